This is an optimization exercise on Yosys and OpenROAD, whose aim is small area, not a production implementation. RTL that was checked went through simulation tests only; none was proved equivalent to the original. Runs are listed by start time; runs that overlapped did not see each other's results, and the first one shown may already differ from the original design. Some runs may be left out. An edit can pass the tests and still lose a function that they never use. The RTL of runs 15, 17, 34 and 35 was laid out without a check of its function. The clock input has no modelled driver; a real chip could not lean on it and would need a root buffer or a full tree.

File: flow/design.v
module uart_receiver #(
    parameter int BIT_RATE = 9600,          
    parameter int CLK_FREQ = 50_000_000,    
    parameter int PAYLOAD_BITS = 8,         
    parameter int EOF_BITS = 1              
)(
    input wire clk,                         
    input wire resetn,                      
    input wire receiver_pin,                
    input wire enabled,                     
    output wire got_break,                  
    output wire is_valid,                   
    output logic [PAYLOAD_BITS-1:0] data    
);
localparam int CLK_PER_BIT = CLK_FREQ / BIT_RATE;       
localparam int HALF_BIT = CLK_PER_BIT / 2;               
localparam int COUNT_REG_LEN = 1 + $clog2(CLK_PER_BIT);  
typedef enum logic [2:0] {
    IDLE       ,     
    START_BIT  ,     
    DATA_BITS  ,     
    STOP_BIT   ,     
    CLEANUP          
} state_t;
state_t curr_state, next_state;            
reg rx_sync1;                              
reg rx_sync2;                              
reg [PAYLOAD_BITS-1:0] rx_shift_reg;         
reg [COUNT_REG_LEN-1:0] cycle_counter;    
reg [$clog2(PAYLOAD_BITS):0] bit_counter;    
reg data_valid;                            
reg break_detected;                        
always_ff @(posedge clk or negedge resetn) begin 
    if(!resetn) begin
        curr_state <= IDLE;
        cycle_counter <= 0;
        bit_counter <= 0;
        rx_shift_reg <= 0;
        data <= 0;
        data_valid <= 0;
        break_detected <= 0;
        rx_sync1 <= 1;
        rx_sync2 <= 1;
    end else if (enabled) begin 
        rx_sync1 <= receiver_pin;
        rx_sync2 <= rx_sync1;
        curr_state <= next_state;
        data_valid <= 0;
        case (curr_state) 
            IDLE: begin
                cycle_counter <= 0;
                bit_counter <= 0;
                break_detected <= 0;
            end
            START_BIT: begin
                if(cycle_counter == HALF_BIT - 1) begin
                    cycle_counter <= 0;
                end else begin 
                    cycle_counter <= cycle_counter + 1;
                end 
            end
            DATA_BITS: begin
                if(cycle_counter == CLK_PER_BIT - 1) begin
                    cycle_counter <= 0;
                    if (bit_counter < PAYLOAD_BITS)
                        rx_shift_reg[bit_counter[$clog2(PAYLOAD_BITS)-1:0]] <= rx_sync2;
                    bit_counter <= bit_counter + 1;
                end else begin 
                    cycle_counter <= cycle_counter + 1;
                end
            end
            STOP_BIT: begin 
                if(cycle_counter == CLK_PER_BIT - 1) begin
                    cycle_counter <= 0;
                    if(rx_sync2 == 1) begin
                        data <= rx_shift_reg;
                        data_valid <= 1;
                    end else begin
                        break_detected <= 1;
                    end
                end else begin
                    cycle_counter <= cycle_counter + 1;
                end
            end
            CLEANUP: begin
                cycle_counter <= 0;
                bit_counter <= 0;
            end
        endcase
    end 
end 
always_comb begin
    next_state = curr_state;
    case (curr_state)
        IDLE: begin
            if(rx_sync2 == 0) begin
                next_state = START_BIT;
            end
        end
        START_BIT: begin
            if (cycle_counter == HALF_BIT - 1) begin
                if(rx_sync2 == 0) begin
                    next_state = DATA_BITS;
                end else begin
                    next_state = IDLE;
                end
            end 
        end 
        DATA_BITS: begin
            if (cycle_counter == CLK_PER_BIT - 1) begin
                if (bit_counter >= PAYLOAD_BITS) begin
                    next_state = STOP_BIT;
                end
            end 
        end
        STOP_BIT: begin
            if(cycle_counter == CLK_PER_BIT - 1) begin
                next_state = CLEANUP;
            end
        end
        CLEANUP: begin
            next_state = IDLE;
        end
        default: begin
            next_state = IDLE;
        end
    endcase
end 
assign is_valid = data_valid;
assign got_break = break_detected;
endmodule
module uart_transmitter #(
    parameter int BIT_RATE = 9600,          
    parameter int CLK_FREQ = 50_000_000,    
    parameter int PAYLOAD_BITS = 8,         
    parameter int STOP_BITS = 1             
)(
    input wire clk,                         
    input wire resetn,                      
    input wire [PAYLOAD_BITS-1:0] tx_data,  
    input wire tx_start,                    
    output logic tx,                        
    output logic tx_busy                    
);
localparam int CLK_PER_BIT = CLK_FREQ / BIT_RATE;       
localparam int COUNT_REG_LEN = 1 + $clog2(CLK_PER_BIT);  
typedef enum logic [2:0] {
    IDLE       ,     
    START_BIT  ,     
    DATA_BITS  ,     
    STOP_BIT   ,     
    CLEANUP          
} state_t;
state_t curr_state, next_state;            
reg [PAYLOAD_BITS-1:0] tx_shift_reg;       
reg [COUNT_REG_LEN-1:0] cycle_counter;     
reg [$clog2(PAYLOAD_BITS):0] bit_counter;  
reg tx_reg;                                
reg busy_reg;                              
always_ff @(posedge clk or negedge resetn) begin
    if (!resetn) begin
        curr_state <= IDLE;
        cycle_counter <= 0;
        bit_counter <= 0;
        tx_shift_reg <= 0;
        tx_reg <= 1;          
        busy_reg <= 0;
    end else begin
        curr_state <= next_state;
        case (curr_state)
            IDLE: begin
                tx_reg <= 1;
                busy_reg <= 0;
                cycle_counter <= 0;
                bit_counter <= 0;
                if (tx_start) begin
                    tx_shift_reg <= tx_data;
                    busy_reg <= 1;
                end
            end
            START_BIT: begin
                tx_reg <= 0;
                if (cycle_counter == CLK_PER_BIT - 1) begin
                    cycle_counter <= 0;
                end else begin
                    cycle_counter <= cycle_counter + 1;
                end
            end
            DATA_BITS: begin
                tx_reg <= tx_shift_reg[bit_counter];
                if (cycle_counter == CLK_PER_BIT - 1) begin
                    cycle_counter <= 0;
                    bit_counter <= bit_counter + 1;
                end else begin
                    cycle_counter <= cycle_counter + 1;
                end
            end
            STOP_BIT: begin
                tx_reg <= 1;
                if (cycle_counter == CLK_PER_BIT - 1) begin
                    cycle_counter <= 0;
                end else begin
                    cycle_counter <= cycle_counter + 1;
                end
            end
            CLEANUP: begin
                tx_reg <= 1;
                busy_reg <= 0;
                cycle_counter <= 0;
                bit_counter <= 0;
            end
        endcase
    end
end
always_comb begin
    next_state = curr_state;
    case (curr_state)
        IDLE: begin
            if (tx_start) begin
                next_state = START_BIT;
            end
        end
        START_BIT: begin
            if (cycle_counter == CLK_PER_BIT - 1) begin
                next_state = DATA_BITS;
            end
        end
        DATA_BITS: begin
            if (cycle_counter == CLK_PER_BIT - 1) begin
                if (bit_counter == PAYLOAD_BITS - 1) begin
                    next_state = STOP_BIT;
                end
            end
        end
        STOP_BIT: begin
            if (cycle_counter == CLK_PER_BIT - 1) begin
                next_state = CLEANUP;
            end
        end
        CLEANUP: begin
            next_state = IDLE;
        end
        default: begin
            next_state = IDLE;
        end
    endcase
end
assign tx = tx_reg;
assign tx_busy = busy_reg;
endmodule
module vect_add_operator #(
    parameter int MAX_N = 128
)(
    input wire [31:0] n,
    input wire [MAX_N-1:0][31:0] v1,
    input wire [MAX_N-1:0][31:0] v2,
    output reg [MAX_N-1:0][31:0] result
);
    always_comb begin
        for (int i = 0; i < MAX_N; i++) begin
            if (i < n) begin
                result[i] = v1[i] + v2[i];
            end else begin
                result[i] = 0;
            end
        end
    end
endmodule
module vect_mult_operator #(
    parameter int MAX_N = 128 
)(
    input wire [31:0] n,
    input wire [MAX_N-1:0][31:0] v1,
    input wire [MAX_N-1:0][31:0] v2,
    output reg [MAX_N-1:0][31:0] result
);
    always_comb begin 
        for (int i = 0; i < MAX_N; i++) begin
            if (i < n) begin
                result[i] = (v1[i] * v2[i]) >> 8;
            end else begin
                result[i] = 0;
            end
        end
    end
endmodule
module vect_dot_operator #(
    parameter int MAX_N = 128 
)(
    input wire [31:0] n,
    input wire [MAX_N-1:0][31:0] v1,
    input wire [MAX_N-1:0][31:0] v2,
    output reg [31:0] result
);
    always_comb begin 
        logic [31:0] temp_sum;
        temp_sum = 32'b0;
        for (int i = 0; i < MAX_N; i++) begin
            if (i < n) begin
                temp_sum += v1[i] * v2[i];
            end
        end
        result = temp_sum >> 16;
    end
endmodule
module mat_add_operator #(
    parameter int MAX_N = 4,
    parameter int MAX_M = 4
)(
    input  wire [31:0] n,
    input  wire [31:0] m,
    input  wire [MAX_N*MAX_M-1:0][31:0] m1,
    input  wire [MAX_N*MAX_M-1:0][31:0] m2,
    output reg [MAX_N*MAX_M-1:0][31:0] result
);
    integer i,j;
    always_comb begin
        for (i=0; i < MAX_N; i=i+1) begin
            for (j=0; j < MAX_M; j=j+1) begin
                result[i*MAX_M + j] = m1[i*MAX_M + j] + m2[i*MAX_M + j];
            end
        end
    end
endmodule
module uart_vector_processor #(
    parameter int BIT_RATE = 115200,       
    parameter int CLK_FREQ = 1_843_200,     
    parameter int MAX_VECT_SIZE = 8,       
    parameter int MAX_MAT_ROWS = 4,        
    parameter int MAX_MAT_COLS = 4         
)(
    input wire clk,
    input wire resetn,
    input wire uart_rx,
    output wire uart_tx,
    output wire led_busy,           
    output wire led_rx_active,      
    output wire led_tx_active,      
    output wire led_error           
);
    typedef enum logic [3:0] {
        IDLE,
        RX_SIZE_N,
        RX_SIZE_M,
        RX_VECTOR1,
        RX_VECTOR2,
        RX_MATRIX1,
        RX_MATRIX2,
        COMPUTE,
        TX_RESULT,
        ERROR
    } state_t;
    state_t state, next_state;
    wire [7:0] rx_data;
    wire rx_valid;
    reg [7:0] tx_data;
    reg tx_start;
    wire tx_busy;
    reg [7:0] command;
    reg [31:0] size_n;          
    reg [31:0] size_m;          
    reg [MAX_VECT_SIZE-1:0][31:0] vector1;
    reg [MAX_VECT_SIZE-1:0][31:0] vector2;
    reg [MAX_VECT_SIZE-1:0][31:0] vect_result;
    reg [MAX_MAT_ROWS*MAX_MAT_COLS-1:0][31:0] matrix1;
    reg [MAX_MAT_ROWS*MAX_MAT_COLS-1:0][31:0] matrix2;
    reg [MAX_MAT_ROWS*MAX_MAT_COLS-1:0][31:0] mat_result;
    reg [31:0] scalar_result;
    reg [1:0] byte_index;       
    reg [31:0] temp_value;      
    reg [31:0] element_count;   
    reg [31:0] total_elements;  
    reg tx_busy_prev;           
    wire tx_all_sent;           
    wire [31:0] mat_index = (element_count / size_m) * MAX_MAT_COLS + element_count % size_m;
    wire [MAX_VECT_SIZE-1:0][31:0] vect_add_out;
    wire [MAX_VECT_SIZE-1:0][31:0] vect_mult_out;
    wire [31:0] vect_dot_out;
    wire [MAX_MAT_ROWS*MAX_MAT_COLS-1:0][31:0] mat_add_out;
    uart_receiver #(
        .BIT_RATE(BIT_RATE),
        .CLK_FREQ(CLK_FREQ),
        .PAYLOAD_BITS(8),
        .EOF_BITS(1)
    ) uart_rx_inst (
        .clk(clk),
        .resetn(resetn),
        .receiver_pin(uart_rx),
        .enabled(1'b1),
        .data(rx_data),
        .is_valid(rx_valid),
        .got_break()
    );
    uart_transmitter #(
        .BIT_RATE(BIT_RATE),
        .CLK_FREQ(CLK_FREQ),
        .PAYLOAD_BITS(8),
        .STOP_BITS(1)
    ) uart_tx_inst (
        .clk(clk),
        .resetn(resetn),
        .tx_data(tx_data),
        .tx_start(tx_start),
        .tx(uart_tx),
        .tx_busy(tx_busy)
    );
    vect_add_operator #(
        .MAX_N(MAX_VECT_SIZE)
    ) vect_add (
        .n(size_n),
        .v1(vector1),
        .v2(vector2),
        .result(vect_add_out)
    );
    vect_mult_operator #(
        .MAX_N(MAX_VECT_SIZE)
    ) vect_mult (
        .n(size_n),
        .v1(vector1),
        .v2(vector2),
        .result(vect_mult_out)
    );
    vect_dot_operator #(
        .MAX_N(MAX_VECT_SIZE)
    ) vect_dot (
        .n(size_n),
        .v1(vector1),
        .v2(vector2),
        .result(vect_dot_out)
    );
    mat_add_operator #(
        .MAX_N(MAX_MAT_ROWS),
        .MAX_M(MAX_MAT_COLS)
    ) mat_add (
        .n(size_n),
        .m(size_m),
        .m1(matrix1),
        .m2(matrix2),
        .result(mat_add_out)
    );
    always_ff @(posedge clk or negedge resetn) begin
        if (!resetn) begin
            state <= IDLE;
            command <= 0;
            size_n <= 0;
            size_m <= 0;
            byte_index <= 0;
            temp_value <= 0;
            element_count <= 0;
            total_elements <= 0;
            tx_start <= 0;
            tx_data <= 0;
            tx_busy_prev <= 0;
            for (int i = 0; i < MAX_VECT_SIZE; i++) begin
                vector1[i] <= 0;
                vector2[i] <= 0;
                vect_result[i] <= 0;
            end
            for (int i = 0; i < MAX_MAT_ROWS; i++) begin
                for (int j = 0; j < MAX_MAT_COLS; j++) begin
                    matrix1[i*MAX_MAT_COLS + j] <= 0;
                    matrix2[i*MAX_MAT_COLS + j] <= 0;
                    mat_result[i*MAX_MAT_COLS + j] <= 0;
                end
            end
            scalar_result <= 0;
        end else begin
            state <= next_state;
            tx_start <= 0;   
            case (state)
                IDLE: begin
                    if (rx_valid) begin
                        command <= rx_data;
                        byte_index <= 0;
                        element_count <= 0;
                        temp_value <= 0;
                    end
                end
                RX_SIZE_N: begin
                    if (rx_valid) begin
                        if (byte_index == 3) begin
                            size_n <= {rx_data, temp_value[23:0]};
                            byte_index <= 0;
                            temp_value <= 0;
                        end else begin
                            temp_value[byte_index*8 +: 8] <= rx_data;
                            byte_index <= byte_index + 1;
                        end
                    end
                end
                RX_SIZE_M: begin
                    if (rx_valid) begin
                        if (byte_index == 3) begin
                            size_m <= {rx_data, temp_value[23:0]};
                            byte_index <= 0;
                            temp_value <= 0;
                            total_elements <= {rx_data, temp_value[23:0]} * size_n;
                        end else begin
                            temp_value[byte_index*8 +: 8] <= rx_data;
                            byte_index <= byte_index + 1;
                        end
                    end
                end
                RX_VECTOR1, RX_VECTOR2: begin
                    if (rx_valid) begin
                        if (byte_index == 3) begin
                            if (state == RX_VECTOR1)
                                vector1[element_count] <= {rx_data, temp_value[23:0]};
                            else
                                vector2[element_count] <= {rx_data, temp_value[23:0]};
                            byte_index <= 0;
                            temp_value <= 0;
                            if ((state == RX_VECTOR1 && element_count == size_n - 1) ||
                                (state == RX_VECTOR2 && element_count == size_n - 1)) begin
                                element_count <= 0;
                            end else begin
                                element_count <= element_count + 1;
                            end
                        end else begin
                            temp_value[byte_index*8 +: 8] <= rx_data;
                            byte_index <= byte_index + 1;
                        end
                    end
                end
                RX_MATRIX1, RX_MATRIX2: begin
                    if (rx_valid) begin
                        if (byte_index == 3) begin
                            if (state == RX_MATRIX1)
                                matrix1[mat_index] <= {rx_data, temp_value[23:0]};
                            else
                                matrix2[mat_index] <= {rx_data, temp_value[23:0]};
                            byte_index <= 0;
                            temp_value <= 0;
                            if ((state == RX_MATRIX1 && element_count == total_elements - 1) ||
                                (state == RX_MATRIX2 && element_count == total_elements - 1)) begin
                                element_count <= 0;
                            end else begin
                                element_count <= element_count + 1;
                            end
                        end else begin
                            temp_value[byte_index*8 +: 8] <= rx_data;
                            byte_index <= byte_index + 1;
                        end
                    end
                end
                COMPUTE: begin
                    case (command)
                        8'h01: begin  
                            for (int i = 0; i < MAX_VECT_SIZE; i++)
                                vect_result[i] <= vect_add_out[i];
                        end
                        8'h02: begin  
                            for (int i = 0; i < MAX_VECT_SIZE; i++)
                                vect_result[i] <= vect_mult_out[i];
                        end
                        8'h03: begin  
                            scalar_result <= vect_dot_out;
                        end
                        8'h04: begin  
                            for (int i = 0; i < MAX_MAT_ROWS; i++)
                                for (int j = 0; j < MAX_MAT_COLS; j++)
                                    mat_result[i*MAX_MAT_COLS + j] <= mat_add_out[i*MAX_MAT_COLS + j];
                        end
                    endcase
                    element_count <= 0;
                    byte_index <= 0;
                    tx_busy_prev <= 0;   
                end
                TX_RESULT: begin
                    tx_busy_prev <= tx_busy;
                    if (!tx_busy && !tx_busy_prev && !tx_start && !tx_all_sent) begin
                        if (command == 8'h03) begin
                            tx_data <= scalar_result[byte_index*8 +: 8];
                        end else if (command == 8'h04) begin
                            tx_data <= mat_result[mat_index][byte_index*8 +: 8];
                        end else begin
                            tx_data <= vect_result[element_count][byte_index*8 +: 8];
                        end
                        tx_start <= 1;
                    end
                    if (tx_busy_prev && !tx_busy) begin
                        if (byte_index == 3) begin
                            byte_index <= 0;
                            element_count <= element_count + 1;
                        end else begin
                            byte_index <= byte_index + 1;
                        end
                    end
                end
                ERROR: begin
                end
            endcase
        end
    end
    always_comb begin
        next_state = state;
        case (state)
            IDLE: begin
                if (rx_valid) begin
                    if (rx_data >= 8'h01 && rx_data <= 8'h04)
                        next_state = RX_SIZE_N;
                    else
                        next_state = ERROR;
                end
            end
            RX_SIZE_N: begin
                if (rx_valid && byte_index == 3) begin
                    if (command == 8'h04)  
                        next_state = RX_SIZE_M;
                    else
                        next_state = RX_VECTOR1;
                end
            end
            RX_SIZE_M: begin
                if (rx_valid && byte_index == 3)
                    next_state = RX_MATRIX1;
            end
            RX_VECTOR1: begin
                if (rx_valid && byte_index == 3 && element_count == size_n - 1)
                    next_state = RX_VECTOR2;
            end
            RX_VECTOR2: begin
                if (rx_valid && byte_index == 3 && element_count == size_n - 1)
                    next_state = COMPUTE;
            end
            RX_MATRIX1: begin
                if (rx_valid && byte_index == 3 && element_count == total_elements - 1)
                    next_state = RX_MATRIX2;
            end
            RX_MATRIX2: begin
                if (rx_valid && byte_index == 3 && element_count == total_elements - 1)
                    next_state = COMPUTE;
            end
            COMPUTE: begin
                next_state = TX_RESULT;
            end
            TX_RESULT: begin
                if (tx_all_sent && !tx_busy && !tx_start)
                    next_state = IDLE;
            end
            ERROR: begin
                next_state = ERROR;
            end
        endcase
    end
    assign tx_all_sent = byte_index == 0 &&
                         (command == 8'h03 ? element_count >= 1 :
                          command == 8'h04 ? element_count >= total_elements :
                                             element_count >= size_n);
    assign led_busy = (state != IDLE && state != ERROR);
    assign led_rx_active = (state >= RX_SIZE_N && state <= RX_MATRIX2);
    assign led_tx_active = (state == TX_RESULT);
    assign led_error = (state == ERROR);
endmodule
File: flow/run.sh
#!/bin/bash
# synth_recipe.tcl (not shown) runs the flow's synth.tcl, then flattens the netlist and writes it again
# the make line also repeats each setting of config.mk as NAME=value (left out here)
make -C /OpenROAD-flow-scripts/flow DESIGN_CONFIG=/design/flow/config.mk WORK_HOME=/design/flow/orfs CLKGATE_MAP_FILE= SYNTH_SCRIPT=/design/flow/synth_recipe.tcl finish
File: flow/config.mk
export PLATFORM = sky130hd
export DESIGN_NAME = uart_vector_processor
export DESIGN_NICKNAME = uart_vector_processor
export VERILOG_FILES = /design/flow/design.v
export SDC_FILE = /design/flow/constraint.sdc
export NUM_CORES = 8
export LEC_CHECK = 0
export CAP_MARGIN = 20
export CORE_MARGIN = 2
export CORE_UTILIZATION = 40
export SLEW_MARGIN = 20
File: flow/constraint.sdc
create_clock -name core_clock -period 100.0 [get_ports {clk}]
set_input_delay 20.0000 -clock core_clock [delete_from_list [all_inputs] [get_ports {clk}]]
set_output_delay 20.0000 -clock core_clock [all_outputs]
set_load 0.01 [all_outputs]
==> impl_metrics.prom, run 1 <==
# TYPE chip_impl_metric gauge
chip_impl_metric{name="avgViaCountPerCell",unit=""} 5.64
chip_impl_metric{name="ant_nets",unit=""} 0
chip_impl_metric{name="number_of_antenna_violations_at_the_first_check_in_global_routing",unit=""} 100
chip_impl_metric{name="report.final.setup_viol",unit=""} 0
chip_impl_metric{name="number_of_global_route_vias_before_repair",unit=""} 256000
chip_impl_info{name="synth_top_family_by_area",value="adder cells"} 1
chip_impl_metric{name="detail_route.iter0.violations",unit=""} 23600
chip_impl_metric{name="synth_warnings",unit=""} 7
chip_impl_info{name="worst_path_most_repeated_cell",value="sky130_fd_sc_hd__o21a_1"} 1
chip_impl_info{name="cts_tree",value="yes"} 1
chip_impl_info{name="timing.critical_path.slowest_stage_cell",value="sky130_fd_sc_hd__o31ai_1"} 1
chip_impl_info{name="element_type_at_the_critical_path_start",value="flop"} 1
chip_impl_info{name="layout_commonest_cell",value="sky130_fd_sc_hd__nand2_1"} 1
chip_impl_info{name="criticalPathCategory",value="reg2reg"} 1
chip_impl_metric{name="worstMarginPinSlew",unit="ps"} 1320
chip_impl_metric{name="use_met2",unit="%"} 40.9
chip_impl_metric{name="path_clk_slew",unit="ps"} 60
chip_impl_info{name="global_route.peak_usage_layer",value="met2"} 1
chip_impl_metric{name="totalNegativeSetupSlack",unit="ps"} 0
chip_impl_metric{name="synth_cell_types",unit=""} 133
chip_impl_metric{name="postSynthNetCount",unit=""} 41300
chip_impl_info{name="ys.flop_type",value="sky130_fd_sc_hd__dfrtp_1"} 1
chip_impl_metric{name="port_buffers",unit=""} 7
chip_impl_metric{name="wl_per_cell",unit="um"} 24.1
chip_impl_metric{name="tritoncts.num_buffers",unit=""} 305
chip_impl_metric{name="ys_ff_latch",unit=""} 2549
chip_impl_metric{name="ioPinCount",unit=""} 8
chip_impl_metric{name="max_transition_viols_final",unit=""} 0
chip_impl_metric{name="synth.yosys.seq_area_share",unit="%"} 19.8
chip_impl_info{name="cts_root_buffer",value="sky130_fd_sc_hd__clkbuf_16"} 1
chip_impl_metric{name="flow.area_growth_from_synthesis",unit="%"} 7.00
chip_impl_metric{name="dr.pass1.iters",unit=""} 8
chip_impl_metric{name="finalWirelength",unit="mm"} 1080
chip_impl_metric{name="core-area",unit="um^2"} 802000
chip_impl_metric{name="ys_async_sr_fraction",unit="%"} 100
chip_impl_metric{name="initial_util",unit="%"} 40.1
chip_impl_metric{name="period_minus_slack",unit="ps"} 93740
chip_impl_metric{name="regToRegSetupSlack",unit="ps"} 6260
chip_impl_metric{name="synth_compound_gate_area_share",unit="%"} 10.1
chip_impl_metric{name="insertion_delay",unit="ps"} 1040
chip_impl_info{name="largestRegisters",value="mat_result x512, matrix1 x512, matrix2 x512"} 1
chip_impl_metric{name="yosys.area_share.simple",unit="%"} 14.2
chip_impl_metric{name="filler_cell_count",unit=""} 77300
chip_impl_metric{name="max_freq",unit="MHz"} 10.7
chip_impl_metric{name="total_non_filler_cell_area_in_the_finished_layout",unit="um^2"} 345000
chip_impl_metric{name="route.vias.total",unit=""} 253000
chip_impl_metric{name="clock_tree.buffer_depth",unit=""} 4
chip_impl_metric{name="post-route-drc-count",unit=""} 0
chip_impl_metric{name="global_route.usage.met3",unit="%"} 4.82
chip_impl_metric{name="synth.mux.area_fraction",unit="%"} 8.87
chip_impl_metric{name="hpwlAfterDp",unit="mm"} 793
chip_impl_metric{name="netlist_instances",unit=""} 34900
chip_impl_metric{name="worst_hold_margin",unit="ps"} 361
chip_impl_metric{name="final_hold_vio_count",unit=""} 0
chip_impl_info{name="outcome",value="complete, no violations"} 1
chip_impl_metric{name="critical_path_arrival",unit="ps"} 94620
chip_impl_metric{name="detailed_place.area",unit="um^2"} 333000
chip_impl_metric{name="placement_rows",unit=""} 329
chip_impl_metric{name="clkSinkCount",unit=""} 2549
chip_impl_info{name="mostFrequentLayoutCells",value="sky130_fd_sc_hd__nand2_1 (5,094), sky130_fd_sc_hd__inv_1 (5,020), sky130_fd_sc_hd__fa_1 (3,704), sky130_fd_sc_hd__ha_1 (2,705), sky130_fd_sc_hd__dfrtp_1 (2,497)"} 1
chip_impl_metric{name="timing.critical_path.slowest_cell_delay",unit="ps"} 960
chip_impl_metric{name="syn_area_per_cell",unit="um^2"} 9.23
chip_impl_metric{name="chipHeight",unit="um"} 901
chip_impl_metric{name="synth_xor_xnor_area_share",unit="%"} 5.26
chip_impl_metric{name="cts-hold-fix-buffers",unit=""} 0
chip_impl_metric{name="dieWidth",unit="um"} 901
chip_impl_metric{name="worstPathMaxFanout",unit=""} 34
chip_impl_metric{name="post-route-period-util",unit="%"} 93.7
chip_impl_metric{name="grt_first_pass_wirelength",unit="mm"} 1630
chip_impl_metric{name="timing.critical_path.required",unit="ps"} 100880
chip_impl_metric{name="post_synthesis_share_of_cell_area_spent_on_full_adders_half_adders_and_majority_gates",unit="%"} 33.5
chip_impl_metric{name="global_route.overflow_total",unit=""} 0
chip_impl_metric{name="mappedNetlistArea",unit="um^2"} 322000
chip_impl_info{name="critical_path.endpoint_type",value="flop"} 1
chip_impl_metric{name="grt_use_total",unit="%"} 26.2
chip_impl_metric{name="drive_gt1_share",unit="%"} 9.25
chip_impl_metric{name="design.die.area",unit="um^2"} 812000
chip_impl_metric{name="number_of_violations_of_the_max_capacitance_limit",unit=""} 0
chip_impl_metric{name="slew_headroom",unit="%"} 11.6
chip_impl_metric{name="pin_count_of_the_biggest_net_entering_global_routing",unit=""} 237
chip_impl_metric{name="finish.net_count",unit=""} 40500
chip_impl_info{name="grt_setup_unrepaired",value="no"} 1
chip_impl_metric{name="globalRouteMet1Util",unit="%"} 36.6
chip_impl_metric{name="ctsHtreeMaxLevel",unit=""} 5
chip_impl_info{name="worstHoldPathType",value="reg2reg"} 1
chip_impl_metric{name="timing.clock.skew",unit="ps"} 96.2
chip_impl_metric{name="synth-edff-count",unit=""} 0
chip_impl_metric{name="routability_congestion",unit=""} 0.944
## area by class of cell
cell class | count | area, um^2 | area share, %
antenna | 100 | 250 | 0.0726
clock buffer | 417 | 8740 | 2.54
clock inverter | 137 | 1950 | 0.565
inverter | 5038 | 18900 | 5.50
multi-input combinational | 25600 | 233000 | 67.5
sequential | 2549 | 63900 | 18.6
tap | 10600 | 13300 | 3.85
timing repair buffer | 592 | 4810 | 1.40
timing repair inverter | 1 | 5.00 | 0.00145
## per-layer routing
metal | vias up | part of all wire [%]
met3 | 1938 | 9.0
met4 | 50 | 3.9
li1 | 112000 | -
met1 | 129000 | 43
met5 | - | 0.031
met2 | 10700 | 44
## logic make-up after synthesis
kind of cell             after synthesis
AO/OA/AOI/OAI                       5082
multiplexers                        2120
buffers and inverters               6800
AND/OR/NAND/NOR                     9991
flip-flops                          2549
adder cells (fa/ha/maj)             6409
XOR/XNOR                            1933
## path summary, 6_finish.rpt
path	to	depth (start not counted)	startpoint
setup / recovery	matrix1[408]	355	size_m[29]
hold / removal	uart_rx_inst.rx_sync2	0	uart_rx_inst.rx_sync1
setup reg to reg	matrix1[408]	355	size_m[29]
hold reg to reg	uart_rx_inst.rx_sync2	0	uart_rx_inst.rx_sync1
max in group asynchronous	matrix2[238]	8	resetn
min in group asynchronous	vector2[118]	1	resetn
## Yosys cell counts, types with 680 or more instances
cell type	n	share of area, %
sky130_fd_sc_hd__inv_1	5023	5.9
sky130_fd_sc_hd__and2_1	1384	2.7
sky130_fd_sc_hd__fa_1	3704	23
sky130_fd_sc_hd__clkbuf_1	1554	1.8
sky130_fd_sc_hd__o21ai_0	1440	2.2
sky130_fd_sc_hd__ha_1	2705	11
sky130_fd_sc_hd__a21oi_1	1252	1.9
sky130_fd_sc_hd__nor2_1	1418	1.7
sky130_fd_sc_hd__nand2_1	5098	5.9
sky130_fd_sc_hd__mux2_2	806	2.8
sky130_fd_sc_hd__xnor2_1	1252	3.4
sky130_fd_sc_hd__xor2_1	680	1.8
sky130_fd_sc_hd__dfrtp_1	2546	20
## timing repair
item,CTS,global route
endpoints found under the hold margin,0,0
setup endpoints to repair,0,1032
setup buffers,0,18
resized for setup,0,69
## metrics by stage
stage | cells | util (%) | setup slack (ps)
final | 45000 | 43.0 | 6260
after global routing | 44900 | 42.9 | 21.2
after CTS | 44800 | 42.8 | 951
after detailed placement | 44300 | 41.5 | 1240
after global placement | 44300 | 41.5 | 2280
after floorplan | 34900 | - | 20650
## worst max-delay path: cells and delay by family (launching register included)
family / cells / cell delay (ps)
AND/OR/NAND/NOR: 67 / 16930
AO/OA/AOI/OAI: 216 / 55080
buffers and inverters: 33 / 8410
flip-flops: 1 / 440
adder cells (fa/ha/maj): 33 / 10070
multiplexers: 6 / 2110
Power of run 1 is not shown: default switching activity piles up to over one toggle a cycle in this logic, so the estimate is an artifact.
==> inputs of run 2 (changes only) <==
==> flow/design.v (replaced) <==
module uart_vector_processor #(
    parameter int BIT_RATE = 115200,
    parameter int CLK_FREQ = 1_843_200,
    parameter int MAX_VECT_SIZE = 8,
    parameter int MAX_MAT_ROWS = 4,
    parameter int MAX_MAT_COLS = 4
)(
    input wire clk,
    input wire resetn,
    input wire uart_rx,
    output wire uart_tx,
    output wire led_busy,
    output wire led_rx_active,
    output wire led_tx_active,
    output wire led_error
);
    localparam [2:0] S_IDLE = 3'd0,    
                     S_SZ   = 3'd1,    
                     S_OP1  = 3'd2,    
                     S_OP2  = 3'd3,    
                     S_TX   = 3'd4,    
                     S_ERR  = 3'd6;    
    reg [2:0] st;
    reg       frm;           
    reg [7:0] fc;            
    reg [3:0] ph;            
    reg [3:0] w;             
    reg [1:0] bi;            
    reg [3:0] L;             
    reg [1:0] op;            
    reg       c;             
    reg       dA;            
    reg       bcur;          
    reg       act;           
    reg       txo;           
    wire [3:0] m = fc[7:4];
    wire [3:0] e = fc[3:0];
    wire is_tx  = (st == S_TX);
    wire is_mat = (op == 2'b00);
    wire is_dot = (op == 2'b11);
    wire muldot = op[1];
    reg [15:0] rE [0:15];
    reg [15:0] rO [0:15];
    wire [2:0] yidx = is_dot ? 3'd0 : w[2:0];
    wire XE_lo = rE[{1'b0, w[2:0]}][0];
    wire XO_lo = rO[{1'b0, w[2:0]}][0];
    wire YE = rE[{1'b1, yidx}][0];
    wire YO = rO[{1'b1, yidx}][0];
    wire XE = w[3] ? YE : XE_lo;
    wire XO = w[3] ? YO : XO_lo;
    wire [2:0] bb = {1'b0, bi} + ((is_tx && muldot) ? {1'b0, is_dot, ~is_dot} : 3'd0);
    wire bitwin = frm && !m[3];                        
    wire hit    = bitwin && (ph == {bb[1:0], m[2:1]});  
    wire s15    = (ph == 4'd15);
    wire fend   = frm && (e == 4'd15) && (is_tx ? (m == 4'd9) : (m == 4'd8));
    wire rx   = uart_rx;
    wire XR   = m[0] ? XO : XE;                        
    wire first_bit = (bi == 2'd0) && (m[2:0] == 3'd0);
    wire cin_add = first_bit ? 1'b0 : c;
    wire nb   = (st == S_OP1) ? rx : (XR ^ rx ^ cin_add);
    wire pass  = act;                                   
    wire pfirst = (ph == 4'd0);
    wire cin_m = pfirst ? 1'b0 : c;
    wire t0 = bcur & XE;
    wire s0 = YE ^ t0 ^ cin_m;
    wire c1 = (YE & t0) | (YE & cin_m) | (t0 & cin_m);
    wire t1 = bcur & XO;
    wire s1 = YO ^ t1 ^ c1;
    wire c2 = (YO & t1) | (YO & c1) | (t1 & c1);
    wire rxop = frm && !is_tx;
    wire capv = bb[2] ? 1'b0 : (muldot ? (m[0] ? YO : YE) : (m[0] ? XO : XE));
    wire wrX  = pass || (hit && rxop && (st == S_OP1 || (st == S_OP2 && !muldot)));
    wire wrY  = pass || (st == S_OP1 && muldot);
    wire XdE = pass ? (pfirst ? 1'b0 : dA) : (m[0] ? XE : nb);
    wire XdO = pass ? XE : (m[0] ? nb : XO);
    wire YdE = pass ? s0 : 1'b0;
    wire YdO = pass ? s1 : 1'b0;
    wire UdE = is_mat ? XdE : YdE;
    wire UdO = is_mat ? XdO : YdO;
    genvar gi;
    generate
        for (gi = 0; gi < 16; gi = gi + 1) begin : g_slot
            wire we;
            wire dE, dO;
            if (gi < 8) begin : g_lo
                assign we = wrX && (w == gi);
                assign dE = XdE;
                assign dO = XdO;
            end else begin : g_hi
                assign we = (wrX && (w == gi)) || (wrY && (yidx == gi - 8));
                assign dE = UdE;
                assign dO = UdO;
            end
            always @(posedge clk) begin
                rE[gi] <= {we ? dE : rE[gi][0], rE[gi][15:1]};
                rO[gi] <= {we ? dO : rO[gi][0], rO[gi][15:1]};
            end
        end
    endgenerate
    wire [3:0] wnx = (is_mat && (w[1:0] == L[1:0])) ? {w[3:2] + 2'd1, 2'b00} : (w + 4'd1);
    wire last = (w == L);
    wire [2:0] k = m[2:0];
    wire brin = (k == 3'd0) ? 1'b1 : c;
    wire dbit = rx ^ brin;
    always @(posedge clk) begin
        ph <= ph + 4'd1;
        fc <= (!frm && !rx && st != S_ERR && !is_tx) ? 8'hF1 :
              (is_tx && !frm && s15)               ? 8'h00 : fc + 8'd1;
        if (pass) begin
            c  <= c2;
            dA <= XO;
        end else if (hit && rxop) begin
            if (st == S_SZ) c <= brin & ~rx;
            else            c <= (XR & rx) | (XR & cin_add) | (rx & cin_add);
        end
        if (hit && rxop) begin
            case (st)
                S_IDLE: begin
                    if (k == 3'd0) op[0] <= rx;
                    if (k == 3'd1) op[1] <= rx;
                end
                S_SZ: begin
                    if (bi == 2'd0 && (is_mat ? (k < 3'd2) : (k < 3'd4))) begin
                        if (is_mat && w[0]) L <= {L[3:2], dbit, L[1]};
                        else                L <= {dbit, L[3:1]};
                    end
                end
                default: ;
            endcase
        end
        if (is_tx) begin
            if (hit) bcur <= capv;
        end else if (s15)
            bcur <= rx;
        if (s15)
            act <= bitwin && rxop && st == S_OP2 && muldot;
        if (fend) begin
            case (st)
                S_IDLE: begin bi <= 2'd0; w <= 4'd0; end
                S_SZ: begin
                    bi <= bi + 2'd1;
                    if (bi == 2'd3) w <= (is_mat && !w[0]) ? 4'd1 : 4'd0;
                end
                S_OP1, S_OP2, S_TX: begin
                    bi <= bi + 2'd1;
                    if (bi == 2'd3) w <= last ? 4'd0 : wnx;
                end
                default: ;
            endcase
        end
    end
    always @(posedge clk or negedge resetn) begin
        if (!resetn) begin
            st  <= S_IDLE;
            frm <= 1'b0;
            txo <= 1'b1;
        end else begin
            if (!frm && !rx && st != S_ERR && !is_tx) frm <= 1'b1;
            else if (is_tx && !frm && s15)           frm <= 1'b1;
            else if (fend)                           frm <= 1'b0;
            if (s15)
                txo <= (is_tx && !frm) ? 1'b0 : (is_tx && frm && !m[3]) ? (hit ? capv : bcur) : 1'b1;
            if (hit && rxop && st == S_IDLE) begin
                if (k == 3'd2 && (rx ? (op != 2'b00) : (op == 2'b00))) st <= S_ERR;
                if (k >= 3'd3 && rx) st <= S_ERR;
            end
            if (fend) begin
                case (st)
                    S_IDLE: st <= S_SZ;
                    S_SZ:   if (bi == 2'd3 && !(is_mat && !w[0])) st <= S_OP1;
                    S_OP1:  if (bi == 2'd3 && last) st <= S_OP2;
                    S_OP2:  if (bi == 2'd3 && last) st <= S_TX;
                    S_TX:   if (bi == 2'd3 && (last || is_dot)) st <= S_IDLE;
                    default: ;
                endcase
            end
        end
    end
    assign uart_tx       = txo;
    assign led_tx_active = is_tx;
    assign led_rx_active = (st == S_SZ) || (st == S_OP1) || (st == S_OP2);
    assign led_busy      = led_rx_active || is_tx;
    assign led_error     = (st == S_ERR);
endmodule
==> impl_metrics.prom, run 2 <==
# TYPE chip_impl_metric gauge
chip_impl_info{name="min-delay-start",value="rE[1][9]"} 1
chip_impl_metric{name="number_of_global_route_vias_before_repair",unit=""} 5958
chip_impl_metric{name="mappedNetlistArea",unit="um^2"} 13400
chip_impl_metric{name="timing.critical_path.slowest_cell_delay",unit="ps"} 570
chip_impl_metric{name="placement_rows",unit=""} 67
chip_impl_metric{name="grt_first_pass_wirelength",unit="mm"} 30.9
chip_impl_metric{name="synth-edff-count",unit=""} 16
chip_impl_metric{name="worstPathMaxFanout",unit=""} 16
chip_impl_metric{name="global_route.overflow_total",unit=""} 0
chip_impl_metric{name="drive_gt1_share",unit="%"} 12.1
chip_impl_metric{name="synth_warnings",unit=""} 3
chip_impl_metric{name="multi_input_comb_area",unit="um^2"} 2190
chip_impl_metric{name="timing.clock.skew",unit="ps"} 18.1
chip_impl_metric{name="report.final.setup_viol",unit=""} 0
chip_impl_metric{name="yosys.area_share.simple",unit="%"} 5.30
chip_impl_info{name="critical_path.endpoint_type",value="output pin"} 1
chip_impl_info{name="ys.flop_type",value="sky130_fd_sc_hd__dfxtp_1"} 1
chip_impl_info{name="element_type_at_the_critical_path_start",value="flop"} 1
chip_impl_info{name="synth_top_cell_by_area",value="sky130_fd_sc_hd__dfxtp_1"} 1
chip_impl_metric{name="antenna_diode_count",unit=""} 0
chip_impl_metric{name="ff2ff_path_depth",unit=""} 14
chip_impl_info{name="path_cells",value="nor2_1, xnor2_1, clkdlybuf4s50_1"} 1
chip_impl_metric{name="ant_nets",unit=""} 0
chip_impl_info{name="worstHoldPathType",value="reg2reg"} 1
chip_impl_info{name="synth.cells.most_frequent",value="sky130_fd_sc_hd__dfxtp_1 (524), sky130_fd_sc_hd__nand2_1 (40), sky130_fd_sc_hd__nor2_1 (39)"} 1
chip_impl_info{name="cts_tree",value="yes"} 1
chip_impl_metric{name="post_synthesis_share_of_cell_area_spent_on_full_adders_half_adders_and_majority_gates",unit="%"} 2.18
chip_impl_metric{name="finish.net_count",unit=""} 949
chip_impl_metric{name="ioPinCount",unit=""} 8
chip_impl_metric{name="synth.yosys.seq_area_share",unit="%"} 82.6
chip_impl_metric{name="synth_compound_gate_area_share",unit="%"} 4.79
chip_impl_metric{name="hpwlAfterDp",unit="mm"} 12.0
chip_impl_info{name="netlist_top_cells_area",value="sky130_fd_sc_hd__dfxtp_1 (78%), sky130_fd_sc_hd__edfxtp_1 (3.6%), sky130_fd_sc_hd__mux2_2 (1.8%), sky130_fd_sc_hd__ha_1 (1.6%), sky130_fd_sc_hd__nand2_1 (1.1%)"} 1
chip_impl_metric{name="worstMarginPinSlew",unit="ps"} 833
chip_impl_metric{name="critical_path_arrival",unit="ps"} 2260
chip_impl_info{name="outcome",value="complete, no violations"} 1
chip_impl_info{name="mostFrequentLayoutCells",value="sky130_fd_sc_hd__dfxtp_1 (524), sky130_fd_sc_hd__clkbuf_16 (52), sky130_fd_sc_hd__nand2_1 (40), sky130_fd_sc_hd__nor2_1 (39), sky130_fd_sc_hd__mux2_2 (22)"} 1
chip_impl_info{name="grt_setup_unrepaired",value="no"} 1
chip_impl_metric{name="dr.pass1.iters",unit=""} 4
chip_impl_metric{name="post-route-drc-count",unit=""} 0
chip_impl_metric{name="flow.area_growth_from_synthesis",unit="%"} 16.4
chip_impl_metric{name="routability_congestion",unit=""} 0.818
chip_impl_metric{name="syn_area_per_cell",unit="um^2"} 15.2
chip_impl_metric{name="ys_async_sr_fraction",unit="%"} 0.917
chip_impl_info{name="crit-reg2reg-launch",value="w[1]"} 1
chip_impl_metric{name="number_of_violations_of_the_max_capacitance_limit",unit=""} 0
chip_impl_metric{name="tritoncts.num_buffers",unit=""} 49
chip_impl_metric{name="regArea",unit="um^2"} 11100
chip_impl_metric{name="path_clk_slew",unit="ps"} 60
chip_impl_metric{name="synth_xor_xnor_area_share",unit="%"} 1.17
chip_impl_metric{name="max_transition_viols_final",unit=""} 0
chip_impl_info{name="timing.rr.end",value="rO[6][15]"} 1
chip_impl_metric{name="post_cts.resized_instances",unit=""} 0
chip_impl_metric{name="max_freq",unit="MHz"} 44.9
chip_impl_metric{name="port_buffers",unit=""} 7
chip_impl_metric{name="synth.mux.area_fraction",unit="%"} 2.89
chip_impl_metric{name="initial_util",unit="%"} 40.4
chip_impl_metric{name="timing.critical_path.required",unit="ps"} 80000
chip_impl_metric{name="finalWirelength",unit="mm"} 19.1
chip_impl_info{name="criticalPathCategory",value="reg2out"} 1
chip_impl_metric{name="synth_cell_types",unit=""} 74
chip_impl_metric{name="chipHeight",unit="um"} 187
chip_impl_info{name="crit_start",value="st[1]"} 1
chip_impl_metric{name="grt_use_total",unit="%"} 11.1
chip_impl_info{name="largestRegisters",value="rE x256, rO x256, fc x8"} 1
chip_impl_metric{name="postSynthNetCount",unit=""} 908
chip_impl_metric{name="ctsHtreeMaxLevel",unit=""} 2
chip_impl_info{name="worst_hold_path.endpoint",value="rE[1][8]"} 1
chip_impl_metric{name="hold-path-cell-count",unit=""} 0
chip_impl_metric{name="final_hold_vio_count",unit=""} 0
chip_impl_metric{name="core-area",unit="um^2"} 33300
chip_impl_info{name="synth_most_common_cell",value="sky130_fd_sc_hd__dfxtp_1"} 1
chip_impl_metric{name="detail_route.iter0.violations",unit=""} 336
chip_impl_metric{name="route.vias.total",unit=""} 6183
chip_impl_metric{name="avgViaCountPerCell",unit=""} 4.38
chip_impl_metric{name="insertion_delay",unit="ps"} 540
chip_impl_info{name="cts_root_buffer",value="sky130_fd_sc_hd__clkbuf_16"} 1
chip_impl_info{name="synth_top_family_by_area",value="simple AND/OR/NAND/NOR gates"} 1
chip_impl_metric{name="post-cts-setup-buffer-count",unit=""} 0
chip_impl_metric{name="ys_ff_latch",unit=""} 545
chip_impl_metric{name="wl_per_cell",unit="um"} 13.5
chip_impl_metric{name="totalNegativeSetupSlack",unit="ps"} 0
chip_impl_metric{name="clkSinkCount",unit=""} 545
chip_impl_metric{name="regToRegSetupSlack",unit="ps"} 95410
chip_impl_metric{name="clock_tree.buffer_depth",unit=""} 3
chip_impl_metric{name="slew_headroom",unit="%"} 44.5
chip_impl_metric{name="netlist_instances",unit=""} 884
chip_impl_info{name="layout_commonest_cell",value="sky130_fd_sc_hd__dfxtp_1"} 1
chip_impl_metric{name="filler_cell_count",unit=""} 2887
chip_impl_metric{name="pin_count_of_the_biggest_net_entering_global_routing",unit=""} 24
chip_impl_metric{name="post-route-period-util",unit="%"} 22.3
chip_impl_metric{name="period_minus_slack",unit="ps"} 22260
chip_impl_metric{name="design.die.area",unit="um^2"} 35100
chip_impl_metric{name="yosys.area.top_type_share",unit="%"} 78.1
chip_impl_metric{name="cts-hold-fix-buffers",unit=""} 0
chip_impl_metric{name="number_of_antenna_violations_at_the_first_check_in_global_routing",unit=""} 0
chip_impl_metric{name="dieWidth",unit="um"} 187
chip_impl_info{name="timing.critical_path.slowest_stage_cell",value="sky130_fd_sc_hd__dfrtp_1"} 1
[run 2: logic make-up (layout without fill, tap and decap cells)]
group	count (synthesis)	after routing
xor gates and xnor gates	18	18
muxes	35	35
DFF	545	545
buffers and inverters	32	112
AOI/OAI and AO/OA	88	88
and+or+nand+nor	145	145
adders and majority gates	21	21
[run 2: critical path, delay by kind of cell, from the launching register on]
family,cells,cell delay (ps)
flops,1,570
simple gates,1,380
buf+inv,1,570
xor+xnor,1,200
[run 2: layout make-up]
type,instances,share of cell area (%)
flip-flops and latches,545,71.0
multi-input cells,307,14.0
clock buffers,71,9.22
well taps,448,3.58
clock inverters,19,1.38
repair buffers,8,0.496
inverters,14,0.336
[run 2: worst max-delay path by stage]
stage	to	slack, ps	cells after the start
detailed placement	rO[4][15]	77370	7
global route	led_tx_active	77620	4
CTS	led_tx_active	77710	4
global placement	rO[1][15]	77430	7
finish	led_busy	77740	3
floorplan	rO[0][15]	78410	6
[run 2: stage by stage]
step | hold slack (ps) | area [um^2] | utilization (%) | instances | setup slack (ps)
after CTS | 324 | 15600 | 47.0 | 1412 | 77710
after floorplan | 310 | 13400 | - | 884 | 78410
final | 317 | 15600 | 47.0 | 1412 | 77740
after global placement | 310 | 14000 | 42.0 | 1322 | 77430
after detailed placement | 312 | 14000 | 42.0 | 1322 | 77370
after global routing | 324 | 15600 | 47.0 | 1412 | 77620
[run 2: per-layer routing]
layer	vias to the layer above	track usage, %	wire, um
met1	2933	15.6	9490
met4	0	4.85	647
met3	56	2.76	1030
met2	161	16.1	7930
li1	3033	-	-
met5	-	0	0
Power of run 2 is not shown: the default activity estimate is doubtful for this run.
==> inputs of run 3 (changes only) <==
--- a/flow/config.mk
+++ b/flow/config.mk
@@ -10,2 +10,4 @@
 export CORE_UTILIZATION = 40
+export CTS_BUF_LIST = sky130_fd_sc_hd__clkbuf_8
+export CTS_CLUSTER_SIZE = 30
 export SLEW_MARGIN = 20
==> impl_metrics.prom, run 3 <==
# TYPE chip_impl_metric gauge
chip_impl_info{name="outcome",value="complete, no violations"} 1
chip_impl_metric{name="period_minus_slack",unit="ps"} 22310
chip_impl_info{name="grt_setup_unrepaired",value="no"} 1
chip_impl_info{name="element_type_at_the_critical_path_start",value="flop"} 1
chip_impl_metric{name="avgViaCountPerCell",unit=""} 4.29
chip_impl_metric{name="synth_warnings",unit=""} 3
chip_impl_info{name="cts_tree",value="yes"} 1
chip_impl_metric{name="worstPathMaxFanout",unit=""} 10
chip_impl_metric{name="ioPinCount",unit=""} 8
chip_impl_metric{name="ys_ff_latch",unit=""} 545
chip_impl_metric{name="detail_route.iter0.violations",unit=""} 349
chip_impl_info{name="netlist_top_cells_area",value="sky130_fd_sc_hd__dfxtp_1 (78%), sky130_fd_sc_hd__edfxtp_1 (3.6%), sky130_fd_sc_hd__mux2_2 (1.8%), sky130_fd_sc_hd__ha_1 (1.6%), sky130_fd_sc_hd__nand2_1 (1.1%)"} 1
chip_impl_metric{name="post-cts-setup-buffer-count",unit=""} 0
chip_impl_metric{name="timing.critical_path.required",unit="ps"} 80000
chip_impl_metric{name="grt_use_total",unit="%"} 11.4
chip_impl_metric{name="postSynthNetCount",unit=""} 908
chip_impl_metric{name="route.vias.total",unit=""} 6269
chip_impl_info{name="synth.cells.most_frequent",value="sky130_fd_sc_hd__dfxtp_1 (524), sky130_fd_sc_hd__nand2_1 (40), sky130_fd_sc_hd__nor2_1 (39)"} 1
chip_impl_metric{name="detailed_place.area",unit="um^2"} 14000
chip_impl_info{name="cts_root_buffer",value="sky130_fd_sc_hd__clkbuf_8"} 1
chip_impl_metric{name="routability_congestion",unit=""} 0.818
chip_impl_metric{name="flow.area_growth_from_synthesis",unit="%"} 16.2
chip_impl_metric{name="initial_util",unit="%"} 40.4
chip_impl_metric{name="worstPathBufferInverterCount",unit=""} 2
chip_impl_info{name="synth_most_common_cell",value="sky130_fd_sc_hd__dfxtp_1"} 1
chip_impl_metric{name="timing.critical_path.slowest_cell_delay",unit="ps"} 570
chip_impl_info{name="mostFrequentLayoutCells",value="sky130_fd_sc_hd__dfxtp_1 (524), sky130_fd_sc_hd__clkbuf_8 (98), sky130_fd_sc_hd__nand2_1 (40), sky130_fd_sc_hd__nor2_1 (39), sky130_fd_sc_hd__inv_1 (37)"} 1
chip_impl_info{name="ys.flop_type",value="sky130_fd_sc_hd__dfxtp_1"} 1
chip_impl_metric{name="mappedNetlistArea",unit="um^2"} 13400
chip_impl_metric{name="number_of_global_route_vias_before_repair",unit=""} 6242
chip_impl_metric{name="core-area",unit="um^2"} 33300
chip_impl_metric{name="slew_headroom",unit="%"} 45.2
chip_impl_metric{name="ant_nets",unit=""} 0
chip_impl_metric{name="synth_cell_types",unit=""} 74
chip_impl_metric{name="critical_path_arrival",unit="ps"} 2310
chip_impl_metric{name="regToRegSetupSlack",unit="ps"} 95380
chip_impl_metric{name="dr.pass1.iters",unit=""} 5
chip_impl_metric{name="antenna_diode_count",unit=""} 0
chip_impl_metric{name="totalNegativeSetupSlack",unit="ps"} 0
chip_impl_metric{name="report.final.setup_viol",unit=""} 0
chip_impl_metric{name="chipHeight",unit="um"} 187
chip_impl_metric{name="worstMarginPinSlew",unit="ps"} 822
chip_impl_metric{name="wl_per_cell",unit="um"} 13.3
chip_impl_metric{name="hpwlAfterDp",unit="mm"} 12.0
chip_impl_info{name="critical_path.endpoint_type",value="output pin"} 1
chip_impl_metric{name="netlist_instances",unit=""} 884
chip_impl_metric{name="design.die.area",unit="um^2"} 35100
chip_impl_metric{name="clock_tree.buffer_depth",unit=""} 3
chip_impl_metric{name="dieWidth",unit="um"} 187
chip_impl_metric{name="insertion_delay",unit="ps"} 580
chip_impl_metric{name="path_clk_slew",unit="ps"} 70
chip_impl_metric{name="number_of_violations_of_the_max_capacitance_limit",unit=""} 0
chip_impl_info{name="synth_top_cell_by_area",value="sky130_fd_sc_hd__dfxtp_1"} 1
chip_impl_metric{name="filler_cell_count",unit=""} 2899
chip_impl_info{name="path_cells",value="nor2b_1, nand2b_1, inv_2, clkdlybuf4s50_1"} 1
chip_impl_metric{name="finish.net_count",unit=""} 980
chip_impl_metric{name="clkSinkCount",unit=""} 545
chip_impl_metric{name="post_cts.resized_instances",unit=""} 0
chip_impl_metric{name="cts-hold-fix-buffers",unit=""} 0
chip_impl_metric{name="syn_area_per_cell",unit="um^2"} 15.2
chip_impl_metric{name="pin_count_of_the_biggest_net_entering_global_routing",unit=""} 24
chip_impl_metric{name="post-route-drc-count",unit=""} 0
chip_impl_metric{name="worst_hold_margin",unit="ps"} 298
chip_impl_metric{name="number_of_antenna_violations_at_the_first_check_in_global_routing",unit=""} 0
chip_impl_metric{name="total_non_filler_cell_area_in_the_finished_layout",unit="um^2"} 15600
chip_impl_metric{name="global_route.overflow_total",unit=""} 0
chip_impl_metric{name="drive_gt1_share",unit="%"} 15.3
chip_impl_metric{name="ys_async_sr_fraction",unit="%"} 0.917
chip_impl_metric{name="timing.clock.skew",unit="ps"} 32.2
chip_impl_metric{name="finalWirelength",unit="mm"} 19.5
chip_impl_info{name="cpLargestDelayFamily",value="buffers and inverters"} 1
chip_impl_metric{name="placement_rows",unit=""} 67
chip_impl_metric{name="max_freq",unit="MHz"} 44.8
chip_impl_metric{name="port_buffers",unit=""} 7
chip_impl_metric{name="tritoncts.num_buffers",unit=""} 80
chip_impl_info{name="largestRegisters",value="rE x256, rO x256, fc x8"} 1
chip_impl_info{name="layout_commonest_cell",value="sky130_fd_sc_hd__dfxtp_1"} 1
chip_impl_metric{name="synth.yosys.seq_area_share",unit="%"} 82.6
chip_impl_info{name="criticalPathCategory",value="reg2out"} 1
chip_impl_metric{name="grt_first_pass_wirelength",unit="mm"} 31.4
chip_impl_metric{name="ctsHtreeMaxLevel",unit=""} 3
chip_impl_metric{name="final_hold_vio_count",unit=""} 0
chip_impl_metric{name="max_transition_viols_final",unit=""} 0
chip_impl_metric{name="post-route-period-util",unit="%"} 22.3
chip_impl_info{name="timing.critical_path.slowest_stage_cell",value="sky130_fd_sc_hd__clkdlybuf4s50_1"} 1
chip_impl_metric{name="synth-edff-count",unit=""} 16
chip_impl_metric{name="yosys.area.top_type_share",unit="%"} 78.1
chip_impl_info{name="worstHoldPathType",value="reg2reg"} 1
run 3: layout make-up:
| type | instances | area [um^2] | share of cell area [%] |
|---|---|---|---|
| multi-input cells | 307 | 2190 | 14.0 |
| inverters | 14 | 52.6 | 0.337 |
| well taps | 448 | 561 | 3.59 |
| repair buffers | 8 | 77.6 | 0.497 |
| clock buffers | 98 | 1350 | 8.64 |
| flip-flops and latches | 545 | 11100 | 71.1 |
| clock inverters | 43 | 283 | 1.81 |
run 3: worst paths after layout:
path                       depth (start not counted)             to  startpoint
max in group asynchronous                          1            txo      resetn
min in group asynchronous                          1          st[2]      resetn
hold / removal                                     0       rO[7][7]    rO[7][8]
hold reg to reg                                    0       rO[7][7]    rO[7][8]
setup reg to reg                                  14      rO[4][15]        w[1]
setup / recovery                                   4  led_tx_active       st[2]
run 3: layer usage:
metal	wire length (um)	global-route usage (%)
met1	9670	15.4
met2	8140	16.2
met3	1020	3.13
met4	639	6.93
met5	0	0
run 3: logic make-up (layout without fill, tap and decap cells):
| logic type | count (synthesis) | count (layout) | share of synthesized area [%] |
|---|---|---|---|
| DFF | 545 | 545 | 82.6 |
| and+or+nand+nor | 145 | 145 | 5.30 |
| AOI/OAI and AO/OA | 88 | 88 | 4.79 |
| muxes | 35 | 35 | 2.89 |
| buffers and inverters | 32 | 163 | 1.06 |
| adders and majority gates | 21 | 21 | 2.18 |
| xor gates and xnor gates | 18 | 18 | 1.17 |
run 3: stage by stage:
step / util, % / instances / setup WS, ps
final: 46.9 / 1463 / 77690
after global routing: 46.9 / 1463 / 77550
after CTS: 46.9 / 1463 / 77630
after floorplan: - / 884 / 78410
after global placement: 42.0 / 1322 / 77430
after detailed placement: 42.0 / 1322 / 77370
Power of run 3 is not shown: the default activity estimate is doubtful for this run.
==> inputs of run 4 (changes only) <==
--- a/flow/config.mk
+++ b/flow/config.mk
@@ -9,3 +9,3 @@
 export CORE_MARGIN = 2
-export CORE_UTILIZATION = 40
+export CORE_UTILIZATION = 70
 export CTS_BUF_LIST = sky130_fd_sc_hd__clkbuf_8
==> impl_metrics.prom, run 4 <==
# TYPE chip_impl_metric gauge
chip_impl_info{name="outcome",value="complete, no violations"} 1
chip_impl_metric{name="worstPathMaxFanout",unit=""} 16
chip_impl_info{name="worstHoldPathType",value="reg2reg"} 1
chip_impl_info{name="ys.flop_type",value="sky130_fd_sc_hd__dfxtp_1"} 1
chip_impl_metric{name="chipHeight",unit="um"} 143
chip_impl_info{name="synth_top_family_by_area",value="simple AND/OR/NAND/NOR gates"} 1
chip_impl_info{name="element_type_at_the_critical_path_start",value="flop"} 1
chip_impl_metric{name="synth_xor_xnor_area_share",unit="%"} 1.17
chip_impl_metric{name="ant_nets",unit=""} 0
chip_impl_metric{name="syn_area_per_cell",unit="um^2"} 15.2
chip_impl_metric{name="yosys.area_share.simple",unit="%"} 5.30
chip_impl_metric{name="post-route-drc-count",unit=""} 0
chip_impl_metric{name="netlist_instances",unit=""} 884
chip_impl_info{name="largestRegisters",value="rE x256, rO x256, fc x8"} 1
chip_impl_metric{name="timing.critical_path.required",unit="ps"} 80000
chip_impl_metric{name="postSynthNetCount",unit=""} 908
chip_impl_metric{name="number_of_antenna_violations_at_the_first_check_in_global_routing",unit=""} 1
chip_impl_metric{name="avgViaCountPerCell",unit=""} 5.31
chip_impl_metric{name="synth.yosys.seq_area_share",unit="%"} 82.6
chip_impl_metric{name="synth.mux.area_fraction",unit="%"} 2.89
chip_impl_info{name="synth_most_common_cell",value="sky130_fd_sc_hd__dfxtp_1"} 1
chip_impl_metric{name="report.final.setup_viol",unit=""} 0
chip_impl_metric{name="path_clk_slew",unit="ps"} 70
chip_impl_metric{name="critical_path_arrival",unit="ps"} 2330
chip_impl_metric{name="finish.net_count",unit=""} 974
chip_impl_metric{name="placement_rows",unit=""} 50
chip_impl_metric{name="drive_gt1_share",unit="%"} 15.1
chip_impl_info{name="grt_setup_unrepaired",value="no"} 1
chip_impl_metric{name="clkSinkCount",unit=""} 545
chip_impl_metric{name="max_freq",unit="MHz"} 44.8
chip_impl_metric{name="post-cts-setup-buffer-count",unit=""} 0
chip_impl_info{name="cts_root_buffer",value="sky130_fd_sc_hd__clkbuf_8"} 1
chip_impl_metric{name="totalNegativeSetupSlack",unit="ps"} 0
chip_impl_metric{name="design.die.area",unit="um^2"} 20300
chip_impl_info{name="netlist_top_cells_area",value="sky130_fd_sc_hd__dfxtp_1 (78%), sky130_fd_sc_hd__edfxtp_1 (3.6%), sky130_fd_sc_hd__mux2_2 (1.8%), sky130_fd_sc_hd__ha_1 (1.6%), sky130_fd_sc_hd__nand2_1 (1.1%)"} 1
chip_impl_metric{name="detailed_place.area",unit="um^2"} 13700
chip_impl_metric{name="detail_route.iter0.violations",unit=""} 414
chip_impl_metric{name="dpl_worst_slack",unit="ps"} 77380
chip_impl_info{name="path_cells",value="nor2_1, xnor2_1, clkdlybuf4s50_1"} 1
chip_impl_metric{name="period_minus_slack",unit="ps"} 22330
chip_impl_metric{name="synth_warnings",unit=""} 3
chip_impl_metric{name="pin_count_of_the_biggest_net_entering_global_routing",unit=""} 24
chip_impl_info{name="timing.critical_path.slowest_stage_cell",value="sky130_fd_sc_hd__dfrtp_1"} 1
chip_impl_metric{name="ctsHtreeMaxLevel",unit=""} 3
chip_impl_metric{name="global_route.overflow_total",unit=""} 0
chip_impl_metric{name="grt_first_pass_wirelength",unit="mm"} 38.5
chip_impl_metric{name="yosys.area.top_type_share",unit="%"} 78.1
chip_impl_metric{name="number_of_global_route_vias_before_repair",unit=""} 7127
chip_impl_metric{name="timing.clock.skew",unit="ps"} 26.9
chip_impl_info{name="cpLargestDelayFamily",value="flip-flops"} 1
chip_impl_metric{name="grt_use_total",unit="%"} 25.5
chip_impl_info{name="critical_path.endpoint_type",value="output pin"} 1
chip_impl_metric{name="wl_per_cell",unit="um"} 19.9
chip_impl_metric{name="core-area",unit="um^2"} 18800
chip_impl_metric{name="worstMarginPinSlew",unit="ps"} 879
chip_impl_metric{name="post_cts.resized_instances",unit=""} 0
chip_impl_info{name="layout_commonest_cell",value="sky130_fd_sc_hd__dfxtp_1"} 1
chip_impl_info{name="mostFrequentLayoutCells",value="sky130_fd_sc_hd__dfxtp_1 (524), sky130_fd_sc_hd__clkbuf_8 (97), sky130_fd_sc_hd__nand2_1 (40), sky130_fd_sc_hd__nor2_1 (39), sky130_fd_sc_hd__inv_1 (29)"} 1
chip_impl_metric{name="cts-hold-fix-buffers",unit=""} 0
chip_impl_metric{name="route.vias.total",unit=""} 6571
chip_impl_metric{name="insertion_delay",unit="ps"} 600
chip_impl_metric{name="mappedNetlistArea",unit="um^2"} 13400
chip_impl_metric{name="hpwlAfterDp",unit="mm"} 14.0
chip_impl_metric{name="dieWidth",unit="um"} 143
chip_impl_info{name="cts_tree",value="yes"} 1
chip_impl_metric{name="post-route-period-util",unit="%"} 22.3
chip_impl_metric{name="number_of_violations_of_the_max_capacitance_limit",unit=""} 0
chip_impl_metric{name="max_transition_viols_final",unit=""} 0
chip_impl_metric{name="post_synthesis_share_of_cell_area_spent_on_full_adders_half_adders_and_majority_gates",unit="%"} 2.18
chip_impl_metric{name="timing.critical_path.slowest_cell_delay",unit="ps"} 680
chip_impl_metric{name="ys_async_sr_fraction",unit="%"} 0.917
chip_impl_info{name="synth.cells.most_frequent",value="sky130_fd_sc_hd__dfxtp_1 (524), sky130_fd_sc_hd__nand2_1 (40), sky130_fd_sc_hd__nor2_1 (39)"} 1
chip_impl_metric{name="clock_tree.buffer_depth",unit=""} 3
chip_impl_metric{name="total_non_filler_cell_area_in_the_finished_layout",unit="um^2"} 15300
chip_impl_info{name="synth_top_cell_by_area",value="sky130_fd_sc_hd__dfxtp_1"} 1
chip_impl_metric{name="finalWorstSetupSlack",unit="ps"} 77670
chip_impl_metric{name="tritoncts.num_buffers",unit=""} 75
chip_impl_metric{name="ioPinCount",unit=""} 8
chip_impl_metric{name="ys_ff_latch",unit=""} 545
chip_impl_metric{name="dr.pass1.iters",unit=""} 7
chip_impl_metric{name="port_buffers",unit=""} 7
chip_impl_metric{name="final_hold_vio_count",unit=""} 0
chip_impl_metric{name="antenna_diode_count",unit=""} 0
chip_impl_info{name="criticalPathCategory",value="reg2out"} 1
chip_impl_metric{name="synth_compound_gate_area_share",unit="%"} 4.79
chip_impl_metric{name="initial_util",unit="%"} 71.6
chip_impl_metric{name="flow.area_growth_from_synthesis",unit="%"} 13.7
chip_impl_metric{name="slew_headroom",unit="%"} 41.4
chip_impl_metric{name="synth_cell_types",unit=""} 74
chip_impl_metric{name="synth-edff-count",unit=""} 16
chip_impl_metric{name="worstPathBufferInverterCount",unit=""} 1
chip_impl_metric{name="routability_congestion",unit=""} 0.828
chip_impl_metric{name="finalWirelength",unit="mm"} 24.7
==> run 4: logic make-up (layout without fill, tap and decap cells) <==
logic type | count (synthesis) | in the layout
compound gates | 88 | 88
xor+xnor | 18 | 18
fa+ha+maj | 21 | 21
buf+inv | 32 | 152
flops | 545 | 545
mux | 35 | 35
simple gates | 145 | 145
==> run 4: cell type report <==
cell class	count	area, um^2
Tap cell	234	293
Clock inverter	34	238
Sequential cell	545	11100
Clock buffer	97	1340
Inverter	14	52.6
Multi-Input combinational cell	307	2190
Fill cell	888	3490
Timing Repair Buffer	7	70.1
==> run 4: path summary, 6_finish.rpt <==
check / startpoint / to / slack (ps) / cells after the start
worst max-delay path: st[1] / led_busy / 77670 / 3
worst min-delay path: rE[6][7] / rE[6][6] / 320 / 0
worst max register to register: w[0] / rO[2][15] / 95270 / 14
worst min register to register: rE[6][7] / rE[6][6] / 320 / 0
max in group asynchronous: resetn / txo / 80070 / 1
min in group asynchronous: resetn / st[2] / 19660 / 1
==> run 4: metrics by stage <==
step / hold WS [ps] / utilization (%) / std cells
floorplan: 310 / - / 884
global placement: 309 / 73.0 / 1107
detailed placement: 312 / 73.0 / 1107
CTS: 311 / 81.4 / 1238
global route: 325 / 81.4 / 1238
finish: 316 / 81.4 / 1238
==> run 4: routing by layer <==
metal	vias up	global-route usage, %	share of wire [%]
met5	-	0	0
met4	0	13.9	3.8
met3	72	5.79	4.7
met2	215	41.2	48
met1	3188	32.3	43
li1	3096	-	-
Power of run 4 is not shown: the default activity estimate is doubtful for this run.
==> inputs of run 5 (changes only) <==
--- a/flow/config.mk
+++ b/flow/config.mk
@@ -9,5 +9,5 @@
 export CORE_MARGIN = 2
-export CORE_UTILIZATION = 70
-export CTS_BUF_LIST = sky130_fd_sc_hd__clkbuf_8
-export CTS_CLUSTER_SIZE = 30
+export CORE_UTILIZATION = 40
+export CTS_BUF_LIST = sky130_fd_sc_hd__clkbuf_4
+export CTS_CLUSTER_SIZE = 20
 export SLEW_MARGIN = 20
==> impl_metrics.prom, run 5 <==
# TYPE chip_impl_metric gauge
chip_impl_info{name="outcome",value="complete, no violations"} 1
chip_impl_info{name="synth_most_common_cell",value="sky130_fd_sc_hd__dfxtp_1"} 1
chip_impl_metric{name="mappedNetlistArea",unit="um^2"} 13400
chip_impl_metric{name="max_transition_viols_final",unit=""} 0
chip_impl_metric{name="layout.cells.non_filler",unit=""} 1538
chip_impl_metric{name="avgViaCountPerCell",unit=""} 4.28
chip_impl_metric{name="dr.pass1.iters",unit=""} 5
chip_impl_metric{name="clock_tree.buffer_depth",unit=""} 3
chip_impl_metric{name="grt_first_pass_wirelength",unit="mm"} 32.1
chip_impl_metric{name="finalWirelength",unit="mm"} 19.5
chip_impl_info{name="element_type_at_the_critical_path_start",value="flop"} 1
chip_impl_info{name="ys.flop_type",value="sky130_fd_sc_hd__dfxtp_1"} 1
chip_impl_metric{name="post_cts.resized_instances",unit=""} 0
chip_impl_metric{name="ctsHtreeMaxLevel",unit=""} 4
chip_impl_metric{name="design.die.area",unit="um^2"} 35100
chip_impl_metric{name="routability_congestion",unit=""} 0.818
chip_impl_info{name="critical_path.endpoint_type",value="output pin"} 1
chip_impl_metric{name="ys_ff_latch",unit=""} 545
chip_impl_metric{name="number_of_violations_of_the_max_capacitance_limit",unit=""} 0
chip_impl_info{name="grt_setup_unrepaired",value="no"} 1
chip_impl_metric{name="totalNegativeSetupSlack",unit="ps"} 0
chip_impl_metric{name="drive_gt1_share",unit="%"} 21.5
chip_impl_metric{name="post-route-period-util",unit="%"} 22.5
chip_impl_info{name="cts_root_buffer",value="sky130_fd_sc_hd__clkbuf_4"} 1
chip_impl_info{name="synth.cells.most_frequent",value="sky130_fd_sc_hd__dfxtp_1 (524), sky130_fd_sc_hd__nand2_1 (40), sky130_fd_sc_hd__nor2_1 (39)"} 1
chip_impl_metric{name="synth_warnings",unit=""} 3
chip_impl_info{name="worstHoldPathType",value="reg2reg"} 1
chip_impl_metric{name="critical_path_arrival",unit="ps"} 2470
chip_impl_metric{name="yosys.area.top_type_share",unit="%"} 78.1
chip_impl_metric{name="slew_headroom",unit="%"} 43.6
chip_impl_metric{name="worstPathMaxFanout",unit=""} 10
chip_impl_metric{name="clkSinkCount",unit=""} 545
chip_impl_metric{name="synth.yosys.seq_area_share",unit="%"} 82.6
chip_impl_metric{name="global_route.overflow_total",unit=""} 0
chip_impl_metric{name="flow.area_growth_from_synthesis",unit="%"} 16.3
chip_impl_metric{name="path_clk_slew",unit="ps"} 60
chip_impl_info{name="layout_commonest_cell",value="sky130_fd_sc_hd__dfxtp_1"} 1
chip_impl_metric{name="postSynthNetCount",unit=""} 908
chip_impl_metric{name="cts-hold-fix-buffers",unit=""} 0
chip_impl_info{name="cts_tree",value="yes"} 1
chip_impl_metric{name="ant_nets",unit=""} 0
chip_impl_info{name="largestRegisters",value="rE x256, rO x256, fc x8"} 1
chip_impl_metric{name="synth-edff-count",unit=""} 16
chip_impl_metric{name="chipHeight",unit="um"} 187
chip_impl_metric{name="finish.net_count",unit=""} 1031
chip_impl_metric{name="timing.clock.skew",unit="ps"} 41.1
chip_impl_info{name="netlist_top_cells_area",value="sky130_fd_sc_hd__dfxtp_1 (78%), sky130_fd_sc_hd__edfxtp_1 (3.6%), sky130_fd_sc_hd__mux2_2 (1.8%), sky130_fd_sc_hd__ha_1 (1.6%), sky130_fd_sc_hd__nand2_1 (1.1%)"} 1
chip_impl_info{name="crit_start",value="st[2]"} 1
chip_impl_info{name="synth_top_cell_by_area",value="sky130_fd_sc_hd__dfxtp_1"} 1
chip_impl_metric{name="report.final.setup_viol",unit=""} 0
chip_impl_metric{name="synth_cell_types",unit=""} 74
chip_impl_metric{name="tritoncts.num_buffers",unit=""} 131
chip_impl_metric{name="post-route-drc-count",unit=""} 0
chip_impl_info{name="crit-reg2reg-launch",value="w[1]"} 1
chip_impl_metric{name="finalWorstSetupSlack",unit="ps"} 77530
chip_impl_metric{name="netlist_instances",unit=""} 884
chip_impl_metric{name="grt_use_total",unit="%"} 11.7
chip_impl_metric{name="ioPinCount",unit=""} 8
chip_impl_metric{name="filler_cell_count",unit=""} 2935
chip_impl_metric{name="dieWidth",unit="um"} 187
chip_impl_metric{name="detail_route.iter0.violations",unit=""} 235
chip_impl_metric{name="core-area",unit="um^2"} 33300
chip_impl_metric{name="period_minus_slack",unit="ps"} 22470
chip_impl_metric{name="place.detailed.instances",unit=""} 1322
chip_impl_metric{name="worstMarginPinSlew",unit="ps"} 846
chip_impl_info{name="mostFrequentLayoutCells",value="sky130_fd_sc_hd__dfxtp_1 (524), sky130_fd_sc_hd__clkbuf_4 (177), sky130_fd_sc_hd__nand2_1 (40), sky130_fd_sc_hd__nor2_1 (39), sky130_fd_sc_hd__mux2_2 (22)"} 1
chip_impl_metric{name="timing.critical_path.required",unit="ps"} 80000
chip_impl_metric{name="final_hold_vio_count",unit=""} 0
chip_impl_metric{name="wl_per_cell",unit="um"} 12.7
chip_impl_metric{name="syn_area_per_cell",unit="um^2"} 15.2
chip_impl_metric{name="max_freq",unit="MHz"} 44.5
chip_impl_metric{name="number_of_antenna_violations_at_the_first_check_in_global_routing",unit=""} 1
chip_impl_metric{name="initial_util",unit="%"} 40.4
chip_impl_metric{name="route.vias.total",unit=""} 6575
chip_impl_metric{name="final_util",unit="%"} 46.9
chip_impl_metric{name="dpl_worst_slack",unit="ps"} 77370
chip_impl_metric{name="ys_async_sr_fraction",unit="%"} 0.917
chip_impl_metric{name="number_of_global_route_vias_before_repair",unit=""} 6707
chip_impl_metric{name="post-cts-setup-buffer-count",unit=""} 0
chip_impl_metric{name="hpwlAfterDp",unit="mm"} 12.0
chip_impl_metric{name="insertion_delay",unit="ps"} 750
chip_impl_info{name="min-delay-start",value="rO[1][10]"} 1
chip_impl_metric{name="pin_count_of_the_biggest_net_entering_global_routing",unit=""} 24
chip_impl_metric{name="port_buffers",unit=""} 7
chip_impl_info{name="criticalPathCategory",value="reg2out"} 1
chip_impl_metric{name="placement_rows",unit=""} 67
==> run 5: path summary, 6_finish.rpt <==
kind | endpoint | slack, ps | cells after the start
max | led_tx_active | 77530 | 4
min | rO[1][9] | 300 | 0
max reg2reg | rO[6][15] | 95420 | 14
min reg2reg | rO[1][9] | 300 | 0
max in group asynchronous | txo | 80230 | 1
min in group asynchronous | st[0] | 19490 | 1
==> run 5: metal layers <==
layer	track usage, %	part of all wire (%)
met1	14.9	49
met2	16.4	43
met3	4.90	5.7
met4	7.17	2.8
met5	0	0
==> run 5: cells by family after synthesis <==
kind of cell,after synthesis,share of synthesized area (%)
AOI/OAI and AO/OA,88,4.79
buffers and inverters,32,1.06
muxes,35,2.89
xor gates and xnor gates,18,1.17
DFF,545,82.6
adders and majority gates,21,2.18
and+or+nand+nor,145,5.30
==> run 5: metrics by stage <==
step | cell area, um^2 | hold WS, ps
2_1_floorplan | 13400 | 310
6_report | 15600 | 303
3_5_place_dp | 14000 | 312
5_1_grt | 15600 | 306
4_1_cts | 15600 | 297
3_3_place_gp | 14000 | 310
==> run 5: area by class of cell <==
cell class / instances / area (um^2) / share of cell area [%]
flip-flops and latches: 545 / 11100 / 71.1
multi-input cells: 307 / 2190 / 14.0
clock buffers: 177 / 1330 / 8.51
well taps: 448 / 561 / 3.59
clock inverters: 37 / 302 / 1.93
repair buffers: 8 / 77.6 / 0.497
inverters: 14 / 52.6 / 0.337
diodes: 2 / 5.00 / 0.0320
==> run 5: worst max-delay path, cell delays in order (launching register included) <==
cell and delay (ps):
sky130_fd_sc_hd__dfrtp_1 550, sky130_fd_sc_hd__nor2b_1 240, sky130_fd_sc_hd__nand2b_1 170, sky130_fd_sc_hd__inv_2 190
sky130_fd_sc_hd__clkdlybuf4s50_1 570
Power of run 5 is not shown: the default activity estimate is doubtful for this run.
==> inputs of run 6 (changes only) <==
--- a/flow/config.mk
+++ b/flow/config.mk
@@ -10,4 +10,4 @@
 export CORE_UTILIZATION = 40
-export CTS_BUF_LIST = sky130_fd_sc_hd__clkbuf_4
-export CTS_CLUSTER_SIZE = 20
+export CTS_CLUSTER_DIAMETER = 100
+export CTS_CLUSTER_SIZE = 30
 export SLEW_MARGIN = 20
==> impl_metrics.prom, run 6 <==
# TYPE chip_impl_metric gauge
chip_impl_metric{name="grt_use_total",unit="%"} 10.6
chip_impl_metric{name="pin_count_of_the_biggest_net_entering_global_routing",unit=""} 32
chip_impl_info{name="synth_most_common_cell",value="sky130_fd_sc_hd__dfxtp_1"} 1
chip_impl_metric{name="regToRegSetupSlack",unit="ps"} 95450
chip_impl_metric{name="dieWidth",unit="um"} 187
chip_impl_metric{name="postSynthNetCount",unit=""} 908
chip_impl_metric{name="synth.mux.area_fraction",unit="%"} 2.89
chip_impl_metric{name="ys_ff_latch",unit=""} 545
chip_impl_info{name="grt_setup_unrepaired",value="no"} 1
chip_impl_metric{name="drive_gt1_share",unit="%"} 7.10
chip_impl_info{name="cts_tree",value="yes"} 1
chip_impl_info{name="outcome",value="complete, no violations"} 1
chip_impl_metric{name="finish.net_count",unit=""} 922
chip_impl_info{name="element_type_at_the_critical_path_start",value="flop"} 1
chip_impl_metric{name="max_freq",unit="MHz"} 44.9
chip_impl_metric{name="final_hold_vio_count",unit=""} 0
chip_impl_metric{name="global_route.overflow_total",unit=""} 0
chip_impl_metric{name="totalNegativeSetupSlack",unit="ps"} 0
chip_impl_metric{name="syn_area_per_cell",unit="um^2"} 15.2
chip_impl_metric{name="max_transition_viols_final",unit=""} 0
chip_impl_metric{name="worst_hold_margin",unit="ps"} 319
chip_impl_metric{name="timing.clock.skew",unit="ps"} 20.0
chip_impl_metric{name="synth_xor_xnor_area_share",unit="%"} 1.17
chip_impl_metric{name="synth-edff-count",unit=""} 16
chip_impl_info{name="cts_root_buffer",value="sky130_fd_sc_hd__clkbuf_16"} 1
chip_impl_metric{name="grt_first_pass_wirelength",unit="mm"} 29.9
chip_impl_metric{name="routability_congestion",unit=""} 0.818
chip_impl_metric{name="wl_per_cell",unit="um"} 13.6
chip_impl_info{name="synth_top_cell_by_area",value="sky130_fd_sc_hd__dfxtp_1"} 1
chip_impl_info{name="mostFrequentLayoutCells",value="sky130_fd_sc_hd__dfxtp_1 (524), sky130_fd_sc_hd__nand2_1 (40), sky130_fd_sc_hd__nor2_1 (39), sky130_fd_sc_hd__clkbuf_16 (24), sky130_fd_sc_hd__mux2_2 (22)"} 1
chip_impl_metric{name="detail_route.iter0.violations",unit=""} 294
chip_impl_metric{name="yosys.area.top_type_share",unit="%"} 78.1
chip_impl_metric{name="tritoncts.num_buffers",unit=""} 22
chip_impl_info{name="worstHoldPathType",value="reg2reg"} 1
chip_impl_metric{name="port_buffers",unit=""} 7
chip_impl_metric{name="post_synthesis_share_of_cell_area_spent_on_full_adders_half_adders_and_majority_gates",unit="%"} 2.18
chip_impl_metric{name="placement_rows",unit=""} 67
chip_impl_info{name="synth.cells.most_frequent",value="sky130_fd_sc_hd__dfxtp_1 (524), sky130_fd_sc_hd__nand2_1 (40), sky130_fd_sc_hd__nor2_1 (39)"} 1
chip_impl_info{name="synth_top_family_by_area",value="simple AND/OR/NAND/NOR gates"} 1
chip_impl_metric{name="post_cts.resized_instances",unit=""} 0
chip_impl_metric{name="flow.area_growth_from_synthesis",unit="%"} 8.88
chip_impl_metric{name="yosys.area_share.simple",unit="%"} 5.30
chip_impl_metric{name="multi_input_comb_area",unit="um^2"} 2190
chip_impl_metric{name="avgViaCountPerCell",unit=""} 4.35
chip_impl_metric{name="synth_warnings",unit=""} 3
chip_impl_metric{name="post-route-period-util",unit="%"} 22.3
chip_impl_metric{name="clock_tree.buffer_depth",unit=""} 3
chip_impl_metric{name="ioPinCount",unit=""} 8
chip_impl_metric{name="synth.yosys.seq_area_share",unit="%"} 82.6
chip_impl_metric{name="number_of_antenna_violations_at_the_first_check_in_global_routing",unit=""} 0
chip_impl_info{name="criticalPathCategory",value="reg2out"} 1
chip_impl_metric{name="insertion_delay",unit="ps"} 540
chip_impl_metric{name="slew_headroom",unit="%"} 44.4
chip_impl_metric{name="ys_async_sr_fraction",unit="%"} 0.917
chip_impl_info{name="largestRegisters",value="rE x256, rO x256, fc x8"} 1
chip_impl_info{name="cpLargestDelayFamily",value="buffers and inverters"} 1
chip_impl_metric{name="mappedNetlistArea",unit="um^2"} 13400
chip_impl_metric{name="dr.pass1.iters",unit=""} 4
chip_impl_info{name="layout_commonest_cell",value="sky130_fd_sc_hd__dfxtp_1"} 1
chip_impl_metric{name="timing.critical_path.required",unit="ps"} 80000
chip_impl_metric{name="timing.critical_path.slowest_cell_delay",unit="ps"} 570
chip_impl_metric{name="ant_nets",unit=""} 0
chip_impl_metric{name="synth_cell_types",unit=""} 74
chip_impl_metric{name="number_of_violations_of_the_max_capacitance_limit",unit=""} 0
chip_impl_metric{name="cts-hold-fix-buffers",unit=""} 0
chip_impl_metric{name="worstMarginPinSlew",unit="ps"} 834
chip_impl_metric{name="route.vias.total",unit=""} 5872
chip_impl_metric{name="clkSinkCount",unit=""} 545
chip_impl_metric{name="hpwlAfterDp",unit="mm"} 12.0
chip_impl_metric{name="initial_util",unit="%"} 40.4
chip_impl_metric{name="worstPathBufferInverterCount",unit=""} 2
chip_impl_metric{name="regArea",unit="um^2"} 11100
chip_impl_info{name="critical_path.endpoint_type",value="output pin"} 1
chip_impl_metric{name="period_minus_slack",unit="ps"} 22280
chip_impl_metric{name="design.die.area",unit="um^2"} 35100
chip_impl_metric{name="filler_cell_count",unit=""} 2980
chip_impl_metric{name="synth_compound_gate_area_share",unit="%"} 4.79
chip_impl_info{name="path_cells",value="nor2b_1, nand2b_1, inv_2, clkdlybuf4s50_1"} 1
chip_impl_metric{name="path_clk_slew",unit="ps"} 110
chip_impl_metric{name="finalWirelength",unit="mm"} 18.4
chip_impl_info{name="timing.critical_path.slowest_stage_cell",value="sky130_fd_sc_hd__dfrtp_1"} 1
chip_impl_metric{name="post-cts-setup-buffer-count",unit=""} 0
chip_impl_info{name="netlist_top_cells_area",value="sky130_fd_sc_hd__dfxtp_1 (78%), sky130_fd_sc_hd__edfxtp_1 (3.6%), sky130_fd_sc_hd__mux2_2 (1.8%), sky130_fd_sc_hd__ha_1 (1.6%), sky130_fd_sc_hd__nand2_1 (1.1%)"} 1
chip_impl_metric{name="worstPathMaxFanout",unit=""} 10
chip_impl_metric{name="core-area",unit="um^2"} 33300
chip_impl_info{name="ys.flop_type",value="sky130_fd_sc_hd__dfxtp_1"} 1
chip_impl_metric{name="number_of_global_route_vias_before_repair",unit=""} 5687
chip_impl_metric{name="critical_path_arrival",unit="ps"} 2280
chip_impl_metric{name="report.final.setup_viol",unit=""} 0
chip_impl_metric{name="chipHeight",unit="um"} 187
chip_impl_metric{name="netlist_instances",unit=""} 884
chip_impl_metric{name="post-route-drc-count",unit=""} 0
chip_impl_metric{name="detailed_place.area",unit="um^2"} 14000
chip_impl_metric{name="ctsHtreeMaxLevel",unit=""} 1
chip_impl_metric{name="total_non_filler_cell_area_in_the_finished_layout",unit="um^2"} 14600
-- run 6: logic make-up (layout without fill, tap and decap cells) --
logic type / after synthesis / after routing
flip-flops: 545 / 545
other: 0 / 1
AO/OA/AOI/OAI: 88 / 88
buffers and inverters: 32 / 50
adder cells (fa/ha/maj): 21 / 21
AND/OR/NAND/NOR: 145 / 145
XOR/XNOR: 18 / 18
multiplexers: 35 / 35
-- run 6: cell type report --
class,instances,area share [%]
Multi-Input combinational cell,307,15.0
Timing Repair Buffer,8,0.530
Tap cell,448,3.83
Clock inverter,1,0.205
Clock buffer,27,4.18
Sequential cell,545,75.9
Inverter,14,0.359
Antenna cell,1,0.0171
-- run 6: through the flow --
step / utilization (%) / setup WS [ps] / std cells
2_1_floorplan: - / 78410 / 884
3_3_place_gp: 42.0 / 77430 / 1322
3_5_place_dp: 42.0 / 77370 / 1322
4_1_cts: 43.9 / 77700 / 1350
5_1_grt: 43.9 / 77590 / 1350
6_report: 43.9 / 77720 / 1351
-- run 6: layer usage --
metal | share of wire [%] | track usage (%)
met5 | 0 | 0
met3 | 4.4 | 1.84
met2 | 42 | 16.0
met4 | 2.3 | 3.51
met1 | 51 | 15.4
-- run 6: worst paths after layout --
| check | start | to | cells past startpoint |
|---|---|---|---|
| min in group asynchronous | resetn | st[0] | 1 |
| hold reg to reg | rO[6][11] | rO[6][10] | 0 |
| max in group asynchronous | resetn | txo | 1 |
| setup reg to reg | w[1] | rO[6][15] | 14 |
| hold / removal | rO[6][11] | rO[6][10] | 0 |
| setup / recovery | st[2] | led_tx_active | 4 |
Power of run 6 is not shown: the default activity estimate is doubtful for this run.
==> inputs of run 7 (changes only) <==
--- a/flow/config.mk
+++ b/flow/config.mk
@@ -10,4 +10,4 @@
 export CORE_UTILIZATION = 40
-export CTS_CLUSTER_DIAMETER = 100
-export CTS_CLUSTER_SIZE = 30
+export CTS_CLUSTER_DIAMETER = 60
+export CTS_CLUSTER_SIZE = 40
 export SLEW_MARGIN = 20
==> impl_metrics.prom, run 7 <==
# TYPE chip_impl_metric gauge
chip_impl_info{name="outcome",value="complete, no violations"} 1
chip_impl_metric{name="wl_per_cell",unit="um"} 13.6
chip_impl_info{name="element_type_at_the_critical_path_start",value="flop"} 1
chip_impl_metric{name="dr.pass1.iters",unit=""} 5
chip_impl_metric{name="clock_tree.buffer_depth",unit=""} 3
chip_impl_metric{name="insertion_delay",unit="ps"} 570
chip_impl_info{name="netlist_top_cells_area",value="sky130_fd_sc_hd__dfxtp_1 (78%), sky130_fd_sc_hd__edfxtp_1 (3.6%), sky130_fd_sc_hd__mux2_2 (1.8%), sky130_fd_sc_hd__ha_1 (1.6%), sky130_fd_sc_hd__nand2_1 (1.1%)"} 1
chip_impl_metric{name="design.die.area",unit="um^2"} 35100
chip_impl_metric{name="hpwlAfterDp",unit="mm"} 12.0
chip_impl_metric{name="flow.area_growth_from_synthesis",unit="%"} 11.9
chip_impl_metric{name="number_of_antenna_violations_at_the_first_check_in_global_routing",unit=""} 0
chip_impl_metric{name="post-route-drc-count",unit=""} 0
chip_impl_metric{name="initial_util",unit="%"} 40.4
chip_impl_info{name="ys.flop_type",value="sky130_fd_sc_hd__dfxtp_1"} 1
chip_impl_metric{name="path_clk_slew",unit="ps"} 120
chip_impl_metric{name="slew_headroom",unit="%"} 45.5
chip_impl_metric{name="grt_use_total",unit="%"} 10.6
chip_impl_metric{name="filler_cell_count",unit=""} 2934
chip_impl_metric{name="post-route-period-util",unit="%"} 22.3
chip_impl_info{name="grt_setup_unrepaired",value="no"} 1
chip_impl_metric{name="multi_input_comb_area",unit="um^2"} 2190
chip_impl_metric{name="totalNegativeSetupSlack",unit="ps"} 0
chip_impl_metric{name="timing.critical_path.slowest_cell_delay",unit="ps"} 570
chip_impl_metric{name="final_hold_vio_count",unit=""} 0
chip_impl_metric{name="post_cts.resized_instances",unit=""} 0
chip_impl_metric{name="synth-edff-count",unit=""} 16
chip_impl_metric{name="max_transition_viols_final",unit=""} 0
chip_impl_info{name="layout_commonest_cell",value="sky130_fd_sc_hd__dfxtp_1"} 1
chip_impl_metric{name="netlist_instances",unit=""} 884
chip_impl_metric{name="port_buffers",unit=""} 7
chip_impl_metric{name="cts-hold-fix-buffers",unit=""} 0
chip_impl_metric{name="placement_rows",unit=""} 67
chip_impl_metric{name="timing.clock.skew",unit="ps"} 42.4
chip_impl_metric{name="finish.net_count",unit=""} 927
chip_impl_metric{name="synth_warnings",unit=""} 3
chip_impl_info{name="synth_top_cell_by_area",value="sky130_fd_sc_hd__dfxtp_1"} 1
chip_impl_metric{name="number_of_violations_of_the_max_capacitance_limit",unit=""} 0
chip_impl_metric{name="worstPathMaxFanout",unit=""} 10
chip_impl_metric{name="grt_first_pass_wirelength",unit="mm"} 29.9
chip_impl_metric{name="post-cts-setup-buffer-count",unit=""} 0
chip_impl_metric{name="max_freq",unit="MHz"} 44.8
chip_impl_metric{name="core-area",unit="um^2"} 33300
chip_impl_metric{name="chipHeight",unit="um"} 187
chip_impl_metric{name="tritoncts.num_buffers",unit=""} 27
chip_impl_info{name="largestRegisters",value="rE x256, rO x256, fc x8"} 1
chip_impl_metric{name="syn_area_per_cell",unit="um^2"} 15.2
chip_impl_info{name="critical_path.endpoint_type",value="output pin"} 1
chip_impl_info{name="timing.critical_path.slowest_stage_cell",value="sky130_fd_sc_hd__dfrtp_1"} 1
chip_impl_info{name="synth.cells.most_frequent",value="sky130_fd_sc_hd__dfxtp_1 (524), sky130_fd_sc_hd__nand2_1 (40), sky130_fd_sc_hd__nor2_1 (39)"} 1
chip_impl_metric{name="postSynthNetCount",unit=""} 908
chip_impl_metric{name="avgViaCountPerCell",unit=""} 4.35
chip_impl_metric{name="dieWidth",unit="um"} 187
chip_impl_metric{name="routability_congestion",unit=""} 0.818
chip_impl_metric{name="timing.critical_path.required",unit="ps"} 80000
chip_impl_metric{name="synth.yosys.seq_area_share",unit="%"} 82.6
chip_impl_metric{name="global_route.overflow_total",unit=""} 0
chip_impl_metric{name="yosys.area.top_type_share",unit="%"} 78.1
chip_impl_metric{name="critical_path_arrival",unit="ps"} 2300
chip_impl_metric{name="ioPinCount",unit=""} 8
chip_impl_metric{name="finalWirelength",unit="mm"} 18.6
chip_impl_metric{name="ys_ff_latch",unit=""} 545
chip_impl_info{name="worstHoldPathType",value="reg2reg"} 1
chip_impl_metric{name="ctsHtreeMaxLevel",unit=""} 1
chip_impl_info{name="synth_most_common_cell",value="sky130_fd_sc_hd__dfxtp_1"} 1
chip_impl_metric{name="route.vias.total",unit=""} 5961
chip_impl_metric{name="mappedNetlistArea",unit="um^2"} 13400
chip_impl_info{name="cts_root_buffer",value="sky130_fd_sc_hd__clkbuf_16"} 1
chip_impl_metric{name="number_of_global_route_vias_before_repair",unit=""} 5732
chip_impl_metric{name="regToRegSetupSlack",unit="ps"} 95450
chip_impl_metric{name="period_minus_slack",unit="ps"} 22300
chip_impl_metric{name="detail_route.iter0.violations",unit=""} 288
chip_impl_metric{name="worstMarginPinSlew",unit="ps"} 818
chip_impl_metric{name="drive_gt1_share",unit="%"} 9.22
chip_impl_info{name="criticalPathCategory",value="reg2out"} 1
chip_impl_metric{name="ant_nets",unit=""} 0
chip_impl_info{name="path_cells",value="nor2b_1, nand2b_1, inv_2, clkdlybuf4s50_1"} 1
chip_impl_metric{name="pin_count_of_the_biggest_net_entering_global_routing",unit=""} 41
chip_impl_info{name="cts_tree",value="yes"} 1
chip_impl_metric{name="clkSinkCount",unit=""} 545
chip_impl_metric{name="report.final.setup_viol",unit=""} 0
chip_impl_metric{name="regArea",unit="um^2"} 11100
chip_impl_info{name="mostFrequentLayoutCells",value="sky130_fd_sc_hd__dfxtp_1 (524), sky130_fd_sc_hd__nand2_1 (40), sky130_fd_sc_hd__nor2_1 (39), sky130_fd_sc_hd__clkbuf_16 (27), sky130_fd_sc_hd__mux2_2 (22)"} 1
chip_impl_metric{name="ys_async_sr_fraction",unit="%"} 0.917
chip_impl_metric{name="synth_cell_types",unit=""} 74
==> run 7: cell types whose count changed in the layout (fill, tap and decap cells not counted), sizes merged <==
cell | before | now
clkinv | 1 | 10
clkinvlp | 0 | 1
inv | 14 | 24
==> run 7: kinds of logic (layout without fill, tap and decap cells) <==
logic type / after synthesis / in the layout / synth area share [%]
flops: 545 / 545 / 82.6
simple gates: 145 / 145 / 5.30
compound gates: 88 / 88 / 4.79
mux: 35 / 35 / 2.89
buf+inv: 32 / 70 / 1.06
fa+ha+maj: 21 / 21 / 2.18
xor+xnor: 18 / 18 / 1.17
other cells: 0 / 1 / 0
==> run 7: cell type report <==
class | instances | area share (%)
diodes | 1 | 0.0166
clock buffers | 27 | 4.49
clock inverters | 21 | 2.50
inverters | 14 | 0.350
multi-input cells | 307 | 14.6
flip-flops and latches | 545 | 73.8
well taps | 448 | 3.73
repair buffers | 8 | 0.516
==> run 7: layer usage <==
metal / global-route usage [%] / vias to the layer above / share of wire [%]
li1: - / 2972 / -
met1: 15.3 / 2859 / 52
met2: 15.9 / 91 / 41
met3: 1.97 / 39 / 3.9
met4: 4.03 / 0 / 2.9
met5: 0 / - / 0
==> run 7: critical path: cells and delay by family, from the launching register on <==
family | cells | cell delay (ps)
flip-flops | 1 | 570
buffers and inverters | 2 | 760
AND/OR/NAND/NOR | 2 | 410
==> run 7: final timing paths <==
check	startpoint	end	cells past startpoint
hold / removal	rO[1][7]	rO[1][6]	0
setup / recovery	st[2]	led_tx_active	4
hold reg to reg	rO[1][7]	rO[1][6]	0
min in group asynchronous	resetn	st[2]	1
max in group asynchronous	resetn	txo	1
setup reg to reg	w[1]	rO[1][15]	14
==> run 7: stage by stage <==
step / cell area [um^2] / cells / utilization (%) / hold slack (ps) / worst slack, ps
global route: 15000 / 1370 / 45.2 / 286 / 77570
global placement: 14000 / 1322 / 42.0 / 310 / 77430
floorplan: 13400 / 884 / - / 310 / 78410
detailed placement: 14000 / 1322 / 42.0 / 312 / 77370
CTS: 15000 / 1370 / 45.2 / 290 / 77670
finish: 15000 / 1371 / 45.2 / 287 / 77700
Power of run 7 is not shown: the default activity estimate is doubtful for this run.
==> inputs of run 8 (changes only) <==
--- a/flow/config.mk
+++ b/flow/config.mk
@@ -9,5 +9,5 @@
 export CORE_MARGIN = 2
-export CORE_UTILIZATION = 40
-export CTS_CLUSTER_DIAMETER = 60
-export CTS_CLUSTER_SIZE = 40
+export CORE_UTILIZATION = 70
+export CTS_CLUSTER_DIAMETER = 100
+export CTS_CLUSTER_SIZE = 35
 export SLEW_MARGIN = 20
==> impl_metrics.prom, run 8 <==
# TYPE chip_impl_metric gauge
chip_impl_metric{name="ant_nets",unit=""} 0
chip_impl_metric{name="synth.mux.area_fraction",unit="%"} 2.89
chip_impl_metric{name="worstMarginPinSlew",unit="ps"} 892
chip_impl_metric{name="worstPathMaxFanout",unit=""} 10
chip_impl_metric{name="finalWirelength",unit="mm"} 23.3
chip_impl_info{name="timing.critical_path.slowest_stage_cell",value="sky130_fd_sc_hd__clkdlybuf4s50_1"} 1
chip_impl_metric{name="filler_cell_count",unit=""} 1026
chip_impl_metric{name="synth_warnings",unit=""} 3
chip_impl_metric{name="synth_cell_types",unit=""} 74
chip_impl_info{name="layout_commonest_cell",value="sky130_fd_sc_hd__dfxtp_1"} 1
chip_impl_metric{name="antenna_diode_count",unit=""} 0
chip_impl_metric{name="synth_xor_xnor_area_share",unit="%"} 1.17
chip_impl_info{name="crit-reg2reg-launch",value="w[0]"} 1
chip_impl_info{name="netlist_top_cells_area",value="sky130_fd_sc_hd__dfxtp_1 (78%), sky130_fd_sc_hd__edfxtp_1 (3.6%), sky130_fd_sc_hd__mux2_2 (1.8%), sky130_fd_sc_hd__ha_1 (1.6%), sky130_fd_sc_hd__nand2_1 (1.1%)"} 1
chip_impl_metric{name="pin_count_of_the_biggest_net_entering_global_routing",unit=""} 37
chip_impl_metric{name="dieWidth",unit="um"} 143
chip_impl_info{name="synth_most_common_cell",value="sky130_fd_sc_hd__dfxtp_1"} 1
chip_impl_metric{name="flow.area_growth_from_synthesis",unit="%"} 5.77
chip_impl_metric{name="routability_congestion",unit=""} 0.828
chip_impl_metric{name="number_of_antenna_violations_at_the_first_check_in_global_routing",unit=""} 0
chip_impl_metric{name="ioPinCount",unit=""} 8
chip_impl_info{name="critical_path.endpoint_type",value="output pin"} 1
chip_impl_metric{name="timing.clock.skew",unit="ps"} 20.3
chip_impl_metric{name="detail_route.iter0.violations",unit=""} 497
chip_impl_info{name="cts_tree",value="yes"} 1
chip_impl_info{name="synth_top_cell_by_area",value="sky130_fd_sc_hd__dfxtp_1"} 1
chip_impl_metric{name="yosys.area_share.simple",unit="%"} 5.30
chip_impl_info{name="synth.cells.most_frequent",value="sky130_fd_sc_hd__dfxtp_1 (524), sky130_fd_sc_hd__nand2_1 (40), sky130_fd_sc_hd__nor2_1 (39)"} 1
chip_impl_metric{name="postSynthNetCount",unit=""} 908
chip_impl_metric{name="grt_first_pass_wirelength",unit="mm"} 35.9
chip_impl_metric{name="period_minus_slack",unit="ps"} 22310
chip_impl_metric{name="yosys.area.top_type_share",unit="%"} 78.1
chip_impl_metric{name="finish.net_count",unit=""} 918
chip_impl_metric{name="final_hold_vio_count",unit=""} 0
chip_impl_metric{name="initial_util",unit="%"} 71.6
chip_impl_metric{name="synth_compound_gate_area_share",unit="%"} 4.79
chip_impl_metric{name="critical_path_arrival",unit="ps"} 2310
chip_impl_metric{name="drive_gt1_share",unit="%"} 6.47
chip_impl_info{name="cpLargestDelayFamily",value="buffers and inverters"} 1
chip_impl_metric{name="placement_rows",unit=""} 50
chip_impl_info{name="largestRegisters",value="rE x256, rO x256, fc x8"} 1
chip_impl_metric{name="mappedNetlistArea",unit="um^2"} 13400
chip_impl_info{name="min-delay-start",value="rE[6][9]"} 1
chip_impl_info{name="crit_start",value="st[2]"} 1
chip_impl_metric{name="design.die.area",unit="um^2"} 20300
chip_impl_metric{name="insertion_delay",unit="ps"} 540
chip_impl_metric{name="max_freq",unit="MHz"} 44.8
chip_impl_metric{name="slew_headroom",unit="%"} 40.5
chip_impl_info{name="worstHoldPathType",value="reg2reg"} 1
chip_impl_metric{name="number_of_global_route_vias_before_repair",unit=""} 6349
chip_impl_info{name="criticalPathCategory",value="reg2out"} 1
chip_impl_metric{name="chipHeight",unit="um"} 143
chip_impl_info{name="outcome",value="complete, no violations"} 1
chip_impl_metric{name="path_clk_slew",unit="ps"} 120
chip_impl_metric{name="report.final.setup_viol",unit=""} 0
chip_impl_metric{name="port_buffers",unit=""} 7
chip_impl_metric{name="avgViaCountPerCell",unit=""} 5.47
chip_impl_metric{name="hpwlAfterDp",unit="mm"} 14.0
chip_impl_metric{name="worstPathBufferInverterCount",unit=""} 2
chip_impl_info{name="grt_setup_unrepaired",value="no"} 1
chip_impl_metric{name="post-route-period-util",unit="%"} 22.3
chip_impl_metric{name="ys_async_sr_fraction",unit="%"} 0.917
chip_impl_info{name="synth_top_family_by_area",value="simple AND/OR/NAND/NOR gates"} 1
chip_impl_metric{name="clkSinkCount",unit=""} 545
chip_impl_metric{name="max_transition_viols_final",unit=""} 0
chip_impl_info{name="path_cells",value="nor2b_1, nand2b_1, inv_2, clkdlybuf4s50_1"} 1
chip_impl_metric{name="global_route.overflow_total",unit=""} 0
chip_impl_metric{name="synth-edff-count",unit=""} 16
chip_impl_metric{name="dr.pass1.iters",unit=""} 5
chip_impl_info{name="element_type_at_the_critical_path_start",value="flop"} 1
chip_impl_info{name="ys.flop_type",value="sky130_fd_sc_hd__dfxtp_1"} 1
chip_impl_metric{name="totalNegativeSetupSlack",unit="ps"} 0
chip_impl_metric{name="post-route-drc-count",unit=""} 0
chip_impl_metric{name="core-area",unit="um^2"} 18800
chip_impl_metric{name="timing.critical_path.required",unit="ps"} 80000
chip_impl_metric{name="synth.yosys.seq_area_share",unit="%"} 82.6
chip_impl_metric{name="cts-hold-fix-buffers",unit=""} 0
chip_impl_metric{name="timing.critical_path.slowest_cell_delay",unit="ps"} 560
chip_impl_info{name="cts_root_buffer",value="sky130_fd_sc_hd__clkbuf_16"} 1
chip_impl_info{name="mostFrequentLayoutCells",value="sky130_fd_sc_hd__dfxtp_1 (524), sky130_fd_sc_hd__nand2_1 (40), sky130_fd_sc_hd__nor2_1 (39), sky130_fd_sc_hd__mux2_2 (22), sky130_fd_sc_hd__clkbuf_16 (19)"} 1
chip_impl_metric{name="grt_use_total",unit="%"} 23.4
chip_impl_metric{name="post-cts-setup-buffer-count",unit=""} 0
chip_impl_metric{name="syn_area_per_cell",unit="um^2"} 15.2
chip_impl_metric{name="tritoncts.num_buffers",unit=""} 19
chip_impl_metric{name="post_synthesis_share_of_cell_area_spent_on_full_adders_half_adders_and_majority_gates",unit="%"} 2.18
chip_impl_metric{name="post_cts.resized_instances",unit=""} 0
chip_impl_metric{name="netlist_instances",unit=""} 884
chip_impl_metric{name="clock_tree.buffer_depth",unit=""} 3
chip_impl_metric{name="route.vias.total",unit=""} 6185
chip_impl_metric{name="ys_ff_latch",unit=""} 545
chip_impl_metric{name="wl_per_cell",unit="um"} 20.6
chip_impl_metric{name="number_of_violations_of_the_max_capacitance_limit",unit=""} 0
chip_impl_metric{name="ctsHtreeMaxLevel",unit=""} 1
==> run 8: routing by layer <==
metal	vias up	track usage, %	share of wire (%)
li1	2943	-	-
met1	2974	32.0	45
met2	191	38.4	47
met3	77	3.16	4.2
met4	0	9.43	4.1
met5	-	0	0
==> run 8: worst reg2reg max path, delay by kind of cell (launching register included) <==
kind	cells	cell delay [ps]
AND/OR/NAND/NOR	2	240
adder cells (fa/ha/maj)	2	880
multiplexers	2	710
AO/OA/AOI/OAI	7	1630
buffers and inverters	1	340
flip-flops	1	890
==> run 8: final cells by class <==
class | count | area (um^2) | share of cell area [%]
clock buffer | 22 | 487 | 3.43
timing repair buffer | 7 | 70.1 | 0.493
tap | 234 | 293 | 2.06
sequential | 545 | 11100 | 78.1
multi-input combinational | 307 | 2190 | 15.4
clock inverter | 1 | 16.3 | 0.114
inverter | 14 | 52.6 | 0.370
==> run 8: worst paths after layout <==
kind                            depth (start not counted)  slack, ps       endpoint
worst min register to register                          0        320       rE[6][8]
max in group asynchronous                               1      80040            txo
worst max-delay path                                    4      77690  led_tx_active
worst max register to register                         14      95190      rO[4][15]
worst min-delay path                                    0        320       rE[6][8]
min in group asynchronous                               1      19690          st[0]
==> run 8: cells by family after synthesis <==
kind of cell | after synthesis
flops | 545
simple gates | 145
compound gates | 88
mux | 35
buf+inv | 32
fa+ha+maj | 21
xor+xnor | 18
==> run 8: through the flow <==
step | worst slack (ps) | utilization [%] | hold WS (ps) | instances | instance area [um^2]
after CTS | 77660 | 75.7 | 327 | 1130 | 14200
after global placement | 77500 | 73.0 | 309 | 1107 | 13700
after floorplan | 78410 | - | 310 | 884 | 13400
after global routing | 77510 | 75.7 | 326 | 1130 | 14200
after detailed placement | 77380 | 73.0 | 312 | 1107 | 13700
final | 77690 | 75.7 | 320 | 1130 | 14200
Power of run 8 is not shown: the default activity estimate is doubtful for this run.
==> inputs of run 9 (changes only) <==
--- a/flow/config.mk
+++ b/flow/config.mk
@@ -9,5 +9,5 @@
 export CORE_MARGIN = 2
-export CORE_UTILIZATION = 70
+export CORE_UTILIZATION = 55
 export CTS_CLUSTER_DIAMETER = 100
-export CTS_CLUSTER_SIZE = 35
+export CTS_CLUSTER_SIZE = 36
 export SLEW_MARGIN = 20
==> impl_metrics.prom, run 9 <==
# TYPE chip_impl_metric gauge
chip_impl_metric{name="final_util",unit="%"} 59.3
chip_impl_info{name="crit_start",value="st[1]"} 1
chip_impl_info{name="synth_most_common_cell",value="sky130_fd_sc_hd__dfxtp_1"} 1
chip_impl_metric{name="post-cts-setup-buffer-count",unit=""} 0
chip_impl_info{name="synth_top_cell_by_area",value="sky130_fd_sc_hd__dfxtp_1"} 1
chip_impl_metric{name="ctsHtreeMaxLevel",unit=""} 1
chip_impl_metric{name="worstPathMaxFanout",unit=""} 16
chip_impl_metric{name="ant_nets",unit=""} 0
chip_impl_metric{name="drive_gt1_share",unit="%"} 6.58
chip_impl_metric{name="synth_cell_types",unit=""} 74
chip_impl_metric{name="number_of_violations_of_the_max_capacitance_limit",unit=""} 0
chip_impl_metric{name="postSynthNetCount",unit=""} 908
chip_impl_metric{name="pin_count_of_the_biggest_net_entering_global_routing",unit=""} 38
chip_impl_metric{name="mappedNetlistArea",unit="um^2"} 13400
chip_impl_metric{name="path_clk_slew",unit="ps"} 120
chip_impl_metric{name="report.final.setup_viol",unit=""} 0
chip_impl_metric{name="slew_headroom",unit="%"} 45.4
chip_impl_metric{name="period_minus_slack",unit="ps"} 22300
chip_impl_info{name="criticalPathCategory",value="reg2out"} 1
chip_impl_metric{name="insertion_delay",unit="ps"} 540
chip_impl_metric{name="avgViaCountPerCell",unit=""} 4.85
chip_impl_info{name="largestRegisters",value="rE x256, rO x256, fc x8"} 1
chip_impl_info{name="critical_path.endpoint_type",value="output pin"} 1
chip_impl_info{name="layout_commonest_cell",value="sky130_fd_sc_hd__dfxtp_1"} 1
chip_impl_metric{name="detail_route.iter0.violations",unit=""} 297
chip_impl_metric{name="hpwlAfterDp",unit="mm"} 12.7
chip_impl_metric{name="finish.net_count",unit=""} 918
chip_impl_metric{name="post_cts.resized_instances",unit=""} 0
chip_impl_metric{name="synth-edff-count",unit=""} 16
chip_impl_metric{name="initial_util",unit="%"} 55.6
chip_impl_metric{name="cts-hold-fix-buffers",unit=""} 0
chip_impl_info{name="grt_setup_unrepaired",value="no"} 1
chip_impl_metric{name="synth.yosys.seq_area_share",unit="%"} 82.6
chip_impl_metric{name="ys_ff_latch",unit=""} 545
chip_impl_metric{name="dieWidth",unit="um"} 160
chip_impl_metric{name="tritoncts.num_buffers",unit=""} 19
chip_impl_info{name="timing.critical_path.slowest_stage_cell",value="sky130_fd_sc_hd__dfrtp_1"} 1
chip_impl_metric{name="ioPinCount",unit=""} 8
chip_impl_metric{name="netlist_instances",unit=""} 884
chip_impl_metric{name="chipHeight",unit="um"} 160
chip_impl_metric{name="dr.pass1.iters",unit=""} 4
chip_impl_metric{name="max_transition_viols_final",unit=""} 0
chip_impl_metric{name="number_of_antenna_violations_at_the_first_check_in_global_routing",unit=""} 0
chip_impl_metric{name="timing.critical_path.required",unit="ps"} 80000
chip_impl_metric{name="flow.area_growth_from_synthesis",unit="%"} 6.76
chip_impl_metric{name="clkSinkCount",unit=""} 545
chip_impl_metric{name="timing.clock.skew",unit="ps"} 26.0
chip_impl_metric{name="synth_warnings",unit=""} 3
chip_impl_metric{name="grt_first_pass_wirelength",unit="mm"} 31.1
chip_impl_info{name="element_type_at_the_critical_path_start",value="flop"} 1
chip_impl_info{name="cts_tree",value="yes"} 1
chip_impl_info{name="synth.cells.most_frequent",value="sky130_fd_sc_hd__dfxtp_1 (524), sky130_fd_sc_hd__nand2_1 (40), sky130_fd_sc_hd__nor2_1 (39)"} 1
chip_impl_metric{name="post-route-drc-count",unit=""} 0
chip_impl_metric{name="finalWirelength",unit="mm"} 19.4
chip_impl_metric{name="antenna_diode_count",unit=""} 0
chip_impl_metric{name="worstMarginPinSlew",unit="ps"} 819
chip_impl_metric{name="grt_use_total",unit="%"} 15.4
chip_impl_info{name="min-delay-start",value="rO[13][1]"} 1
chip_impl_info{name="crit-reg2reg-launch",value="w[0]"} 1
chip_impl_metric{name="port_buffers",unit=""} 7
chip_impl_metric{name="routability_congestion",unit=""} 0.806
chip_impl_info{name="ys.flop_type",value="sky130_fd_sc_hd__dfxtp_1"} 1
chip_impl_metric{name="wl_per_cell",unit="um"} 15.9
chip_impl_metric{name="core-area",unit="um^2"} 24200
chip_impl_info{name="mostFrequentLayoutCells",value="sky130_fd_sc_hd__dfxtp_1 (524), sky130_fd_sc_hd__nand2_1 (40), sky130_fd_sc_hd__nor2_1 (39), sky130_fd_sc_hd__mux2_2 (22), sky130_fd_sc_hd__clkbuf_16 (19)"} 1
chip_impl_info{name="cts_root_buffer",value="sky130_fd_sc_hd__clkbuf_16"} 1
chip_impl_metric{name="post-route-period-util",unit="%"} 22.3
chip_impl_info{name="path_cells",value="nor2_1, xnor2_1, clkdlybuf4s50_1"} 1
chip_impl_metric{name="syn_area_per_cell",unit="um^2"} 15.2
chip_impl_metric{name="number_of_global_route_vias_before_repair",unit=""} 5931
chip_impl_metric{name="route.vias.total",unit=""} 5922
chip_impl_metric{name="final_hold_vio_count",unit=""} 0
chip_impl_metric{name="totalNegativeSetupSlack",unit="ps"} 0
chip_impl_metric{name="global_route.overflow_total",unit=""} 0
chip_impl_metric{name="yosys.area.top_type_share",unit="%"} 78.1
chip_impl_info{name="outcome",value="complete, no violations"} 1
chip_impl_info{name="worstHoldPathType",value="reg2reg"} 1
chip_impl_metric{name="critical_path_arrival",unit="ps"} 2300
chip_impl_metric{name="max_freq",unit="MHz"} 44.8
chip_impl_metric{name="timing.critical_path.slowest_cell_delay",unit="ps"} 690
chip_impl_metric{name="design.die.area",unit="um^2"} 25700
chip_impl_metric{name="clock_tree.buffer_depth",unit=""} 3
chip_impl_metric{name="ys_async_sr_fraction",unit="%"} 0.917
chip_impl_metric{name="placement_rows",unit=""} 57
chip_impl_info{name="netlist_top_cells_area",value="sky130_fd_sc_hd__dfxtp_1 (78%), sky130_fd_sc_hd__edfxtp_1 (3.6%), sky130_fd_sc_hd__mux2_2 (1.8%), sky130_fd_sc_hd__ha_1 (1.6%), sky130_fd_sc_hd__nand2_1 (1.1%)"} 1
[run 9: critical path: cells and delay by family (launching register included)]
kind / cells / cell delay [ps]
AND/OR/NAND/NOR: 1 / 200
flip-flops: 1 / 690
XOR/XNOR: 1 / 280
buffers and inverters: 1 / 590
[run 9: kinds of logic after synthesis]
| kind of cell | share of synthesized area, % |
|---|---|
| flops | 82.6 |
| simple gates | 5.30 |
| compound gates | 4.79 |
| mux | 2.89 |
| buf+inv | 1.06 |
| fa+ha+maj | 2.18 |
| xor+xnor | 1.17 |
[run 9: path summary, 6_finish.rpt]
check | depth (start not counted) | end | slack, ps
max | 3 | led_busy | 77700
min reg2reg | 0 | rO[13][0] | 320
min | 0 | rO[13][0] | 320
max in group asynchronous | 1 | txo | 80040
min in group asynchronous | 1 | st[0] | 19690
max reg2reg | 14 | rO[0][15] | 95390
[run 9: final cells by class]
cell class                 instances  area, um^2
sequential                       545       11100
fill                            1874        9840
multi-input combinational        307        2190
clock buffer                      22         487
tap                              324         405
timing repair buffer               7        70.1
inverter                          14        52.6
clock inverter                     2        36.3
[run 9: layer usage]
metal | vias up | track usage (%) | part of all wire (%)
met1 | 2832 | 22.3 | 50
li1 | 2935 | - | -
met3 | 41 | 2.60 | 4.0
met4 | 0 | 4.59 | 2.3
met5 | - | 0 | 0
met2 | 114 | 24.1 | 44
[run 9: stage by stage]
step / worst slack, ps / std cells / cell area [um^2] / hold slack, ps
final: 77700 / 1221 / 14300 / 316
after global routing: 77540 / 1221 / 14300 / 317
after CTS: 77680 / 1221 / 14300 / 323
after detailed placement: 77390 / 1197 / 13800 / 312
after global placement: 77480 / 1197 / 13800 / 309
after floorplan: 78410 / 884 / 13400 / 310
Power of run 9 is not shown: the default activity estimate is doubtful for this run.
==> inputs of run 10 (changes only) <==
--- a/flow/config.mk
+++ b/flow/config.mk
@@ -9,5 +9,5 @@
 export CORE_MARGIN = 2
-export CORE_UTILIZATION = 55
+export CORE_UTILIZATION = 40
 export CTS_CLUSTER_DIAMETER = 100
-export CTS_CLUSTER_SIZE = 36
+export CTS_CLUSTER_SIZE = 35
 export SLEW_MARGIN = 20
==> impl_metrics.prom, run 10 <==
# TYPE chip_impl_metric gauge
chip_impl_info{name="outcome",value="complete, no violations"} 1
chip_impl_metric{name="synth.yosys.seq_area_share",unit="%"} 82.6
chip_impl_metric{name="post-route-drc-count",unit=""} 0
chip_impl_metric{name="ys_ff_latch",unit=""} 545
chip_impl_metric{name="ant_nets",unit=""} 0
chip_impl_metric{name="number_of_antenna_violations_at_the_first_check_in_global_routing",unit=""} 0
chip_impl_metric{name="post-route-period-util",unit="%"} 22.3
chip_impl_info{name="synth_top_family_by_area",value="simple AND/OR/NAND/NOR gates"} 1
chip_impl_metric{name="post_cts.resized_instances",unit=""} 0
chip_impl_metric{name="timing.critical_path.required",unit="ps"} 80000
chip_impl_metric{name="synth_xor_xnor_area_share",unit="%"} 1.17
chip_impl_metric{name="synth_warnings",unit=""} 3
chip_impl_metric{name="final_hold_vio_count",unit=""} 0
chip_impl_metric{name="synth_compound_gate_area_share",unit="%"} 4.79
chip_impl_metric{name="postSynthNetCount",unit=""} 908
chip_impl_metric{name="finalWirelength",unit="mm"} 18.3
chip_impl_info{name="cts_root_buffer",value="sky130_fd_sc_hd__clkbuf_16"} 1
chip_impl_metric{name="filler_cell_count",unit=""} 2981
chip_impl_metric{name="syn_area_per_cell",unit="um^2"} 15.2
chip_impl_metric{name="synth.mux.area_fraction",unit="%"} 2.89
chip_impl_metric{name="number_of_global_route_vias_before_repair",unit=""} 5599
chip_impl_metric{name="dieWidth",unit="um"} 187
chip_impl_metric{name="synth-edff-count",unit=""} 16
chip_impl_metric{name="clock_tree.buffer_depth",unit=""} 3
chip_impl_metric{name="flow.area_growth_from_synthesis",unit="%"} 7.92
chip_impl_metric{name="cts-hold-fix-buffers",unit=""} 0
chip_impl_metric{name="synth_cell_types",unit=""} 74
chip_impl_metric{name="clkSinkCount",unit=""} 545
chip_impl_metric{name="post_synthesis_share_of_cell_area_spent_on_full_adders_half_adders_and_majority_gates",unit="%"} 2.18
chip_impl_info{name="layout_commonest_cell",value="sky130_fd_sc_hd__dfxtp_1"} 1
chip_impl_metric{name="routability_congestion",unit=""} 0.818
chip_impl_info{name="grt_setup_unrepaired",value="no"} 1
chip_impl_info{name="netlist_top_cells_area",value="sky130_fd_sc_hd__dfxtp_1 (78%), sky130_fd_sc_hd__edfxtp_1 (3.6%), sky130_fd_sc_hd__mux2_2 (1.8%), sky130_fd_sc_hd__ha_1 (1.6%), sky130_fd_sc_hd__nand2_1 (1.1%)"} 1
chip_impl_info{name="synth.cells.most_frequent",value="sky130_fd_sc_hd__dfxtp_1 (524), sky130_fd_sc_hd__nand2_1 (40), sky130_fd_sc_hd__nor2_1 (39)"} 1
chip_impl_metric{name="critical_path_arrival",unit="ps"} 2270
chip_impl_metric{name="finish.net_count",unit=""} 919
chip_impl_metric{name="placement_rows",unit=""} 67
chip_impl_info{name="criticalPathCategory",value="reg2out"} 1
chip_impl_metric{name="port_buffers",unit=""} 7
chip_impl_metric{name="max_freq",unit="MHz"} 44.9
chip_impl_metric{name="worstMarginPinSlew",unit="ps"} 868
chip_impl_metric{name="totalNegativeSetupSlack",unit="ps"} 0
chip_impl_metric{name="number_of_violations_of_the_max_capacitance_limit",unit=""} 0
chip_impl_metric{name="tritoncts.num_buffers",unit=""} 19
chip_impl_metric{name="dr.pass1.iters",unit=""} 4
chip_impl_metric{name="detail_route.iter0.violations",unit=""} 326
chip_impl_metric{name="core-area",unit="um^2"} 33300
chip_impl_metric{name="path_clk_slew",unit="ps"} 120
chip_impl_metric{name="pin_count_of_the_biggest_net_entering_global_routing",unit=""} 37
chip_impl_metric{name="ys_async_sr_fraction",unit="%"} 0.917
chip_impl_metric{name="global_route.overflow_total",unit=""} 0
chip_impl_info{name="cts_tree",value="yes"} 1
chip_impl_metric{name="design.die.area",unit="um^2"} 35100
chip_impl_metric{name="yosys.area.top_type_share",unit="%"} 78.1
chip_impl_info{name="element_type_at_the_critical_path_start",value="flop"} 1
chip_impl_info{name="largestRegisters",value="rE x256, rO x256, fc x8"} 1
chip_impl_metric{name="grt_first_pass_wirelength",unit="mm"} 29.5
chip_impl_metric{name="report.final.setup_viol",unit=""} 0
chip_impl_metric{name="worst_hold_margin",unit="ps"} 327
chip_impl_metric{name="ioPinCount",unit=""} 8
chip_impl_metric{name="netlist_instances",unit=""} 884
chip_impl_metric{name="hpwlAfterDp",unit="mm"} 12.0
chip_impl_info{name="critical_path.endpoint_type",value="output pin"} 1
chip_impl_info{name="synth_most_common_cell",value="sky130_fd_sc_hd__dfxtp_1"} 1
chip_impl_metric{name="insertion_delay",unit="ps"} 540
chip_impl_metric{name="mappedNetlistArea",unit="um^2"} 13400
chip_impl_metric{name="grt_use_total",unit="%"} 10.5
chip_impl_metric{name="avgViaCountPerCell",unit=""} 4.33
chip_impl_metric{name="max_transition_viols_final",unit=""} 0
chip_impl_metric{name="route.vias.total",unit=""} 5831
chip_impl_metric{name="worstPathMaxFanout",unit=""} 16
chip_impl_info{name="synth_top_cell_by_area",value="sky130_fd_sc_hd__dfxtp_1"} 1
chip_impl_metric{name="period_minus_slack",unit="ps"} 22270
chip_impl_metric{name="timing.clock.skew",unit="ps"} 17.5
chip_impl_info{name="worstHoldPathType",value="reg2reg"} 1
chip_impl_metric{name="chipHeight",unit="um"} 187
chip_impl_metric{name="antenna_diode_count",unit=""} 0
chip_impl_metric{name="slew_headroom",unit="%"} 42.1
chip_impl_metric{name="drive_gt1_share",unit="%"} 6.67
chip_impl_metric{name="layout.cells.non_filler",unit=""} 1347
chip_impl_metric{name="final_util",unit="%"} 43.6
chip_impl_metric{name="ctsHtreeMaxLevel",unit=""} 1
chip_impl_metric{name="wl_per_cell",unit="um"} 13.6
chip_impl_info{name="ys.flop_type",value="sky130_fd_sc_hd__dfxtp_1"} 1
chip_impl_info{name="mostFrequentLayoutCells",value="sky130_fd_sc_hd__dfxtp_1 (524), sky130_fd_sc_hd__nand2_1 (40), sky130_fd_sc_hd__nor2_1 (39), sky130_fd_sc_hd__mux2_2 (22), sky130_fd_sc_hd__clkbuf_16 (19)"} 1
chip_impl_metric{name="post-cts-setup-buffer-count",unit=""} 0
chip_impl_metric{name="initial_util",unit="%"} 40.4
chip_impl_metric{name="place.detailed.instances",unit=""} 1322
chip_impl_metric{name="yosys.area_share.simple",unit="%"} 5.30
-- run 10: cell counts after synthesis --
No cell type changed its count.
-- run 10: cell families after synthesis --
logic type,after synthesis
flip-flops,545
XOR/XNOR,18
AND/OR/NAND/NOR,145
AO/OA/AOI/OAI,88
buffers and inverters,32
adder cells (fa/ha/maj),21
multiplexers,35
-- run 10: through the flow --
step | area, um^2 | setup WS [ps]
after floorplan | 13400 | 78410
after global placement | 14000 | 77430
after detailed placement | 14000 | 77370
after CTS | 14500 | 77690
after global routing | 14500 | 77590
final | 14500 | 77730
-- run 10: metal layers --
metal	track usage, %	vias up	share of wire (%)
met5	0	-	0
met4	3.48	0	2.6
met3	1.80	38	4.3
met2	15.7	87	41
met1	15.4	2765	52
li1	-	2941	-
-- run 10: worst max-delay path, cell delays in order, from the launching register on --
cell	delay, ps
sky130_fd_sc_hd__dfrtp_1	590
sky130_fd_sc_hd__nor2_1	370
sky130_fd_sc_hd__xnor2_1	200
sky130_fd_sc_hd__clkdlybuf4s50_1	570
-- run 10: worst paths after layout --
check	startpoint	cells past startpoint	endpoint	slack, ps
min in group asynchronous	resetn	1	st[2]	19680
min reg2reg	rO[4][5]	0	rO[4][4]	330
max reg2reg	w[1]	14	rO[6][15]	95440
max in group asynchronous	resetn	1	txo	80050
max	st[1]	3	led_busy	77730
min	rO[4][5]	0	rO[4][4]	330
-- run 10: layout make-up --
type                            instances  area (um^2)  area share (%)
Timing Repair Buffer                    8         77.6           0.535
Clock buffer                           23          490            3.38
Tap cell                              448          561            3.87
Inverter                               14         52.6           0.363
Sequential cell                       545        11100            76.5
Multi-Input combinational cell        307         2190            15.1
Clock inverter                          2         25.0           0.173
Power of run 10 is not shown: the default activity estimate is doubtful for this run.
==> inputs of run 11 (changes only) <==
==> flow/design.v (replaced) <==
module uart_vector_processor #(
    parameter int BIT_RATE = 115200,
    parameter int CLK_FREQ = 1_843_200,
    parameter int MAX_VECT_SIZE = 8,
    parameter int MAX_MAT_ROWS = 4,
    parameter int MAX_MAT_COLS = 4
)(
    input wire clk,
    input wire resetn,
    input wire uart_rx,
    output wire uart_tx,
    output wire led_busy,
    output wire led_rx_active,
    output wire led_tx_active,
    output wire led_error
);
    localparam [2:0] S_IDLE = 3'b000,    
                     S_SZ   = 3'b001,    
                     S_OP1  = 3'b010,    
                     S_OP2  = 3'b011,    
                     S_TX   = 3'b100,    
                     S_ERR  = 3'b101;    
    reg [2:0] st;
    reg       frm;           
    reg [7:0] fc;            
    reg [3:0] ph;            
    reg [3:0] w;             
    reg [1:0] bi;            
    reg [3:0] L;             
    reg [1:0] op;            
    reg       c;             
    reg       dA;            
    reg       bcur;          
    reg       act;           
    reg       txo;           
    wire [3:0] m = fc[7:4];
    wire s_idle = (st == S_IDLE);
    wire s_sz   = (st == S_SZ);
    wire s_op1  = (st == S_OP1);
    wire s_op2  = (st == S_OP2);
    wire is_tx  = (st == S_TX);
    wire is_err = (st == S_ERR);
    wire is_mat = ~op[1] & ~op[0];
    wire is_dot = op[1] & op[0];
    wire muldot = op[1];
    reg [15:0] rE [0:15];
    reg [15:0] rO [0:15];
    wire [2:0] yidx = w[2:0] & {3{~is_dot}};
    wire XE_lo = rE[{1'b0, w[2:0]}][0];
    wire XO_lo = rO[{1'b0, w[2:0]}][0];
    wire YE = rE[{1'b1, yidx}][0];
    wire YO = rO[{1'b1, yidx}][0];
    wire XE = w[3] ? YE : XE_lo;
    wire XO = w[3] ? YO : XO_lo;
    wire [2:0] bb = {1'b0, bi} + {1'b0, is_tx & is_dot, is_tx & op[1] & ~op[0]};
    wire bitwin = frm & ~m[3];                           
    wire hit    = bitwin & (ph == {bb[1:0], m[2:1]});    
    wire s15    = &ph;
    wire fend   = frm & s15 & m[3] & (m[0] == is_tx);
    wire rxstart = ~frm & ~uart_rx & ~is_err & ~is_tx;
    wire txstart = ~frm & is_tx & s15;
    wire rx   = uart_rx;
    wire rxop = frm & ~is_tx;
    wire rhit = hit & rxop;
    wire [2:0] k = m[2:0];
    wire XR   = m[0] ? XO : XE;                          
    wire cin_add = c & ~((bi == 2'd0) & (k == 3'd0));
    wire nb   = s_op1 ? rx : (XR ^ rx ^ cin_add);
    wire cadd = (XR & rx) | (cin_add & (XR ^ rx));
    wire pass   = act;
    wire pfirst = (ph == 4'd0);
    wire cin_m  = c & ~pfirst;
    wire t0 = bcur & XE;
    wire s0 = YE ^ t0 ^ cin_m;
    wire c1 = (YE & t0) | (cin_m & (YE ^ t0));
    wire t1 = bcur & XO;
    wire s1 = YO ^ t1 ^ c1;
    wire c2 = (YO & t1) | (c1 & (YO ^ t1));
    wire capv = ~bb[2] & (muldot ? (m[0] ? YO : YE) : XR);
    wire wrX  = pass | (rhit & (s_op1 | (s_op2 & ~muldot)));
    wire wrY  = pass | (s_op1 & muldot);
    wire XdE = pass ? (dA & ~pfirst) : (m[0] ? XE : nb);
    wire XdO = pass ? XE : (m[0] ? nb : XO);
    wire YdE = pass & s0;
    wire YdO = pass & s1;
    wire UdE = is_mat ? XdE : YdE;
    wire UdO = is_mat ? XdO : YdO;
    genvar gi;
    generate
        for (gi = 0; gi < 16; gi = gi + 1) begin : g_slot
            wire we;
            wire dE, dO;
            if (gi < 8) begin : g_lo
                assign we = wrX & (w == gi);
                assign dE = XdE;
                assign dO = XdO;
            end else begin : g_hi
                assign we = (wrX & (w == gi)) | (wrY & (yidx == gi - 8));
                assign dE = UdE;
                assign dO = UdO;
            end
            always @(posedge clk) begin
                rE[gi] <= {we ? dE : rE[gi][0], rE[gi][15:1]};
                rO[gi] <= {we ? dO : rO[gi][0], rO[gi][15:1]};
            end
        end
    endgenerate
    wire skip = is_mat & (w[1:0] == L[1:0]);
    wire [3:0] wnx = (w | {2'b00, skip, skip}) + 4'd1;
    wire last = (w == L);
    wire brin = (k == 3'd0) | c;
    wire dbit = rx ^ brin;
    always @(posedge clk) begin
        ph <= ph + 4'd1;
        fc <= rxstart ? 8'hF1 : txstart ? 8'h00 : fc + 8'd1;
        if (pass) begin
            c  <= c2;
            dA <= XO;
        end else if (rhit) begin
            c <= s_sz ? (brin & ~rx) : cadd;
        end
        if (rhit & s_idle) begin
            if (k == 3'd0) op[0] <= rx;
            if (k == 3'd1) op[1] <= rx;
        end
        if (rhit & s_sz & (bi == 2'd0) & ~k[2] & (~k[1] | ~is_mat)) begin
            if (is_mat & w[0]) L <= {L[3:2], dbit, L[1]};
            else               L <= {dbit, L[3:1]};
        end
        if (is_tx) begin
            if (hit) bcur <= capv;
        end else if (s15)
            bcur <= rx;
        if (s15)
            act <= bitwin & rxop & s_op2 & muldot;
        if (fend) begin
            if (s_idle) begin
                bi <= 2'd0;
                w  <= 4'd0;
            end else begin
                bi <= bi + 2'd1;
                if (bi == 2'd3)
                    w <= s_sz ? {3'b000, is_mat & ~w[0]} : (last ? 4'd0 : wnx);
            end
        end
    end
    always @(posedge clk or negedge resetn) begin
        if (!resetn) begin
            st  <= S_IDLE;
            frm <= 1'b0;
            txo <= 1'b1;
        end else begin
            if (rxstart | txstart) frm <= 1'b1;
            else if (fend)         frm <= 1'b0;
            if (s15)
                txo <= ~txstart & ~(is_tx & bitwin & ~(hit ? capv : bcur));
            if (rhit & s_idle & (k[2] | k[1]) & (rx ^ (~k[2] & ~k[0] & is_mat)))
                st <= S_ERR;
            else if (fend & (bi == 2'd3 | s_idle)) begin
                case (st)
                    S_IDLE: st <= S_SZ;
                    S_SZ:   if (~(is_mat & ~w[0])) st <= S_OP1;
                    S_OP1:  if (last) st <= S_OP2;
                    S_OP2:  if (last) st <= S_TX;
                    S_TX:   if (last | is_dot) st <= S_IDLE;
                    default: ;
                endcase
            end
        end
    end
    assign uart_tx       = txo;
    assign led_tx_active = is_tx;
    assign led_rx_active = ~st[2] & (st[1] | st[0]);
    assign led_busy      = led_rx_active | is_tx;
    assign led_error     = is_err;
endmodule
==> impl_metrics.prom, run 11 <==
# TYPE chip_impl_metric gauge
chip_impl_metric{name="pin_count_of_the_biggest_net_entering_global_routing",unit=""} 37
chip_impl_metric{name="drive_gt1_share",unit="%"} 9.15
chip_impl_metric{name="slew_headroom",unit="%"} 41.4
chip_impl_metric{name="dieWidth",unit="um"} 186
chip_impl_metric{name="syn_area_per_cell",unit="um^2"} 15.6
chip_impl_info{name="mostFrequentLayoutCells",value="sky130_fd_sc_hd__dfxtp_1 (524), sky130_fd_sc_hd__nor2_1 (38), sky130_fd_sc_hd__mux2_2 (34), sky130_fd_sc_hd__nand2_1 (29), sky130_fd_sc_hd__inv_1 (21)"} 1
chip_impl_metric{name="synth_cell_types",unit=""} 64
chip_impl_metric{name="grt_first_pass_wirelength",unit="mm"} 27.6
chip_impl_info{name="netlist_top_cells_area",value="sky130_fd_sc_hd__dfxtp_1 (79%), sky130_fd_sc_hd__edfxtp_1 (3.6%), sky130_fd_sc_hd__mux2_2 (2.9%), sky130_fd_sc_hd__ha_1 (1.1%), sky130_fd_sc_hd__nor2_1 (1.1%)"} 1
chip_impl_metric{name="routability_congestion",unit=""} 0.790
chip_impl_metric{name="post-route-drc-count",unit=""} 0
chip_impl_metric{name="cts-hold-fix-buffers",unit=""} 0
chip_impl_metric{name="wl_per_cell",unit="um"} 13.4
chip_impl_metric{name="post_cts.resized_instances",unit=""} 0
chip_impl_metric{name="report.final.setup_viol",unit=""} 0
chip_impl_info{name="largestRegisters",value="rE x256, rO x256, fc x8"} 1
chip_impl_info{name="cts_tree",value="yes"} 1
chip_impl_info{name="ys.flop_type",value="sky130_fd_sc_hd__dfxtp_1"} 1
chip_impl_metric{name="clkSinkCount",unit=""} 545
chip_impl_metric{name="postSynthNetCount",unit=""} 869
chip_impl_metric{name="worstPathMaxFanout",unit=""} 10
chip_impl_info{name="synth_most_common_cell",value="sky130_fd_sc_hd__dfxtp_1"} 1
chip_impl_info{name="timing.critical_path.slowest_stage_cell",value="sky130_fd_sc_hd__clkdlybuf4s50_1"} 1
chip_impl_metric{name="path_clk_slew",unit="ps"} 120
chip_impl_metric{name="core-area",unit="um^2"} 32600
chip_impl_metric{name="synth.yosys.seq_area_share",unit="%"} 83.5
chip_impl_metric{name="worstMarginPinSlew",unit="ps"} 879
chip_impl_metric{name="clock_tree.buffer_depth",unit=""} 3
chip_impl_info{name="worstHoldPathType",value="reg2reg"} 1
chip_impl_metric{name="route.vias.total",unit=""} 5438
chip_impl_metric{name="synth_warnings",unit=""} 3
chip_impl_metric{name="design.die.area",unit="um^2"} 34700
chip_impl_info{name="critical_path.endpoint_type",value="output pin"} 1
chip_impl_metric{name="detail_route.iter0.violations",unit=""} 303
chip_impl_metric{name="placement_rows",unit=""} 66
chip_impl_metric{name="insertion_delay",unit="ps"} 540
chip_impl_info{name="path_cells",value="nor2_1, ha_1, clkdlybuf4s50_1"} 1
chip_impl_metric{name="netlist_instances",unit=""} 850
chip_impl_metric{name="totalNegativeSetupSlack",unit="ps"} 0
chip_impl_info{name="synth.cells.most_frequent",value="sky130_fd_sc_hd__dfxtp_1 (524), sky130_fd_sc_hd__nor2_1 (38), sky130_fd_sc_hd__mux2_2 (34)"} 1
chip_impl_metric{name="period_minus_slack",unit="ps"} 22450
chip_impl_metric{name="critical_path_arrival",unit="ps"} 2450
chip_impl_metric{name="number_of_violations_of_the_max_capacitance_limit",unit=""} 0
chip_impl_metric{name="flow.area_growth_from_synthesis",unit="%"} 7.96
chip_impl_metric{name="finalWirelength",unit="mm"} 17.5
chip_impl_metric{name="timing.clock.skew",unit="ps"} 18.0
chip_impl_metric{name="synth-edff-count",unit=""} 16
chip_impl_metric{name="ioPinCount",unit=""} 8
chip_impl_metric{name="final_util",unit="%"} 44.0
chip_impl_metric{name="initial_util",unit="%"} 40.7
chip_impl_metric{name="dr.pass1.iters",unit=""} 5
chip_impl_metric{name="yosys.area.top_type_share",unit="%"} 79.0
chip_impl_info{name="element_type_at_the_critical_path_start",value="flop"} 1
chip_impl_metric{name="avgViaCountPerCell",unit=""} 4.17
chip_impl_metric{name="global_route.overflow_total",unit=""} 0
chip_impl_metric{name="grt_use_total",unit="%"} 10.3
chip_impl_metric{name="filler_cell_count",unit=""} 2931
chip_impl_info{name="synth_top_cell_by_area",value="sky130_fd_sc_hd__dfxtp_1"} 1
chip_impl_metric{name="timing.critical_path.required",unit="ps"} 80000
chip_impl_metric{name="mappedNetlistArea",unit="um^2"} 13300
chip_impl_metric{name="ant_nets",unit=""} 0
chip_impl_metric{name="ys_async_sr_fraction",unit="%"} 0.917
chip_impl_metric{name="timing.critical_path.slowest_cell_delay",unit="ps"} 620
chip_impl_metric{name="post-route-period-util",unit="%"} 22.5
chip_impl_metric{name="max_freq",unit="MHz"} 44.5
chip_impl_metric{name="post-cts-setup-buffer-count",unit=""} 0
chip_impl_metric{name="antenna_diode_count",unit=""} 0
chip_impl_info{name="grt_setup_unrepaired",value="no"} 1
chip_impl_info{name="outcome",value="complete, no violations"} 1
chip_impl_metric{name="tritoncts.num_buffers",unit=""} 19
chip_impl_metric{name="ctsHtreeMaxLevel",unit=""} 1
chip_impl_metric{name="number_of_global_route_vias_before_repair",unit=""} 5033
chip_impl_info{name="layout_commonest_cell",value="sky130_fd_sc_hd__dfxtp_1"} 1
chip_impl_metric{name="hpwlAfterDp",unit="mm"} 11.3
chip_impl_metric{name="chipHeight",unit="um"} 186
chip_impl_metric{name="finish.net_count",unit=""} 880
chip_impl_metric{name="number_of_antenna_violations_at_the_first_check_in_global_routing",unit=""} 0
chip_impl_metric{name="final_hold_vio_count",unit=""} 0
chip_impl_metric{name="ys_ff_latch",unit=""} 545
chip_impl_info{name="cts_root_buffer",value="sky130_fd_sc_hd__clkbuf_16"} 1
chip_impl_metric{name="port_buffers",unit=""} 7
chip_impl_metric{name="max_transition_viols_final",unit=""} 0
chip_impl_info{name="criticalPathCategory",value="reg2out"} 1
[run 11: cell types whose count changed after synthesis, sizes merged, moves of 5 or more]
cell,before,now
a31oi,12,6
a22oi,5,0
mux4,0,5
inv,14,21
nand2,40,29
ha,17,12
mux2,30,35
o21ai,20,11
[run 11: worst max-delay path: cells and delay by family (launching register included)]
family	cells	cell delay (ps)
flops	1	480
fa+ha+maj	1	510
simple gates	1	300
buf+inv	1	620
[run 11: metrics by stage]
stage	area [um^2]	std cells	hold WS, ps	worst slack, ps
global route	14300	1305	338	77410
global placement	13800	1282	310	77530
detailed placement	13800	1282	312	77490
finish	14300	1305	322	77550
CTS	14300	1305	330	77540
floorplan	13300	850	310	78510
[run 11: logic make-up after synthesis]
kind of cell,synth area share (%)
AO/OA/AOI/OAI,2.80
XOR/XNOR,1.25
adder cells (fa/ha/maj),1.73
buffers and inverters,1.26
flip-flops,83.5
multiplexers,4.22
AND/OR/NAND/NOR,5.19
[run 11: cell type report]
class | count | area [um^2] | area share, %
Sequential cell | 545 | 11100 | 77.4
Tap cell | 442 | 553 | 3.86
Clock inverter | 2 | 25.0 | 0.175
Inverter | 21 | 78.8 | 0.550
Timing Repair Buffer | 9 | 85.1 | 0.593
Clock buffer | 21 | 483 | 3.37
Multi-Input combinational cell | 265 | 2020 | 14.1
[run 11: per-layer routing]
layer,global-route usage (%),vias up,part of all wire [%]
met1,15.9,2572,53
met5,0,-,0
met4,2.39,0,2.1
met3,1.85,21,4.2
met2,15.1,73,40
li1,-,2772,-
[run 11: path summary, 6_finish.rpt]
check,from,to,slack (ps),depth (start not counted)
worst min register to register,rO[1][5],rO[1][4],320,0
min in group asynchronous,resetn,st[2],19680,1
max in group asynchronous,resetn,txo,80060,1
worst min-delay path,rO[1][5],rO[1][4],320,0
worst max-delay path,st[1],led_tx_active,77550,3
worst max register to register,st[1],rO[12][15],95950,11
Power of run 11 is not shown: the default activity estimate is doubtful for this run.
==> inputs of run 12 (changes only) <==
--- a/flow/design.v
+++ b/flow/design.v
@@ -115,5 +115,5 @@
         fc <= rxstart ? 8'hF1 : txstart ? 8'h00 : fc + 8'd1;
+        dA <= XO;
         if (pass) begin
             c  <= c2;
-            dA <= XO;
         end else if (rhit) begin
==> impl_metrics.prom, run 12 <==
# TYPE chip_impl_metric gauge
chip_impl_metric{name="path_clk_slew",unit="ps"} 120
chip_impl_metric{name="worstMarginPinSlew",unit="ps"} 930
chip_impl_metric{name="postSynthNetCount",unit=""} 909
chip_impl_info{name="netlist_top_cells_area",value="sky130_fd_sc_hd__dfxtp_1 (78%), sky130_fd_sc_hd__edfxtp_1 (3.3%), sky130_fd_sc_hd__mux2_2 (1.4%), sky130_fd_sc_hd__ha_1 (1.1%), sky130_fd_sc_hd__o21ai_0 (0.86%)"} 1
chip_impl_metric{name="number_of_antenna_violations_at_the_first_check_in_global_routing",unit=""} 0
chip_impl_info{name="cts_root_buffer",value="sky130_fd_sc_hd__clkbuf_16"} 1
chip_impl_metric{name="filler_cell_count",unit=""} 3071
chip_impl_metric{name="grt_first_pass_wirelength",unit="mm"} 29.8
chip_impl_metric{name="cts-hold-fix-buffers",unit=""} 0
chip_impl_info{name="outcome",value="complete, no violations"} 1
chip_impl_metric{name="post-route-drc-count",unit=""} 0
chip_impl_metric{name="synth_xor_xnor_area_share",unit="%"} 1.24
chip_impl_metric{name="number_of_violations_of_the_max_capacitance_limit",unit=""} 0
chip_impl_metric{name="dieWidth",unit="um"} 187
chip_impl_metric{name="layout.cells.non_filler",unit=""} 1350
chip_impl_metric{name="post_synthesis_share_of_cell_area_spent_on_full_adders_half_adders_and_majority_gates",unit="%"} 1.71
chip_impl_metric{name="yosys.area_share.simple",unit="%"} 6.00
chip_impl_metric{name="critical_path_arrival",unit="ps"} 2450
chip_impl_metric{name="syn_area_per_cell",unit="um^2"} 15.1
chip_impl_info{name="element_type_at_the_critical_path_start",value="flop"} 1
chip_impl_metric{name="totalNegativeSetupSlack",unit="ps"} 0
chip_impl_metric{name="yosys.area.top_type_share",unit="%"} 78.1
chip_impl_info{name="cpLargestDelayFamily",value="buffers and inverters"} 1
chip_impl_metric{name="synth_warnings",unit=""} 3
chip_impl_metric{name="chipHeight",unit="um"} 187
chip_impl_metric{name="report.final.setup_viol",unit=""} 0
chip_impl_info{name="synth_top_cell_by_area",value="sky130_fd_sc_hd__dfxtp_1"} 1
chip_impl_metric{name="post-cts-setup-buffer-count",unit=""} 0
chip_impl_metric{name="ant_nets",unit=""} 0
chip_impl_metric{name="tritoncts.num_buffers",unit=""} 19
chip_impl_metric{name="grt_use_total",unit="%"} 10.5
chip_impl_info{name="layout_commonest_cell",value="sky130_fd_sc_hd__dfxtp_1"} 1
chip_impl_metric{name="initial_util",unit="%"} 40.3
chip_impl_metric{name="pin_count_of_the_biggest_net_entering_global_routing",unit=""} 38
chip_impl_metric{name="mappedNetlistArea",unit="um^2"} 13500
chip_impl_metric{name="timing.critical_path.required",unit="ps"} 80000
chip_impl_metric{name="avgViaCountPerCell",unit=""} 4.34
chip_impl_metric{name="place.detailed.instances",unit=""} 1326
chip_impl_metric{name="wl_per_cell",unit="um"} 13.6
chip_impl_info{name="worstHoldPathType",value="reg2reg"} 1
chip_impl_metric{name="synth-edff-count",unit=""} 15
chip_impl_metric{name="clock_tree.buffer_depth",unit=""} 3
chip_impl_metric{name="finish.net_count",unit=""} 918
chip_impl_metric{name="max_freq",unit="MHz"} 44.5
chip_impl_metric{name="finalWirelength",unit="mm"} 18.4
chip_impl_metric{name="synth_compound_gate_area_share",unit="%"} 5.13
chip_impl_metric{name="regToRegSetupSlack",unit="ps"} 95680
chip_impl_metric{name="port_buffers",unit=""} 7
chip_impl_metric{name="ys_ff_latch",unit=""} 545
chip_impl_info{name="synth_most_common_cell",value="sky130_fd_sc_hd__dfxtp_1"} 1
chip_impl_metric{name="insertion_delay",unit="ps"} 550
chip_impl_metric{name="synth.yosys.seq_area_share",unit="%"} 82.4
chip_impl_metric{name="timing.clock.skew",unit="ps"} 30.3
chip_impl_metric{name="drive_gt1_share",unit="%"} 6.43
chip_impl_metric{name="global_route.overflow_total",unit=""} 0
chip_impl_info{name="criticalPathCategory",value="reg2out"} 1
chip_impl_metric{name="worstPathMaxFanout",unit=""} 11
chip_impl_info{name="mostFrequentLayoutCells",value="sky130_fd_sc_hd__dfxtp_1 (525), sky130_fd_sc_hd__nor2_1 (30), sky130_fd_sc_hd__nand2_1 (26), sky130_fd_sc_hd__o21ai_0 (23), sky130_fd_sc_hd__inv_1 (20)"} 1
chip_impl_metric{name="period_minus_slack",unit="ps"} 22450
chip_impl_metric{name="route.vias.total",unit=""} 5858
chip_impl_metric{name="final_hold_vio_count",unit=""} 0
chip_impl_metric{name="finalWorstSetupSlack",unit="ps"} 77550
chip_impl_metric{name="placement_rows",unit=""} 67
chip_impl_metric{name="flow.area_growth_from_synthesis",unit="%"} 7.74
chip_impl_metric{name="max_transition_viols_final",unit=""} 0
chip_impl_info{name="ys.flop_type",value="sky130_fd_sc_hd__dfxtp_1"} 1
chip_impl_metric{name="number_of_global_route_vias_before_repair",unit=""} 5648
chip_impl_metric{name="clkSinkCount",unit=""} 545
chip_impl_metric{name="ctsHtreeMaxLevel",unit=""} 1
chip_impl_info{name="synth.cells.most_frequent",value="sky130_fd_sc_hd__dfxtp_1 (525), sky130_fd_sc_hd__nor2_1 (30), sky130_fd_sc_hd__nand2_1 (26)"} 1
chip_impl_metric{name="detail_route.iter0.violations",unit=""} 350
chip_impl_metric{name="ioPinCount",unit=""} 8
chip_impl_metric{name="worstPathBufferInverterCount",unit=""} 1
chip_impl_metric{name="post-route-period-util",unit="%"} 22.5
chip_impl_metric{name="antenna_diode_count",unit=""} 0
chip_impl_metric{name="synth_cell_types",unit=""} 72
chip_impl_info{name="largestRegisters",value="rE x256, rO x256, fc x8"} 1
chip_impl_info{name="grt_setup_unrepaired",value="no"} 1
chip_impl_metric{name="core-area",unit="um^2"} 33400
chip_impl_info{name="path_cells",value="nor2_1, ha_1, clkdlybuf4s50_1"} 1
chip_impl_metric{name="dr.pass1.iters",unit=""} 4
chip_impl_info{name="timing.critical_path.slowest_stage_cell",value="sky130_fd_sc_hd__clkdlybuf4s50_1"} 1
chip_impl_metric{name="synth.mux.area_fraction",unit="%"} 2.19
chip_impl_metric{name="dpl_worst_slack",unit="ps"} 77460
chip_impl_metric{name="ys_async_sr_fraction",unit="%"} 0.917
chip_impl_metric{name="netlist_instances",unit=""} 890
chip_impl_metric{name="hpwlAfterDp",unit="mm"} 12.0
chip_impl_metric{name="timing.critical_path.slowest_cell_delay",unit="ps"} 630
chip_impl_metric{name="design.die.area",unit="um^2"} 35100
chip_impl_metric{name="post_cts.resized_instances",unit=""} 0
chip_impl_info{name="synth_top_family_by_area",value="simple AND/OR/NAND/NOR gates"} 1
chip_impl_metric{name="routability_congestion",unit=""} 0.869
chip_impl_metric{name="slew_headroom",unit="%"} 38.0
chip_impl_info{name="critical_path.endpoint_type",value="output pin"} 1
chip_impl_info{name="cts_tree",value="yes"} 1
run 12: metrics by stage:
stage	area, um^2	utilization, %	hold WS [ps]
floorplan	13500	-	310
global placement	14000	41.9	310
detailed placement	14000	41.9	312
CTS	14500	43.5	326
global route	14500	43.5	336
finish	14500	43.5	324
run 12: final timing paths:
path	start	endpoint	cells after the start
max	st[0]	led_tx_active	3
min	rE[5][7]	rE[5][6]	0
max reg2reg	w[0]	rE[11][15]	11
min reg2reg	rE[5][7]	rE[5][6]	0
max in group asynchronous	resetn	txo	1
min in group asynchronous	resetn	st[1]	1
run 12: cell type report:
class | instances | area (um^2) | area share, %
inverters | 20 | 75.1 | 0.518
clock buffers | 21 | 483 | 3.33
flip-flops and latches | 545 | 11100 | 76.4
well taps | 448 | 561 | 3.87
repair buffers | 8 | 77.6 | 0.535
multi-input cells | 305 | 2190 | 15.1
clock inverters | 3 | 28.8 | 0.198
run 12: metal layers:
| layer | share of wire [%] | global-route usage [%] |
|---|---|---|
| met1 | 52 | 15.3 |
| met2 | 42 | 16.2 |
| met3 | 3.6 | 2.03 |
| met4 | 1.9 | 2.82 |
| met5 | 0 | 0 |
run 12: cells by family after synthesis:
kind of cell	count (synthesis)
compound gates	96
xor+xnor	19
fa+ha+maj	16
buf+inv	40
flops	545
mux	27
simple gates	147
Power of run 12 is not shown: the default activity estimate is doubtful for this run.
==> inputs of run 13 (changes only) <==
--- a/flow/config.mk
+++ b/flow/config.mk
@@ -7,2 +7,3 @@
 export LEC_CHECK = 0
+export ABC_AREA = 1
 export CAP_MARGIN = 20
==> impl_metrics.prom, run 13 <==
# TYPE chip_impl_metric gauge
chip_impl_metric{name="pin_count_of_the_biggest_net_entering_global_routing",unit=""} 37
chip_impl_metric{name="finalWirelength",unit="mm"} 18.3
chip_impl_metric{name="timing.critical_path.required",unit="ps"} 80000
chip_impl_info{name="critical_path.endpoint_type",value="output pin"} 1
chip_impl_metric{name="ff2ff_path_depth",unit=""} 18
chip_impl_metric{name="max_freq",unit="MHz"} 44.9
chip_impl_info{name="synth.cells.most_frequent",value="sky130_fd_sc_hd__dfxtp_1 (525), sky130_fd_sc_hd__nand2_1 (147), sky130_fd_sc_hd__nand3_1 (74)"} 1
chip_impl_metric{name="route.vias.total",unit=""} 6216
chip_impl_metric{name="post-route-drc-count",unit=""} 0
chip_impl_metric{name="ys_ff_latch",unit=""} 545
chip_impl_metric{name="regArea",unit="um^2"} 11100
chip_impl_info{name="largestRegisters",value="rE x256, rO x256, fc x8"} 1
chip_impl_info{name="synth_top_family_by_area",value="simple AND/OR/NAND/NOR gates"} 1
chip_impl_metric{name="cts-hold-fix-buffers",unit=""} 0
chip_impl_metric{name="timing.clock.skew",unit="ps"} 19.2
chip_impl_metric{name="design.die.area",unit="um^2"} 35600
chip_impl_metric{name="core-area",unit="um^2"} 33500
chip_impl_info{name="ys.flop_type",value="sky130_fd_sc_hd__dfxtp_1"} 1
chip_impl_metric{name="antenna_diode_count",unit=""} 0
chip_impl_metric{name="totalNegativeSetupSlack",unit="ps"} 0
chip_impl_metric{name="grt_use_total",unit="%"} 10.5
chip_impl_metric{name="chipHeight",unit="um"} 189
chip_impl_metric{name="synth_xor_xnor_area_share",unit="%"} 0.706
chip_impl_metric{name="post_synthesis_share_of_cell_area_spent_on_full_adders_half_adders_and_majority_gates",unit="%"} 1.69
chip_impl_info{name="outcome",value="complete, no violations"} 1
chip_impl_metric{name="period_minus_slack",unit="ps"} 22290
chip_impl_metric{name="yosys.area.top_type_share",unit="%"} 77.1
chip_impl_metric{name="mappedNetlistArea",unit="um^2"} 13600
chip_impl_metric{name="path_clk_slew",unit="ps"} 120
chip_impl_metric{name="routability_congestion",unit=""} 0.862
chip_impl_info{name="grt_setup_unrepaired",value="no"} 1
chip_impl_info{name="synth_top_cell_by_area",value="sky130_fd_sc_hd__dfxtp_1"} 1
chip_impl_metric{name="grt_first_pass_wirelength",unit="mm"} 29.9
chip_impl_info{name="element_type_at_the_critical_path_start",value="flop"} 1
chip_impl_metric{name="hold-path-cell-count",unit=""} 0
chip_impl_metric{name="finish.net_count",unit=""} 1051
chip_impl_metric{name="wl_per_cell",unit="um"} 12.3
chip_impl_metric{name="worst_hold_margin",unit="ps"} 327
chip_impl_metric{name="number_of_antenna_violations_at_the_first_check_in_global_routing",unit=""} 1
chip_impl_metric{name="clock_tree.buffer_depth",unit=""} 3
chip_impl_info{name="cts_tree",value="yes"} 1
chip_impl_metric{name="postSynthNetCount",unit=""} 1036
chip_impl_metric{name="initial_util",unit="%"} 40.7
chip_impl_info{name="netlist_top_cells_area",value="sky130_fd_sc_hd__dfxtp_1 (77%), sky130_fd_sc_hd__nand2_1 (4.0%), sky130_fd_sc_hd__edfxtp_1 (3.3%), sky130_fd_sc_hd__nand3_1 (2.7%), sky130_fd_sc_hd__nor2_1 (1.5%)"} 1
chip_impl_info{name="worstHoldPathType",value="reg2reg"} 1
chip_impl_info{name="timing.critical_path.slowest_stage_cell",value="sky130_fd_sc_hd__clkdlybuf4s50_1"} 1
chip_impl_metric{name="layout.cells.non_filler",unit=""} 1482
chip_impl_metric{name="yosys.area_share.simple",unit="%"} 12.2
chip_impl_info{name="criticalPathCategory",value="reg2out"} 1
chip_impl_metric{name="timing.critical_path.slowest_cell_delay",unit="ps"} 610
chip_impl_metric{name="post-route-period-util",unit="%"} 22.3
chip_impl_metric{name="final_hold_vio_count",unit=""} 0
chip_impl_metric{name="multi_input_comb_area",unit="um^2"} 2210
chip_impl_metric{name="synth-edff-count",unit=""} 15
chip_impl_metric{name="synth.mux.area_fraction",unit="%"} 0
chip_impl_metric{name="port_buffers",unit=""} 7
chip_impl_metric{name="ys_async_sr_fraction",unit="%"} 0.917
chip_impl_metric{name="filler_cell_count",unit=""} 3088
chip_impl_metric{name="syn_area_per_cell",unit="um^2"} 13.4
chip_impl_metric{name="worstPathMaxFanout",unit=""} 9
chip_impl_metric{name="post-cts-setup-buffer-count",unit=""} 0
chip_impl_metric{name="global_route.overflow_total",unit=""} 0
chip_impl_metric{name="insertion_delay",unit="ps"} 530
chip_impl_metric{name="slew_headroom",unit="%"} 48.1
chip_impl_metric{name="tritoncts.num_buffers",unit=""} 19
chip_impl_metric{name="report.final.setup_viol",unit=""} 0
chip_impl_metric{name="dr.pass1.iters",unit=""} 4
chip_impl_metric{name="finalWorstSetupSlack",unit="ps"} 77710
chip_impl_metric{name="max_transition_viols_final",unit=""} 0
chip_impl_metric{name="synth.yosys.seq_area_share",unit="%"} 81.3
chip_impl_metric{name="avgViaCountPerCell",unit=""} 4.19
chip_impl_metric{name="detail_route.iter0.violations",unit=""} 356
chip_impl_metric{name="clkSinkCount",unit=""} 545
chip_impl_metric{name="synth_compound_gate_area_share",unit="%"} 1.55
chip_impl_metric{name="post_cts.resized_instances",unit=""} 0
chip_impl_metric{name="flow.area_growth_from_synthesis",unit="%"} 7.61
chip_impl_metric{name="hpwlAfterDp",unit="mm"} 12.3
chip_impl_info{name="synth_most_common_cell",value="sky130_fd_sc_hd__dfxtp_1"} 1
chip_impl_metric{name="netlist_instances",unit=""} 1017
chip_impl_metric{name="dpl_worst_slack",unit="ps"} 77740
chip_impl_metric{name="worstMarginPinSlew",unit="ps"} 772
chip_impl_info{name="layout_commonest_cell",value="sky130_fd_sc_hd__dfxtp_1"} 1
chip_impl_metric{name="dieWidth",unit="um"} 189
chip_impl_metric{name="synth_warnings",unit=""} 3
chip_impl_info{name="mostFrequentLayoutCells",value="sky130_fd_sc_hd__dfxtp_1 (525), sky130_fd_sc_hd__nand2_1 (147), sky130_fd_sc_hd__nand3_1 (74), sky130_fd_sc_hd__nor2_1 (53), sky130_fd_sc_hd__inv_1 (51)"} 1
chip_impl_metric{name="number_of_violations_of_the_max_capacitance_limit",unit=""} 0
chip_impl_metric{name="number_of_global_route_vias_before_repair",unit=""} 5950
chip_impl_metric{name="critical_path_arrival",unit="ps"} 2290
chip_impl_metric{name="drive_gt1_share",unit="%"} 6.58
chip_impl_metric{name="ant_nets",unit=""} 0
chip_impl_metric{name="place.detailed.instances",unit=""} 1459
chip_impl_metric{name="synth_cell_types",unit=""} 47
chip_impl_metric{name="ioPinCount",unit=""} 8
chip_impl_metric{name="ctsHtreeMaxLevel",unit=""} 1
chip_impl_info{name="path_cells",value="nor2_1, ha_1, clkdlybuf4s50_1"} 1
chip_impl_metric{name="placement_rows",unit=""} 67
chip_impl_info{name="cts_root_buffer",value="sky130_fd_sc_hd__clkbuf_16"} 1
## run 13: changes by cell type in the layout (fill, tap and decap cells not counted), sizes merged, moves of 8 or more
cell / previous run / this run
nand3: 13 / 78
nand2: 26 / 164
inv: 22 / 55
a31oi: 12 / 2
nand2b: 10 / 0
o31ai: 12 / 2
nor2b: 8 / 0
mux2: 20 / 0
nor2: 31 / 67
## run 13: path summary, 6_finish.rpt
| check | start | end | slack, ps |
|---|---|---|---|
| min in group asynchronous | resetn | st[1] | 19680 |
| hold / removal | rE[2][2] | rE[2][1] | 330 |
| setup / recovery | st[1] | led_tx_active | 77710 |
| max in group asynchronous | resetn | txo | 80050 |
| setup reg to reg | st[1] | rO[2][15] | 96230 |
| hold reg to reg | rE[2][2] | rE[2][1] | 330 |
## run 13: kinds of logic (layout without fill, tap and decap cells)
group | after synthesis | after routing
buf+inv | 68 | 85
xor+xnor | 11 | 11
flops | 545 | 545
simple gates | 340 | 340
compound gates | 37 | 37
fa+ha+maj | 16 | 16
## run 13: stage by stage
| step | utilization [%] | instance area [um^2] |
|---|---|---|
| 2_1_floorplan | - | 13600 |
| 3_3_place_gp | 42.2 | 14100 |
| 3_5_place_dp | 42.2 | 14100 |
| 4_1_cts | 43.8 | 14700 |
| 5_1_grt | 43.8 | 14700 |
| 6_report | 43.8 | 14700 |
## run 13: final cells by class
class	count	share of cell area, %
sequential	545	75.6
multi-input combinational	404	15.0
tap	448	3.82
inverter	55	1.49
clock buffer	21	3.29
timing repair buffer	7	0.477
clock inverter	2	0.315
## run 13: per-layer routing
| layer | part of all wire, % | up-vias | routed length (um) | track usage [%] |
|---|---|---|---|---|
| met1 | 53 | 2871 | 9690 | 15.4 |
| met2 | 41 | 93 | 7440 | 15.8 |
| met3 | 3.9 | 25 | 722 | 1.90 |
| li1 | - | 3227 | - | - |
| met5 | 0 | - | 0 | 0 |
| met4 | 2.3 | 0 | 427 | 2.91 |
## run 13: worst max-delay path: cells and delay by family (launching register included)
| kind | cells | cell delay [ps] |
|---|---|---|
| adder cells (fa/ha/maj) | 1 | 430 |
| flip-flops | 1 | 450 |
| buffers and inverters | 1 | 610 |
| AND/OR/NAND/NOR | 1 | 270 |
Power of run 13 is not shown: the default activity estimate is doubtful for this run.
==> inputs of run 14 (changes only) <==
--- a/flow/design.v
+++ b/flow/design.v
@@ -115,5 +115,5 @@
         fc <= rxstart ? 8'hF1 : txstart ? 8'h00 : fc + 8'd1;
-        dA <= XO;
         if (pass) begin
             c  <= c2;
+            dA <= XO;
         end else if (rhit) begin
==> impl_metrics.prom, run 14 <==
# TYPE chip_impl_metric gauge
chip_impl_metric{name="antenna_diode_count",unit=""} 0
chip_impl_metric{name="insertion_delay",unit="ps"} 530
chip_impl_metric{name="hold-path-cell-count",unit=""} 0
chip_impl_info{name="largestRegisters",value="rE x256, rO x256, fc x8"} 1
chip_impl_metric{name="ff2ff_path_depth",unit=""} 16
chip_impl_metric{name="ys_ff_latch",unit=""} 545
chip_impl_metric{name="path_clk_slew",unit="ps"} 120
chip_impl_metric{name="number_of_global_route_vias_before_repair",unit=""} 5927
chip_impl_metric{name="wl_per_cell",unit="um"} 12.8
chip_impl_metric{name="worstMarginPinSlew",unit="ps"} 767
chip_impl_metric{name="dpl_worst_slack",unit="ps"} 77640
chip_impl_metric{name="worstPathMaxFanout",unit=""} 9
chip_impl_metric{name="syn_area_per_cell",unit="um^2"} 13.4
chip_impl_metric{name="detail_route.iter0.violations",unit=""} 451
chip_impl_info{name="min-delay-start",value="rE[12][12]"} 1
chip_impl_metric{name="pin_count_of_the_biggest_net_entering_global_routing",unit=""} 37
chip_impl_metric{name="finish.net_count",unit=""} 1036
chip_impl_metric{name="final_util",unit="%"} 43.6
chip_impl_metric{name="grt_use_total",unit="%"} 10.8
chip_impl_info{name="netlist_top_cells_area",value="sky130_fd_sc_hd__dfxtp_1 (78%), sky130_fd_sc_hd__edfxtp_1 (3.6%), sky130_fd_sc_hd__nand2_1 (3.5%), sky130_fd_sc_hd__nand3_1 (3.0%), sky130_fd_sc_hd__nor2_1 (1.6%)"} 1
chip_impl_metric{name="dr.pass1.iters",unit=""} 5
chip_impl_metric{name="avgViaCountPerCell",unit=""} 4.28
chip_impl_metric{name="layout.cells.non_filler",unit=""} 1467
chip_impl_info{name="cts_tree",value="yes"} 1
chip_impl_info{name="worst_hold_path.endpoint",value="rE[12][11]"} 1
chip_impl_metric{name="number_of_violations_of_the_max_capacitance_limit",unit=""} 0
chip_impl_info{name="crit-reg2reg-launch",value="w[2]"} 1
chip_impl_metric{name="regToRegSetupSlack",unit="ps"} 96320
chip_impl_metric{name="drive_gt1_share",unit="%"} 5.40
chip_impl_info{name="synth.cells.most_frequent",value="sky130_fd_sc_hd__dfxtp_1 (524), sky130_fd_sc_hd__nand2_1 (125), sky130_fd_sc_hd__nand3_1 (80)"} 1
chip_impl_info{name="grt_setup_unrepaired",value="no"} 1
chip_impl_info{name="synth_top_cell_by_area",value="sky130_fd_sc_hd__dfxtp_1"} 1
chip_impl_metric{name="ioPinCount",unit=""} 8
chip_impl_metric{name="ctsHtreeMaxLevel",unit=""} 1
chip_impl_metric{name="totalNegativeSetupSlack",unit="ps"} 0
chip_impl_metric{name="finalWirelength",unit="mm"} 18.8
chip_impl_metric{name="finalWorstSetupSlack",unit="ps"} 77770
chip_impl_metric{name="clkSinkCount",unit=""} 545
chip_impl_metric{name="period_minus_slack",unit="ps"} 22230
chip_impl_info{name="timing.critical_path.slowest_stage_cell",value="sky130_fd_sc_hd__clkdlybuf4s50_1"} 1
chip_impl_metric{name="post-cts-setup-buffer-count",unit=""} 0
chip_impl_metric{name="slew_headroom",unit="%"} 48.8
chip_impl_metric{name="port_buffers",unit=""} 7
chip_impl_metric{name="hpwlAfterDp",unit="mm"} 12.5
chip_impl_metric{name="timing.critical_path.slowest_cell_delay",unit="ps"} 610
chip_impl_metric{name="flow.area_growth_from_synthesis",unit="%"} 7.94
chip_impl_info{name="synth_most_common_cell",value="sky130_fd_sc_hd__dfxtp_1"} 1
chip_impl_metric{name="number_of_antenna_violations_at_the_first_check_in_global_routing",unit=""} 1
chip_impl_info{name="ys.flop_type",value="sky130_fd_sc_hd__dfxtp_1"} 1
chip_impl_metric{name="placement_rows",unit=""} 67
chip_impl_metric{name="dieWidth",unit="um"} 187
chip_impl_info{name="path_cells",value="nor2_1, ha_1, clkdlybuf4s50_1"} 1
chip_impl_metric{name="grt_first_pass_wirelength",unit="mm"} 30.3
chip_impl_metric{name="routability_congestion",unit=""} 0.830
chip_impl_metric{name="report.final.setup_viol",unit=""} 0
chip_impl_metric{name="cts-hold-fix-buffers",unit=""} 0
chip_impl_metric{name="max_freq",unit="MHz"} 45.0
chip_impl_metric{name="initial_util",unit="%"} 40.4
chip_impl_info{name="layout_commonest_cell",value="sky130_fd_sc_hd__dfxtp_1"} 1
chip_impl_metric{name="post_cts.resized_instances",unit=""} 0
chip_impl_metric{name="synth-edff-count",unit=""} 16
chip_impl_metric{name="synth_cell_types",unit=""} 45
chip_impl_info{name="criticalPathCategory",value="reg2out"} 1
chip_impl_metric{name="netlist_instances",unit=""} 1000
chip_impl_metric{name="core-area",unit="um^2"} 33300
chip_impl_metric{name="chipHeight",unit="um"} 187
chip_impl_metric{name="design.die.area",unit="um^2"} 35100
chip_impl_metric{name="timing.critical_path.required",unit="ps"} 80000
chip_impl_metric{name="post-route-drc-count",unit=""} 0
chip_impl_metric{name="postSynthNetCount",unit=""} 1019
chip_impl_metric{name="critical_path_arrival",unit="ps"} 2230
chip_impl_metric{name="synth.yosys.seq_area_share",unit="%"} 82.6
chip_impl_metric{name="tritoncts.num_buffers",unit=""} 19
chip_impl_info{name="worstHoldPathType",value="reg2reg"} 1
chip_impl_metric{name="max_transition_viols_final",unit=""} 0
chip_impl_info{name="mostFrequentLayoutCells",value="sky130_fd_sc_hd__dfxtp_1 (524), sky130_fd_sc_hd__nand2_1 (125), sky130_fd_sc_hd__nand3_1 (80), sky130_fd_sc_hd__nor2_1 (59), sky130_fd_sc_hd__inv_1 (51)"} 1
chip_impl_metric{name="mappedNetlistArea",unit="um^2"} 13400
chip_impl_metric{name="final_hold_vio_count",unit=""} 0
chip_impl_metric{name="ys_async_sr_fraction",unit="%"} 0.917
chip_impl_info{name="timing.rr.end",value="rO[7][15]"} 1
chip_impl_metric{name="place.detailed.instances",unit=""} 1444
chip_impl_metric{name="ant_nets",unit=""} 0
chip_impl_info{name="element_type_at_the_critical_path_start",value="flop"} 1
chip_impl_info{name="critical_path.endpoint_type",value="output pin"} 1
chip_impl_metric{name="yosys.area.top_type_share",unit="%"} 78.1
chip_impl_metric{name="synth_warnings",unit=""} 3
chip_impl_info{name="outcome",value="complete, no violations"} 1
chip_impl_metric{name="clock_tree.buffer_depth",unit=""} 3
chip_impl_metric{name="timing.clock.skew",unit="ps"} 25.5
chip_impl_metric{name="post-route-period-util",unit="%"} 22.2
chip_impl_metric{name="route.vias.total",unit=""} 6273
chip_impl_metric{name="global_route.overflow_total",unit=""} 0
chip_impl_info{name="cts_root_buffer",value="sky130_fd_sc_hd__clkbuf_16"} 1
## run 14: layout make-up
class	instances	area (um^2)
Clock buffer	21	483
Clock inverter	2	18.8
Fill cell	3070	18800
Inverter	55	209
Multi-Input combinational cell	389	2060
Sequential cell	545	11100
Tap cell	448	561
Timing Repair Buffer	7	70.1
## run 14: worst max path at each step
stage | startpoint | to | slack (ps) | cells after the start
2_1_floorplan | uart_rx | rE[8][15] | 78630 | 8
3_3_place_gp | uart_rx | rO[0][15] | 77700 | 8
3_5_place_dp | uart_rx | rO[2][15] | 77640 | 8
4_1_cts | st[1] | led_tx_active | 77760 | 3
5_1_grt | st[0] | led_tx_active | 77700 | 3
6_report | st[1] | led_tx_active | 77770 | 3
## run 14: logic make-up (layout without fill, tap and decap cells)
logic type               Yosys count  count (layout)  share of synthesized area (%)
AND/OR/NAND/NOR                  312             312                           10.6
buffers and inverters             66              85                           2.04
XOR/XNOR                          11              11                          0.717
adder cells (fa/ha/maj)           16              16                           1.71
flip-flops                       545             545                           82.6
AO/OA/AOI/OAI                     50              50                           2.32
## run 14: layer usage
metal / share of wire [%] / vias to the layer above / routed length (um) / GRT usage (%)
li1: - / 3201 / - / -
met1: 55 / 2917 / 10300 / 16.7
met2: 39 / 122 / 7300 / 15.3
met3: 3.6 / 33 / 678 / 1.67
met4: 2.4 / 0 / 454 / 3.27
met5: 0 / - / 0 / 0
## run 14: critical path: cells and delay by family (launching register included)
kind	cells	cell delay, ps
buffers and inverters	1	610
adders and majority gates	1	420
and+or+nand+nor	1	240
DFF	1	430
## run 14: through the flow
stage          hold slack (ps)  instance area (um^2)
6_report                   318                 14500
5_1_grt                    329                 14500
4_1_cts                    323                 14500
3_5_place_dp               312                 14000
3_3_place_gp               309                 14000
2_1_floorplan              310                 13400
Power of run 14 is not shown: the default activity estimate is doubtful for this run.
==> inputs of run 15 (changes only) <==
--- a/flow/design.v
+++ b/flow/design.v
@@ -45,9 +45,20 @@
     wire muldot = op[1];
-    reg [15:0] rE [0:15];
-    reg [15:0] rO [0:15];
+    wire [15:0] hE, hO;                  
+    wire [15:0] we;
+    wire XdE, XdO, UdE, UdO;
+    genvar gi;
+    generate
+        for (gi = 0; gi < 16; gi = gi + 1) begin : g_slot
+            vp_slot u_slot (
+                .clk(clk), .we(we[gi]),
+                .dE(gi < 8 ? XdE : UdE), .dO(gi < 8 ? XdO : UdO),
+                .hE(hE[gi]), .hO(hO[gi])
+            );
+        end
+    endgenerate
     wire [2:0] yidx = w[2:0] & {3{~is_dot}};
-    wire XE_lo = rE[{1'b0, w[2:0]}][0];
-    wire XO_lo = rO[{1'b0, w[2:0]}][0];
-    wire YE = rE[{1'b1, yidx}][0];
-    wire YO = rO[{1'b1, yidx}][0];
+    wire XE_lo = hE[{1'b0, w[2:0]}];
+    wire XO_lo = hO[{1'b0, w[2:0]}];
+    wire YE = hE[{1'b1, yidx}];
+    wire YO = hO[{1'b1, yidx}];
     wire XE = w[3] ? YE : XE_lo;
@@ -81,25 +92,14 @@
     wire wrY  = pass | (s_op1 & muldot);
-    wire XdE = pass ? (dA & ~pfirst) : (m[0] ? XE : nb);
-    wire XdO = pass ? XE : (m[0] ? nb : XO);
+    assign XdE = pass ? (dA & ~pfirst) : (m[0] ? XE : nb);
+    assign XdO = pass ? XE : (m[0] ? nb : XO);
     wire YdE = pass & s0;
     wire YdO = pass & s1;
-    wire UdE = is_mat ? XdE : YdE;
-    wire UdO = is_mat ? XdO : YdO;
-    genvar gi;
+    assign UdE = is_mat ? XdE : YdE;
+    assign UdO = is_mat ? XdO : YdO;
     generate
-        for (gi = 0; gi < 16; gi = gi + 1) begin : g_slot
-            wire we;
-            wire dE, dO;
+        for (gi = 0; gi < 16; gi = gi + 1) begin : g_we
             if (gi < 8) begin : g_lo
-                assign we = wrX & (w == gi);
-                assign dE = XdE;
-                assign dO = XdO;
+                assign we[gi] = wrX & (w == gi);
             end else begin : g_hi
-                assign we = (wrX & (w == gi)) | (wrY & (yidx == gi - 8));
-                assign dE = UdE;
-                assign dO = UdO;
-            end
-            always @(posedge clk) begin
-                rE[gi] <= {we ? dE : rE[gi][0], rE[gi][15:1]};
-                rO[gi] <= {we ? dO : rO[gi][0], rO[gi][15:1]};
+                assign we[gi] = (wrX & (w == gi)) | (wrY & (yidx == gi - 8));
             end
@@ -115,5 +115,5 @@
         fc <= rxstart ? 8'hF1 : txstart ? 8'h00 : fc + 8'd1;
+        dA <= XO;
         if (pass) begin
             c  <= c2;
-            dA <= XO;
         end else if (rhit) begin
@@ -176 +176,17 @@
 endmodule
+module vp_slot (
+    input  wire clk,
+    input  wire we,
+    input  wire dE,
+    input  wire dO,
+    output wire hE,
+    output wire hO
+);
+    reg [15:0] rE, rO;
+    always @(posedge clk) begin
+        rE <= {we ? dE : rE[0], rE[15:1]};
+        rO <= {we ? dO : rO[0], rO[15:1]};
+    end
+    assign hE = rE[0];
+    assign hO = rO[0];
+endmodule
--- a/flow/config.mk
+++ b/flow/config.mk
@@ -7,3 +7,2 @@
 export LEC_CHECK = 0
-export ABC_AREA = 1
 export CAP_MARGIN = 20
@@ -14 +13,2 @@
 export SLEW_MARGIN = 20
+export SYNTH_HIERARCHICAL = 1
==> impl_metrics.prom, run 15 <==
# TYPE chip_impl_metric gauge
chip_impl_metric{name="slew_headroom",unit="%"} 43.0
chip_impl_info{name="ys.flop_type",value="sky130_fd_sc_hd__dfxtp_1"} 1
chip_impl_info{name="crit-reg2reg-launch",value="w[1]"} 1
chip_impl_metric{name="avgViaCountPerCell",unit=""} 4.25
chip_impl_metric{name="ys_ff_latch",unit=""} 545
chip_impl_metric{name="netlist_instances",unit=""} 846
chip_impl_info{name="cts_tree",value="yes"} 1
chip_impl_metric{name="worst_hold_margin",unit="ps"} 320
chip_impl_metric{name="ctsHtreeMaxLevel",unit=""} 1
chip_impl_metric{name="tritoncts.num_buffers",unit=""} 19
chip_impl_metric{name="detailed_place.area",unit="um^2"} 13900
chip_impl_metric{name="clock_tree.buffer_depth",unit=""} 3
chip_impl_metric{name="hpwlAfterDp",unit="mm"} 11.4
chip_impl_metric{name="grt_first_pass_wirelength",unit="mm"} 27.6
chip_impl_info{name="outcome",value="complete, no violations"} 1
chip_impl_metric{name="number_of_antenna_violations_at_the_first_check_in_global_routing",unit=""} 0
chip_impl_metric{name="period_minus_slack",unit="ps"} 22490
chip_impl_metric{name="synth.yosys.seq_area_share",unit="%"} 83.3
chip_impl_metric{name="route.vias.total",unit=""} 5527
chip_impl_metric{name="report.final.setup_viol",unit=""} 0
chip_impl_metric{name="chipHeight",unit="um"} 186
chip_impl_metric{name="grt_use_total",unit="%"} 9.88
chip_impl_metric{name="worstPathBufferInverterCount",unit=""} 1
chip_impl_metric{name="post_cts.resized_instances",unit=""} 0
chip_impl_info{name="timing.critical_path.slowest_stage_cell",value="sky130_fd_sc_hd__clkdlybuf4s50_1"} 1
chip_impl_metric{name="placement_rows",unit=""} 66
chip_impl_metric{name="post-cts-setup-buffer-count",unit=""} 0
chip_impl_metric{name="total_non_filler_cell_area_in_the_finished_layout",unit="um^2"} 14400
chip_impl_metric{name="place.detailed.instances",unit=""} 1277
chip_impl_info{name="critical_path.endpoint_type",value="output pin"} 1
chip_impl_metric{name="global_route.overflow_total",unit=""} 0
chip_impl_metric{name="totalNegativeSetupSlack",unit="ps"} 0
chip_impl_info{name="min-delay-start",value="g_slot[12].u_slot.rE[14]"} 1
chip_impl_metric{name="drive_gt1_share",unit="%"} 9.21
chip_impl_info{name="grt_setup_unrepaired",value="no"} 1
chip_impl_info{name="mostFrequentLayoutCells",value="sky130_fd_sc_hd__dfxtp_1 (525), sky130_fd_sc_hd__mux2_2 (37), sky130_fd_sc_hd__nor2_1 (35), sky130_fd_sc_hd__nand2_1 (20)"} 1
chip_impl_metric{name="post-route-period-util",unit="%"} 22.5
chip_impl_info{name="netlist_top_cells_area",value="sky130_fd_sc_hd__dfxtp_1 (79%), sky130_fd_sc_hd__edfxtp_1 (3.4%), sky130_fd_sc_hd__mux2_2 (3.1%), sky130_fd_sc_hd__ha_1 (1.1%), sky130_fd_sc_hd__nor2_1 (0.99%)"} 1
chip_impl_metric{name="finish.net_count",unit=""} 875
chip_impl_metric{name="port_buffers",unit=""} 7
chip_impl_metric{name="max_transition_viols_final",unit=""} 0
chip_impl_metric{name="worstPathMaxFanout",unit=""} 14
chip_impl_metric{name="post-route-drc-count",unit=""} 0
chip_impl_metric{name="timing.critical_path.slowest_cell_delay",unit="ps"} 650
chip_impl_info{name="largestRegisters",value="g_slot.u_slot.rE x256, g_slot.u_slot.rO x256, fc x8"} 1
chip_impl_metric{name="pin_count_of_the_biggest_net_entering_global_routing",unit=""} 37
chip_impl_metric{name="ioPinCount",unit=""} 8
chip_impl_metric{name="ys_async_sr_fraction",unit="%"} 0.917
chip_impl_metric{name="mappedNetlistArea",unit="um^2"} 13300
chip_impl_metric{name="core-area",unit="um^2"} 32600
chip_impl_metric{name="cts-hold-fix-buffers",unit=""} 0
chip_impl_info{name="criticalPathCategory",value="reg2out"} 1
chip_impl_metric{name="synth_cell_types",unit=""} 63
chip_impl_metric{name="number_of_global_route_vias_before_repair",unit=""} 5201
chip_impl_metric{name="insertion_delay",unit="ps"} 540
chip_impl_metric{name="antenna_diode_count",unit=""} 0
chip_impl_metric{name="detail_route.iter0.violations",unit=""} 281
chip_impl_metric{name="finalWirelength",unit="mm"} 17.4
chip_impl_metric{name="yosys.area.top_type_share",unit="%"} 78.9
chip_impl_metric{name="synth_warnings",unit=""} 8
chip_impl_metric{name="filler_cell_count",unit=""} 2893
chip_impl_info{name="cpLargestDelayFamily",value="buffers and inverters"} 1
chip_impl_metric{name="timing.clock.skew",unit="ps"} 24.3
chip_impl_metric{name="max_freq",unit="MHz"} 44.5
chip_impl_info{name="layout_commonest_cell",value="sky130_fd_sc_hd__dfxtp_1"} 1
chip_impl_metric{name="wl_per_cell",unit="um"} 13.4
chip_impl_metric{name="final_hold_vio_count",unit=""} 0
chip_impl_info{name="path_cells",value="nor2_1, ha_1, clkdlybuf4s50_1"} 1
chip_impl_metric{name="ant_nets",unit=""} 0
chip_impl_info{name="worstHoldPathType",value="reg2reg"} 1
chip_impl_info{name="element_type_at_the_critical_path_start",value="flop"} 1
chip_impl_metric{name="critical_path_arrival",unit="ps"} 2490
chip_impl_metric{name="syn_area_per_cell",unit="um^2"} 15.7
chip_impl_metric{name="routability_congestion",unit=""} 0.774
chip_impl_info{name="synth.cells.most_frequent",value="sky130_fd_sc_hd__dfxtp_1 (525), sky130_fd_sc_hd__mux2_2 (37), sky130_fd_sc_hd__nor2_1 (35)"} 1
chip_impl_metric{name="initial_util",unit="%"} 40.8
chip_impl_metric{name="synth-edff-count",unit=""} 15
chip_impl_metric{name="path_clk_slew",unit="ps"} 120
chip_impl_info{name="synth_most_common_cell",value="sky130_fd_sc_hd__dfxtp_1"} 1
chip_impl_metric{name="dieWidth",unit="um"} 186
chip_impl_metric{name="timing.critical_path.required",unit="ps"} 80000
chip_impl_info{name="crit_start",value="st[0]"} 1
chip_impl_metric{name="flow.area_growth_from_synthesis",unit="%"} 7.92
chip_impl_metric{name="clkSinkCount",unit=""} 545
chip_impl_info{name="cts_root_buffer",value="sky130_fd_sc_hd__clkbuf_16"} 1
chip_impl_metric{name="layout.cells.non_filler",unit=""} 1300
chip_impl_metric{name="postSynthNetCount",unit=""} 865
chip_impl_info{name="synth_top_cell_by_area",value="sky130_fd_sc_hd__dfxtp_1"} 1
chip_impl_metric{name="worstMarginPinSlew",unit="ps"} 849
chip_impl_metric{name="dr.pass1.iters",unit=""} 5
chip_impl_metric{name="design.die.area",unit="um^2"} 34800
chip_impl_metric{name="number_of_violations_of_the_max_capacitance_limit",unit=""} 0
-- run 15: per-layer routing --
metal | up-vias | global-route usage, % | wire length [um]
met5 | - | 0 | 0
met4 | 0 | 2.31 | 365
met3 | 24 | 1.82 | 768
met2 | 73 | 14.9 | 7140
met1 | 2649 | 14.7 | 9130
li1 | 2781 | - | -
-- run 15: logic make-up (layout without fill, tap and decap cells) --
| logic type | Yosys count | in the layout | synth area share, % |
|---|---|---|---|
| compound gates | 57 | 57 | 3.19 |
| flops | 545 | 545 | 83.3 |
| buf+inv | 40 | 52 | 1.28 |
| fa+ha+maj | 16 | 16 | 1.73 |
| mux | 48 | 48 | 4.55 |
| xor+xnor | 21 | 21 | 1.38 |
| simple gates | 119 | 119 | 4.60 |
-- run 15: final timing paths --
check | endpoint | slack, ps | cells after the start
min reg2reg | g_slot[12].u_slot.rE[13] | 320 | 0
max in group asynchronous | txo | 80060 | 1
max | led_tx_active | 77510 | 3
max reg2reg | g_slot[12].u_slot.rE[15] | 95940 | 9
min in group asynchronous | frm | 19680 | 1
min | g_slot[12].u_slot.rE[13] | 320 | 0
-- run 15: cell type report --
class | instances | area (um^2) | share of cell area (%)
Clock buffer | 21 | 483 | 3.36
Clock inverter | 2 | 25.0 | 0.174
Inverter | 21 | 78.8 | 0.549
Multi-Input combinational cell | 261 | 2060 | 14.4
Sequential cell | 545 | 11100 | 77.2
Tap cell | 442 | 553 | 3.85
Timing Repair Buffer | 8 | 77.6 | 0.540
-- run 15: metrics by stage --
| stage | util, % | worst slack, ps |
|---|---|---|
| floorplan | - | 78330 |
| global placement | 42.5 | 77050 |
| detailed placement | 42.5 | 77040 |
| CTS | 44.0 | 77490 |
| global route | 44.1 | 77370 |
| finish | 44.1 | 77510 |
-- run 15: modules after synthesis (local to each module, per instance) --
module,times used,flip-flops and latches
vp_slot,16,32
uart_vector_processor,1,33
Power of run 15 is not shown: the default activity estimate is doubtful for this run.
==> inputs of run 16 (changes only) <==
==> flow/design.v: back to that of run 11 <==
--- a/flow/config.mk
+++ b/flow/config.mk
@@ -7,2 +7,3 @@
 export LEC_CHECK = 0
+export ABC_CLOCK_PERIOD_IN_PS = 1000000
 export CAP_MARGIN = 20
@@ -13,2 +14 @@
 export SLEW_MARGIN = 20
-export SYNTH_HIERARCHICAL = 1
==> impl_metrics.prom, run 16 <==
# TYPE chip_impl_metric gauge
chip_impl_info{name="outcome",value="complete, no violations"} 1
chip_impl_metric{name="max_transition_viols_final",unit=""} 0
chip_impl_metric{name="number_of_antenna_violations_at_the_first_check_in_global_routing",unit=""} 0
chip_impl_metric{name="totalNegativeSetupSlack",unit="ps"} 0
chip_impl_info{name="critical_path.endpoint_type",value="output pin"} 1
chip_impl_info{name="element_type_at_the_critical_path_start",value="flop"} 1
chip_impl_info{name="netlist_top_cells_area",value="sky130_fd_sc_hd__dfxtp_1 (79%), sky130_fd_sc_hd__edfxtp_1 (3.6%), sky130_fd_sc_hd__mux2_2 (2.9%), sky130_fd_sc_hd__ha_1 (1.1%), sky130_fd_sc_hd__nor2_1 (1.1%)"} 1
chip_impl_metric{name="final_hold_vio_count",unit=""} 0
chip_impl_metric{name="dr.pass1.iters",unit=""} 5
chip_impl_metric{name="filler_cell_count",unit=""} 2931
chip_impl_metric{name="placement_rows",unit=""} 66
chip_impl_metric{name="syn_area_per_cell",unit="um^2"} 15.6
chip_impl_metric{name="initial_util",unit="%"} 40.7
chip_impl_metric{name="yosys.area.top_type_share",unit="%"} 79.0
chip_impl_metric{name="multi_input_comb_area",unit="um^2"} 2020
chip_impl_metric{name="synth_warnings",unit=""} 3
chip_impl_metric{name="timing.clock.skew",unit="ps"} 18.0
chip_impl_info{name="ys.flop_type",value="sky130_fd_sc_hd__dfxtp_1"} 1
chip_impl_metric{name="finalWirelength",unit="mm"} 17.5
chip_impl_metric{name="synth_cell_types",unit=""} 64
chip_impl_metric{name="routability_congestion",unit=""} 0.790
chip_impl_metric{name="post_cts.resized_instances",unit=""} 0
chip_impl_info{name="synth_top_family_by_area",value="simple AND/OR/NAND/NOR gates"} 1
chip_impl_metric{name="ctsHtreeMaxLevel",unit=""} 1
chip_impl_metric{name="grt_first_pass_wirelength",unit="mm"} 27.6
chip_impl_info{name="layout_commonest_cell",value="sky130_fd_sc_hd__dfxtp_1"} 1
chip_impl_metric{name="number_of_global_route_vias_before_repair",unit=""} 5033
chip_impl_metric{name="design.die.area",unit="um^2"} 34700
chip_impl_metric{name="route.vias.total",unit=""} 5438
chip_impl_metric{name="global_route.overflow_total",unit=""} 0
chip_impl_metric{name="synth.mux.area_fraction",unit="%"} 4.22
chip_impl_info{name="grt_setup_unrepaired",value="no"} 1
chip_impl_metric{name="avgViaCountPerCell",unit=""} 4.17
chip_impl_metric{name="detail_route.iter0.violations",unit=""} 303
chip_impl_info{name="mostFrequentLayoutCells",value="sky130_fd_sc_hd__dfxtp_1 (524), sky130_fd_sc_hd__nor2_1 (38), sky130_fd_sc_hd__mux2_2 (34), sky130_fd_sc_hd__nand2_1 (29), sky130_fd_sc_hd__inv_1 (21)"} 1
chip_impl_metric{name="max_freq",unit="MHz"} 44.5
chip_impl_metric{name="tritoncts.num_buffers",unit=""} 19
chip_impl_metric{name="ys_ff_latch",unit=""} 545
chip_impl_info{name="worstHoldPathType",value="reg2reg"} 1
chip_impl_metric{name="chipHeight",unit="um"} 186
chip_impl_metric{name="post-route-period-util",unit="%"} 22.5
chip_impl_info{name="cts_tree",value="yes"} 1
chip_impl_metric{name="ant_nets",unit=""} 0
chip_impl_metric{name="path_clk_slew",unit="ps"} 120
chip_impl_info{name="synth_most_common_cell",value="sky130_fd_sc_hd__dfxtp_1"} 1
chip_impl_metric{name="flow.area_growth_from_synthesis",unit="%"} 7.96
chip_impl_metric{name="worstPathMaxFanout",unit=""} 10
chip_impl_metric{name="hpwlAfterDp",unit="mm"} 11.3
chip_impl_metric{name="ys_async_sr_fraction",unit="%"} 0.917
chip_impl_metric{name="post_synthesis_share_of_cell_area_spent_on_full_adders_half_adders_and_majority_gates",unit="%"} 1.73
chip_impl_metric{name="period_minus_slack",unit="ps"} 22450
chip_impl_metric{name="netlist_instances",unit=""} 850
chip_impl_metric{name="synth_compound_gate_area_share",unit="%"} 2.80
chip_impl_metric{name="antenna_diode_count",unit=""} 0
chip_impl_metric{name="synth.yosys.seq_area_share",unit="%"} 83.5
chip_impl_info{name="crit_start",value="st[1]"} 1
chip_impl_metric{name="timing.critical_path.required",unit="ps"} 80000
chip_impl_metric{name="worstMarginPinSlew",unit="ps"} 879
chip_impl_metric{name="slew_headroom",unit="%"} 41.4
chip_impl_metric{name="drive_gt1_share",unit="%"} 9.15
chip_impl_info{name="min-delay-start",value="rO[1][5]"} 1
chip_impl_metric{name="regToRegSetupSlack",unit="ps"} 95950
chip_impl_metric{name="core-area",unit="um^2"} 32600
chip_impl_metric{name="postSynthNetCount",unit=""} 869
chip_impl_info{name="cts_root_buffer",value="sky130_fd_sc_hd__clkbuf_16"} 1
chip_impl_metric{name="report.final.setup_viol",unit=""} 0
chip_impl_metric{name="cts-hold-fix-buffers",unit=""} 0
chip_impl_metric{name="number_of_violations_of_the_max_capacitance_limit",unit=""} 0
chip_impl_info{name="crit-reg2reg-launch",value="st[1]"} 1
chip_impl_metric{name="grt_use_total",unit="%"} 10.3
chip_impl_metric{name="synth_xor_xnor_area_share",unit="%"} 1.25
chip_impl_info{name="largestRegisters",value="rE x256, rO x256, fc x8"} 1
chip_impl_metric{name="synth-edff-count",unit=""} 16
chip_impl_metric{name="yosys.area_share.simple",unit="%"} 5.19
chip_impl_metric{name="post-route-drc-count",unit=""} 0
chip_impl_metric{name="clkSinkCount",unit=""} 545
chip_impl_metric{name="regArea",unit="um^2"} 11100
chip_impl_metric{name="dieWidth",unit="um"} 186
chip_impl_metric{name="clock_tree.buffer_depth",unit=""} 3
chip_impl_metric{name="critical_path_arrival",unit="ps"} 2450
chip_impl_metric{name="port_buffers",unit=""} 7
chip_impl_metric{name="insertion_delay",unit="ps"} 540
chip_impl_info{name="criticalPathCategory",value="reg2out"} 1
chip_impl_info{name="synth.cells.most_frequent",value="sky130_fd_sc_hd__dfxtp_1 (524), sky130_fd_sc_hd__nor2_1 (38), sky130_fd_sc_hd__mux2_2 (34)"} 1
chip_impl_metric{name="wl_per_cell",unit="um"} 13.4
chip_impl_metric{name="mappedNetlistArea",unit="um^2"} 13300
chip_impl_metric{name="finish.net_count",unit=""} 880
chip_impl_metric{name="ioPinCount",unit=""} 8
chip_impl_metric{name="pin_count_of_the_biggest_net_entering_global_routing",unit=""} 37
chip_impl_metric{name="post-cts-setup-buffer-count",unit=""} 0
chip_impl_info{name="synth_top_cell_by_area",value="sky130_fd_sc_hd__dfxtp_1"} 1
## run 16: cell count changes in the layout (fill, tap and decap cells not counted), moves of 4 or more
cell / delta
sky130_fd_sc_hd__and2_1: +4
sky130_fd_sc_hd__xor2_1: -4
sky130_fd_sc_hd__o211ai_1: -4
sky130_fd_sc_hd__nand3_1: -6
sky130_fd_sc_hd__nand2_1: +9
## run 16: critical path, stage by stage, from the launching register on
cell and delay (ps):
sky130_fd_sc_hd__dfrtp_1 480, sky130_fd_sc_hd__nor2_1 300, sky130_fd_sc_hd__ha_1 510, sky130_fd_sc_hd__clkdlybuf4s50_1 620
## run 16: final timing paths
| check | end | depth (start not counted) |
|---|---|---|
| min reg2reg | rO[1][4] | 0 |
| max reg2reg | rO[12][15] | 11 |
| max | led_tx_active | 3 |
| min | rO[1][4] | 0 |
| min in group asynchronous | st[2] | 1 |
| max in group asynchronous | txo | 1 |
## run 16: cell families after synthesis
logic type                 count (synthesis)
buffers and inverters                     40
AOI/OAI and AO/OA                         50
muxes                                     45
xor gates and xnor gates                  19
adders and majority gates                 16
DFF                                      545
and+or+nand+nor                          135
## run 16: metrics by stage
| step | area (um^2) | setup slack [ps] | hold WS (ps) | util (%) | std cells |
|---|---|---|---|---|---|
| finish | 14300 | 77550 | 322 | 44.0 | 1305 |
| global route | 14300 | 77410 | 338 | 44.0 | 1305 |
| CTS | 14300 | 77540 | 330 | 44.0 | 1305 |
| detailed placement | 13800 | 77490 | 312 | 42.4 | 1282 |
| global placement | 13800 | 77530 | 310 | 42.4 | 1282 |
| floorplan | 13300 | 78510 | 310 | - | 850 |
## run 16: area by class of cell
class / count / share of cell area, %
repair buffers: 9 / 0.593
clock inverters: 2 / 0.175
clock buffers: 21 / 3.37
multi-input cells: 265 / 14.1
inverters: 21 / 0.550
well taps: 442 / 3.86
flip-flops and latches: 545 / 77.4
## run 16: layer usage
| metal | track usage (%) | wire (um) | up-vias |
|---|---|---|---|
| li1 | - | - | 2772 |
| met5 | 0 | 0 | - |
| met4 | 2.39 | 364 | 0 |
| met1 | 15.9 | 9340 | 2572 |
| met3 | 1.85 | 733 | 21 |
| met2 | 15.1 | 7100 | 73 |
Power of run 16 is not shown: the default activity estimate is doubtful for this run.
==> inputs of run 17 (changes only) <==
==> flow/design.v: back to that of run 15 <==
--- a/flow/config.mk
+++ b/flow/config.mk
@@ -14 +14,2 @@
 export SLEW_MARGIN = 20
+export SYNTH_HIERARCHICAL = 1
==> impl_metrics.prom, run 17 <==
# TYPE chip_impl_metric gauge
chip_impl_info{name="largestRegisters",value="g_slot.u_slot.rE x256, g_slot.u_slot.rO x256, fc x8"} 1
chip_impl_metric{name="totalNegativeSetupSlack",unit="ps"} 0
chip_impl_info{name="ys.flop_type",value="sky130_fd_sc_hd__dfxtp_1"} 1
chip_impl_metric{name="syn_area_per_cell",unit="um^2"} 15.7
chip_impl_metric{name="placement_rows",unit=""} 66
chip_impl_metric{name="netlist_instances",unit=""} 846
chip_impl_info{name="element_type_at_the_critical_path_start",value="flop"} 1
chip_impl_metric{name="total_non_filler_cell_area_in_the_finished_layout",unit="um^2"} 14400
chip_impl_info{name="synth_most_common_cell",value="sky130_fd_sc_hd__dfxtp_1"} 1
chip_impl_metric{name="pin_count_of_the_biggest_net_entering_global_routing",unit=""} 37
chip_impl_metric{name="wl_per_cell",unit="um"} 13.4
chip_impl_info{name="netlist_top_cells_area",value="sky130_fd_sc_hd__dfxtp_1 (79%), sky130_fd_sc_hd__edfxtp_1 (3.4%), sky130_fd_sc_hd__mux2_2 (3.1%), sky130_fd_sc_hd__ha_1 (1.1%), sky130_fd_sc_hd__nor2_1 (0.99%)"} 1
chip_impl_metric{name="synth_warnings",unit=""} 8
chip_impl_metric{name="synth.yosys.seq_area_share",unit="%"} 83.3
chip_impl_metric{name="post-cts-setup-buffer-count",unit=""} 0
chip_impl_info{name="crit_start",value="st[0]"} 1
chip_impl_info{name="worstHoldPathType",value="reg2reg"} 1
chip_impl_metric{name="post_cts.resized_instances",unit=""} 0
chip_impl_metric{name="ys_ff_latch",unit=""} 545
chip_impl_metric{name="clkSinkCount",unit=""} 545
chip_impl_metric{name="report.final.setup_viol",unit=""} 0
chip_impl_metric{name="tritoncts.num_buffers",unit=""} 19
chip_impl_metric{name="timing.clock.skew",unit="ps"} 24.3
chip_impl_metric{name="max_freq",unit="MHz"} 44.5
chip_impl_metric{name="slew_headroom",unit="%"} 43.0
chip_impl_metric{name="final_hold_vio_count",unit=""} 0
chip_impl_metric{name="design.die.area",unit="um^2"} 34800
chip_impl_metric{name="period_minus_slack",unit="ps"} 22490
chip_impl_info{name="mostFrequentLayoutCells",value="sky130_fd_sc_hd__dfxtp_1 (525), sky130_fd_sc_hd__mux2_2 (37), sky130_fd_sc_hd__nor2_1 (35), sky130_fd_sc_hd__nand2_1 (20)"} 1
chip_impl_metric{name="number_of_global_route_vias_before_repair",unit=""} 5201
chip_impl_metric{name="ant_nets",unit=""} 0
chip_impl_metric{name="detailed_place.area",unit="um^2"} 13900
chip_impl_metric{name="synth-edff-count",unit=""} 15
chip_impl_metric{name="core-area",unit="um^2"} 32600
chip_impl_info{name="layout_commonest_cell",value="sky130_fd_sc_hd__dfxtp_1"} 1
chip_impl_metric{name="detail_route.iter0.violations",unit=""} 281
chip_impl_metric{name="mappedNetlistArea",unit="um^2"} 13300
chip_impl_metric{name="route.vias.total",unit=""} 5527
chip_impl_metric{name="worstPathMaxFanout",unit=""} 14
chip_impl_metric{name="avgViaCountPerCell",unit=""} 4.25
chip_impl_metric{name="ctsHtreeMaxLevel",unit=""} 1
chip_impl_metric{name="layout.cells.non_filler",unit=""} 1300
chip_impl_metric{name="number_of_violations_of_the_max_capacitance_limit",unit=""} 0
chip_impl_info{name="outcome",value="complete, no violations"} 1
chip_impl_metric{name="routability_congestion",unit=""} 0.774
chip_impl_metric{name="flow.area_growth_from_synthesis",unit="%"} 7.92
chip_impl_info{name="cts_root_buffer",value="sky130_fd_sc_hd__clkbuf_16"} 1
chip_impl_info{name="cts_tree",value="yes"} 1
chip_impl_metric{name="drive_gt1_share",unit="%"} 9.21
chip_impl_info{name="grt_setup_unrepaired",value="no"} 1
chip_impl_metric{name="ys_async_sr_fraction",unit="%"} 0.917
chip_impl_metric{name="postSynthNetCount",unit=""} 865
chip_impl_metric{name="post-route-drc-count",unit=""} 0
chip_impl_metric{name="chipHeight",unit="um"} 186
chip_impl_metric{name="cts-hold-fix-buffers",unit=""} 0
chip_impl_metric{name="post-route-period-util",unit="%"} 22.5
chip_impl_info{name="critical_path.endpoint_type",value="output pin"} 1
chip_impl_metric{name="global_route.overflow_total",unit=""} 0
chip_impl_info{name="synth_top_cell_by_area",value="sky130_fd_sc_hd__dfxtp_1"} 1
chip_impl_metric{name="synth_cell_types",unit=""} 63
chip_impl_metric{name="grt_use_total",unit="%"} 9.88
chip_impl_metric{name="port_buffers",unit=""} 7
chip_impl_metric{name="ioPinCount",unit=""} 8
chip_impl_metric{name="grt_first_pass_wirelength",unit="mm"} 27.6
chip_impl_metric{name="path_clk_slew",unit="ps"} 120
chip_impl_metric{name="clock_tree.buffer_depth",unit=""} 3
chip_impl_metric{name="timing.critical_path.slowest_cell_delay",unit="ps"} 650
chip_impl_info{name="timing.critical_path.slowest_stage_cell",value="sky130_fd_sc_hd__clkdlybuf4s50_1"} 1
chip_impl_metric{name="worstMarginPinSlew",unit="ps"} 849
chip_impl_metric{name="yosys.area.top_type_share",unit="%"} 78.9
chip_impl_metric{name="timing.critical_path.required",unit="ps"} 80000
chip_impl_metric{name="number_of_antenna_violations_at_the_first_check_in_global_routing",unit=""} 0
chip_impl_metric{name="place.detailed.instances",unit=""} 1277
chip_impl_metric{name="finalWirelength",unit="mm"} 17.4
chip_impl_info{name="criticalPathCategory",value="reg2out"} 1
chip_impl_metric{name="hpwlAfterDp",unit="mm"} 11.4
chip_impl_metric{name="dr.pass1.iters",unit=""} 5
chip_impl_info{name="min-delay-start",value="g_slot[12].u_slot.rE[14]"} 1
chip_impl_info{name="crit-reg2reg-launch",value="w[1]"} 1
chip_impl_metric{name="dieWidth",unit="um"} 186
chip_impl_metric{name="initial_util",unit="%"} 40.8
chip_impl_info{name="path_cells",value="nor2_1, ha_1, clkdlybuf4s50_1"} 1
chip_impl_metric{name="insertion_delay",unit="ps"} 540
chip_impl_info{name="synth.cells.most_frequent",value="sky130_fd_sc_hd__dfxtp_1 (525), sky130_fd_sc_hd__mux2_2 (37), sky130_fd_sc_hd__nor2_1 (35)"} 1
chip_impl_metric{name="critical_path_arrival",unit="ps"} 2490
chip_impl_metric{name="antenna_diode_count",unit=""} 0
chip_impl_metric{name="max_transition_viols_final",unit=""} 0
chip_impl_metric{name="finish.net_count",unit=""} 875
-- run 17: path summary, 6_finish.rpt --
check | endpoint | slack [ps] | depth (start not counted)
worst max-delay path | led_tx_active | 77510 | 3
worst min-delay path | g_slot[12].u_slot.rE[13] | 320 | 0
worst max register to register | g_slot[12].u_slot.rE[15] | 95940 | 9
worst min register to register | g_slot[12].u_slot.rE[13] | 320 | 0
max in group asynchronous | txo | 80060 | 1
min in group asynchronous | frm | 19680 | 1
-- run 17: per-module statistics from Yosys, one instance, submodules excluded --
module                 cells inside  times used  flops+latches
uart_vector_processor           302           1             33
vp_slot                          34          16             32
-- run 17: layer usage --
layer | up-vias | global-route usage (%) | routed length (um)
met5 | - | 0 | 0
met4 | 0 | 2.31 | 365
met3 | 24 | 1.82 | 768
met2 | 73 | 14.9 | 7140
met1 | 2649 | 14.7 | 9130
li1 | 2781 | - | -
-- run 17: worst max-delay path: cells and delay by family, from the launching register on --
kind / cells / cell delay (ps)
buf+inv: 1 / 650
simple gates: 1 / 260
fa+ha+maj: 1 / 580
flops: 1 / 470
-- run 17: kinds of logic (layout without fill, tap and decap cells) --
kind of cell	count (synthesis)	in the layout	synth area share [%]
AND/OR/NAND/NOR	119	119	4.60
multiplexers	48	48	4.55
flip-flops	545	545	83.3
adder cells (fa/ha/maj)	16	16	1.73
buffers and inverters	40	52	1.28
AO/OA/AOI/OAI	57	57	3.19
XOR/XNOR	21	21	1.38
-- run 17: cell type report --
class,count,area (um^2)
Clock buffer,21,483
Clock inverter,2,25.0
Fill cell,2893,18300
Inverter,21,78.8
Multi-Input combinational cell,261,2060
Sequential cell,545,11100
Tap cell,442,553
Timing Repair Buffer,8,77.6
-- run 17: metrics by stage --
step / hold WS (ps) / util, % / setup slack (ps)
after global placement: 310 / 42.5 / 77050
final: 320 / 44.1 / 77510
after detailed placement: 312 / 42.5 / 77040
after global routing: 337 / 44.1 / 77370
after floorplan: 310 / - / 78330
after CTS: 331 / 44.0 / 77490
Power of run 17 is not shown: the default activity estimate is doubtful for this run.
==> inputs of run 18 (changes only) <==
==> flow/design.v: back to that of run 11 <==
==> flow/flow/run.sh (new file) <==
#!/bin/bash
# Own layout flow: the standard ORFS flow (standard.sh), with
#  - synthesis unchanged except that ABC maps the logic with an area-oriented
#    script (flow/abc_area.script) instead of ORFS's speed script; registers
#    are mapped before ABC runs, so they are the standard synthesis's;
#  - smaller port buffers and no CTS dummy loads.
# Each tool's output goes to a log file in the work folder (and ORFS's own
# logs under orfs/logs).
set -euo pipefail
W=$(pwd)

# ORFS scripts, with ABC's script replaced
rm -rf "$W/scripts_area"
cp -r "$FLOW_HOME/scripts" "$W/scripts_area"
cp "$W/flow/abc_area.script" "$W/scripts_area/abc_speed.script"

bash standard.sh SCRIPTS_DIR="$W/scripts_area" synth > "$W/synth.log" 2>&1

export BUFFER_PORTS_ARGS="-buffer_cell sky130_fd_sc_hd__buf_1"
export CTS_ARGS="-sink_clustering_enable -repair_clock_nets -sink_clustering_size 35 -sink_clustering_max_diameter 100 -dont_use_dummy_load"
bash standard.sh > "$W/layout.log" 2>&1
==> flow/flow/abc_area.script (new file) <==
strash
ifraig
dc2
dch -f
map -a
topo
==> flow/standard.sh (new file) <==
#!/bin/bash
# synth_recipe.tcl (not shown) runs the flow's synth.tcl, then flattens the netlist and writes it again
# the make line also repeats each setting of config.mk as NAME=value (left out here)
make -C /OpenROAD-flow-scripts/flow DESIGN_CONFIG=/design/flow/config.mk WORK_HOME=/design/flow/orfs CLKGATE_MAP_FILE= SYNTH_SCRIPT=/design/flow/synth_recipe.tcl "${@:-finish}"
--- a/flow/config.mk
+++ b/flow/config.mk
@@ -7,3 +7,2 @@
 export LEC_CHECK = 0
-export ABC_CLOCK_PERIOD_IN_PS = 1000000
 export CAP_MARGIN = 20
@@ -14,2 +13 @@
 export SLEW_MARGIN = 20
-export SYNTH_HIERARCHICAL = 1
removed: flow/run.sh
==> impl_metrics.prom, run 18 <==
# TYPE chip_impl_metric gauge
chip_impl_info{name="synth.cells.most_frequent",value="sky130_fd_sc_hd__dfxtp_1 (524), sky130_fd_sc_hd__nor2_1 (80), sky130_fd_sc_hd__clkinv_1 (55)"} 1
chip_impl_metric{name="placement_rows",unit=""} 65
chip_impl_info{name="timing.critical_path.slowest_stage_cell",value="sky130_fd_sc_hd__o21ai_0"} 1
chip_impl_metric{name="worstPathMaxFanout",unit=""} 9
chip_impl_metric{name="netlist_instances",unit=""} 896
chip_impl_metric{name="clock_tree.buffer_depth",unit=""} 3
chip_impl_info{name="outcome",value="complete, no violations"} 1
chip_impl_info{name="largestRegisters",value="rE x256, rO x256, fc x8"} 1
chip_impl_metric{name="route.vias.total",unit=""} 5705
chip_impl_metric{name="syn_area_per_cell",unit="um^2"} 14.4
chip_impl_metric{name="ioPinCount",unit=""} 8
chip_impl_metric{name="cts-hold-fix-buffers",unit=""} 0
chip_impl_metric{name="critical_path_arrival",unit="ps"} 22950
chip_impl_metric{name="max_transition_viols_final",unit=""} 0
chip_impl_info{name="path_cells",value="buf_1, clkinv_1, fa_1, nor2_1, a21oi_1, o21ai_0, o21ai_0, nor2_1, a31oi_1, o21ai_0"} 1
chip_impl_metric{name="number_of_violations_of_the_max_capacitance_limit",unit=""} 0
chip_impl_metric{name="dieWidth",unit="um"} 184
chip_impl_metric{name="design.die.area",unit="um^2"} 33700
chip_impl_metric{name="routability_congestion",unit=""} 0.910
chip_impl_info{name="critical_path.endpoint_type",value="flop"} 1
chip_impl_metric{name="synth-edff-count",unit=""} 16
chip_impl_metric{name="totalNegativeSetupSlack",unit="ps"} 0
chip_impl_metric{name="detail_route.iter0.violations",unit=""} 315
chip_impl_metric{name="slew_headroom",unit="%"} 34.9
chip_impl_info{name="cts_tree",value="yes"} 1
chip_impl_info{name="grt_setup_unrepaired",value="no"} 1
chip_impl_metric{name="pin_count_of_the_biggest_net_entering_global_routing",unit=""} 36
chip_impl_metric{name="postSynthNetCount",unit=""} 915
chip_impl_metric{name="insertion_delay",unit="ps"} 530
chip_impl_metric{name="post_cts.resized_instances",unit=""} 0
chip_impl_metric{name="avgViaCountPerCell",unit=""} 4.31
chip_impl_metric{name="core-area",unit="um^2"} 31600
chip_impl_metric{name="yosys.area.top_type_share",unit="%"} 81.3
chip_impl_metric{name="ctsHtreeMaxLevel",unit=""} 1
chip_impl_metric{name="number_of_antenna_violations_at_the_first_check_in_global_routing",unit=""} 0
chip_impl_metric{name="post-route-drc-count",unit=""} 0
chip_impl_metric{name="mappedNetlistArea",unit="um^2"} 12900
chip_impl_metric{name="port_buffers",unit=""} 7
chip_impl_metric{name="max_freq",unit="MHz"} 44.3
chip_impl_metric{name="report.final.setup_viol",unit=""} 0
chip_impl_metric{name="path_clk_slew",unit="ps"} 120
chip_impl_metric{name="ant_nets",unit=""} 0
chip_impl_metric{name="chipHeight",unit="um"} 184
chip_impl_metric{name="finish.net_count",unit=""} 944
chip_impl_info{name="synth_top_cell_by_area",value="sky130_fd_sc_hd__dfxtp_1"} 1
chip_impl_info{name="worst_path_most_repeated_cell",value="sky130_fd_sc_hd__o21ai_0"} 1
chip_impl_metric{name="ys_async_sr_fraction",unit="%"} 0.917
chip_impl_metric{name="synth.yosys.seq_area_share",unit="%"} 86.0
chip_impl_metric{name="grt_use_total",unit="%"} 9.94
chip_impl_metric{name="number_of_global_route_vias_before_repair",unit=""} 5322
chip_impl_metric{name="final_hold_vio_count",unit=""} 0
chip_impl_info{name="element_type_at_the_critical_path_start",value="primary input"} 1
chip_impl_metric{name="timing.critical_path.slowest_cell_delay",unit="ps"} 770
chip_impl_metric{name="drive_gt1_share",unit="%"} 2.82
chip_impl_metric{name="wl_per_cell",unit="um"} 12.4
chip_impl_info{name="criticalPathCategory",value="in2reg"} 1
chip_impl_metric{name="antenna_diode_count",unit=""} 0
chip_impl_metric{name="filler_cell_count",unit=""} 2828
chip_impl_info{name="cts_root_buffer",value="sky130_fd_sc_hd__clkbuf_16"} 1
chip_impl_info{name="worstHoldPathType",value="reg2reg"} 1
chip_impl_info{name="netlist_top_cells_area",value="sky130_fd_sc_hd__dfxtp_1 (81%), sky130_fd_sc_hd__edfxtp_1 (3.7%), sky130_fd_sc_hd__nor2_1 (2.3%), sky130_fd_sc_hd__clkinv_1 (1.6%), sky130_fd_sc_hd__nand2_1 (1.5%)"} 1
chip_impl_metric{name="timing.clock.skew",unit="ps"} 25.3
chip_impl_metric{name="tritoncts.num_buffers",unit=""} 19
chip_impl_info{name="layout_commonest_cell",value="sky130_fd_sc_hd__dfxtp_1"} 1
chip_impl_metric{name="dr.pass1.iters",unit=""} 5
chip_impl_metric{name="global_route.overflow_total",unit=""} 0
chip_impl_metric{name="ys_ff_latch",unit=""} 545
chip_impl_metric{name="synth_cell_types",unit=""} 31
chip_impl_metric{name="period_minus_slack",unit="ps"} 22560
chip_impl_metric{name="clkSinkCount",unit=""} 545
chip_impl_metric{name="grt_first_pass_wirelength",unit="mm"} 26.5
chip_impl_metric{name="hpwlAfterDp",unit="mm"} 10.9
chip_impl_metric{name="worstMarginPinSlew",unit="ps"} 952
chip_impl_metric{name="finalWirelength",unit="mm"} 16.4
chip_impl_info{name="ys.flop_type",value="sky130_fd_sc_hd__dfxtp_1"} 1
chip_impl_metric{name="flow.area_growth_from_synthesis",unit="%"} 7.85
chip_impl_metric{name="post-route-period-util",unit="%"} 22.6
chip_impl_metric{name="post-cts-setup-buffer-count",unit=""} 0
chip_impl_info{name="synth_most_common_cell",value="sky130_fd_sc_hd__dfxtp_1"} 1
chip_impl_metric{name="synth_warnings",unit=""} 3
chip_impl_metric{name="timing.critical_path.required",unit="ps"} 100390
chip_impl_info{name="mostFrequentLayoutCells",value="sky130_fd_sc_hd__dfxtp_1 (524), sky130_fd_sc_hd__nor2_1 (80), sky130_fd_sc_hd__clkinv_1 (55), sky130_fd_sc_hd__nand2_1 (51), sky130_fd_sc_hd__o21ai_0 (38)"} 1
chip_impl_metric{name="initial_util",unit="%"} 40.8
==> run 18: critical path: cells and delay by family <==
kind                       cells  cell delay [ps]
buffers and inverters          2              490
adders and majority gates      1              560
and+or+nand+nor                2              110
AOI/OAI and AO/OA              5             1790
==> run 18: worst paths after layout <==
check	slack [ps]	start	depth (start not counted)	end
max reg2reg	94910	w[0]	19	rO[9][15]
min	310	rE[7][9]	0	rE[7][8]
min in group asynchronous	19310	resetn	1	frm
max in group asynchronous	80410	resetn	1	txo
max	77440	uart_rx	10	rO[9][15]
min reg2reg	310	rE[7][9]	0	rE[7][8]
==> run 18: layout make-up <==
type / instances / area [um^2] / share of cell area, %
clock buffers: 19 / 475 / 3.42
inverters: 55 / 206 / 1.48
multi-input cells: 296 / 1600 / 11.5
flip-flops and latches: 545 / 11100 / 79.8
well taps: 402 / 503 / 3.62
repair buffers: 8 / 33.8 / 0.243
==> run 18: routing by layer <==
metal  wire length, um  track usage [%]
met2              6480             14.6
met4               478             3.30
met5                 0                0
met1              8820             14.7
met3               606             1.98
==> run 18: kinds of logic (layout without fill, tap and decap cells) <==
| group | count (synthesis) | count (layout) | share of synthesized area, % |
|---|---|---|---|
| buffers and inverters | 55 | 82 | 1.60 |
| and+or+nand+nor | 172 | 172 | 5.55 |
| DFF | 545 | 545 | 86.0 |
| adders and majority gates | 16 | 16 | 1.78 |
| xor gates and xnor gates | 9 | 9 | 0.611 |
| AOI/OAI and AO/OA | 99 | 99 | 4.43 |
==> run 18: stage by stage <==
step	setup slack [ps]	instances	cell area, um^2	utilization [%]	hold WS, ps
after floorplan	77990	896	12900	-	310
after global placement	76960	1306	13400	42.5	310
after detailed placement	76870	1306	13400	42.5	312
after CTS	77430	1325	13900	44.0	309
after global routing	77040	1325	13900	44.0	313
final	77440	1325	13900	44.0	308
Power of run 18 is not shown: the default activity estimate is doubtful for this run.
==> inputs of run 19 (changes only) <==
--- a/flow/flow/run.sh
+++ b/flow/flow/run.sh
@@ -19,3 +19,3 @@
 export BUFFER_PORTS_ARGS="-buffer_cell sky130_fd_sc_hd__buf_1"
-export CTS_ARGS="-sink_clustering_enable -repair_clock_nets -sink_clustering_size 35 -sink_clustering_max_diameter 100 -dont_use_dummy_load"
+export CTS_ARGS="-sink_clustering_enable -repair_clock_nets -sink_clustering_size 38 -sink_clustering_max_diameter 60 -dont_use_dummy_load"
 bash standard.sh > "$W/layout.log" 2>&1
--- a/flow/config.mk
+++ b/flow/config.mk
@@ -10,4 +10,2 @@
 export CORE_UTILIZATION = 40
-export CTS_CLUSTER_DIAMETER = 100
-export CTS_CLUSTER_SIZE = 35
 export SLEW_MARGIN = 20
==> impl_metrics.prom, run 19 <==
# TYPE chip_impl_metric gauge
chip_impl_metric{name="worst_hold_margin",unit="ps"} 259
chip_impl_metric{name="filler_cell_count",unit=""} 2804
chip_impl_info{name="outcome",value="complete, no violations"} 1
chip_impl_metric{name="routed-wl-met2",unit="mm"} 6.51
chip_impl_metric{name="grt_first_pass_wirelength",unit="mm"} 26.9
chip_impl_metric{name="slew_headroom",unit="%"} 33.4
chip_impl_info{name="crit_path_end",value="rO[9][15]"} 1
chip_impl_metric{name="timing.critical_path.required",unit="ps"} 100370
chip_impl_info{name="largestRegisters",value="rE x256, rO x256, fc x8"} 1
chip_impl_metric{name="max_transition_viols_final",unit=""} 0
chip_impl_metric{name="critical_path_arrival",unit="ps"} 22960
chip_impl_metric{name="number_of_antenna_violations_at_the_first_check_in_global_routing",unit=""} 0
chip_impl_info{name="crit-reg2reg-launch",value="w[0]"} 1
chip_impl_info{name="element_type_at_the_critical_path_start",value="primary input"} 1
chip_impl_metric{name="number_of_global_route_vias_before_repair",unit=""} 5398
chip_impl_info{name="cts_tree",value="yes"} 1
chip_impl_metric{name="synth-edff-count",unit=""} 16
chip_impl_metric{name="cts-hold-fix-buffers",unit=""} 0
chip_impl_metric{name="ctsHtreeMaxLevel",unit=""} 1
chip_impl_metric{name="initial_util",unit="%"} 40.8
chip_impl_metric{name="dieWidth",unit="um"} 184
chip_impl_metric{name="route.vias.total",unit=""} 5731
chip_impl_metric{name="synth_cell_types",unit=""} 31
chip_impl_info{name="top_signal_layer_used",value="met4"} 1
chip_impl_metric{name="regToRegSetupSlack",unit="ps"} 94830
chip_impl_metric{name="dr.pass1.iters",unit=""} 4
chip_impl_metric{name="timing.clock.skew",unit="ps"} 67.5
chip_impl_info{name="timing.rr.end",value="rO[9][15]"} 1
chip_impl_metric{name="design.die.area",unit="um^2"} 33700
chip_impl_metric{name="worstPathMaxFanout",unit=""} 9
chip_impl_metric{name="routability_congestion",unit=""} 0.910
chip_impl_info{name="netlist_top_cells_area",value="sky130_fd_sc_hd__dfxtp_1 (81%), sky130_fd_sc_hd__edfxtp_1 (3.7%), sky130_fd_sc_hd__nor2_1 (2.3%), sky130_fd_sc_hd__clkinv_1 (1.6%), sky130_fd_sc_hd__nand2_1 (1.5%)"} 1
chip_impl_metric{name="synth.yosys.seq_area_share",unit="%"} 86.0
chip_impl_metric{name="final_hold_vio_count",unit=""} 0
chip_impl_metric{name="report.final.setup_viol",unit=""} 0
chip_impl_metric{name="hpwlAfterDp",unit="mm"} 10.9
chip_impl_info{name="synth_top_cell_by_area",value="sky130_fd_sc_hd__dfxtp_1"} 1
chip_impl_metric{name="netlist_instances",unit=""} 896
chip_impl_metric{name="post_cts.resized_instances",unit=""} 0
chip_impl_metric{name="port_buffers",unit=""} 7
chip_impl_metric{name="ioPinCount",unit=""} 8
chip_impl_metric{name="flow.area_growth_from_synthesis",unit="%"} 9.40
chip_impl_metric{name="pin_count_of_the_biggest_net_entering_global_routing",unit=""} 39
chip_impl_metric{name="routedLengthMet1",unit="mm"} 8.59
chip_impl_metric{name="avgViaCountPerCell",unit=""} 4.30
chip_impl_metric{name="global_route.overflow_total",unit=""} 0
chip_impl_info{name="synth.cells.most_frequent",value="sky130_fd_sc_hd__dfxtp_1 (524), sky130_fd_sc_hd__nor2_1 (80), sky130_fd_sc_hd__clkinv_1 (55)"} 1
chip_impl_metric{name="wl_per_cell",unit="um"} 12.4
chip_impl_metric{name="post-route-drc-count",unit=""} 0
chip_impl_metric{name="mappedNetlistArea",unit="um^2"} 12900
chip_impl_metric{name="detail_route.iter0.violations",unit=""} 330
chip_impl_info{name="layout_commonest_cell",value="sky130_fd_sc_hd__dfxtp_1"} 1
chip_impl_info{name="mostFrequentLayoutCells",value="sky130_fd_sc_hd__dfxtp_1 (524), sky130_fd_sc_hd__nor2_1 (80), sky130_fd_sc_hd__clkinv_1 (55), sky130_fd_sc_hd__nand2_1 (51), sky130_fd_sc_hd__o21ai_0 (38)"} 1
chip_impl_metric{name="path_clk_slew",unit="ps"} 120
chip_impl_metric{name="number_of_violations_of_the_max_capacitance_limit",unit=""} 0
chip_impl_metric{name="finish.net_count",unit=""} 952
chip_impl_metric{name="antenna_diode_count",unit=""} 0
chip_impl_metric{name="finalWirelength",unit="mm"} 16.5
chip_impl_metric{name="ant_nets",unit=""} 0
chip_impl_metric{name="ff2ff_path_depth",unit=""} 19
chip_impl_metric{name="post-route-period-util",unit="%"} 22.6
chip_impl_info{name="synth_most_common_cell",value="sky130_fd_sc_hd__dfxtp_1"} 1
chip_impl_metric{name="met3_wirelength",unit="um"} 844
chip_impl_info{name="criticalPathCategory",value="in2reg"} 1
chip_impl_metric{name="chipHeight",unit="um"} 184
chip_impl_metric{name="clock_tree.buffer_depth",unit=""} 3
chip_impl_metric{name="postSynthNetCount",unit=""} 915
chip_impl_metric{name="ys_async_sr_fraction",unit="%"} 0.917
chip_impl_metric{name="insertion_delay",unit="ps"} 580
chip_impl_info{name="ys.flop_type",value="sky130_fd_sc_hd__dfxtp_1"} 1
chip_impl_metric{name="totalNegativeSetupSlack",unit="ps"} 0
chip_impl_metric{name="post-cts-setup-buffer-count",unit=""} 0
chip_impl_metric{name="synth_warnings",unit=""} 3
chip_impl_info{name="critical_path.endpoint_type",value="flop"} 1
chip_impl_metric{name="placement_rows",unit=""} 65
chip_impl_info{name="grt_setup_unrepaired",value="no"} 1
chip_impl_metric{name="max_freq",unit="MHz"} 44.3
chip_impl_metric{name="drive_gt1_share",unit="%"} 3.65
chip_impl_info{name="cts_root_buffer",value="sky130_fd_sc_hd__clkbuf_16"} 1
chip_impl_info{name="worstHoldPathType",value="reg2reg"} 1
chip_impl_metric{name="ys_ff_latch",unit=""} 545
chip_impl_metric{name="grt_use_total",unit="%"} 10.1
chip_impl_metric{name="period_minus_slack",unit="ps"} 22590
chip_impl_metric{name="syn_area_per_cell",unit="um^2"} 14.4
chip_impl_metric{name="clkSinkCount",unit=""} 545
chip_impl_info{name="crit_start",value="uart_rx"} 1
chip_impl_metric{name="tritoncts.num_buffers",unit=""} 27
chip_impl_metric{name="worstMarginPinSlew",unit="ps"} 989
chip_impl_metric{name="core-area",unit="um^2"} 31600
chip_impl_metric{name="yosys.area.top_type_share",unit="%"} 81.3
[run 19: cell counts after synthesis]
Identical to the previous run, type by type.
[run 19: worst max-delay path: stages]
cell,delay (ps)
sky130_fd_sc_hd__buf_1,290
sky130_fd_sc_hd__clkinv_1,190
sky130_fd_sc_hd__fa_1,560
sky130_fd_sc_hd__nor2_1,40
sky130_fd_sc_hd__a21oi_1,170
sky130_fd_sc_hd__o21ai_0,100
sky130_fd_sc_hd__o21ai_0,790
sky130_fd_sc_hd__nor2_1,70
sky130_fd_sc_hd__a31oi_1,590
sky130_fd_sc_hd__o21ai_0,160
[run 19: logic make-up after synthesis]
group	Yosys count	synth area share, %
AO/OA/AOI/OAI	99	4.43
flip-flops	545	86.0
AND/OR/NAND/NOR	172	5.55
adder cells (fa/ha/maj)	16	1.78
buffers and inverters	55	1.60
XOR/XNOR	9	0.611
[run 19: final cells by class]
| class | instances | area (um^2) | share of cell area [%] |
|---|---|---|---|
| Sequential cell | 545 | 11100 | 78.6 |
| Multi-Input combinational cell | 296 | 1600 | 11.3 |
| Clock buffer | 27 | 676 | 4.79 |
| Tap cell | 402 | 503 | 3.56 |
| Inverter | 55 | 206 | 1.46 |
| Timing Repair Buffer | 8 | 33.8 | 0.239 |
[run 19: per-layer routing]
| layer | vias up | track usage (%) |
|---|---|---|
| li1 | 2941 | - |
| met1 | 2651 | 14.9 |
| met2 | 101 | 14.4 |
| met3 | 38 | 2.16 |
| met4 | 0 | 3.81 |
| met5 | - | 0 |
[run 19: how the worst min path moves through the flow]
stage / start / to / slack [ps] / cells after the start
floorplan: rE[0][1] / rE[0][0] / 310 / 0
global placement: rE[15][9] / rE[15][8] / 310 / 0
detailed placement: rE[10][4] / rE[10][3] / 310 / 0
CTS: rO[9][12] / rO[9][11] / 260 / 0
global route: rO[9][12] / rO[9][11] / 250 / 0
finish: rO[9][12] / rO[9][11] / 260 / 0
[run 19: through the flow]
stage / worst slack [ps] / utilization, % / area [um^2] / std cells
final: 77410 / 44.6 / 14100 / 1333
after global routing: 77050 / 44.6 / 14100 / 1333
after CTS: 77420 / 44.6 / 14100 / 1333
after detailed placement: 76870 / 42.5 / 13400 / 1306
after global placement: 76960 / 42.5 / 13400 / 1306
after floorplan: 77990 / - / 12900 / 896
Power of run 19 is not shown: the default activity estimate is doubtful for this run.
==> inputs of run 20 (changes only) <==
--- a/flow/flow/run.sh
+++ b/flow/flow/run.sh
@@ -19,3 +19,3 @@
 export BUFFER_PORTS_ARGS="-buffer_cell sky130_fd_sc_hd__buf_1"
-export CTS_ARGS="-sink_clustering_enable -repair_clock_nets -sink_clustering_size 38 -sink_clustering_max_diameter 60 -dont_use_dummy_load"
+export CTS_ARGS="-sink_clustering_enable -repair_clock_nets -sink_clustering_size 35 -sink_clustering_max_diameter 100 -dont_use_dummy_load -buf_list sky130_fd_sc_hd__clkbuf_16 -root_buf sky130_fd_sc_hd__clkbuf_16"
 bash standard.sh > "$W/layout.log" 2>&1
--- a/flow/config.mk
+++ b/flow/config.mk
@@ -10,2 +10,4 @@
 export CORE_UTILIZATION = 40
+export CTS_CLUSTER_DIAMETER = 100
+export CTS_CLUSTER_SIZE = 35
 export SLEW_MARGIN = 20
==> impl_metrics.prom, run 20 <==
# TYPE chip_impl_metric gauge
chip_impl_metric{name="synth-edff-count",unit=""} 16
chip_impl_metric{name="post-route-period-util",unit="%"} 22.6
chip_impl_metric{name="path_clk_slew",unit="ps"} 120
chip_impl_metric{name="ys_ff_latch",unit=""} 545
chip_impl_metric{name="global_route.overflow_total",unit=""} 0
chip_impl_metric{name="multi_input_comb_area",unit="um^2"} 1600
chip_impl_info{name="crit_path_end",value="rO[9][15]"} 1
chip_impl_metric{name="insertion_delay",unit="ps"} 530
chip_impl_info{name="outcome",value="complete, no violations"} 1
chip_impl_metric{name="regToRegSetupSlack",unit="ps"} 94910
chip_impl_metric{name="synth_warnings",unit=""} 3
chip_impl_metric{name="timing.critical_path.slowest_cell_delay",unit="ps"} 770
chip_impl_metric{name="antenna_diode_count",unit=""} 0
chip_impl_metric{name="final_hold_vio_count",unit=""} 0
chip_impl_info{name="largestRegisters",value="rE x256, rO x256, fc x8"} 1
chip_impl_metric{name="dieWidth",unit="um"} 184
chip_impl_metric{name="synth_cell_types",unit=""} 31
chip_impl_metric{name="ctsHtreeMaxLevel",unit=""} 1
chip_impl_metric{name="chipHeight",unit="um"} 184
chip_impl_metric{name="yosys.area.top_type_share",unit="%"} 81.3
chip_impl_metric{name="detail_route.iter0.violations",unit=""} 315
chip_impl_metric{name="worstPathBufferInverterCount",unit=""} 2
chip_impl_metric{name="wl_per_cell",unit="um"} 12.4
chip_impl_metric{name="ant_nets",unit=""} 0
chip_impl_metric{name="ioPinCount",unit=""} 8
chip_impl_info{name="timing.rr.end",value="rO[9][15]"} 1
chip_impl_metric{name="critical_path_arrival",unit="ps"} 22950
chip_impl_info{name="synth_top_cell_by_area",value="sky130_fd_sc_hd__dfxtp_1"} 1
chip_impl_metric{name="routability_congestion",unit=""} 0.910
chip_impl_metric{name="worstPathMaxFanout",unit=""} 9
chip_impl_metric{name="initial_util",unit="%"} 40.8
chip_impl_metric{name="timing.critical_path.depth",unit=""} 10
chip_impl_metric{name="filler_cell_count",unit=""} 2828
chip_impl_metric{name="placement_rows",unit=""} 65
chip_impl_info{name="worstHoldPathType",value="reg2reg"} 1
chip_impl_metric{name="number_of_antenna_violations_at_the_first_check_in_global_routing",unit=""} 0
chip_impl_metric{name="number_of_global_route_vias_before_repair",unit=""} 5322
chip_impl_info{name="cts_tree",value="yes"} 1
chip_impl_metric{name="port_buffers",unit=""} 7
chip_impl_metric{name="hpwlAfterDp",unit="mm"} 10.9
chip_impl_metric{name="finish.net_count",unit=""} 944
chip_impl_info{name="cts_root_buffer",value="sky130_fd_sc_hd__clkbuf_16"} 1
chip_impl_metric{name="post-route-drc-count",unit=""} 0
chip_impl_info{name="timing.critical_path.slowest_stage_cell",value="sky130_fd_sc_hd__o21ai_0"} 1
chip_impl_metric{name="tritoncts.num_buffers",unit=""} 19
chip_impl_info{name="crit_start",value="uart_rx"} 1
chip_impl_info{name="ys.flop_type",value="sky130_fd_sc_hd__dfxtp_1"} 1
chip_impl_metric{name="core-area",unit="um^2"} 31600
chip_impl_info{name="crit-reg2reg-launch",value="w[0]"} 1
chip_impl_info{name="critical_path.endpoint_type",value="flop"} 1
chip_impl_metric{name="synth.yosys.seq_area_share",unit="%"} 86.0
chip_impl_metric{name="clock_tree.buffer_depth",unit=""} 3
chip_impl_metric{name="design.die.area",unit="um^2"} 33700
chip_impl_metric{name="regArea",unit="um^2"} 11100
chip_impl_metric{name="flow.area_growth_from_synthesis",unit="%"} 7.85
chip_impl_metric{name="postSynthNetCount",unit=""} 915
chip_impl_metric{name="worstMarginPinSlew",unit="ps"} 952
chip_impl_metric{name="route.vias.total",unit=""} 5705
chip_impl_metric{name="ff2ff_path_depth",unit=""} 19
chip_impl_metric{name="cts-hold-fix-buffers",unit=""} 0
chip_impl_info{name="criticalPathCategory",value="in2reg"} 1
chip_impl_metric{name="post-cts-setup-buffer-count",unit=""} 0
chip_impl_metric{name="dr.pass1.iters",unit=""} 5
chip_impl_metric{name="timing.clock.skew",unit="ps"} 25.3
chip_impl_metric{name="report.final.setup_viol",unit=""} 0
chip_impl_metric{name="avgViaCountPerCell",unit=""} 4.31
chip_impl_metric{name="timing.critical_path.required",unit="ps"} 100390
chip_impl_metric{name="totalNegativeSetupSlack",unit="ps"} 0
chip_impl_metric{name="pin_count_of_the_biggest_net_entering_global_routing",unit=""} 36
chip_impl_metric{name="slew_headroom",unit="%"} 34.9
chip_impl_metric{name="mappedNetlistArea",unit="um^2"} 12900
chip_impl_metric{name="finalWirelength",unit="mm"} 16.4
chip_impl_info{name="layout_commonest_cell",value="sky130_fd_sc_hd__dfxtp_1"} 1
chip_impl_info{name="synth.cells.most_frequent",value="sky130_fd_sc_hd__dfxtp_1 (524), sky130_fd_sc_hd__nor2_1 (80), sky130_fd_sc_hd__clkinv_1 (55)"} 1
chip_impl_info{name="path_cells",value="buf_1, clkinv_1, fa_1, nor2_1, a21oi_1, o21ai_0, o21ai_0, nor2_1, a31oi_1, o21ai_0"} 1
chip_impl_metric{name="post_cts.resized_instances",unit=""} 0
chip_impl_metric{name="netlist_instances",unit=""} 896
chip_impl_metric{name="clkSinkCount",unit=""} 545
chip_impl_metric{name="max_transition_viols_final",unit=""} 0
chip_impl_info{name="mostFrequentLayoutCells",value="sky130_fd_sc_hd__dfxtp_1 (524), sky130_fd_sc_hd__nor2_1 (80), sky130_fd_sc_hd__clkinv_1 (55), sky130_fd_sc_hd__nand2_1 (51), sky130_fd_sc_hd__o21ai_0 (38)"} 1
chip_impl_info{name="cpLargestDelayFamily",value="compound AO/OA/AOI/OAI gates"} 1
chip_impl_metric{name="ys_async_sr_fraction",unit="%"} 0.917
chip_impl_metric{name="number_of_violations_of_the_max_capacitance_limit",unit=""} 0
chip_impl_info{name="element_type_at_the_critical_path_start",value="primary input"} 1
chip_impl_info{name="netlist_top_cells_area",value="sky130_fd_sc_hd__dfxtp_1 (81%), sky130_fd_sc_hd__edfxtp_1 (3.7%), sky130_fd_sc_hd__nor2_1 (2.3%), sky130_fd_sc_hd__clkinv_1 (1.6%), sky130_fd_sc_hd__nand2_1 (1.5%)"} 1
chip_impl_info{name="worst_path_most_repeated_cell",value="sky130_fd_sc_hd__o21ai_0"} 1
chip_impl_metric{name="grt_use_total",unit="%"} 9.94
chip_impl_info{name="grt_setup_unrepaired",value="no"} 1
chip_impl_metric{name="grt_first_pass_wirelength",unit="mm"} 26.5
chip_impl_info{name="synth_most_common_cell",value="sky130_fd_sc_hd__dfxtp_1"} 1
chip_impl_metric{name="max_freq",unit="MHz"} 44.3
chip_impl_metric{name="period_minus_slack",unit="ps"} 22560
chip_impl_metric{name="syn_area_per_cell",unit="um^2"} 14.4
chip_impl_metric{name="drive_gt1_share",unit="%"} 2.82
-- run 20: area by class of cell --
type	count	share of cell area, %
flip-flops and latches	545	79.8
inverters	55	1.48
clock buffers	19	3.42
well taps	402	3.62
multi-input cells	296	11.5
repair buffers	8	0.243
-- run 20: layer usage --
layer	share of wire [%]	global-route usage, %
met3	3.7	1.98
met4	2.9	3.30
met2	40	14.6
met5	0	0
met1	54	14.7
-- run 20: worst min-delay path by stage --
stage,start,slack (ps),cells past startpoint,endpoint
after CTS,rO[4][13],310,0,rO[4][12]
after global placement,rE[15][9],310,0,rE[15][8]
after detailed placement,rE[10][4],310,0,rE[10][3]
after global routing,rO[4][11],310,0,rO[4][10]
after floorplan,rE[0][1],310,0,rE[0][0]
final,rE[7][9],310,0,rE[7][8]
-- run 20: through the flow --
step                      cell area (um^2)  hold slack [ps]  util [%]  worst slack [ps]  instances
final                                13900              308      44.0             77440       1325
after global routing                 13900              313      44.0             77040       1325
after CTS                            13900              309      44.0             77430       1325
after detailed placement             13400              312      42.5             76870       1306
after global placement               13400              310      42.5             76960       1306
after floorplan                      12900              310         -             77990        896
-- run 20: worst reg2reg max path, stage by stage (launching register included) --
cell and delay [ps]:
sky130_fd_sc_hd__edfxtp_1 460, sky130_fd_sc_hd__clkinv_1 210, sky130_fd_sc_hd__nor2_1 320, sky130_fd_sc_hd__clkinv_1 140, sky130_fd_sc_hd__nor2_1 320, sky130_fd_sc_hd__clkinv_1 170
sky130_fd_sc_hd__nor2_1 150, sky130_fd_sc_hd__a22oi_1 90, sky130_fd_sc_hd__nand4_1 190, sky130_fd_sc_hd__a22oi_1 170, sky130_fd_sc_hd__nand2_1 90, sky130_fd_sc_hd__o21ai_0 200
sky130_fd_sc_hd__fa_1 560, sky130_fd_sc_hd__nor2_1 40, sky130_fd_sc_hd__a21oi_1 180, sky130_fd_sc_hd__o21ai_0 100, sky130_fd_sc_hd__o21ai_0 770, sky130_fd_sc_hd__nor2_1 70
sky130_fd_sc_hd__a31oi_1 580, sky130_fd_sc_hd__o21ai_0 160
-- run 20: cell families (layout without fill, tap and decap cells) --
family          Yosys count  in the layout  share of synthesized area (%)
compound gates           99             99                           4.43
xor+xnor                  9              9                          0.611
fa+ha+maj                16             16                           1.78
buf+inv                  55             82                           1.60
flops                   545            545                           86.0
simple gates            172            172                           5.55
Power of run 20 is not shown: the default activity estimate is doubtful for this run.
==> inputs of run 21 (changes only) <==
--- a/flow/flow/run.sh
+++ b/flow/flow/run.sh
@@ -19,3 +19,3 @@
 export BUFFER_PORTS_ARGS="-buffer_cell sky130_fd_sc_hd__buf_1"
-export CTS_ARGS="-sink_clustering_enable -repair_clock_nets -sink_clustering_size 35 -sink_clustering_max_diameter 100 -dont_use_dummy_load -buf_list sky130_fd_sc_hd__clkbuf_16 -root_buf sky130_fd_sc_hd__clkbuf_16"
+export CTS_ARGS="-sink_clustering_enable -repair_clock_nets -sink_clustering_size 30 -sink_clustering_max_diameter 100 -dont_use_dummy_load -buf_list sky130_fd_sc_hd__buf_12"
 bash standard.sh > "$W/layout.log" 2>&1
==> impl_metrics.prom, run 21 <==
# TYPE chip_impl_metric gauge
chip_impl_info{name="cts_tree",value="yes"} 1
chip_impl_metric{name="wl_per_cell",unit="um"} 12.5
chip_impl_info{name="cts_root_buffer",value="sky130_fd_sc_hd__buf_12"} 1
chip_impl_metric{name="ys_ff_latch",unit=""} 545
chip_impl_metric{name="global_route.overflow_total",unit=""} 0
chip_impl_metric{name="dr.pass1.iters",unit=""} 7
chip_impl_info{name="layout_commonest_cell",value="sky130_fd_sc_hd__dfxtp_1"} 1
chip_impl_metric{name="synth-edff-count",unit=""} 16
chip_impl_info{name="ys.flop_type",value="sky130_fd_sc_hd__dfxtp_1"} 1
chip_impl_metric{name="hpwlAfterDp",unit="mm"} 10.9
chip_impl_metric{name="syn_area_per_cell",unit="um^2"} 14.4
chip_impl_metric{name="chipHeight",unit="um"} 184
chip_impl_metric{name="finalWorstSetupSlack",unit="ps"} 77350
chip_impl_metric{name="ys_async_sr_fraction",unit="%"} 0.917
chip_impl_metric{name="post-route-period-util",unit="%"} 22.6
chip_impl_metric{name="final_hold_vio_count",unit=""} 0
chip_impl_info{name="element_type_at_the_critical_path_start",value="primary input"} 1
chip_impl_metric{name="synth_cell_types",unit=""} 31
chip_impl_metric{name="post-route-drc-count",unit=""} 0
chip_impl_metric{name="core-area",unit="um^2"} 31600
chip_impl_metric{name="clock_tree.buffer_depth",unit=""} 3
chip_impl_metric{name="report.final.setup_viol",unit=""} 0
chip_impl_info{name="outcome",value="complete, no violations"} 1
chip_impl_info{name="largestRegisters",value="rE x256, rO x256, fc x8"} 1
chip_impl_metric{name="yosys.area.top_type_share",unit="%"} 81.3
chip_impl_metric{name="timing.clock.skew",unit="ps"} 47.4
chip_impl_metric{name="period_minus_slack",unit="ps"} 22650
chip_impl_metric{name="mappedNetlistArea",unit="um^2"} 12900
chip_impl_metric{name="post-cts-setup-buffer-count",unit=""} 0
chip_impl_metric{name="filler_cell_count",unit=""} 2822
chip_impl_metric{name="path_clk_slew",unit="ps"} 100
chip_impl_metric{name="detail_route.iter0.violations",unit=""} 327
chip_impl_metric{name="cts-hold-fix-buffers",unit=""} 0
chip_impl_metric{name="synth.yosys.seq_area_share",unit="%"} 86.0
chip_impl_metric{name="dpl_worst_slack",unit="ps"} 76870
chip_impl_metric{name="totalNegativeSetupSlack",unit="ps"} 0
chip_impl_metric{name="insertion_delay",unit="ps"} 480
chip_impl_metric{name="ctsHtreeMaxLevel",unit=""} 1
chip_impl_metric{name="post_cts.resized_instances",unit=""} 0
chip_impl_metric{name="critical_path_arrival",unit="ps"} 22970
chip_impl_metric{name="antenna_diode_count",unit=""} 0
chip_impl_info{name="synth.cells.most_frequent",value="sky130_fd_sc_hd__dfxtp_1 (524), sky130_fd_sc_hd__nor2_1 (80), sky130_fd_sc_hd__clkinv_1 (55)"} 1
chip_impl_metric{name="multi_input_comb_area",unit="um^2"} 1600
chip_impl_metric{name="route.vias.total",unit=""} 5705
chip_impl_info{name="mostFrequentLayoutCells",value="sky130_fd_sc_hd__dfxtp_1 (524), sky130_fd_sc_hd__nor2_1 (80), sky130_fd_sc_hd__clkinv_1 (55), sky130_fd_sc_hd__nand2_1 (51), sky130_fd_sc_hd__o21ai_0 (38)"} 1
chip_impl_metric{name="worstMarginPinSlew",unit="ps"} 988
chip_impl_info{name="criticalPathCategory",value="in2reg"} 1
chip_impl_metric{name="ant_nets",unit=""} 0
chip_impl_metric{name="finalWirelength",unit="mm"} 16.6
chip_impl_metric{name="tritoncts.num_buffers",unit=""} 22
chip_impl_metric{name="worstPathMaxFanout",unit=""} 9
chip_impl_metric{name="clkSinkCount",unit=""} 545
chip_impl_metric{name="flow.area_growth_from_synthesis",unit="%"} 7.58
chip_impl_metric{name="grt_first_pass_wirelength",unit="mm"} 27.0
chip_impl_metric{name="slew_headroom",unit="%"} 33.4
chip_impl_metric{name="number_of_violations_of_the_max_capacitance_limit",unit=""} 0
chip_impl_metric{name="routability_congestion",unit=""} 0.910
chip_impl_metric{name="max_freq",unit="MHz"} 44.2
chip_impl_metric{name="pin_count_of_the_biggest_net_entering_global_routing",unit=""} 31
chip_impl_metric{name="number_of_antenna_violations_at_the_first_check_in_global_routing",unit=""} 0
chip_impl_info{name="critical_path.endpoint_type",value="flop"} 1
chip_impl_metric{name="regArea",unit="um^2"} 11100
chip_impl_metric{name="initial_util",unit="%"} 40.8
chip_impl_info{name="netlist_top_cells_area",value="sky130_fd_sc_hd__dfxtp_1 (81%), sky130_fd_sc_hd__edfxtp_1 (3.7%), sky130_fd_sc_hd__nor2_1 (2.3%), sky130_fd_sc_hd__clkinv_1 (1.6%), sky130_fd_sc_hd__nand2_1 (1.5%)"} 1
chip_impl_metric{name="postSynthNetCount",unit=""} 915
chip_impl_metric{name="synth_warnings",unit=""} 3
chip_impl_info{name="synth_most_common_cell",value="sky130_fd_sc_hd__dfxtp_1"} 1
chip_impl_metric{name="finish.net_count",unit=""} 947
chip_impl_metric{name="timing.critical_path.required",unit="ps"} 100320
chip_impl_metric{name="ioPinCount",unit=""} 8
chip_impl_metric{name="port_buffers",unit=""} 7
chip_impl_info{name="synth_top_cell_by_area",value="sky130_fd_sc_hd__dfxtp_1"} 1
chip_impl_metric{name="drive_gt1_share",unit="%"} 3.13
chip_impl_metric{name="max_transition_viols_final",unit=""} 0
chip_impl_metric{name="netlist_instances",unit=""} 896
chip_impl_metric{name="dieWidth",unit="um"} 184
chip_impl_info{name="grt_setup_unrepaired",value="no"} 1
chip_impl_metric{name="number_of_global_route_vias_before_repair",unit=""} 5407
chip_impl_metric{name="grt_use_total",unit="%"} 10.1
chip_impl_metric{name="placement_rows",unit=""} 65
chip_impl_metric{name="avgViaCountPerCell",unit=""} 4.30
chip_impl_info{name="worstHoldPathType",value="reg2reg"} 1
chip_impl_metric{name="design.die.area",unit="um^2"} 33700
[run 21: cell counts after synthesis]
Identical to the previous run, type by type.
[run 21: final cells by class]
cell class / instances / share of cell area (%)
tap: 402 / 3.62
clock buffer: 22 / 3.17
sequential: 545 / 80.0
timing repair buffer: 8 / 0.243
multi-input combinational: 296 / 11.5
inverter: 55 / 1.49
[run 21: path summary, 6_finish.rpt]
check | from | end | slack, ps | cells after the start
max | uart_rx | rO[8][15] | 77350 | 10
min | rO[4][13] | rO[4][12] | 270 | 0
max reg2reg | w[0] | rO[8][15] | 94820 | 19
min reg2reg | rO[4][13] | rO[4][12] | 270 | 0
max in group asynchronous | resetn | txo | 80350 | 1
min in group asynchronous | resetn | st[1] | 19350 | 1
[run 21: kinds of logic after synthesis]
| kind of cell | count (synthesis) | share of synthesized area [%] |
|---|---|---|
| flops | 545 | 86.0 |
| xor+xnor | 9 | 0.611 |
| simple gates | 172 | 5.55 |
| buf+inv | 55 | 1.60 |
| compound gates | 99 | 4.43 |
| fa+ha+maj | 16 | 1.78 |
[run 21: through the flow]
step           instance area (um^2)  cells  utilization [%]  hold slack, ps
2_1_floorplan                 12900    896                -             310
3_3_place_gp                  13400   1306             42.5             310
3_5_place_dp                  13400   1306             42.5             312
4_1_cts                       13900   1328             43.9             266
5_1_grt                       13900   1328             43.9             264
6_report                      13900   1328             43.9             269
[run 21: worst max-delay path, stage by stage]
cell and delay, ps:
sky130_fd_sc_hd__buf_1 290, sky130_fd_sc_hd__clkinv_1 200, sky130_fd_sc_hd__fa_1 560, sky130_fd_sc_hd__nor2_1 40, sky130_fd_sc_hd__a21oi_1 180, sky130_fd_sc_hd__o21ai_0 100, sky130_fd_sc_hd__o21ai_0 790, sky130_fd_sc_hd__nor2_1 70
sky130_fd_sc_hd__a31oi_1 600, sky130_fd_sc_hd__a21oi_1 140
[run 21: metal layers]
layer	vias to the layer above	global-route usage (%)	routed length (um)
li1	2928	-	-
met1	2659	15.0	8940
met2	82	14.7	6470
met3	36	2.06	741
met4	0	3.49	425
met5	-	0	0
Power of run 21 is not shown: the default activity estimate is doubtful for this run.
==> inputs of run 22 (changes only) <==
--- a/flow/flow/run.sh
+++ b/flow/flow/run.sh
@@ -19,3 +19,3 @@
 export BUFFER_PORTS_ARGS="-buffer_cell sky130_fd_sc_hd__buf_1"
-export CTS_ARGS="-sink_clustering_enable -repair_clock_nets -sink_clustering_size 30 -sink_clustering_max_diameter 100 -dont_use_dummy_load -buf_list sky130_fd_sc_hd__buf_12"
+export CTS_ARGS="-sink_clustering_enable -repair_clock_nets -sink_clustering_size 35 -sink_clustering_max_diameter 80 -dont_use_dummy_load"
 bash standard.sh > "$W/layout.log" 2>&1
==> impl_metrics.prom, run 22 <==
# TYPE chip_impl_metric gauge
chip_impl_metric{name="synth.yosys.seq_area_share",unit="%"} 86.0
chip_impl_metric{name="post-cts-setup-buffer-count",unit=""} 0
chip_impl_metric{name="grt_first_pass_wirelength",unit="mm"} 26.6
chip_impl_metric{name="dr.pass1.iters",unit=""} 5
chip_impl_metric{name="number_of_violations_of_the_max_capacitance_limit",unit=""} 0
chip_impl_metric{name="yosys.area.top_type_share",unit="%"} 81.3
chip_impl_info{name="element_type_at_the_critical_path_start",value="primary input"} 1
chip_impl_info{name="synth.cells.most_frequent",value="sky130_fd_sc_hd__dfxtp_1 (524), sky130_fd_sc_hd__nor2_1 (80), sky130_fd_sc_hd__clkinv_1 (55)"} 1
chip_impl_metric{name="port_buffers",unit=""} 7
chip_impl_metric{name="detail_route.iter0.violations",unit=""} 367
chip_impl_info{name="grt_setup_unrepaired",value="no"} 1
chip_impl_metric{name="report.final.setup_viol",unit=""} 0
chip_impl_metric{name="worst_hold_margin",unit="ps"} 310
chip_impl_metric{name="ff2ff_path_depth",unit=""} 19
chip_impl_metric{name="regToRegSetupSlack",unit="ps"} 94890
chip_impl_info{name="synth_most_common_cell",value="sky130_fd_sc_hd__dfxtp_1"} 1
chip_impl_info{name="critical_path.endpoint_type",value="flop"} 1
chip_impl_metric{name="flow.area_growth_from_synthesis",unit="%"} 7.85
chip_impl_metric{name="grt_use_total",unit="%"} 9.97
chip_impl_metric{name="totalNegativeSetupSlack",unit="ps"} 0
chip_impl_metric{name="drive_gt1_share",unit="%"} 2.82
chip_impl_metric{name="global_route.overflow_total",unit=""} 0
chip_impl_metric{name="period_minus_slack",unit="ps"} 22590
chip_impl_metric{name="avgViaCountPerCell",unit=""} 4.30
chip_impl_metric{name="path_clk_slew",unit="ps"} 120
chip_impl_metric{name="clock_tree.buffer_depth",unit=""} 3
chip_impl_metric{name="design.die.area",unit="um^2"} 33700
chip_impl_metric{name="syn_area_per_cell",unit="um^2"} 14.4
chip_impl_metric{name="antenna_diode_count",unit=""} 0
chip_impl_metric{name="post-route-period-util",unit="%"} 22.6
chip_impl_metric{name="worstMarginPinSlew",unit="ps"} 948
chip_impl_metric{name="route.vias.total",unit=""} 5691
chip_impl_metric{name="netlist_instances",unit=""} 896
chip_impl_metric{name="slew_headroom",unit="%"} 35.1
chip_impl_metric{name="ys_async_sr_fraction",unit="%"} 0.917
chip_impl_metric{name="ctsHtreeMaxLevel",unit=""} 1
chip_impl_metric{name="max_freq",unit="MHz"} 44.3
chip_impl_metric{name="critical_path_arrival",unit="ps"} 22960
chip_impl_info{name="cts_root_buffer",value="sky130_fd_sc_hd__clkbuf_16"} 1
chip_impl_info{name="worstHoldPathType",value="reg2reg"} 1
chip_impl_metric{name="finalWirelength",unit="mm"} 16.5
chip_impl_metric{name="timing.critical_path.required",unit="ps"} 100370
chip_impl_info{name="cts_tree",value="yes"} 1
chip_impl_metric{name="tritoncts.num_buffers",unit=""} 19
chip_impl_metric{name="postSynthNetCount",unit=""} 915
chip_impl_metric{name="filler_cell_count",unit=""} 2825
chip_impl_metric{name="worstPathMaxFanout",unit=""} 9
chip_impl_metric{name="place.detailed.instances",unit=""} 1306
chip_impl_metric{name="ys_ff_latch",unit=""} 545
chip_impl_info{name="netlist_top_cells_area",value="sky130_fd_sc_hd__dfxtp_1 (81%), sky130_fd_sc_hd__edfxtp_1 (3.7%), sky130_fd_sc_hd__nor2_1 (2.3%), sky130_fd_sc_hd__clkinv_1 (1.6%), sky130_fd_sc_hd__nand2_1 (1.5%)"} 1
chip_impl_info{name="mostFrequentLayoutCells",value="sky130_fd_sc_hd__dfxtp_1 (524), sky130_fd_sc_hd__nor2_1 (80), sky130_fd_sc_hd__clkinv_1 (55), sky130_fd_sc_hd__nand2_1 (51), sky130_fd_sc_hd__o21ai_0 (38)"} 1
chip_impl_metric{name="post_cts.resized_instances",unit=""} 0
chip_impl_metric{name="timing.clock.skew",unit="ps"} 42.5
chip_impl_metric{name="ioPinCount",unit=""} 8
chip_impl_metric{name="cts-hold-fix-buffers",unit=""} 0
chip_impl_metric{name="final_hold_vio_count",unit=""} 0
chip_impl_metric{name="number_of_global_route_vias_before_repair",unit=""} 5294
chip_impl_metric{name="routability_congestion",unit=""} 0.910
chip_impl_metric{name="mappedNetlistArea",unit="um^2"} 12900
chip_impl_metric{name="post-route-drc-count",unit=""} 0
chip_impl_metric{name="final_util",unit="%"} 44.0
chip_impl_metric{name="synth_warnings",unit=""} 3
chip_impl_info{name="layout_commonest_cell",value="sky130_fd_sc_hd__dfxtp_1"} 1
chip_impl_metric{name="max_transition_viols_final",unit=""} 0
chip_impl_info{name="ys.flop_type",value="sky130_fd_sc_hd__dfxtp_1"} 1
chip_impl_metric{name="ant_nets",unit=""} 0
chip_impl_metric{name="core-area",unit="um^2"} 31600
chip_impl_metric{name="clkSinkCount",unit=""} 545
chip_impl_metric{name="hold-path-cell-count",unit=""} 0
chip_impl_metric{name="wl_per_cell",unit="um"} 12.4
chip_impl_info{name="outcome",value="complete, no violations"} 1
chip_impl_info{name="largestRegisters",value="rE x256, rO x256, fc x8"} 1
chip_impl_metric{name="hpwlAfterDp",unit="mm"} 10.9
chip_impl_metric{name="insertion_delay",unit="ps"} 530
chip_impl_metric{name="pin_count_of_the_biggest_net_entering_global_routing",unit=""} 36
chip_impl_metric{name="initial_util",unit="%"} 40.8
chip_impl_metric{name="synth-edff-count",unit=""} 16
chip_impl_metric{name="layout.cells.non_filler",unit=""} 1325
chip_impl_metric{name="placement_rows",unit=""} 65
chip_impl_metric{name="number_of_antenna_violations_at_the_first_check_in_global_routing",unit=""} 0
chip_impl_metric{name="finish.net_count",unit=""} 944
chip_impl_metric{name="dieWidth",unit="um"} 184
chip_impl_info{name="synth_top_cell_by_area",value="sky130_fd_sc_hd__dfxtp_1"} 1
chip_impl_info{name="criticalPathCategory",value="in2reg"} 1
chip_impl_metric{name="chipHeight",unit="um"} 184
chip_impl_metric{name="synth_cell_types",unit=""} 31
run 22: cell counts after synthesis:
No cell type changed its count.
run 22: final cells by class:
cell class | count | area [um^2] | share of cell area [%]
inverters | 55 | 206 | 1.48
flip-flops and latches | 545 | 11100 | 79.8
clock buffers | 19 | 475 | 3.42
well taps | 402 | 503 | 3.62
repair buffers | 8 | 33.8 | 0.243
multi-input cells | 296 | 1600 | 11.5
run 22: through the flow:
stage	worst slack [ps]	area, um^2
floorplan	77990	12900
global placement	76960	13400
detailed placement	76870	13400
CTS	77410	13900
global route	77040	13900
finish	77410	13900
run 22: final timing paths:
check                           startpoint    endpoint
worst max-delay path               uart_rx   rO[9][15]
worst min-delay path            rO[10][11]  rO[10][10]
worst max register to register        w[0]   rO[9][15]
worst min register to register  rO[10][11]  rO[10][10]
max in group asynchronous           resetn         txo
min in group asynchronous           resetn         frm
run 22: logic make-up (layout without fill, tap and decap cells):
group / after synthesis / count (layout) / synth area share, %
xor gates and xnor gates: 9 / 9 / 0.611
AOI/OAI and AO/OA: 99 / 99 / 4.43
DFF: 545 / 545 / 86.0
and+or+nand+nor: 172 / 172 / 5.55
buffers and inverters: 55 / 82 / 1.60
adders and majority gates: 16 / 16 / 1.78
run 22: metal layers:
layer  global-route usage [%]  vias to the layer above  part of all wire, %
met3                     1.94                       27                  3.6
met2                     14.5                       79                   39
met4                     3.49                        0                  3.0
li1                         -                     2920                    -
met5                        0                        -                    0
met1                     14.8                     2665                   54
run 22: worst max-delay path, cell delays in order:
cell	delay, ps
sky130_fd_sc_hd__buf_1	290
sky130_fd_sc_hd__clkinv_1	200
sky130_fd_sc_hd__fa_1	560
sky130_fd_sc_hd__nor2_1	40
sky130_fd_sc_hd__a21oi_1	180
sky130_fd_sc_hd__o21ai_0	100
sky130_fd_sc_hd__o21ai_0	760
sky130_fd_sc_hd__nor2_1	70
sky130_fd_sc_hd__a31oi_1	600
sky130_fd_sc_hd__o21ai_0	160
Power of run 22 is not shown: the default activity estimate is doubtful for this run.
==> inputs of run 23 (changes only) <==
--- a/flow/flow/run.sh
+++ b/flow/flow/run.sh
@@ -19,3 +19,3 @@
 export BUFFER_PORTS_ARGS="-buffer_cell sky130_fd_sc_hd__buf_1"
-export CTS_ARGS="-sink_clustering_enable -repair_clock_nets -sink_clustering_size 35 -sink_clustering_max_diameter 80 -dont_use_dummy_load"
+export CTS_ARGS="-sink_clustering_enable -repair_clock_nets -sink_clustering_size 37 -sink_clustering_max_diameter 100 -dont_use_dummy_load"
 bash standard.sh > "$W/layout.log" 2>&1
==> impl_metrics.prom, run 23 <==
# TYPE chip_impl_metric gauge
chip_impl_info{name="outcome",value="complete, no violations"} 1
chip_impl_metric{name="route.vias.total",unit=""} 5682
chip_impl_metric{name="max_transition_viols_final",unit=""} 0
chip_impl_info{name="netlist_top_cells_area",value="sky130_fd_sc_hd__dfxtp_1 (81%), sky130_fd_sc_hd__edfxtp_1 (3.7%), sky130_fd_sc_hd__nor2_1 (2.3%), sky130_fd_sc_hd__clkinv_1 (1.6%), sky130_fd_sc_hd__nand2_1 (1.5%)"} 1
chip_impl_metric{name="pin_count_of_the_biggest_net_entering_global_routing",unit=""} 38
chip_impl_metric{name="synth_warnings",unit=""} 3
chip_impl_metric{name="worstMarginPinSlew",unit="ps"} 1030
chip_impl_info{name="min-delay-start",value="rO[9][3]"} 1
chip_impl_metric{name="wl_per_cell",unit="um"} 12.5
chip_impl_metric{name="ioPinCount",unit=""} 8
chip_impl_metric{name="finish.net_count",unit=""} 943
chip_impl_info{name="grt_setup_unrepaired",value="no"} 1
chip_impl_metric{name="finalWirelength",unit="mm"} 16.5
chip_impl_info{name="synth_top_family_by_area",value="simple AND/OR/NAND/NOR gates"} 1
chip_impl_metric{name="dieWidth",unit="um"} 184
chip_impl_metric{name="period_minus_slack",unit="ps"} 22630
chip_impl_metric{name="slew_headroom",unit="%"} 30.8
chip_impl_info{name="synth.cells.most_frequent",value="sky130_fd_sc_hd__dfxtp_1 (524), sky130_fd_sc_hd__nor2_1 (80), sky130_fd_sc_hd__clkinv_1 (55)"} 1
chip_impl_metric{name="ys_async_sr_fraction",unit="%"} 0.917
chip_impl_metric{name="design.die.area",unit="um^2"} 33700
chip_impl_metric{name="post_cts.resized_instances",unit=""} 0
chip_impl_metric{name="clkSinkCount",unit=""} 545
chip_impl_info{name="crit_start",value="uart_rx"} 1
chip_impl_metric{name="drive_gt1_share",unit="%"} 2.71
chip_impl_info{name="ys.flop_type",value="sky130_fd_sc_hd__dfxtp_1"} 1
chip_impl_info{name="layout_commonest_cell",value="sky130_fd_sc_hd__dfxtp_1"} 1
chip_impl_metric{name="report.final.setup_viol",unit=""} 0
chip_impl_metric{name="detailed_place.area",unit="um^2"} 13400
chip_impl_metric{name="yosys.area_share.simple",unit="%"} 5.55
chip_impl_metric{name="regToRegSetupSlack",unit="ps"} 94810
chip_impl_metric{name="post_synthesis_share_of_cell_area_spent_on_full_adders_half_adders_and_majority_gates",unit="%"} 1.78
chip_impl_metric{name="grt_first_pass_wirelength",unit="mm"} 26.6
chip_impl_metric{name="path_clk_slew",unit="ps"} 120
chip_impl_metric{name="number_of_violations_of_the_max_capacitance_limit",unit=""} 0
chip_impl_metric{name="totalNegativeSetupSlack",unit="ps"} 0
chip_impl_metric{name="synth_cell_types",unit=""} 31
chip_impl_metric{name="max_freq",unit="MHz"} 44.2
chip_impl_info{name="element_type_at_the_critical_path_start",value="primary input"} 1
chip_impl_metric{name="total_non_filler_cell_area_in_the_finished_layout",unit="um^2"} 13900
chip_impl_metric{name="mappedNetlistArea",unit="um^2"} 12900
chip_impl_metric{name="flow.area_growth_from_synthesis",unit="%"} 7.65
chip_impl_info{name="criticalPathCategory",value="in2reg"} 1
chip_impl_metric{name="clock_tree.buffer_depth",unit=""} 3
chip_impl_metric{name="post-cts-setup-buffer-count",unit=""} 0
chip_impl_info{name="worstHoldPathType",value="reg2reg"} 1
chip_impl_metric{name="global_route.overflow_total",unit=""} 0
chip_impl_metric{name="synth.yosys.seq_area_share",unit="%"} 86.0
chip_impl_metric{name="place.detailed.instances",unit=""} 1306
chip_impl_metric{name="routability_congestion",unit=""} 0.910
chip_impl_metric{name="worstPathMaxFanout",unit=""} 9
chip_impl_metric{name="synth.mux.area_fraction",unit="%"} 0
chip_impl_metric{name="post-route-period-util",unit="%"} 22.6
chip_impl_metric{name="layout.cells.non_filler",unit=""} 1324
chip_impl_metric{name="avgViaCountPerCell",unit=""} 4.29
chip_impl_metric{name="placement_rows",unit=""} 65
chip_impl_metric{name="final_util",unit="%"} 43.9
chip_impl_metric{name="grt_use_total",unit="%"} 9.99
chip_impl_metric{name="hpwlAfterDp",unit="mm"} 10.9
chip_impl_info{name="timing.rr.end",value="rO[12][15]"} 1
chip_impl_metric{name="ant_nets",unit=""} 0
chip_impl_info{name="cts_tree",value="yes"} 1
chip_impl_metric{name="initial_util",unit="%"} 40.8
chip_impl_metric{name="port_buffers",unit=""} 7
chip_impl_metric{name="synth-edff-count",unit=""} 16
chip_impl_info{name="crit-reg2reg-launch",value="w[0]"} 1
chip_impl_metric{name="ctsHtreeMaxLevel",unit=""} 1
chip_impl_metric{name="number_of_global_route_vias_before_repair",unit=""} 5336
chip_impl_metric{name="post-route-drc-count",unit=""} 0
chip_impl_metric{name="syn_area_per_cell",unit="um^2"} 14.4
chip_impl_metric{name="timing.clock.skew",unit="ps"} 28.5
chip_impl_metric{name="netlist_instances",unit=""} 896
chip_impl_metric{name="ff2ff_path_depth",unit=""} 19
chip_impl_metric{name="number_of_antenna_violations_at_the_first_check_in_global_routing",unit=""} 0
chip_impl_info{name="synth_most_common_cell",value="sky130_fd_sc_hd__dfxtp_1"} 1
chip_impl_info{name="mostFrequentLayoutCells",value="sky130_fd_sc_hd__dfxtp_1 (524), sky130_fd_sc_hd__nor2_1 (80), sky130_fd_sc_hd__clkinv_1 (55), sky130_fd_sc_hd__nand2_1 (51), sky130_fd_sc_hd__o21ai_0 (38)"} 1
chip_impl_metric{name="chipHeight",unit="um"} 184
chip_impl_metric{name="cts-hold-fix-buffers",unit=""} 0
chip_impl_metric{name="synth_compound_gate_area_share",unit="%"} 4.43
chip_impl_info{name="largestRegisters",value="rE x256, rO x256, fc x8"} 1
chip_impl_metric{name="ys_ff_latch",unit=""} 545
chip_impl_metric{name="synth_xor_xnor_area_share",unit="%"} 0.611
chip_impl_metric{name="final_hold_vio_count",unit=""} 0
chip_impl_metric{name="yosys.area.top_type_share",unit="%"} 81.3
chip_impl_info{name="critical_path.endpoint_type",value="flop"} 1
chip_impl_info{name="synth_top_cell_by_area",value="sky130_fd_sc_hd__dfxtp_1"} 1
chip_impl_info{name="cts_root_buffer",value="sky130_fd_sc_hd__clkbuf_16"} 1
chip_impl_metric{name="core-area",unit="um^2"} 31600
chip_impl_metric{name="critical_path_arrival",unit="ps"} 23000
chip_impl_metric{name="dr.pass1.iters",unit=""} 5
chip_impl_metric{name="insertion_delay",unit="ps"} 530
chip_impl_info{name="crit_path_end",value="rO[12][15]"} 1
chip_impl_metric{name="antenna_diode_count",unit=""} 0
chip_impl_metric{name="detail_route.iter0.violations",unit=""} 284
chip_impl_metric{name="tritoncts.num_buffers",unit=""} 18
chip_impl_metric{name="postSynthNetCount",unit=""} 915
chip_impl_metric{name="timing.critical_path.required",unit="ps"} 100380
-- run 23: how the worst min path moves through the flow --
stage               slack, ps  cells after the start         to
floorplan                 310                      0   rE[0][0]
global placement          310                      0  rE[15][8]
detailed placement        310                      0  rE[10][3]
CTS                       320                      0   rO[9][0]
global route              340                      0   rO[7][2]
finish                    320                      0   rO[9][2]
-- run 23: metal layers --
layer | vias to the layer above | routed length (um) | global-route usage, %
li1 | 2916 | - | -
met1 | 2638 | 8930 | 14.8
met2 | 95 | 6420 | 14.5
met3 | 33 | 740 | 2.08
met4 | 0 | 396 | 3.26
met5 | - | 0 | 0
-- run 23: cell families (layout without fill, tap and decap cells) --
group / after synthesis / count (layout)
simple gates: 172 / 172
buf+inv: 55 / 81
xor+xnor: 9 / 9
flops: 545 / 545
fa+ha+maj: 16 / 16
compound gates: 99 / 99
-- run 23: stage by stage --
step / setup slack, ps / hold WS, ps
6_report: 77370 / 320
5_1_grt: 77060 / 337
4_1_cts: 77430 / 323
3_5_place_dp: 76870 / 312
3_3_place_gp: 76960 / 310
2_1_floorplan: 77990 / 310
-- run 23: cell type report --
cell class	count	area, um^2
Sequential cell	545	11100
Inverter	55	206
Tap cell	402	503
Clock buffer	18	450
Timing Repair Buffer	8	33.8
Multi-Input combinational cell	296	1600
Fill cell	2829	17700
-- run 23: worst max-delay path, cell delays in order --
cell and delay [ps]:
sky130_fd_sc_hd__buf_1 300, sky130_fd_sc_hd__clkinv_1 200, sky130_fd_sc_hd__fa_1 560, sky130_fd_sc_hd__nor2_1 50, sky130_fd_sc_hd__a21oi_1 170, sky130_fd_sc_hd__o21ai_0 100, sky130_fd_sc_hd__o21ai_0 820, sky130_fd_sc_hd__nor2_1 70
sky130_fd_sc_hd__a31oi_1 610, sky130_fd_sc_hd__a21oi_1 140
Power of run 23 is not shown: the default activity estimate is doubtful for this run.
==> inputs of run 24 (changes only) <==
--- a/flow/flow/run.sh
+++ b/flow/flow/run.sh
@@ -19,3 +19,3 @@
 export BUFFER_PORTS_ARGS="-buffer_cell sky130_fd_sc_hd__buf_1"
-export CTS_ARGS="-sink_clustering_enable -repair_clock_nets -sink_clustering_size 37 -sink_clustering_max_diameter 100 -dont_use_dummy_load"
+export CTS_ARGS="-sink_clustering_enable -repair_clock_nets -sink_clustering_size 32 -sink_clustering_max_diameter 100 -dont_use_dummy_load -buf_list sky130_fd_sc_hd__buf_12"
 bash standard.sh > "$W/layout.log" 2>&1
==> impl_metrics.prom, run 24 <==
# TYPE chip_impl_metric gauge
chip_impl_info{name="netlist_top_cells_area",value="sky130_fd_sc_hd__dfxtp_1 (81%), sky130_fd_sc_hd__edfxtp_1 (3.7%), sky130_fd_sc_hd__nor2_1 (2.3%), sky130_fd_sc_hd__clkinv_1 (1.6%), sky130_fd_sc_hd__nand2_1 (1.5%)"} 1
chip_impl_info{name="worst_hold_path.endpoint",value="rE[6][9]"} 1
chip_impl_metric{name="initial_util",unit="%"} 40.8
chip_impl_metric{name="worst_hold_margin",unit="ps"} 319
chip_impl_metric{name="tritoncts.num_buffers",unit=""} 21
chip_impl_metric{name="routability_congestion",unit=""} 0.910
chip_impl_metric{name="grt_use_total",unit="%"} 10.1
chip_impl_metric{name="flow.area_growth_from_synthesis",unit="%"} 7.42
chip_impl_info{name="timing.critical_path.slowest_stage_cell",value="sky130_fd_sc_hd__o21ai_0"} 1
chip_impl_metric{name="max_freq",unit="MHz"} 44.1
chip_impl_metric{name="placement_rows",unit=""} 65
chip_impl_metric{name="number_of_global_route_vias_before_repair",unit=""} 5341
chip_impl_metric{name="yosys.area_share.simple",unit="%"} 5.55
chip_impl_metric{name="post-route-drc-count",unit=""} 0
chip_impl_metric{name="finish.net_count",unit=""} 946
chip_impl_metric{name="timing.critical_path.required",unit="ps"} 100320
chip_impl_info{name="synth_top_cell_by_area",value="sky130_fd_sc_hd__dfxtp_1"} 1
chip_impl_info{name="mostFrequentLayoutCells",value="sky130_fd_sc_hd__dfxtp_1 (524), sky130_fd_sc_hd__nor2_1 (80), sky130_fd_sc_hd__clkinv_1 (55), sky130_fd_sc_hd__nand2_1 (51), sky130_fd_sc_hd__o21ai_0 (38)"} 1
chip_impl_metric{name="hpwlAfterDp",unit="mm"} 10.9
chip_impl_metric{name="wl_per_cell",unit="um"} 12.5
chip_impl_metric{name="ff2ff_path_depth",unit=""} 19
chip_impl_info{name="timing.rr.end",value="rO[9][15]"} 1
chip_impl_metric{name="ioPinCount",unit=""} 8
chip_impl_metric{name="finalWirelength",unit="mm"} 16.5
chip_impl_metric{name="slew_headroom",unit="%"} 30.7
chip_impl_metric{name="timing.critical_path.slowest_cell_delay",unit="ps"} 820
chip_impl_metric{name="route.vias.total",unit=""} 5747
chip_impl_metric{name="number_of_antenna_violations_at_the_first_check_in_global_routing",unit=""} 1
chip_impl_metric{name="report.final.setup_viol",unit=""} 0
chip_impl_metric{name="synth_compound_gate_area_share",unit="%"} 4.43
chip_impl_metric{name="worstPathMaxFanout",unit=""} 9
chip_impl_info{name="crit-reg2reg-launch",value="w[0]"} 1
chip_impl_metric{name="insertion_delay",unit="ps"} 470
chip_impl_metric{name="totalNegativeSetupSlack",unit="ps"} 0
chip_impl_metric{name="number_of_violations_of_the_max_capacitance_limit",unit=""} 0
chip_impl_metric{name="dpl_worst_slack",unit="ps"} 76870
chip_impl_metric{name="worstMarginPinSlew",unit="ps"} 1030
chip_impl_metric{name="post-route-period-util",unit="%"} 22.7
chip_impl_metric{name="clock_tree.buffer_depth",unit=""} 3
chip_impl_metric{name="post_synthesis_share_of_cell_area_spent_on_full_adders_half_adders_and_majority_gates",unit="%"} 1.78
chip_impl_metric{name="synth.mux.area_fraction",unit="%"} 0
chip_impl_metric{name="netlist_instances",unit=""} 896
chip_impl_metric{name="post_cts.resized_instances",unit=""} 0
chip_impl_metric{name="drive_gt1_share",unit="%"} 3.03
chip_impl_metric{name="dieWidth",unit="um"} 184
chip_impl_metric{name="synth_xor_xnor_area_share",unit="%"} 0.611
chip_impl_metric{name="port_buffers",unit=""} 7
chip_impl_metric{name="avgViaCountPerCell",unit=""} 4.33
chip_impl_metric{name="grt_first_pass_wirelength",unit="mm"} 26.8
chip_impl_info{name="largestRegisters",value="rE x256, rO x256, fc x8"} 1
chip_impl_metric{name="max_transition_viols_final",unit=""} 0
chip_impl_metric{name="design.die.area",unit="um^2"} 33700
chip_impl_metric{name="detail_route.iter0.violations",unit=""} 369
chip_impl_metric{name="filler_cell_count",unit=""} 2828
chip_impl_metric{name="dr.pass1.iters",unit=""} 4
chip_impl_metric{name="mappedNetlistArea",unit="um^2"} 12900
chip_impl_info{name="synth_most_common_cell",value="sky130_fd_sc_hd__dfxtp_1"} 1
chip_impl_metric{name="synth_cell_types",unit=""} 31
chip_impl_metric{name="chipHeight",unit="um"} 184
chip_impl_metric{name="ant_nets",unit=""} 0
chip_impl_info{name="min-delay-start",value="rE[6][10]"} 1
chip_impl_info{name="ys.flop_type",value="sky130_fd_sc_hd__dfxtp_1"} 1
chip_impl_metric{name="core-area",unit="um^2"} 31600
chip_impl_info{name="worst_path_most_repeated_cell",value="sky130_fd_sc_hd__o21ai_0"} 1
chip_impl_metric{name="synth-edff-count",unit=""} 16
chip_impl_metric{name="finalWorstSetupSlack",unit="ps"} 77320
chip_impl_metric{name="yosys.area.top_type_share",unit="%"} 81.3
chip_impl_info{name="criticalPathCategory",value="in2reg"} 1
chip_impl_info{name="cts_tree",value="yes"} 1
chip_impl_metric{name="synth.yosys.seq_area_share",unit="%"} 86.0
chip_impl_metric{name="regToRegSetupSlack",unit="ps"} 94810
chip_impl_metric{name="path_clk_slew",unit="ps"} 110
chip_impl_info{name="critical_path.endpoint_type",value="flop"} 1
chip_impl_metric{name="cts-hold-fix-buffers",unit=""} 0
chip_impl_info{name="layout_commonest_cell",value="sky130_fd_sc_hd__dfxtp_1"} 1
chip_impl_metric{name="hold-path-cell-count",unit=""} 0
chip_impl_metric{name="timing.clock.skew",unit="ps"} 34.0
chip_impl_metric{name="period_minus_slack",unit="ps"} 22680
chip_impl_info{name="synth.cells.most_frequent",value="sky130_fd_sc_hd__dfxtp_1 (524), sky130_fd_sc_hd__nor2_1 (80), sky130_fd_sc_hd__clkinv_1 (55)"} 1
chip_impl_metric{name="syn_area_per_cell",unit="um^2"} 14.4
chip_impl_metric{name="antenna_diode_count",unit=""} 0
chip_impl_info{name="synth_top_family_by_area",value="simple AND/OR/NAND/NOR gates"} 1
chip_impl_metric{name="critical_path_arrival",unit="ps"} 23000
chip_impl_metric{name="ys_ff_latch",unit=""} 545
chip_impl_metric{name="final_hold_vio_count",unit=""} 0
chip_impl_info{name="grt_setup_unrepaired",value="no"} 1
chip_impl_info{name="path_cells",value="buf_1, clkinv_1, fa_1, nor2_1, a21oi_1, o21ai_0, o21ai_0, nor2_1, a31oi_1, o21ai_0"} 1
chip_impl_metric{name="postSynthNetCount",unit=""} 915
chip_impl_metric{name="ys_async_sr_fraction",unit="%"} 0.917
chip_impl_metric{name="post-cts-setup-buffer-count",unit=""} 0
chip_impl_info{name="worstHoldPathType",value="reg2reg"} 1
chip_impl_metric{name="synth_warnings",unit=""} 3
chip_impl_metric{name="pin_count_of_the_biggest_net_entering_global_routing",unit=""} 33
chip_impl_info{name="cts_root_buffer",value="sky130_fd_sc_hd__buf_12"} 1
chip_impl_metric{name="clkSinkCount",unit=""} 545
chip_impl_info{name="outcome",value="complete, no violations"} 1
chip_impl_metric{name="global_route.overflow_total",unit=""} 0
chip_impl_metric{name="ctsHtreeMaxLevel",unit=""} 1
chip_impl_info{name="element_type_at_the_critical_path_start",value="primary input"} 1
==> run 24: changes by cell type in the layout (fill, tap and decap cells not counted) <==
cell                        previous run  this run
sky130_fd_sc_hd__buf_12                0        21
sky130_fd_sc_hd__clkbuf_16            18         0
==> run 24: layout make-up <==
type / count / area, um^2 / share of cell area (%)
Clock buffer: 21 / 420 / 3.03
Inverter: 55 / 206 / 1.49
Multi-Input combinational cell: 296 / 1600 / 11.5
Sequential cell: 545 / 11100 / 80.1
Tap cell: 402 / 503 / 3.63
Timing Repair Buffer: 8 / 33.8 / 0.244
==> run 24: worst max path at each step <==
| stage | start | to | slack (ps) |
|---|---|---|---|
| floorplan | uart_rx | rO[9][15] | 77990 |
| global placement | uart_rx | rO[9][15] | 76960 |
| detailed placement | uart_rx | rO[12][15] | 76870 |
| CTS | uart_rx | rO[9][15] | 77350 |
| global route | uart_rx | rO[12][15] | 77010 |
| finish | uart_rx | rO[9][15] | 77320 |
==> run 24: metal layers <==
metal  wire length (um)  vias up  part of all wire (%)  track usage (%)
li1                   -     2928                     -                -
met1               8890     2697                    54             15.0
met2               6530       95                    40             14.5
met3                748       27                   4.5             2.08
met4                355        0                   2.1             3.33
met5                  0        -                     0                0
==> run 24: cells by family after synthesis <==
kind of cell               Yosys count
xor gates and xnor gates             9
DFF                                545
AOI/OAI and AO/OA                   99
and+or+nand+nor                    172
adders and majority gates           16
buffers and inverters               55
==> run 24: worst max-delay path: cells and delay by family <==
kind            cells  cell delay [ps]
simple gates        2              110
compound gates      5             1840
buf+inv             2              500
fa+ha+maj           1              560
==> run 24: per-stage QoR <==
step	std cells	util (%)	cell area, um^2
after floorplan	896	-	12900
after global routing	1327	43.8	13900
after detailed placement	1306	42.5	13400
after global placement	1306	42.5	13400
after CTS	1327	43.8	13900
final	1327	43.8	13900
Power of run 24 is not shown: the default activity estimate is doubtful for this run.
==> inputs of run 25 (changes only) <==
--- a/flow/flow/run.sh
+++ b/flow/flow/run.sh
@@ -19,3 +19,3 @@
 export BUFFER_PORTS_ARGS="-buffer_cell sky130_fd_sc_hd__buf_1"
-export CTS_ARGS="-sink_clustering_enable -repair_clock_nets -sink_clustering_size 32 -sink_clustering_max_diameter 100 -dont_use_dummy_load -buf_list sky130_fd_sc_hd__buf_12"
+export CTS_ARGS="-sink_clustering_enable -repair_clock_nets -sink_clustering_max_diameter 100 -dont_use_dummy_load -sink_clustering_size 34 -buf_list sky130_fd_sc_hd__buf_12"
 bash standard.sh > "$W/layout.log" 2>&1
==> impl_metrics.prom, run 25 <==
# TYPE chip_impl_metric gauge
chip_impl_info{name="cts_root_buffer",value="sky130_fd_sc_hd__buf_12"} 1
chip_impl_metric{name="report.final.setup_viol",unit=""} 0
chip_impl_info{name="ys.flop_type",value="sky130_fd_sc_hd__dfxtp_1"} 1
chip_impl_metric{name="core-area",unit="um^2"} 31600
chip_impl_metric{name="regToRegSetupSlack",unit="ps"} 94850
chip_impl_info{name="crit_start",value="uart_rx"} 1
chip_impl_metric{name="drive_gt1_share",unit="%"} 2.92
chip_impl_metric{name="critical_path_arrival",unit="ps"} 22970
chip_impl_metric{name="pin_count_of_the_biggest_net_entering_global_routing",unit=""} 35
chip_impl_metric{name="global_route.overflow_total",unit=""} 0
chip_impl_metric{name="ff2ff_path_depth",unit=""} 19
chip_impl_info{name="mostFrequentLayoutCells",value="sky130_fd_sc_hd__dfxtp_1 (524), sky130_fd_sc_hd__nor2_1 (80), sky130_fd_sc_hd__clkinv_1 (55), sky130_fd_sc_hd__nand2_1 (51), sky130_fd_sc_hd__o21ai_0 (38)"} 1
chip_impl_metric{name="route.vias.total",unit=""} 5644
chip_impl_metric{name="worstPathBufferInverterCount",unit=""} 2
chip_impl_metric{name="yosys.area.top_type_share",unit="%"} 81.3
chip_impl_metric{name="tritoncts.num_buffers",unit=""} 20
chip_impl_metric{name="synth.yosys.seq_area_share",unit="%"} 86.0
chip_impl_metric{name="post_synthesis_share_of_cell_area_spent_on_full_adders_half_adders_and_majority_gates",unit="%"} 1.78
chip_impl_metric{name="slew_headroom",unit="%"} 31.5
chip_impl_metric{name="netlist_instances",unit=""} 896
chip_impl_info{name="synth_top_cell_by_area",value="sky130_fd_sc_hd__dfxtp_1"} 1
chip_impl_metric{name="worstPathMaxFanout",unit=""} 9
chip_impl_metric{name="antenna_diode_count",unit=""} 0
chip_impl_metric{name="yosys.area_share.simple",unit="%"} 5.55
chip_impl_metric{name="avgViaCountPerCell",unit=""} 4.26
chip_impl_info{name="netlist_top_cells_area",value="sky130_fd_sc_hd__dfxtp_1 (81%), sky130_fd_sc_hd__edfxtp_1 (3.7%), sky130_fd_sc_hd__nor2_1 (2.3%), sky130_fd_sc_hd__clkinv_1 (1.6%), sky130_fd_sc_hd__nand2_1 (1.5%)"} 1
chip_impl_metric{name="post_cts.resized_instances",unit=""} 0
chip_impl_metric{name="post-cts-setup-buffer-count",unit=""} 0
chip_impl_info{name="crit-reg2reg-launch",value="w[0]"} 1
chip_impl_info{name="critical_path.endpoint_type",value="flop"} 1
chip_impl_metric{name="final_util",unit="%"} 43.7
chip_impl_metric{name="flow.area_growth_from_synthesis",unit="%"} 7.26
chip_impl_metric{name="dieWidth",unit="um"} 184
chip_impl_metric{name="ant_nets",unit=""} 0
chip_impl_metric{name="grt_use_total",unit="%"} 9.99
chip_impl_metric{name="post-route-period-util",unit="%"} 22.7
chip_impl_metric{name="synth-edff-count",unit=""} 16
chip_impl_info{name="synth_top_family_by_area",value="simple AND/OR/NAND/NOR gates"} 1
chip_impl_info{name="crit_path_end",value="rO[12][15]"} 1
chip_impl_metric{name="clock_tree.buffer_depth",unit=""} 3
chip_impl_metric{name="dr.pass1.iters",unit=""} 4
chip_impl_info{name="criticalPathCategory",value="in2reg"} 1
chip_impl_info{name="path_cells",value="buf_1, clkinv_1, fa_1, nor2_1, a21oi_1, o21ai_0, o21ai_0, nor2_1, a31oi_1, a21oi_1"} 1
chip_impl_metric{name="routability_congestion",unit=""} 0.910
chip_impl_metric{name="initial_util",unit="%"} 40.8
chip_impl_info{name="timing.critical_path.slowest_stage_cell",value="sky130_fd_sc_hd__o21ai_0"} 1
chip_impl_info{name="outcome",value="complete, no violations"} 1
chip_impl_metric{name="timing.critical_path.depth",unit=""} 10
chip_impl_metric{name="timing.critical_path.required",unit="ps"} 100300
chip_impl_info{name="worstHoldPathType",value="reg2reg"} 1
chip_impl_metric{name="timing.critical_path.slowest_cell_delay",unit="ps"} 810
chip_impl_metric{name="grt_first_pass_wirelength",unit="mm"} 26.7
chip_impl_metric{name="post-route-drc-count",unit=""} 0
chip_impl_metric{name="hpwlAfterDp",unit="mm"} 10.9
chip_impl_metric{name="worstMarginPinSlew",unit="ps"} 1020
chip_impl_metric{name="synth_cell_types",unit=""} 31
chip_impl_metric{name="number_of_global_route_vias_before_repair",unit=""} 5337
chip_impl_metric{name="ys_async_sr_fraction",unit="%"} 0.917
chip_impl_metric{name="clkSinkCount",unit=""} 545
chip_impl_metric{name="insertion_delay",unit="ps"} 480
chip_impl_metric{name="synth_compound_gate_area_share",unit="%"} 4.43
chip_impl_metric{name="use_met2",unit="%"} 14.5
chip_impl_metric{name="synth_warnings",unit=""} 3
chip_impl_metric{name="max_transition_viols_final",unit=""} 0
chip_impl_metric{name="global_route.usage.met3",unit="%"} 1.98
chip_impl_info{name="global_route.peak_usage_layer",value="met1"} 1
chip_impl_metric{name="globalRouteMet1Util",unit="%"} 14.8
chip_impl_info{name="synth_most_common_cell",value="sky130_fd_sc_hd__dfxtp_1"} 1
chip_impl_info{name="cpLargestDelayFamily",value="compound AO/OA/AOI/OAI gates"} 1
chip_impl_metric{name="ioPinCount",unit=""} 8
chip_impl_info{name="layout_commonest_cell",value="sky130_fd_sc_hd__dfxtp_1"} 1
chip_impl_metric{name="synth.mux.area_fraction",unit="%"} 0
chip_impl_metric{name="max_freq",unit="MHz"} 44.1
chip_impl_metric{name="mappedNetlistArea",unit="um^2"} 12900
chip_impl_metric{name="ys_ff_latch",unit=""} 545
chip_impl_info{name="cts_tree",value="yes"} 1
chip_impl_metric{name="finalWirelength",unit="mm"} 16.4
chip_impl_metric{name="number_of_antenna_violations_at_the_first_check_in_global_routing",unit=""} 0
chip_impl_metric{name="wl_per_cell",unit="um"} 12.4
chip_impl_info{name="largestRegisters",value="rE x256, rO x256, fc x8"} 1
chip_impl_metric{name="totalNegativeSetupSlack",unit="ps"} 0
chip_impl_metric{name="final_hold_vio_count",unit=""} 0
chip_impl_metric{name="postSynthNetCount",unit=""} 915
chip_impl_metric{name="port_buffers",unit=""} 7
chip_impl_metric{name="placement_rows",unit=""} 65
chip_impl_metric{name="detail_route.iter0.violations",unit=""} 320
chip_impl_metric{name="design.die.area",unit="um^2"} 33700
chip_impl_metric{name="filler_cell_count",unit=""} 2842
chip_impl_info{name="element_type_at_the_critical_path_start",value="primary input"} 1
chip_impl_metric{name="syn_area_per_cell",unit="um^2"} 14.4
chip_impl_info{name="grt_setup_unrepaired",value="no"} 1
chip_impl_metric{name="cts-hold-fix-buffers",unit=""} 0
chip_impl_metric{name="path_clk_slew",unit="ps"} 120
chip_impl_metric{name="chipHeight",unit="um"} 184
chip_impl_metric{name="place.detailed.instances",unit=""} 1306
chip_impl_metric{name="synth_xor_xnor_area_share",unit="%"} 0.611
chip_impl_info{name="timing.rr.end",value="rO[12][15]"} 1
chip_impl_metric{name="period_minus_slack",unit="ps"} 22670
chip_impl_metric{name="ctsHtreeMaxLevel",unit=""} 1
chip_impl_metric{name="timing.clock.skew",unit="ps"} 64.3
chip_impl_metric{name="number_of_violations_of_the_max_capacitance_limit",unit=""} 0
chip_impl_metric{name="layout.cells.non_filler",unit=""} 1326
chip_impl_info{name="synth.cells.most_frequent",value="sky130_fd_sc_hd__dfxtp_1 (524), sky130_fd_sc_hd__nor2_1 (80), sky130_fd_sc_hd__clkinv_1 (55)"} 1
chip_impl_metric{name="finish.net_count",unit=""} 945
[run 25: cell types whose count changed in the layout (fill, tap and decap cells not counted)]
cell                     previous run  this run
sky130_fd_sc_hd__buf_12            21        20
[run 25: cells by family (layout without fill, tap and decap cells)]
group,Yosys count,count (layout)
adders and majority gates,16,16
AOI/OAI and AO/OA,99,99
xor gates and xnor gates,9,9
and+or+nand+nor,172,172
DFF,545,545
buffers and inverters,55,83
[run 25: final cells by class]
cell class / instances / area, um^2 / share of cell area (%)
repair buffers: 8 / 33.8 / 0.244
clock buffers: 20 / 400 / 2.89
multi-input cells: 296 / 1600 / 11.5
well taps: 402 / 503 / 3.64
flip-flops and latches: 545 / 11100 / 80.2
inverters: 55 / 206 / 1.49
[run 25: routing by layer]
metal  up-vias  part of all wire, %  wire [um]
met5         -                    0          0
met2        79                   39       6410
met1      2614                   54       8860
li1       2921                    -          -
met4         0                  2.9        483
met3        30                  4.2        694
[run 25: worst min-delay path by stage]
stage	start	end	slack, ps	cells past startpoint
floorplan	rE[0][1]	rE[0][0]	310	0
global placement	rE[15][9]	rE[15][8]	310	0
detailed placement	rE[10][4]	rE[10][3]	310	0
CTS	rO[3][14]	rO[3][13]	250	0
global route	rO[3][14]	rO[3][13]	230	0
finish	rO[3][14]	rO[3][13]	250	0
[run 25: through the flow]
step	setup slack [ps]	hold WS, ps	instance area, um^2
2_1_floorplan	77990	310	12900
3_3_place_gp	76960	310	13400
3_5_place_dp	76870	312	13400
4_1_cts	77370	247	13800
5_1_grt	76980	235	13800
6_report	77330	249	13800
Power of run 25 is not shown: the default activity estimate is doubtful for this run.
==> inputs of run 26 (changes only) <==
--- a/flow/design.v
+++ b/flow/design.v
@@ -115,5 +115,5 @@
         fc <= rxstart ? 8'hF1 : txstart ? 8'h00 : fc + 8'd1;
+        dA <= XO;
         if (pass) begin
             c  <= c2;
-            dA <= XO;
         end else if (rhit) begin
--- a/flow/flow/run.sh
+++ b/flow/flow/run.sh
@@ -19,3 +19,3 @@
 export BUFFER_PORTS_ARGS="-buffer_cell sky130_fd_sc_hd__buf_1"
-export CTS_ARGS="-sink_clustering_enable -repair_clock_nets -sink_clustering_max_diameter 100 -dont_use_dummy_load -sink_clustering_size 34 -buf_list sky130_fd_sc_hd__buf_12"
+export CTS_ARGS="-sink_clustering_enable -repair_clock_nets -sink_clustering_max_diameter 100 -dont_use_dummy_load -sink_clustering_size 35"
 bash standard.sh > "$W/layout.log" 2>&1
==> impl_metrics.prom, run 26 <==
# TYPE chip_impl_metric gauge
chip_impl_metric{name="ctsHtreeMaxLevel",unit=""} 1
chip_impl_info{name="timing.critical_path.slowest_stage_cell",value="sky130_fd_sc_hd__a32oi_1"} 1
chip_impl_info{name="worst_hold_path.endpoint",value="rO[2][13]"} 1
chip_impl_metric{name="totalNegativeSetupSlack",unit="ps"} 0
chip_impl_metric{name="placement_rows",unit=""} 65
chip_impl_metric{name="design.die.area",unit="um^2"} 33700
chip_impl_metric{name="max_transition_viols_final",unit=""} 0
chip_impl_metric{name="synth_warnings",unit=""} 3
chip_impl_metric{name="number_of_global_route_vias_before_repair",unit=""} 5396
chip_impl_info{name="synth_most_common_cell",value="sky130_fd_sc_hd__dfxtp_1"} 1
chip_impl_metric{name="core-area",unit="um^2"} 31600
chip_impl_metric{name="clock_tree.buffer_depth",unit=""} 3
chip_impl_metric{name="global_route.overflow_total",unit=""} 0
chip_impl_metric{name="number_of_violations_of_the_max_capacitance_limit",unit=""} 0
chip_impl_metric{name="antenna_diode_count",unit=""} 0
chip_impl_metric{name="final_hold_vio_count",unit=""} 0
chip_impl_info{name="synth_top_cell_by_area",value="sky130_fd_sc_hd__dfxtp_1"} 1
chip_impl_metric{name="grt_first_pass_wirelength",unit="mm"} 26.9
chip_impl_metric{name="detailed_place.area",unit="um^2"} 13400
chip_impl_info{name="min-delay-start",value="rO[2][14]"} 1
chip_impl_metric{name="timing.critical_path.required",unit="ps"} 100370
chip_impl_metric{name="timing.critical_path.slowest_cell_delay",unit="ps"} 690
chip_impl_info{name="criticalPathCategory",value="in2reg"} 1
chip_impl_metric{name="finish.net_count",unit=""} 941
chip_impl_info{name="cts_tree",value="yes"} 1
chip_impl_metric{name="total_non_filler_cell_area_in_the_finished_layout",unit="um^2"} 13900
chip_impl_metric{name="hold-path-cell-count",unit=""} 0
chip_impl_info{name="outcome",value="complete, no violations"} 1
chip_impl_metric{name="number_of_antenna_violations_at_the_first_check_in_global_routing",unit=""} 0
chip_impl_metric{name="netlist_instances",unit=""} 894
chip_impl_metric{name="max_freq",unit="MHz"} 44.3
chip_impl_info{name="worstHoldPathType",value="reg2reg"} 1
chip_impl_info{name="cts_root_buffer",value="sky130_fd_sc_hd__clkbuf_16"} 1
chip_impl_metric{name="insertion_delay",unit="ps"} 530
chip_impl_info{name="critical_path.endpoint_type",value="flop"} 1
chip_impl_metric{name="filler_cell_count",unit=""} 2847
chip_impl_metric{name="drive_gt1_share",unit="%"} 2.61
chip_impl_metric{name="slew_headroom",unit="%"} 38.6
chip_impl_metric{name="syn_area_per_cell",unit="um^2"} 14.4
chip_impl_metric{name="synth.yosys.seq_area_share",unit="%"} 86.0
chip_impl_info{name="ys.flop_type",value="sky130_fd_sc_hd__dfxtp_1"} 1
chip_impl_info{name="grt_setup_unrepaired",value="no"} 1
chip_impl_metric{name="path_clk_slew",unit="ps"} 110
chip_impl_metric{name="hpwlAfterDp",unit="mm"} 11.1
chip_impl_metric{name="synth_cell_types",unit=""} 28
chip_impl_metric{name="initial_util",unit="%"} 40.8
chip_impl_metric{name="detail_route.iter0.violations",unit=""} 399
chip_impl_info{name="path_cells",value="buf_1, clkinv_1, fa_1, nor2_1, a21oi_1, a21oi_1, a32oi_1, nor2_1, a31oi_1, o21ai_0"} 1
chip_impl_metric{name="dr.pass1.iters",unit=""} 4
chip_impl_metric{name="chipHeight",unit="um"} 184
chip_impl_metric{name="postSynthNetCount",unit=""} 913
chip_impl_info{name="layout_commonest_cell",value="sky130_fd_sc_hd__dfxtp_1"} 1
chip_impl_metric{name="finalWirelength",unit="mm"} 16.7
chip_impl_info{name="synth.cells.most_frequent",value="sky130_fd_sc_hd__dfxtp_1 (525), sky130_fd_sc_hd__nor2_1 (88), sky130_fd_sc_hd__clkinv_1 (56)"} 1
chip_impl_metric{name="flow.area_growth_from_synthesis",unit="%"} 7.79
chip_impl_metric{name="grt_use_total",unit="%"} 10.1
chip_impl_info{name="timing.rr.end",value="rE[9][15]"} 1
chip_impl_metric{name="post_cts.resized_instances",unit=""} 0
chip_impl_metric{name="pin_count_of_the_biggest_net_entering_global_routing",unit=""} 36
chip_impl_metric{name="timing.clock.skew",unit="ps"} 30.5
chip_impl_metric{name="report.final.setup_viol",unit=""} 0
chip_impl_metric{name="post-cts-setup-buffer-count",unit=""} 0
chip_impl_metric{name="critical_path_arrival",unit="ps"} 22940
chip_impl_metric{name="ioPinCount",unit=""} 8
chip_impl_metric{name="yosys.area.top_type_share",unit="%"} 81.5
chip_impl_metric{name="mappedNetlistArea",unit="um^2"} 12900
chip_impl_metric{name="ys_ff_latch",unit=""} 545
chip_impl_metric{name="routability_congestion",unit=""} 0.852
chip_impl_info{name="mostFrequentLayoutCells",value="sky130_fd_sc_hd__dfxtp_1 (525), sky130_fd_sc_hd__nor2_1 (88), sky130_fd_sc_hd__clkinv_1 (56), sky130_fd_sc_hd__a21oi_1 (51), sky130_fd_sc_hd__nand2_1 (38)"} 1
chip_impl_info{name="element_type_at_the_critical_path_start",value="primary input"} 1
chip_impl_metric{name="ff2ff_path_depth",unit=""} 19
chip_impl_metric{name="post-route-period-util",unit="%"} 22.6
chip_impl_metric{name="ant_nets",unit=""} 0
chip_impl_metric{name="synth-edff-count",unit=""} 15
chip_impl_metric{name="post-route-drc-count",unit=""} 0
chip_impl_metric{name="regToRegSetupSlack",unit="ps"} 94980
chip_impl_metric{name="worstMarginPinSlew",unit="ps"} 920
chip_impl_metric{name="clkSinkCount",unit=""} 545
chip_impl_metric{name="route.vias.total",unit=""} 5719
chip_impl_metric{name="dieWidth",unit="um"} 184
chip_impl_metric{name="cts-hold-fix-buffers",unit=""} 0
chip_impl_info{name="netlist_top_cells_area",value="sky130_fd_sc_hd__dfxtp_1 (82%), sky130_fd_sc_hd__edfxtp_1 (3.5%), sky130_fd_sc_hd__nor2_1 (2.6%), sky130_fd_sc_hd__a21oi_1 (2.0%), sky130_fd_sc_hd__clkinv_1 (1.6%)"} 1
chip_impl_info{name="largestRegisters",value="rE x256, rO x256, fc x8"} 1
chip_impl_metric{name="ys_async_sr_fraction",unit="%"} 0.917
chip_impl_metric{name="period_minus_slack",unit="ps"} 22570
chip_impl_metric{name="port_buffers",unit=""} 7
chip_impl_info{name="crit-reg2reg-launch",value="w[2]"} 1
chip_impl_metric{name="worstPathMaxFanout",unit=""} 9
chip_impl_metric{name="tritoncts.num_buffers",unit=""} 19
chip_impl_metric{name="avgViaCountPerCell",unit=""} 4.33
chip_impl_metric{name="wl_per_cell",unit="um"} 12.6
-- run 26: cell types whose count changed after synthesis, moves of 3 or more --
cell,before,now
sky130_fd_sc_hd__o31ai_1,0,3
sky130_fd_sc_hd__nor2_1,80,88
sky130_fd_sc_hd__nand2_1,51,38
sky130_fd_sc_hd__a21oi_1,33,51
sky130_fd_sc_hd__o21ai_0,38,17
sky130_fd_sc_hd__nor3_1,8,18
sky130_fd_sc_hd__nand3_1,20,11
-- run 26: kinds of logic after synthesis --
kind of cell	share of synthesized area, %
adder cells (fa/ha/maj)	1.79
AND/OR/NAND/NOR	5.34
AO/OA/AOI/OAI	4.57
XOR/XNOR	0.679
flip-flops	86.0
buffers and inverters	1.63
-- run 26: how the worst max path moves through the flow --
stage                  from  depth (start not counted)   endpoint  slack [ps]
floorplan           uart_rx                          9  rE[9][15]       77990
CTS                 uart_rx                         10  rE[9][15]       77500
global placement    uart_rx                         10  rE[9][15]       77030
global route        uart_rx                         10  rE[9][15]       77150
finish              uart_rx                         10  rE[9][15]       77430
detailed placement  uart_rx                         10  rE[9][15]       76950
-- run 26: layout make-up --
cell class,count,area [um^2],area share (%)
clock buffers,19,475,3.42
well taps,402,503,3.62
repair buffers,7,26.3,0.189
flip-flops and latches,545,11100,79.8
inverters,56,210,1.51
multi-input cells,293,1600,11.5
-- run 26: metrics by stage --
| step | worst slack [ps] | hold slack (ps) | util (%) | instances |
|---|---|---|---|---|
| 2_1_floorplan | 77990 | 310 | - | 894 |
| 6_report | 77430 | 324 | 43.9 | 1322 |
| 4_1_cts | 77500 | 324 | 43.9 | 1322 |
| 3_5_place_dp | 76950 | 312 | 42.4 | 1303 |
| 5_1_grt | 77150 | 330 | 43.9 | 1322 |
| 3_3_place_gp | 77030 | 310 | 42.4 | 1303 |
-- run 26: per-layer routing --
| metal | track usage (%) | share of wire [%] |
|---|---|---|
| met1 | 15.1 | 53 |
| met2 | 14.4 | 39 |
| met3 | 2.02 | 4.8 |
| met4 | 3.65 | 3.3 |
| met5 | 0 | 0 |
-- run 26: critical path, delay by kind of cell --
kind / cells / cell delay [ps]
compound gates: 5 / 1760
fa+ha+maj: 1 / 570
buf+inv: 2 / 460
simple gates: 2 / 140
Power of run 26 is not shown: the default activity estimate is doubtful for this run.
==> inputs of run 27 (changes only) <==
--- a/flow/flow/run.sh
+++ b/flow/flow/run.sh
@@ -19,3 +19,3 @@
 export BUFFER_PORTS_ARGS="-buffer_cell sky130_fd_sc_hd__buf_1"
-export CTS_ARGS="-sink_clustering_enable -repair_clock_nets -sink_clustering_max_diameter 100 -dont_use_dummy_load -sink_clustering_size 35"
+export CTS_ARGS="-sink_clustering_enable -repair_clock_nets -sink_clustering_max_diameter 100 -dont_use_dummy_load -sink_clustering_size 33 -buf_list sky130_fd_sc_hd__buf_12"
 bash standard.sh > "$W/layout.log" 2>&1
==> impl_metrics.prom, run 27 <==
# TYPE chip_impl_metric gauge
chip_impl_info{name="outcome",value="complete, no violations"} 1
chip_impl_metric{name="synth.mux.area_fraction",unit="%"} 0
chip_impl_metric{name="ys_ff_latch",unit=""} 545
chip_impl_metric{name="synth.yosys.seq_area_share",unit="%"} 86.0
chip_impl_metric{name="global_route.overflow_total",unit=""} 0
chip_impl_info{name="ys.flop_type",value="sky130_fd_sc_hd__dfxtp_1"} 1
chip_impl_info{name="element_type_at_the_critical_path_start",value="primary input"} 1
chip_impl_metric{name="routability_congestion",unit=""} 0.852
chip_impl_metric{name="antenna_diode_count",unit=""} 0
chip_impl_metric{name="path_clk_slew",unit="ps"} 120
chip_impl_metric{name="grt_use_total",unit="%"} 10.1
chip_impl_metric{name="port_buffers",unit=""} 7
chip_impl_metric{name="post_cts.resized_instances",unit=""} 0
chip_impl_metric{name="number_of_antenna_violations_at_the_first_check_in_global_routing",unit=""} 0
chip_impl_metric{name="worstPathMaxFanout",unit=""} 9
chip_impl_metric{name="post-cts-setup-buffer-count",unit=""} 0
chip_impl_metric{name="synth_warnings",unit=""} 3
chip_impl_metric{name="hpwlAfterDp",unit="mm"} 11.1
chip_impl_metric{name="pin_count_of_the_biggest_net_entering_global_routing",unit=""} 34
chip_impl_info{name="synth_top_family_by_area",value="simple AND/OR/NAND/NOR gates"} 1
chip_impl_info{name="grt_setup_unrepaired",value="no"} 1
chip_impl_info{name="synth_top_cell_by_area",value="sky130_fd_sc_hd__dfxtp_1"} 1
chip_impl_metric{name="placement_rows",unit=""} 65
chip_impl_metric{name="design.die.area",unit="um^2"} 33700
chip_impl_metric{name="flow.area_growth_from_synthesis",unit="%"} 7.21
chip_impl_metric{name="finalWirelength",unit="mm"} 16.7
chip_impl_info{name="netlist_top_cells_area",value="sky130_fd_sc_hd__dfxtp_1 (82%), sky130_fd_sc_hd__edfxtp_1 (3.5%), sky130_fd_sc_hd__nor2_1 (2.6%), sky130_fd_sc_hd__a21oi_1 (2.0%), sky130_fd_sc_hd__clkinv_1 (1.6%)"} 1
chip_impl_metric{name="synth_xor_xnor_area_share",unit="%"} 0.679
chip_impl_metric{name="grt_first_pass_wirelength",unit="mm"} 27.0
chip_impl_metric{name="ioPinCount",unit=""} 8
chip_impl_metric{name="insertion_delay",unit="ps"} 480
chip_impl_metric{name="slew_headroom",unit="%"} 38.8
chip_impl_info{name="synth_most_common_cell",value="sky130_fd_sc_hd__dfxtp_1"} 1
chip_impl_metric{name="clock_tree.buffer_depth",unit=""} 3
chip_impl_metric{name="critical_path_arrival",unit="ps"} 22950
chip_impl_metric{name="period_minus_slack",unit="ps"} 22640
chip_impl_metric{name="post-route-period-util",unit="%"} 22.6
chip_impl_metric{name="post_synthesis_share_of_cell_area_spent_on_full_adders_half_adders_and_majority_gates",unit="%"} 1.79
chip_impl_metric{name="netlist_instances",unit=""} 894
chip_impl_metric{name="clkSinkCount",unit=""} 545
chip_impl_metric{name="yosys.area.top_type_share",unit="%"} 81.5
chip_impl_metric{name="number_of_violations_of_the_max_capacitance_limit",unit=""} 0
chip_impl_metric{name="core-area",unit="um^2"} 31600
chip_impl_info{name="cts_root_buffer",value="sky130_fd_sc_hd__buf_12"} 1
chip_impl_metric{name="totalNegativeSetupSlack",unit="ps"} 0
chip_impl_metric{name="cts-hold-fix-buffers",unit=""} 0
chip_impl_info{name="worstHoldPathType",value="reg2reg"} 1
chip_impl_metric{name="ctsHtreeMaxLevel",unit=""} 1
chip_impl_metric{name="finish.net_count",unit=""} 942
chip_impl_metric{name="detail_route.iter0.violations",unit=""} 328
chip_impl_metric{name="ant_nets",unit=""} 0
chip_impl_metric{name="yosys.area_share.simple",unit="%"} 5.34
chip_impl_metric{name="report.final.setup_viol",unit=""} 0
chip_impl_metric{name="chipHeight",unit="um"} 184
chip_impl_metric{name="avgViaCountPerCell",unit=""} 4.33
chip_impl_metric{name="number_of_global_route_vias_before_repair",unit=""} 5434
chip_impl_metric{name="max_transition_viols_final",unit=""} 0
chip_impl_metric{name="tritoncts.num_buffers",unit=""} 20
chip_impl_info{name="criticalPathCategory",value="in2reg"} 1
chip_impl_metric{name="initial_util",unit="%"} 40.8
chip_impl_metric{name="max_freq",unit="MHz"} 44.2
chip_impl_info{name="critical_path.endpoint_type",value="flop"} 1
chip_impl_metric{name="dr.pass1.iters",unit=""} 6
chip_impl_metric{name="ys_async_sr_fraction",unit="%"} 0.917
chip_impl_info{name="mostFrequentLayoutCells",value="sky130_fd_sc_hd__dfxtp_1 (525), sky130_fd_sc_hd__nor2_1 (88), sky130_fd_sc_hd__clkinv_1 (56), sky130_fd_sc_hd__a21oi_1 (51), sky130_fd_sc_hd__nand2_1 (38)"} 1
chip_impl_metric{name="synth-edff-count",unit=""} 15
chip_impl_metric{name="syn_area_per_cell",unit="um^2"} 14.4
chip_impl_info{name="largestRegisters",value="rE x256, rO x256, fc x8"} 1
chip_impl_metric{name="postSynthNetCount",unit=""} 913
chip_impl_metric{name="timing.critical_path.required",unit="ps"} 100310
chip_impl_metric{name="timing.clock.skew",unit="ps"} 47.7
chip_impl_metric{name="route.vias.total",unit=""} 5726
chip_impl_metric{name="mappedNetlistArea",unit="um^2"} 12900
chip_impl_info{name="cts_tree",value="yes"} 1
chip_impl_metric{name="synth_compound_gate_area_share",unit="%"} 4.57
chip_impl_metric{name="post-route-drc-count",unit=""} 0
chip_impl_metric{name="wl_per_cell",unit="um"} 12.6
chip_impl_metric{name="drive_gt1_share",unit="%"} 2.71
chip_impl_info{name="synth.cells.most_frequent",value="sky130_fd_sc_hd__dfxtp_1 (525), sky130_fd_sc_hd__nor2_1 (88), sky130_fd_sc_hd__clkinv_1 (56)"} 1
chip_impl_metric{name="dieWidth",unit="um"} 184
chip_impl_metric{name="worstMarginPinSlew",unit="ps"} 918
chip_impl_metric{name="final_hold_vio_count",unit=""} 0
chip_impl_metric{name="synth_cell_types",unit=""} 28
chip_impl_info{name="layout_commonest_cell",value="sky130_fd_sc_hd__dfxtp_1"} 1
-- run 27: cell counts after synthesis --
Identical to the previous run, type by type.
-- run 27: final timing paths --
| path | startpoint | end | slack [ps] | cells after the start |
|---|---|---|---|---|
| worst min-delay path | rO[2][14] | rO[2][13] | 300 | 0 |
| max in group asynchronous | resetn | txo | 80310 | 1 |
| worst max-delay path | uart_rx | rE[9][15] | 77360 | 10 |
| worst min register to register | rO[2][14] | rO[2][13] | 300 | 0 |
| worst max register to register | w[2] | rE[9][15] | 94980 | 19 |
| min in group asynchronous | resetn | st[1] | 19410 | 1 |
-- run 27: layer usage --
metal | GRT usage, % | up-vias | wire (um)
met3 | 1.94 | 37 | 544
met2 | 14.4 | 78 | 6450
li1 | - | 2914 | -
met5 | 0 | - | 0
met1 | 15.1 | 2697 | 9070
met4 | 4.03 | 0 | 634
-- run 27: cells by family after synthesis --
| logic type | after synthesis |
|---|---|
| buffers and inverters | 56 |
| xor gates and xnor gates | 10 |
| AOI/OAI and AO/OA | 101 |
| and+or+nand+nor | 166 |
| adders and majority gates | 16 |
| DFF | 545 |
-- run 27: metrics by stage --
| step | hold slack, ps | std cells | instance area (um^2) | setup WS, ps | util [%] |
|---|---|---|---|---|---|
| 2_1_floorplan | 310 | 894 | 12900 | 77990 | - |
| 3_3_place_gp | 310 | 1303 | 13400 | 77030 | 42.4 |
| 3_5_place_dp | 312 | 1303 | 13400 | 76950 | 42.4 |
| 4_1_cts | 302 | 1323 | 13800 | 77440 | 43.7 |
| 5_1_grt | 302 | 1323 | 13800 | 77100 | 43.7 |
| 6_report | 299 | 1323 | 13800 | 77360 | 43.7 |
-- run 27: area by class of cell --
cell class	count	area (um^2)
fill	2858	17800
sequential	545	11100
multi-input combinational	293	1600
tap	402	503
clock buffer	20	400
inverter	56	210
timing repair buffer	7	26.3
-- run 27: worst max-delay path, cell delays in order --
cell                       delay, ps
sky130_fd_sc_hd__buf_1           250
sky130_fd_sc_hd__clkinv_1        210
sky130_fd_sc_hd__fa_1            570
sky130_fd_sc_hd__nor2_1           50
sky130_fd_sc_hd__a21oi_1         200
sky130_fd_sc_hd__a21oi_1         100
sky130_fd_sc_hd__a32oi_1         690
sky130_fd_sc_hd__nor2_1           90
sky130_fd_sc_hd__a31oi_1         620
sky130_fd_sc_hd__o21ai_0         170
Power of run 27 is not shown: the default activity estimate is doubtful for this run.
==> inputs of run 28 (changes only) <==
--- a/flow/flow/run.sh
+++ b/flow/flow/run.sh
@@ -19,3 +19,3 @@
 export BUFFER_PORTS_ARGS="-buffer_cell sky130_fd_sc_hd__buf_1"
-export CTS_ARGS="-sink_clustering_enable -repair_clock_nets -sink_clustering_max_diameter 100 -dont_use_dummy_load -sink_clustering_size 33 -buf_list sky130_fd_sc_hd__buf_12"
+export CTS_ARGS="-sink_clustering_enable -repair_clock_nets -sink_clustering_max_diameter 100 -dont_use_dummy_load -sink_clustering_size 32 -buf_list sky130_fd_sc_hd__buf_12"
 bash standard.sh > "$W/layout.log" 2>&1
==> impl_metrics.prom, run 28 <==
# TYPE chip_impl_metric gauge
chip_impl_metric{name="insertion_delay",unit="ps"} 480
chip_impl_metric{name="worstPathBufferInverterCount",unit=""} 2
chip_impl_metric{name="cts-hold-fix-buffers",unit=""} 0
chip_impl_metric{name="slew_headroom",unit="%"} 38.2
chip_impl_metric{name="post-cts-setup-buffer-count",unit=""} 0
chip_impl_info{name="crit-reg2reg-launch",value="w[2]"} 1
chip_impl_metric{name="post-route-period-util",unit="%"} 22.6
chip_impl_metric{name="timing.critical_path.slowest_cell_delay",unit="ps"} 700
chip_impl_metric{name="number_of_antenna_violations_at_the_first_check_in_global_routing",unit=""} 0
chip_impl_metric{name="max_freq",unit="MHz"} 44.2
chip_impl_metric{name="ys_async_sr_fraction",unit="%"} 0.917
chip_impl_info{name="criticalPathCategory",value="in2reg"} 1
chip_impl_metric{name="critical_path_arrival",unit="ps"} 22940
chip_impl_metric{name="number_of_global_route_vias_before_repair",unit=""} 5416
chip_impl_info{name="timing.rr.end",value="rE[9][15]"} 1
chip_impl_metric{name="ant_nets",unit=""} 0
chip_impl_metric{name="timing.critical_path.required",unit="ps"} 100340
chip_impl_metric{name="syn_area_per_cell",unit="um^2"} 14.4
chip_impl_metric{name="wl_per_cell",unit="um"} 12.7
chip_impl_metric{name="post-route-drc-count",unit=""} 0
chip_impl_metric{name="timing.clock.skew",unit="ps"} 71.5
chip_impl_metric{name="dieWidth",unit="um"} 184
chip_impl_metric{name="number_of_violations_of_the_max_capacitance_limit",unit=""} 0
chip_impl_metric{name="period_minus_slack",unit="ps"} 22600
chip_impl_info{name="netlist_top_cells_area",value="sky130_fd_sc_hd__dfxtp_1 (82%), sky130_fd_sc_hd__edfxtp_1 (3.5%), sky130_fd_sc_hd__nor2_1 (2.6%), sky130_fd_sc_hd__a21oi_1 (2.0%), sky130_fd_sc_hd__clkinv_1 (1.6%)"} 1
chip_impl_metric{name="core-area",unit="um^2"} 31600
chip_impl_info{name="ys.flop_type",value="sky130_fd_sc_hd__dfxtp_1"} 1
chip_impl_metric{name="clkSinkCount",unit=""} 545
chip_impl_info{name="synth_top_cell_by_area",value="sky130_fd_sc_hd__dfxtp_1"} 1
chip_impl_metric{name="placement_rows",unit=""} 65
chip_impl_metric{name="global_route.overflow_total",unit=""} 0
chip_impl_metric{name="finalWirelength",unit="mm"} 16.8
chip_impl_metric{name="port_buffers",unit=""} 7
chip_impl_metric{name="finish.net_count",unit=""} 943
chip_impl_metric{name="grt_first_pass_wirelength",unit="mm"} 27.1
chip_impl_info{name="largestRegisters",value="rE x256, rO x256, fc x8"} 1
chip_impl_metric{name="tritoncts.num_buffers",unit=""} 21
chip_impl_metric{name="chipHeight",unit="um"} 184
chip_impl_metric{name="regToRegSetupSlack",unit="ps"} 95030
chip_impl_metric{name="avgViaCountPerCell",unit=""} 4.32
chip_impl_info{name="element_type_at_the_critical_path_start",value="primary input"} 1
chip_impl_metric{name="regArea",unit="um^2"} 11100
chip_impl_metric{name="clock_tree.buffer_depth",unit=""} 3
chip_impl_metric{name="timing.critical_path.depth",unit=""} 10
chip_impl_metric{name="dr.pass1.iters",unit=""} 4
chip_impl_metric{name="postSynthNetCount",unit=""} 913
chip_impl_metric{name="multi_input_comb_area",unit="um^2"} 1600
chip_impl_info{name="cpLargestDelayFamily",value="compound AO/OA/AOI/OAI gates"} 1
chip_impl_metric{name="mappedNetlistArea",unit="um^2"} 12900
chip_impl_info{name="layout_commonest_cell",value="sky130_fd_sc_hd__dfxtp_1"} 1
chip_impl_info{name="mostFrequentLayoutCells",value="sky130_fd_sc_hd__dfxtp_1 (525), sky130_fd_sc_hd__nor2_1 (88), sky130_fd_sc_hd__clkinv_1 (56), sky130_fd_sc_hd__a21oi_1 (51), sky130_fd_sc_hd__nand2_1 (38)"} 1
chip_impl_metric{name="route.vias.total",unit=""} 5714
chip_impl_metric{name="dpl_worst_slack",unit="ps"} 76950
chip_impl_metric{name="detail_route.iter0.violations",unit=""} 368
chip_impl_metric{name="yosys.area.top_type_share",unit="%"} 81.5
chip_impl_metric{name="flow.area_growth_from_synthesis",unit="%"} 7.37
chip_impl_info{name="path_cells",value="buf_1, clkinv_1, fa_1, nor2_1, a21oi_1, a21oi_1, a32oi_1, nor2_1, a31oi_1, o21ai_0"} 1
chip_impl_metric{name="report.final.setup_viol",unit=""} 0
chip_impl_info{name="worst_hold_path.endpoint",value="rE[7][8]"} 1
chip_impl_info{name="crit_start",value="uart_rx"} 1
chip_impl_metric{name="finalWorstSetupSlack",unit="ps"} 77400
chip_impl_metric{name="ys_ff_latch",unit=""} 545
chip_impl_info{name="synth_most_common_cell",value="sky130_fd_sc_hd__dfxtp_1"} 1
chip_impl_metric{name="detailed_place.area",unit="um^2"} 13400
chip_impl_metric{name="path_clk_slew",unit="ps"} 120
chip_impl_metric{name="drive_gt1_share",unit="%"} 2.82
chip_impl_info{name="worstHoldPathType",value="reg2reg"} 1
chip_impl_metric{name="worstPathMaxFanout",unit=""} 9
chip_impl_metric{name="hold-path-cell-count",unit=""} 0
chip_impl_metric{name="total_non_filler_cell_area_in_the_finished_layout",unit="um^2"} 13800
chip_impl_metric{name="routability_congestion",unit=""} 0.852
chip_impl_metric{name="worst_hold_margin",unit="ps"} 241
chip_impl_metric{name="synth-edff-count",unit=""} 15
chip_impl_metric{name="ioPinCount",unit=""} 8
chip_impl_metric{name="totalNegativeSetupSlack",unit="ps"} 0
chip_impl_info{name="grt_setup_unrepaired",value="no"} 1
chip_impl_metric{name="filler_cell_count",unit=""} 2861
chip_impl_metric{name="hpwlAfterDp",unit="mm"} 11.1
chip_impl_info{name="cts_tree",value="yes"} 1
chip_impl_metric{name="post_cts.resized_instances",unit=""} 0
chip_impl_metric{name="ctsHtreeMaxLevel",unit=""} 1
chip_impl_info{name="cts_root_buffer",value="sky130_fd_sc_hd__buf_12"} 1
chip_impl_info{name="min-delay-start",value="rE[7][9]"} 1
chip_impl_metric{name="grt_use_total",unit="%"} 10.1
chip_impl_metric{name="final_hold_vio_count",unit=""} 0
chip_impl_metric{name="antenna_diode_count",unit=""} 0
chip_impl_metric{name="synth.yosys.seq_area_share",unit="%"} 86.0
chip_impl_metric{name="design.die.area",unit="um^2"} 33700
chip_impl_metric{name="ff2ff_path_depth",unit=""} 19
chip_impl_metric{name="initial_util",unit="%"} 40.8
chip_impl_metric{name="max_transition_viols_final",unit=""} 0
chip_impl_metric{name="pin_count_of_the_biggest_net_entering_global_routing",unit=""} 33
chip_impl_info{name="synth.cells.most_frequent",value="sky130_fd_sc_hd__dfxtp_1 (525), sky130_fd_sc_hd__nor2_1 (88), sky130_fd_sc_hd__clkinv_1 (56)"} 1
chip_impl_metric{name="worstMarginPinSlew",unit="ps"} 927
chip_impl_info{name="critical_path.endpoint_type",value="flop"} 1
chip_impl_metric{name="synth_warnings",unit=""} 3
chip_impl_metric{name="synth_cell_types",unit=""} 28
chip_impl_info{name="timing.critical_path.slowest_stage_cell",value="sky130_fd_sc_hd__a32oi_1"} 1
chip_impl_info{name="outcome",value="complete, no violations"} 1
chip_impl_metric{name="netlist_instances",unit=""} 894
## run 28: how the worst max path moves through the flow
stage	slack, ps	to
final	77400	rE[9][15]
after global routing	77110	rE[15][15]
after CTS	77480	rE[9][15]
after detailed placement	76950	rE[9][15]
after global placement	77030	rE[9][15]
after floorplan	77990	rE[9][15]
## run 28: cell type report
| cell class | instances | share of cell area (%) |
|---|---|---|
| flip-flops and latches | 545 | 80.1 |
| multi-input cells | 293 | 11.5 |
| well taps | 402 | 3.63 |
| clock buffers | 21 | 3.04 |
| inverters | 56 | 1.52 |
| repair buffers | 7 | 0.190 |
## run 28: metal layers
layer / vias up / wire [um] / share of wire (%) / track usage, %
met4: 0 / 605 / 3.6 / 3.97
met1: 2688 / 8950 / 53 / 15.1
met2: 74 / 6520 / 39 / 14.4
met5: - / 0 / 0 / 0
met3: 39 / 685 / 4.1 / 2.08
li1: 2913 / - / - / -
## run 28: logic make-up after synthesis
kind of cell             after synthesis  synth area share (%)
AND/OR/NAND/NOR                      166                  5.34
adder cells (fa/ha/maj)               16                  1.79
buffers and inverters                 56                  1.63
flip-flops                           545                  86.0
AO/OA/AOI/OAI                        101                  4.57
XOR/XNOR                              10                 0.679
## run 28: per-stage QoR
stage | utilization (%) | std cells
after floorplan | - | 894
after global placement | 42.4 | 1303
after detailed placement | 42.4 | 1303
after CTS | 43.8 | 1324
after global routing | 43.8 | 1324
final | 43.8 | 1324
Power of run 28 is not shown: the default activity estimate is doubtful for this run.
==> inputs of run 29 (changes only) <==
--- a/flow/flow/run.sh
+++ b/flow/flow/run.sh
@@ -19,3 +19,3 @@
 export BUFFER_PORTS_ARGS="-buffer_cell sky130_fd_sc_hd__buf_1"
-export CTS_ARGS="-sink_clustering_enable -repair_clock_nets -sink_clustering_max_diameter 100 -dont_use_dummy_load -sink_clustering_size 32 -buf_list sky130_fd_sc_hd__buf_12"
+export CTS_ARGS="-sink_clustering_enable -repair_clock_nets -sink_clustering_max_diameter 100 -dont_use_dummy_load -sink_clustering_size 33 -buf_list sky130_fd_sc_hd__buf_12 -sink_clustering_levels 1"
 bash standard.sh > "$W/layout.log" 2>&1
==> impl_metrics.prom, run 29 <==
# TYPE chip_impl_metric gauge
chip_impl_info{name="outcome",value="complete, no violations"} 1
chip_impl_metric{name="mappedNetlistArea",unit="um^2"} 12900
chip_impl_metric{name="post-cts-setup-buffer-count",unit=""} 0
chip_impl_metric{name="routability_congestion",unit=""} 0.852
chip_impl_metric{name="yosys.area.top_type_share",unit="%"} 81.5
chip_impl_metric{name="use_met2",unit="%"} 14.4
chip_impl_metric{name="syn_area_per_cell",unit="um^2"} 14.4
chip_impl_metric{name="ys_async_sr_fraction",unit="%"} 0.917
chip_impl_metric{name="dieWidth",unit="um"} 184
chip_impl_metric{name="finalWirelength",unit="mm"} 16.7
chip_impl_metric{name="slew_headroom",unit="%"} 38.8
chip_impl_metric{name="worst_hold_margin",unit="ps"} 299
chip_impl_metric{name="insertion_delay",unit="ps"} 480
chip_impl_info{name="synth_most_common_cell",value="sky130_fd_sc_hd__dfxtp_1"} 1
chip_impl_metric{name="finish.net_count",unit=""} 942
chip_impl_metric{name="avgViaCountPerCell",unit=""} 4.33
chip_impl_info{name="element_type_at_the_critical_path_start",value="primary input"} 1
chip_impl_metric{name="initial_util",unit="%"} 40.8
chip_impl_metric{name="dr.pass1.iters",unit=""} 6
chip_impl_metric{name="ff2ff_path_depth",unit=""} 19
chip_impl_info{name="layout_commonest_cell",value="sky130_fd_sc_hd__dfxtp_1"} 1
chip_impl_info{name="mostFrequentLayoutCells",value="sky130_fd_sc_hd__dfxtp_1 (525), sky130_fd_sc_hd__nor2_1 (88), sky130_fd_sc_hd__clkinv_1 (56), sky130_fd_sc_hd__a21oi_1 (51), sky130_fd_sc_hd__nand2_1 (38)"} 1
chip_impl_metric{name="detailed_place.area",unit="um^2"} 13400
chip_impl_metric{name="flow.area_growth_from_synthesis",unit="%"} 7.21
chip_impl_metric{name="number_of_violations_of_the_max_capacitance_limit",unit=""} 0
chip_impl_metric{name="critical_path_arrival",unit="ps"} 22950
chip_impl_metric{name="number_of_antenna_violations_at_the_first_check_in_global_routing",unit=""} 0
chip_impl_metric{name="drive_gt1_share",unit="%"} 2.71
chip_impl_info{name="synth.cells.most_frequent",value="sky130_fd_sc_hd__dfxtp_1 (525), sky130_fd_sc_hd__nor2_1 (88), sky130_fd_sc_hd__clkinv_1 (56)"} 1
chip_impl_metric{name="worstMarginPinSlew",unit="ps"} 918
chip_impl_metric{name="grt_use_total",unit="%"} 10.1
chip_impl_metric{name="timing.clock.skew",unit="ps"} 47.7
chip_impl_metric{name="port_buffers",unit=""} 7
chip_impl_metric{name="clock_tree.buffer_depth",unit=""} 3
chip_impl_metric{name="grt_first_pass_wirelength",unit="mm"} 27.0
chip_impl_metric{name="total_non_filler_cell_area_in_the_finished_layout",unit="um^2"} 13800
chip_impl_info{name="synth_top_cell_by_area",value="sky130_fd_sc_hd__dfxtp_1"} 1
chip_impl_info{name="timing.rr.end",value="rE[9][15]"} 1
chip_impl_metric{name="totalNegativeSetupSlack",unit="ps"} 0
chip_impl_metric{name="placement_rows",unit=""} 65
chip_impl_metric{name="clkSinkCount",unit=""} 545
chip_impl_metric{name="global_route.usage.met3",unit="%"} 1.94
chip_impl_metric{name="synth_cell_types",unit=""} 28
chip_impl_metric{name="number_of_global_route_vias_before_repair",unit=""} 5434
chip_impl_metric{name="post_cts.resized_instances",unit=""} 0
chip_impl_metric{name="path_clk_slew",unit="ps"} 120
chip_impl_metric{name="period_minus_slack",unit="ps"} 22640
chip_impl_metric{name="antenna_diode_count",unit=""} 0
chip_impl_metric{name="wl_per_cell",unit="um"} 12.6
chip_impl_info{name="largestRegisters",value="rE x256, rO x256, fc x8"} 1
chip_impl_info{name="grt_setup_unrepaired",value="no"} 1
chip_impl_metric{name="ys_ff_latch",unit=""} 545
chip_impl_metric{name="postSynthNetCount",unit=""} 913
chip_impl_metric{name="chipHeight",unit="um"} 184
chip_impl_metric{name="ant_nets",unit=""} 0
chip_impl_info{name="netlist_top_cells_area",value="sky130_fd_sc_hd__dfxtp_1 (82%), sky130_fd_sc_hd__edfxtp_1 (3.5%), sky130_fd_sc_hd__nor2_1 (2.6%), sky130_fd_sc_hd__a21oi_1 (2.0%), sky130_fd_sc_hd__clkinv_1 (1.6%)"} 1
chip_impl_metric{name="core-area",unit="um^2"} 31600
chip_impl_info{name="cts_tree",value="yes"} 1
chip_impl_metric{name="synth_warnings",unit=""} 3
chip_impl_metric{name="hold-path-cell-count",unit=""} 0
chip_impl_metric{name="netlist_instances",unit=""} 894
chip_impl_info{name="cts_root_buffer",value="sky130_fd_sc_hd__buf_12"} 1
chip_impl_metric{name="final_hold_vio_count",unit=""} 0
chip_impl_metric{name="worstPathMaxFanout",unit=""} 9
chip_impl_metric{name="detail_route.iter0.violations",unit=""} 328
chip_impl_metric{name="max_freq",unit="MHz"} 44.2
chip_impl_metric{name="timing.critical_path.required",unit="ps"} 100310
chip_impl_metric{name="post-route-period-util",unit="%"} 22.6
chip_impl_metric{name="report.final.setup_viol",unit=""} 0
chip_impl_metric{name="synth.yosys.seq_area_share",unit="%"} 86.0
chip_impl_metric{name="ioPinCount",unit=""} 8
chip_impl_metric{name="cts-hold-fix-buffers",unit=""} 0
chip_impl_metric{name="pin_count_of_the_biggest_net_entering_global_routing",unit=""} 34
chip_impl_metric{name="route.vias.total",unit=""} 5726
chip_impl_info{name="crit-reg2reg-launch",value="w[2]"} 1
chip_impl_info{name="ys.flop_type",value="sky130_fd_sc_hd__dfxtp_1"} 1
chip_impl_info{name="worstHoldPathType",value="reg2reg"} 1
chip_impl_metric{name="post-route-drc-count",unit=""} 0
chip_impl_metric{name="synth-edff-count",unit=""} 15
chip_impl_info{name="worst_hold_path.endpoint",value="rO[2][13]"} 1
chip_impl_info{name="critical_path.endpoint_type",value="flop"} 1
chip_impl_metric{name="tritoncts.num_buffers",unit=""} 20
chip_impl_info{name="min-delay-start",value="rO[2][14]"} 1
chip_impl_metric{name="max_transition_viols_final",unit=""} 0
chip_impl_metric{name="design.die.area",unit="um^2"} 33700
chip_impl_metric{name="globalRouteMet1Util",unit="%"} 15.1
chip_impl_metric{name="global_route.overflow_total",unit=""} 0
chip_impl_metric{name="hpwlAfterDp",unit="mm"} 11.1
chip_impl_info{name="criticalPathCategory",value="in2reg"} 1
chip_impl_metric{name="regToRegSetupSlack",unit="ps"} 94980
chip_impl_info{name="global_route.peak_usage_layer",value="met1"} 1
chip_impl_metric{name="ctsHtreeMaxLevel",unit=""} 1
[run 29: cell count changes in the layout (fill, tap and decap cells not counted)]
cell / change
sky130_fd_sc_hd__buf_12: -1
[run 29: worst max-delay path by stage]
stage                     startpoint    endpoint  slack, ps  cells past startpoint
after floorplan              uart_rx   rE[9][15]      77990                      9
final                        uart_rx   rE[9][15]      77360                     10
after CTS                    uart_rx   rE[9][15]      77440                     10
after global placement       uart_rx   rE[9][15]      77030                     10
after global routing         uart_rx  rE[12][15]      77100                     10
after detailed placement     uart_rx   rE[9][15]      76950                     10
[run 29: worst max-delay path, stage by stage]
cell	delay, ps
sky130_fd_sc_hd__buf_1	250
sky130_fd_sc_hd__clkinv_1	210
sky130_fd_sc_hd__fa_1	570
sky130_fd_sc_hd__nor2_1	50
sky130_fd_sc_hd__a21oi_1	200
sky130_fd_sc_hd__a21oi_1	100
sky130_fd_sc_hd__a32oi_1	690
sky130_fd_sc_hd__nor2_1	90
sky130_fd_sc_hd__a31oi_1	620
sky130_fd_sc_hd__o21ai_0	170
[run 29: stage by stage]
step	setup WS (ps)	instances	util [%]
after CTS	77440	1323	43.7
after global placement	77030	1303	42.4
after detailed placement	76950	1303	42.4
after floorplan	77990	894	-
after global routing	77100	1323	43.7
final	77360	1323	43.7
[run 29: kinds of logic (layout without fill, tap and decap cells)]
group | count (synthesis) | in the layout | share of synthesized area [%]
xor gates and xnor gates | 10 | 10 | 0.679
adders and majority gates | 16 | 16 | 1.79
AOI/OAI and AO/OA | 101 | 101 | 4.57
DFF | 545 | 545 | 86.0
and+or+nand+nor | 166 | 166 | 5.34
buffers and inverters | 56 | 83 | 1.63
[run 29: area by class of cell]
cell class / count / area [um^2]
Fill cell: 2858 / 17800
Timing Repair Buffer: 7 / 26.3
Multi-Input combinational cell: 293 / 1600
Tap cell: 402 / 503
Sequential cell: 545 / 11100
Clock buffer: 20 / 400
Inverter: 56 / 210
[run 29: layer usage]
| metal | share of wire (%) | vias up |
|---|---|---|
| met5 | 0 | - |
| met4 | 3.8 | 0 |
| met3 | 3.3 | 37 |
| met2 | 39 | 78 |
| met1 | 54 | 2697 |
| li1 | - | 2914 |
Power of run 29 is not shown: the default activity estimate is doubtful for this run.
==> inputs of run 30 (changes only) <==
--- a/flow/flow/run.sh
+++ b/flow/flow/run.sh
@@ -19,3 +19,3 @@
 export BUFFER_PORTS_ARGS="-buffer_cell sky130_fd_sc_hd__buf_1"
-export CTS_ARGS="-sink_clustering_enable -repair_clock_nets -sink_clustering_max_diameter 100 -dont_use_dummy_load -sink_clustering_size 33 -buf_list sky130_fd_sc_hd__buf_12 -sink_clustering_levels 1"
+export CTS_ARGS="-sink_clustering_enable -repair_clock_nets -sink_clustering_max_diameter 100 -dont_use_dummy_load -sink_clustering_size 33 -buf_list sky130_fd_sc_hd__buf_12 -branching_point_buffers_distance 500"
 bash standard.sh > "$W/layout.log" 2>&1
==> impl_metrics.prom, run 30 <==
# TYPE chip_impl_metric gauge
chip_impl_info{name="outcome",value="complete, no violations"} 1
chip_impl_info{name="netlist_top_cells_area",value="sky130_fd_sc_hd__dfxtp_1 (82%), sky130_fd_sc_hd__edfxtp_1 (3.5%), sky130_fd_sc_hd__nor2_1 (2.6%), sky130_fd_sc_hd__a21oi_1 (2.0%), sky130_fd_sc_hd__clkinv_1 (1.6%)"} 1
chip_impl_info{name="layout_commonest_cell",value="sky130_fd_sc_hd__dfxtp_1"} 1
chip_impl_metric{name="totalNegativeSetupSlack",unit="ps"} 0
chip_impl_metric{name="worstMarginPinSlew",unit="ps"} 918
chip_impl_metric{name="antenna_diode_count",unit=""} 0
chip_impl_metric{name="slew_headroom",unit="%"} 38.8
chip_impl_metric{name="drive_gt1_share",unit="%"} 2.71
chip_impl_metric{name="timing.clock.skew",unit="ps"} 47.7
chip_impl_metric{name="finish.net_count",unit=""} 942
chip_impl_metric{name="synth.yosys.seq_area_share",unit="%"} 86.0
chip_impl_metric{name="ctsHtreeMaxLevel",unit=""} 1
chip_impl_info{name="critical_path.endpoint_type",value="flop"} 1
chip_impl_info{name="grt_setup_unrepaired",value="no"} 1
chip_impl_info{name="synth_most_common_cell",value="sky130_fd_sc_hd__dfxtp_1"} 1
chip_impl_metric{name="yosys.area.top_type_share",unit="%"} 81.5
chip_impl_metric{name="final_hold_vio_count",unit=""} 0
chip_impl_metric{name="filler_cell_count",unit=""} 2858
chip_impl_metric{name="cts-hold-fix-buffers",unit=""} 0
chip_impl_metric{name="avgViaCountPerCell",unit=""} 4.33
chip_impl_metric{name="post_cts.resized_instances",unit=""} 0
chip_impl_metric{name="wl_per_cell",unit="um"} 12.6
chip_impl_info{name="worstHoldPathType",value="reg2reg"} 1
chip_impl_metric{name="chipHeight",unit="um"} 184
chip_impl_info{name="largestRegisters",value="rE x256, rO x256, fc x8"} 1
chip_impl_metric{name="insertion_delay",unit="ps"} 480
chip_impl_info{name="min-delay-start",value="rO[2][14]"} 1
chip_impl_info{name="path_cells",value="buf_1, clkinv_1, fa_1, nor2_1, a21oi_1, a21oi_1, a32oi_1, nor2_1, a31oi_1, o21ai_0"} 1
chip_impl_info{name="crit_start",value="uart_rx"} 1
chip_impl_info{name="synth.cells.most_frequent",value="sky130_fd_sc_hd__dfxtp_1 (525), sky130_fd_sc_hd__nor2_1 (88), sky130_fd_sc_hd__clkinv_1 (56)"} 1
chip_impl_metric{name="max_transition_viols_final",unit=""} 0
chip_impl_metric{name="ys_async_sr_fraction",unit="%"} 0.917
chip_impl_metric{name="synth_warnings",unit=""} 3
chip_impl_metric{name="synth-edff-count",unit=""} 15
chip_impl_metric{name="placement_rows",unit=""} 65
chip_impl_metric{name="syn_area_per_cell",unit="um^2"} 14.4
chip_impl_metric{name="yosys.area_share.simple",unit="%"} 5.34
chip_impl_metric{name="period_minus_slack",unit="ps"} 22640
chip_impl_metric{name="max_freq",unit="MHz"} 44.2
chip_impl_metric{name="mappedNetlistArea",unit="um^2"} 12900
chip_impl_metric{name="number_of_violations_of_the_max_capacitance_limit",unit=""} 0
chip_impl_metric{name="pin_count_of_the_biggest_net_entering_global_routing",unit=""} 34
chip_impl_metric{name="route.vias.total",unit=""} 5726
chip_impl_metric{name="worstPathMaxFanout",unit=""} 9
chip_impl_metric{name="detail_route.iter0.violations",unit=""} 328
chip_impl_metric{name="ant_nets",unit=""} 0
chip_impl_info{name="cts_tree",value="yes"} 1
chip_impl_metric{name="path_clk_slew",unit="ps"} 120
chip_impl_metric{name="finalWirelength",unit="mm"} 16.7
chip_impl_metric{name="synth_cell_types",unit=""} 28
chip_impl_metric{name="critical_path_arrival",unit="ps"} 22950
chip_impl_info{name="cts_root_buffer",value="sky130_fd_sc_hd__buf_12"} 1
chip_impl_info{name="element_type_at_the_critical_path_start",value="primary input"} 1
chip_impl_metric{name="number_of_global_route_vias_before_repair",unit=""} 5434
chip_impl_metric{name="tritoncts.num_buffers",unit=""} 20
chip_impl_metric{name="synth.mux.area_fraction",unit="%"} 0
chip_impl_metric{name="ioPinCount",unit=""} 8
chip_impl_metric{name="initial_util",unit="%"} 40.8
chip_impl_metric{name="post_synthesis_share_of_cell_area_spent_on_full_adders_half_adders_and_majority_gates",unit="%"} 1.79
chip_impl_metric{name="synth_xor_xnor_area_share",unit="%"} 0.679
chip_impl_info{name="ys.flop_type",value="sky130_fd_sc_hd__dfxtp_1"} 1
chip_impl_metric{name="post-route-period-util",unit="%"} 22.6
chip_impl_info{name="crit-reg2reg-launch",value="w[2]"} 1
chip_impl_metric{name="post-route-drc-count",unit=""} 0
chip_impl_info{name="criticalPathCategory",value="in2reg"} 1
chip_impl_metric{name="post-cts-setup-buffer-count",unit=""} 0
chip_impl_metric{name="netlist_instances",unit=""} 894
chip_impl_metric{name="grt_use_total",unit="%"} 10.1
chip_impl_metric{name="synth_compound_gate_area_share",unit="%"} 4.57
chip_impl_metric{name="number_of_antenna_violations_at_the_first_check_in_global_routing",unit=""} 0
chip_impl_info{name="timing.critical_path.slowest_stage_cell",value="sky130_fd_sc_hd__a32oi_1"} 1
chip_impl_info{name="synth_top_family_by_area",value="simple AND/OR/NAND/NOR gates"} 1
chip_impl_metric{name="clkSinkCount",unit=""} 545
chip_impl_metric{name="core-area",unit="um^2"} 31600
chip_impl_metric{name="ys_ff_latch",unit=""} 545
chip_impl_metric{name="dr.pass1.iters",unit=""} 6
chip_impl_info{name="synth_top_cell_by_area",value="sky130_fd_sc_hd__dfxtp_1"} 1
chip_impl_metric{name="grt_first_pass_wirelength",unit="mm"} 27.0
chip_impl_metric{name="clock_tree.buffer_depth",unit=""} 3
chip_impl_metric{name="dieWidth",unit="um"} 184
chip_impl_metric{name="flow.area_growth_from_synthesis",unit="%"} 7.21
chip_impl_metric{name="postSynthNetCount",unit=""} 913
chip_impl_metric{name="routability_congestion",unit=""} 0.852
chip_impl_metric{name="global_route.overflow_total",unit=""} 0
chip_impl_metric{name="report.final.setup_viol",unit=""} 0
chip_impl_metric{name="design.die.area",unit="um^2"} 33700
chip_impl_metric{name="timing.critical_path.slowest_cell_delay",unit="ps"} 690
chip_impl_metric{name="timing.critical_path.required",unit="ps"} 100310
chip_impl_info{name="mostFrequentLayoutCells",value="sky130_fd_sc_hd__dfxtp_1 (525), sky130_fd_sc_hd__nor2_1 (88), sky130_fd_sc_hd__clkinv_1 (56), sky130_fd_sc_hd__a21oi_1 (51), sky130_fd_sc_hd__nand2_1 (38)"} 1
chip_impl_metric{name="port_buffers",unit=""} 7
chip_impl_metric{name="hpwlAfterDp",unit="mm"} 11.1
## run 30: cell counts after synthesis
No cell type changed its count.
## run 30: final cells by class
class                           instances  area [um^2]  share of cell area, %
Multi-Input combinational cell        293         1600                   11.5
Clock buffer                           20          400                   2.90
Tap cell                              402          503                   3.64
Sequential cell                       545        11100                   80.2
Inverter                               56          210                   1.52
Timing Repair Buffer                    7         26.3                  0.190
## run 30: worst paths after layout
check	to	slack, ps	cells past startpoint
min reg2reg	rO[2][13]	300	0
max	rE[9][15]	77360	10
max in group asynchronous	txo	80310	1
min	rO[2][13]	300	0
max reg2reg	rE[9][15]	94980	19
min in group asynchronous	st[1]	19410	1
## run 30: cell families (layout without fill, tap and decap cells)
kind of cell / Yosys count / in the layout
AND/OR/NAND/NOR: 166 / 166
buffers and inverters: 56 / 83
XOR/XNOR: 10 / 10
flip-flops: 545 / 545
AO/OA/AOI/OAI: 101 / 101
adder cells (fa/ha/maj): 16 / 16
## run 30: routing by layer
| layer | track usage [%] | up-vias | share of wire [%] |
|---|---|---|---|
| met1 | 15.1 | 2697 | 54 |
| met3 | 1.94 | 37 | 3.3 |
| met4 | 4.03 | 0 | 3.8 |
| li1 | - | 2914 | - |
| met5 | 0 | - | 0 |
| met2 | 14.4 | 78 | 39 |
## run 30: per-stage QoR
stage	utilization [%]	cells	worst slack [ps]	hold WS (ps)	area (um^2)
floorplan	-	894	77990	310	12900
global placement	42.4	1303	77030	310	13400
detailed placement	42.4	1303	76950	312	13400
CTS	43.7	1323	77440	302	13800
global route	43.7	1323	77100	302	13800
finish	43.7	1323	77360	299	13800
## run 30: critical path, delay by kind of cell
family                   cells  cell delay (ps)
AO/OA/AOI/OAI                5             1780
adder cells (fa/ha/maj)      1              570
buffers and inverters        2              460
AND/OR/NAND/NOR              2              140
Power of run 30 is not shown: the default activity estimate is doubtful for this run.
==> inputs of run 31 (changes only) <==
--- a/flow/flow/run.sh
+++ b/flow/flow/run.sh
@@ -19,3 +19,3 @@
 export BUFFER_PORTS_ARGS="-buffer_cell sky130_fd_sc_hd__buf_1"
-export CTS_ARGS="-sink_clustering_enable -repair_clock_nets -sink_clustering_max_diameter 100 -dont_use_dummy_load -sink_clustering_size 33 -buf_list sky130_fd_sc_hd__buf_12 -branching_point_buffers_distance 500"
+export CTS_ARGS="-sink_clustering_enable -repair_clock_nets -sink_clustering_max_diameter 100 -dont_use_dummy_load -sink_clustering_size 33 -buf_list sky130_fd_sc_hd__buf_12 -distance_between_buffers 500"
 bash standard.sh > "$W/layout.log" 2>&1
==> impl_metrics.prom, run 31 <==
# TYPE chip_impl_metric gauge
chip_impl_info{name="worst_hold_path.endpoint",value="rO[2][13]"} 1
chip_impl_metric{name="timing.critical_path.depth",unit=""} 10
chip_impl_metric{name="routability_congestion",unit=""} 0.852
chip_impl_metric{name="ioPinCount",unit=""} 8
chip_impl_metric{name="initial_util",unit="%"} 40.8
chip_impl_metric{name="number_of_antenna_violations_at_the_first_check_in_global_routing",unit=""} 0
chip_impl_info{name="timing.critical_path.slowest_stage_cell",value="sky130_fd_sc_hd__a32oi_1"} 1
chip_impl_metric{name="report.final.setup_viol",unit=""} 0
chip_impl_info{name="cpLargestDelayFamily",value="compound AO/OA/AOI/OAI gates"} 1
chip_impl_info{name="largestRegisters",value="rE x256, rO x256, fc x8"} 1
chip_impl_info{name="outcome",value="complete, no violations"} 1
chip_impl_metric{name="design.die.area",unit="um^2"} 33700
chip_impl_metric{name="post-route-drc-count",unit=""} 0
chip_impl_metric{name="synth-edff-count",unit=""} 15
chip_impl_metric{name="worstMarginPinSlew",unit="ps"} 918
chip_impl_info{name="mostFrequentLayoutCells",value="sky130_fd_sc_hd__dfxtp_1 (525), sky130_fd_sc_hd__nor2_1 (88), sky130_fd_sc_hd__clkinv_1 (56), sky130_fd_sc_hd__a21oi_1 (51), sky130_fd_sc_hd__nand2_1 (38)"} 1
chip_impl_metric{name="timing.critical_path.required",unit="ps"} 100310
chip_impl_info{name="ys.flop_type",value="sky130_fd_sc_hd__dfxtp_1"} 1
chip_impl_metric{name="core-area",unit="um^2"} 31600
chip_impl_metric{name="mappedNetlistArea",unit="um^2"} 12900
chip_impl_metric{name="globalRouteMet1Util",unit="%"} 15.1
chip_impl_metric{name="clkSinkCount",unit=""} 545
chip_impl_metric{name="ys_ff_latch",unit=""} 545
chip_impl_metric{name="wl_per_cell",unit="um"} 12.6
chip_impl_metric{name="drive_gt1_share",unit="%"} 2.71
chip_impl_metric{name="placement_rows",unit=""} 65
chip_impl_metric{name="multi_input_comb_area",unit="um^2"} 1600
chip_impl_metric{name="filler_cell_count",unit=""} 2858
chip_impl_metric{name="regToRegSetupSlack",unit="ps"} 94980
chip_impl_metric{name="dpl_worst_slack",unit="ps"} 76950
chip_impl_metric{name="postSynthNetCount",unit=""} 913
chip_impl_metric{name="totalNegativeSetupSlack",unit="ps"} 0
chip_impl_metric{name="synth_cell_types",unit=""} 28
chip_impl_info{name="worstHoldPathType",value="reg2reg"} 1
chip_impl_info{name="netlist_top_cells_area",value="sky130_fd_sc_hd__dfxtp_1 (82%), sky130_fd_sc_hd__edfxtp_1 (3.5%), sky130_fd_sc_hd__nor2_1 (2.6%), sky130_fd_sc_hd__a21oi_1 (2.0%), sky130_fd_sc_hd__clkinv_1 (1.6%)"} 1
chip_impl_metric{name="number_of_global_route_vias_before_repair",unit=""} 5434
chip_impl_info{name="global_route.peak_usage_layer",value="met1"} 1
chip_impl_metric{name="finalWirelength",unit="mm"} 16.7
chip_impl_info{name="layout_commonest_cell",value="sky130_fd_sc_hd__dfxtp_1"} 1
chip_impl_metric{name="regArea",unit="um^2"} 11100
chip_impl_metric{name="worst_hold_margin",unit="ps"} 299
chip_impl_info{name="path_cells",value="buf_1, clkinv_1, fa_1, nor2_1, a21oi_1, a21oi_1, a32oi_1, nor2_1, a31oi_1, o21ai_0"} 1
chip_impl_metric{name="finish.net_count",unit=""} 942
chip_impl_metric{name="post_cts.resized_instances",unit=""} 0
chip_impl_info{name="synth_top_cell_by_area",value="sky130_fd_sc_hd__dfxtp_1"} 1
chip_impl_metric{name="ctsHtreeMaxLevel",unit=""} 1
chip_impl_metric{name="yosys.area.top_type_share",unit="%"} 81.5
chip_impl_info{name="synth_most_common_cell",value="sky130_fd_sc_hd__dfxtp_1"} 1
chip_impl_metric{name="chipHeight",unit="um"} 184
chip_impl_metric{name="synth_warnings",unit=""} 3
chip_impl_info{name="element_type_at_the_critical_path_start",value="primary input"} 1
chip_impl_metric{name="grt_first_pass_wirelength",unit="mm"} 27.0
chip_impl_metric{name="route.vias.total",unit=""} 5726
chip_impl_metric{name="hold-path-cell-count",unit=""} 0
chip_impl_metric{name="path_clk_slew",unit="ps"} 120
chip_impl_metric{name="critical_path_arrival",unit="ps"} 22950
chip_impl_metric{name="finalWorstSetupSlack",unit="ps"} 77360
chip_impl_info{name="crit-reg2reg-launch",value="w[2]"} 1
chip_impl_metric{name="slew_headroom",unit="%"} 38.8
chip_impl_metric{name="cts-hold-fix-buffers",unit=""} 0
chip_impl_metric{name="insertion_delay",unit="ps"} 480
chip_impl_metric{name="max_transition_viols_final",unit=""} 0
chip_impl_metric{name="pin_count_of_the_biggest_net_entering_global_routing",unit=""} 34
chip_impl_metric{name="tritoncts.num_buffers",unit=""} 20
chip_impl_metric{name="dieWidth",unit="um"} 184
chip_impl_metric{name="grt_use_total",unit="%"} 10.1
chip_impl_info{name="synth.cells.most_frequent",value="sky130_fd_sc_hd__dfxtp_1 (525), sky130_fd_sc_hd__nor2_1 (88), sky130_fd_sc_hd__clkinv_1 (56)"} 1
chip_impl_metric{name="period_minus_slack",unit="ps"} 22640
chip_impl_info{name="min-delay-start",value="rO[2][14]"} 1
chip_impl_metric{name="global_route.overflow_total",unit=""} 0
chip_impl_metric{name="final_hold_vio_count",unit=""} 0
chip_impl_metric{name="port_buffers",unit=""} 7
chip_impl_info{name="critical_path.endpoint_type",value="flop"} 1
chip_impl_info{name="criticalPathCategory",value="in2reg"} 1
chip_impl_metric{name="max_freq",unit="MHz"} 44.2
chip_impl_metric{name="layout.cells.non_filler",unit=""} 1323
chip_impl_metric{name="post-route-period-util",unit="%"} 22.6
chip_impl_metric{name="global_route.usage.met3",unit="%"} 1.94
chip_impl_info{name="cts_root_buffer",value="sky130_fd_sc_hd__buf_12"} 1
chip_impl_metric{name="dr.pass1.iters",unit=""} 6
chip_impl_metric{name="timing.clock.skew",unit="ps"} 47.7
chip_impl_metric{name="use_met2",unit="%"} 14.4
chip_impl_info{name="timing.rr.end",value="rE[9][15]"} 1
chip_impl_metric{name="flow.area_growth_from_synthesis",unit="%"} 7.21
chip_impl_metric{name="synth.yosys.seq_area_share",unit="%"} 86.0
chip_impl_metric{name="netlist_instances",unit=""} 894
chip_impl_metric{name="ant_nets",unit=""} 0
chip_impl_metric{name="ys_async_sr_fraction",unit="%"} 0.917
chip_impl_metric{name="timing.critical_path.slowest_cell_delay",unit="ps"} 690
chip_impl_metric{name="place.detailed.instances",unit=""} 1303
chip_impl_info{name="cts_tree",value="yes"} 1
chip_impl_metric{name="clock_tree.buffer_depth",unit=""} 3
chip_impl_metric{name="worstPathBufferInverterCount",unit=""} 2
chip_impl_metric{name="antenna_diode_count",unit=""} 0
chip_impl_metric{name="detail_route.iter0.violations",unit=""} 328
chip_impl_metric{name="avgViaCountPerCell",unit=""} 4.33
chip_impl_metric{name="hpwlAfterDp",unit="mm"} 11.1
chip_impl_metric{name="ff2ff_path_depth",unit=""} 19
chip_impl_metric{name="syn_area_per_cell",unit="um^2"} 14.4
chip_impl_info{name="grt_setup_unrepaired",value="no"} 1
chip_impl_metric{name="worstPathMaxFanout",unit=""} 9
chip_impl_metric{name="number_of_violations_of_the_max_capacitance_limit",unit=""} 0
chip_impl_metric{name="post-cts-setup-buffer-count",unit=""} 0
## run 31: cell counts in the layout (fill, tap and decap cells not counted)
Identical to the previous run, type by type.
## run 31: cell type report
type | count | share of cell area (%)
multi-input cells | 293 | 11.5
inverters | 56 | 1.52
repair buffers | 7 | 0.190
well taps | 402 | 3.64
clock buffers | 20 | 2.90
flip-flops and latches | 545 | 80.2
## run 31: cells by family after synthesis
family | Yosys count | synth area share (%)
DFF | 545 | 86.0
and+or+nand+nor | 166 | 5.34
AOI/OAI and AO/OA | 101 | 4.57
buffers and inverters | 56 | 1.63
adders and majority gates | 16 | 1.79
xor gates and xnor gates | 10 | 0.679
## run 31: worst max path at each step
stage	startpoint	to
after global routing	uart_rx	rE[12][15]
after CTS	uart_rx	rE[9][15]
after floorplan	uart_rx	rE[9][15]
after detailed placement	uart_rx	rE[9][15]
after global placement	uart_rx	rE[9][15]
final	uart_rx	rE[9][15]
## run 31: worst reg2reg max path, delay by kind of cell (launching register included)
family / cells / cell delay, ps
AO/OA/AOI/OAI: 7 / 2060
AND/OR/NAND/NOR: 8 / 1140
flip-flops: 1 / 590
buffers and inverters: 3 / 550
adder cells (fa/ha/maj): 1 / 540
## run 31: per-layer routing
layer	vias up	share of wire, %
li1	2914	-
met1	2697	54
met2	78	39
met3	37	3.3
met4	0	3.8
met5	-	0
## run 31: stage by stage
step	cell area, um^2	utilization, %
floorplan	12900	-
CTS	13800	43.7
global route	13800	43.7
detailed placement	13400	42.4
finish	13800	43.7
global placement	13400	42.4
Power of run 31 is not shown: the default activity estimate is doubtful for this run.
==> inputs of run 32 (changes only) <==
--- a/flow/flow/run.sh
+++ b/flow/flow/run.sh
@@ -19,3 +19,3 @@
 export BUFFER_PORTS_ARGS="-buffer_cell sky130_fd_sc_hd__buf_1"
-export CTS_ARGS="-sink_clustering_enable -repair_clock_nets -sink_clustering_max_diameter 100 -dont_use_dummy_load -sink_clustering_size 33 -buf_list sky130_fd_sc_hd__buf_12 -distance_between_buffers 500"
+export CTS_ARGS="-sink_clustering_enable -repair_clock_nets -sink_clustering_max_diameter 100 -dont_use_dummy_load -sink_clustering_size 33 -buf_list sky130_fd_sc_hd__buf_12 -no_insertion_delay"
 bash standard.sh > "$W/layout.log" 2>&1
==> impl_metrics.prom, run 32 <==
# TYPE chip_impl_metric gauge
chip_impl_metric{name="initial_util",unit="%"} 40.8
chip_impl_metric{name="detail_route.iter0.violations",unit=""} 328
chip_impl_metric{name="path_clk_slew",unit="ps"} 120
chip_impl_metric{name="place.detailed.instances",unit=""} 1303
chip_impl_metric{name="filler_cell_count",unit=""} 2858
chip_impl_metric{name="ff2ff_path_depth",unit=""} 19
chip_impl_metric{name="number_of_global_route_vias_before_repair",unit=""} 5434
chip_impl_info{name="path_cells",value="buf_1, clkinv_1, fa_1, nor2_1, a21oi_1, a21oi_1, a32oi_1, nor2_1, a31oi_1, o21ai_0"} 1
chip_impl_metric{name="post-cts-setup-buffer-count",unit=""} 0
chip_impl_metric{name="total_non_filler_cell_area_in_the_finished_layout",unit="um^2"} 13800
chip_impl_metric{name="finish.net_count",unit=""} 942
chip_impl_info{name="cts_tree",value="yes"} 1
chip_impl_metric{name="worstPathBufferInverterCount",unit=""} 2
chip_impl_metric{name="dpl_worst_slack",unit="ps"} 76950
chip_impl_metric{name="post_cts.resized_instances",unit=""} 0
chip_impl_metric{name="number_of_antenna_violations_at_the_first_check_in_global_routing",unit=""} 0
chip_impl_metric{name="ys_async_sr_fraction",unit="%"} 0.917
chip_impl_metric{name="avgViaCountPerCell",unit=""} 4.33
chip_impl_info{name="worst_hold_path.endpoint",value="rO[2][13]"} 1
chip_impl_metric{name="insertion_delay",unit="ps"} 480
chip_impl_info{name="outcome",value="complete, no violations"} 1
chip_impl_metric{name="global_route.overflow_total",unit=""} 0
chip_impl_metric{name="mappedNetlistArea",unit="um^2"} 12900
chip_impl_metric{name="post-route-drc-count",unit=""} 0
chip_impl_metric{name="synth.yosys.seq_area_share",unit="%"} 86.0
chip_impl_metric{name="report.final.setup_viol",unit=""} 0
chip_impl_metric{name="ctsHtreeMaxLevel",unit=""} 1
chip_impl_metric{name="final_hold_vio_count",unit=""} 0
chip_impl_metric{name="routability_congestion",unit=""} 0.852
chip_impl_info{name="ys.flop_type",value="sky130_fd_sc_hd__dfxtp_1"} 1
chip_impl_info{name="largestRegisters",value="rE x256, rO x256, fc x8"} 1
chip_impl_metric{name="route.vias.total",unit=""} 5726
chip_impl_metric{name="worstPathMaxFanout",unit=""} 9
chip_impl_metric{name="max_transition_viols_final",unit=""} 0
chip_impl_metric{name="ys_ff_latch",unit=""} 545
chip_impl_metric{name="timing.critical_path.required",unit="ps"} 100310
chip_impl_info{name="worstHoldPathType",value="reg2reg"} 1
chip_impl_metric{name="antenna_diode_count",unit=""} 0
chip_impl_metric{name="ant_nets",unit=""} 0
chip_impl_info{name="cpLargestDelayFamily",value="compound AO/OA/AOI/OAI gates"} 1
chip_impl_metric{name="port_buffers",unit=""} 7
chip_impl_info{name="criticalPathCategory",value="in2reg"} 1
chip_impl_metric{name="grt_first_pass_wirelength",unit="mm"} 27.0
chip_impl_metric{name="yosys.area.top_type_share",unit="%"} 81.5
chip_impl_metric{name="critical_path_arrival",unit="ps"} 22950
chip_impl_info{name="synth_most_common_cell",value="sky130_fd_sc_hd__dfxtp_1"} 1
chip_impl_info{name="cts_root_buffer",value="sky130_fd_sc_hd__buf_12"} 1
chip_impl_metric{name="wl_per_cell",unit="um"} 12.6
chip_impl_info{name="element_type_at_the_critical_path_start",value="primary input"} 1
chip_impl_info{name="grt_setup_unrepaired",value="no"} 1
chip_impl_metric{name="totalNegativeSetupSlack",unit="ps"} 0
chip_impl_metric{name="regToRegSetupSlack",unit="ps"} 94980
chip_impl_info{name="layout_commonest_cell",value="sky130_fd_sc_hd__dfxtp_1"} 1
chip_impl_metric{name="drive_gt1_share",unit="%"} 2.71
chip_impl_info{name="min-delay-start",value="rO[2][14]"} 1
chip_impl_metric{name="cts-hold-fix-buffers",unit=""} 0
chip_impl_metric{name="clkSinkCount",unit=""} 545
chip_impl_metric{name="synth_warnings",unit=""} 3
chip_impl_metric{name="tritoncts.num_buffers",unit=""} 20
chip_impl_info{name="synth_top_cell_by_area",value="sky130_fd_sc_hd__dfxtp_1"} 1
chip_impl_metric{name="hpwlAfterDp",unit="mm"} 11.1
chip_impl_metric{name="flow.area_growth_from_synthesis",unit="%"} 7.21
chip_impl_metric{name="worstMarginPinSlew",unit="ps"} 918
chip_impl_metric{name="dr.pass1.iters",unit=""} 6
chip_impl_info{name="timing.rr.end",value="rE[9][15]"} 1
chip_impl_metric{name="timing.clock.skew",unit="ps"} 47.7
chip_impl_metric{name="syn_area_per_cell",unit="um^2"} 14.4
chip_impl_metric{name="finalWorstSetupSlack",unit="ps"} 77360
chip_impl_metric{name="postSynthNetCount",unit=""} 913
chip_impl_info{name="timing.critical_path.slowest_stage_cell",value="sky130_fd_sc_hd__a32oi_1"} 1
chip_impl_metric{name="layout.cells.non_filler",unit=""} 1323
chip_impl_metric{name="post-route-period-util",unit="%"} 22.6
chip_impl_info{name="crit-reg2reg-launch",value="w[2]"} 1
chip_impl_metric{name="pin_count_of_the_biggest_net_entering_global_routing",unit=""} 34
chip_impl_metric{name="grt_use_total",unit="%"} 10.1
chip_impl_metric{name="placement_rows",unit=""} 65
chip_impl_metric{name="ioPinCount",unit=""} 8
chip_impl_metric{name="design.die.area",unit="um^2"} 33700
chip_impl_metric{name="finalWirelength",unit="mm"} 16.7
chip_impl_metric{name="number_of_violations_of_the_max_capacitance_limit",unit=""} 0
chip_impl_metric{name="hold-path-cell-count",unit=""} 0
chip_impl_info{name="synth.cells.most_frequent",value="sky130_fd_sc_hd__dfxtp_1 (525), sky130_fd_sc_hd__nor2_1 (88), sky130_fd_sc_hd__clkinv_1 (56)"} 1
chip_impl_metric{name="max_freq",unit="MHz"} 44.2
chip_impl_metric{name="dieWidth",unit="um"} 184
chip_impl_metric{name="core-area",unit="um^2"} 31600
chip_impl_metric{name="slew_headroom",unit="%"} 38.8
chip_impl_info{name="critical_path.endpoint_type",value="flop"} 1
chip_impl_metric{name="synth-edff-count",unit=""} 15
chip_impl_info{name="mostFrequentLayoutCells",value="sky130_fd_sc_hd__dfxtp_1 (525), sky130_fd_sc_hd__nor2_1 (88), sky130_fd_sc_hd__clkinv_1 (56), sky130_fd_sc_hd__a21oi_1 (51), sky130_fd_sc_hd__nand2_1 (38)"} 1
chip_impl_info{name="netlist_top_cells_area",value="sky130_fd_sc_hd__dfxtp_1 (82%), sky130_fd_sc_hd__edfxtp_1 (3.5%), sky130_fd_sc_hd__nor2_1 (2.6%), sky130_fd_sc_hd__a21oi_1 (2.0%), sky130_fd_sc_hd__clkinv_1 (1.6%)"} 1
chip_impl_metric{name="period_minus_slack",unit="ps"} 22640
chip_impl_metric{name="netlist_instances",unit=""} 894
chip_impl_metric{name="chipHeight",unit="um"} 184
chip_impl_metric{name="detailed_place.area",unit="um^2"} 13400
chip_impl_metric{name="synth_cell_types",unit=""} 28
chip_impl_metric{name="timing.critical_path.slowest_cell_delay",unit="ps"} 690
chip_impl_metric{name="clock_tree.buffer_depth",unit=""} 3
[run 32: cell counts in the layout (fill, tap and decap cells not counted)]
Identical to the previous run, type by type.
[run 32: per-layer routing]
layer / vias to the layer above / wire, um / track usage, % / share of wire (%)
met5: - / 0 / 0 / 0
met4: 0 / 634 / 4.03 / 3.8
met3: 37 / 544 / 1.94 / 3.3
met2: 78 / 6450 / 14.4 / 39
met1: 2697 / 9070 / 15.1 / 54
li1: 2914 / - / - / -
[run 32: kinds of logic (layout without fill, tap and decap cells)]
| group | Yosys count | after routing | synth area share [%] |
|---|---|---|---|
| DFF | 545 | 545 | 86.0 |
| and+or+nand+nor | 166 | 166 | 5.34 |
| AOI/OAI and AO/OA | 101 | 101 | 4.57 |
| buffers and inverters | 56 | 83 | 1.63 |
| adders and majority gates | 16 | 16 | 1.79 |
| xor gates and xnor gates | 10 | 10 | 0.679 |
[run 32: how the worst max path moves through the flow]
stage                  from          to  slack [ps]  cells past startpoint
floorplan           uart_rx   rE[9][15]       77990                      9
CTS                 uart_rx   rE[9][15]       77440                     10
finish              uart_rx   rE[9][15]       77360                     10
global route        uart_rx  rE[12][15]       77100                     10
detailed placement  uart_rx   rE[9][15]       76950                     10
global placement    uart_rx   rE[9][15]       77030                     10
[run 32: through the flow]
step / util (%) / hold slack (ps)
after floorplan: - / 310
after global placement: 42.4 / 310
after CTS: 43.7 / 302
final: 43.7 / 299
after global routing: 43.7 / 302
after detailed placement: 42.4 / 312
[run 32: final cells by class]
type	count	area, um^2	area share [%]
Inverter	56	210	1.52
Sequential cell	545	11100	80.2
Multi-Input combinational cell	293	1600	11.5
Tap cell	402	503	3.64
Timing Repair Buffer	7	26.3	0.190
Clock buffer	20	400	2.90
Power of run 32 is not shown: the default activity estimate is doubtful for this run.
==> inputs of run 33 (changes only) <==
--- a/flow/flow/run.sh
+++ b/flow/flow/run.sh
@@ -5,3 +5,5 @@
 #    are mapped before ABC runs, so they are the standard synthesis's;
-#  - smaller port buffers and no CTS dummy loads.
+#  - smaller port buffers, no CTS dummy loads, buf_12 clock buffers, and the
+#    clock tree's intermediate level removed (root buffer drives the leaf
+#    buffers directly).
 # Each tool's output goes to a log file in the work folder (and ORFS's own
@@ -19,3 +21,8 @@
 export BUFFER_PORTS_ARGS="-buffer_cell sky130_fd_sc_hd__buf_1"
-export CTS_ARGS="-sink_clustering_enable -repair_clock_nets -sink_clustering_max_diameter 100 -dont_use_dummy_load -sink_clustering_size 33 -buf_list sky130_fd_sc_hd__buf_12 -no_insertion_delay"
+export CTS_ARGS="-sink_clustering_enable -repair_clock_nets -sink_clustering_size 33 -sink_clustering_max_diameter 100 -dont_use_dummy_load -buf_list sky130_fd_sc_hd__buf_12"
+bash standard.sh cts > "$W/place_cts.log" 2>&1
+
+CTS_ODB=$(ls -d "$W"/orfs/results/*/uart_vector_processor/base)/4_cts.odb
+CTS_ODB="$CTS_ODB" openroad -no_init -exit "$W/flow/flatten_ctree.tcl" > "$W/flatten_ctree.log" 2>&1
+
 bash standard.sh > "$W/layout.log" 2>&1
==> flow/flow/flatten_ctree.tcl (new file) <==
# Removes the intermediate level of the clock tree that CTS builds: every
# buffer named clkbuf_1_* (between the root buffer and the leaf buffers) is
# deleted and its loads are connected to the root buffer's output net.
read_db $::env(CTS_ODB)
set block [ord::get_db_block]
set removed 0
foreach inst [$block getInsts] {
  set name [$inst getName]
  if { ![string match "clkbuf_1_*" $name] } { continue }
  set in_net ""
  set out_net ""
  foreach it [$inst getITerms] {
    set mt [$it getMTerm]
    if { [$mt getSigType] != "SIGNAL" && [$mt getSigType] != "CLOCK" } { continue }
    if { [$mt getIoType] == "INPUT" } { set in_net [$it getNet] }
    if { [$mt getIoType] == "OUTPUT" } { set out_net [$it getNet] }
  }
  if { $in_net == "" || $out_net == "" } { continue }
  set loads {}
  foreach it [$out_net getITerms] {
    if { [$it getInst] != $inst } { lappend loads $it }
  }
  foreach it $loads {
    $it disconnect
    $it connect $in_net
  }
  odb::dbInst_destroy $inst
  odb::dbNet_destroy $out_net
  incr removed
  puts "removed $name, moved [llength $loads] loads to [$in_net getName]"
}
puts "removed $removed intermediate clock buffers"
write_db $::env(CTS_ODB)
==> impl_metrics.prom, run 33 <==
# TYPE chip_impl_metric gauge
chip_impl_info{name="worstHoldPathType",value="reg2reg"} 1
chip_impl_metric{name="mappedNetlistArea",unit="um^2"} 12900
chip_impl_info{name="synth_most_common_cell",value="sky130_fd_sc_hd__dfxtp_1"} 1
chip_impl_info{name="mostFrequentLayoutCells",value="sky130_fd_sc_hd__dfxtp_1 (525), sky130_fd_sc_hd__nor2_1 (88), sky130_fd_sc_hd__clkinv_1 (56), sky130_fd_sc_hd__a21oi_1 (51), sky130_fd_sc_hd__nand2_1 (38)"} 1
chip_impl_metric{name="synth_warnings",unit=""} 3
chip_impl_metric{name="routability_congestion",unit=""} 0.852
chip_impl_metric{name="final_hold_vio_count",unit=""} 0
chip_impl_metric{name="insertion_delay",unit="ps"} 470
chip_impl_metric{name="path_clk_slew",unit="ps"} 120
chip_impl_metric{name="routed-wl-met2",unit="mm"} 6.42
chip_impl_metric{name="avgViaCountPerCell",unit=""} 4.30
chip_impl_metric{name="clkSinkCount",unit=""} 545
chip_impl_metric{name="number_of_violations_of_the_max_capacitance_limit",unit=""} 0
chip_impl_metric{name="netlist_instances",unit=""} 894
chip_impl_metric{name="totalNegativeSetupSlack",unit="ps"} 0
chip_impl_info{name="critical_path.endpoint_type",value="flop"} 1
chip_impl_metric{name="report.final.setup_viol",unit=""} 0
chip_impl_metric{name="grt_use_total",unit="%"} 10.7
chip_impl_metric{name="finalWirelength",unit="mm"} 16.6
chip_impl_metric{name="global_route.overflow_total",unit=""} 0
chip_impl_metric{name="post-route-period-util",unit="%"} 22.6
chip_impl_metric{name="detail_route.iter0.violations",unit=""} 358
chip_impl_metric{name="hpwlAfterDp",unit="mm"} 11.1
chip_impl_metric{name="placement_rows",unit=""} 65
chip_impl_metric{name="critical_path_arrival",unit="ps"} 22940
chip_impl_metric{name="period_minus_slack",unit="ps"} 22590
chip_impl_metric{name="timing.clock.skew",unit="ps"} 23.7
chip_impl_metric{name="number_of_global_route_vias_before_repair",unit=""} 5394
chip_impl_info{name="path_cells",value="buf_1, clkinv_1, fa_1, nor2_1, a21oi_1, a21oi_1, a32oi_1, nor2_1, a31oi_1, o21ai_0"} 1
chip_impl_metric{name="port_buffers",unit=""} 7
chip_impl_metric{name="post-route-drc-count",unit=""} 0
chip_impl_metric{name="dr.pass1.iters",unit=""} 4
chip_impl_info{name="element_type_at_the_critical_path_start",value="primary input"} 1
chip_impl_info{name="netlist_top_cells_area",value="sky130_fd_sc_hd__dfxtp_1 (82%), sky130_fd_sc_hd__edfxtp_1 (3.5%), sky130_fd_sc_hd__nor2_1 (2.6%), sky130_fd_sc_hd__a21oi_1 (2.0%), sky130_fd_sc_hd__clkinv_1 (1.6%)"} 1
chip_impl_metric{name="slew_headroom",unit="%"} 38.6
chip_impl_metric{name="ys_async_sr_fraction",unit="%"} 0.917
chip_impl_metric{name="number_of_antenna_violations_at_the_first_check_in_global_routing",unit=""} 0
chip_impl_metric{name="postSynthNetCount",unit=""} 913
chip_impl_info{name="synth_top_cell_by_area",value="sky130_fd_sc_hd__dfxtp_1"} 1
chip_impl_metric{name="synth_cell_types",unit=""} 28
chip_impl_metric{name="dieWidth",unit="um"} 184
chip_impl_info{name="timing.critical_path.slowest_stage_cell",value="sky130_fd_sc_hd__a32oi_1"} 1
chip_impl_metric{name="initial_util",unit="%"} 40.8
chip_impl_info{name="criticalPathCategory",value="in2reg"} 1
chip_impl_metric{name="yosys.area.top_type_share",unit="%"} 81.5
chip_impl_metric{name="routedLengthMet1",unit="mm"} 9.00
chip_impl_metric{name="syn_area_per_cell",unit="um^2"} 14.4
chip_impl_metric{name="cts-hold-fix-buffers",unit=""} 0
chip_impl_metric{name="met3_wirelength",unit="um"} 592
chip_impl_metric{name="pin_count_of_the_biggest_net_entering_global_routing",unit=""} 34
chip_impl_info{name="ys.flop_type",value="sky130_fd_sc_hd__dfxtp_1"} 1
chip_impl_metric{name="worstPathMaxFanout",unit=""} 9
chip_impl_metric{name="grt_first_pass_wirelength",unit="mm"} 26.9
chip_impl_info{name="largestRegisters",value="rE x256, rO x256, fc x8"} 1
chip_impl_info{name="synth.cells.most_frequent",value="sky130_fd_sc_hd__dfxtp_1 (525), sky130_fd_sc_hd__nor2_1 (88), sky130_fd_sc_hd__clkinv_1 (56)"} 1
chip_impl_metric{name="route.vias.total",unit=""} 5681
chip_impl_metric{name="core-area",unit="um^2"} 31600
chip_impl_metric{name="flow.area_growth_from_synthesis",unit="%"} 6.90
chip_impl_metric{name="timing.critical_path.required",unit="ps"} 100350
chip_impl_metric{name="chipHeight",unit="um"} 184
chip_impl_metric{name="design.die.area",unit="um^2"} 33700
chip_impl_metric{name="detailed_place.area",unit="um^2"} 13400
chip_impl_metric{name="synth.yosys.seq_area_share",unit="%"} 86.0
chip_impl_info{name="grt_setup_unrepaired",value="no"} 1
chip_impl_metric{name="ys_ff_latch",unit=""} 545
chip_impl_info{name="layout_commonest_cell",value="sky130_fd_sc_hd__dfxtp_1"} 1
chip_impl_metric{name="finish.net_count",unit=""} 940
chip_impl_metric{name="post_cts.resized_instances",unit=""} 0
chip_impl_info{name="outcome",value="complete, no violations"} 1
chip_impl_metric{name="ff2ff_path_depth",unit=""} 21
chip_impl_metric{name="drive_gt1_share",unit="%"} 2.50
chip_impl_metric{name="synth-edff-count",unit=""} 15
chip_impl_metric{name="place.detailed.instances",unit=""} 1303
chip_impl_metric{name="worstMarginPinSlew",unit="ps"} 920
chip_impl_metric{name="ant_nets",unit=""} 0
chip_impl_metric{name="timing.critical_path.slowest_cell_delay",unit="ps"} 690
chip_impl_metric{name="max_freq",unit="MHz"} 44.3
chip_impl_metric{name="max_transition_viols_final",unit=""} 0
chip_impl_metric{name="layout.cells.non_filler",unit=""} 1321
chip_impl_metric{name="ioPinCount",unit=""} 8
chip_impl_metric{name="post-cts-setup-buffer-count",unit=""} 0
chip_impl_metric{name="hold-path-cell-count",unit=""} 0
chip_impl_metric{name="wl_per_cell",unit="um"} 12.6
chip_impl_metric{name="antenna_diode_count",unit=""} 0
chip_impl_info{name="top_signal_layer_used",value="met4"} 1
chip_impl_metric{name="total_non_filler_cell_area_in_the_finished_layout",unit="um^2"} 13800
## run 33: cell counts after synthesis
Identical to the previous run, type by type.
## run 33: layer usage
layer | track usage (%) | vias to the layer above
met5 | 0 | -
li1 | - | 2909
met4 | 6.43 | 0
met3 | 3.09 | 36
met2 | 14.4 | 77
met1 | 15.1 | 2659
## run 33: through the flow
step	worst slack (ps)	hold WS, ps	utilization (%)
after floorplan	77990	310	-
after global placement	77030	310	42.4
after detailed placement	76950	312	42.4
after CTS	77440	302	43.7
after global routing	77120	313	43.6
final	77410	307	43.6
## run 33: cells by family after synthesis
| kind of cell | Yosys count | share of synthesized area (%) |
|---|---|---|
| buf+inv | 56 | 1.63 |
| simple gates | 166 | 5.34 |
| flops | 545 | 86.0 |
| fa+ha+maj | 16 | 1.79 |
| compound gates | 101 | 4.57 |
| xor+xnor | 10 | 0.679 |
## run 33: layout make-up
type	instances	area (um^2)
clock buffers	18	360
fillers	2862	17900
inverters	56	210
multi-input cells	293	1600
flip-flops and latches	545	11100
well taps	402	503
repair buffers	7	26.3
## run 33: critical path, delay by kind of cell
| kind | cells | cell delay [ps] |
|---|---|---|
| simple gates | 2 | 140 |
| compound gates | 5 | 1760 |
| buf+inv | 2 | 470 |
| fa+ha+maj | 1 | 570 |
## run 33: worst paths after layout
check,endpoint,slack (ps),start
worst min register to register,rE[7][6],310,rE[7][7]
worst min-delay path,rE[7][6],310,rE[7][7]
worst max-delay path,rE[9][15],77410,uart_rx
worst max register to register,rE[9][15],95040,w[0]
max in group asynchronous,txo,80340,resetn
min in group asynchronous,st[1],19370,resetn
Power of run 33 is not shown: the default activity estimate is doubtful for this run.
==> inputs of run 34 (changes only) <==
--- a/flow/design.v
+++ b/flow/design.v
@@ -58,4 +58,4 @@
     wire s15    = &ph;
-    wire fend   = frm & s15 & m[3] & (m[0] == is_tx);
-    wire rxstart = ~frm & ~uart_rx & ~is_err & ~is_tx;
+    wire fend   = frm & s15 & m[3] & ~m[1] & m[0];
+    wire rxstart = ~frm & ~uart_rx & ~is_tx;
     wire txstart = ~frm & is_tx & s15;
==> impl_metrics.prom, run 34 <==
# TYPE chip_impl_metric gauge
chip_impl_info{name="mostFrequentLayoutCells",value="sky130_fd_sc_hd__dfxtp_1 (525), sky130_fd_sc_hd__nor2_1 (91), sky130_fd_sc_hd__clkinv_1 (55), sky130_fd_sc_hd__a21oi_1 (51), sky130_fd_sc_hd__nand2_1 (38)"} 1
chip_impl_info{name="element_type_at_the_critical_path_start",value="primary input"} 1
chip_impl_metric{name="grt_first_pass_wirelength",unit="mm"} 27.5
chip_impl_metric{name="finalWirelength",unit="mm"} 16.8
chip_impl_metric{name="synth_warnings",unit=""} 3
chip_impl_metric{name="grt_use_total",unit="%"} 10.9
chip_impl_metric{name="design.die.area",unit="um^2"} 33700
chip_impl_metric{name="pin_count_of_the_biggest_net_entering_global_routing",unit=""} 34
chip_impl_info{name="netlist_top_cells_area",value="sky130_fd_sc_hd__dfxtp_1 (82%), sky130_fd_sc_hd__edfxtp_1 (3.5%), sky130_fd_sc_hd__nor2_1 (2.6%), sky130_fd_sc_hd__a21oi_1 (2.0%), sky130_fd_sc_hd__clkinv_1 (1.6%)"} 1
chip_impl_metric{name="final_hold_vio_count",unit=""} 0
chip_impl_metric{name="totalNegativeSetupSlack",unit="ps"} 0
chip_impl_metric{name="worstPathMaxFanout",unit=""} 9
chip_impl_metric{name="cts-hold-fix-buffers",unit=""} 0
chip_impl_metric{name="finish.net_count",unit=""} 942
chip_impl_metric{name="detail_route.iter0.violations",unit=""} 395
chip_impl_metric{name="ys_ff_latch",unit=""} 545
chip_impl_metric{name="route.vias.total",unit=""} 5750
chip_impl_metric{name="path_clk_slew",unit="ps"} 120
chip_impl_metric{name="post-cts-setup-buffer-count",unit=""} 0
chip_impl_metric{name="number_of_violations_of_the_max_capacitance_limit",unit=""} 0
chip_impl_metric{name="post_cts.resized_instances",unit=""} 0
chip_impl_info{name="synth_top_cell_by_area",value="sky130_fd_sc_hd__dfxtp_1"} 1
chip_impl_metric{name="chipHeight",unit="um"} 184
chip_impl_metric{name="hpwlAfterDp",unit="mm"} 11.2
chip_impl_metric{name="ant_nets",unit=""} 0
chip_impl_metric{name="syn_area_per_cell",unit="um^2"} 14.4
chip_impl_metric{name="placement_rows",unit=""} 65
chip_impl_metric{name="yosys.area_share.simple",unit="%"} 5.50
chip_impl_metric{name="drive_gt1_share",unit="%"} 2.50
chip_impl_info{name="grt_setup_unrepaired",value="no"} 1
chip_impl_info{name="path_cells",value="buf_1, clkinv_1, fa_1, nor2_1, a21oi_1, a21oi_1, a32oi_1, nor2_1, a31oi_1, o21ai_0"} 1
chip_impl_metric{name="ioPinCount",unit=""} 8
chip_impl_metric{name="avgViaCountPerCell",unit=""} 4.35
chip_impl_metric{name="number_of_global_route_vias_before_repair",unit=""} 5529
chip_impl_metric{name="clkSinkCount",unit=""} 545
chip_impl_info{name="synth_top_family_by_area",value="simple AND/OR/NAND/NOR gates"} 1
chip_impl_metric{name="critical_path_arrival",unit="ps"} 22870
chip_impl_metric{name="antenna_diode_count",unit=""} 0
chip_impl_info{name="ys.flop_type",value="sky130_fd_sc_hd__dfxtp_1"} 1
chip_impl_metric{name="routability_congestion",unit=""} 0.854
chip_impl_metric{name="post-route-drc-count",unit=""} 0
chip_impl_metric{name="initial_util",unit="%"} 40.8
chip_impl_metric{name="synth_cell_types",unit=""} 30
chip_impl_metric{name="max_freq",unit="MHz"} 44.4
chip_impl_info{name="layout_commonest_cell",value="sky130_fd_sc_hd__dfxtp_1"} 1
chip_impl_metric{name="synth_compound_gate_area_share",unit="%"} 4.66
chip_impl_metric{name="worstMarginPinSlew",unit="ps"} 842
chip_impl_info{name="criticalPathCategory",value="in2reg"} 1
chip_impl_metric{name="dr.pass1.iters",unit=""} 5
chip_impl_metric{name="core-area",unit="um^2"} 31600
chip_impl_metric{name="timing.clock.skew",unit="ps"} 25.3
chip_impl_metric{name="wl_per_cell",unit="um"} 12.7
chip_impl_metric{name="period_minus_slack",unit="ps"} 22530
chip_impl_metric{name="global_route.overflow_total",unit=""} 0
chip_impl_metric{name="post-route-period-util",unit="%"} 22.5
chip_impl_info{name="largestRegisters",value="rE x256, rO x256, fc x8"} 1
chip_impl_metric{name="max_transition_viols_final",unit=""} 0
chip_impl_metric{name="synth.yosys.seq_area_share",unit="%"} 86.0
chip_impl_info{name="synth.cells.most_frequent",value="sky130_fd_sc_hd__dfxtp_1 (525), sky130_fd_sc_hd__nor2_1 (91), sky130_fd_sc_hd__clkinv_1 (55)"} 1
chip_impl_metric{name="port_buffers",unit=""} 7
chip_impl_metric{name="report.final.setup_viol",unit=""} 0
chip_impl_metric{name="flow.area_growth_from_synthesis",unit="%"} 6.90
chip_impl_metric{name="slew_headroom",unit="%"} 43.6
chip_impl_metric{name="synth-edff-count",unit=""} 15
chip_impl_metric{name="synth_xor_xnor_area_share",unit="%"} 0.475
chip_impl_metric{name="timing.critical_path.slowest_cell_delay",unit="ps"} 660
chip_impl_metric{name="worstPathBufferInverterCount",unit=""} 2
chip_impl_info{name="synth_most_common_cell",value="sky130_fd_sc_hd__dfxtp_1"} 1
chip_impl_info{name="critical_path.endpoint_type",value="flop"} 1
chip_impl_metric{name="mappedNetlistArea",unit="um^2"} 12900
chip_impl_metric{name="postSynthNetCount",unit=""} 915
chip_impl_metric{name="synth.mux.area_fraction",unit="%"} 0
chip_impl_metric{name="timing.critical_path.required",unit="ps"} 100340
chip_impl_metric{name="post_synthesis_share_of_cell_area_spent_on_full_adders_half_adders_and_majority_gates",unit="%"} 1.79
chip_impl_info{name="worstHoldPathType",value="reg2reg"} 1
chip_impl_info{name="outcome",value="complete, no violations"} 1
chip_impl_metric{name="insertion_delay",unit="ps"} 470
chip_impl_info{name="cpLargestDelayFamily",value="compound AO/OA/AOI/OAI gates"} 1
chip_impl_metric{name="netlist_instances",unit=""} 896
chip_impl_metric{name="number_of_antenna_violations_at_the_first_check_in_global_routing",unit=""} 0
chip_impl_metric{name="ys_async_sr_fraction",unit="%"} 0.917
chip_impl_info{name="timing.critical_path.slowest_stage_cell",value="sky130_fd_sc_hd__a31oi_1"} 1
chip_impl_metric{name="yosys.area.top_type_share",unit="%"} 81.5
chip_impl_metric{name="dieWidth",unit="um"} 184
## run 34: cell types whose count changed after synthesis, sizes merged, moves of 2 or more
| cell | before | now |
|---|---|---|
| a211oi | 3 | 1 |
| o21ai | 17 | 19 |
| xor2 | 5 | 2 |
| nor2 | 88 | 91 |
| nand4 | 5 | 7 |
| a32oi | 3 | 5 |
| nor3b | 0 | 2 |
| nor4 | 3 | 1 |
## run 34: final timing paths
kind / slack (ps) / end / cells past startpoint / from
worst max-delay path: 77470 / rE[9][15] / 10 / uart_rx
worst min-delay path: 310 / rE[11][10] / 0 / rE[11][11]
worst max register to register: 94970 / rE[9][15] / 19 / w[2]
worst min register to register: 310 / rE[11][10] / 0 / rE[11][11]
max in group asynchronous: 80370 / txo / 1 / resetn
min in group asynchronous: 19350 / st[1] / 1 / resetn
## run 34: layout make-up
type	count	area [um^2]
well taps	402	503
repair buffers	7	26.3
fillers	2859	17900
multi-input cells	296	1600
clock buffers	18	360
flip-flops and latches	545	11100
inverters	55	206
## run 34: stage by stage
stage / instance area (um^2) / hold slack [ps] / setup WS, ps / utilization [%] / instances
finish: 13800 / 305 / 77470 / 43.6 / 1323
global route: 13800 / 308 / 77220 / 43.6 / 1323
CTS: 13800 / 309 / 77470 / 43.7 / 1325
detailed placement: 13400 / 312 / 76930 / 42.4 / 1305
global placement: 13400 / 310 / 77040 / 42.4 / 1305
floorplan: 12900 / 310 / 77960 / - / 896
## run 34: cell families after synthesis
group | Yosys count
and+or+nand+nor | 170
DFF | 545
AOI/OAI and AO/OA | 103
buffers and inverters | 55
xor gates and xnor gates | 7
adders and majority gates | 16
## run 34: metal layers
metal | up-vias | track usage [%] | routed length [um]
met5 | - | 0 | 0
met4 | 0 | 5.28 | 503
met3 | 33 | 4.06 | 735
met1 | 2698 | 15.1 | 9010
met2 | 89 | 14.8 | 6530
li1 | 2930 | - | -
Power of run 34 is not shown: the default activity estimate is doubtful for this run.
==> inputs of run 35 (changes only) <==
--- a/flow/design.v
+++ b/flow/design.v
@@ -58,4 +58,4 @@
     wire s15    = &ph;
-    wire fend   = frm & s15 & m[3] & ~m[1] & m[0];
-    wire rxstart = ~frm & ~uart_rx & ~is_tx;
+    wire fend   = frm & s15 & m[3] & (m[0] == is_tx);
+    wire rxstart = ~frm & ~uart_rx;
     wire txstart = ~frm & is_tx & s15;
==> impl_metrics.prom, run 35 <==
# TYPE chip_impl_metric gauge
chip_impl_info{name="outcome",value="complete, no violations"} 1
chip_impl_metric{name="hpwlAfterDp",unit="mm"} 11.5
chip_impl_metric{name="regArea",unit="um^2"} 11100
chip_impl_metric{name="post-route-drc-count",unit=""} 0
chip_impl_info{name="netlist_top_cells_area",value="sky130_fd_sc_hd__dfxtp_1 (81%), sky130_fd_sc_hd__edfxtp_1 (3.5%), sky130_fd_sc_hd__nor2_1 (2.6%), sky130_fd_sc_hd__a21oi_1 (2.1%), sky130_fd_sc_hd__clkinv_1 (1.6%)"} 1
chip_impl_metric{name="report.final.setup_viol",unit=""} 0
chip_impl_metric{name="ioPinCount",unit=""} 8
chip_impl_metric{name="timing.critical_path.required",unit="ps"} 100360
chip_impl_info{name="grt_setup_unrepaired",value="no"} 1
chip_impl_metric{name="flow.area_growth_from_synthesis",unit="%"} 6.94
chip_impl_metric{name="max_transition_viols_final",unit=""} 0
chip_impl_metric{name="routability_congestion",unit=""} 0.859
chip_impl_info{name="ys.flop_type",value="sky130_fd_sc_hd__dfxtp_1"} 1
chip_impl_metric{name="final_hold_vio_count",unit=""} 0
chip_impl_metric{name="slew_headroom",unit="%"} 44.7
chip_impl_info{name="mostFrequentLayoutCells",value="sky130_fd_sc_hd__dfxtp_1 (525), sky130_fd_sc_hd__nor2_1 (90), sky130_fd_sc_hd__clkinv_1 (54), sky130_fd_sc_hd__a21oi_1 (53), sky130_fd_sc_hd__nand2_1 (44)"} 1
chip_impl_metric{name="ys_async_sr_fraction",unit="%"} 0.917
chip_impl_info{name="largestRegisters",value="rE x256, rO x256, fc x8"} 1
chip_impl_metric{name="port_buffers",unit=""} 7
chip_impl_metric{name="post_cts.resized_instances",unit=""} 0
chip_impl_metric{name="postSynthNetCount",unit=""} 918
chip_impl_metric{name="number_of_global_route_vias_before_repair",unit=""} 5572
chip_impl_metric{name="insertion_delay",unit="ps"} 480
chip_impl_metric{name="synth_warnings",unit=""} 3
chip_impl_metric{name="synth.yosys.seq_area_share",unit="%"} 85.9
chip_impl_metric{name="ant_nets",unit=""} 0
chip_impl_info{name="critical_path.endpoint_type",value="flop"} 1
chip_impl_metric{name="detail_route.iter0.violations",unit=""} 279
chip_impl_metric{name="finish.net_count",unit=""} 945
chip_impl_metric{name="dr.pass1.iters",unit=""} 4
chip_impl_info{name="synth_most_common_cell",value="sky130_fd_sc_hd__dfxtp_1"} 1
chip_impl_info{name="global_route.peak_usage_layer",value="met2"} 1
chip_impl_metric{name="filler_cell_count",unit=""} 2848
chip_impl_info{name="crit_start",value="uart_rx"} 1
chip_impl_metric{name="placement_rows",unit=""} 65
chip_impl_metric{name="route.vias.total",unit=""} 5728
chip_impl_info{name="layout_commonest_cell",value="sky130_fd_sc_hd__dfxtp_1"} 1
chip_impl_metric{name="syn_area_per_cell",unit="um^2"} 14.3
chip_impl_metric{name="number_of_violations_of_the_max_capacitance_limit",unit=""} 0
chip_impl_metric{name="totalNegativeSetupSlack",unit="ps"} 0
chip_impl_metric{name="dieWidth",unit="um"} 184
chip_impl_metric{name="worstPathMaxFanout",unit=""} 9
chip_impl_info{name="min-delay-start",value="rE[3][12]"} 1
chip_impl_metric{name="drive_gt1_share",unit="%"} 2.49
chip_impl_info{name="crit-reg2reg-launch",value="w[2]"} 1
chip_impl_metric{name="number_of_antenna_violations_at_the_first_check_in_global_routing",unit=""} 1
chip_impl_metric{name="worstMarginPinSlew",unit="ps"} 830
chip_impl_metric{name="clkSinkCount",unit=""} 545
chip_impl_metric{name="mappedNetlistArea",unit="um^2"} 12900
chip_impl_metric{name="period_minus_slack",unit="ps"} 22470
chip_impl_metric{name="avgViaCountPerCell",unit=""} 4.31
chip_impl_metric{name="netlist_instances",unit=""} 899
chip_impl_info{name="criticalPathCategory",value="in2reg"} 1
chip_impl_metric{name="max_freq",unit="MHz"} 44.5
chip_impl_metric{name="global_route.usage.met3",unit="%"} 3.49
chip_impl_info{name="element_type_at_the_critical_path_start",value="primary input"} 1
chip_impl_metric{name="grt_use_total",unit="%"} 11.0
chip_impl_metric{name="critical_path_arrival",unit="ps"} 22830
chip_impl_metric{name="global_route.overflow_total",unit=""} 0
chip_impl_metric{name="yosys.area.top_type_share",unit="%"} 81.5
chip_impl_metric{name="path_clk_slew",unit="ps"} 120
chip_impl_metric{name="initial_util",unit="%"} 40.8
chip_impl_metric{name="post-cts-setup-buffer-count",unit=""} 0
chip_impl_metric{name="multi_input_comb_area",unit="um^2"} 1610
chip_impl_metric{name="ys_ff_latch",unit=""} 545
chip_impl_info{name="synth.cells.most_frequent",value="sky130_fd_sc_hd__dfxtp_1 (525), sky130_fd_sc_hd__nor2_1 (90), sky130_fd_sc_hd__clkinv_1 (54)"} 1
chip_impl_metric{name="post-route-period-util",unit="%"} 22.5
chip_impl_info{name="worstHoldPathType",value="reg2reg"} 1
chip_impl_metric{name="core-area",unit="um^2"} 31600
chip_impl_info{name="synth_top_cell_by_area",value="sky130_fd_sc_hd__dfxtp_1"} 1
chip_impl_metric{name="pin_count_of_the_biggest_net_entering_global_routing",unit=""} 34
chip_impl_metric{name="grt_first_pass_wirelength",unit="mm"} 27.6
chip_impl_metric{name="cts-hold-fix-buffers",unit=""} 0
chip_impl_metric{name="synth-edff-count",unit=""} 15
chip_impl_metric{name="finalWirelength",unit="mm"} 17.2
chip_impl_metric{name="wl_per_cell",unit="um"} 12.9
chip_impl_metric{name="timing.clock.skew",unit="ps"} 37.6
chip_impl_metric{name="synth_cell_types",unit=""} 29
chip_impl_metric{name="design.die.area",unit="um^2"} 33700
chip_impl_metric{name="globalRouteMet1Util",unit="%"} 15.0
chip_impl_metric{name="use_met2",unit="%"} 15.6
chip_impl_metric{name="chipHeight",unit="um"} 184
run 35: cell count changes in the layout (fill, tap and decap cells not counted), sizes merged, moves of 2 or more:
cell / delta
diode: +2
nor4: +2
nand4: -3
nand3: +4
a21oi: +2
nand2: +6
a22oi: -3
o21ai: -3
run 35: cell type report:
class                      instances  share of cell area, %
multi-input combinational        300                   11.7
sequential                       545                   80.4
antenna                            2                 0.0363
timing repair buffer               7                  0.190
tap                              402                   3.65
inverter                          54                   1.47
clock buffer                      18                   2.61
run 35: routing by layer:
layer,up-vias,wire (um),part of all wire [%]
li1,2933,-,-
met1,2690,9100,53
met2,76,7040,41
met3,29,641,3.7
met4,0,383,2.2
met5,-,0,0
run 35: logic make-up (layout without fill, tap and decap cells):
family | count (synthesis) | count (layout) | share of synthesized area, %
DFF | 545 | 545 | 85.9
and+or+nand+nor | 177 | 177 | 5.69
AOI/OAI and AO/OA | 100 | 100 | 4.53
buffers and inverters | 54 | 79 | 1.57
adders and majority gates | 16 | 16 | 1.78
xor gates and xnor gates | 7 | 7 | 0.475
other | 0 | 2 | 0
run 35: worst paths after layout:
| path | endpoint | slack, ps | cells after the start |
|---|---|---|---|
| setup / recovery | rE[9][15] | 77530 | 10 |
| hold / removal | rE[3][11] | 290 | 0 |
| setup reg to reg | rE[9][15] | 95140 | 19 |
| hold reg to reg | rE[3][11] | 290 | 0 |
| max in group asynchronous | txo | 80340 | 1 |
| min in group asynchronous | frm | 19370 | 1 |
run 35: through the flow:
step	worst slack [ps]	cell area, um^2	hold WS [ps]	instances	util (%)
6_report	77530	13800	286	1328	43.6
2_1_floorplan	77990	12900	310	899	-
5_1_grt	77290	13800	292	1326	43.6
3_5_place_dp	77050	13400	312	1308	42.4
3_3_place_gp	77120	13400	310	1308	42.4
4_1_cts	77560	13800	290	1328	43.7
run 35: worst max-delay path, cell delays in order:
cell and delay (ps):
sky130_fd_sc_hd__buf_1 230, sky130_fd_sc_hd__clkinv_1 240, sky130_fd_sc_hd__fa_1 570, sky130_fd_sc_hd__nor2_1 40
sky130_fd_sc_hd__a21oi_1 190, sky130_fd_sc_hd__nand2_1 70, sky130_fd_sc_hd__a21oi_1 660, sky130_fd_sc_hd__nor2_1 70
sky130_fd_sc_hd__a31oi_1 590, sky130_fd_sc_hd__o21ai_0 160
Power of run 35 is not shown: the default activity estimate is doubtful for this run.
==> inputs of run 36 (changes only) <==
--- a/flow/design.v
+++ b/flow/design.v
@@ -20,4 +20,4 @@
                      S_OP2  = 3'b011,    
-                     S_TX   = 3'b100,    
-                     S_ERR  = 3'b101;    
+                     S_TX   = 3'b110,    
+                     S_ERR  = 3'b111;    
     reg [2:0] st;
@@ -59,3 +59,3 @@
     wire fend   = frm & s15 & m[3] & (m[0] == is_tx);
-    wire rxstart = ~frm & ~uart_rx;
+    wire rxstart = ~frm & ~uart_rx & ~is_err & ~is_tx;
     wire txstart = ~frm & is_tx & s15;
@@ -172,3 +172,3 @@
     assign led_tx_active = is_tx;
-    assign led_rx_active = ~st[2] & (st[1] | st[0]);
+    assign led_rx_active = s_sz | s_op1 | s_op2;
     assign led_busy      = led_rx_active | is_tx;
==> impl_metrics.prom, run 36 <==
# TYPE chip_impl_metric gauge
chip_impl_info{name="largestRegisters",value="rE x256, rO x256, fc x8"} 1
chip_impl_metric{name="post_cts.resized_instances",unit=""} 0
chip_impl_metric{name="global_route.overflow_total",unit=""} 0
chip_impl_metric{name="filler_cell_count",unit=""} 2843
chip_impl_info{name="path_cells",value="buf_1, clkinv_1, fa_1, nor2_1, a21oi_1, a21oi_1, a22oi_1, nor2_1, a31oi_1, a21oi_1"} 1
chip_impl_metric{name="pin_count_of_the_biggest_net_entering_global_routing",unit=""} 34
chip_impl_metric{name="totalNegativeSetupSlack",unit="ps"} 0
chip_impl_info{name="layout_commonest_cell",value="sky130_fd_sc_hd__dfxtp_1"} 1
chip_impl_info{name="worst_path_most_repeated_cell",value="sky130_fd_sc_hd__a21oi_1"} 1
chip_impl_metric{name="post-cts-setup-buffer-count",unit=""} 0
chip_impl_info{name="synth_top_cell_by_area",value="sky130_fd_sc_hd__dfxtp_1"} 1
chip_impl_metric{name="final_util",unit="%"} 43.5
chip_impl_metric{name="postSynthNetCount",unit=""} 908
chip_impl_metric{name="worst_hold_margin",unit="ps"} 286
chip_impl_metric{name="worstPathMaxFanout",unit=""} 9
chip_impl_metric{name="placement_rows",unit=""} 65
chip_impl_metric{name="layout.cells.non_filler",unit=""} 1320
chip_impl_metric{name="chipHeight",unit="um"} 183
chip_impl_metric{name="critical_path_arrival",unit="ps"} 22880
chip_impl_metric{name="drive_gt1_share",unit="%"} 2.40
chip_impl_info{name="criticalPathCategory",value="in2reg"} 1
chip_impl_metric{name="synth-edff-count",unit=""} 15
chip_impl_metric{name="worstMarginPinSlew",unit="ps"} 990
chip_impl_metric{name="mappedNetlistArea",unit="um^2"} 12800
chip_impl_metric{name="syn_area_per_cell",unit="um^2"} 14.4
chip_impl_metric{name="dieWidth",unit="um"} 183
chip_impl_info{name="ys.flop_type",value="sky130_fd_sc_hd__dfxtp_1"} 1
chip_impl_metric{name="finish.net_count",unit=""} 935
chip_impl_info{name="critical_path.endpoint_type",value="flop"} 1
chip_impl_info{name="grt_setup_unrepaired",value="no"} 1
chip_impl_metric{name="ant_nets",unit=""} 0
chip_impl_metric{name="ioPinCount",unit=""} 8
chip_impl_metric{name="max_freq",unit="MHz"} 44.4
chip_impl_metric{name="post-route-period-util",unit="%"} 22.5
chip_impl_metric{name="yosys.area.top_type_share",unit="%"} 81.8
chip_impl_info{name="synth_most_common_cell",value="sky130_fd_sc_hd__dfxtp_1"} 1
chip_impl_metric{name="grt_first_pass_wirelength",unit="mm"} 26.8
chip_impl_metric{name="cts-hold-fix-buffers",unit=""} 0
chip_impl_metric{name="place.detailed.instances",unit=""} 1302
chip_impl_info{name="outcome",value="complete, no violations"} 1
chip_impl_metric{name="path_clk_slew",unit="ps"} 120
chip_impl_metric{name="synth_cell_types",unit=""} 29
chip_impl_metric{name="period_minus_slack",unit="ps"} 22550
chip_impl_metric{name="ys_async_sr_fraction",unit="%"} 0.917
chip_impl_metric{name="hpwlAfterDp",unit="mm"} 11.1
chip_impl_metric{name="design.die.area",unit="um^2"} 33600
chip_impl_metric{name="insertion_delay",unit="ps"} 470
chip_impl_metric{name="dr.pass1.iters",unit=""} 4
chip_impl_metric{name="max_transition_viols_final",unit=""} 0
chip_impl_metric{name="report.final.setup_viol",unit=""} 0
chip_impl_info{name="worstHoldPathType",value="reg2reg"} 1
chip_impl_info{name="netlist_top_cells_area",value="sky130_fd_sc_hd__dfxtp_1 (82%), sky130_fd_sc_hd__edfxtp_1 (3.5%), sky130_fd_sc_hd__nor2_1 (2.8%), sky130_fd_sc_hd__a21oi_1 (2.0%), sky130_fd_sc_hd__clkinv_1 (1.6%)"} 1
chip_impl_metric{name="avgViaCountPerCell",unit=""} 4.25
chip_impl_info{name="mostFrequentLayoutCells",value="sky130_fd_sc_hd__dfxtp_1 (525), sky130_fd_sc_hd__nor2_1 (95), sky130_fd_sc_hd__clkinv_1 (55), sky130_fd_sc_hd__a21oi_1 (51), sky130_fd_sc_hd__nand2_1 (38)"} 1
chip_impl_metric{name="port_buffers",unit=""} 7
chip_impl_metric{name="timing.clock.skew",unit="ps"} 37.0
chip_impl_metric{name="final_hold_vio_count",unit=""} 0
chip_impl_metric{name="number_of_antenna_violations_at_the_first_check_in_global_routing",unit=""} 0
chip_impl_metric{name="core-area",unit="um^2"} 31600
chip_impl_metric{name="ys_ff_latch",unit=""} 545
chip_impl_info{name="synth.cells.most_frequent",value="sky130_fd_sc_hd__dfxtp_1 (525), sky130_fd_sc_hd__nor2_1 (95), sky130_fd_sc_hd__clkinv_1 (55)"} 1
chip_impl_metric{name="initial_util",unit="%"} 40.7
chip_impl_metric{name="number_of_violations_of_the_max_capacitance_limit",unit=""} 0
chip_impl_metric{name="clkSinkCount",unit=""} 545
chip_impl_metric{name="flow.area_growth_from_synthesis",unit="%"} 6.94
chip_impl_info{name="element_type_at_the_critical_path_start",value="primary input"} 1
chip_impl_metric{name="detail_route.iter0.violations",unit=""} 300
chip_impl_metric{name="timing.critical_path.slowest_cell_delay",unit="ps"} 710
chip_impl_info{name="timing.critical_path.slowest_stage_cell",value="sky130_fd_sc_hd__a22oi_1"} 1
chip_impl_metric{name="slew_headroom",unit="%"} 33.3
chip_impl_metric{name="synth_warnings",unit=""} 3
chip_impl_metric{name="route.vias.total",unit=""} 5609
chip_impl_metric{name="netlist_instances",unit=""} 893
chip_impl_metric{name="antenna_diode_count",unit=""} 0
chip_impl_metric{name="wl_per_cell",unit="um"} 12.5
chip_impl_metric{name="routability_congestion",unit=""} 0.805
chip_impl_metric{name="finalWirelength",unit="mm"} 16.5
chip_impl_metric{name="synth.yosys.seq_area_share",unit="%"} 86.3
chip_impl_metric{name="worstPathBufferInverterCount",unit=""} 2
chip_impl_metric{name="number_of_global_route_vias_before_repair",unit=""} 5260
chip_impl_info{name="cpLargestDelayFamily",value="compound AO/OA/AOI/OAI gates"} 1
chip_impl_metric{name="post-route-drc-count",unit=""} 0
chip_impl_metric{name="grt_use_total",unit="%"} 10.7
chip_impl_metric{name="timing.critical_path.required",unit="ps"} 100330
-- run 36: worst register-to-register path: cells and delay by family, from the launching register on --
family	cells	cell delay, ps
simple gates	6	1420
fa+ha+maj	2	700
flops	1	390
buf+inv	5	950
compound gates	5	1690
-- run 36: final cells by class --
cell class	count	area, um^2	share of cell area [%]
Clock buffer	18	360	2.62
Inverter	55	206	1.50
Multi-Input combinational cell	293	1550	11.3
Sequential cell	545	11100	80.7
Tap cell	402	503	3.66
Timing Repair Buffer	7	26.3	0.191
-- run 36: final timing paths --
kind                       startpoint         end  slack, ps  cells after the start
min reg2reg                 rO[2][14]   rO[2][13]        290                      0
max                           uart_rx  rE[10][15]      77450                     10
min                         rO[2][14]   rO[2][13]        290                      0
min in group asynchronous      resetn         frm      19360                      1
max reg2reg                     st[1]  rO[11][15]      94700                     18
max in group asynchronous      resetn         txo      80370                      1
-- run 36: cell families (layout without fill, tap and decap cells) --
kind of cell    after synthesis  count (layout)  synth area share [%]
fa+ha+maj                    12              12                  1.40
buf+inv                      55              80                  1.61
flops                       545             545                  86.3
xor+xnor                      9               9                 0.614
compound gates               99              99                  4.51
simple gates                173             173                  5.52
-- run 36: metrics by stage --
stage | worst slack, ps | cell area, um^2
after floorplan | 78000 | 12800
after global placement | 77020 | 13400
after detailed placement | 76960 | 13400
after CTS | 77460 | 13800
after global routing | 77150 | 13700
final | 77450 | 13700
-- run 36: routing by layer --
layer | vias to the layer above | track usage [%] | part of all wire [%]
li1 | 2909 | - | -
met1 | 2604 | 15.2 | 54
met2 | 74 | 14.8 | 40
met3 | 22 | 3.77 | 4.0
met4 | 0 | 4.03 | 1.7
met5 | - | 0 | 0
Power of run 36 is not shown: the default activity estimate is doubtful for this run.
==> inputs of run 37 (changes only) <==
--- a/flow/flow/run.sh
+++ b/flow/flow/run.sh
@@ -3,3 +3,4 @@
 #  - synthesis unchanged except that ABC maps the logic with an area-oriented
-#    script (flow/abc_area.script) instead of ORFS's speed script; registers
+#    script (flow/abc_area.script: deepsyn AIG optimisation, then area
+#    mapping) instead of ORFS's speed script; registers
 #    are mapped before ABC runs, so they are the standard synthesis's;
==> flow/flow/abc_area.script (replaced) <==
strash
&get -n
&deepsyn -I 2 -J 1000
&put
dch -f
map -a
topo
==> impl_metrics.prom, run 37 <==
# TYPE chip_impl_metric gauge
chip_impl_info{name="layout_commonest_cell",value="sky130_fd_sc_hd__dfxtp_1"} 1
chip_impl_metric{name="syn_area_per_cell",unit="um^2"} 14.3
chip_impl_info{name="grt_setup_unrepaired",value="no"} 1
chip_impl_metric{name="wl_per_cell",unit="um"} 13.2
chip_impl_metric{name="dieWidth",unit="um"} 183
chip_impl_metric{name="mappedNetlistArea",unit="um^2"} 12800
chip_impl_info{name="outcome",value="complete, no violations"} 1
chip_impl_metric{name="ff2ff_path_depth",unit=""} 20
chip_impl_metric{name="netlist_instances",unit=""} 895
chip_impl_metric{name="filler_cell_count",unit=""} 2858
chip_impl_metric{name="timing.critical_path.required",unit="ps"} 80000
chip_impl_metric{name="max_freq",unit="MHz"} 44.9
chip_impl_metric{name="route.vias.total",unit=""} 5640
chip_impl_metric{name="hold-path-cell-count",unit=""} 0
chip_impl_info{name="largestRegisters",value="rE x256, rO x256, fc x8"} 1
chip_impl_metric{name="ys_ff_latch",unit=""} 545
chip_impl_info{name="criticalPathCategory",value="reg2out"} 1
chip_impl_metric{name="number_of_violations_of_the_max_capacitance_limit",unit=""} 0
chip_impl_metric{name="worstPathMaxFanout",unit=""} 7
chip_impl_metric{name="initial_util",unit="%"} 40.7
chip_impl_metric{name="antenna_diode_count",unit=""} 0
chip_impl_metric{name="report.final.setup_viol",unit=""} 0
chip_impl_metric{name="grt_first_pass_wirelength",unit="mm"} 27.4
chip_impl_metric{name="routability_congestion",unit=""} 0.820
chip_impl_metric{name="worstMarginPinSlew",unit="ps"} 828
chip_impl_metric{name="post-route-drc-count",unit=""} 0
chip_impl_metric{name="number_of_global_route_vias_before_repair",unit=""} 5138
chip_impl_metric{name="chipHeight",unit="um"} 183
chip_impl_metric{name="hpwlAfterDp",unit="mm"} 11.7
chip_impl_metric{name="number_of_antenna_violations_at_the_first_check_in_global_routing",unit=""} 0
chip_impl_info{name="netlist_top_cells_area",value="sky130_fd_sc_hd__dfxtp_1 (82%), sky130_fd_sc_hd__edfxtp_1 (3.5%), sky130_fd_sc_hd__nor2_1 (2.4%), sky130_fd_sc_hd__clkinv_1 (1.8%), sky130_fd_sc_hd__a21oi_1 (1.4%)"} 1
chip_impl_metric{name="insertion_delay",unit="ps"} 480
chip_impl_metric{name="pin_count_of_the_biggest_net_entering_global_routing",unit=""} 34
chip_impl_metric{name="finish.net_count",unit=""} 937
chip_impl_metric{name="synth_warnings",unit=""} 3
chip_impl_metric{name="synth.yosys.seq_area_share",unit="%"} 86.4
chip_impl_metric{name="core-area",unit="um^2"} 31600
chip_impl_metric{name="yosys.area.top_type_share",unit="%"} 81.9
chip_impl_metric{name="ioPinCount",unit=""} 8
chip_impl_metric{name="placement_rows",unit=""} 65
chip_impl_metric{name="ant_nets",unit=""} 0
chip_impl_metric{name="detail_route.iter0.violations",unit=""} 351
chip_impl_metric{name="path_clk_slew",unit="ps"} 120
chip_impl_metric{name="max_transition_viols_final",unit=""} 0
chip_impl_metric{name="totalNegativeSetupSlack",unit="ps"} 0
chip_impl_metric{name="clkSinkCount",unit=""} 545
chip_impl_info{name="mostFrequentLayoutCells",value="sky130_fd_sc_hd__dfxtp_1 (525), sky130_fd_sc_hd__nor2_1 (83), sky130_fd_sc_hd__clkinv_1 (61), sky130_fd_sc_hd__nand2_1 (49), sky130_fd_sc_hd__a21oi_1 (37)"} 1
chip_impl_metric{name="period_minus_slack",unit="ps"} 22250
chip_impl_metric{name="grt_use_total",unit="%"} 11.1
chip_impl_metric{name="port_buffers",unit=""} 7
chip_impl_metric{name="layout.cells.non_filler",unit=""} 1322
chip_impl_info{name="critical_path.endpoint_type",value="output pin"} 1
chip_impl_metric{name="timing.clock.skew",unit="ps"} 28.9
chip_impl_info{name="synth_most_common_cell",value="sky130_fd_sc_hd__dfxtp_1"} 1
chip_impl_metric{name="slew_headroom",unit="%"} 44.5
chip_impl_metric{name="avgViaCountPerCell",unit=""} 4.27
chip_impl_metric{name="critical_path_arrival",unit="ps"} 2250
chip_impl_metric{name="synth_cell_types",unit=""} 32
chip_impl_metric{name="dr.pass1.iters",unit=""} 4
chip_impl_info{name="element_type_at_the_critical_path_start",value="flop"} 1
chip_impl_metric{name="place.detailed.instances",unit=""} 1304
chip_impl_metric{name="flow.area_growth_from_synthesis",unit="%"} 6.93
chip_impl_metric{name="post-cts-setup-buffer-count",unit=""} 0
chip_impl_info{name="synth_top_cell_by_area",value="sky130_fd_sc_hd__dfxtp_1"} 1
chip_impl_info{name="worstHoldPathType",value="reg2reg"} 1
chip_impl_metric{name="ys_async_sr_fraction",unit="%"} 0.917
chip_impl_metric{name="cts-hold-fix-buffers",unit=""} 0
chip_impl_metric{name="drive_gt1_share",unit="%"} 2.72
chip_impl_metric{name="finalWirelength",unit="mm"} 17.4
chip_impl_metric{name="global_route.overflow_total",unit=""} 0
chip_impl_info{name="synth.cells.most_frequent",value="sky130_fd_sc_hd__dfxtp_1 (525), sky130_fd_sc_hd__nor2_1 (83), sky130_fd_sc_hd__clkinv_1 (61)"} 1
chip_impl_metric{name="postSynthNetCount",unit=""} 910
chip_impl_metric{name="synth-edff-count",unit=""} 15
chip_impl_metric{name="final_hold_vio_count",unit=""} 0
chip_impl_info{name="ys.flop_type",value="sky130_fd_sc_hd__dfxtp_1"} 1
chip_impl_metric{name="post_cts.resized_instances",unit=""} 0
chip_impl_metric{name="design.die.area",unit="um^2"} 33500
chip_impl_metric{name="post-route-period-util",unit="%"} 22.2
-- run 37: changes by cell type after synthesis, moves of 3 or more --
| cell | before | now |
|---|---|---|
| sky130_fd_sc_hd__o21ai_0 | 16 | 34 |
| sky130_fd_sc_hd__a221oi_1 | 0 | 5 |
| sky130_fd_sc_hd__nand3_1 | 10 | 16 |
| sky130_fd_sc_hd__a21oi_1 | 51 | 37 |
| sky130_fd_sc_hd__xor2_1 | 4 | 1 |
| sky130_fd_sc_hd__o31ai_1 | 4 | 1 |
| sky130_fd_sc_hd__nand2_1 | 38 | 49 |
| sky130_fd_sc_hd__nor3_1 | 22 | 17 |
| sky130_fd_sc_hd__clkinv_1 | 55 | 61 |
| sky130_fd_sc_hd__a22oi_1 | 13 | 2 |
| sky130_fd_sc_hd__nor2_1 | 95 | 83 |
-- run 37: routing by layer --
metal | share of wire, % | GRT usage [%] | up-vias | wire (um)
met5 | 0 | 0 | - | 0
met4 | 2.2 | 5.66 | 0 | 389
met3 | 4.6 | 3.65 | 24 | 796
met2 | 37 | 13.9 | 75 | 6460
met1 | 56 | 16.7 | 2634 | 9740
li1 | - | - | 2907 | -
-- run 37: cells by family (layout without fill, tap and decap cells) --
kind of cell | Yosys count | after routing | share of synthesized area [%]
AO/OA/AOI/OAI | 95 | 95 | 4.29
AND/OR/NAND/NOR | 177 | 177 | 5.77
buffers and inverters | 61 | 86 | 1.78
XOR/XNOR | 5 | 5 | 0.341
flip-flops | 545 | 545 | 86.4
adder cells (fa/ha/maj) | 12 | 12 | 1.40
-- run 37: cell type report --
type | instances | area [um^2] | share of cell area, %
Timing Repair Buffer | 7 | 26.3 | 0.192
Tap cell | 402 | 503 | 3.67
Inverter | 61 | 229 | 1.67
Clock buffer | 18 | 360 | 2.63
Sequential cell | 545 | 11100 | 80.8
Multi-Input combinational cell | 289 | 1520 | 11.0
-- run 37: path summary, 6_finish.rpt --
check / startpoint / endpoint / slack (ps)
worst min-delay path: rE[0][8] / rE[0][7] / 310
worst min register to register: rE[0][8] / rE[0][7] / 310
min in group asynchronous: resetn / st[2] / 19360
worst max-delay path: st[1] / led_busy / 77750
worst max register to register: w[2] / rO[10][15] / 95100
max in group asynchronous: resetn / txo / 80340
-- run 37: worst max-delay path, cell delays in order, from the launching register on --
cell and delay, ps:
sky130_fd_sc_hd__dfrtp_1 410, sky130_fd_sc_hd__clkinv_1 120, sky130_fd_sc_hd__nor2_1 160, sky130_fd_sc_hd__clkinv_1 100, sky130_fd_sc_hd__nor2_1 400, sky130_fd_sc_hd__clkinv_1 260, sky130_fd_sc_hd__nand2_1 150, sky130_fd_sc_hd__buf_1 160
-- run 37: metrics by stage --
step	hold slack (ps)	setup slack, ps	util, %	instance area [um^2]
2_1_floorplan	310	78340	-	12800
3_3_place_gp	310	77500	42.3	13400
3_5_place_dp	312	77410	42.3	13400
4_1_cts	313	77730	43.6	13800
5_1_grt	317	77430	43.5	13700
6_report	310	77750	43.5	13700
Power of run 37 is not shown: the default activity estimate is doubtful for this run.
==> inputs of run 38 (changes only) <==
--- a/flow/flow/run.sh
+++ b/flow/flow/run.sh
@@ -22,3 +22,3 @@
 export BUFFER_PORTS_ARGS="-buffer_cell sky130_fd_sc_hd__buf_1"
-export CTS_ARGS="-sink_clustering_enable -repair_clock_nets -sink_clustering_size 33 -sink_clustering_max_diameter 100 -dont_use_dummy_load -buf_list sky130_fd_sc_hd__buf_12"
+export CTS_ARGS="-sink_clustering_enable -repair_clock_nets -sink_clustering_size 30 -sink_clustering_max_diameter 100 -dont_use_dummy_load -buf_list sky130_fd_sc_hd__buf_12"
 bash standard.sh cts > "$W/place_cts.log" 2>&1
==> impl_metrics.prom, run 38 <==
# TYPE chip_impl_metric gauge
chip_impl_metric{name="finish.net_count",unit=""} 939
chip_impl_metric{name="post-route-period-util",unit="%"} 22.2
chip_impl_metric{name="grt_first_pass_wirelength",unit="mm"} 27.5
chip_impl_info{name="critical_path.endpoint_type",value="output pin"} 1
chip_impl_metric{name="dr.pass1.iters",unit=""} 4
chip_impl_metric{name="initial_util",unit="%"} 40.7
chip_impl_metric{name="finalWirelength",unit="mm"} 17.5
chip_impl_metric{name="core-area",unit="um^2"} 31600
chip_impl_info{name="synth.cells.most_frequent",value="sky130_fd_sc_hd__dfxtp_1 (525), sky130_fd_sc_hd__nor2_1 (83), sky130_fd_sc_hd__clkinv_1 (61)"} 1
chip_impl_metric{name="worstMarginPinSlew",unit="ps"} 839
chip_impl_metric{name="syn_area_per_cell",unit="um^2"} 14.3
chip_impl_info{name="netlist_top_cells_area",value="sky130_fd_sc_hd__dfxtp_1 (82%), sky130_fd_sc_hd__edfxtp_1 (3.5%), sky130_fd_sc_hd__nor2_1 (2.4%), sky130_fd_sc_hd__clkinv_1 (1.8%), sky130_fd_sc_hd__a21oi_1 (1.4%)"} 1
chip_impl_info{name="element_type_at_the_critical_path_start",value="flop"} 1
chip_impl_metric{name="drive_gt1_share",unit="%"} 2.93
chip_impl_metric{name="synth_warnings",unit=""} 3
chip_impl_metric{name="report.final.setup_viol",unit=""} 0
chip_impl_metric{name="grt_use_total",unit="%"} 11.3
chip_impl_metric{name="ys_ff_latch",unit=""} 545
chip_impl_metric{name="number_of_violations_of_the_max_capacitance_limit",unit=""} 0
chip_impl_metric{name="number_of_global_route_vias_before_repair",unit=""} 5130
chip_impl_metric{name="ant_nets",unit=""} 0
chip_impl_info{name="largestRegisters",value="rE x256, rO x256, fc x8"} 1
chip_impl_info{name="synth_most_common_cell",value="sky130_fd_sc_hd__dfxtp_1"} 1
chip_impl_info{name="criticalPathCategory",value="reg2out"} 1
chip_impl_metric{name="global_route.overflow_total",unit=""} 0
chip_impl_metric{name="timing.clock.skew",unit="ps"} 30.2
chip_impl_metric{name="hpwlAfterDp",unit="mm"} 11.7
chip_impl_metric{name="synth-edff-count",unit=""} 15
chip_impl_metric{name="postSynthNetCount",unit=""} 910
chip_impl_metric{name="max_transition_viols_final",unit=""} 0
chip_impl_metric{name="design.die.area",unit="um^2"} 33500
chip_impl_metric{name="cts-hold-fix-buffers",unit=""} 0
chip_impl_metric{name="insertion_delay",unit="ps"} 500
chip_impl_metric{name="synth.yosys.seq_area_share",unit="%"} 86.4
chip_impl_info{name="crit_path_end",value="led_busy"} 1
chip_impl_info{name="timing.critical_path.slowest_stage_cell",value="sky130_fd_sc_hd__nor2_1"} 1
chip_impl_metric{name="ff2ff_path_depth",unit=""} 20
chip_impl_metric{name="layout.cells.non_filler",unit=""} 1324
chip_impl_metric{name="multi_input_comb_area",unit="um^2"} 1520
chip_impl_metric{name="routability_congestion",unit=""} 0.820
chip_impl_info{name="worstHoldPathType",value="reg2reg"} 1
chip_impl_metric{name="timing.critical_path.required",unit="ps"} 80000
chip_impl_metric{name="period_minus_slack",unit="ps"} 22250
chip_impl_metric{name="post-route-drc-count",unit=""} 0
chip_impl_metric{name="pin_count_of_the_biggest_net_entering_global_routing",unit=""} 31
chip_impl_info{name="crit_start",value="st[1]"} 1
chip_impl_metric{name="slew_headroom",unit="%"} 43.8
chip_impl_metric{name="max_freq",unit="MHz"} 44.9
chip_impl_info{name="timing.rr.end",value="rO[10][15]"} 1
chip_impl_metric{name="chipHeight",unit="um"} 183
chip_impl_metric{name="synth_cell_types",unit=""} 32
chip_impl_metric{name="flow.area_growth_from_synthesis",unit="%"} 7.25
chip_impl_metric{name="ioPinCount",unit=""} 8
chip_impl_metric{name="path_clk_slew",unit="ps"} 100
chip_impl_metric{name="worst_hold_margin",unit="ps"} 303
chip_impl_metric{name="dieWidth",unit="um"} 183
chip_impl_info{name="outcome",value="complete, no violations"} 1
chip_impl_info{name="worst_path_most_repeated_cell",value="sky130_fd_sc_hd__clkinv_1"} 1
chip_impl_info{name="path_cells",value="clkinv_1, nor2_1, clkinv_1, nor2_1, clkinv_1, nand2_1, buf_1"} 1
chip_impl_metric{name="critical_path_arrival",unit="ps"} 2250
chip_impl_metric{name="ys_async_sr_fraction",unit="%"} 0.917
chip_impl_metric{name="placement_rows",unit=""} 65
chip_impl_metric{name="post_cts.resized_instances",unit=""} 0
chip_impl_metric{name="regToRegSetupSlack",unit="ps"} 95090
chip_impl_metric{name="worstPathMaxFanout",unit=""} 7
chip_impl_metric{name="number_of_antenna_violations_at_the_first_check_in_global_routing",unit=""} 0
chip_impl_metric{name="detail_route.iter0.violations",unit=""} 281
chip_impl_info{name="grt_setup_unrepaired",value="no"} 1
chip_impl_metric{name="post-cts-setup-buffer-count",unit=""} 0
chip_impl_metric{name="place.detailed.instances",unit=""} 1304
chip_impl_info{name="layout_commonest_cell",value="sky130_fd_sc_hd__dfxtp_1"} 1
chip_impl_metric{name="netlist_instances",unit=""} 895
chip_impl_info{name="synth_top_cell_by_area",value="sky130_fd_sc_hd__dfxtp_1"} 1
chip_impl_metric{name="filler_cell_count",unit=""} 2862
chip_impl_metric{name="wl_per_cell",unit="um"} 13.2
chip_impl_info{name="mostFrequentLayoutCells",value="sky130_fd_sc_hd__dfxtp_1 (525), sky130_fd_sc_hd__nor2_1 (83), sky130_fd_sc_hd__clkinv_1 (61), sky130_fd_sc_hd__nand2_1 (49), sky130_fd_sc_hd__a21oi_1 (37)"} 1
chip_impl_metric{name="avgViaCountPerCell",unit=""} 4.29
chip_impl_metric{name="antenna_diode_count",unit=""} 0
chip_impl_metric{name="clkSinkCount",unit=""} 545
chip_impl_metric{name="timing.critical_path.slowest_cell_delay",unit="ps"} 410
chip_impl_metric{name="regArea",unit="um^2"} 11100
chip_impl_metric{name="route.vias.total",unit=""} 5680
chip_impl_metric{name="mappedNetlistArea",unit="um^2"} 12800
chip_impl_metric{name="totalNegativeSetupSlack",unit="ps"} 0
chip_impl_metric{name="final_hold_vio_count",unit=""} 0
chip_impl_metric{name="yosys.area.top_type_share",unit="%"} 81.9
chip_impl_metric{name="final_util",unit="%"} 43.6
chip_impl_info{name="ys.flop_type",value="sky130_fd_sc_hd__dfxtp_1"} 1
chip_impl_metric{name="port_buffers",unit=""} 7
chip_impl_info{name="crit-reg2reg-launch",value="w[2]"} 1
run 38: cell count changes in the layout (fill, tap and decap cells not counted), sizes merged:
cell  delta
buf      +2
run 38: how the worst min path moves through the flow:
| stage | startpoint | to | slack [ps] | depth (start not counted) |
|---|---|---|---|---|
| CTS | rE[0][11] | rE[0][10] | 300 | 0 |
| detailed placement | rE[11][3] | rE[11][2] | 310 | 0 |
| global route | rE[0][8] | rE[0][7] | 310 | 0 |
| floorplan | rE[0][1] | rE[0][0] | 310 | 0 |
| finish | rE[0][8] | rE[0][7] | 300 | 0 |
| global placement | rE[2][10] | rE[2][9] | 310 | 0 |
run 38: through the flow:
| stage | instance area, um^2 | setup slack, ps |
|---|---|---|
| after floorplan | 12800 | 78340 |
| after global placement | 13400 | 77500 |
| after detailed placement | 13400 | 77410 |
| after CTS | 13800 | 77750 |
| after global routing | 13800 | 77440 |
| final | 13800 | 77750 |
run 38: cell families (layout without fill, tap and decap cells):
logic type	after synthesis	count (layout)	share of synthesized area, %
adders and majority gates	12	12	1.40
buffers and inverters	61	88	1.78
xor gates and xnor gates	5	5	0.341
AOI/OAI and AO/OA	95	95	4.29
DFF	545	545	86.4
and+or+nand+nor	177	177	5.77
run 38: cell type report:
cell class / instances / area share [%]
Clock buffer: 20 / 2.91
Inverter: 61 / 1.66
Multi-Input combinational cell: 289 / 11.0
Sequential cell: 545 / 80.6
Tap cell: 402 / 3.66
Timing Repair Buffer: 7 / 0.191
run 38: metal layers:
| layer | vias up | track usage [%] | wire, um |
|---|---|---|---|
| met5 | - | 0 | 0 |
| met4 | 0 | 5.95 | 452 |
| met3 | 33 | 4.17 | 864 |
| met2 | 86 | 14.0 | 6390 |
| met1 | 2641 | 16.7 | 9780 |
| li1 | 2920 | - | - |
run 38: critical path, delay by kind of cell (launching register included):
family	cells	cell delay (ps)
simple gates	3	720
flops	1	400
buf+inv	4	650
Power of run 38 is not shown: the default activity estimate is doubtful for this run.
==> inputs of run 39 (changes only) <==
--- a/flow/flow/run.sh
+++ b/flow/flow/run.sh
@@ -22,3 +22,3 @@
 export BUFFER_PORTS_ARGS="-buffer_cell sky130_fd_sc_hd__buf_1"
-export CTS_ARGS="-sink_clustering_enable -repair_clock_nets -sink_clustering_size 30 -sink_clustering_max_diameter 100 -dont_use_dummy_load -buf_list sky130_fd_sc_hd__buf_12"
+export CTS_ARGS="-sink_clustering_enable -repair_clock_nets -sink_clustering_size 31 -sink_clustering_max_diameter 100 -dont_use_dummy_load -buf_list sky130_fd_sc_hd__buf_12"
 bash standard.sh cts > "$W/place_cts.log" 2>&1
==> impl_metrics.prom, run 39 <==
# TYPE chip_impl_metric gauge
chip_impl_metric{name="timing.clock.skew",unit="ps"} 16.7
chip_impl_metric{name="hpwlAfterDp",unit="mm"} 11.7
chip_impl_metric{name="ff2ff_path_depth",unit=""} 20
chip_impl_metric{name="worstMarginPinSlew",unit="ps"} 834
chip_impl_metric{name="wl_per_cell",unit="um"} 13.1
chip_impl_metric{name="max_transition_viols_final",unit=""} 0
chip_impl_metric{name="worstPathMaxFanout",unit=""} 7
chip_impl_metric{name="post-route-period-util",unit="%"} 22.2
chip_impl_metric{name="chipHeight",unit="um"} 183
chip_impl_metric{name="timing.critical_path.slowest_cell_delay",unit="ps"} 410
chip_impl_metric{name="regToRegSetupSlack",unit="ps"} 95100
chip_impl_info{name="cpLargestDelayFamily",value="simple AND/OR/NAND/NOR gates"} 1
chip_impl_metric{name="avgViaCountPerCell",unit=""} 4.27
chip_impl_metric{name="worstPathBufferInverterCount",unit=""} 4
chip_impl_metric{name="synth_warnings",unit=""} 3
chip_impl_metric{name="pin_count_of_the_biggest_net_entering_global_routing",unit=""} 32
chip_impl_metric{name="max_freq",unit="MHz"} 45.0
chip_impl_metric{name="route.vias.total",unit=""} 5644
chip_impl_info{name="ys.flop_type",value="sky130_fd_sc_hd__dfxtp_1"} 1
chip_impl_metric{name="filler_cell_count",unit=""} 2853
chip_impl_metric{name="number_of_violations_of_the_max_capacitance_limit",unit=""} 0
chip_impl_metric{name="routability_congestion",unit=""} 0.820
chip_impl_metric{name="ys_async_sr_fraction",unit="%"} 0.917
chip_impl_metric{name="dpl_worst_slack",unit="ps"} 77410
chip_impl_info{name="grt_setup_unrepaired",value="no"} 1
chip_impl_info{name="path_cells",value="clkinv_1, nor2_1, clkinv_1, nor2_1, clkinv_1, nand2_1, buf_1"} 1
chip_impl_metric{name="timing.critical_path.depth",unit=""} 7
chip_impl_metric{name="synth_cell_types",unit=""} 32
chip_impl_info{name="worst_path_most_repeated_cell",value="sky130_fd_sc_hd__clkinv_1"} 1
chip_impl_metric{name="period_minus_slack",unit="ps"} 22240
chip_impl_metric{name="synth.yosys.seq_area_share",unit="%"} 86.4
chip_impl_metric{name="dieWidth",unit="um"} 183
chip_impl_info{name="synth_most_common_cell",value="sky130_fd_sc_hd__dfxtp_1"} 1
chip_impl_metric{name="insertion_delay",unit="ps"} 480
chip_impl_metric{name="finalWirelength",unit="mm"} 17.4
chip_impl_metric{name="number_of_global_route_vias_before_repair",unit=""} 5141
chip_impl_metric{name="number_of_antenna_violations_at_the_first_check_in_global_routing",unit=""} 0
chip_impl_metric{name="detail_route.iter0.violations",unit=""} 411
chip_impl_metric{name="flow.area_growth_from_synthesis",unit="%"} 7.09
chip_impl_metric{name="yosys.area.top_type_share",unit="%"} 81.9
chip_impl_metric{name="clkSinkCount",unit=""} 545
chip_impl_metric{name="finalWorstSetupSlack",unit="ps"} 77760
chip_impl_metric{name="finish.net_count",unit=""} 938
chip_impl_metric{name="critical_path_arrival",unit="ps"} 2240
chip_impl_metric{name="totalNegativeSetupSlack",unit="ps"} 0
chip_impl_metric{name="grt_first_pass_wirelength",unit="mm"} 27.4
chip_impl_metric{name="timing.critical_path.required",unit="ps"} 80000
chip_impl_info{name="outcome",value="complete, no violations"} 1
chip_impl_metric{name="cts-hold-fix-buffers",unit=""} 0
chip_impl_metric{name="ant_nets",unit=""} 0
chip_impl_info{name="critical_path.endpoint_type",value="output pin"} 1
chip_impl_info{name="element_type_at_the_critical_path_start",value="flop"} 1
chip_impl_metric{name="antenna_diode_count",unit=""} 0
chip_impl_info{name="synth_top_cell_by_area",value="sky130_fd_sc_hd__dfxtp_1"} 1
chip_impl_info{name="criticalPathCategory",value="reg2out"} 1
chip_impl_metric{name="post-cts-setup-buffer-count",unit=""} 0
chip_impl_metric{name="initial_util",unit="%"} 40.7
chip_impl_metric{name="netlist_instances",unit=""} 895
chip_impl_info{name="netlist_top_cells_area",value="sky130_fd_sc_hd__dfxtp_1 (82%), sky130_fd_sc_hd__edfxtp_1 (3.5%), sky130_fd_sc_hd__nor2_1 (2.4%), sky130_fd_sc_hd__clkinv_1 (1.8%), sky130_fd_sc_hd__a21oi_1 (1.4%)"} 1
chip_impl_info{name="timing.critical_path.slowest_stage_cell",value="sky130_fd_sc_hd__dfrtp_1"} 1
chip_impl_metric{name="core-area",unit="um^2"} 31600
chip_impl_info{name="worstHoldPathType",value="reg2reg"} 1
chip_impl_metric{name="ys_ff_latch",unit=""} 545
chip_impl_metric{name="report.final.setup_viol",unit=""} 0
chip_impl_metric{name="mappedNetlistArea",unit="um^2"} 12800
chip_impl_metric{name="post_cts.resized_instances",unit=""} 0
chip_impl_metric{name="placement_rows",unit=""} 65
chip_impl_info{name="crit_start",value="st[1]"} 1
chip_impl_info{name="layout_commonest_cell",value="sky130_fd_sc_hd__dfxtp_1"} 1
chip_impl_metric{name="port_buffers",unit=""} 7
chip_impl_metric{name="final_util",unit="%"} 43.5
chip_impl_metric{name="synth-edff-count",unit=""} 15
chip_impl_metric{name="drive_gt1_share",unit="%"} 2.82
chip_impl_metric{name="postSynthNetCount",unit=""} 910
chip_impl_metric{name="final_hold_vio_count",unit=""} 0
chip_impl_info{name="timing.rr.end",value="rO[10][15]"} 1
chip_impl_metric{name="ioPinCount",unit=""} 8
chip_impl_metric{name="path_clk_slew",unit="ps"} 110
chip_impl_info{name="crit-reg2reg-launch",value="w[2]"} 1
chip_impl_info{name="crit_path_end",value="led_busy"} 1
chip_impl_metric{name="dr.pass1.iters",unit=""} 4
chip_impl_metric{name="design.die.area",unit="um^2"} 33500
chip_impl_metric{name="post-route-drc-count",unit=""} 0
chip_impl_info{name="largestRegisters",value="rE x256, rO x256, fc x8"} 1
chip_impl_metric{name="syn_area_per_cell",unit="um^2"} 14.3
chip_impl_metric{name="global_route.overflow_total",unit=""} 0
chip_impl_metric{name="grt_use_total",unit="%"} 11.2
chip_impl_metric{name="slew_headroom",unit="%"} 44.2
chip_impl_info{name="synth.cells.most_frequent",value="sky130_fd_sc_hd__dfxtp_1 (525), sky130_fd_sc_hd__nor2_1 (83), sky130_fd_sc_hd__clkinv_1 (61)"} 1
chip_impl_info{name="mostFrequentLayoutCells",value="sky130_fd_sc_hd__dfxtp_1 (525), sky130_fd_sc_hd__nor2_1 (83), sky130_fd_sc_hd__clkinv_1 (61), sky130_fd_sc_hd__nand2_1 (49), sky130_fd_sc_hd__a21oi_1 (37)"} 1
==> run 39: cell count changes in the layout (fill, tap and decap cells not counted) <==
cell	change
sky130_fd_sc_hd__buf_12	-1
==> run 39: cell type report <==
class | count | area (um^2) | share of cell area [%]
multi-input cells | 289 | 1520 | 11.0
repair buffers | 7 | 26.3 | 0.191
clock buffers | 19 | 380 | 2.77
well taps | 402 | 503 | 3.66
inverters | 61 | 229 | 1.67
flip-flops and latches | 545 | 11100 | 80.7
==> run 39: cell families (layout without fill, tap and decap cells) <==
family	after synthesis	in the layout	synth area share, %
AO/OA/AOI/OAI	95	95	4.29
XOR/XNOR	5	5	0.341
adder cells (fa/ha/maj)	12	12	1.40
buffers and inverters	61	87	1.78
flip-flops	545	545	86.4
AND/OR/NAND/NOR	177	177	5.77
==> run 39: worst min path at each step <==
stage / from / slack, ps / endpoint / cells past startpoint
3_5_place_dp: rE[11][3] / 310 / rE[11][2] / 0
3_3_place_gp: rE[2][10] / 310 / rE[2][9] / 0
5_1_grt: rO[9][11] / 310 / rO[9][10] / 0
4_1_cts: rO[9][11] / 320 / rO[9][10] / 0
2_1_floorplan: rE[0][1] / 310 / rE[0][0] / 0
6_report: rE[9][13] / 320 / rE[9][12] / 0
==> run 39: routing by layer <==
layer  routed length, um  vias to the layer above  track usage, %
met5                   0                        -               0
met4                 426                        0            5.92
met3                 860                       25            3.93
met2                6510                       81            14.1
met1                9600                     2639            16.5
li1                    -                     2899               -
==> run 39: per-stage QoR <==
| stage | area, um^2 | hold WS, ps | cells |
|---|---|---|---|
| finish | 13700 | 318 | 1323 |
| global route | 13700 | 315 | 1323 |
| CTS | 13800 | 321 | 1325 |
| detailed placement | 13400 | 312 | 1304 |
| global placement | 13400 | 310 | 1304 |
| floorplan | 12800 | 310 | 895 |
Power of run 39 is not shown: the default activity estimate is doubtful for this run.
==> inputs of run 40 (changes only) <==
--- a/flow/flow/run.sh
+++ b/flow/flow/run.sh
@@ -22,3 +22,3 @@
 export BUFFER_PORTS_ARGS="-buffer_cell sky130_fd_sc_hd__buf_1"
-export CTS_ARGS="-sink_clustering_enable -repair_clock_nets -sink_clustering_size 31 -sink_clustering_max_diameter 100 -dont_use_dummy_load -buf_list sky130_fd_sc_hd__buf_12"
+export CTS_ARGS="-sink_clustering_enable -repair_clock_nets -sink_clustering_size 34 -sink_clustering_max_diameter 100 -dont_use_dummy_load -buf_list sky130_fd_sc_hd__buf_12"
 bash standard.sh cts > "$W/place_cts.log" 2>&1
==> impl_metrics.prom, run 40 <==
# TYPE chip_impl_metric gauge
chip_impl_metric{name="max_transition_viols_final",unit=""} 0
chip_impl_metric{name="number_of_antenna_violations_at_the_first_check_in_global_routing",unit=""} 0
chip_impl_metric{name="post-route-drc-count",unit=""} 0
chip_impl_metric{name="ant_nets",unit=""} 0
chip_impl_metric{name="yosys.area.top_type_share",unit="%"} 81.9
chip_impl_metric{name="global_route.overflow_total",unit=""} 0
chip_impl_info{name="cpLargestDelayFamily",value="simple AND/OR/NAND/NOR gates"} 1
chip_impl_metric{name="avgViaCountPerCell",unit=""} 4.29
chip_impl_metric{name="critical_path_arrival",unit="ps"} 2210
chip_impl_info{name="element_type_at_the_critical_path_start",value="flop"} 1
chip_impl_metric{name="port_buffers",unit=""} 7
chip_impl_metric{name="routability_congestion",unit=""} 0.820
chip_impl_metric{name="post_cts.resized_instances",unit=""} 0
chip_impl_metric{name="synth_cell_types",unit=""} 32
chip_impl_metric{name="synth_warnings",unit=""} 3
chip_impl_info{name="ys.flop_type",value="sky130_fd_sc_hd__dfxtp_1"} 1
chip_impl_metric{name="regToRegSetupSlack",unit="ps"} 95130
chip_impl_info{name="criticalPathCategory",value="reg2out"} 1
chip_impl_metric{name="insertion_delay",unit="ps"} 480
chip_impl_metric{name="final_hold_vio_count",unit=""} 0
chip_impl_metric{name="timing.critical_path.slowest_cell_delay",unit="ps"} 400
chip_impl_info{name="synth_most_common_cell",value="sky130_fd_sc_hd__dfxtp_1"} 1
chip_impl_metric{name="pin_count_of_the_biggest_net_entering_global_routing",unit=""} 35
chip_impl_metric{name="postSynthNetCount",unit=""} 910
chip_impl_metric{name="drive_gt1_share",unit="%"} 2.72
chip_impl_metric{name="synth.yosys.seq_area_share",unit="%"} 86.4
chip_impl_info{name="synth_top_family_by_area",value="simple AND/OR/NAND/NOR gates"} 1
chip_impl_metric{name="wl_per_cell",unit="um"} 13.1
chip_impl_metric{name="yosys.area_share.simple",unit="%"} 5.77
chip_impl_info{name="mostFrequentLayoutCells",value="sky130_fd_sc_hd__dfxtp_1 (525), sky130_fd_sc_hd__nor2_1 (83), sky130_fd_sc_hd__clkinv_1 (61), sky130_fd_sc_hd__nand2_1 (49), sky130_fd_sc_hd__a21oi_1 (37)"} 1
chip_impl_info{name="layout_commonest_cell",value="sky130_fd_sc_hd__dfxtp_1"} 1
chip_impl_metric{name="final_util",unit="%"} 43.5
chip_impl_info{name="worst_hold_path.endpoint",value="rE[0][7]"} 1
chip_impl_info{name="path_cells",value="clkinv_1, nor2_1, clkinv_1, nor2_1, clkinv_1, nand2_1, buf_1"} 1
chip_impl_metric{name="design.die.area",unit="um^2"} 33500
chip_impl_metric{name="report.final.setup_viol",unit=""} 0
chip_impl_metric{name="timing.critical_path.required",unit="ps"} 80000
chip_impl_metric{name="global_route.usage.met3",unit="%"} 4.23
chip_impl_metric{name="synth_xor_xnor_area_share",unit="%"} 0.341
chip_impl_metric{name="initial_util",unit="%"} 40.7
chip_impl_metric{name="post_synthesis_share_of_cell_area_spent_on_full_adders_half_adders_and_majority_gates",unit="%"} 1.40
chip_impl_metric{name="dpl_worst_slack",unit="ps"} 77410
chip_impl_info{name="outcome",value="complete, no violations"} 1
chip_impl_metric{name="finalWorstSetupSlack",unit="ps"} 77790
chip_impl_info{name="synth_top_cell_by_area",value="sky130_fd_sc_hd__dfxtp_1"} 1
chip_impl_metric{name="post-cts-setup-buffer-count",unit=""} 0
chip_impl_metric{name="ys_ff_latch",unit=""} 545
chip_impl_info{name="timing.critical_path.slowest_stage_cell",value="sky130_fd_sc_hd__dfrtp_1"} 1
chip_impl_metric{name="hold-path-cell-count",unit=""} 0
chip_impl_metric{name="clkSinkCount",unit=""} 545
chip_impl_metric{name="ys_async_sr_fraction",unit="%"} 0.917
chip_impl_metric{name="synth.mux.area_fraction",unit="%"} 0
chip_impl_info{name="largestRegisters",value="rE x256, rO x256, fc x8"} 1
chip_impl_info{name="global_route.peak_usage_layer",value="met1"} 1
chip_impl_metric{name="period_minus_slack",unit="ps"} 22210
chip_impl_metric{name="netlist_instances",unit=""} 895
chip_impl_metric{name="globalRouteMet1Util",unit="%"} 16.5
chip_impl_metric{name="cts-hold-fix-buffers",unit=""} 0
chip_impl_metric{name="path_clk_slew",unit="ps"} 120
chip_impl_metric{name="totalNegativeSetupSlack",unit="ps"} 0
chip_impl_metric{name="use_met2",unit="%"} 14.0
chip_impl_metric{name="synth_compound_gate_area_share",unit="%"} 4.29
chip_impl_metric{name="finalWirelength",unit="mm"} 17.3
chip_impl_info{name="worstHoldPathType",value="reg2reg"} 1
chip_impl_metric{name="timing.clock.skew",unit="ps"} 39.2
chip_impl_metric{name="worstMarginPinSlew",unit="ps"} 795
chip_impl_info{name="grt_setup_unrepaired",value="no"} 1
chip_impl_metric{name="hpwlAfterDp",unit="mm"} 11.7
chip_impl_info{name="netlist_top_cells_area",value="sky130_fd_sc_hd__dfxtp_1 (82%), sky130_fd_sc_hd__edfxtp_1 (3.5%), sky130_fd_sc_hd__nor2_1 (2.4%), sky130_fd_sc_hd__clkinv_1 (1.8%), sky130_fd_sc_hd__a21oi_1 (1.4%)"} 1
chip_impl_metric{name="grt_use_total",unit="%"} 11.2
chip_impl_metric{name="grt_first_pass_wirelength",unit="mm"} 27.4
chip_impl_metric{name="antenna_diode_count",unit=""} 0
chip_impl_metric{name="route.vias.total",unit=""} 5671
chip_impl_metric{name="placement_rows",unit=""} 65
chip_impl_info{name="synth.cells.most_frequent",value="sky130_fd_sc_hd__dfxtp_1 (525), sky130_fd_sc_hd__nor2_1 (83), sky130_fd_sc_hd__clkinv_1 (61)"} 1
chip_impl_metric{name="slew_headroom",unit="%"} 46.8
chip_impl_metric{name="dieWidth",unit="um"} 183
chip_impl_metric{name="number_of_global_route_vias_before_repair",unit=""} 5130
chip_impl_metric{name="ioPinCount",unit=""} 8
chip_impl_metric{name="syn_area_per_cell",unit="um^2"} 14.3
chip_impl_metric{name="chipHeight",unit="um"} 183
chip_impl_metric{name="synth-edff-count",unit=""} 15
chip_impl_metric{name="number_of_violations_of_the_max_capacitance_limit",unit=""} 0
chip_impl_metric{name="mappedNetlistArea",unit="um^2"} 12800
chip_impl_metric{name="detail_route.iter0.violations",unit=""} 348
chip_impl_metric{name="worstPathMaxFanout",unit=""} 7
chip_impl_info{name="crit-reg2reg-launch",value="w[2]"} 1
chip_impl_metric{name="flow.area_growth_from_synthesis",unit="%"} 6.93
chip_impl_metric{name="ff2ff_path_depth",unit=""} 20
chip_impl_metric{name="worstPathBufferInverterCount",unit=""} 4
chip_impl_metric{name="core-area",unit="um^2"} 31600
chip_impl_info{name="min-delay-start",value="rE[0][8]"} 1
chip_impl_metric{name="finish.net_count",unit=""} 937
chip_impl_metric{name="max_freq",unit="MHz"} 45.0
chip_impl_metric{name="dr.pass1.iters",unit=""} 5
chip_impl_metric{name="worst_hold_margin",unit="ps"} 292
chip_impl_info{name="timing.rr.end",value="rO[10][15]"} 1
chip_impl_metric{name="post-route-period-util",unit="%"} 22.2
chip_impl_info{name="worst_path_most_repeated_cell",value="sky130_fd_sc_hd__clkinv_1"} 1
chip_impl_info{name="critical_path.endpoint_type",value="output pin"} 1
run 40: cell count changes in the layout (fill, tap and decap cells not counted), sizes merged:
cell,before,now
buf,26,25
run 40: layout make-up:
class | instances | area (um^2)
sequential | 545 | 11100
clock buffer | 18 | 360
inverter | 61 | 229
fill | 2859 | 17800
multi-input combinational | 289 | 1520
timing repair buffer | 7 | 26.3
tap | 402 | 503
run 40: cells by family (layout without fill, tap and decap cells):
group	count (synthesis)	count (layout)
DFF	545	545
and+or+nand+nor	177	177
AOI/OAI and AO/OA	95	95
buffers and inverters	61	86
xor gates and xnor gates	5	5
adders and majority gates	12	12
run 40: layer usage:
metal	share of wire, %	wire [um]	vias up
li1	-	-	2906
met1	55	9600	2660
met2	37	6470	76
met3	5.1	885	29
met4	2.2	389	0
met5	0	0	-
run 40: worst max-delay path by stage:
stage,slack [ps],startpoint,end,cells past startpoint
2_1_floorplan,78340,uart_rx,rE[10][15],9
3_3_place_gp,77500,uart_rx,rO[9][15],10
3_5_place_dp,77410,uart_rx,rO[8][15],10
4_1_cts,77770,st[1],led_busy,7
5_1_grt,77470,st[1],led_busy,7
6_report,77790,st[1],led_busy,7
run 40: worst register-to-register path, delay by kind of cell (launching register included):
family | cells | cell delay, ps
fa+ha+maj | 1 | 500
simple gates | 6 | 860
flops | 1 | 630
buf+inv | 5 | 840
compound gates | 8 | 1950
run 40: metrics by stage:
stage	std cells	area [um^2]
global route	1322	13700
global placement	1304	13400
finish	1322	13700
detailed placement	1304	13400
CTS	1324	13800
floorplan	895	12800
Power of run 40 is not shown: the default activity estimate is doubtful for this run.
==> inputs of run 41 (changes only) <==
--- a/flow/flow/run.sh
+++ b/flow/flow/run.sh
@@ -22,3 +22,3 @@
 export BUFFER_PORTS_ARGS="-buffer_cell sky130_fd_sc_hd__buf_1"
-export CTS_ARGS="-sink_clustering_enable -repair_clock_nets -sink_clustering_size 34 -sink_clustering_max_diameter 100 -dont_use_dummy_load -buf_list sky130_fd_sc_hd__buf_12"
+export CTS_ARGS="-sink_clustering_enable -repair_clock_nets -sink_clustering_size 35 -sink_clustering_max_diameter 100 -dont_use_dummy_load -buf_list sky130_fd_sc_hd__buf_12"
 bash standard.sh cts > "$W/place_cts.log" 2>&1
==> impl_metrics.prom, run 41 <==
# TYPE chip_impl_metric gauge
chip_impl_metric{name="post_cts.resized_instances",unit=""} 0
chip_impl_info{name="synth.cells.most_frequent",value="sky130_fd_sc_hd__dfxtp_1 (525), sky130_fd_sc_hd__nor2_1 (83), sky130_fd_sc_hd__clkinv_1 (61)"} 1
chip_impl_metric{name="filler_cell_count",unit=""} 2850
chip_impl_metric{name="netlist_instances",unit=""} 895
chip_impl_info{name="outcome",value="complete, no violations"} 1
chip_impl_metric{name="postSynthNetCount",unit=""} 910
chip_impl_info{name="criticalPathCategory",value="reg2out"} 1
chip_impl_metric{name="mappedNetlistArea",unit="um^2"} 12800
chip_impl_metric{name="path_clk_slew",unit="ps"} 120
chip_impl_metric{name="ioPinCount",unit=""} 8
chip_impl_info{name="critical_path.endpoint_type",value="output pin"} 1
chip_impl_metric{name="yosys.area.top_type_share",unit="%"} 81.9
chip_impl_metric{name="number_of_violations_of_the_max_capacitance_limit",unit=""} 0
chip_impl_metric{name="port_buffers",unit=""} 7
chip_impl_metric{name="worstPathBufferInverterCount",unit=""} 4
chip_impl_metric{name="grt_first_pass_wirelength",unit="mm"} 27.2
chip_impl_info{name="timing.rr.end",value="rO[10][15]"} 1
chip_impl_metric{name="placement_rows",unit=""} 65
chip_impl_metric{name="pin_count_of_the_biggest_net_entering_global_routing",unit=""} 36
chip_impl_metric{name="timing.critical_path.depth",unit=""} 7
chip_impl_metric{name="report.final.setup_viol",unit=""} 0
chip_impl_metric{name="dieWidth",unit="um"} 183
chip_impl_info{name="layout_commonest_cell",value="sky130_fd_sc_hd__dfxtp_1"} 1
chip_impl_info{name="crit_start",value="st[1]"} 1
chip_impl_info{name="worst_path_most_repeated_cell",value="sky130_fd_sc_hd__clkinv_1"} 1
chip_impl_metric{name="globalRouteMet1Util",unit="%"} 16.3
chip_impl_metric{name="ys_ff_latch",unit=""} 545
chip_impl_metric{name="cts-hold-fix-buffers",unit=""} 0
chip_impl_metric{name="number_of_antenna_violations_at_the_first_check_in_global_routing",unit=""} 0
chip_impl_metric{name="synth_warnings",unit=""} 3
chip_impl_metric{name="insertion_delay",unit="ps"} 470
chip_impl_metric{name="period_minus_slack",unit="ps"} 22260
chip_impl_info{name="ys.flop_type",value="sky130_fd_sc_hd__dfxtp_1"} 1
chip_impl_metric{name="use_met2",unit="%"} 14.0
chip_impl_metric{name="flow.area_growth_from_synthesis",unit="%"} 6.78
chip_impl_metric{name="global_route.overflow_total",unit=""} 0
chip_impl_info{name="crit_path_end",value="led_busy"} 1
chip_impl_metric{name="clkSinkCount",unit=""} 545
chip_impl_metric{name="post-route-period-util",unit="%"} 22.3
chip_impl_metric{name="hpwlAfterDp",unit="mm"} 11.7
chip_impl_metric{name="initial_util",unit="%"} 40.7
chip_impl_metric{name="avgViaCountPerCell",unit=""} 4.29
chip_impl_info{name="worstHoldPathType",value="reg2reg"} 1
chip_impl_info{name="timing.critical_path.slowest_stage_cell",value="sky130_fd_sc_hd__nor2_1"} 1
chip_impl_metric{name="synth_cell_types",unit=""} 32
chip_impl_metric{name="max_transition_viols_final",unit=""} 0
chip_impl_metric{name="core-area",unit="um^2"} 31600
chip_impl_metric{name="number_of_global_route_vias_before_repair",unit=""} 5145
chip_impl_metric{name="routability_congestion",unit=""} 0.820
chip_impl_metric{name="finish.net_count",unit=""} 936
chip_impl_info{name="global_route.peak_usage_layer",value="met1"} 1
chip_impl_info{name="crit-reg2reg-launch",value="w[2]"} 1
chip_impl_metric{name="worstPathMaxFanout",unit=""} 7
chip_impl_metric{name="final_hold_vio_count",unit=""} 0
chip_impl_metric{name="timing.critical_path.slowest_cell_delay",unit="ps"} 420
chip_impl_metric{name="post-route-drc-count",unit=""} 0
chip_impl_metric{name="slew_headroom",unit="%"} 44.0
chip_impl_metric{name="synth.yosys.seq_area_share",unit="%"} 86.4
chip_impl_metric{name="syn_area_per_cell",unit="um^2"} 14.3
chip_impl_metric{name="max_freq",unit="MHz"} 44.9
chip_impl_metric{name="route.vias.total",unit=""} 5663
chip_impl_metric{name="ys_async_sr_fraction",unit="%"} 0.917
chip_impl_metric{name="ff2ff_path_depth",unit=""} 20
chip_impl_metric{name="regToRegSetupSlack",unit="ps"} 95090
chip_impl_metric{name="detail_route.iter0.violations",unit=""} 306
chip_impl_metric{name="post-cts-setup-buffer-count",unit=""} 0
chip_impl_metric{name="antenna_diode_count",unit=""} 0
chip_impl_info{name="synth_most_common_cell",value="sky130_fd_sc_hd__dfxtp_1"} 1
chip_impl_metric{name="timing.clock.skew",unit="ps"} 23.5
chip_impl_info{name="cpLargestDelayFamily",value="simple AND/OR/NAND/NOR gates"} 1
chip_impl_info{name="largestRegisters",value="rE x256, rO x256, fc x8"} 1
chip_impl_info{name="mostFrequentLayoutCells",value="sky130_fd_sc_hd__dfxtp_1 (525), sky130_fd_sc_hd__nor2_1 (83), sky130_fd_sc_hd__clkinv_1 (61), sky130_fd_sc_hd__nand2_1 (49), sky130_fd_sc_hd__a21oi_1 (37)"} 1
chip_impl_metric{name="global_route.usage.met3",unit="%"} 4.17
chip_impl_info{name="netlist_top_cells_area",value="sky130_fd_sc_hd__dfxtp_1 (82%), sky130_fd_sc_hd__edfxtp_1 (3.5%), sky130_fd_sc_hd__nor2_1 (2.4%), sky130_fd_sc_hd__clkinv_1 (1.8%), sky130_fd_sc_hd__a21oi_1 (1.4%)"} 1
chip_impl_metric{name="dr.pass1.iters",unit=""} 4
chip_impl_metric{name="finalWirelength",unit="mm"} 17.2
chip_impl_metric{name="chipHeight",unit="um"} 183
chip_impl_metric{name="grt_use_total",unit="%"} 11.0
chip_impl_metric{name="drive_gt1_share",unit="%"} 2.61
chip_impl_info{name="element_type_at_the_critical_path_start",value="flop"} 1
chip_impl_metric{name="totalNegativeSetupSlack",unit="ps"} 0
chip_impl_info{name="grt_setup_unrepaired",value="no"} 1
chip_impl_metric{name="ant_nets",unit=""} 0
chip_impl_info{name="synth_top_cell_by_area",value="sky130_fd_sc_hd__dfxtp_1"} 1
chip_impl_info{name="path_cells",value="clkinv_1, nor2_1, clkinv_1, nor2_1, clkinv_1, nand2_1, buf_1"} 1
chip_impl_metric{name="synth-edff-count",unit=""} 15
chip_impl_metric{name="design.die.area",unit="um^2"} 33500
chip_impl_metric{name="critical_path_arrival",unit="ps"} 2260
chip_impl_metric{name="wl_per_cell",unit="um"} 13.0
chip_impl_metric{name="worstMarginPinSlew",unit="ps"} 836
chip_impl_metric{name="timing.critical_path.required",unit="ps"} 80000
## run 41: cell counts after synthesis
Identical to the previous run, type by type.
## run 41: worst register-to-register path, stage by stage, from the launching register on
cell,delay (ps)
sky130_fd_sc_hd__edfxtp_1,650
sky130_fd_sc_hd__nor2_1,200
sky130_fd_sc_hd__clkinv_1,90
sky130_fd_sc_hd__nor2_1,60
sky130_fd_sc_hd__nor2_1,160
sky130_fd_sc_hd__clkinv_1,130
sky130_fd_sc_hd__a221oi_1,270
sky130_fd_sc_hd__nand3_1,160
sky130_fd_sc_hd__o21ai_0,120
sky130_fd_sc_hd__clkinv_1,160
sky130_fd_sc_hd__o21ai_0,450
sky130_fd_sc_hd__clkinv_1,120
sky130_fd_sc_hd__o21ai_0,380
sky130_fd_sc_hd__fa_1,490
sky130_fd_sc_hd__a21oi_1,220
sky130_fd_sc_hd__nand3_1,100
sky130_fd_sc_hd__o221ai_1,100
sky130_fd_sc_hd__clkinv_1,340
sky130_fd_sc_hd__nor2_1,180
sky130_fd_sc_hd__a31oi_1,170
sky130_fd_sc_hd__o21ai_0,260
## run 41: final cells by class
class / count / area [um^2] / area share [%]
inverters: 61 / 229 / 1.67
well taps: 402 / 503 / 3.67
clock buffers: 17 / 340 / 2.48
multi-input cells: 289 / 1520 / 11.1
flip-flops and latches: 545 / 11100 / 80.9
repair buffers: 7 / 26.3 / 0.192
## run 41: kinds of logic after synthesis
logic type	count (synthesis)	synth area share (%)
xor+xnor	5	0.341
compound gates	95	4.29
fa+ha+maj	12	1.40
buf+inv	61	1.78
simple gates	177	5.77
flops	545	86.4
## run 41: metrics by stage
step                utilization [%]  hold WS, ps  instance area, um^2  setup WS, ps  std cells
floorplan                         -          310                12800         78340        895
global placement               42.3          310                13400         77500       1304
detailed placement             42.3          312                13400         77410       1304
CTS                            43.5          317                13700         77740       1323
global route                   43.4          310                13700         77430       1321
finish                         43.4          314                13700         77740       1321
## run 41: how the worst min path moves through the flow
stage	startpoint	endpoint	cells past startpoint	slack, ps
5_1_grt	rO[9][11]	rO[9][10]	0	310
2_1_floorplan	rE[0][1]	rE[0][0]	0	310
3_5_place_dp	rE[11][3]	rE[11][2]	0	310
4_1_cts	rO[9][11]	rO[9][10]	0	320
6_report	rO[9][11]	rO[9][10]	0	310
3_3_place_gp	rE[2][10]	rE[2][9]	0	310
## run 41: routing by layer
| metal | vias up | share of wire, % |
|---|---|---|
| met5 | - | 0 |
| met4 | 0 | 2.2 |
| li1 | 2902 | - |
| met1 | 2656 | 55 |
| met2 | 79 | 37 |
| met3 | 26 | 5.3 |
Power of run 41 is not shown: the default activity estimate is doubtful for this run.
==> inputs of run 42 (changes only) <==
--- a/flow/design.v
+++ b/flow/design.v
@@ -59,3 +59,3 @@
     wire fend   = frm & s15 & m[3] & (m[0] == is_tx);
-    wire rxstart = ~frm & ~uart_rx & ~is_err & ~is_tx;
+    wire rxstart = ~frm & ~uart_rx;
     wire txstart = ~frm & is_tx & s15;
==> impl_metrics.prom, run 42 <==
# TYPE chip_impl_metric gauge
chip_impl_metric{name="finish.net_count",unit=""} 931
chip_impl_metric{name="placement_rows",unit=""} 65
chip_impl_info{name="layout_commonest_cell",value="sky130_fd_sc_hd__dfxtp_1"} 1
chip_impl_metric{name="dieWidth",unit="um"} 183
chip_impl_metric{name="grt_use_total",unit="%"} 11.1
chip_impl_info{name="largestRegisters",value="rE x256, rO x256, fc x8"} 1
chip_impl_metric{name="synth.yosys.seq_area_share",unit="%"} 86.5
chip_impl_metric{name="worstMarginPinSlew",unit="ps"} 908
chip_impl_metric{name="avgViaCountPerCell",unit=""} 4.29
chip_impl_metric{name="slew_headroom",unit="%"} 39.0
chip_impl_metric{name="yosys.area.top_type_share",unit="%"} 82.0
chip_impl_metric{name="syn_area_per_cell",unit="um^2"} 14.4
chip_impl_info{name="outcome",value="complete, no violations"} 1
chip_impl_metric{name="core-area",unit="um^2"} 31600
chip_impl_metric{name="insertion_delay",unit="ps"} 460
chip_impl_metric{name="route.vias.total",unit=""} 5645
chip_impl_info{name="synth_most_common_cell",value="sky130_fd_sc_hd__dfxtp_1"} 1
chip_impl_info{name="synth_top_cell_by_area",value="sky130_fd_sc_hd__dfxtp_1"} 1
chip_impl_metric{name="ys_async_sr_fraction",unit="%"} 0.917
chip_impl_metric{name="hpwlAfterDp",unit="mm"} 12.0
chip_impl_metric{name="clkSinkCount",unit=""} 545
chip_impl_metric{name="max_freq",unit="MHz"} 45.3
chip_impl_metric{name="critical_path_arrival",unit="ps"} 2080
chip_impl_metric{name="pin_count_of_the_biggest_net_entering_global_routing",unit=""} 36
chip_impl_metric{name="number_of_violations_of_the_max_capacitance_limit",unit=""} 0
chip_impl_metric{name="timing.clock.skew",unit="ps"} 16.1
chip_impl_metric{name="post_cts.resized_instances",unit=""} 0
chip_impl_metric{name="post-route-period-util",unit="%"} 22.1
chip_impl_metric{name="netlist_instances",unit=""} 890
chip_impl_metric{name="antenna_diode_count",unit=""} 0
chip_impl_info{name="ys.flop_type",value="sky130_fd_sc_hd__dfxtp_1"} 1
chip_impl_metric{name="grt_first_pass_wirelength",unit="mm"} 27.8
chip_impl_metric{name="postSynthNetCount",unit=""} 905
chip_impl_info{name="netlist_top_cells_area",value="sky130_fd_sc_hd__dfxtp_1 (82%), sky130_fd_sc_hd__edfxtp_1 (3.5%), sky130_fd_sc_hd__nor2_1 (2.3%), sky130_fd_sc_hd__clkinv_1 (1.7%), sky130_fd_sc_hd__a21oi_1 (1.6%)"} 1
chip_impl_info{name="mostFrequentLayoutCells",value="sky130_fd_sc_hd__dfxtp_1 (525), sky130_fd_sc_hd__nor2_1 (80), sky130_fd_sc_hd__clkinv_1 (58), sky130_fd_sc_hd__nand2_1 (54), sky130_fd_sc_hd__a21oi_1 (42)"} 1
chip_impl_metric{name="synth_cell_types",unit=""} 36
chip_impl_metric{name="initial_util",unit="%"} 40.6
chip_impl_info{name="synth.cells.most_frequent",value="sky130_fd_sc_hd__dfxtp_1 (525), sky130_fd_sc_hd__nor2_1 (80), sky130_fd_sc_hd__clkinv_1 (58)"} 1
chip_impl_metric{name="number_of_antenna_violations_at_the_first_check_in_global_routing",unit=""} 1
chip_impl_metric{name="design.die.area",unit="um^2"} 33500
chip_impl_metric{name="final_hold_vio_count",unit=""} 0
chip_impl_metric{name="worst_hold_margin",unit="ps"} 320
chip_impl_metric{name="path_clk_slew",unit="ps"} 120
chip_impl_metric{name="finalWirelength",unit="mm"} 17.8
chip_impl_metric{name="ant_nets",unit=""} 0
chip_impl_metric{name="synth-edff-count",unit=""} 15
chip_impl_info{name="worstHoldPathType",value="reg2reg"} 1
chip_impl_metric{name="wl_per_cell",unit="um"} 13.5
chip_impl_metric{name="routability_congestion",unit=""} 0.907
chip_impl_info{name="critical_path.endpoint_type",value="output pin"} 1
chip_impl_metric{name="final_util",unit="%"} 43.4
chip_impl_info{name="criticalPathCategory",value="reg2out"} 1
chip_impl_metric{name="global_route.overflow_total",unit=""} 0
chip_impl_metric{name="number_of_global_route_vias_before_repair",unit=""} 5284
chip_impl_metric{name="detail_route.iter0.violations",unit=""} 311
chip_impl_metric{name="report.final.setup_viol",unit=""} 0
chip_impl_metric{name="drive_gt1_share",unit="%"} 2.41
chip_impl_metric{name="totalNegativeSetupSlack",unit="ps"} 0
chip_impl_info{name="grt_setup_unrepaired",value="no"} 1
chip_impl_metric{name="dr.pass1.iters",unit=""} 5
chip_impl_metric{name="mappedNetlistArea",unit="um^2"} 12800
chip_impl_metric{name="period_minus_slack",unit="ps"} 22080
chip_impl_metric{name="filler_cell_count",unit=""} 2888
chip_impl_metric{name="ioPinCount",unit=""} 8
chip_impl_metric{name="chipHeight",unit="um"} 183
chip_impl_info{name="element_type_at_the_critical_path_start",value="flop"} 1
chip_impl_metric{name="flow.area_growth_from_synthesis",unit="%"} 6.78
chip_impl_metric{name="ys_ff_latch",unit=""} 545
chip_impl_metric{name="worstPathMaxFanout",unit=""} 7
chip_impl_metric{name="post-cts-setup-buffer-count",unit=""} 0
chip_impl_metric{name="post-route-drc-count",unit=""} 0
chip_impl_metric{name="synth_warnings",unit=""} 3
chip_impl_metric{name="max_transition_viols_final",unit=""} 0
chip_impl_metric{name="port_buffers",unit=""} 7
chip_impl_metric{name="cts-hold-fix-buffers",unit=""} 0
chip_impl_metric{name="timing.critical_path.required",unit="ps"} 80000
[run 42: routing by layer]
metal	wire [um]	track usage (%)	vias up
li1	-	-	2893
met1	10100	17.0	2661
met2	6740	14.5	65
met3	539	2.86	26
met4	430	5.18	0
met5	0	0	-
[run 42: through the flow]
step	setup slack [ps]	instance area [um^2]	instances
5_1_grt	77750	13700	1316
6_report	77920	13700	1316
2_1_floorplan	78260	12800	890
4_1_cts	77920	13700	1318
3_5_place_dp	77490	13300	1299
3_3_place_gp	77580	13300	1299
[run 42: logic make-up (layout without fill, tap and decap cells)]
group | after synthesis | count (layout) | share of synthesized area [%]
flip-flops | 545 | 545 | 86.5
AND/OR/NAND/NOR | 173 | 173 | 5.60
AO/OA/AOI/OAI | 96 | 96 | 4.40
buffers and inverters | 58 | 82 | 1.70
adder cells (fa/ha/maj) | 12 | 12 | 1.41
XOR/XNOR | 6 | 6 | 0.410
[run 42: final timing paths]
check                           startpoint       endpoint  slack (ps)  cells after the start
worst max-delay path                 st[1]  led_tx_active       77920                      5
worst min-delay path             rO[2][12]      rO[2][11]         320                      0
worst max register to register        w[0]     rE[14][15]       95170                     15
worst min register to register   rO[2][12]      rO[2][11]         320                      0
max in group asynchronous           resetn            txo       80360                      1
min in group asynchronous           resetn            frm       19370                      1
[run 42: critical path, stage by stage (launching register included)]
cell	delay (ps)
sky130_fd_sc_hd__dfrtp_1	410
sky130_fd_sc_hd__clkinv_1	140
sky130_fd_sc_hd__nor2_1	200
sky130_fd_sc_hd__clkinv_1	190
sky130_fd_sc_hd__nor2_1	470
sky130_fd_sc_hd__buf_1	200
[run 42: final cells by class]
type | count | area [um^2] | share of cell area, %
inverters | 58 | 218 | 1.59
flip-flops and latches | 545 | 11100 | 81.0
multi-input cells | 287 | 1520 | 11.1
well taps | 402 | 503 | 3.67
clock buffers | 17 | 340 | 2.49
repair buffers | 7 | 26.3 | 0.192
Power of run 42 is not shown: the default activity estimate is doubtful for this run.

## port drivers added, routing unchanged
How much do the figures lean on ideal ports? The routed layouts below were timed once more, with nothing changed but the port constraints.
Step 1 assumes that a clkbuf_16 drives the clock port and a buf_2 every other input.
Step 2, shift: input delay + t, output delay - t, t = (earliest + latest rising clock arrival at the registers) / 2. This alone moves slack from input paths to output paths.
a / b / c = no drivers / after step 1 / after step 2; a / b = the first two.
run | shift t [ns] | setup WS [ns] | hold WS [ns] | worst setup path after step 2 | latest minus earliest clock arrival (ns)
run 1 | 1.115 | 6.259 / 6.259 / 6.259 | 0.361 / 0.361 / 0.361 | register to register | 0.115 / 0.115
run 2 | 0.581 | 77.742 / 77.695 / 77.344 | 0.317 / 0.317 / 0.317 | input to register | 0.018 / 0.018
run 3 | 0.613 | 77.694 / 77.650 / 77.324 | 0.298 / 0.298 / 0.298 | input to register | 0.033 / 0.032
run 4 | 0.633 | 77.670 / 77.628 / 77.317 | 0.316 / 0.316 / 0.316 | input to register | 0.029 / 0.030
run 5 | 0.766 | 77.532 / 77.490 / 77.320 | 0.303 / 0.303 / 0.303 | input to register | 0.044 / 0.044
run 6 | 0.576 | 77.719 / 77.673 / 77.350 | 0.319 / 0.319 / 0.319 | input to register | 0.027 / 0.027
run 7 | 0.595 | 77.697 / 77.649 / 77.347 | 0.287 / 0.287 / 0.287 | input to register | 0.043 / 0.042
run 8 | 0.570 | 77.689 / 77.641 / 77.329 | 0.320 / 0.320 / 0.320 | input to register | 0.028 / 0.028
run 9 | 0.574 | 77.702 / 77.655 / 77.362 | 0.316 / 0.316 / 0.316 | input to register | 0.029 / 0.029
run 10 | 0.581 | 77.731 / 77.680 / 77.322 | 0.327 / 0.327 / 0.327 | input to register | 0.018 / 0.019
run 11 | 0.575 | 77.546 / 77.502 / 77.461 | 0.322 / 0.322 / 0.322 | input to register | 0.019 / 0.019
run 12 | 0.583 | 77.548 / 77.500 / 77.407 | 0.324 / 0.324 / 0.324 | input to register | 0.035 / 0.035
run 13 | 0.570 | 77.714 / 77.669 / 77.743 | 0.327 / 0.327 / 0.327 | input to register | 0.020 / 0.020
run 14 | 0.572 | 77.767 / 77.718 / 77.638 | 0.318 / 0.318 / 0.318 | input to register | 0.031 / 0.031
run 15 | 0.572 | 77.513 / 77.468 / 77.409 | 0.320 / 0.320 / 0.320 | input to register | 0.025 / 0.025
run 16 | 0.575 | 77.546 / 77.502 / 77.461 | 0.322 / 0.322 / 0.322 | input to register | 0.019 / 0.019
run 17 | 0.572 | 77.513 / 77.468 / 77.409 | 0.320 / 0.320 / 0.320 | input to register | 0.025 / 0.025
run 18 | 0.560 | 77.441 / 77.459 / 76.899 | 0.308 / 0.308 / 0.308 | input to register | 0.026 / 0.026
run 19 | 0.579 | 77.409 / 77.427 / 76.848 | 0.259 / 0.259 / 0.259 | input to register | 0.094 / 0.093
run 20 | 0.560 | 77.441 / 77.459 / 76.899 | 0.308 / 0.308 / 0.308 | input to register | 0.026 / 0.026
run 21 | 0.505 | 77.351 / 77.370 / 76.865 | 0.269 / 0.269 / 0.269 | input to register | 0.055 / 0.054
run 22 | 0.557 | 77.406 / 77.423 / 76.866 | 0.310 / 0.310 / 0.310 | input to register | 0.043 / 0.043
run 23 | 0.561 | 77.374 / 77.391 / 76.830 | 0.320 / 0.320 / 0.320 | input to register | 0.029 / 0.029
run 24 | 0.497 | 77.316 / 77.337 / 76.839 | 0.319 / 0.319 / 0.319 | input to register | 0.035 / 0.035
run 25 | 0.495 | 77.330 / 77.349 / 76.855 | 0.249 / 0.249 / 0.249 | input to register | 0.070 / 0.071
run 26 | 0.567 | 77.430 / 77.448 / 76.882 | 0.324 / 0.324 / 0.324 | input to register | 0.031 / 0.031
run 27 | 0.507 | 77.365 / 77.385 / 76.878 | 0.299 / 0.299 / 0.299 | input to register | 0.048 / 0.048
run 28 | 0.495 | 77.400 / 77.420 / 76.925 | 0.241 / 0.241 / 0.241 | input to register | 0.076 / 0.076
run 29 | 0.507 | 77.365 / 77.385 / 76.878 | 0.299 / 0.299 / 0.299 | input to register | 0.048 / 0.048
run 30 | 0.507 | 77.365 / 77.385 / 76.878 | 0.299 / 0.299 / 0.299 | input to register | 0.048 / 0.048
run 31 | 0.507 | 77.365 / 77.385 / 76.878 | 0.299 / 0.299 / 0.299 | input to register | 0.048 / 0.048
run 32 | 0.507 | 77.365 / 77.385 / 76.878 | 0.299 / 0.299 / 0.299 | input to register | 0.048 / 0.048
run 33 | 0.510 | 77.411 / 77.429 / 76.918 | 0.307 / 0.307 / 0.307 | input to register | 0.029 / 0.029
run 34 | 0.510 | 77.473 / 77.498 / 76.988 | 0.305 / 0.305 / 0.305 | input to register | 0.033 / 0.033
run 35 | 0.513 | 77.529 / 77.553 / 77.040 | 0.286 / 0.286 / 0.286 | input to register | 0.043 / 0.044
run 36 | 0.498 | 77.452 / 77.471 / 76.972 | 0.286 / 0.286 / 0.286 | input to register | 0.046 / 0.045
run 37 | 0.513 | 77.750 / 77.702 / 77.376 | 0.310 / 0.310 / 0.310 | input to register | 0.030 / 0.030
run 38 | 0.532 | 77.750 / 77.702 / 77.356 | 0.303 / 0.303 / 0.303 | input to register | 0.030 / 0.030
run 39 | 0.522 | 77.756 / 77.706 / 77.349 | 0.318 / 0.318 / 0.318 | input to register | 0.019 / 0.019
run 40 | 0.514 | 77.791 / 77.739 / 77.387 | 0.292 / 0.292 / 0.292 | input to register | 0.040 / 0.039
run 41 | 0.506 | 77.742 / 77.692 / 77.359 | 0.314 / 0.314 / 0.314 | input to register | 0.027 / 0.027
run 42 | 0.507 | 77.924 / 77.874 / 77.469 | 0.320 / 0.320 / 0.320 | input to register | 0.016 / 0.016
After both steps every run listed still meets setup and hold. For run 19, which loses most, drivers alone change the setup slack by +0.018 ns; drivers and shift together by -0.561 ns.
